This design comes from an exercise in tuning for small area and a short achievable clock period on the open sky130 flow, not from production work.
Where RTL was checked, it was by simulation tests only, not by an equivalence proof against the original.
Order is by start time. A run may have started before the one above it ended, and the first run may already hold edits.
The series may have gaps, and a smaller design here may also do less where the tests do not look.
The RTL of runs 2 to 10, 14, 15, 17, 20, 22, 23, 27 to 31, 35, 38 to 42 and 47 to 50 was laid out without a check of its function.
No activity file was given, so power comes from the tool's default toggle rates.

File: flow/config.mk
export PLATFORM = sky130hd
export DESIGN_NAME = sigmoid8_pla
export DESIGN_NICKNAME = sigmoid8_pla
export VERILOG_FILES = /design/flow/design.v
export SDC_FILE = /design/flow/constraint.sdc
export NUM_CORES = 4
export LEC_CHECK = 0
export CAP_MARGIN = 20
export CORE_MARGIN = 2
export CORE_UTILIZATION = 40
export SLEW_MARGIN = 20
File: flow/constraint.sdc
create_clock -name core_clock -period 5.5 [get_ports {clk}]
set_input_delay 1.1000 -clock core_clock [delete_from_list [all_inputs] [get_ports {clk}]]
set_output_delay 1.1000 -clock core_clock [all_outputs]
set_load 0.01 [all_outputs]
File: flow/design.v
module sigmoid8_pla #(
    parameter WIDTH = 16,
    parameter SLICES = 8,
    parameter FP = 12
) (
    input wire clk,
    input wire rst,
    input wire signed [WIDTH - 1:0] x,
    output wire [WIDTH - 1:0] y
);
    localparam signed [(WIDTH * (SLICES >> 1) - 1):0] SLOPES = {
        16'sd867,
        16'sd369,
        16'sd99,
        16'sd23
    };
    localparam signed [(WIDTH * SLICES - 1):0] INTERCEPTS = {
        16'sd3946,
        16'sd3603,
        16'sd2796,
        16'sd2048,
        16'sd2048,
        16'sd1300,
        16'sd493,
        16'sd150
    };
    localparam signed [(WIDTH * (SLICES + 1) - 1):0] BREAKPOINTS = {
        16'sd24576,
        16'sd18432,
        16'sd12288,
        16'sd6144,
        16'sd0,
        -16'sd6144,
        -16'sd12288,
        -16'sd18432,
        -16'sd24576
    };
    reg [SLICES:0] sel;  
    reg signed [(2 * WIDTH - 1):0] segmult [(SLICES >> 1) - 1:0];  
    reg [WIDTH - 1:0] segres [SLICES - 1:0];  
    reg [WIDTH - 1:0] mux;  
    integer i;
    always @(*) begin
        for (i = 0; i < SLICES + 1; i = i + 1) begin
            sel[i] = (x_reg > $signed(BREAKPOINTS[WIDTH * i +: WIDTH]));
        end
        for (i = 0; i < (SLICES >> 1); i = i + 1) begin
            segmult[i] = x_reg * $signed(SLOPES[WIDTH * i +: WIDTH]);
        end
        for (i = 0; i < (SLICES >> 1); i = i + 1) begin
            segres[i] = (segmult_reg[i] >> FP) + $signed(INTERCEPTS[WIDTH * i +: WIDTH]);
            segres[(SLICES - 1) - i] = (segmult_reg[i] >> FP) + $signed(INTERCEPTS[(WIDTH * SLICES - 1) - (WIDTH * i) -: WIDTH]);
        end
        mux = {WIDTH{1'b0}};
        if (sel_reg2 == {(SLICES+1){1'b0}}) begin
            mux = {WIDTH{1'b0}};
        end else if (sel_reg2 == {(SLICES+1){1'b1}}) begin
            mux = 16'd4096;
        end else begin
            for (i = 0; i < SLICES; i = i + 1) begin
                if (sel_reg2 == ((1 << (i + 1)) - 1)) begin
                    mux = segres_reg[i];
                end
            end
        end
    end
    reg signed [WIDTH - 1:0] x_reg;
    reg [SLICES:0] sel_reg1;
    reg signed [2 * WIDTH - 1:0] segmult_reg [(SLICES >> 1) - 1:0];
    reg [SLICES:0] sel_reg2;
    reg [WIDTH - 1:0] segres_reg [SLICES - 1:0];
    reg [WIDTH - 1:0] mux_reg;
    always @(posedge clk or posedge rst) begin
        if (rst) begin
            x_reg <= {WIDTH{1'b0}};
            sel_reg1 <= {(SLICES + 1){1'b0}};
            for (i = 0; i < (SLICES >> 1); i = i + 1) begin
                segmult_reg[i] <= {(WIDTH * 2){1'b0}};
            end
            sel_reg2 <= {(SLICES + 1){1'b0}};
            for (i = 0; i < SLICES; i = i + 1) begin
                segres_reg[i] <= {WIDTH{1'b0}};
            end
            mux_reg <= {WIDTH{1'b0}};
        end else begin
            x_reg <= x;
            sel_reg1 <= sel;
            for (i = 0; i < (SLICES >> 1); i = i + 1) begin
                segmult_reg[i] <= segmult[i];
            end
            sel_reg2 <= sel_reg1;
            for (i = 0; i < SLICES; i = i + 1) begin
                segres_reg[i] <= segres[i];
            end
            mux_reg <= mux;
        end
    end
    assign y = mux_reg;
endmodule
File: flow/run.sh
#!/bin/bash
# synth_recipe.tcl (not shown) runs the flow's synth.tcl, then flattens the netlist and writes it again
# the make line also repeats each setting of config.mk as NAME=value (left out here)
make -C /OpenROAD-flow-scripts/flow DESIGN_CONFIG=/design/flow/config.mk WORK_HOME=/design/flow/orfs CLKGATE_MAP_FILE= SYNTH_SCRIPT=/design/flow/synth_recipe.tcl finish
==> impl_metrics.py, run 1 <==
metrics = {
    "sta": {
        "slew_viol_final": 0,
        "fin_crit_ns": 5.20,
        "finalCritPeriodShare_pct": 94.5,
        "fmax_mhz": 192,
        "skew_ns": 0.0164,
        "finalSetupViolCount": 0,
        "relSlewSlack_pct": 44.5,
        "worst_slew_pin_slew_ns": 0.831,
        "hold_viol_final": 0,
        "rsz0062_at_grt": "false",
        "fin_ws_ns": 0.304,
        "tns_ns": 0,
    },
    "placement": {
        "post-place-ws_ns": 0.138,
        "gp_congestion": 0.938,
        "port_buffers": 33,
        "place_hpwl_um": 26800,
    },
    "detailed_routing": {
        "wire_per_inst_um": 17.1,
        "vias": 9385,
        "drt_iter0_drc": 492,
        "routed_via_density": 4.92,
        "wl_um": 32600,
        "drc": 0,
        "ant_nets": 0,
        "drt_first_pass_iters": 5,
    },
    "final_layout": {
        "synthToLayoutAreaGrowth_pct": 12.3,
        "n_fill_cell": 3423,
        "nNetsFinal": 1748,
        "final_layout_size_suffix_gt1_share_pct": 6.47,
        "largest_reg_flops": 101,
        "n_antenna_cell": 0,
    },
    "run": {
        "drv_cap": 0,
    },
    "clocking": {
        "cts_buffer_depth": 3,
        "cts_root_buffer": "clkbuf_16",
        "cts_hold_buf": 0,
        "h-tree-depth": 1,
        "clock_latency_ns": 0.53,
        "numCtsBuffers": 23,
        "numClockSinks": 202,
        "cts_tree": "yes",
        "cts.clk_slew.worst_paths_ns": 0.06,
    },
    "global_route": {
        "first_global_vias": 9884,
        "gr-total-overflow": 0,
        "antenna_found_initial": 0,
        "grt_max_degree": 110,
        "grt_usage_pct": 18.0,
        "grt_pass1_wl_um": 53500,
    },
    "power_and_ir_drop": {
        "vdd_drop_max_mv": 0.286,
        "power_density_mw_per_mm2": 513,
        "leakagePower_nw": 7.98,
    },
    "synthesis": {
        "yosys_most_used_dff": "dfrtp_1",
        "ys_types": 65,
        "synthCells": 1366,
        "ys_warn_count": 5,
        "synth_area_per_cell_sq_um": 10.7,
        "synth_edf_count": 0,
        "syn-cell-area_sq_mm": 0.0146,
        "synthArstFlopShare_pct": 100,
        "seq_area_frac_synth_pct": 34.6,
        "synth_seq_cells": 202,
    },
    "min_path": {
        "timing.hold.worst.class": "flip-flop to flip-flop",
    },
    "critical_path": {
        "reg2reg_slack_ns": 0.30,
        "crit_path_end_kind": "flip-flop",
        "crit_chain": "inv_2 -> ha_1 -> xor2_1 -> ha_1 -> or2_2 -> fa_1 -> inv_1 -> fa_1 -> fa_1 -> inv_1 -> ha_1 -> and3_1 -> nand3_1 -> or2_2 -> o221ai_2 -> o221a_2 -> a41o_1 -> o21ai_1 -> xor2_1",
        "cp_slowest_cell": "fa_1",
        "required_ns": 5.91,
        "cp_num_buf_inv": 3,
        "cp-start-kind": "flip-flop",
        "critPathKind": "flip-flop to flip-flop",
        "arrival_ns": 5.60,
        "cp_slowest_stage_delay_ns": 0.51,
        "cp_top_family": "adder cells",
        "critPathMaxFanout": 6,
    },
    "floorplan": {
        "core_area_sq_mm": 0.0363,
        "die-height_um": 195,
        "fp-row-count": 70,
        "die_area_sq_mm": 0.0381,
        "initial_utilization_pct": 40.3,
        "die_width_um": 195,
        "io_pins": 34,
    },
    "run_status": {
        "status": "complete, no violations",
    },
}
-- routing by layer --
layer	vias up	wire length, um	track usage [%]
li1	4540	-	-
met1	4578	14700	24.4
met2	203	15500	29.9
met3	64	1140	2.07
met4	0	1200	6.39
met5	-	0	0
-- cell usage in the layout (no fill, tap or decap), types with 5 or more instances in the layout --
master           instances
inv_1                  259
dfrtp_1                200
ha_1                   179
fa_1                   129
nor2_1                  73
xnor2_1                 71
nand2_1                 59
o21ai_0                 48
a21oi_1                 42
clkdlybuf4s50_1         33
xor2_1                  30
nand3_1                 23
clkbuf_16               23
buf_4                   23
o21a_1                  19
a31oi_1                 18
nor3_1                  17
and2_1                  12
a221o_1                 12
or2_2                   10
a21o_1                  10
o31ai_1                  9
a21boi_0                 8
nand4_1                  8
a221oi_1                 7
nand2b_1                 6
o21ai_1                  6
nor2b_1                  6
a211oi_1                 5
o211ai_1                 5
a222oi_1                 5
-- synthesized netlist by cell type, drive strengths merged, types with 19 or more instances --
library cell | instances | area, sq um
ha | 180 | 2250
dfrtp | 202 | 5050
o21ai | 54 | 270
nand3 | 23 | 115
nand2 | 59 | 221
xor2 | 30 | 263
o21a | 19 | 143
clkbuf | 19 | 71.3
fa | 129 | 2580
a21oi | 42 | 210
inv | 263 | 987
nor2 | 74 | 285
xnor2 | 71 | 622
-- power by group --
group | leakage [nW] | internal, mW | switching [mW]
Combinational | 5.18 | 1.82 | 2.43
Clock | 0.394 | 0.976 | 0.628
Sequential | 2.41 | 2.12 | 0.453
Total | 7.98 | 4.92 | 3.51
-- stage by stage --
step / utilization (%) / std cells / cell area, sq um / power [mW] / hold WS [ns]
floorplan: - / 1366 / 14600 / 5.66 / 0.331
global placement: 43.0 / 1863 / 15600 / 6.73 / 0.336
detailed placement: 43.0 / 1863 / 15600 / 6.82 / 0.335
CTS: 45.2 / 1905 / 16400 / 8.48 / 0.348
global route: 45.3 / 1906 / 16400 / 9.21 / 0.354
finish: 45.3 / 1906 / 16400 / 8.43 / 0.347
-- area by class of cell --
class                   instances  area [sq um]  share of cell area [%]
inverters                     264           996                    6.07
flip-flops and latches        202          5060                    30.8
repair buffers                 57           523                    3.19
multi-input cells             873          8440                    51.5
clock inverters                11           159                   0.968
clock buffers                  31           646                    3.93
well taps                     468           586                    3.57
-- kinds of logic after synthesis --
| kind of cell | share of synthesized area, % |
|---|---|
| other | 0.0257 |
| muxes | 0.137 |
| buffers and inverters | 7.72 |
| DFF | 34.6 |
| adders and majority gates | 33.1 |
| and+or+nand+nor | 7.66 |
| xor gates and xnor gates | 6.05 |
| AOI/OAI and AO/OA | 10.7 |
-- worst paths after layout --
kind / start / end / cells past startpoint
hold / removal: segmult_reg[3][22]$_DFF_PP0_ / segres_reg[4][10]$_DFF_PP0_ / 0
max in group asynchronous: rst / x_reg[3]$_DFF_PP0_ / 4
min in group asynchronous: rst / mux_reg[13]$_DFF_PP0_ / 3
hold reg to reg: segmult_reg[3][22]$_DFF_PP0_ / segres_reg[4][10]$_DFF_PP0_ / 0
setup / recovery: x_reg[4]$_DFF_PP0_ / segmult_reg[3][26]$_DFF_PP0_ / 19
setup reg to reg: x_reg[4]$_DFF_PP0_ / segmult_reg[3][26]$_DFF_PP0_ / 19
-- timing repair --
| item | in CTS | in global routing |
|---|---|---|
| endpoints found under the setup margin | 0 | 8 |
| gates resized for setup | 0 | 10 |
| buffers inserted | 0 | 1 |
==> inputs of run 2 (changes only) <==
==> flow/design.v (replaced) <==
module sigmoid8_pla #(
    parameter WIDTH = 16,
    parameter SLICES = 8,
    parameter FP = 12
) (
    input wire clk,
    input wire rst,
    input wire signed [WIDTH - 1:0] x,
    output wire [WIDTH - 1:0] y
);
    reg [15:0] x_reg;
    always @(posedge clk) x_reg <= x;
    wire [4:0]  q = x_reg[15:11];
    wire [10:0] r = x_reg[10:0];
    wire        z = ~|r;
    reg s23, s99, s369, s867;
    always @(*) begin
        s23 = 1'b0; s99 = 1'b0; s369 = 1'b0; s867 = 1'b0;
        case (q)
            5'd20, 5'd21, 5'd22, 5'd9, 5'd10, 5'd11: s23 = 1'b1;
            5'd23, 5'd24, 5'd25, 5'd6, 5'd7, 5'd8:   s99 = 1'b1;
            5'd26, 5'd27, 5'd28, 5'd3, 5'd4, 5'd5:   s369 = 1'b1;
            5'd29, 5'd30, 5'd31, 5'd0, 5'd1, 5'd2:   s867 = 1'b1;
            default: ;
        endcase
    end
    wire [20:0] p23  = r * 10'd23;
    wire [20:0] p99  = r * 10'd99;
    wire [20:0] p369 = r * 10'd369;
    wire [20:0] p867 = r * 10'd867;
    wire [20:0] prod = ({21{s23}} & p23) | ({21{s99}} & p99) |
                       ({21{s369}} & p369) | ({21{s867}} & p867);
    wire [20:0] psum = prod + {9'd0, q[0] & (s23 | s99 | s369 | s867), 11'd0};
    reg [8:0] p_reg;
    reg [4:0] q_reg;
    reg       z_reg;
    always @(posedge clk) begin
        p_reg <= psum[20:12];
        q_reg <= q;
        z_reg <= z;
    end
    reg [12:0] t;
    always @(*) begin
        case ({q_reg, z_reg})
            {5'd20,1'b0}: t = 13'd12;   {5'd20,1'b1}: t = 13'd0;
            {5'd21,1'b0}: t = 13'd23;   {5'd21,1'b1}: t = 13'd23;
            {5'd22,1'b0}: t = 13'd35;   {5'd22,1'b1}: t = 13'd35;
            {5'd23,1'b0}: t = 13'd47;   {5'd23,1'b1}: t = 13'd46;
            {5'd24,1'b0}: t = 13'd97;   {5'd24,1'b1}: t = 13'd97;
            {5'd25,1'b0}: t = 13'd146;  {5'd25,1'b1}: t = 13'd146;
            {5'd26,1'b0}: t = 13'd193;  {5'd26,1'b1}: t = 13'd196;
            {5'd27,1'b0}: t = 13'd377;  {5'd27,1'b1}: t = 13'd377;
            {5'd28,1'b0}: t = 13'd562;  {5'd28,1'b1}: t = 13'd562;
            {5'd29,1'b0}: t = 13'd747;  {5'd29,1'b1}: t = 13'd746;
            {5'd30,1'b0}: t = 13'd1181; {5'd30,1'b1}: t = 13'd1181;
            {5'd31,1'b0}: t = 13'd1614; {5'd31,1'b1}: t = 13'd1614;
            {5'd0,1'b0}:  t = 13'd2048; {5'd0,1'b1}:  t = 13'd2048;
            {5'd1,1'b0}:  t = 13'd2481; {5'd1,1'b1}:  t = 13'd2481;
            {5'd2,1'b0}:  t = 13'd2915; {5'd2,1'b1}:  t = 13'd2915;
            {5'd3,1'b0}:  t = 13'd3349; {5'd3,1'b1}:  t = 13'd3348;
            {5'd4,1'b0}:  t = 13'd3534; {5'd4,1'b1}:  t = 13'd3534;
            {5'd5,1'b0}:  t = 13'd3718; {5'd5,1'b1}:  t = 13'd3718;
            {5'd6,1'b0}:  t = 13'd3900; {5'd6,1'b1}:  t = 13'd3903;
            {5'd7,1'b0}:  t = 13'd3949; {5'd7,1'b1}:  t = 13'd3949;
            {5'd8,1'b0}:  t = 13'd3999; {5'd8,1'b1}:  t = 13'd3999;
            {5'd9,1'b0}:  t = 13'd4049; {5'd9,1'b1}:  t = 13'd4048;
            {5'd10,1'b0}: t = 13'd4061; {5'd10,1'b1}: t = 13'd4061;
            {5'd11,1'b0}: t = 13'd4072; {5'd11,1'b1}: t = 13'd4072;
            {5'd12,1'b1}: t = 13'd4084;
            {5'd12,1'b0}, {5'd13,1'b0}, {5'd13,1'b1}, {5'd14,1'b0},
            {5'd14,1'b1}, {5'd15,1'b0}, {5'd15,1'b1}: t = 13'd4096;
            default: t = 13'd0;
        endcase
    end
    reg [12:0] f_reg;
    always @(posedge clk) f_reg <= t + {4'd0, p_reg};
    reg [12:0] y_reg;
    always @(posedge clk or posedge rst) begin
        if (rst) y_reg <= 13'd0;
        else     y_reg <= f_reg;
    end
    assign y = {3'b000, y_reg};
endmodule
==> run 2 against run 1 <==
  * Clock skew is 0.0057 ns higher
  * Utilization is 0.54 points higher
  * Critical endpoint is now p_reg[8]$_DFF_P_
  * Largest cell class unchanged
  * Flip-flop and latch count down 134
  * Largest power group unchanged
  * Sequential power is 74% lower
==> impl_metrics.py, run 2 <==
metrics = {
    "run_status": {
        "status": "complete, no violations",
    },
    "synthesis": {
        "synth_area_per_cell_sq_um": 8.98,
        "syn-cell-area_sq_mm": 0.00816,
        "synthArstFlopShare_pct": 19.1,
        "ys_warn_count": 1,
        "synthCells": 908,
        "synth_edf_count": 0,
        "yosysMostFrequentCell": "inv_1",
        "synth_area_leaders": "ha_1, fa_1, dfxtp_1",
        "ys_types": 71,
        "seq_area_frac_synth_pct": 17.5,
        "yosys_most_used_dff": "dfxtp_1",
        "synth_seq_cells": 68,
        "synth_top_area_cell": "ha_1",
        "synth_common_cells": "inv_1, ha_1, fa_1, dfxtp_1, a21oi_1",
        "yosysTopAreaCellShare_pct": 25.0,
    },
    "detailed_routing": {
        "routed_via_density": 5.10,
        "drt_iter0_drc": 309,
        "wl_um": 18400,
        "drt_first_pass_iters": 4,
        "vias": 6250,
        "ant_nets": 0,
        "wire_per_inst_um": 15.0,
        "drc": 0,
    },
    "final_layout": {
        "multiInputGateArea_sq_mm": 0.00599,
        "nNetsFinal": 1200,
        "layout_common_cells": "inv_1, ha_1, fa_1",
        "largest_reg_flops": 16,
        "final_layout_size_suffix_gt1_share_pct": 6.28,
        "final_common_cell": "inv_1",
        "n_antenna_cell": 0,
        "seqCellArea_sq_mm": 0.00143,
        "synthToLayoutAreaGrowth_pct": 12.9,
        "n_fill_cell": 1950,
    },
    "run": {
        "drv_cap": 0,
    },
    "sta": {
        "finalSetupViolCount": 0,
        "fin_crit_ns": 5.21,
        "rsz0062_at_grt": "false",
        "worst_slew_pin_slew_ns": 0.769,
        "relSlewSlack_pct": 48.7,
        "skew_ns": 0.0221,
        "tns_ns": 0,
        "slew_viol_final": 0,
        "hold_viol_final": 0,
        "fmax_mhz": 192,
        "finalCritPeriodShare_pct": 94.7,
    },
    "critical_path": {
        "cp_slowest_cell": "fa_1",
        "cp-start-kind": "flip-flop",
        "cp_slowest_stage_delay_ns": 0.54,
        "cp_top_family": "adder cells",
        "cp_num_buf_inv": 4,
        "critPathMaxFanout": 5,
        "critPathKind": "flip-flop to flip-flop",
        "arrival_ns": 5.42,
        "crit_chain": "buf_4 -> inv_1 -> ha_2 -> inv_1 -> fa_1 -> fa_1 -> inv_1 -> fa_1 -> ha_1 -> ha_1 -> o21ai_0 -> o21bai_1 -> a21o_1 -> a221oi_2 -> mux2_2 -> and4_4 -> nor3_4 -> nand4_2 -> xor2_1",
        "reg2reg_slack_ns": 0.29,
        "required_ns": 5.72,
        "crit_path_end_kind": "flip-flop",
    },
    "floorplan": {
        "core_area_sq_mm": 0.0201,
        "initial_utilization_pct": 40.6,
        "die_width_um": 147,
        "die-height_um": 147,
        "die_area_sq_mm": 0.0216,
        "fp-row-count": 52,
        "io_pins": 34,
    },
    "power_and_ir_drop": {
        "vdd_drop_max_mv": 0.174,
        "leakagePower_nw": 4.63,
        "power_density_mw_per_mm2": 381,
        "finalPower_mw": 3.51,
    },
    "placement": {
        "gp_congestion": 0.877,
        "place_hpwl_um": 15500,
        "port_buffers": 30,
    },
    "clocking": {
        "cts_root_buffer": "clkbuf_16",
        "cts_buffer_depth": 2,
        "cts.clk_slew.worst_paths_ns": 0.07,
        "clock_latency_ns": 0.35,
        "cts_hold_buf": 0,
        "cts_tree": "yes",
        "h-tree-depth": 3,
        "numClockSinks": 68,
        "numCtsBuffers": 9,
    },
    "global_route": {
        "first_global_vias": 6204,
        "grt_pass1_wl_um": 31000,
        "gr-total-overflow": 0,
        "grt_usage_pct": 18.2,
        "antenna_found_initial": 0,
        "grt_max_degree": 27,
    },
    "min_path": {
        "timing.hold.worst.class": "flip-flop to flip-flop",
    },
}
-- run 2: final timing paths --
path	to	start	cells past startpoint
worst max-delay path	p_reg[8]$_DFF_P_	x_reg[2]$_DFF_P_	19
worst min-delay path	y_reg[8]$_DFF_PP0_	f_reg[8]$_DFF_P_	0
worst max register to register	p_reg[8]$_DFF_P_	x_reg[2]$_DFF_P_	19
worst min register to register	y_reg[8]$_DFF_PP0_	f_reg[8]$_DFF_P_	0
max in group asynchronous	y_reg[6]$_DFF_PP0_	rst	2
min in group asynchronous	y_reg[8]$_DFF_PP0_	rst	2
-- run 2: power by group --
group | leakage (nW) | internal (mW) | switching [mW] | total, mW
clock | 0.145 | 0.360 | 0.258 | 0.617
sequential | 0.618 | 0.614 | 0.0533 | 0.668
combinational | 3.87 | 0.991 | 1.23 | 2.22
total | 4.63 | 1.97 | 1.54 | 3.51
-- run 2: metrics by stage --
stage / setup slack, ns / hold WS (ns) / util, % / instance area [sq um] / cells
2_1_floorplan: 0.378 / 0.316 / - / 8170 / 910
3_3_place_gp: 0.191 / 0.317 / 44.0 / 8850 / 1210
3_5_place_dp: 0.141 / 0.320 / 44.0 / 8850 / 1210
4_1_cts: 0.111 / 0.326 / 45.6 / 9160 / 1226
5_1_grt: 0.0396 / 0.334 / 45.8 / 9210 / 1226
6_report: 0.294 / 0.326 / 45.8 / 9210 / 1226
-- run 2: per-layer routing --
metal,share of wire [%],vias up,wire length (um),global-route usage [%]
li1,-,3167,-,-
met3,3.9,26,716,2.98
met5,0,-,0,0
met2,46,97,8430,29.8
met4,1.9,0,348,4.95
met1,48,2960,8930,24.9
-- run 2: timing repair --
| item | 4_1_cts | 5_1_grt |
|---|---|---|
| hold endpoints to repair | 0 | 0 |
| buffers inserted | 0 | 0 |
| setup endpoints to repair | 0 | 7 |
| resized for setup | 0 | 13 |
-- run 2: cell type report --
type	instances	share of cell area, %
multi-input combinational	635	65.0
sequential	68	15.5
inverter	189	7.70
timing repair buffer	48	4.73
tap	270	3.67
clock buffer	9	2.45
clock inverter	7	0.897
-- run 2: worst register-to-register path, delay by kind of cell, from the launching register on --
kind,cells,cell delay [ns]
AOI/OAI and AO/OA,4,0.76
xor gates and xnor gates,1,0.17
adders and majority gates,6,2.56
buffers and inverters,4,0.33
DFF,1,0.35
muxes,1,0.36
and+or+nand+nor,3,0.56
-- run 2: logic make-up after synthesis --
family                     synth area share (%)
xor gates and xnor gates                   3.54
buffers and inverters                      9.74
and+or+nand+nor                            10.4
AOI/OAI and AO/OA                          15.7
other                                    0.0460
adders and majority gates                  41.7
DFF                                        17.5
muxes                                      1.33
==> inputs of run 3 (changes only) <==
--- a/flow/design.v
+++ b/flow/design.v
@@ -14,3 +14,12 @@
     wire [10:0] r = x_reg[10:0];
-    wire        z = ~|r;
+    reg [10:0] r_reg;
+    reg [12:1] r3_reg;
+    reg [4:0]  q_reg;
+    always @(posedge clk) begin
+        r_reg  <= r;
+        r3_reg <= ({1'b0, r, 1'b0} + {2'b0, r}) >> 1;
+        q_reg  <= q;
+    end
+    wire [12:0] r3 = {r3_reg, r_reg[0]};
+    wire z2 = ~|r_reg;
     reg s23, s99, s369, s867;
@@ -18,3 +27,3 @@
         s23 = 1'b0; s99 = 1'b0; s369 = 1'b0; s867 = 1'b0;
-        case (q)
+        case (q_reg)
             5'd20, 5'd21, 5'd22, 5'd9, 5'd10, 5'd11: s23 = 1'b1;
@@ -26,16 +35,22 @@
     end
-    wire [20:0] p23  = r * 10'd23;
-    wire [20:0] p99  = r * 10'd99;
-    wire [20:0] p369 = r * 10'd369;
-    wire [20:0] p867 = r * 10'd867;
-    wire [20:0] prod = ({21{s23}} & p23) | ({21{s99}} & p99) |
-                       ({21{s369}} & p369) | ({21{s867}} & p867);
-    wire [20:0] psum = prod + {9'd0, q[0] & (s23 | s99 | s369 | s867), 11'd0};
+    wire [20:0] ta = ({21{s23}}  & {5'd0, r3, 3'd0}) |
+                     ({21{s99}}  & {3'd0, r3, 5'd0}) |
+                     ({21{s369}} & {1'd0, r3, 7'd0}) |
+                     ({21{s867}} & {r3, 8'd0});
+    wire [20:0] tb = ({21{s23}}  & ~{10'd0, r_reg}) |
+                     ({21{s99}}  & {8'd0, r3}) |
+                     ({21{s369}} & ~{6'd0, r3, 2'd0}) |
+                     ({21{s867}} & {3'd0, r3, 5'd0});
+    wire [20:0] tc = ({21{s369}} & ~{8'd0, r3}) |
+                     ({21{s867}} & {8'd0, r3});
+    wire [1:0]  ones = {s369, s23};
+    wire [20:0] psum = ta + tb + tc + {19'd0, ones} +
+                       {9'd0, q_reg[0] & (s23 | s99 | s369 | s867), 11'd0};
     reg [8:0] p_reg;
-    reg [4:0] q_reg;
+    reg [4:0] q2_reg;
     reg       z_reg;
     always @(posedge clk) begin
-        p_reg <= psum[20:12];
-        q_reg <= q;
-        z_reg <= z;
+        p_reg  <= psum[20:12];
+        q2_reg <= q_reg;
+        z_reg  <= z2;
     end
@@ -43,3 +58,3 @@
     always @(*) begin
-        case ({q_reg, z_reg})
+        case ({q2_reg, z_reg})
             {5'd20,1'b0}: t = 13'd12;   {5'd20,1'b1}: t = 13'd0;
@@ -74,4 +89,2 @@
     end
-    reg [12:0] f_reg;
-    always @(posedge clk) f_reg <= t + {4'd0, p_reg};
     reg [12:0] y_reg;
@@ -79,3 +92,3 @@
         if (rst) y_reg <= 13'd0;
-        else     y_reg <= f_reg;
+        else     y_reg <= t + {4'd0, p_reg};
     end
--- a/flow/config.mk
+++ b/flow/config.mk
@@ -7,2 +7,3 @@
 export LEC_CHECK = 0
+export ABC_CLOCK_PERIOD_IN_PS = 2500
 export CAP_MARGIN = 20
@@ -10,2 +11,3 @@
 export CORE_UTILIZATION = 40
+export SETUP_SLACK_MARGIN = 3.0
 export SLEW_MARGIN = 20
==> run 3 against run 2 <==
  * Still clean on timing, DRC and antenna
  * Sequential power is 24% higher
  * Setup slack better by 1.9 ns
  * Highest routed layer unchanged
  * Sequential share of layout area is 11 points higher
  * Largest cell class unchanged
  * Global-route usage is 1.5 points lower
==> impl_metrics.py, run 3 <==
metrics = {
    "critical_path": {
        "cp-start-kind": "flip-flop",
        "crit_chain": "nand2_1 -> and3_1 -> fa_1 -> inv_2 -> fa_1 -> ha_4 -> nand4_1 -> o22ai_2 -> nor3_2 -> a21oi_2 -> a221oi_2 -> o21bai_1 -> xor2_1",
        "cp_slowest_stage_delay_ns": 0.58,
        "critPathKind": "flip-flop to flip-flop",
        "cp_top_family": "adder cells",
        "cp-startpoint": "r3_reg[6]$_DFF_P_",
        "crit_path_end_kind": "flip-flop",
        "cp_num_buf_inv": 1,
        "arrival_ns": 3.54,
        "r2r-start": "r3_reg[6]$_DFF_P_",
        "cp_slowest_cell": "fa_1",
        "critPathMaxFanout": 7,
        "required_ns": 5.72,
        "path_common_cell": "fa_1",
    },
    "floorplan": {
        "core_area_sq_mm": 0.0131,
        "initial_utilization_pct": 40.6,
        "die_width_um": 119,
        "io_pins": 34,
        "die-height_um": 119,
        "fp-row-count": 42,
        "die_area_sq_mm": 0.0142,
    },
    "detailed_routing": {
        "routed_via_density": 5.34,
        "wl_um": 11700,
        "vias": 4335,
        "drt_first_pass_iters": 5,
        "drt_iter0_drc": 450,
        "drc": 0,
        "wire_per_inst_um": 14.4,
        "ant_nets": 0,
    },
    "synthesis": {
        "synth_area_leaders": "dfxtp_1, ha_1, fa_1",
        "synth_seq_cells": 83,
        "synthCells": 585,
        "synth_area_per_cell_sq_um": 9.08,
        "yosys_most_used_dff": "dfxtp_1",
        "synth_edf_count": 0,
        "synth_common_cells": "dfxtp_1, ha_1, nand2_1, inv_1, nor2_1",
        "seq_area_frac_synth_pct": 32.5,
        "ys_types": 66,
        "ys_warn_count": 1,
        "synth_top_area_cell": "dfxtp_1",
        "yosysMostFrequentCell": "dfxtp_1",
        "yosysTopAreaCellShare_pct": 26.4,
        "synthArstFlopShare_pct": 15.7,
        "syn-cell-area_sq_mm": 0.00531,
    },
    "placement": {
        "dp_cells": 765,
        "place_hpwl_um": 8030,
        "gp_congestion": 0.849,
        "port_buffers": 30,
    },
    "global_route": {
        "first_global_vias": 4136,
        "grt_max_degree": 27,
        "gr-total-overflow": 0,
        "antenna_found_initial": 0,
        "grt_pass1_wl_um": 19200,
        "grt_usage_pct": 16.7,
    },
    "sta": {
        "tns_ns": 0,
        "fin_crit_ns": 3.31,
        "finalCritPeriodShare_pct": 60.3,
        "slew_viol_final": 0,
        "relSlewSlack_pct": 49.6,
        "hold_viol_final": 0,
        "fmax_mhz": 302,
        "rsz0062_at_grt": "true",
        "worst_slew_pin_slew_ns": 0.756,
        "finalSetupViolCount": 0,
        "skew_ns": 0.0103,
    },
    "power_and_ir_drop": {
        "leakagePower_nw": 2.90,
        "power_switching_uw": 870,
        "vdd_drop_max_mv": 0.158,
        "seqPwrFrac_pct": 33.9,
        "power.clock.fraction_pct": 22.9,
        "combPwrFrac_pct": 43.2,
        "power_density_mw_per_mm2": 371,
        "swShare_pct": 35.7,
        "internal_power_mw": 1.57,
    },
    "final_layout": {
        "largest_reg_flops": 16,
        "final_layout_size_suffix_gt1_share_pct": 17.9,
        "instances_no_fill": 812,
        "n_antenna_cell": 0,
        "layout_common_cells": "dfxtp_1, ha_1, nand2_1",
        "synthToLayoutAreaGrowth_pct": 23.7,
        "final_common_cell": "dfxtp_1",
        "nNetsFinal": 734,
    },
    "clocking": {
        "numCtsBuffers": 9,
        "cts.clk_slew.worst_paths_ns": 0.06,
        "cts_tree": "yes",
        "numClockSinks": 83,
        "clock_latency_ns": 0.34,
        "cts_buffer_depth": 2,
        "cts_root_buffer": "clkbuf_16",
        "h-tree-depth": 3,
    },
    "run": {
        "drv_cap": 0,
    },
    "min_path": {
        "timing.hold.worst.class": "flip-flop to flip-flop",
        "min_from": "x_reg[0]$_DFF_P_",
    },
    "run_status": {
        "status": "complete, no violations",
    },
}
## run 3: path summary, 6_finish.rpt
| path | slack (ns) | to | depth (start not counted) |
|---|---|---|---|
| max | 2.19 | p_reg[6]$_DFF_P_ | 13 |
| min | 0.35 | r_reg[0]$_DFF_P_ | 0 |
| max reg2reg | 2.19 | p_reg[6]$_DFF_P_ | 13 |
| min reg2reg | 0.35 | r_reg[0]$_DFF_P_ | 0 |
| max in group asynchronous | 4.14 | y_reg[12]$_DFF_PP0_ | 2 |
| min in group asynchronous | 1.06 | y_reg[1]$_DFF_PP0_ | 2 |
## run 3: stage by stage
step	worst slack (ns)	cell area, sq um	util (%)	power (mW)	hold WS, ns
after floorplan	2.17	5400	-	1.50	0.329
after global placement	1.64	5760	44.1	1.73	0.340
after detailed placement	1.52	5760	44.1	1.74	0.349
after CTS	2.22	6290	48.0	2.37	0.352
after global routing	2.00	6570	50.2	2.63	0.369
final	2.19	6570	50.2	2.44	0.351
## run 3: repair_timing
item / CTS / global route
buffers inserted: 20 / 11
pin swaps: 15 / 21
setup endpoints to repair: 9 / 10
hold buffers: 0 / 0
resized for setup: 30 / 54
## run 3: routing by layer
metal / track usage [%] / share of wire (%) / vias to the layer above
met4: 7.51 / 3.4 / 0
met3: 2.97 / 5.6 / 36
li1: - / - / 2140
met5: 0 / 0 / -
met1: 21.7 / 45 / 1989
met2: 26.9 / 47 / 170
## run 3: power by group through the flow
stage	Clock (mW)	Combinational [mW]	Sequential, mW
4_1_cts	0.573	0.978	0.820
6_report	0.557	1.05	0.827
5_1_grt	0.605	1.18	0.842
3_3_place_gp	0	0.893	0.837
2_1_floorplan	0	0.688	0.812
3_5_place_dp	0	0.906	0.838
## run 3: logic make-up after synthesis
| kind of cell | after synthesis | share of synthesized area [%] |
|---|---|---|
| xor+xnor | 27 | 4.45 |
| flops | 83 | 32.5 |
| fa+ha+maj | 85 | 23.0 |
| simple gates | 156 | 13.9 |
| compound gates | 150 | 19.1 |
| other cells | 1 | 0.0706 |
| mux | 6 | 1.18 |
| buf+inv | 77 | 5.84 |
## run 3: final cells by class
cell class                 count  area [sq um]
timing repair buffer          61           574
clock buffer                  11           233
fill                        1182          6520
multi-input combinational    427          3540
clock inverter                 5          38.8
inverter                      49           200
sequential                    83          1760
tap                          176           220
==> inputs of run 4 (changes only) <==
--- a/flow/config.mk
+++ b/flow/config.mk
@@ -7,3 +7,3 @@
 export LEC_CHECK = 0
-export ABC_CLOCK_PERIOD_IN_PS = 2500
+export ABC_CLOCK_PERIOD_IN_PS = 2000
 export CAP_MARGIN = 20
@@ -11,3 +11,3 @@
 export CORE_UTILIZATION = 40
-export SETUP_SLACK_MARGIN = 3.0
+export SETUP_SLACK_MARGIN = 3.5
 export SLEW_MARGIN = 20
==> run 4 against run 3 <==
  * Clock-buffer cell count did not move
  * Utilization rose by 0.96 points
  * Critical path depth fell by 1
  * Combinational power rose by 5%
  * Total power rose by 5.0%
  * Synthesized cell count did not move
  * Sequential share of layout area fell by 0.45 points
  * Via count rose by 1.2%
  * Flip-flop and latch count did not move
  * Global-route usage rose by 0.26 points
  * Critical endpoint is now p_reg[8]$_DFF_P_
  * Largest power group unchanged
  * Highest routed layer unchanged
==> impl_metrics.py, run 4 <==
metrics = {
    "sta": {
        "finalCritPeriodShare_pct": 60.3,
        "worst_slew_pin_slew_ns": 0.775,
        "fin_ws_ns": 2.19,
        "slew_viol_final": 0,
        "rsz0062_at_grt": "true",
        "hold_viol_final": 0,
        "fmax_mhz": 302,
        "skew_ns": 0.0114,
        "relSlewSlack_pct": 48.3,
        "tns_ns": 0,
        "worst_hold_slack_ns": 0.376,
        "fin_crit_ns": 3.31,
        "finalSetupViolCount": 0,
    },
    "detailed_routing": {
        "ant_nets": 0,
        "vias": 4389,
        "wire_per_inst_um": 14.6,
        "wl_um": 11900,
        "drc": 0,
        "routed_via_density": 5.38,
        "drt_first_pass_iters": 5,
        "drt_iter0_drc": 410,
    },
    "final_layout": {
        "largest_reg_flops": 16,
        "n_antenna_cell": 0,
        "final_layout_size_suffix_gt1_share_pct": 25.5,
        "final_common_cell": "ha_1",
        "fin_util_pct": 51.2,
        "fin_area_sq_mm": 0.00670,
        "nNetsFinal": 738,
        "synthToLayoutAreaGrowth_pct": 26.1,
        "layout_common_cells": "ha_1, dfxtp_1, nand2_1",
    },
    "synthesis": {
        "synth_area_per_cell_sq_um": 9.08,
        "ys_warn_count": 1,
        "synth_common_cells": "dfxtp_1, ha_1, nand2_1, inv_1, nor2_1",
        "synthCells": 585,
        "ys_types": 66,
        "yosys_most_used_dff": "dfxtp_1",
        "yosysMostFrequentCell": "dfxtp_1",
        "seq_area_frac_synth_pct": 32.5,
        "synthArstFlopShare_pct": 15.7,
        "yosysTopAreaCellShare_pct": 26.4,
        "synth_edf_count": 0,
        "synth_top_area_cell": "dfxtp_1",
        "synth_area_leaders": "dfxtp_1, ha_1, fa_1",
        "syn-cell-area_sq_mm": 0.00531,
        "synth_seq_cells": 83,
    },
    "placement": {
        "gp_congestion": 0.855,
        "placed_cell_area_sq_mm": 0.00577,
        "place_hpwl_um": 8060,
        "port_buffers": 30,
        "post-place-ws_ns": 1.52,
    },
    "clocking": {
        "clock_latency_ns": 0.34,
        "numCtsBuffers": 9,
        "cts_tree": "yes",
        "cts_root_buffer": "clkbuf_16",
        "cts.clk_slew.worst_paths_ns": 0.07,
        "numClockSinks": 83,
        "h-tree-depth": 3,
        "cts_hold_buf": 0,
        "cts_buffer_depth": 2,
    },
    "run": {
        "drv_cap": 0,
    },
    "global_route": {
        "first_global_vias": 4241,
        "gr-total-overflow": 0,
        "grt_max_degree": 27,
        "grt_pass1_wl_um": 19600,
        "grt_usage_pct": 16.9,
        "antenna_found_initial": 0,
    },
    "critical_path": {
        "critPathKind": "flip-flop to flip-flop",
        "crit_path_end_kind": "flip-flop",
        "critPathMaxFanout": 6,
        "cp-start-kind": "flip-flop",
        "reg2reg_slack_ns": 2.19,
        "arrival_ns": 3.53,
        "required_ns": 5.72,
    },
    "floorplan": {
        "die-height_um": 119,
        "die_area_sq_mm": 0.0142,
        "die_width_um": 119,
        "io_pins": 34,
        "core_area_sq_mm": 0.0131,
        "fp-row-count": 42,
        "initial_utilization_pct": 40.6,
    },
    "min_path": {
        "timing.hold.worst.class": "flip-flop to flip-flop",
    },
    "power_and_ir_drop": {
        "power_density_mw_per_mm2": 382,
        "leakagePower_nw": 2.96,
        "vdd_drop_max_mv": 0.148,
    },
    "run_status": {
        "status": "complete, no violations",
    },
}
-- run 4: cell counts after synthesis --
No cell type changed its count.
-- run 4: final cells by class --
cell class / count / area (sq um)
Tap cell: 176 / 220
Clock buffer: 11 / 253
Clock inverter: 5 / 66.3
Timing Repair inverter: 1 / 7.51
Timing Repair Buffer: 64 / 528
Sequential cell: 83 / 1770
Multi-Input combinational cell: 427 / 3660
Inverter: 49 / 193
Fill cell: 1160 / 6390
-- run 4: worst max-delay path, stage by stage, from the launching register on --
cell and delay (ns):
dfxtp_4 0.41, clkinvlp_4 0.21, buf_6 0.18, o211ai_1 0.25, fa_1 0.49, ha_4 0.20
ha_4 0.23, a211o_1 0.30, o221ai_2 0.22, a21oi_2 0.12, a31o_1 0.22, a41o_1 0.24
xnor2_1 0.12
-- run 4: cells by family (layout without fill, tap and decap cells) --
logic type / after synthesis / count (layout) / share of synthesized area (%)
adders and majority gates: 85 / 85 / 23.0
muxes: 6 / 6 / 1.18
DFF: 83 / 83 / 32.5
and+or+nand+nor: 156 / 156 / 13.9
AOI/OAI and AO/OA: 150 / 150 / 19.1
xor gates and xnor gates: 27 / 27 / 4.45
buffers and inverters: 77 / 130 / 5.84
other: 1 / 3 / 0.0706
-- run 4: stage by stage --
step / power, mW / cells
after floorplan: 1.50 / 587
after global placement: 1.73 / 765
after detailed placement: 1.75 / 765
after CTS: 2.47 / 806
after global routing: 2.76 / 816
final: 2.56 / 816
-- run 4: repair_timing --
| action | 4_1_cts | 5_1_grt |
|---|---|---|
| cloned | 1 | 0 |
| pin swaps | 28 | 34 |
| setup buffers | 24 | 10 |
| setup endpoints to repair | 36 | 26 |
| gates resized for setup | 109 | 53 |
-- run 4: power by group --
group | leakage, nW | switching [mW] | internal [mW]
sequential | 0.748 | 0.0961 | 0.731
clock | 0.155 | 0.253 | 0.383
combinational | 2.06 | 0.558 | 0.537
-- run 4: metal layers --
layer	GRT usage (%)	vias up	part of all wire, %
met5	0	-	0
met4	5.43	0	1.4
met3	4.21	20	5.2
met2	27.6	150	48
met1	22.0	2076	45
li1	-	2143	-
-- run 4: path summary, 6_finish.rpt --
kind,from,endpoint,cells after the start
worst max-delay path,ones[0]$_DFF_P_,p_reg[8]$_DFF_P_,12
worst min-delay path,x_reg[0]$_DFF_P_,r_reg[0]$_DFF_P_,0
worst max register to register,ones[0]$_DFF_P_,p_reg[8]$_DFF_P_,12
worst min register to register,x_reg[0]$_DFF_P_,r_reg[0]$_DFF_P_,0
max in group asynchronous,rst,y_reg[12]$_DFF_PP0_,2
min in group asynchronous,rst,y_reg[0]$_DFF_PP0_,2
==> inputs of run 5 (changes only) <==
==> flow/design.v (replaced) <==
module sigmoid8_pla #(
    parameter WIDTH = 16,
    parameter SLICES = 8,
    parameter FP = 12
) (
    input wire clk,
    input wire rst,
    input wire signed [WIDTH - 1:0] x,
    output wire [WIDTH - 1:0] y
);
    reg [15:0] x_reg;
    always @(posedge clk) x_reg <= x;
    reg [10:0] r_reg;
    reg [12:1] r3_reg;
    reg [4:0]  q_reg;
    always @(posedge clk) begin
        r_reg  <= x_reg[10:0];
        r3_reg <= ({1'b0, x_reg[10:0], 1'b0} + {2'b0, x_reg[10:0]}) >> 1;
        q_reg  <= x_reg[15:11];
    end
    wire [12:0] r3 = {r3_reg, r_reg[0]};
    wire z = ~|r_reg;
    reg s23, s99, s369, s867;
    always @(*) begin
        s23 = 1'b0; s99 = 1'b0; s369 = 1'b0; s867 = 1'b0;
        case (q_reg)
            5'd20, 5'd21, 5'd22, 5'd9, 5'd10, 5'd11: s23 = 1'b1;
            5'd23, 5'd24, 5'd25, 5'd6, 5'd7, 5'd8:   s99 = 1'b1;
            5'd26, 5'd27, 5'd28, 5'd3, 5'd4, 5'd5:   s369 = 1'b1;
            5'd29, 5'd30, 5'd31, 5'd0, 5'd1, 5'd2:   s867 = 1'b1;
            default: ;
        endcase
    end
    reg [13:0] tt;
    always @(*) begin
        case ({q_reg, z})
            6'd32: tt = 14'd0;
            6'd33: tt = 14'd0;
            6'd34: tt = 14'd0;
            6'd35: tt = 14'd0;
            6'd36: tt = 14'd0;
            6'd37: tt = 14'd0;
            6'd38: tt = 14'd0;
            6'd39: tt = 14'd0;
            6'd40: tt = 14'd24;
            6'd41: tt = 14'd0;
            6'd42: tt = 14'd47;
            6'd43: tt = 14'd46;
            6'd44: tt = 14'd70;
            6'd45: tt = 14'd70;
            6'd46: tt = 14'd95;
            6'd47: tt = 14'd92;
            6'd48: tt = 14'd194;
            6'd49: tt = 14'd194;
            6'd50: tt = 14'd293;
            6'd51: tt = 14'd292;
            6'd52: tt = 14'd386;
            6'd53: tt = 14'd392;
            6'd54: tt = 14'd755;
            6'd55: tt = 14'd754;
            6'd56: tt = 14'd1124;
            6'd57: tt = 14'd1124;
            6'd58: tt = 14'd1495;
            6'd59: tt = 14'd1492;
            6'd60: tt = 14'd2362;
            6'd61: tt = 14'd2362;
            6'd62: tt = 14'd3229;
            6'd63: tt = 14'd3228;
            6'd0: tt = 14'd4096;
            6'd1: tt = 14'd4096;
            6'd2: tt = 14'd4963;
            6'd3: tt = 14'd4962;
            6'd4: tt = 14'd5830;
            6'd5: tt = 14'd5830;
            6'd6: tt = 14'd6699;
            6'd7: tt = 14'd6696;
            6'd8: tt = 14'd7068;
            6'd9: tt = 14'd7068;
            6'd10: tt = 14'd7437;
            6'd11: tt = 14'd7436;
            6'd12: tt = 14'd7800;
            6'd13: tt = 14'd7806;
            6'd14: tt = 14'd7899;
            6'd15: tt = 14'd7898;
            6'd16: tt = 14'd7998;
            6'd17: tt = 14'd7998;
            6'd18: tt = 14'd8099;
            6'd19: tt = 14'd8096;
            6'd20: tt = 14'd8122;
            6'd21: tt = 14'd8122;
            6'd22: tt = 14'd8145;
            6'd23: tt = 14'd8144;
            6'd24: tt = 14'd8192;
            6'd25: tt = 14'd8168;
            6'd26: tt = 14'd8192;
            6'd27: tt = 14'd8192;
            6'd28: tt = 14'd8192;
            6'd29: tt = 14'd8192;
            6'd30: tt = 14'd8192;
            6'd31: tt = 14'd8192;
            default: tt = 14'd0;
        endcase
    end
    wire [24:0] ta = ({25{s23}}  & {14'd0, r3, 3'd0}) |
                     ({25{s99}}  & {12'd0, r3, 5'd0}) |
                     ({25{s369}} & {10'd0, r3, 7'd0}) |
                     ({25{s867}} & {9'd0, r3, 8'd0}) |
                     {23'd0, s369, s23};
    wire [24:0] tb = ({25{s23}}  & ~{14'd0, r_reg}) |
                     ({25{s99}}  & {12'd0, r3}) |
                     ({25{s369}} & ~{10'd0, r3, 2'd0}) |
                     ({25{s867}} & {7'd0, r3, 5'd0});
    wire [24:0] tc = ({25{s369}} & ~{12'd0, r3}) |
                     ({25{s867}} & {12'd0, r3});
    wire [24:0] td = {tt, 11'd0};
    wire [24:0] s1 = ta ^ tb ^ tc;
    wire [24:0] c1 = {(ta[23:0] & tb[23:0]) | (ta[23:0] & tc[23:0]) | (tb[23:0] & tc[23:0]), 1'b0};
    wire [24:0] s2 = s1 ^ c1 ^ td;
    wire [24:0] c2 = {(s1[23:0] & c1[23:0]) | (s1[23:0] & td[23:0]) | (c1[23:0] & td[23:0]), 1'b0};
    wire [12:0] lo = {1'b0, s2[11:0]} + {1'b0, c2[11:0]};
    reg [12:0] hs_reg, hc_reg;
    reg        lc_reg;
    always @(posedge clk) begin
        hs_reg <= s2[24:12];
        hc_reg <= c2[24:12];
        lc_reg <= lo[12];
    end
    reg [12:0] y_reg;
    always @(posedge clk or posedge rst) begin
        if (rst) y_reg <= 13'd0;
        else     y_reg <= hs_reg + hc_reg + {12'd0, lc_reg};
    end
    assign y = {3'b000, y_reg};
endmodule
--- a/flow/config.mk
+++ b/flow/config.mk
@@ -11,3 +11,3 @@
 export CORE_UTILIZATION = 40
-export SETUP_SLACK_MARGIN = 3.5
+export SETUP_SLACK_MARGIN = 3.0
 export SLEW_MARGIN = 20
==> run 5 against run 4 <==
  * Via count decreased by 8.7%
  * Hold slack got worse by 0.021 ns
  * Critical path depth is 1 lower
  * Synthesized area up 0.42%
  * Synthesized cell count shrank 3.8%
  * Global-route usage decreased by 0.090 points
  * Largest power group unchanged
  * Still clean on timing, DRC and antenna
  * Flip-flop and latch count grew 5
  * Design area fell by 6.5%
  * Die area up 0.41%
==> impl_metrics.py, run 5 <==
metrics = {
    "synthesis": {
        "ys_warn_count": 1,
        "synth_area_leaders": "dfxtp_1, fa_1, ha_1",
        "syn-cell-area_sq_mm": 0.00533,
        "yosys_most_used_dff": "dfxtp_1",
        "synth_seq_cells": 88,
        "synthArstFlopShare_pct": 14.8,
        "yosysMostFrequentCell": "dfxtp_1",
        "synth_edf_count": 0,
        "yosysTopAreaCellShare_pct": 28.1,
        "synthCells": 563,
        "synth_common_cells": "dfxtp_1, ha_1, nand2_1, inv_1, o21ai_0",
        "seq_area_frac_synth_pct": 34.2,
        "ys_types": 54,
        "synth_top_area_cell": "dfxtp_1",
        "synth_area_per_cell_sq_um": 9.47,
    },
    "placement": {
        "placed_cell_area_sq_mm": 0.00576,
        "port_buffers": 30,
        "gp_congestion": 0.908,
        "place_hpwl_um": 8040,
        "post-place-ws_ns": 1.98,
    },
    "run_status": {
        "status": "complete, no violations",
    },
    "global_route": {
        "first_global_vias": 4022,
        "gr-total-overflow": 0,
        "grt_max_degree": 28,
        "grt_pass1_wl_um": 19300,
        "antenna_found_initial": 0,
        "grt_usage_pct": 16.8,
    },
    "sta": {
        "finalSetupViolCount": 0,
        "fin_crit_ns": 2.62,
        "hold_viol_final": 0,
        "worst_hold_slack_ns": 0.355,
        "tns_ns": 0,
        "fin_ws_ns": 2.88,
        "slew_viol_final": 0,
        "rsz0062_at_grt": "true",
        "finalCritPeriodShare_pct": 47.6,
        "fmax_mhz": 382,
        "skew_ns": 0.00755,
    },
    "final_layout": {
        "synthToLayoutAreaGrowth_pct": 17.4,
        "largest_reg_flops": 16,
        "final_layout_size_suffix_gt1_share_pct": 11.2,
        "layout_common_cells": "dfxtp_1, nand2_1, ha_1",
        "final_common_cell": "dfxtp_1",
        "nNetsFinal": 691,
        "fin_area_sq_mm": 0.00626,
        "n_antenna_cell": 0,
    },
    "detailed_routing": {
        "wire_per_inst_um": 14.5,
        "ant_nets": 0,
        "vias": 4008,
        "drt_iter0_drc": 299,
        "wl_um": 11200,
        "drt_first_pass_iters": 7,
        "drc": 0,
        "routed_via_density": 5.19,
    },
    "clocking": {
        "cts_tree": "yes",
        "cts_root_buffer": "clkbuf_16",
        "cts.clk_slew.worst_paths_ns": 0.07,
        "cts_hold_buf": 0,
        "numCtsBuffers": 9,
        "h-tree-depth": 3,
        "numClockSinks": 88,
        "cts_buffer_depth": 2,
        "clock_latency_ns": 0.34,
    },
    "power_and_ir_drop": {
        "power_density_mw_per_mm2": 384,
        "seqPwrFrac_pct": 37.2,
        "power_switching_uw": 800,
        "power.clock.fraction_pct": 25.3,
        "leakagePower_nw": 2.78,
        "vdd_drop_max_mv": 0.166,
        "swShare_pct": 33.3,
        "combPwrFrac_pct": 37.4,
        "internal_power_mw": 1.60,
    },
    "critical_path": {
        "crit_path_end_kind": "flip-flop",
        "arrival_ns": 2.90,
        "critPathMaxFanout": 5,
        "cp_slowest_stage_delay_ns": 0.51,
        "crit_chain": "clkinvlp_2 -> buf_4 -> o21ai_0 -> nor2_1 -> fa_1 -> inv_1 -> ha_1 -> ha_1 -> nand4_1 -> o21a_1 -> o21ai_1",
        "critPathKind": "flip-flop to flip-flop",
        "required_ns": 5.78,
        "cp-start-kind": "flip-flop",
        "cp_slowest_cell": "fa_1",
        "path_common_cell": "ha_1",
    },
    "floorplan": {
        "io_pins": 34,
        "core_area_sq_mm": 0.0131,
        "die_area_sq_mm": 0.0143,
        "die-height_um": 119,
        "initial_utilization_pct": 40.6,
        "fp-row-count": 42,
        "die_width_um": 119,
    },
    "min_path": {
        "timing.hold.worst.class": "flip-flop to flip-flop",
    },
    "run": {
        "drv_cap": 0,
    },
}
run 5: cell count changes after synthesis, moves of 5 or more:
cell	previous run	this run
ha_1	64	50
o21ai_0	30	42
fa_1	21	32
nor2_1	41	31
xnor2_1	23	16
a221oi_1	2	7
dfxtp_1	70	75
nand2_1	55	50
run 5: worst paths after layout:
path	start	end	slack, ns	depth (start not counted)
hold reg to reg	x_reg[0]$_DFF_P_	r_reg[0]$_DFF_P_	0.36	0
min in group asynchronous	rst	y_reg[1]$_DFF_PP0_	1.06	2
hold / removal	x_reg[0]$_DFF_P_	r_reg[0]$_DFF_P_	0.36	0
setup reg to reg	s23$_DFF_P_	lc_reg$_DFF_P_	2.88	11
setup / recovery	s23$_DFF_P_	lc_reg$_DFF_P_	2.88	11
max in group asynchronous	rst	y_reg[7]$_DFF_PP0_	4.13	2
run 5: cell families (layout without fill, tap and decap cells):
group           Yosys count  count (layout)  share of synthesized area [%]
flops                    88              88                           34.2
fa+ha+maj                82              82                           23.7
xor+xnor                 23              23                           3.78
compound gates          148             148                           18.1
mux                       7               7                           1.38
other cells               1               3                         0.0703
simple gates            134             134                           12.5
buf+inv                  80             111                           6.15
run 5: metrics by stage:
stage               std cells  util [%]  total power, mW
global placement          742      43.8             1.75
CTS                       771      47.5             2.42
floorplan                 565         -             1.51
global route              772      47.7             2.60
finish                    772      47.7             2.40
detailed placement        742      43.8             1.77
run 5: repair_timing:
item | CTS | global route
resized for setup | 29 | 6
buffers inserted | 11 | 1
setup endpoints to repair | 22 | 8
gates cloned | 2 | 0
pin swaps | 14 | 1
run 5: power groups by stage:
stage	sequential, mW	clock, mW	combinational, mW
6_report	0.895	0.608	0.900
5_1_grt	0.911	0.655	1.03
4_1_cts	0.894	0.625	0.902
3_5_place_dp	0.913	0	0.858
3_3_place_gp	0.910	0	0.840
2_1_floorplan	0.893	0	0.615
run 5: layer usage:
metal	GRT usage, %	up-vias	part of all wire, %
met3	3.11	20	4.8
met1	21.8	1842	46
li1	-	2016	-
met4	6.62	0	2.3
met2	27.9	130	47
met5	0	-	0
run 5: worst max-delay path, delay by kind of cell (launching register included):
kind,cells,cell delay [ns]
and+or+nand+nor,2,0.16
DFF,1,0.39
buffers and inverters,3,0.44
adders and majority gates,3,1.09
AOI/OAI and AO/OA,3,0.48
run 5: area by class of cell:
class | instances | area (sq um)
inverter | 51 | 205
clock inverter | 5 | 56.3
clock buffer | 11 | 243
timing repair buffer | 42 | 402
fill | 1267 | 6880
sequential | 88 | 1850
timing repair inverter | 2 | 12.5
multi-input combinational | 397 | 3270
tap | 176 | 220
==> inputs of run 6 (changes only) <==
--- a/flow/config.mk
+++ b/flow/config.mk
@@ -7,3 +7,3 @@
 export LEC_CHECK = 0
-export ABC_CLOCK_PERIOD_IN_PS = 2000
+export ABC_CLOCK_PERIOD_IN_PS = 1500
 export CAP_MARGIN = 20
@@ -11,3 +11,3 @@
 export CORE_UTILIZATION = 40
-export SETUP_SLACK_MARGIN = 3.0
+export SETUP_SLACK_MARGIN = 3.3
 export SLEW_MARGIN = 20
==> run 6 against run 5 <==
  * Still clean on timing, DRC and antenna
  * Critical path depth decreased by 2
  * Global-route usage increased by 0.80 points
  * First-iteration DRC count increased by 37%
  * Critical endpoint unchanged
==> impl_metrics.py, run 6 <==
metrics = {
    "detailed_routing": {
        "met2_length_um": 5650,
        "wl_um": 12200,
        "top_layer_used": "met4",
        "routed-wl-met3_um": 791,
        "drt_iter0_drc": 409,
        "drt-met1-wl_um": 5410,
        "routed_via_density": 5.32,
        "drc": 0,
        "drt_first_pass_iters": 6,
        "vias": 4205,
        "wire_per_inst_um": 15.4,
        "ant_nets": 0,
    },
    "sta": {
        "fin_crit_ns": 2.62,
        "finalSetupViolCount": 0,
        "slew_viol_final": 0,
        "finalCritPeriodShare_pct": 47.7,
        "fin_ws_ns": 2.88,
        "hold_viol_final": 0,
        "skew_ns": 0.0119,
        "fmax_mhz": 381,
        "rsz0062_at_grt": "true",
        "relSlewSlack_pct": 65.0,
        "worst_hold_slack_ns": 0.349,
        "worst_slew_pin_slew_ns": 0.525,
        "tns_ns": 0,
    },
    "clocking": {
        "cts_tree": "yes",
        "numClockSinks": 88,
        "cts_hold_buf": 0,
        "cts_root_buffer": "clkbuf_16",
        "cts_buffer_depth": 2,
        "numCtsBuffers": 9,
        "cts.clk_slew.worst_paths_ns": 0.07,
        "clock_latency_ns": 0.36,
        "h-tree-depth": 3,
    },
    "global_route": {
        "antenna_found_initial": 0,
        "use_met3_pct": 3.02,
        "grt_usage_pct": 17.6,
        "first_global_vias": 4131,
        "grt_use_met1_pct": 23.2,
        "grt_max_degree": 28,
        "busiest_layer": "met2",
        "grt_pass1_wl_um": 20100,
        "gr-usage-met2_pct": 28.3,
        "gr-total-overflow": 0,
    },
    "synthesis": {
        "yosysMostFrequentCell": "dfxtp_1",
        "synth_edf_count": 0,
        "yosys_most_used_dff": "dfxtp_1",
        "seq_area_frac_synth_pct": 34.2,
        "yosysTopAreaCellShare_pct": 28.1,
        "synthArstFlopShare_pct": 14.8,
        "ys_warn_count": 1,
        "synth_top_area_cell": "dfxtp_1",
        "synth_area_per_cell_sq_um": 9.47,
        "synthCells": 563,
        "syn-cell-area_sq_mm": 0.00533,
        "synth_common_cells": "dfxtp_1, ha_1, nand2_1, inv_1, o21ai_0",
        "ys_types": 54,
        "synth_area_leaders": "dfxtp_1, fa_1, ha_1",
        "synth_seq_cells": 88,
    },
    "critical_path": {
        "crit_chain": "clkinvlp_4 -> buf_6 -> o211ai_1 -> fa_2 -> ha_1 -> ha_1 -> a21o_1 -> a21oi_1 -> o21ai_1",
        "cp_slowest_cell": "fa_2",
        "cp-start-kind": "flip-flop",
        "cp_slowest_stage_delay_ns": 0.50,
        "crit_path_end_kind": "flip-flop",
        "critPathKind": "flip-flop to flip-flop",
        "path_common_cell": "ha_1",
        "critPathMaxFanout": 7,
        "required_ns": 5.74,
        "arrival_ns": 2.86,
    },
    "final_layout": {
        "n_antenna_cell": 0,
        "layout_common_cells": "dfxtp_1, nand2_1, inv_1",
        "largest_reg_flops": 16,
        "fin_util_pct": 50.4,
        "final_common_cell": "dfxtp_1",
        "synthToLayoutAreaGrowth_pct": 24.2,
        "final_layout_size_suffix_gt1_share_pct": 20.5,
        "nNetsFinal": 709,
        "n_fill_cell": 1216,
    },
    "power_and_ir_drop": {
        "swShare_pct": 35.1,
        "vdd_drop_max_mv": 0.163,
        "combPwrFrac_pct": 38.0,
        "power.clock.fraction_pct": 25.8,
        "power_switching_uw": 868,
        "internal_power_mw": 1.60,
        "seqPwrFrac_pct": 36.2,
        "power_density_mw_per_mm2": 373,
        "leakagePower_nw": 2.90,
    },
    "run": {
        "drv_cap": 0,
    },
    "placement": {
        "post-place-ws_ns": 1.96,
        "place_hpwl_um": 8140,
        "port_buffers": 30,
        "gp_congestion": 0.909,
    },
    "floorplan": {
        "die_area_sq_mm": 0.0143,
        "die-height_um": 119,
        "core_area_sq_mm": 0.0131,
        "initial_utilization_pct": 40.6,
        "io_pins": 34,
        "die_width_um": 119,
        "fp-row-count": 42,
    },
    "run_status": {
        "status": "complete, no violations",
    },
    "min_path": {
        "timing.hold.worst.class": "flip-flop to flip-flop",
    },
}
## run 6: changes by cell type in the layout (fill, tap and decap cells not counted), moves of 8 or more
cell             before  now
buf_4                10   24
ha_1                 48   40
dlygate4sd2_1         0   13
clkdlybuf4s50_1      30   17
o21ai_1               2   11
o21ai_0              39   29
## run 6: final cells by class
type | count | area [sq um] | share of cell area, %
clock buffers | 9 | 225 | 3.40
clock inverters | 7 | 76.3 | 1.15
inverters | 51 | 219 | 3.30
multi-input cells | 397 | 3470 | 52.3
flip-flops and latches | 88 | 1870 | 28.2
well taps | 176 | 220 | 3.32
repair buffers | 61 | 543 | 8.19
repair inverters | 1 | 7.51 | 0.113
## run 6: worst paths after layout
path	from	endpoint	slack, ns	cells after the start
max	s23$_DFF_P_	lc_reg$_DFF_P_	2.88	9
min	x_reg[0]$_DFF_P_	r_reg[0]$_DFF_P_	0.35	0
max reg2reg	s23$_DFF_P_	lc_reg$_DFF_P_	2.88	9
min reg2reg	x_reg[0]$_DFF_P_	r_reg[0]$_DFF_P_	0.35	0
max in group asynchronous	rst	y_reg[9]$_DFF_PP0_	4.14	2
min in group asynchronous	rst	y_reg[7]$_DFF_PP0_	1.05	2
## run 6: timing repair
action                                 in CTS  in global routing
setup endpoints to repair                  39                 18
buffers inserted                           23                  8
endpoints found under the hold margin       0                  0
resized for setup                          70                 40
gates cloned                                1                  0
pin swaps                                  19                 12
## run 6: cell families (layout without fill, tap and decap cells)
group	count (synthesis)	after routing	synth area share [%]
xor+xnor	23	23	3.78
fa+ha+maj	82	82	23.7
other cells	1	3	0.0703
mux	7	7	1.38
compound gates	148	148	18.1
flops	88	88	34.2
simple gates	134	134	12.5
buf+inv	80	129	6.15
## run 6: worst max-delay path, delay by kind of cell, from the launching register on
kind	cells	cell delay, ns
adders and majority gates	3	1.08
DFF	1	0.36
AOI/OAI and AO/OA	4	0.69
buffers and inverters	2	0.38
## run 6: power groups by stage
stage	clock network [mW]	logic [mW]	registers, mW
6_report	0.638	0.938	0.894
5_1_grt	0.678	1.08	0.910
4_1_cts	0.651	0.904	0.891
3_5_place_dp	0	0.857	0.914
3_3_place_gp	0	0.840	0.910
2_1_floorplan	0	0.615	0.893
## run 6: metrics by stage
step / cells / total power, mW / cell area, sq um
2_1_floorplan: 565 / 1.51 / 5420
5_1_grt: 790 / 2.66 / 6630
6_report: 790 / 2.47 / 6630
3_5_place_dp: 742 / 1.77 / 5770
4_1_cts: 782 / 2.45 / 6440
3_3_place_gp: 742 / 1.75 / 5770
==> inputs of run 7 (changes only) <==
==> flow/design.v (replaced) <==
module sigmoid8_pla #(
    parameter WIDTH = 16,
    parameter SLICES = 8,
    parameter FP = 12
) (
    input wire clk,
    input wire rst,
    input wire signed [WIDTH - 1:0] x,
    output wire [WIDTH - 1:0] y
);
    reg [15:0] x_reg;
    always @(posedge clk) x_reg <= x;
    reg [11:0] r_reg;
    reg [13:1] r3_reg;
    reg [4:0]  q_reg;
    always @(posedge clk) begin
        r_reg  <= x_reg[11:0];
        r3_reg <= ({1'b0, x_reg[11:0], 1'b0} + {2'b0, x_reg[11:0]}) >> 1;
        q_reg  <= x_reg[15:11];
    end
    wire [13:0] r3 = {r3_reg, r_reg[0]};
    wire z = ~|r_reg[10:0];
    reg s23, s99, s369, s867;
    always @(*) begin
        s23 = 1'b0; s99 = 1'b0; s369 = 1'b0; s867 = 1'b0;
        case (q_reg)
            5'd20, 5'd21, 5'd22, 5'd9, 5'd10, 5'd11: s23 = 1'b1;
            5'd23, 5'd24, 5'd25, 5'd6, 5'd7, 5'd8: s99 = 1'b1;
            5'd26, 5'd27, 5'd28, 5'd3, 5'd4, 5'd5: s369 = 1'b1;
            5'd29, 5'd30, 5'd31, 5'd0, 5'd1, 5'd2: s867 = 1'b1;
            default: ;
        endcase
    end
    reg [12:0] tt;
    always @(*) begin
        case ({q_reg, z})
            6'd32: tt = 13'd0;
            6'd33: tt = 13'd0;
            6'd34: tt = 13'd0;
            6'd35: tt = 13'd0;
            6'd36: tt = 13'd0;
            6'd37: tt = 13'd0;
            6'd38: tt = 13'd0;
            6'd39: tt = 13'd0;
            6'd40: tt = 13'd11;
            6'd41: tt = 13'd8191;
            6'd42: tt = 13'd11;
            6'd43: tt = 13'd11;
            6'd44: tt = 13'd34;
            6'd45: tt = 13'd34;
            6'd46: tt = 13'd8190;
            6'd47: tt = 13'd8189;
            6'd48: tt = 13'd97;
            6'd49: tt = 13'd97;
            6'd50: tt = 13'd97;
            6'd51: tt = 13'd97;
            6'd52: tt = 13'd173;
            6'd53: tt = 13'd176;
            6'd54: tt = 13'd173;
            6'd55: tt = 13'd173;
            6'd56: tt = 13'd542;
            6'd57: tt = 13'd542;
            6'd58: tt = 13'd314;
            6'd59: tt = 13'd313;
            6'd60: tt = 13'd1181;
            6'd61: tt = 13'd1181;
            6'd62: tt = 13'd1181;
            6'd63: tt = 13'd1181;
            6'd0: tt = 13'd2048;
            6'd1: tt = 13'd2048;
            6'd2: tt = 13'd2048;
            6'd3: tt = 13'd2048;
            6'd4: tt = 13'd2915;
            6'd5: tt = 13'd2915;
            6'd6: tt = 13'd3145;
            6'd7: tt = 13'd3144;
            6'd8: tt = 13'd3514;
            6'd9: tt = 13'd3514;
            6'd10: tt = 13'd3514;
            6'd11: tt = 13'd3514;
            6'd12: tt = 13'd3900;
            6'd13: tt = 13'd3903;
            6'd14: tt = 13'd3900;
            6'd15: tt = 13'd3900;
            6'd16: tt = 13'd3999;
            6'd17: tt = 13'd3999;
            6'd18: tt = 13'd4037;
            6'd19: tt = 13'd4036;
            6'd20: tt = 13'd4060;
            6'd21: tt = 13'd4060;
            6'd22: tt = 13'd4060;
            6'd23: tt = 13'd4060;
            6'd24: tt = 13'd4096;
            6'd25: tt = 13'd4084;
            6'd26: tt = 13'd4096;
            6'd27: tt = 13'd4096;
            6'd28: tt = 13'd4096;
            6'd29: tt = 13'd4096;
            6'd30: tt = 13'd4096;
            6'd31: tt = 13'd4096;
            default: tt = 13'd0;
        endcase
    end
    wire [22:0] ta = ({23{s23}}  & {6'd0, r3, 3'd0}) |
                     ({23{s99}}  & {4'd0, r3, 5'd0}) |
                     ({23{s369}} & {2'd0, r3, 7'd0}) |
                     ({23{s867}} & {1'd0, r3, 8'd0}) |
                     {20'd0, s369, 1'b0, s23 | s369};
    wire [22:0] tb = ({23{s23}}  & {11'd0, ~r_reg}) |
                     ({23{s99}}  & {9'd0, r3}) |
                     ({23{s369}} & {7'd0, ~r3, 2'd0}) |
                     ({23{s867}} & {4'd0, r3, 5'd0});
    wire [22:0] tc = ({23{s369}} & {9'd0, ~r3}) |
                     ({23{s867}} & {9'd0, r3});
    wire [22:0] s1 = ta ^ tb ^ tc;
    wire [23:0] c1 = {(ta & tb) | (ta & tc) | (tb & tc), 1'b0};
    wire [12:0] lo = {1'b0, s1[11:0]} + {1'b0, c1[11:0]};
    wire [12:0] u1 = {2'b0, s1[22:12]};
    wire [12:0] u2 = {1'b0, c1[23:12]};
    wire [12:0] us = u1 ^ u2 ^ tt;
    wire [12:0] uc = {(u1[11:0] & u2[11:0]) | (u1[11:0] & tt[11:0]) | (u2[11:0] & tt[11:0]), 1'b0};
    reg [12:0] hs_reg;
    reg [12:1] hc_reg;
    reg        lc_reg;
    always @(posedge clk) begin
        hs_reg <= us;
        hc_reg <= uc[12:1];
        lc_reg <= lo[12];
    end
    reg [12:0] y_reg;
    always @(posedge clk or posedge rst) begin
        if (rst) y_reg <= 13'd0;
        else     y_reg <= hs_reg + {hc_reg, 1'b0} + {12'd0, lc_reg};
    end
    assign y = {3'b000, y_reg};
endmodule
--- a/flow/config.mk
+++ b/flow/config.mk
@@ -7,3 +7,3 @@
 export LEC_CHECK = 0
-export ABC_CLOCK_PERIOD_IN_PS = 1500
+export ABC_CLOCK_PERIOD_IN_PS = 1200
 export CAP_MARGIN = 20
@@ -11,3 +11,3 @@
 export CORE_UTILIZATION = 40
-export SETUP_SLACK_MARGIN = 3.3
+export SETUP_SLACK_MARGIN = 3.2
 export SLEW_MARGIN = 20
==> run 7 against run 6 <==
  * Still clean on timing, DRC and antenna
  * Clock skew shrank 0.0057 ns
  * Sequential share of layout area grew 1.6 points
  * Via count shrank 0.81%
  * Global-route usage is essentially flat
  * Utilization shrank 0.47 points
  * Critical endpoint is now hs_reg[9]$_DFF_P_
  * Largest cell class unchanged
  * Largest power group is now sequential cells
==> impl_metrics.py, run 7 <==
metrics = {
    "run_status": {
        "status": "complete, no violations",
    },
    "placement": {
        "port_buffers": 30,
        "dp_cells": 726,
        "gp_congestion": 0.853,
        "place_hpwl_um": 8210,
        "post-place-ws_ns": 2.37,
    },
    "sta": {
        "relSlewSlack_pct": 57.8,
        "tns_ns": 0,
        "skew_ns": 0.00622,
        "fmax_mhz": 413,
        "finalSetupViolCount": 0,
        "finalCritPeriodShare_pct": 44.0,
        "hold_viol_final": 0,
        "fin_crit_ns": 2.42,
        "worst_slew_pin_slew_ns": 0.632,
        "slew_viol_final": 0,
        "rsz0062_at_grt": "true",
        "fin_ws_ns": 3.08,
    },
    "clocking": {
        "clock_latency_ns": 0.35,
        "cts.clk_slew.worst_paths_ns": 0.07,
        "numCtsBuffers": 9,
        "cts_hold_buf": 0,
        "numClockSinks": 86,
        "cts_buffer_depth": 2,
        "cts_root_buffer": "clkbuf_16",
        "cts_tree": "yes",
        "h-tree-depth": 3,
    },
    "critical_path": {
        "cp-start-kind": "flip-flop",
        "cp_slowest_stage_delay_ns": 0.57,
        "r2r-start": "r_reg[7]$_DFF_P_",
        "reg2reg_slack_ns": 3.08,
        "cp-startpoint": "r_reg[7]$_DFF_P_",
        "reg2reg_depth": 6,
        "r2r_end": "hs_reg[9]$_DFF_P_",
        "cp_slowest_cell": "or4_4",
        "critPathMaxFanout": 6,
        "crit_path_end_kind": "flip-flop",
        "arrival_ns": 2.65,
        "crit_chain": "or4_4 -> or3_4 -> buf_4 -> maj3_2 -> o31ai_4 -> ha_1",
        "critPathKind": "flip-flop to flip-flop",
        "required_ns": 5.73,
        "cp-endpoint": "hs_reg[9]$_DFF_P_",
    },
    "min_path": {
        "timing.hold.worst.class": "flip-flop to flip-flop",
    },
    "final_layout": {
        "seqCellArea_sq_mm": 0.00181,
        "n_antenna_cell": 0,
        "instances_no_fill": 760,
        "multiInputGateArea_sq_mm": 0.00316,
        "final_common_cell": "dfxtp_1",
        "largest_reg_flops": 16,
        "synthToLayoutAreaGrowth_pct": 20.8,
        "final_layout_size_suffix_gt1_share_pct": 14.2,
        "n_fill_cell": 1116,
        "nNetsFinal": 669,
        "layout_common_cells": "dfxtp_1, nand2_1, ha_1",
    },
    "floorplan": {
        "core_area_sq_mm": 0.0122,
        "initial_utilization_pct": 41.4,
        "io_pins": 34,
        "die_area_sq_mm": 0.0135,
        "die-height_um": 116,
        "die_width_um": 116,
        "fp-row-count": 40,
    },
    "detailed_routing": {
        "vias": 4171,
        "drc": 0,
        "routed_via_density": 5.49,
        "wl_um": 11500,
        "drt_first_pass_iters": 6,
        "wire_per_inst_um": 15.1,
        "ant_nets": 0,
        "drt_iter0_drc": 532,
    },
    "synthesis": {
        "synth-xor-area-share_pct": 3.48,
        "synth_area_leaders": "dfxtp_1, ha_1, fa_1",
        "ys_types": 62,
        "synth_common_cells": "dfxtp_1, nand2_1, a21oi_1, ha_1, inv_1",
        "yosys_most_used_dff": "dfxtp_1",
        "synth_top_family_by_area": "compound AO/OA/AOI/OAI gates",
        "synth_area_per_cell_sq_um": 9.11,
        "yosys.area_share.simple_pct": 14.3,
        "ys_warn_count": 1,
        "syn-cell-area_sq_mm": 0.00503,
        "synthArstFlopShare_pct": 15.1,
        "synth_edf_count": 0,
        "synth-compound-area-share_pct": 20.5,
        "synth_seq_cells": 86,
        "synthCells": 552,
        "synth_top_area_cell": "dfxtp_1",
        "yosys.area_share.adder_pct": 19.4,
        "seq_area_frac_synth_pct": 35.5,
        "yosys-mux-area-fraction_pct": 0.846,
        "yosysTopAreaCellShare_pct": 29.0,
        "yosysMostFrequentCell": "dfxtp_1",
    },
    "run": {
        "drv_cap": 0,
    },
    "global_route": {
        "grt_pass1_wl_um": 18500,
        "gr-total-overflow": 0,
        "first_global_vias": 3836,
        "grt_usage_pct": 17.6,
        "antenna_found_initial": 0,
        "grt_max_degree": 24,
    },
    "power_and_ir_drop": {
        "vdd_drop_max_mv": 0.238,
        "power_density_mw_per_mm2": 357,
        "leakagePower_nw": 2.76,
    },
}
==> run 7: cell types whose count changed after synthesis, sizes merged, moves of 4 or more <==
| cell | change |
|---|---|
| fa | -10 |
| inv | -7 |
| nand2 | +11 |
| a22o | -6 |
| ha | -8 |
| clkbuf | -6 |
| a21oi | +11 |
| a221oi | -4 |
| o21ai | -11 |
| a22oi | +10 |
==> run 7: kinds of logic after synthesis <==
family | Yosys count
XOR/XNOR | 20
flip-flops | 86
buffers and inverters | 67
AND/OR/NAND/NOR | 152
adder cells (fa/ha/maj) | 65
other | 1
AO/OA/AOI/OAI | 157
multiplexers | 4
==> run 7: how the worst min path moves through the flow <==
stage                            from                to  slack [ns]  depth (start not counted)
CTS                  x_reg[0]$_DFF_P_  r_reg[0]$_DFF_P_        0.37                          0
global placement     x_reg[0]$_DFF_P_  r_reg[0]$_DFF_P_        0.35                          0
floorplan           x_reg[13]$_DFF_P_  q_reg[2]$_DFF_P_        0.33                          0
finish               x_reg[0]$_DFF_P_  r_reg[0]$_DFF_P_        0.36                          0
detailed placement   x_reg[3]$_DFF_P_  r_reg[3]$_DFF_P_        0.37                          0
global route         x_reg[0]$_DFF_P_  r_reg[0]$_DFF_P_        0.36                          0
==> run 7: power breakdown <==
part	internal [mW]	switching (mW)
logic	0.329	0.379
registers	0.748	0.0873
clock network	0.367	0.261
==> run 7: metal layers <==
layer  vias up  part of all wire [%]  GRT usage, %
li1       2025                     -             -
met1      1926                    44          23.3
met5         -                     0             0
met2       201                    47          28.6
met4         0                   1.5          5.08
met3        19                   7.4          4.67
==> run 7: worst max-delay path, delay by kind of cell (launching register included) <==
family | cells | cell delay (ns)
buffers and inverters | 1 | 0.16
and+or+nand+nor | 2 | 1.05
DFF | 1 | 0.32
AOI/OAI and AO/OA | 1 | 0.18
adders and majority gates | 2 | 0.60
==> run 7: per-stage QoR <==
stage	total power, mW	cell area, sq um	hold slack [ns]	utilization (%)
finish	2.17	6080	0.356	50.0
global route	2.33	6080	0.364	50.0
CTS	2.15	5880	0.366	48.4
detailed placement	1.53	5410	0.370	44.5
global placement	1.51	5410	0.346	44.5
floorplan	1.31	5070	0.329	-
==> run 7: what timing repair did <==
action,4_1_cts,5_1_grt
gates cloned,1,0
pin swaps,12,27
endpoints found under the setup margin,31,17
buffers inserted,12,5
resized for setup,39,38
==> run 7: final cells by class <==
class                           instances  share of cell area, %
Multi-Input combinational cell        401                   52.0
Sequential cell                        86                   29.8
Timing Repair Buffer                   47                   6.96
Clock buffer                           10                   3.93
Tap cell                              168                   3.46
Inverter                               41                   2.64
Clock inverter                          6                   1.11
Timing Repair inverter                  1                  0.124
==> inputs of run 8 (changes only) <==
--- a/flow/config.mk
+++ b/flow/config.mk
@@ -7,3 +7,3 @@
 export LEC_CHECK = 0
-export ABC_CLOCK_PERIOD_IN_PS = 1200
+export ABC_CLOCK_PERIOD_IN_PS = 2000
 export CAP_MARGIN = 20
==> run 8 against run 7 <==
  * Clock power barely moved
  * Non-clock buffer count did not move
  * Die area did not move
  * Synthesized area did not move
  * Total power did not move
  * Combinational power barely moved
  * Clock-buffer cell count did not move
  * Largest power group unchanged
==> impl_metrics.py, run 8 <==
metrics = {
    "run_status": {
        "status": "complete, no violations",
    },
    "global_route": {
        "grt_usage_pct": 17.6,
        "antenna_found_initial": 0,
        "first_global_vias": 3836,
        "grt_max_degree": 24,
        "gr-total-overflow": 0,
        "grt_pass1_wl_um": 18500,
    },
    "critical_path": {
        "r2r_end": "hs_reg[9]$_DFF_P_",
        "cp_num_buf_inv": 1,
        "r2r-start": "r_reg[7]$_DFF_P_",
        "cp_top_family": "simple AND/OR/NAND/NOR gates",
        "cp-start-kind": "flip-flop",
        "reg2reg_slack_ns": 3.08,
        "cp_slowest_stage_delay_ns": 0.57,
        "crit_path_end_kind": "flip-flop",
        "reg2reg_depth": 6,
        "required_ns": 5.73,
        "arrival_ns": 2.65,
        "critPathMaxFanout": 6,
        "cp_slowest_cell": "or4_4",
        "critPathKind": "flip-flop to flip-flop",
        "crit_chain": "or4_4 -> or3_4 -> buf_4 -> maj3_2 -> o31ai_4 -> ha_1",
    },
    "floorplan": {
        "core_area_sq_mm": 0.0122,
        "io_pins": 34,
        "initial_utilization_pct": 41.4,
        "fp-row-count": 40,
        "die-height_um": 116,
        "die_width_um": 116,
        "die_area_sq_mm": 0.0135,
    },
    "synthesis": {
        "yosys_most_used_dff": "dfxtp_1",
        "synth_top_area_cell": "dfxtp_1",
        "syn-cell-area_sq_mm": 0.00503,
        "ys_types": 62,
        "synthArstFlopShare_pct": 15.1,
        "synthCells": 552,
        "synth_area_per_cell_sq_um": 9.11,
        "synth_edf_count": 0,
        "synth_seq_cells": 86,
        "seq_area_frac_synth_pct": 35.5,
        "synth_common_cells": "dfxtp_1, nand2_1, a21oi_1, ha_1, inv_1",
        "synth_area_leaders": "dfxtp_1, ha_1, fa_1",
        "yosysMostFrequentCell": "dfxtp_1",
        "ys_warn_count": 1,
        "yosysTopAreaCellShare_pct": 29.0,
    },
    "clocking": {
        "numCtsBuffers": 9,
        "clock_latency_ns": 0.35,
        "cts_buffer_depth": 2,
        "numClockSinks": 86,
        "cts.clk_slew.worst_paths_ns": 0.07,
        "cts_hold_buf": 0,
        "cts_tree": "yes",
        "h-tree-depth": 3,
        "cts_root_buffer": "clkbuf_16",
    },
    "detailed_routing": {
        "ant_nets": 0,
        "routed_via_density": 5.49,
        "drt_iter0_drc": 532,
        "drc": 0,
        "wl_um": 11500,
        "wire_per_inst_um": 15.1,
        "vias": 4171,
        "drt_first_pass_iters": 6,
    },
    "sta": {
        "slew_viol_final": 0,
        "hold_viol_final": 0,
        "fin_crit_ns": 2.42,
        "skew_ns": 0.00622,
        "worst_slew_pin_slew_ns": 0.632,
        "tns_ns": 0,
        "finalSetupViolCount": 0,
        "rsz0062_at_grt": "true",
        "relSlewSlack_pct": 57.8,
        "finalCritPeriodShare_pct": 44.0,
        "fmax_mhz": 413,
    },
    "power_and_ir_drop": {
        "clk-power_uw": 627,
        "powerComb_uw": 708,
        "seqPwrFrac_pct": 38.5,
        "power_switching_uw": 727,
        "power_top_consumer": "sequential cells",
        "power_density_mw_per_mm2": 357,
        "power.clock.fraction_pct": 28.9,
        "combPwrFrac_pct": 32.6,
        "internal_power_mw": 1.44,
        "swShare_pct": 33.5,
        "leakagePower_nw": 2.76,
        "pg_seq_uw": 836,
        "vdd_drop_max_mv": 0.238,
    },
    "placement": {
        "dp_cells": 726,
        "gp_congestion": 0.853,
        "place_hpwl_um": 8210,
        "port_buffers": 30,
    },
    "final_layout": {
        "n_antenna_cell": 0,
        "largest_reg_flops": 16,
        "nNetsFinal": 669,
        "final_layout_size_suffix_gt1_share_pct": 14.2,
        "synthToLayoutAreaGrowth_pct": 20.8,
        "final_common_cell": "dfxtp_1",
        "instances_no_fill": 760,
        "layout_common_cells": "dfxtp_1, nand2_1, ha_1",
    },
    "min_path": {
        "min_to": "r_reg[0]$_DFF_P_",
        "hold_depth": 0,
        "min_from": "x_reg[0]$_DFF_P_",
        "timing.hold.worst.class": "flip-flop to flip-flop",
    },
    "run": {
        "drv_cap": 0,
    },
}
==> run 8: cell counts in the layout (fill, tap and decap cells not counted) <==
Identical to the previous run, type by type.
==> run 8: cells by family (layout without fill, tap and decap cells) <==
family | after synthesis | after routing | synth area share (%)
AOI/OAI and AO/OA | 157 | 157 | 20.5
and+or+nand+nor | 152 | 152 | 14.3
DFF | 86 | 86 | 35.5
buffers and inverters | 67 | 105 | 5.87
adders and majority gates | 65 | 65 | 19.4
xor gates and xnor gates | 20 | 20 | 3.48
muxes | 4 | 4 | 0.846
other | 1 | 3 | 0.0745
==> run 8: worst register-to-register path: cells and delay by family (launching register included) <==
family | cells | cell delay, ns
DFF | 1 | 0.32
adders and majority gates | 2 | 0.60
AOI/OAI and AO/OA | 1 | 0.18
and+or+nand+nor | 2 | 1.05
buffers and inverters | 1 | 0.16
==> run 8: how the worst max path moves through the flow <==
stage | start | end | slack (ns) | cells past startpoint
floorplan | s23$_DFF_P_ | lc_reg$_DFF_P_ | 3.20 | 12
detailed placement | s369$_DFF_P_ | lc_reg$_DFF_P_ | 2.37 | 10
finish | r_reg[7]$_DFF_P_ | hs_reg[9]$_DFF_P_ | 3.08 | 6
global placement | s369$_DFF_P_ | lc_reg$_DFF_P_ | 2.46 | 10
CTS | r_reg[5]$_DFF_P_ | hs_reg[1]$_DFF_P_ | 3.08 | 6
global route | r_reg[7]$_DFF_P_ | hs_reg[4]$_DFF_P_ | 3.03 | 6
==> run 8: through the flow <==
stage	utilization [%]	hold slack, ns	area, sq um	setup WS (ns)	power, mW
floorplan	-	0.329	5070	3.20	1.31
global placement	44.5	0.346	5410	2.46	1.51
detailed placement	44.5	0.370	5410	2.37	1.53
CTS	48.4	0.366	5880	3.08	2.15
global route	50.0	0.364	6080	3.03	2.33
finish	50.0	0.356	6080	3.08	2.17
==> run 8: repair_timing <==
item,4_1_cts,5_1_grt
pin swaps,12,27
gates cloned,1,0
setup buffers,12,5
endpoints found under the setup margin,31,17
gates resized for setup,39,38
==> run 8: cell type report <==
cell class              instances  area (sq um)
clock inverters                 6          67.6
repair buffers                 47           423
well taps                     168           210
multi-input cells             401          3160
repair inverters                1          7.51
clock buffers                  10           239
flip-flops and latches         86          1810
inverters                      41           160
fillers                      1116          6080
==> run 8: layer usage <==
layer / wire, um / share of wire [%] / vias up / track usage [%]
li1: - / - / 2025 / -
met1: 5040 / 44 / 1926 / 23.3
met2: 5430 / 47 / 201 / 28.6
met3: 846 / 7.4 / 19 / 4.67
met4: 172 / 1.5 / 0 / 5.08
met5: 0 / 0 / - / 0
==> inputs of run 9 (changes only) <==
--- a/flow/design.v
+++ b/flow/design.v
@@ -15,2 +15,3 @@
     reg [4:0]  q_reg;
+    reg        z_reg;
     always @(posedge clk) begin
@@ -19,5 +20,6 @@
         q_reg  <= x_reg[15:11];
+        z_reg  <= ~|x_reg[10:0];
     end
     wire [13:0] r3 = {r3_reg, r_reg[0]};
-    wire z = ~|r_reg[10:0];
+    wire z = z_reg;
     reg s23, s99, s369, s867;
--- a/flow/config.mk
+++ b/flow/config.mk
@@ -7,3 +7,2 @@
 export LEC_CHECK = 0
-export ABC_CLOCK_PERIOD_IN_PS = 2000
 export CAP_MARGIN = 20
@@ -11,3 +10,3 @@
 export CORE_UTILIZATION = 40
-export SETUP_SLACK_MARGIN = 3.2
+export SETUP_SLACK_MARGIN = 3.3
 export SLEW_MARGIN = 20
==> run 9 against run 8 <==
  * Critical path type unchanged
  * Global-route usage is 1.3 points lower
  * Largest cell class unchanged
  * Total power increased by 6.4%
  * Fmax increased by 5.3%
  * Critical path depth up 2
  * Still clean on timing, DRC and antenna
==> impl_metrics.py, run 9 <==
metrics = {
    "run_status": {
        "status": "complete, no violations",
    },
    "global_route": {
        "grt_pass1_wl_um": 19000,
        "antenna_found_initial": 0,
        "grt_usage_pct": 16.4,
        "gr-total-overflow": 0,
        "first_global_vias": 3935,
        "grt_max_degree": 32,
    },
    "power_and_ir_drop": {
        "vdd_drop_max_mv": 0.159,
        "power_density_mw_per_mm2": 363,
        "leakagePower_nw": 2.90,
    },
    "floorplan": {
        "die-height_um": 120,
        "initial_utilization_pct": 40.8,
        "fp-row-count": 42,
        "die_width_um": 120,
        "io_pins": 34,
        "core_area_sq_mm": 0.0132,
        "die_area_sq_mm": 0.0145,
    },
    "synthesis": {
        "yosysMostFrequentCell": "dfxtp_1",
        "yosys_most_used_dff": "dfxtp_1",
        "synth_common_cells": "dfxtp_1, nand2_1, inv_1, ha_1, a21oi_1",
        "synth_area_leaders": "dfxtp_1, ha_1, fa_1",
        "synthArstFlopShare_pct": 13.7,
        "synth_edf_count": 0,
        "seq_area_frac_synth_pct": 36.4,
        "synth_top_area_cell": "dfxtp_1",
        "ys_warn_count": 1,
        "synth_seq_cells": 95,
        "synth_area_per_cell_sq_um": 8.93,
        "ys_types": 69,
        "yosysTopAreaCellShare_pct": 30.4,
        "synthCells": 605,
        "syn-cell-area_sq_mm": 0.00540,
    },
    "sta": {
        "finalSetupViolCount": 0,
        "hold_viol_final": 0,
        "worst_slew_pin_slew_ns": 0.996,
        "finalCritPeriodShare_pct": 41.8,
        "slew_viol_final": 0,
        "fin_crit_ns": 2.30,
        "tns_ns": 0,
        "skew_ns": 0.00621,
        "relSlewSlack_pct": 33.5,
        "fin_ws_ns": 3.20,
        "rsz0062_at_grt": "true",
        "fmax_mhz": 435,
    },
    "placement": {
        "place_hpwl_um": 8640,
        "port_buffers": 30,
        "gp_congestion": 0.941,
        "post-place-ws_ns": 2.85,
        "placed_cell_area_sq_mm": 0.00582,
        "dp_cells": 785,
    },
    "critical_path": {
        "cp_top_family": "adder cells",
        "cp_num_buf_inv": 1,
        "cp-start-kind": "flip-flop",
        "critPathMaxFanout": 7,
        "arrival_ns": 2.52,
        "cp_slowest_stage_delay_ns": 0.58,
        "critPathKind": "flip-flop to flip-flop",
        "crit_path_end_kind": "flip-flop",
        "cp_slowest_cell": "fa_2",
        "crit_chain": "buf_4 -> a22oi_2 -> nand3_2 -> fa_2 -> ha_1 -> a31o_2 -> o32ai_2 -> a21oi_1",
        "required_ns": 5.72,
    },
    "min_path": {
        "timing.hold.worst.class": "flip-flop to flip-flop",
    },
    "detailed_routing": {
        "routed_via_density": 5.32,
        "drt_first_pass_iters": 7,
        "wl_um": 11800,
        "wire_per_inst_um": 14.5,
        "ant_nets": 0,
        "vias": 4331,
        "drt_iter0_drc": 268,
        "drc": 0,
    },
    "final_layout": {
        "instances_no_fill": 814,
        "fin_area_sq_mm": 0.00637,
        "synthToLayoutAreaGrowth_pct": 17.9,
        "final_layout_size_suffix_gt1_share_pct": 11.6,
        "fin_util_pct": 48.1,
        "n_antenna_cell": 0,
        "largest_reg_flops": 16,
        "layout_common_cells": "nand2_1, dfxtp_1, inv_1",
        "nNetsFinal": 720,
    },
    "clocking": {
        "h-tree-depth": 3,
        "cts_tree": "yes",
        "cts_hold_buf": 0,
        "numCtsBuffers": 9,
        "cts_root_buffer": "clkbuf_16",
        "cts_buffer_depth": 2,
        "numClockSinks": 95,
        "clock_latency_ns": 0.34,
        "cts.clk_slew.worst_paths_ns": 0.07,
    },
    "run": {
        "drv_cap": 0,
    },
}
run 9: power breakdown:
group	total (mW)	switching (mW)	internal, mW
Sequential	0.908	0.0895	0.819
Combinational	0.696	0.364	0.332
Clock	0.706	0.260	0.446
run 9: kinds of logic after synthesis:
group           count (synthesis)  synth area share [%]
other cells                     1                0.0694
simple gates                  172                  15.1
xor+xnor                       16                  2.59
fa+ha+maj                      70                  19.2
flops                          95                  36.4
mux                             2                 0.370
compound gates                152                  19.1
buf+inv                        97                  7.15
run 9: stage by stage:
stage / hold WS [ns] / power, mW
after detailed placement: 0.313 / 1.60
after global routing: 0.335 / 2.47
after floorplan: 0.310 / 1.39
after global placement: 0.313 / 1.59
after CTS: 0.328 / 2.29
final: 0.327 / 2.31
run 9: area by class of cell:
type	count	area, sq um
Clock buffer	11	233
Clock inverter	5	106
Fill cell	1273	6870
Inverter	69	267
Multi-Input combinational cell	415	3160
Sequential cell	95	1990
Tap cell	176	220
Timing Repair Buffer	43	393
run 9: routing by layer:
metal / global-route usage, % / share of wire [%]
met1: 22.7 / 46
met2: 25.7 / 46
met3: 2.78 / 5.7
met4: 6.03 / 2.2
met5: 0 / 0
run 9: path summary, 6_finish.rpt:
path	from	to	slack (ns)	cells after the start
worst min-delay path	tt[11]$_DFF_P_	hs_reg[11]$_DFF_P_	0.33	0
min in group asynchronous	rst	y_reg[0]$_DFF_PP0_	1.07	2
worst max-delay path	s23$_DFF_P_	lc_reg$_DFF_P_	3.20	8
worst max register to register	s23$_DFF_P_	lc_reg$_DFF_P_	3.20	8
max in group asynchronous	rst	y_reg[6]$_DFF_PP0_	4.12	2
worst min register to register	tt[11]$_DFF_P_	hs_reg[11]$_DFF_P_	0.33	0
run 9: timing repair:
action                     CTS  global route
hold endpoints to repair     0             0
setup endpoints to repair   16             6
setup buffers                1            12
pin swaps                    0             9
gates resized for setup     26            36
==> inputs of run 10 (changes only) <==
--- a/flow/config.mk
+++ b/flow/config.mk
@@ -9,3 +9,5 @@
 export CORE_MARGIN = 2
-export CORE_UTILIZATION = 40
+export CORE_UTILIZATION = 65
+export CTS_BUF_LIST = sky130_fd_sc_hd__clkbuf_8
+export CTS_CLUSTER_SIZE = 30
 export SETUP_SLACK_MARGIN = 3.3
==> run 10 against run 9 <==
  * Synthesized cell count stayed put
  * Total power is 13% lower
  * Final cell count is 9.1% lower
  * Critical endpoint unchanged
  * Largest cell class unchanged
  * Highest routed layer unchanged
==> impl_metrics.py, run 10 <==
metrics = {
    "detailed_routing": {
        "wire_per_inst_um": 16.0,
        "wl_um": 11800,
        "ant_nets": 0,
        "vias": 4462,
        "drc": 0,
        "drt_iter0_drc": 556,
        "routed_via_density": 6.03,
        "drt_first_pass_iters": 6,
    },
    "synthesis": {
        "synthCells": 605,
        "synthArstFlopShare_pct": 13.7,
        "ys_types": 69,
        "yosysMostFrequentCell": "dfxtp_1",
        "synth_seq_cells": 95,
        "synth_edf_count": 0,
        "synth_area_per_cell_sq_um": 8.93,
        "yosys_most_used_dff": "dfxtp_1",
        "syn-cell-area_sq_mm": 0.00540,
        "synth_common_cells": "dfxtp_1, nand2_1, inv_1, ha_1, a21oi_1",
        "yosysTopAreaCellShare_pct": 30.4,
        "synth_area_leaders": "dfxtp_1, ha_1, fa_1",
        "ys_warn_count": 1,
        "synth_top_area_cell": "dfxtp_1",
        "seq_area_frac_synth_pct": 36.4,
    },
    "critical_path": {
        "crit_path_end_kind": "flip-flop",
        "required_ns": 5.75,
        "reg2reg_slack_ns": 3.14,
        "critPathKind": "flip-flop to flip-flop",
        "cp-start-kind": "flip-flop",
        "arrival_ns": 2.60,
        "r2r-start": "s369$_DFF_P_",
        "cp-startpoint": "s369$_DFF_P_",
        "critPathMaxFanout": 6,
    },
    "final_layout": {
        "nNetsFinal": 717,
        "n_antenna_cell": 0,
        "synthToLayoutAreaGrowth_pct": 11.8,
        "instances_no_fill": 740,
        "fin_area_sq_mm": 0.00604,
        "final_common_cell": "dfxtp_1",
        "layout_common_cells": "dfxtp_1, nand2_1, inv_1",
        "final_layout_size_suffix_gt1_share_pct": 9.13,
        "largest_reg_flops": 16,
        "n_fill_cell": 596,
    },
    "placement": {
        "gp_congestion": 0.928,
        "dp_cells": 714,
        "place_hpwl_um": 8760,
        "post-place-ws_ns": 2.84,
        "port_buffers": 30,
        "placed_cell_area_sq_mm": 0.00573,
    },
    "floorplan": {
        "die_area_sq_mm": 0.00906,
        "initial_utilization_pct": 66.4,
        "die_width_um": 95.2,
        "fp-row-count": 33,
        "die-height_um": 95.2,
        "core_area_sq_mm": 0.00813,
        "io_pins": 34,
    },
    "global_route": {
        "first_global_vias": 3991,
        "antenna_found_initial": 0,
        "gr-total-overflow": 0,
        "grt_max_degree": 32,
        "grt_pass1_wl_um": 18900,
        "grt_usage_pct": 26.8,
    },
    "sta": {
        "worst_hold_slack_ns": 0.347,
        "slew_viol_final": 0,
        "finalSetupViolCount": 0,
        "fmax_mhz": 424,
        "finalCritPeriodShare_pct": 42.8,
        "fin_ws_ns": 3.14,
        "worst_slew_pin_slew_ns": 1.00,
        "fin_crit_ns": 2.36,
        "tns_ns": 0,
        "skew_ns": 0.0107,
        "relSlewSlack_pct": 33.3,
        "hold_viol_final": 0,
        "rsz0062_at_grt": "true",
    },
    "clocking": {
        "h-tree-depth": 3,
        "cts_root_buffer": "clkbuf_8",
        "numCtsBuffers": 9,
        "cts_tree": "yes",
        "clock_latency_ns": 0.36,
        "cts_buffer_depth": 2,
        "numClockSinks": 95,
        "cts.clk_slew.worst_paths_ns": 0.09,
    },
    "min_path": {
        "min_from": "tt[11]$_DFF_P_",
        "timing.hold.worst.class": "flip-flop to flip-flop",
    },
    "power_and_ir_drop": {
        "power_density_mw_per_mm2": 334,
        "leakagePower_nw": 2.80,
        "vdd_drop_max_mv": 0.225,
    },
    "run": {
        "drv_cap": 0,
    },
    "run_status": {
        "status": "complete, no violations",
    },
}
-- run 10: cell count changes in the layout (fill, tap and decap cells not counted), moves of 3 or more --
| cell | delta |
|---|---|
| dfxtp_1 | +4 |
| clkbuf_16 | -9 |
| clkbuf_8 | +10 |
| bufinv_16 | -3 |
| dfxtp_2 | -4 |
-- run 10: stage by stage --
| stage | utilization (%) | total power, mW |
|---|---|---|
| 5_1_grt | 74.3 | 2.17 |
| 6_report | 74.3 | 2.02 |
| 2_1_floorplan | - | 1.39 |
| 3_3_place_gp | 70.4 | 1.59 |
| 3_5_place_dp | 70.4 | 1.62 |
| 4_1_cts | 72.9 | 2.01 |
-- run 10: final cells by class --
type / instances / area [sq um] / area share (%)
sequential: 95 / 1990 / 32.9
clock buffer: 10 / 138 / 2.28
tap: 105 / 131 / 2.18
multi-input combinational: 415 / 3110 / 51.6
clock inverter: 6 / 45.0 / 0.746
timing repair buffer: 40 / 360 / 5.97
inverter: 69 / 264 / 4.37
-- run 10: logic make-up after synthesis --
logic type | synth area share, %
and+or+nand+nor | 15.1
AOI/OAI and AO/OA | 19.1
buffers and inverters | 7.15
DFF | 36.4
adders and majority gates | 19.2
xor gates and xnor gates | 2.59
muxes | 0.370
other | 0.0694
-- run 10: per-layer routing --
metal	track usage (%)	share of wire, %	vias to the layer above
li1	-	-	2133
met1	37.5	43	2077
met2	43.1	47	224
met3	5.14	8.0	28
met4	6.40	1.6	0
met5	0	0	-
-- run 10: timing repair --
item                       CTS  global route
pin swaps                    0             7
setup endpoints to repair   15             6
hold buffers                 0             0
setup buffers                1             9
gates resized for setup     25            16
cloned                       0             0
-- run 10: path summary, 6_finish.rpt --
kind,end,cells after the start
max,lc_reg$_DFF_P_,9
min,hs_reg[11]$_DFF_P_,0
max reg2reg,lc_reg$_DFF_P_,9
min reg2reg,hs_reg[11]$_DFF_P_,0
max in group asynchronous,y_reg[5]$_DFF_PP0_,2
min in group asynchronous,y_reg[0]$_DFF_PP0_,2
-- run 10: power by group --
| group | internal, mW | leakage (nW) | switching [mW] |
|---|---|---|---|
| combinational | 0.323 | 1.87 | 0.374 |
| clock | 0.178 | 0.0903 | 0.236 |
| sequential | 0.816 | 0.844 | 0.0899 |
-- run 10: critical path, cell delays in order, from the launching register on --
cell	delay [ns]
dfxtp_4	0.37
buf_6	0.13
a222oi_1	0.47
fa_1	0.51
inv_2	0.08
ha_4	0.20
a21oi_2	0.12
o21ai_1	0.08
nor4_1	0.20
a21oi_1	0.10
==> inputs of run 11 (changes only) <==
==> flow/design.v (replaced) <==
module sigmoid8_pla #(
    parameter WIDTH = 16,
    parameter SLICES = 8,
    parameter FP = 12
) (
    input wire clk,
    input wire rst,
    input wire signed [WIDTH - 1:0] x,
    output wire [WIDTH - 1:0] y
);
    localparam [64*13-1:0] TTAB = {13'd1181, 13'd1181, 13'd1181, 13'd1181, 13'd313, 13'd314, 13'd542, 13'd542, 13'd173, 13'd173, 13'd176, 13'd173, 13'd97, 13'd97, 13'd97, 13'd97, 13'd8189, 13'd8190, 13'd34, 13'd34, 13'd11, 13'd11, 13'd8191, 13'd11, 13'd0, 13'd0, 13'd0, 13'd0, 13'd0, 13'd0, 13'd0, 13'd0, 13'd4096, 13'd4096, 13'd4096, 13'd4096, 13'd4096, 13'd4096, 13'd4084, 13'd4096, 13'd4060, 13'd4060, 13'd4060, 13'd4060, 13'd4036, 13'd4037, 13'd3999, 13'd3999, 13'd3900, 13'd3900, 13'd3903, 13'd3900, 13'd3514, 13'd3514, 13'd3514, 13'd3514, 13'd3144, 13'd3145, 13'd2915, 13'd2915, 13'd2048, 13'd2048, 13'd2048, 13'd2048};
    reg [15:0] x_reg;
    always @(posedge clk) x_reg <= x;
    reg [11:0] r_reg;
    reg [13:1] r3_reg;
    reg [4:0]  q_reg;
    reg        z_reg;
    always @(posedge clk) begin
        r_reg  <= x_reg[11:0];
        r3_reg <= ({1'b0, x_reg[11:0], 1'b0} + {2'b0, x_reg[11:0]}) >> 1;
        q_reg  <= x_reg[15:11];
        z_reg  <= ~|x_reg[10:0];
    end
    wire [13:0] r3 = {r3_reg, r_reg[0]};
    reg s23, s99, s369, s867;
    always @(*) begin
        s23 = 1'b0; s99 = 1'b0; s369 = 1'b0; s867 = 1'b0;
        case (q_reg)
            5'd20, 5'd21, 5'd22, 5'd9, 5'd10, 5'd11: s23 = 1'b1;
            5'd23, 5'd24, 5'd25, 5'd6, 5'd7, 5'd8: s99 = 1'b1;
            5'd26, 5'd27, 5'd28, 5'd3, 5'd4, 5'd5: s369 = 1'b1;
            5'd29, 5'd30, 5'd31, 5'd0, 5'd1, 5'd2: s867 = 1'b1;
            default: ;
        endcase
    end
    wire [12:0] tt = TTAB[{q_reg, z_reg}*13 +: 13];
    wire [22:0] ta = ({23{s23}}  & {6'd0, r3, 3'd0}) |
                     ({23{s99}}  & {4'd0, r3, 5'd0}) |
                     ({23{s369}} & {2'd0, r3, 7'd0}) |
                     ({23{s867}} & {1'd0, r3, 8'd0}) |
                     {20'd0, s369, 1'b0, s23 | s369};
    wire [22:0] tb = ({23{s23}}  & {11'd0, ~r_reg}) |
                     ({23{s99}}  & {9'd0, r3}) |
                     ({23{s369}} & {7'd0, ~r3, 2'd0}) |
                     ({23{s867}} & {4'd0, r3, 5'd0});
    wire [22:0] tc = ({23{s369}} & {9'd0, ~r3}) |
                     ({23{s867}} & {9'd0, r3});
    wire [24:0] s1 = {2'b0, ta ^ tb ^ tc};
    wire [24:0] c1 = {1'b0, (ta & tb) | (ta & tc) | (tb & tc), 1'b0};
    wire [8:0] lo = {1'b0, s1[7:0]} + {1'b0, c1[7:0]};
    wire [16:0] u1 = s1[24:8];
    wire [16:0] u2 = c1[24:8];
    wire [16:0] u3 = {tt, {(4){1'b0}}};
    wire [16:0] us = u1 ^ u2 ^ u3;
    wire [16:0] uc = {(u1[15:0] & u2[15:0]) | (u1[15:0] & u3[15:0]) | (u2[15:0] & u3[15:0]), 1'b0};
    reg [16:0] hs_reg;
    reg [16:1] hc_reg;
    reg         lc_reg;
    always @(posedge clk) begin
        hs_reg <= us;
        hc_reg <= uc[16:1];
        lc_reg <= lo[8];
    end
    wire [16:0] ysum = hs_reg + {hc_reg, 1'b0} + {{(16){1'b0}}, lc_reg};
    reg [12:0] y_reg;
    always @(posedge clk or posedge rst) begin
        if (rst) y_reg <= 13'd0;
        else     y_reg <= ysum[16:4];
    end
    assign y = {3'b000, y_reg};
endmodule
--- a/flow/config.mk
+++ b/flow/config.mk
@@ -9,5 +9,3 @@
 export CORE_MARGIN = 2
-export CORE_UTILIZATION = 65
-export CTS_BUF_LIST = sky130_fd_sc_hd__clkbuf_8
-export CTS_CLUSTER_SIZE = 30
+export CORE_UTILIZATION = 40
 export SETUP_SLACK_MARGIN = 3.3
==> run 11 against run 10 <==
  * Sequential share of layout area is 0.27 points lower
  * Global-route usage is 10 points lower
  * Non-clock buffer count is 5 higher
  * Register-to-register slack better by 0.04 ns
  * Clock power is 42% higher
  * Hold slack better by 0.045 ns
  * Die area is 54% higher
  * Sequential power is 2% higher
  * Clock-buffer cell count is 1 lower
  * First-iteration DRC count is 6.7% lower
  * Synthesized area is 3.8% lower
  * Critical endpoint unchanged
  * Highest routed layer unchanged
==> impl_metrics.py, run 11 <==
metrics = {
    "detailed_routing": {
        "drt-met1-wl_um": 5400,
        "vias": 4099,
        "routed_via_density": 5.30,
        "drt_first_pass_iters": 5,
        "drc": 0,
        "ant_nets": 0,
        "top_layer_used": "met4",
        "wire_per_inst_um": 14.5,
        "met2_length_um": 5080,
        "routed-wl-met3_um": 570,
        "wl_um": 11200,
        "drt_iter0_drc": 519,
    },
    "synthesis": {
        "synth_common_cells": "dfxtp_1, ha_1, nand2_1, a21oi_1, inv_1",
        "synth_area_per_cell_sq_um": 9.15,
        "synth_area_leaders": "dfxtp_1, ha_1, fa_1",
        "ys_warn_count": 1,
        "yosysTopAreaCellShare_pct": 31.6,
        "syn-cell-area_sq_mm": 0.00520,
        "synth_top_family_by_area": "compound AO/OA/AOI/OAI gates",
        "synthArstFlopShare_pct": 13.7,
        "yosysMostFrequentCell": "dfxtp_1",
        "synth-xor-area-share_pct": 2.53,
        "ys_types": 59,
        "seq_area_frac_synth_pct": 37.8,
        "yosys.area_share.simple_pct": 12.9,
        "synth_edf_count": 0,
        "synthCells": 568,
        "yosys.area_share.adder_pct": 20.1,
        "synth_seq_cells": 95,
        "synth-compound-area-share_pct": 20.4,
        "yosys_most_used_dff": "dfxtp_1",
        "synth_top_area_cell": "dfxtp_1",
        "yosys-mux-area-fraction_pct": 0.602,
    },
    "clocking": {
        "h-tree-depth": 3,
        "numCtsBuffers": 9,
        "clock_latency_ns": 0.35,
        "cts_root_buffer": "clkbuf_16",
        "cts_tree": "yes",
        "cts.clk_slew.worst_paths_ns": 0.07,
        "numClockSinks": 95,
        "cts_buffer_depth": 2,
    },
    "critical_path": {
        "cp-start-kind": "flip-flop",
        "reg2reg_depth": 10,
        "required_ns": 5.73,
        "critPathMaxFanout": 4,
        "arrival_ns": 2.55,
        "critPathKind": "flip-flop to flip-flop",
        "crit_path_end_kind": "flip-flop",
    },
    "final_layout": {
        "final_layout_size_suffix_gt1_share_pct": 12.3,
        "n_fill_cell": 1238,
        "n_antenna_cell": 0,
        "layout_common_cells": "dfxtp_1, ha_1, nand2_1",
        "seqCellArea_sq_mm": 0.00200,
        "fin_util_pct": 48.4,
        "multiInputGateArea_sq_mm": 0.00306,
        "largest_reg_flops": 17,
        "synthToLayoutAreaGrowth_pct": 18.0,
        "nNetsFinal": 685,
        "final_common_cell": "dfxtp_1",
        "fin_area_sq_mm": 0.00613,
        "instances_no_fill": 773,
    },
    "sta": {
        "finalCritPeriodShare_pct": 42.1,
        "worst_hold_slack_ns": 0.392,
        "fin_crit_ns": 2.31,
        "rsz0062_at_grt": "true",
        "finalSetupViolCount": 0,
        "tns_ns": 0,
        "slew_viol_final": 0,
        "worst_slew_pin_slew_ns": 0.549,
        "fmax_mhz": 432,
        "fin_ws_ns": 3.19,
        "skew_ns": 0.00805,
        "hold_viol_final": 0,
        "relSlewSlack_pct": 63.0,
    },
    "floorplan": {
        "initial_utilization_pct": 41.0,
        "fp-row-count": 41,
        "die_width_um": 118,
        "core_area_sq_mm": 0.0127,
        "io_pins": 34,
        "die_area_sq_mm": 0.0139,
        "die-height_um": 118,
    },
    "placement": {
        "placed_cell_area_sq_mm": 0.00560,
        "post-place-ws_ns": 2.40,
        "place_hpwl_um": 8090,
        "dp_cells": 742,
        "gp_congestion": 0.862,
        "port_buffers": 30,
    },
    "min_path": {
        "hold_depth": 0,
        "timing.hold.worst.class": "flip-flop to flip-flop",
    },
    "power_and_ir_drop": {
        "vdd_drop_max_mv": 0.155,
        "finalPower_mw": 2.19,
        "power_density_mw_per_mm2": 357,
        "leakagePower_nw": 2.72,
    },
    "global_route": {
        "antenna_found_initial": 0,
        "grt_usage_pct": 16.7,
        "first_global_vias": 3834,
        "grt_max_degree": 30,
        "grt_pass1_wl_um": 18800,
        "gr-total-overflow": 0,
    },
    "run_status": {
        "status": "complete, no violations",
    },
    "run": {
        "drv_cap": 0,
    },
}
==> run 11: cells by family (layout without fill, tap and decap cells) <==
kind of cell / after synthesis / count (layout)
AOI/OAI and AO/OA: 165 / 165
xor gates and xnor gates: 15 / 15
adders and majority gates: 71 / 71
buffers and inverters: 74 / 105
DFF: 95 / 95
muxes: 3 / 3
other: 1 / 3
and+or+nand+nor: 144 / 144
==> run 11: critical path, stage by stage (launching register included) <==
cell	delay, ns
dfxtp_4	0.37
clkinvlp_4	0.15
buf_6	0.16
o221a_2	0.26
fa_1	0.47
inv_1	0.04
ha_1	0.28
nor2_1	0.13
a211oi_2	0.05
a211oi_2	0.20
o21ai_1	0.08
==> run 11: what timing repair did <==
item                                    CTS  global route
pin swaps                                 7            12
hold buffers                              0             0
endpoints found under the setup margin   39            13
buffers inserted                          9             6
resized for setup                        34            30
==> run 11: final timing paths <==
| path | from | endpoint | slack [ns] |
|---|---|---|---|
| max | s369$_DFF_P_ | lc_reg$_DFF_P_ | 3.19 |
| min | x_reg[3]$_DFF_P_ | r_reg[3]$_DFF_P_ | 0.39 |
| max reg2reg | s369$_DFF_P_ | lc_reg$_DFF_P_ | 3.19 |
| min reg2reg | x_reg[3]$_DFF_P_ | r_reg[3]$_DFF_P_ | 0.39 |
| max in group asynchronous | rst | y_reg[0]$_DFF_PP0_ | 4.13 |
| min in group asynchronous | rst | y_reg[2]$_DFF_PP0_ | 1.05 |
==> run 11: final cells by class <==
type | instances | share of cell area (%)
multi-input cells | 401 | 49.9
well taps | 172 | 3.51
clock buffers | 9 | 3.67
flip-flops and latches | 95 | 32.6
repair buffers | 45 | 6.55
inverters | 44 | 2.81
clock inverters | 7 | 0.918
==> run 11: where the power goes <==
group,switching [mW],leakage (nW),total [mW],internal (mW)
Clock,0.277,0.136,0.589,0.312
Sequential,0.0910,0.845,0.924,0.833
Combinational,0.363,1.74,0.680,0.318
==> run 11: routing by layer <==
layer	vias to the layer above	track usage [%]
met5	-	0
met3	13	4.02
met1	1917	22.7
li1	2053	-
met2	116	25.9
met4	0	5.95
==> inputs of run 12 (changes only) <==
--- a/flow/config.mk
+++ b/flow/config.mk
@@ -9,3 +9,5 @@
 export CORE_MARGIN = 2
-export CORE_UTILIZATION = 40
+export CORE_UTILIZATION = 65
+export CTS_BUF_LIST = sky130_fd_sc_hd__clkbuf_8
+export CTS_CLUSTER_SIZE = 30
 export SETUP_SLACK_MARGIN = 3.3
==> run 12 against run 11 <==
  * First-iteration DRC count up 43%
  * Final cell count shrank 8.9%
  * Die area shrank 37%
  * Critical path depth is 2 lower
  * Combinational power about the same
  * Register-to-register slack about the same
  * Design area decreased by 2.2%
  * Via count increased by 3.5%
  * Synthesized area is the same
  * Largest power group unchanged
==> impl_metrics.py, run 12 <==
metrics = {
    "run_status": {
        "status": "complete, no violations",
    },
    "sta": {
        "rsz0062_at_grt": "true",
        "skew_ns": 0.00887,
        "finalCritPeriodShare_pct": 41.8,
        "worst_hold_slack_ns": 0.404,
        "fmax_mhz": 435,
        "slew_viol_final": 0,
        "finalSetupViolCount": 0,
        "relSlewSlack_pct": 66.0,
        "fin_crit_ns": 2.30,
        "tns_ns": 0,
        "worst_slew_pin_slew_ns": 0.510,
        "hold_viol_final": 0,
    },
    "synthesis": {
        "yosysMostFrequentCell": "dfxtp_1",
        "synth_common_cells": "dfxtp_1, ha_1, nand2_1, a21oi_1, inv_1",
        "synth_edf_count": 0,
        "synthCells": 568,
        "seq_area_frac_synth_pct": 37.8,
        "yosysTopAreaCellShare_pct": 31.6,
        "ys_types": 59,
        "synth_top_area_cell": "dfxtp_1",
        "synthArstFlopShare_pct": 13.7,
        "syn-cell-area_sq_mm": 0.00520,
        "synth_area_per_cell_sq_um": 9.15,
        "synth_seq_cells": 95,
        "ys_warn_count": 1,
        "yosys_most_used_dff": "dfxtp_1",
        "synth_area_leaders": "dfxtp_1, ha_1, fa_1",
    },
    "final_layout": {
        "n_antenna_cell": 0,
        "synthToLayoutAreaGrowth_pct": 15.4,
        "final_layout_size_suffix_gt1_share_pct": 12.3,
        "final_common_cell": "dfxtp_1",
        "nNetsFinal": 686,
        "largest_reg_flops": 17,
        "layout_common_cells": "dfxtp_1, nand2_1, ha_1",
        "n_fill_cell": 543,
        "fin_util_pct": 77.6,
    },
    "global_route": {
        "first_global_vias": 3887,
        "grt_pass1_wl_um": 17900,
        "antenna_found_initial": 0,
        "grt_usage_pct": 25.6,
        "gr-total-overflow": 0,
        "grt_max_degree": 30,
    },
    "clocking": {
        "clock_latency_ns": 0.36,
        "numCtsBuffers": 9,
        "cts_hold_buf": 0,
        "cts_tree": "yes",
        "cts.clk_slew.worst_paths_ns": 0.10,
        "cts_buffer_depth": 2,
        "h-tree-depth": 3,
        "cts_root_buffer": "clkbuf_8",
        "numClockSinks": 95,
    },
    "critical_path": {
        "arrival_ns": 2.56,
        "crit_path_end_kind": "flip-flop",
        "r2r-start": "s23$_DFF_P_",
        "cp-startpoint": "s23$_DFF_P_",
        "critPathMaxFanout": 9,
        "cp_num_buf_inv": 3,
        "required_ns": 5.76,
        "cp-start-kind": "flip-flop",
        "crit_chain": "buf_4 -> buf_4 -> a222oi_1 -> fa_1 -> inv_1 -> ha_1 -> a21oi_1 -> o21ai_1",
        "path_common_cell": "buf_4",
        "cp_slowest_cell": "fa_1",
        "cp_top_family": "adder cells",
        "critPathKind": "flip-flop to flip-flop",
        "cp_slowest_stage_delay_ns": 0.50,
    },
    "power_and_ir_drop": {
        "swShare_pct": 34.4,
        "combPwrFrac_pct": 32.5,
        "power_switching_uw": 721,
        "internal_power_mw": 1.38,
        "power.clock.fraction_pct": 23.5,
        "power_density_mw_per_mm2": 350,
        "seqPwrFrac_pct": 44.0,
        "leakagePower_nw": 2.70,
        "vdd_drop_max_mv": 0.162,
    },
    "detailed_routing": {
        "drc": 0,
        "vias": 4241,
        "routed_via_density": 6.02,
        "wl_um": 11100,
        "ant_nets": 0,
        "drt_first_pass_iters": 6,
        "drt_iter0_drc": 742,
        "wire_per_inst_um": 15.7,
    },
    "min_path": {
        "timing.hold.worst.class": "flip-flop to flip-flop",
        "min_from": "x_reg[3]$_DFF_P_",
    },
    "run": {
        "drv_cap": 0,
    },
    "floorplan": {
        "core_area_sq_mm": 0.00773,
        "die_area_sq_mm": 0.00873,
        "die_width_um": 93.4,
        "initial_utilization_pct": 67.3,
        "die-height_um": 93.4,
        "io_pins": 34,
        "fp-row-count": 32,
    },
    "placement": {
        "port_buffers": 30,
        "place_hpwl_um": 7720,
        "gp_congestion": 0.947,
    },
}
## run 12: cell counts after synthesis
Identical to the previous run, type by type.
## run 12: power by group through the flow
stage	clock network [mW]	logic [mW]	registers, mW
after floorplan	0	0.453	0.924
after detailed placement	0	0.651	0.942
after global routing	0.526	0.778	0.937
final	0.493	0.682	0.923
after CTS	0.496	0.640	0.922
after global placement	0	0.632	0.939
## run 12: final timing paths
kind                                           end  slack [ns]  cells past startpoint
worst max-delay path                lc_reg$_DFF_P_        3.20                      8
worst min-delay path              r_reg[3]$_DFF_P_        0.40                      0
worst max register to register      lc_reg$_DFF_P_        3.20                      8
worst min register to register    r_reg[3]$_DFF_P_        0.40                      0
max in group asynchronous       y_reg[3]$_DFF_PP0_        4.13                      2
min in group asynchronous       y_reg[0]$_DFF_PP0_        1.05                      2
## run 12: what timing repair did
item / CTS / global route
gates resized for setup: 31 / 28
endpoints found under the setup margin: 36 / 18
buffers inserted: 8 / 8
pin swaps: 7 / 15
## run 12: final cells by class
| class | count | area [sq um] | share of cell area (%) |
|---|---|---|---|
| multi-input cells | 401 | 3070 | 51.3 |
| well taps | 102 | 128 | 2.13 |
| repair buffers | 46 | 412 | 6.86 |
| clock buffers | 10 | 138 | 2.30 |
| flip-flops and latches | 95 | 2000 | 33.3 |
| inverters | 44 | 173 | 2.88 |
| clock inverters | 6 | 75.1 | 1.25 |
## run 12: metrics by stage
step | area [sq um] | total power [mW] | setup WS [ns] | instances
detailed placement | 5510 | 1.59 | 2.51 | 672
global placement | 5510 | 1.57 | 2.69 | 672
finish | 6000 | 2.10 | 3.20 | 704
global route | 6000 | 2.24 | 3.09 | 704
floorplan | 5210 | 1.38 | 3.26 | 570
CTS | 5810 | 2.06 | 3.20 | 696
## run 12: logic make-up (layout without fill, tap and decap cells)
group,Yosys count,in the layout,share of synthesized area [%]
AND/OR/NAND/NOR,144,144,12.9
AO/OA/AOI/OAI,165,165,20.4
buffers and inverters,74,106,5.56
other,1,3,0.0721
flip-flops,95,95,37.8
XOR/XNOR,15,15,2.53
multiplexers,3,3,0.602
adder cells (fa/ha/maj),71,71,20.1
## run 12: metal layers
| layer | track usage (%) | vias up | routed length [um] |
|---|---|---|---|
| li1 | - | 2050 | - |
| met1 | 36.1 | 1963 | 5010 |
| met2 | 41.0 | 207 | 5100 |
| met3 | 3.46 | 21 | 766 |
| met4 | 7.97 | 0 | 191 |
| met5 | 0 | - | 0 |
==> inputs of run 13 (changes only) <==
==> flow/flow/run.sh (new file) <==
#!/bin/bash
# Own layout flow: the standard ORFS flow (standard.sh, unchanged synthesis),
# with a plain buffer on every port instead of the delay cells buffer_ports
# picks by default, and a clock tree with fewer, smaller buffers.
set -euo pipefail
export BUFFER_PORTS_ARGS="-buffer_cell ${OWN_PORT_BUF:-sky130_fd_sc_hd__buf_2}"
export CTS_ARGS="-sink_clustering_enable -repair_clock_nets -sink_clustering_size ${OWN_CTS_SIZE:-30} -sink_clustering_max_diameter ${OWN_CTS_DIAM:-80} -buf_list ${OWN_CTS_BUF:-sky130_fd_sc_hd__clkbuf_8} -dont_use_dummy_load"
bash standard.sh > standard_flow.log 2>&1
==> flow/standard.sh (new file) <==
#!/bin/bash
# synth_recipe.tcl (not shown) runs the flow's synth.tcl, then flattens the netlist and writes it again
# the make line also repeats each setting of config.mk as NAME=value (left out here)
make -C /OpenROAD-flow-scripts/flow DESIGN_CONFIG=/design/flow/config.mk WORK_HOME=/design/flow/orfs CLKGATE_MAP_FILE= SYNTH_SCRIPT=/design/flow/synth_recipe.tcl "${@:-finish}"
--- a/flow/config.mk
+++ b/flow/config.mk
@@ -10,4 +10,2 @@
 export CORE_UTILIZATION = 65
-export CTS_BUF_LIST = sky130_fd_sc_hd__clkbuf_8
-export CTS_CLUSTER_SIZE = 30
 export SETUP_SLACK_MARGIN = 3.3
removed: flow/run.sh
==> run 13 against run 12 <==
  * Still clean
  * Sequential power barely moved
  * Non-clock buffer count did not move
  * First-iteration DRC count fell by 28%
  * Setup slack improved by 0.068 ns
  * Register-to-register slack improved by 0.07 ns
  * Routed wire length fell by 2.2%
  * Clock power fell by 28%
  * Design area fell by 4.6%
  * Die area did not move
  * Critical path depth did not move
  * Via count fell by 0.47%
  * Flip-flop and latch count did not move
  * Critical path type unchanged
  * Largest cell class unchanged
==> impl_metrics.py, run 13 <==
metrics = {
    "clocking": {
        "cts_tree": "yes",
        "cts_buffer_depth": 2,
        "numClockSinks": 95,
        "cts.clk_slew.worst_paths_ns": 0.10,
        "clock_latency_ns": 0.36,
        "cts_root_buffer": "clkbuf_8",
        "h-tree-depth": 3,
        "numCtsBuffers": 9,
    },
    "power_and_ir_drop": {
        "power_switching_uw": 658,
        "power_density_mw_per_mm2": 338,
        "vdd_drop_max_mv": 0.194,
        "power.clock.fraction_pct": 18.3,
        "swShare_pct": 34.1,
        "leakagePower_nw": 2.63,
        "combPwrFrac_pct": 33.9,
        "internal_power_mw": 1.27,
        "seqPwrFrac_pct": 47.8,
    },
    "placement": {
        "gp_congestion": 0.946,
        "port_buffers": 30,
        "post-place-ws_ns": 2.54,
        "place_hpwl_um": 7750,
    },
    "synthesis": {
        "yosys_most_used_dff": "dfxtp_1",
        "synth_area_per_cell_sq_um": 9.15,
        "synthCells": 568,
        "ys_types": 59,
        "yosysMostFrequentCell": "dfxtp_1",
        "synth_seq_cells": 95,
        "synth_common_cells": "dfxtp_1, ha_1, nand2_1, a21oi_1, inv_1",
        "synthArstFlopShare_pct": 13.7,
        "syn-cell-area_sq_mm": 0.00520,
        "synth_area_leaders": "dfxtp_1, ha_1, fa_1",
        "ys_warn_count": 1,
        "synth_top_area_cell": "dfxtp_1",
        "seq_area_frac_synth_pct": 37.8,
        "yosysTopAreaCellShare_pct": 31.6,
        "synth_edf_count": 0,
    },
    "sta": {
        "slew_viol_final": 0,
        "hold_viol_final": 0,
        "worst_slew_pin_slew_ns": 0.575,
        "skew_ns": 0.0362,
        "relSlewSlack_pct": 60.7,
        "tns_ns": 0,
        "fin_crit_ns": 2.23,
        "fin_ws_ns": 3.27,
        "finalCritPeriodShare_pct": 40.6,
        "fmax_mhz": 448,
        "rsz0062_at_grt": "true",
        "finalSetupViolCount": 0,
    },
    "critical_path": {
        "crit_chain": "ha_4 -> fa_2 -> a211oi_2 -> o21bai_2 -> a2111oi_4 -> o41ai_2 -> a21oi_2 -> xor2_1",
        "cp_num_buf_inv": 0,
        "critPathKind": "flip-flop to flip-flop",
        "cp_top_family": "compound AO/OA/AOI/OAI gates",
        "critPathMaxFanout": 3,
        "cp-start-kind": "flip-flop",
        "cp_slowest_cell": "fa_2",
        "arrival_ns": 2.48,
        "crit_path_end_kind": "flip-flop",
        "cp_slowest_stage_delay_ns": 0.39,
        "required_ns": 5.75,
    },
    "floorplan": {
        "initial_utilization_pct": 67.3,
        "die-height_um": 93.4,
        "io_pins": 34,
        "core_area_sq_mm": 0.00773,
        "die_area_sq_mm": 0.00873,
        "fp-row-count": 32,
        "die_width_um": 93.4,
    },
    "final_layout": {
        "final_layout_size_suffix_gt1_share_pct": 15.3,
        "synthToLayoutAreaGrowth_pct": 10.0,
        "largest_reg_flops": 17,
        "nNetsFinal": 686,
        "n_fill_cell": 592,
        "layout_common_cells": "dfxtp_1, ha_1, nand2_1",
        "n_antenna_cell": 0,
        "final_common_cell": "dfxtp_1",
    },
    "global_route": {
        "grt_use_met1_pct": 35.4,
        "antenna_found_initial": 0,
        "grt_max_degree": 30,
        "gr-usage-met2_pct": 42.1,
        "grt_pass1_wl_um": 17800,
        "use_met3_pct": 3.30,
        "first_global_vias": 3809,
        "gr-total-overflow": 0,
        "grt_usage_pct": 25.5,
        "busiest_layer": "met2",
    },
    "detailed_routing": {
        "wire_per_inst_um": 15.5,
        "drt_first_pass_iters": 6,
        "top_layer_used": "met4",
        "met2_length_um": 4970,
        "routed-wl-met3_um": 751,
        "drc": 0,
        "routed_via_density": 6.06,
        "vias": 4221,
        "ant_nets": 0,
        "drt_iter0_drc": 532,
        "drt-met1-wl_um": 4920,
        "wl_um": 10800,
    },
    "min_path": {
        "timing.hold.worst.class": "flip-flop to flip-flop",
    },
    "run": {
        "drv_cap": 0,
    },
    "run_status": {
        "status": "complete, no violations",
    },
}
==> run 13: cell count changes in the layout (fill, tap and decap cells not counted), sizes merged, moves of 3 or more <==
cell           delta
dlygate4sd2      -13
clkdlybuf4s50    -17
buf              +30
inv               -3
==> run 13: logic make-up (layout without fill, tap and decap cells) <==
kind of cell | count (synthesis) | after routing | synth area share (%)
adder cells (fa/ha/maj) | 71 | 71 | 20.1
AND/OR/NAND/NOR | 144 | 144 | 12.9
other | 1 | 3 | 0.0721
flip-flops | 95 | 95 | 37.8
AO/OA/AOI/OAI | 165 | 165 | 20.4
multiplexers | 3 | 3 | 0.602
XOR/XNOR | 15 | 15 | 2.53
buffers and inverters | 74 | 99 | 5.56
==> run 13: cell type report <==
class | count | area [sq um] | area share (%)
Clock buffer | 9 | 124 | 2.17
Inverter | 44 | 173 | 3.02
Multi-Input combinational cell | 401 | 3030 | 52.9
Sequential cell | 95 | 2000 | 35.0
Tap cell | 102 | 128 | 2.23
Timing Repair Buffer | 46 | 270 | 4.73
==> run 13: through the flow <==
stage / hold WS, ns / util [%] / std cells / power (mW) / cell area (sq um)
after detailed placement: 0.377 / 69.4 / 672 / 1.55 / 5360
after global placement: 0.377 / 69.4 / 672 / 1.53 / 5360
after global routing: 0.404 / 74.0 / 697 / 2.07 / 5720
final: 0.402 / 74.0 / 697 / 1.93 / 5720
after CTS: 0.401 / 72.4 / 687 / 1.91 / 5590
after floorplan: 0.329 / - / 570 / 1.38 / 5210
==> run 13: path summary, 6_finish.rpt <==
kind	start	to	slack (ns)	depth (start not counted)
min in group asynchronous	rst	y_reg[10]$_DFF_PP0_	0.74	2
max in group asynchronous	rst	y_reg[1]$_DFF_PP0_	4.43	2
setup / recovery	x_reg[1]$_DFF_P_	r3_reg[11]$_DFF_P_	3.27	8
hold reg to reg	x_reg[7]$_DFF_P_	r_reg[7]$_DFF_P_	0.40	0
hold / removal	x_reg[7]$_DFF_P_	r_reg[7]$_DFF_P_	0.40	0
setup reg to reg	x_reg[1]$_DFF_P_	r3_reg[11]$_DFF_P_	3.27	8
==> run 13: power groups by stage <==
stage	registers [mW]	clock network (mW)	logic (mW)
2_1_floorplan	0.924	0	0.453
6_report	0.924	0.354	0.655
4_1_cts	0.921	0.359	0.632
3_5_place_dp	0.938	0	0.611
5_1_grt	0.938	0.385	0.750
3_3_place_gp	0.938	0	0.588
==> run 13: timing repair <==
item / in CTS / in global routing
gates resized for setup: 21 / 17
pin swaps: 7 / 0
buffers inserted: 6 / 10
hold buffers: 0 / 0
setup endpoints to repair: 20 / 15
cloned: 0 / 0
==> inputs of run 14 (changes only) <==
==> flow/design.v (replaced) <==
module sigmoid8_pla #(
    parameter WIDTH = 16,
    parameter SLICES = 8,
    parameter FP = 12
) (
    input wire clk,
    input wire rst,
    input wire signed [WIDTH - 1:0] x,
    output wire [WIDTH - 1:0] y
);
    localparam [64*13-1:0] TTAB = {13'd1181, 13'd1181, 13'd1181, 13'd1181, 13'd313, 13'd314, 13'd546, 13'd546, 13'd177, 13'd177, 13'd180, 13'd177, 13'd97, 13'd97, 13'd97, 13'd97, 13'd8189, 13'd8190, 13'd34, 13'd34, 13'd11, 13'd11, 13'd8191, 13'd11, 13'd0, 13'd0, 13'd0, 13'd0, 13'd0, 13'd0, 13'd0, 13'd0, 13'd4096, 13'd4096, 13'd4096, 13'd4096, 13'd4096, 13'd4096, 13'd4084, 13'd4096, 13'd4060, 13'd4060, 13'd4060, 13'd4060, 13'd4036, 13'd4037, 13'd3999, 13'd3999, 13'd3900, 13'd3900, 13'd3903, 13'd3900, 13'd3518, 13'd3518, 13'd3518, 13'd3518, 13'd3148, 13'd3149, 13'd2915, 13'd2915, 13'd2048, 13'd2048, 13'd2048, 13'd2048};
    reg [15:0] x_reg;
    always @(posedge clk) x_reg <= x;
    wire [9:0] r3lo = {1'b0, x_reg[8:0]} + {1'b0, x_reg[7:0], 1'b0};
    wire [4:0] r3hi = {2'b0, x_reg[11:9]} + {1'b0, x_reg[11:8]};
    reg [11:0] r_reg;
    reg [8:1] r3l_reg;
    reg [13:9] r3h_reg, r3h1_reg;
    reg        r3c_reg;
    reg [4:0]  q_reg;
    reg        z_reg;
    always @(posedge clk) begin
        r_reg   <= x_reg[11:0];
        r3l_reg <= r3lo[8:1];
        r3h_reg <= r3hi;
        r3h1_reg <= r3hi + 1'b1;
        r3c_reg <= r3lo[9];
        q_reg   <= x_reg[15:11];
        z_reg   <= ~|x_reg[10:0];
    end
    wire [13:0] r3 = {r3c_reg ? r3h1_reg : r3h_reg, r3l_reg, r_reg[0]};
    reg s23, s99, s369, s867, sc;
    always @(*) begin
        s23 = 1'b0; s99 = 1'b0; s369 = 1'b0; s867 = 1'b0; sc = 1'b0;
        case (q_reg)
            5'd20, 5'd21, 5'd22, 5'd9, 5'd10, 5'd11: s23 = 1'b1;
            5'd23, 5'd24, 5'd25, 5'd6, 5'd7, 5'd8: begin s99 = 1'b1; sc = 1'b1; end
            5'd26, 5'd27, 5'd28, 5'd3, 5'd4, 5'd5: s369 = 1'b1;
            5'd29, 5'd30, 5'd31, 5'd0, 5'd1, 5'd2: begin s867 = 1'b1; sc = 1'b1; end
            default: ;
        endcase
    end
    wire [12:0] tt = TTAB[{q_reg, z_reg}*13 +: 13];
    wire [11:0] nr = ~r_reg;
    wire [22:0] ta = ({23{s23}}  & {6'd0, r3, 3'd0}) |
                     ({23{s99}}  & {4'd0, r3, 5'd0}) |
                     ({23{s369}} & {2'd0, r3, 7'd0}) |
                     ({23{s867}} & {1'd0, r3, 8'd0}) |
                     {18'd0, s369, 3'b0, s23};
    wire [22:0] tb = ({23{s23}}  & {11'd0, nr}) |
                     ({23{s369}} & {7'd0, nr, 4'd0}) |
                     ({23{s867}} & {4'd0, r3, 5'd0});
    wire [22:0] tc = ({23{sc}} & {9'd0, r3}) |
                     ({23{s369}} & {11'd0, r_reg});
    wire [24:0] s1 = {2'b0, ta ^ tb ^ tc};
    wire [24:0] c1 = {1'b0, (ta & tb) | (ta & tc) | (tb & tc), 1'b0};
    wire [8:0] lo = {1'b0, s1[7:0]} + {1'b0, c1[7:0]};
    wire [16:0] u1 = s1[24:8];
    wire [16:0] u2 = c1[24:8];
    wire [16:0] u3 = {tt, {(4){1'b0}}};
    wire [16:0] us = u1 ^ u2 ^ u3;
    wire [16:0] uc = {(u1[15:0] & u2[15:0]) | (u1[15:0] & u3[15:0]) | (u2[15:0] & u3[15:0]), 1'b0};
    reg [16:0] hs_reg;
    reg [16:1] hc_reg;
    reg         lc_reg;
    always @(posedge clk) begin
        hs_reg <= us;
        hc_reg <= uc[16:1];
        lc_reg <= lo[8];
    end
    wire [16:0] ysum = hs_reg + {hc_reg, 1'b0} + {{(16){1'b0}}, lc_reg};
    reg [12:0] y_reg;
    always @(posedge clk or posedge rst) begin
        if (rst) y_reg <= 13'd0;
        else     y_reg <= ysum[16:4];
    end
    assign y = {3'b000, y_reg};
endmodule
==> run 14 against run 13 <==
  * Largest power group unchanged
  * Clock-buffer cell count stayed put
  * Sequential share of layout area is 1.3 points higher
  * Critical path depth is 2 lower
  * Clock skew is 0.0062 ns lower
  * Still clean
  * Total power is 7.7% higher
  * Largest cell class unchanged
  * Fmax is 3.5% higher
  * Synthesized cell count is 2.1% higher
  * First-iteration DRC count is 2.1% lower
  * Sequential power is 7.4% higher
==> impl_metrics.py, run 14 <==
metrics = {
    "global_route": {
        "first_global_vias": 3873,
        "grt_pass1_wl_um": 17900,
        "grt_max_degree": 32,
        "gr-total-overflow": 0,
        "antenna_found_initial": 0,
        "grt_usage_pct": 25.4,
    },
    "critical_path": {
        "required_ns": 5.72,
        "cp_top_family": "adder cells",
        "r2r_end": "hs_reg[4]$_DFF_P_",
        "cp-start-kind": "flip-flop",
        "crit_path_end_kind": "flip-flop",
        "cp_slowest_cell": "fa_1",
        "crit_chain": "buf_4 -> a222oi_1 -> a21boi_0 -> fa_1 -> inv_1 -> fa_1",
        "critPathMaxFanout": 10,
        "r2r-start": "s369$_DFF_P_",
        "cp_slowest_stage_delay_ns": 0.44,
        "arrival_ns": 2.38,
        "cp_num_buf_inv": 2,
        "reg2reg_depth": 6,
        "critPathKind": "flip-flop to flip-flop",
        "reg2reg_slack_ns": 3.34,
        "path_common_cell": "fa_1",
    },
    "sta": {
        "fmax_mhz": 463,
        "fin_ws_ns": 3.34,
        "tns_ns": 0,
        "slew_viol_final": 0,
        "fin_crit_ns": 2.16,
        "rsz0062_at_grt": "true",
        "finalCritPeriodShare_pct": 39.2,
        "finalSetupViolCount": 0,
        "hold_viol_final": 0,
        "skew_ns": 0.0300,
    },
    "synthesis": {
        "ys_types": 68,
        "synth_area_leaders": "dfxtp_1, ha_1, fa_1",
        "synthArstFlopShare_pct": 12.7,
        "yosysMostFrequentCell": "dfxtp_1",
        "synth_top_area_cell": "dfxtp_1",
        "synth_seq_cells": 102,
        "yosysTopAreaCellShare_pct": 32.2,
        "synth_edf_count": 0,
        "syn-cell-area_sq_mm": 0.00554,
        "yosys_most_used_dff": "dfxtp_1",
        "synthCells": 580,
        "synth_common_cells": "dfxtp_1, inv_1, ha_1, a21oi_1, nand2_1",
        "seq_area_frac_synth_pct": 38.1,
        "synth_area_per_cell_sq_um": 9.54,
        "ys_warn_count": 1,
    },
    "placement": {
        "gp_congestion": 0.910,
        "port_buffers": 30,
        "dp_cells": 684,
        "post-place-ws_ns": 2.57,
        "place_hpwl_um": 8390,
    },
    "final_layout": {
        "final_layout_size_suffix_gt1_share_pct": 11.8,
        "nNetsFinal": 686,
        "synthToLayoutAreaGrowth_pct": 6.53,
        "layout_common_cells": "dfxtp_1, inv_1, ha_1",
        "final_common_cell": "dfxtp_1",
        "largest_reg_flops": 17,
        "instances_no_fill": 698,
        "n_antenna_cell": 0,
    },
    "run": {
        "drv_cap": 0,
    },
    "min_path": {
        "timing.hold.worst.class": "flip-flop to flip-flop",
        "hold_depth": 0,
        "min_from": "x_reg[0]$_DFF_P_",
        "min_to": "r_reg[0]$_DFF_P_",
    },
    "detailed_routing": {
        "drt_iter0_drc": 521,
        "ant_nets": 0,
        "vias": 4314,
        "drt_first_pass_iters": 8,
        "drc": 0,
        "wire_per_inst_um": 16.3,
        "routed_via_density": 6.18,
        "wl_um": 11400,
    },
    "power_and_ir_drop": {
        "vdd_drop_max_mv": 0.206,
        "power_density_mw_per_mm2": 353,
        "leakagePower_nw": 2.76,
    },
    "clocking": {
        "cts_hold_buf": 0,
        "clock_latency_ns": 0.36,
        "cts_buffer_depth": 2,
        "h-tree-depth": 3,
        "cts_tree": "yes",
        "cts.clk_slew.worst_paths_ns": 0.10,
        "cts_root_buffer": "clkbuf_8",
        "numClockSinks": 102,
        "numCtsBuffers": 9,
    },
    "floorplan": {
        "die_area_sq_mm": 0.00927,
        "die-height_um": 96.3,
        "die_width_um": 96.3,
        "fp-row-count": 33,
        "initial_utilization_pct": 67.4,
        "core_area_sq_mm": 0.00822,
        "io_pins": 34,
    },
    "run_status": {
        "status": "complete, no violations",
    },
}
[run 14: stage by stage]
stage	utilization, %	area (sq um)	power (mW)	hold slack [ns]
2_1_floorplan	-	5550	1.53	0.329
3_3_place_gp	69.1	5680	1.69	0.390
3_5_place_dp	69.1	5680	1.72	0.389
4_1_cts	70.9	5830	2.08	0.369
5_1_grt	71.8	5900	2.23	0.381
6_report	71.8	5900	2.08	0.375
[run 14: final cells by class]
cell class / count / area (sq um)
multi-input cells: 393 / 3110
inverters: 54 / 203
clock buffers: 9 / 124
well taps: 105 / 131
flip-flops and latches: 102 / 2140
fillers: 655 / 2320
repair buffers: 35 / 188
[run 14: power breakdown]
| group | leakage, nW | internal (mW) | switching, mW | total, mW |
|---|---|---|---|---|
| Combinational | 1.79 | 0.323 | 0.412 | 0.734 |
| Clock | 0.0647 | 0.147 | 0.208 | 0.355 |
| Sequential | 0.904 | 0.894 | 0.0986 | 0.992 |
| Total | 2.76 | 1.36 | 0.718 | 2.08 |
[run 14: worst max-delay path by stage]
stage,cells past startpoint,end,slack (ns),startpoint
floorplan,9,lc_reg$_DFF_P_,3.34,s369$_DFF_P_
detailed placement,7,lc_reg$_DFF_P_,2.57,s369$_DFF_P_
finish,6,hs_reg[4]$_DFF_P_,3.34,s369$_DFF_P_
CTS,7,lc_reg$_DFF_P_,3.27,s23$_DFF_P_
global route,7,lc_reg$_DFF_P_,3.26,s23$_DFF_P_
global placement,8,lc_reg$_DFF_P_,2.67,s369$_DFF_P_
[run 14: worst reg2reg max path, cell delays in order, from the launching register on]
cell and delay (ns):
dfxtp_4 0.38, buf_4 0.16, a222oi_1 0.28, a21boi_0 0.32
fa_1 0.44, inv_1 0.09, fa_1 0.39
[run 14: timing repair]
item                       4_1_cts  5_1_grt
buffers inserted                 1        4
resized for setup               13       12
pin swaps                        1        2
setup endpoints to repair       22       12
[run 14: logic make-up after synthesis]
logic type | share of synthesized area (%)
and+or+nand+nor | 9.36
adders and majority gates | 19.3
other | 0.0677
buffers and inverters | 6.33
AOI/OAI and AO/OA | 22.1
xor gates and xnor gates | 3.16
DFF | 38.1
muxes | 1.60
[run 14: routing by layer]
layer	GRT usage, %	part of all wire, %	vias to the layer above
met4	10.2	1.6	0
met2	42.8	48	212
met1	31.9	43	2008
met5	0	0	-
met3	5.09	7.5	18
li1	-	-	2076
==> inputs of run 15 (changes only) <==
--- a/flow/design.v
+++ b/flow/design.v
@@ -56,10 +56,10 @@
     wire [24:0] c1 = {1'b0, (ta & tb) | (ta & tc) | (tb & tc), 1'b0};
-    wire [8:0] lo = {1'b0, s1[7:0]} + {1'b0, c1[7:0]};
-    wire [16:0] u1 = s1[24:8];
-    wire [16:0] u2 = c1[24:8];
-    wire [16:0] u3 = {tt, {(4){1'b0}}};
-    wire [16:0] us = u1 ^ u2 ^ u3;
-    wire [16:0] uc = {(u1[15:0] & u2[15:0]) | (u1[15:0] & u3[15:0]) | (u2[15:0] & u3[15:0]), 1'b0};
-    reg [16:0] hs_reg;
-    reg [16:1] hc_reg;
+    wire [6:0] lo = {1'b0, s1[5:0]} + {1'b0, c1[5:0]};
+    wire [18:0] u1 = s1[24:6];
+    wire [18:0] u2 = c1[24:6];
+    wire [18:0] u3 = {tt, {(6){1'b0}}};
+    wire [18:0] us = u1 ^ u2 ^ u3;
+    wire [18:0] uc = {(u1[17:0] & u2[17:0]) | (u1[17:0] & u3[17:0]) | (u2[17:0] & u3[17:0]), 1'b0};
+    reg [18:0] hs_reg;
+    reg [18:1] hc_reg;
     reg         lc_reg;
@@ -67,6 +67,6 @@
         hs_reg <= us;
-        hc_reg <= uc[16:1];
-        lc_reg <= lo[8];
+        hc_reg <= uc[18:1];
+        lc_reg <= lo[6];
     end
-    wire [16:0] ysum = hs_reg + {hc_reg, 1'b0} + {{(16){1'b0}}, lc_reg};
+    wire [18:0] ysum = hs_reg + {hc_reg, 1'b0} + {{(18){1'b0}}, lc_reg};
     reg [12:0] y_reg;
@@ -74,3 +74,3 @@
         if (rst) y_reg <= 13'd0;
-        else     y_reg <= ysum[16:4];
+        else     y_reg <= ysum[18:6];
     end
==> run 15 against run 14 <==
  * Sequential power rose by 4%
  * Fmax grew 1.8%
  * Register-to-register slack gained 0.04 ns
==> impl_metrics.py, run 15 <==
metrics = {
    "global_route": {
        "gr-total-overflow": 0,
        "grt_usage_pct": 23.8,
        "grt_pass1_wl_um": 18400,
        "first_global_vias": 4045,
        "antenna_found_initial": 0,
        "grt_use_met1_pct": 31.1,
        "busiest_layer": "met2",
        "use_met3_pct": 3.45,
        "grt_max_degree": 33,
        "gr-usage-met2_pct": 41.2,
    },
    "detailed_routing": {
        "routed_via_density": 6.00,
        "wire_per_inst_um": 15.6,
        "wl_um": 11200,
        "drt_iter0_drc": 601,
        "drc": 0,
        "vias": 4304,
        "drt_first_pass_iters": 6,
        "ant_nets": 0,
    },
    "critical_path": {
        "required_ns": 5.74,
        "crit_chain": "inv_1 -> nor2_1 -> fa_1 -> ha_1 -> a21o_1 -> a21o_1 -> a21o_1",
        "critPathKind": "flip-flop to flip-flop",
        "critPathMaxFanout": 21,
        "crit_path_end_kind": "flip-flop",
        "arrival_ns": 2.36,
        "cp-start-kind": "flip-flop",
        "path_common_cell": "a21o_1",
        "cp_slowest_cell": "dfxtp_4",
        "cp_slowest_stage_delay_ns": 0.49,
    },
    "sta": {
        "finalSetupViolCount": 0,
        "finalCritPeriodShare_pct": 38.5,
        "slew_viol_final": 0,
        "worst_slew_pin_slew_ns": 0.518,
        "fin_crit_ns": 2.12,
        "fmax_mhz": 472,
        "rsz0062_at_grt": "false",
        "skew_ns": 0.0247,
        "tns_ns": 0,
        "relSlewSlack_pct": 65.2,
        "worst_hold_slack_ns": 0.386,
        "hold_viol_final": 0,
    },
    "power_and_ir_drop": {
        "vdd_drop_max_mv": 0.165,
        "finalPower_mw": 2.14,
        "power.clock.fraction_pct": 17.0,
        "power_switching_uw": 740,
        "combPwrFrac_pct": 34.9,
        "power_density_mw_per_mm2": 355,
        "swShare_pct": 34.6,
        "internal_power_mw": 1.40,
        "leakagePower_nw": 2.91,
        "seqPwrFrac_pct": 48.1,
    },
    "synthesis": {
        "syn-cell-area_sq_mm": 0.00566,
        "yosys-mux-area-fraction_pct": 1.37,
        "synth_edf_count": 0,
        "synth_area_per_cell_sq_um": 9.56,
        "synthArstFlopShare_pct": 12.3,
        "synth_top_area_cell": "dfxtp_1",
        "seq_area_frac_synth_pct": 38.7,
        "synth-compound-area-share_pct": 20.8,
        "yosys.area_share.simple_pct": 10.6,
        "synthCells": 592,
        "ys_types": 64,
        "yosys.area_share.adder_pct": 19.4,
        "synth-xor-area-share_pct": 3.41,
        "synth_top_family_by_area": "compound AO/OA/AOI/OAI gates",
        "yosys_most_used_dff": "dfxtp_1",
        "synth_seq_cells": 106,
        "ys_warn_count": 1,
        "synth_area_leaders": "dfxtp_1, ha_1, fa_1",
        "synth_common_cells": "dfxtp_1, ha_1, inv_1, nand2_1, a21oi_1",
        "yosysTopAreaCellShare_pct": 32.9,
        "yosysMostFrequentCell": "dfxtp_1",
    },
    "floorplan": {
        "core_area_sq_mm": 0.00859,
        "die_area_sq_mm": 0.00946,
        "initial_utilization_pct": 65.8,
        "io_pins": 34,
        "fp-row-count": 34,
        "die_width_um": 97.3,
        "die-height_um": 97.3,
    },
    "clocking": {
        "cts_root_buffer": "clkbuf_8",
        "cts.clk_slew.worst_paths_ns": 0.10,
        "h-tree-depth": 3,
        "numClockSinks": 106,
        "clock_latency_ns": 0.35,
        "numCtsBuffers": 9,
        "cts_tree": "yes",
        "cts_buffer_depth": 2,
    },
    "placement": {
        "gp_congestion": 0.883,
        "placed_cell_area_sq_mm": 0.00582,
        "place_hpwl_um": 8320,
        "port_buffers": 30,
    },
    "run_status": {
        "status": "complete, no violations",
    },
    "final_layout": {
        "nNetsFinal": 704,
        "n_antenna_cell": 0,
        "final_layout_size_suffix_gt1_share_pct": 13.0,
        "fin_area_sq_mm": 0.00603,
        "final_common_cell": "dfxtp_1",
        "layout_common_cells": "dfxtp_1, ha_1, nand2_1",
        "synthToLayoutAreaGrowth_pct": 6.59,
        "largest_reg_flops": 19,
        "fin_util_pct": 70.2,
    },
    "min_path": {
        "timing.hold.worst.class": "flip-flop to flip-flop",
    },
    "run": {
        "drv_cap": 0,
    },
}
==> run 15: final cells by class <==
cell class | instances | area [sq um]
tap | 108 | 135
fill | 682 | 2560
timing repair buffer | 37 | 203
sequential | 106 | 2210
multi-input combinational | 407 | 3160
inverter | 50 | 193
clock buffer | 9 | 124
==> run 15: per-layer routing <==
| layer | vias to the layer above | routed length, um |
|---|---|---|
| met1 | 1997 | 5100 |
| met3 | 18 | 553 |
| met4 | 0 | 176 |
| li1 | 2126 | - |
| met5 | - | 0 |
| met2 | 163 | 5360 |
==> run 15: worst max-delay path: cells and delay by family (launching register included) <==
| family | cells | cell delay [ns] |
|---|---|---|
| AOI/OAI and AO/OA | 3 | 0.47 |
| buffers and inverters | 1 | 0.16 |
| and+or+nand+nor | 1 | 0.17 |
| adders and majority gates | 2 | 0.73 |
| DFF | 1 | 0.49 |
==> run 15: stage by stage <==
step | std cells | worst slack, ns
detailed placement | 701 | 2.60
finish | 717 | 3.38
CTS | 711 | 3.27
floorplan | 594 | 3.34
global placement | 701 | 2.66
global route | 717 | 3.29
==> run 15: kinds of logic (layout without fill, tap and decap cells) <==
family	Yosys count	count (layout)
AO/OA/AOI/OAI	172	172
AND/OR/NAND/NOR	128	128
flip-flops	106	106
buffers and inverters	81	96
adder cells (fa/ha/maj)	75	75
XOR/XNOR	22	22
multiplexers	7	7
other	1	3
==> run 15: worst paths after layout <==
kind                                   from                  to  slack (ns)  cells past startpoint
hold reg to reg            x_reg[0]$_DFF_P_    r_reg[0]$_DFF_P_        0.39                      0
setup reg to reg                s23$_DFF_P_      lc_reg$_DFF_P_        3.38                      7
hold / removal             x_reg[0]$_DFF_P_    r_reg[0]$_DFF_P_        0.39                      0
min in group asynchronous               rst  y_reg[7]$_DFF_PP0_        0.75                      2
max in group asynchronous               rst  y_reg[6]$_DFF_PP0_        4.42                      2
setup / recovery                s23$_DFF_P_      lc_reg$_DFF_P_        3.38                      7
==> run 15: repair_timing <==
| item | in CTS | in global routing |
|---|---|---|
| gates resized for setup | 11 | 9 |
| endpoints found under the setup margin | 20 | 13 |
| buffers inserted | 1 | 6 |
| gates cloned | 0 | 0 |
| pin swaps | 0 | 1 |
| hold buffers | 0 | 0 |
==> run 15: power by group through the flow <==
stage | Sequential, mW | Combinational, mW | Clock [mW]
final | 1.03 | 0.748 | 0.363
after CTS | 1.03 | 0.732 | 0.371
after detailed placement | 1.05 | 0.725 | 0
after global placement | 1.05 | 0.701 | 0
after global routing | 1.05 | 0.831 | 0.398
after floorplan | 1.02 | 0.555 | 0
==> inputs of run 16 (changes only) <==
--- a/flow/design.v
+++ b/flow/design.v
@@ -17,3 +17,3 @@
     reg [8:1] r3l_reg;
-    reg [13:9] r3h_reg, r3h1_reg;
+    reg [13:9] r3h_reg;
     reg        r3c_reg;
@@ -25,3 +25,2 @@
         r3h_reg <= r3hi;
-        r3h1_reg <= r3hi + 1'b1;
         r3c_reg <= r3lo[9];
@@ -30,11 +29,11 @@
     end
-    wire [13:0] r3 = {r3c_reg ? r3h1_reg : r3h_reg, r3l_reg, r_reg[0]};
-    reg s23, s99, s369, s867, sc;
+    wire [13:0] r3 = {r3h_reg + {{(4){1'b0}}, r3c_reg}, r3l_reg, r_reg[0]};
+    reg s23, s99, s369, s867;
     always @(*) begin
-        s23 = 1'b0; s99 = 1'b0; s369 = 1'b0; s867 = 1'b0; sc = 1'b0;
+        s23 = 1'b0; s99 = 1'b0; s369 = 1'b0; s867 = 1'b0;
         case (q_reg)
             5'd20, 5'd21, 5'd22, 5'd9, 5'd10, 5'd11: s23 = 1'b1;
-            5'd23, 5'd24, 5'd25, 5'd6, 5'd7, 5'd8: begin s99 = 1'b1; sc = 1'b1; end
+            5'd23, 5'd24, 5'd25, 5'd6, 5'd7, 5'd8: s99 = 1'b1;
             5'd26, 5'd27, 5'd28, 5'd3, 5'd4, 5'd5: s369 = 1'b1;
-            5'd29, 5'd30, 5'd31, 5'd0, 5'd1, 5'd2: begin s867 = 1'b1; sc = 1'b1; end
+            5'd29, 5'd30, 5'd31, 5'd0, 5'd1, 5'd2: s867 = 1'b1;
             default: ;
@@ -52,3 +51,3 @@
                      ({23{s867}} & {4'd0, r3, 5'd0});
-    wire [22:0] tc = ({23{sc}} & {9'd0, r3}) |
+    wire [22:0] tc = ({23{s99 | s867}} & {9'd0, r3}) |
                      ({23{s369}} & {11'd0, r_reg});
@@ -56,10 +55,10 @@
     wire [24:0] c1 = {1'b0, (ta & tb) | (ta & tc) | (tb & tc), 1'b0};
-    wire [6:0] lo = {1'b0, s1[5:0]} + {1'b0, c1[5:0]};
-    wire [18:0] u1 = s1[24:6];
-    wire [18:0] u2 = c1[24:6];
-    wire [18:0] u3 = {tt, {(6){1'b0}}};
-    wire [18:0] us = u1 ^ u2 ^ u3;
-    wire [18:0] uc = {(u1[17:0] & u2[17:0]) | (u1[17:0] & u3[17:0]) | (u2[17:0] & u3[17:0]), 1'b0};
-    reg [18:0] hs_reg;
-    reg [18:1] hc_reg;
+    wire [8:0] lo = {1'b0, s1[7:0]} + {1'b0, c1[7:0]};
+    wire [16:0] u1 = s1[24:8];
+    wire [16:0] u2 = c1[24:8];
+    wire [16:0] u3 = {tt, {(4){1'b0}}};
+    wire [16:0] us = u1 ^ u2 ^ u3;
+    wire [16:0] uc = {(u1[15:0] & u2[15:0]) | (u1[15:0] & u3[15:0]) | (u2[15:0] & u3[15:0]), 1'b0};
+    reg [16:0] hs_reg;
+    reg [16:1] hc_reg;
     reg         lc_reg;
@@ -67,6 +66,6 @@
         hs_reg <= us;
-        hc_reg <= uc[18:1];
-        lc_reg <= lo[6];
+        hc_reg <= uc[16:1];
+        lc_reg <= lo[8];
     end
-    wire [18:0] ysum = hs_reg + {hc_reg, 1'b0} + {{(18){1'b0}}, lc_reg};
+    wire [16:0] ysum = hs_reg + {hc_reg, 1'b0} + {{(16){1'b0}}, lc_reg};
     reg [12:0] y_reg;
@@ -74,3 +73,3 @@
         if (rst) y_reg <= 13'd0;
-        else     y_reg <= ysum[18:6];
+        else     y_reg <= ysum[16:4];
     end
--- a/flow/config.mk
+++ b/flow/config.mk
@@ -10,3 +10,3 @@
 export CORE_UTILIZATION = 65
-export SETUP_SLACK_MARGIN = 3.3
+export SETUP_SLACK_MARGIN = 3.5
 export SLEW_MARGIN = 20
==> run 16 against run 15 <==
  * Hold slack got worse by 0.0080 ns
  * Highest routed layer unchanged
  * Still clean
  * Clock power decreased by 5%
  * Setup slack got worse by 0.10 ns
  * Combinational power decreased by 4.8%
  * Largest power group unchanged
==> impl_metrics.py, run 16 <==
metrics = {
    "final_layout": {
        "final_layout_size_suffix_gt1_share_pct": 20.9,
        "nNetsFinal": 664,
        "final_common_cell": "dfxtp_1",
        "seqCellArea_sq_mm": 0.00202,
        "largest_reg_flops": 17,
        "fin_area_sq_mm": 0.00586,
        "n_fill_cell": 584,
        "layout_common_cells": "dfxtp_1, nand2_1, ha_1",
        "n_antenna_cell": 0,
        "synthToLayoutAreaGrowth_pct": 13.9,
        "multiInputGateArea_sq_mm": 0.00312,
    },
    "critical_path": {
        "cp_slowest_stage_delay_ns": 0.55,
        "reg2reg_depth": 8,
        "reg2reg_slack_ns": 3.28,
        "cp_slowest_cell": "fa_2",
        "arrival_ns": 2.52,
        "cp-start-kind": "flip-flop",
        "required_ns": 5.81,
        "critPathKind": "flip-flop to flip-flop",
        "path_common_cell": "ha_4",
        "critPathMaxFanout": 3,
        "r2r_end": "hs_reg[9]$_DFF_P_",
        "cp_top_family": "adder cells",
        "r2r-start": "r3c_reg$_DFF_P_",
        "crit_path_end_kind": "flip-flop",
        "cp_num_buf_inv": 3,
        "crit_chain": "ha_4 -> ha_4 -> buf_4 -> buf_6 -> a222oi_1 -> inv_1 -> ha_4 -> fa_2",
    },
    "synthesis": {
        "yosysTopAreaCellShare_pct": 32.3,
        "synth-xor-area-share_pct": 3.92,
        "synth_area_per_cell_sq_um": 9.65,
        "synth_top_family_by_area": "adder cells",
        "yosys-mux-area-fraction_pct": 0.219,
        "synthArstFlopShare_pct": 13.5,
        "synth_edf_count": 0,
        "yosysMostFrequentCell": "dfxtp_1",
        "synth-compound-area-share_pct": 18.6,
        "yosys_most_used_dff": "dfxtp_1",
        "ys_types": 56,
        "ys_warn_count": 1,
        "synth_top_area_cell": "dfxtp_1",
        "synth_area_leaders": "dfxtp_1, ha_1, fa_1",
        "yosys.area_share.adder_pct": 21.1,
        "yosys.area_share.simple_pct": 12.7,
        "synth_seq_cells": 96,
        "syn-cell-area_sq_mm": 0.00514,
        "synthCells": 533,
        "seq_area_frac_synth_pct": 38.6,
        "synth_common_cells": "dfxtp_1, ha_1, nand2_1, a21oi_1, inv_1",
    },
    "clocking": {
        "h-tree-depth": 3,
        "cts_buffer_depth": 2,
        "numClockSinks": 96,
        "cts_tree": "yes",
        "cts_root_buffer": "clkbuf_8",
        "cts.clk_slew.worst_paths_ns": 0.09,
        "numCtsBuffers": 9,
        "clock_latency_ns": 0.36,
    },
    "sta": {
        "slew_viol_final": 0,
        "worst_hold_slack_ns": 0.378,
        "skew_ns": 0.0229,
        "relSlewSlack_pct": 64.1,
        "finalSetupViolCount": 0,
        "fmax_mhz": 451,
        "fin_crit_ns": 2.22,
        "hold_viol_final": 0,
        "tns_ns": 0,
        "rsz0062_at_grt": "true",
        "fin_ws_ns": 3.28,
        "worst_slew_pin_slew_ns": 0.538,
        "finalCritPeriodShare_pct": 40.4,
    },
    "detailed_routing": {
        "wire_per_inst_um": 15.1,
        "routed_via_density": 5.79,
        "met2_length_um": 4780,
        "vias": 3889,
        "drt_iter0_drc": 478,
        "top_layer_used": "met4",
        "drc": 0,
        "drt-met1-wl_um": 4560,
        "routed-wl-met3_um": 609,
        "wl_um": 10100,
        "drt_first_pass_iters": 5,
        "ant_nets": 0,
    },
    "placement": {
        "placed_cell_area_sq_mm": 0.00537,
        "port_buffers": 30,
        "gp_congestion": 0.899,
        "place_hpwl_um": 7400,
        "post-place-ws_ns": 2.76,
    },
    "run": {
        "drv_cap": 0,
    },
    "power_and_ir_drop": {
        "seqPwrFrac_pct": 46.7,
        "power_switching_uw": 661,
        "power_density_mw_per_mm2": 339,
        "vdd_drop_max_mv": 0.172,
        "power.clock.fraction_pct": 17.4,
        "leakagePower_nw": 2.74,
        "finalPower_mw": 1.98,
        "internal_power_mw": 1.32,
        "combPwrFrac_pct": 35.9,
        "swShare_pct": 33.3,
    },
    "min_path": {
        "min_from": "x_reg[0]$_DFF_P_",
        "hold_depth": 0,
        "timing.hold.worst.class": "flip-flop to flip-flop",
        "min_to": "r_reg[0]$_DFF_P_",
    },
    "global_route": {
        "grt_usage_pct": 24.4,
        "antenna_found_initial": 0,
        "first_global_vias": 3644,
        "grt_max_degree": 37,
        "gr-total-overflow": 0,
        "grt_pass1_wl_um": 16700,
    },
    "floorplan": {
        "die_area_sq_mm": 0.00864,
        "fp-row-count": 32,
        "initial_utilization_pct": 66.9,
        "die-height_um": 93.0,
        "core_area_sq_mm": 0.00769,
        "io_pins": 34,
        "die_width_um": 93.0,
    },
    "run_status": {
        "status": "complete, no violations",
    },
}
[run 16: changes by cell type after synthesis, moves of 4 or more]
| cell | change |
|---|---|
| a22oi_1 | -5 |
| dfxtp_1 | -10 |
| o221ai_1 | +5 |
| xnor2_1 | +8 |
| inv_1 | -15 |
| mux2_2 | -5 |
| a222oi_1 | -4 |
| a21o_1 | -4 |
| xor2_1 | -7 |
| nor2b_1 | +4 |
| o21ai_0 | -11 |
| o22ai_1 | -6 |
[run 16: worst max-delay path by stage]
stage,slack (ns),endpoint,depth (start not counted),start
final,3.28,hs_reg[9]$_DFF_P_,8,r3c_reg$_DFF_P_
after global routing,3.25,hs_reg[5]$_DFF_P_,7,r3c_reg$_DFF_P_
after CTS,3.30,lc_reg$_DFF_P_,9,s99$_DFF_P_
after detailed placement,2.76,lc_reg$_DFF_P_,8,s369$_DFF_P_
after global placement,2.77,lc_reg$_DFF_P_,8,s369$_DFF_P_
after floorplan,3.39,hs_reg[5]$_DFF_P_,7,r3h_reg[9]$_DFF_P_
[run 16: power groups by stage]
stage / Sequential (mW) / Clock [mW] / Combinational, mW
4_1_cts: 0.928 / 0.355 / 0.654
5_1_grt: 0.943 / 0.378 / 0.806
6_report: 0.926 / 0.346 / 0.712
2_1_floorplan: 0.929 / 0 / 0.473
3_3_place_gp: 0.944 / 0 / 0.604
3_5_place_dp: 0.943 / 0 / 0.626
[run 16: through the flow]
step	cells	utilization, %
finish	672	76.2
global route	672	76.2
CTS	656	73.4
detailed placement	640	69.9
global placement	640	69.9
floorplan	535	-
[run 16: timing repair]
action                                  4_1_cts  5_1_grt
endpoints found under the setup margin       27       27
pin swaps                                    13        6
gates resized for setup                      26       29
buffers inserted                              7       16
hold buffers                                  0        0
[run 16: cell type report]
cell class              instances  area share [%]
clock buffers                   9            2.11
inverters                      34            2.31
multi-input cells             378            53.2
flip-flops and latches         96            34.5
well taps                     102            2.18
repair buffers                 53            5.70
[run 16: cells by family after synthesis]
family,after synthesis
compound gates,139
xor+xnor,23
fa+ha+maj,74
buf+inv,61
flops,96
mux,1
other cells,1
simple gates,138
[run 16: per-layer routing]
layer / global-route usage (%) / vias up
li1: - / 1941
met1: 33.4 / 1783
met2: 39.6 / 149
met3: 3.50 / 16
met4: 9.07 / 0
met5: 0 / -
--- run 17: outline of the changes from run 16 ---
flow/design.v: 77 -> 104 lines; modules unchanged: 0
  sigmoid8_pla: edited, 77 -> 104 lines, shown in part
==> module sigmoid8_pla, changes in run 17, first 17 of 138 lines <==
@@ -10,30 +10,64 @@
 );
-    localparam [64*13-1:0] TTAB = {13'd1181, 13'd1181, 13'd1181, 13'd1181, 13'd313, 13'd314, 13'd546, 13'd546, 13'd177, 13'd177, 13'd180, 13'd177, 13'd97, 13'd97, 13'd97, 13'd97, 13'd8189, 13'd8190, 13'd34, 13'd34, 13'd11, 13'd11, 13'd8191, 13'd11, 13'd0, 13'd0, 13'd0, 13'd0, 13'd0, 13'd0, 13'd0, 13'd0, 13'd4096, 13'd4096, 13'd4096, 13'd4096, 13'd4096, 13'd4096, 13'd4084, 13'd4096, 13'd4060, 13'd4060, 13'd4060, 13'd4060, 13'd4036, 13'd4037, 13'd3999, 13'd3999, 13'd3900, 13'd3900, 13'd3903, 13'd3900, 13'd3518, 13'd3518, 13'd3518, 13'd3518, 13'd3148, 13'd3149, 13'd2915, 13'd2915, 13'd2048, 13'd2048, 13'd2048, 13'd2048};
+    localparam [256*13-1:0] TTAB = {13'd1183, 13'd1183, 13'd1182, 13'd1181, 13'd1183, 13'd1183, 13'd1182, 13'd1181,
+        13'd1183, 13'd1183, 13'd1182, 13'd1181, 13'd1183, 13'd1183, 13'd1182, 13'd1181,
+        13'd315, 13'd315, 13'd314, 13'd313, 13'd316, 13'd316, 13'd315, 13'd314,
+        13'd546, 13'd546, 13'd546, 13'd546, 13'd546, 13'd546, 13'd546, 13'd546,
+        13'd177, 13'd177, 13'd177, 13'd177, 13'd177, 13'd177, 13'd177, 13'd177,
+        13'd180, 13'd180, 13'd180, 13'd180, 13'd177, 13'd177, 13'd177, 13'd177,
+        13'd99, 13'd99, 13'd98, 13'd97, 13'd99, 13'd99, 13'd98, 13'd97,
+        13'd99, 13'd99, 13'd98, 13'd97, 13'd99, 13'd99, 13'd98, 13'd97,
+        13'd8191, 13'd8191, 13'd8190, 13'd8189, 13'd0, 13'd0, 13'd8191, 13'd8190,
+        13'd34, 13'd34, 13'd34, 13'd34, 13'd34, 13'd34, 13'd34, 13'd34,
+        13'd11, 13'd11, 13'd11, 13'd11, 13'd11, 13'd11, 13'd11, 13'd11,
+        13'd8191, 13'd8191, 13'd8191, 13'd8191, 13'd11, 13'd11, 13'd11, 13'd11,
+        13'd0, 13'd0, 13'd0, 13'd0, 13'd0, 13'd0, 13'd0, 13'd0,
+        13'd0, 13'd0, 13'd0, 13'd0, 13'd0, 13'd0, 13'd0, 13'd0,
--- a/flow/config.mk
+++ b/flow/config.mk
@@ -10,3 +10,3 @@
 export CORE_UTILIZATION = 65
-export SETUP_SLACK_MARGIN = 3.5
+export SETUP_SLACK_MARGIN = 3.3
 export SLEW_MARGIN = 20
==> run 17 against run 16 <==
  * Still clean
  * Clock-buffer cell count is the same
  * Design area grew 12%
  * Die area grew 9.7%
  * Combinational power shrank 14%
  * Critical endpoint is now t_reg[0]$_DFF_P_
  * Largest cell class unchanged
==> impl_metrics.py, run 17 <==
metrics = {
    "critical_path": {
        "cp-start-kind": "flip-flop",
        "crit_path_end_kind": "flip-flop",
        "required_ns": 5.71,
        "r2r-start": "x_reg[1]$_DFF_P_",
        "reg2reg_slack_ns": 3.17,
        "cp_num_buf_inv": 1,
        "cp_slowest_cell": "or4_1",
        "reg2reg_depth": 9,
        "r2r_end": "t_reg[0]$_DFF_P_",
        "cp_top_family": "simple AND/OR/NAND/NOR gates",
        "critPathMaxFanout": 8,
        "arrival_ns": 2.54,
        "crit_chain": "inv_1 -> ha_1 -> and4b_2 -> nand3_4 -> a211oi_2 -> o41ai_1 -> o2111ai_1 -> nor2_1 -> or4_1",
        "cp_slowest_stage_delay_ns": 0.48,
        "critPathKind": "flip-flop to flip-flop",
    },
    "placement": {
        "dp_cells": 693,
        "place_hpwl_um": 8490,
        "gp_congestion": 0.919,
        "port_buffers": 30,
        "placed_cell_area_sq_mm": 0.00581,
    },
    "final_layout": {
        "largest_reg_flops": 17,
        "seqCellArea_sq_mm": 0.00234,
        "n_antenna_cell": 0,
        "fin_util_pct": 76.1,
        "final_common_cell": "dfxtp_1",
        "fin_area_sq_mm": 0.00654,
        "instances_no_fill": 743,
        "final_layout_size_suffix_gt1_share_pct": 24.9,
        "n_fill_cell": 576,
        "nNetsFinal": 728,
        "multiInputGateArea_sq_mm": 0.00332,
        "synthToLayoutAreaGrowth_pct": 15.4,
        "layout_common_cells": "dfxtp_1, nand2_1, ha_1",
    },
    "global_route": {
        "grt_pass1_wl_um": 20500,
        "first_global_vias": 4137,
        "use_met3_pct": 3.81,
        "gr-usage-met2_pct": 42.1,
        "grt_use_met1_pct": 36.9,
        "busiest_layer": "met2",
        "grt_usage_pct": 26.5,
        "gr-total-overflow": 0,
        "antenna_found_initial": 0,
        "grt_max_degree": 30,
    },
    "sta": {
        "tns_ns": 0,
        "relSlewSlack_pct": 53.5,
        "finalCritPeriodShare_pct": 42.4,
        "rsz0062_at_grt": "true",
        "slew_viol_final": 0,
        "finalSetupViolCount": 0,
        "fin_crit_ns": 2.33,
        "worst_slew_pin_slew_ns": 0.695,
        "hold_viol_final": 0,
        "skew_ns": 0.0453,
        "fmax_mhz": 429,
    },
    "min_path": {
        "min_from": "t_reg[10]$_DFF_P_",
        "hold_depth": 0,
        "timing.hold.worst.class": "flip-flop to flip-flop",
        "min_to": "hs_reg[22]$_DFF_P_",
    },
    "detailed_routing": {
        "drt_iter0_drc": 375,
        "routed-wl-met3_um": 1110,
        "wire_per_inst_um": 18.2,
        "drt_first_pass_iters": 7,
        "drc": 0,
        "vias": 4622,
        "met2_length_um": 6210,
        "drt-met1-wl_um": 5800,
        "top_layer_used": "met4",
        "ant_nets": 0,
        "routed_via_density": 6.22,
        "wl_um": 13500,
    },
    "floorplan": {
        "core_area_sq_mm": 0.00859,
        "die-height_um": 97.4,
        "initial_utilization_pct": 65.9,
        "fp-row-count": 34,
        "die_area_sq_mm": 0.00948,
        "die_width_um": 97.4,
        "io_pins": 34,
    },
    "clocking": {
        "cts_hold_buf": 0,
        "cts_root_buffer": "clkbuf_8",
        "cts_tree": "yes",
        "cts.clk_slew.worst_paths_ns": 0.12,
        "numClockSinks": 111,
        "h-tree-depth": 3,
        "numCtsBuffers": 9,
        "clock_latency_ns": 0.38,
        "cts_buffer_depth": 2,
    },
    "synthesis": {
        "synth_seq_cells": 111,
        "synth_area_leaders": "dfxtp_1, ha_1, fa_1",
        "synthArstFlopShare_pct": 11.7,
        "synth_common_cells": "dfxtp_1, nand2_1, ha_1, inv_1, a21oi_1",
        "synth_edf_count": 0,
        "seq_area_frac_synth_pct": 40.4,
        "synth_top_area_cell": "dfxtp_1",
        "yosys_most_used_dff": "dfxtp_1",
        "synthCells": 581,
        "synth_area_per_cell_sq_um": 9.75,
        "ys_types": 69,
        "yosysMostFrequentCell": "dfxtp_1",
        "yosysTopAreaCellShare_pct": 34.6,
        "syn-cell-area_sq_mm": 0.00567,
        "ys_warn_count": 1,
    },
    "run_status": {
        "status": "complete, no violations",
    },
    "power_and_ir_drop": {
        "leakagePower_nw": 2.95,
        "power.clock.fraction_pct": 18.7,
        "combPwrFrac_pct": 30.0,
        "seqPwrFrac_pct": 51.3,
        "power_density_mw_per_mm2": 312,
        "internal_power_mw": 1.38,
        "power_switching_uw": 663,
        "vdd_drop_max_mv": 0.165,
        "swShare_pct": 32.5,
        "finalPower_mw": 2.04,
    },
    "run": {
        "drv_cap": 0,
    },
}
-- run 17: changes by cell type after synthesis, moves of 4 or more --
cell / change
nand2_1: +9
and2_1: -5
dfxtp_1: +15
mux2_2: +5
o211ai_1: +10
nand2b_1: -6
inv_1: +5
o21ai_0: +4
a21o_1: -5
nor2b_1: -6
-- run 17: cells by family (layout without fill, tap and decap cells) --
| logic type | Yosys count | count (layout) | share of synthesized area, % |
|---|---|---|---|
| muxes | 8 | 8 | 1.55 |
| buffers and inverters | 69 | 120 | 5.32 |
| AOI/OAI and AO/OA | 162 | 163 | 20.0 |
| and+or+nand+nor | 133 | 133 | 10.5 |
| DFF | 111 | 111 | 40.4 |
| other | 1 | 3 | 0.0662 |
| xor gates and xnor gates | 23 | 23 | 3.56 |
| adders and majority gates | 74 | 74 | 18.7 |
-- run 17: worst reg2reg max path: stages, from the launching register on --
cell and delay (ns):
dfxtp_4 0.39, inv_1 0.06, ha_1 0.17, and4b_2 0.31, nand3_4 0.17, a211oi_2 0.27, o41ai_1 0.12, o2111ai_1 0.12
nor2_1 0.06, or4_1 0.48
-- run 17: timing repair --
item	in CTS	in global routing
setup buffers	15	24
gates cloned	1	1
resized for setup	54	39
pin swaps	14	19
setup endpoints to repair	14	12
-- run 17: area by class of cell --
cell class,instances,area share [%]
Clock buffer,9,1.89
Inverter,40,2.51
Multi-Input combinational cell,404,50.8
Sequential cell,111,35.8
Tap cell,108,2.07
Timing Repair Buffer,70,6.91
Timing Repair inverter,1,0.0765
-- run 17: per-stage QoR --
stage / worst slack (ns) / hold slack (ns)
floorplan: 3.32 / 0.310
global placement: 2.80 / 0.315
detailed placement: 2.72 / 0.313
CTS: 3.26 / 0.323
global route: 3.09 / 0.323
finish: 3.17 / 0.322
-- run 17: worst max-delay path by stage --
stage	slack, ns	start	depth (start not counted)	to
2_1_floorplan	3.32	s369$_DFF_P_	10	lc_reg$_DFF_P_
3_3_place_gp	2.80	x_reg[11]$_DFF_P_	7	t_reg[0]$_DFF_P_
3_5_place_dp	2.72	x_reg[11]$_DFF_P_	7	t_reg[0]$_DFF_P_
4_1_cts	3.26	x_reg[2]$_DFF_P_	8	t_reg[0]$_DFF_P_
5_1_grt	3.09	x_reg[1]$_DFF_P_	9	t_reg[0]$_DFF_P_
6_report	3.17	x_reg[1]$_DFF_P_	9	t_reg[0]$_DFF_P_
-- run 17: power groups by stage --
stage,Clock [mW],Combinational [mW],Sequential [mW]
2_1_floorplan,0,0.398,1.05
3_3_place_gp,0,0.509,1.06
3_5_place_dp,0,0.532,1.06
4_1_cts,0.388,0.553,1.04
5_1_grt,0.418,0.681,1.06
6_report,0.381,0.612,1.05
==> inputs of run 18 (changes only) <==
==> flow/design.v: back to that of run 16 <==
==> run 18 against run 17 <==
  * Still clean on timing, DRC and antenna
  * Sequential share of layout area shrank 0.22 points
  * Utilization shrank 2.5 points
  * Synthesized area shrank 9.2%
  * Hold slack gained 0.059 ns
  * Critical path type unchanged
  * Critical endpoint is now hs_reg[5]$_DFF_P_
  * Highest routed layer unchanged
==> impl_metrics.py, run 18 <==
metrics = {
    "global_route": {
        "grt_max_degree": 37,
        "grt_usage_pct": 24.0,
        "first_global_vias": 3525,
        "antenna_found_initial": 0,
        "gr-total-overflow": 0,
        "grt_pass1_wl_um": 16400,
    },
    "critical_path": {
        "cp-start-kind": "flip-flop",
        "cp_slowest_stage_delay_ns": 0.55,
        "cp_slowest_cell": "fa_1",
        "required_ns": 5.78,
        "arrival_ns": 2.49,
        "critPathKind": "flip-flop to flip-flop",
        "cp_num_buf_inv": 1,
        "crit_chain": "ha_4 -> ha_4 -> a22oi_1 -> and3_1 -> fa_1 -> inv_2 -> fa_2",
        "cp_top_family": "adder cells",
        "critPathMaxFanout": 3,
        "path_common_cell": "ha_4",
        "crit_path_end_kind": "flip-flop",
    },
    "detailed_routing": {
        "drt-met1-wl_um": 4550,
        "wl_um": 10000,
        "drc": 0,
        "top_layer_used": "met4",
        "routed-wl-met3_um": 560,
        "vias": 3877,
        "wire_per_inst_um": 15.2,
        "ant_nets": 0,
        "met2_length_um": 4730,
        "drt_first_pass_iters": 5,
        "drt_iter0_drc": 489,
        "routed_via_density": 5.87,
    },
    "floorplan": {
        "core_area_sq_mm": 0.00769,
        "die_area_sq_mm": 0.00864,
        "io_pins": 34,
        "die-height_um": 93.0,
        "fp-row-count": 32,
        "initial_utilization_pct": 66.9,
        "die_width_um": 93.0,
    },
    "synthesis": {
        "synth_edf_count": 0,
        "syn-cell-area_sq_mm": 0.00514,
        "synth_common_cells": "dfxtp_1, ha_1, nand2_1, a21oi_1, inv_1",
        "yosysTopAreaCellShare_pct": 32.3,
        "ys_types": 56,
        "synthArstFlopShare_pct": 13.5,
        "synth_area_per_cell_sq_um": 9.65,
        "synthCells": 533,
        "synth_area_leaders": "dfxtp_1, ha_1, fa_1",
        "synth_seq_cells": 96,
        "ys_warn_count": 1,
        "yosysMostFrequentCell": "dfxtp_1",
        "seq_area_frac_synth_pct": 38.6,
        "synth_top_area_cell": "dfxtp_1",
        "yosys_most_used_dff": "dfxtp_1",
    },
    "sta": {
        "finalSetupViolCount": 0,
        "slew_viol_final": 0,
        "tns_ns": 0,
        "fmax_mhz": 452,
        "worst_slew_pin_slew_ns": 0.604,
        "relSlewSlack_pct": 59.3,
        "fin_crit_ns": 2.21,
        "skew_ns": 0.0259,
        "fin_ws_ns": 3.29,
        "rsz0062_at_grt": "true",
        "hold_viol_final": 0,
        "finalCritPeriodShare_pct": 40.2,
    },
    "power_and_ir_drop": {
        "vdd_drop_max_mv": 0.183,
        "leakagePower_nw": 2.68,
        "power_density_mw_per_mm2": 343,
        "finalPower_mw": 1.94,
    },
    "placement": {
        "port_buffers": 30,
        "post-place-ws_ns": 2.70,
        "gp_congestion": 0.930,
        "place_hpwl_um": 7380,
    },
    "final_layout": {
        "fin_util_pct": 73.6,
        "final_common_cell": "dfxtp_1",
        "n_antenna_cell": 0,
        "synthToLayoutAreaGrowth_pct": 10.0,
        "layout_common_cells": "dfxtp_1, nand2_1, ha_1",
        "nNetsFinal": 652,
        "largest_reg_flops": 17,
        "final_layout_size_suffix_gt1_share_pct": 15.2,
    },
    "clocking": {
        "cts_tree": "yes",
        "cts_buffer_depth": 2,
        "cts.clk_slew.worst_paths_ns": 0.08,
        "cts_hold_buf": 0,
        "numClockSinks": 96,
        "h-tree-depth": 3,
        "cts_root_buffer": "clkbuf_8",
        "numCtsBuffers": 9,
        "clock_latency_ns": 0.35,
    },
    "run_status": {
        "status": "complete, no violations",
    },
    "run": {
        "drv_cap": 0,
    },
    "min_path": {
        "timing.hold.worst.class": "flip-flop to flip-flop",
    },
}
-- run 18: repair_timing --
item | in CTS | in global routing
buffers inserted | 3 | 8
pin swaps | 7 | 10
endpoints found under the hold margin | 0 | 0
setup endpoints to repair | 21 | 13
gates resized for setup | 20 | 12
-- run 18: final cells by class --
type	count	area, sq um
timing repair buffer	41	239
tap	102	128
clock buffer	9	124
sequential	96	2010
multi-input combinational	378	3030
inverter	34	131
fill	588	2030
-- run 18: per-stage QoR --
stage | area [sq um] | hold WS, ns | instances
after floorplan | 5160 | 0.329 | 535
after global placement | 5320 | 0.366 | 640
after detailed placement | 5320 | 0.370 | 640
after CTS | 5550 | 0.381 | 652
after global routing | 5660 | 0.398 | 660
final | 5660 | 0.381 | 660
-- run 18: layer usage --
metal  up-vias  global-route usage [%]
met4         0                    8.46
met5         -                       0
met3        21                    4.07
met1      1801                    32.4
met2       139                    38.9
li1       1916                       -
-- run 18: where the power goes --
part	switching (mW)	total, mW	internal (mW)
Combinational	0.358	0.665	0.308
Clock	0.198	0.345	0.147
Sequential	0.0920	0.931	0.839
Total	0.648	1.94	1.29
-- run 18: cells by family (layout without fill, tap and decap cells) --
kind of cell,count (synthesis),count (layout),synth area share [%]
flip-flops,96,96,38.6
buffers and inverters,61,84,4.84
AND/OR/NAND/NOR,138,138,12.7
XOR/XNOR,23,23,3.92
multiplexers,1,1,0.219
AO/OA/AOI/OAI,139,139,18.6
other,1,3,0.0729
adder cells (fa/ha/maj),74,74,21.1
-- run 18: worst paths after layout --
path | slack (ns) | from | endpoint | depth (start not counted)
hold / removal | 0.38 | x_reg[0]$_DFF_P_ | r_reg[0]$_DFF_P_ | 0
min in group asynchronous | 0.74 | rst | y_reg[10]$_DFF_PP0_ | 2
hold reg to reg | 0.38 | x_reg[0]$_DFF_P_ | r_reg[0]$_DFF_P_ | 0
setup reg to reg | 3.29 | r3c_reg$_DFF_P_ | hs_reg[5]$_DFF_P_ | 7
max in group asynchronous | 4.41 | rst | y_reg[2]$_DFF_PP0_ | 2
setup / recovery | 3.29 | r3c_reg$_DFF_P_ | hs_reg[5]$_DFF_P_ | 7
==> inputs of run 19 (changes only) <==
--- a/flow/config.mk
+++ b/flow/config.mk
@@ -7,2 +7,3 @@
 export LEC_CHECK = 0
+export ABC_AREA = 1
 export CAP_MARGIN = 20
==> run 19 against run 18 <==
  * Still clean
  * Clock-buffer cell count did not move
  * Clock power about the same
  * Final cell count rose by 18%
  * Setup slack better by 0.083 ns
  * Critical endpoint unchanged
  * Largest power group unchanged
==> impl_metrics.py, run 19 <==
metrics = {
    "run_status": {
        "status": "complete, no violations",
    },
    "final_layout": {
        "nNetsFinal": 768,
        "instances_no_fill": 779,
        "synthToLayoutAreaGrowth_pct": 8.83,
        "fin_area_sq_mm": 0.00587,
        "final_layout_size_suffix_gt1_share_pct": 14.5,
        "n_antenna_cell": 0,
        "fin_util_pct": 72.2,
        "largest_reg_flops": 17,
        "final_common_cell": "nand2_1",
        "layout_common_cells": "nand2_1, inv_1, dfxtp_1",
    },
    "critical_path": {
        "critPathMaxFanout": 11,
        "r2r-start": "s99$_DFF_P_",
        "cp-start-kind": "flip-flop",
        "arrival_ns": 2.34,
        "critPathKind": "flip-flop to flip-flop",
        "reg2reg_slack_ns": 3.37,
        "r2r_end": "hs_reg[5]$_DFF_P_",
        "crit_path_end_kind": "flip-flop",
        "required_ns": 5.71,
        "reg2reg_depth": 6,
    },
    "synthesis": {
        "synthCells": 640,
        "ys_warn_count": 1,
        "ys_types": 48,
        "yosysTopAreaCellShare_pct": 30.8,
        "synth-compound-area-share_pct": 13.9,
        "synth_area_leaders": "dfxtp_1, ha_1, nand2_1",
        "yosys-mux-area-fraction_pct": 0,
        "synth_common_cells": "nand2_1, dfxtp_1, inv_1, ha_1, nor2_1",
        "synth_area_per_cell_sq_um": 8.43,
        "yosys.area_share.simple_pct": 18.7,
        "synth_edf_count": 0,
        "syn-cell-area_sq_mm": 0.00540,
        "synth_top_family_by_area": "adder cells",
        "seq_area_frac_synth_pct": 36.8,
        "yosysMostFrequentCell": "nand2_1",
        "synth_seq_cells": 96,
        "synth_top_area_cell": "dfxtp_1",
        "synthArstFlopShare_pct": 13.5,
        "yosys_most_used_dff": "dfxtp_1",
        "yosys.area_share.adder_pct": 20.1,
        "synth-xor-area-share_pct": 2.27,
    },
    "global_route": {
        "use_met3_pct": 4.19,
        "grt_use_met1_pct": 31.4,
        "gr-total-overflow": 0,
        "grt_max_degree": 20,
        "grt_pass1_wl_um": 18800,
        "first_global_vias": 4275,
        "busiest_layer": "met2",
        "gr-usage-met2_pct": 48.1,
        "grt_usage_pct": 26.5,
        "antenna_found_initial": 0,
    },
    "placement": {
        "post-place-ws_ns": 2.75,
        "gp_congestion": 0.910,
        "dp_cells": 760,
        "port_buffers": 30,
        "place_hpwl_um": 9100,
        "placed_cell_area_sq_mm": 0.00558,
    },
    "run": {
        "drv_cap": 0,
    },
    "sta": {
        "relSlewSlack_pct": 61.5,
        "finalCritPeriodShare_pct": 38.7,
        "tns_ns": 0,
        "hold_viol_final": 0,
        "skew_ns": 0.0262,
        "worst_slew_pin_slew_ns": 0.572,
        "worst_hold_slack_ns": 0.381,
        "rsz0062_at_grt": "true",
        "fin_crit_ns": 2.13,
        "slew_viol_final": 0,
        "fmax_mhz": 470,
        "fin_ws_ns": 3.37,
        "finalSetupViolCount": 0,
    },
    "min_path": {
        "timing.hold.worst.class": "flip-flop to flip-flop",
        "min_from": "x_reg[0]$_DFF_P_",
        "min_to": "r_reg[0]$_DFF_P_",
        "hold_depth": 0,
    },
    "detailed_routing": {
        "wire_per_inst_um": 14.7,
        "drt_iter0_drc": 305,
        "ant_nets": 0,
        "drc": 0,
        "vias": 4420,
        "drt_first_pass_iters": 5,
        "routed_via_density": 5.67,
        "wl_um": 11500,
    },
    "power_and_ir_drop": {
        "finalPower_mw": 2.06,
        "power_density_mw_per_mm2": 351,
        "leakagePower_nw": 2.96,
        "vdd_drop_max_mv": 0.157,
    },
    "floorplan": {
        "core_area_sq_mm": 0.00813,
        "die_width_um": 95.1,
        "fp-row-count": 33,
        "die-height_um": 95.1,
        "die_area_sq_mm": 0.00905,
        "io_pins": 34,
        "initial_utilization_pct": 66.3,
    },
    "clocking": {
        "cts_hold_buf": 0,
        "numCtsBuffers": 9,
        "clock_latency_ns": 0.35,
        "h-tree-depth": 3,
        "cts_root_buffer": "clkbuf_8",
        "cts_buffer_depth": 2,
        "numClockSinks": 96,
        "cts_tree": "yes",
        "cts.clk_slew.worst_paths_ns": 0.09,
    },
}
==> run 19: cell types whose count changed in the layout (fill, tap and decap cells not counted), sizes merged, moves of 7 or more <==
| cell | change |
|---|---|
| a21o | -10 |
| a22o | -8 |
| a22oi | -8 |
| inv | +54 |
| nand2 | +102 |
| nand2b | -9 |
| nand3 | +16 |
| nand4 | +10 |
| nor2b | -7 |
| xnor2 | -13 |
==> run 19: area by class of cell <==
cell class	instances	area (sq um)
Clock buffer	9	124
Multi-Input combinational cell	441	3050
Sequential cell	96	2000
Timing Repair inverter	1	5.00
Inverter	88	339
Tap cell	105	131
Timing Repair Buffer	39	218
Fill cell	636	2260
==> run 19: worst max path at each step <==
stage	slack, ns	endpoint	start	depth (start not counted)
floorplan	3.37	hs_reg[5]$_DFF_P_	r3h_reg[9]$_DFF_P_	6
finish	3.37	hs_reg[5]$_DFF_P_	s99$_DFF_P_	6
CTS	3.30	hs_reg[5]$_DFF_P_	s99$_DFF_P_	6
detailed placement	2.75	lc_reg$_DFF_P_	s369$_DFF_P_	9
global route	3.28	lc_reg$_DFF_P_	s369$_DFF_P_	10
global placement	2.83	lc_reg$_DFF_P_	s369$_DFF_P_	9
==> run 19: cells by family after synthesis <==
family	after synthesis
AOI/OAI and AO/OA	113
buffers and inverters	105
and+or+nand+nor	237
xor gates and xnor gates	14
adders and majority gates	74
DFF	96
other	1
==> run 19: power breakdown <==
part / switching, mW / leakage [nW] / internal [mW] / total, mW
clock: 0.198 / 0.0647 / 0.147 / 0.345
sequential: 0.0818 / 0.855 / 0.841 / 0.922
combinational: 0.495 / 2.04 / 0.302 / 0.796
==> run 19: metal layers <==
| metal | wire length, um | vias to the layer above |
|---|---|---|
| met5 | 0 | - |
| met3 | 558 | 35 |
| met1 | 4860 | 2029 |
| li1 | - | 2188 |
| met4 | 310 | 0 |
| met2 | 5720 | 168 |
==> run 19: repair_timing <==
action	in CTS	in global routing
setup buffers	3	6
gates resized for setup	14	17
pin swaps	3	5
setup endpoints to repair	23	13
cloned	1	0
==> run 19: critical path, stage by stage (launching register included) <==
cell and delay, ns:
dfxtp_4 0.46, inv_1 0.15, o21ai_1 0.26, a221oi_4 0.06
fa_1 0.56, inv_2 0.04, fa_1 0.46
==> inputs of run 20 (changes only) <==
--- a/flow/design.v
+++ b/flow/design.v
@@ -17,3 +17,3 @@
     reg [8:1] r3l_reg;
-    reg [13:9] r3h_reg;
+    reg [13:9] r3h_reg, r3h1_reg;
     reg        r3c_reg;
@@ -25,2 +25,3 @@
         r3h_reg <= r3hi;
+        r3h1_reg <= r3hi + 1'b1;
         r3c_reg <= r3lo[9];
@@ -29,11 +30,11 @@
     end
-    wire [13:0] r3 = {r3h_reg + {{(4){1'b0}}, r3c_reg}, r3l_reg, r_reg[0]};
-    reg s23, s99, s369, s867;
+    wire [13:0] r3 = {r3c_reg ? r3h1_reg : r3h_reg, r3l_reg, r_reg[0]};
+    reg s23, s99, s369, s867, sc;
     always @(*) begin
-        s23 = 1'b0; s99 = 1'b0; s369 = 1'b0; s867 = 1'b0;
+        s23 = 1'b0; s99 = 1'b0; s369 = 1'b0; s867 = 1'b0; sc = 1'b0;
         case (q_reg)
             5'd20, 5'd21, 5'd22, 5'd9, 5'd10, 5'd11: s23 = 1'b1;
-            5'd23, 5'd24, 5'd25, 5'd6, 5'd7, 5'd8: s99 = 1'b1;
+            5'd23, 5'd24, 5'd25, 5'd6, 5'd7, 5'd8: begin s99 = 1'b1; sc = 1'b1; end
             5'd26, 5'd27, 5'd28, 5'd3, 5'd4, 5'd5: s369 = 1'b1;
-            5'd29, 5'd30, 5'd31, 5'd0, 5'd1, 5'd2: s867 = 1'b1;
+            5'd29, 5'd30, 5'd31, 5'd0, 5'd1, 5'd2: begin s867 = 1'b1; sc = 1'b1; end
             default: ;
@@ -51,3 +52,3 @@
                      ({23{s867}} & {4'd0, r3, 5'd0});
-    wire [22:0] tc = ({23{s99 | s867}} & {9'd0, r3}) |
+    wire [22:0] tc = ({23{sc}} & {9'd0, r3}) |
                      ({23{s369}} & {11'd0, r_reg});
==> run 20 against run 19 <==
  * First-iteration DRC count up 30%
  * Via count increased by 7.0%
  * Clock power up 1%
  * Synthesized area is 6.3% higher
  * Clock skew rose by 0.018 ns
  * Die area is 6.0% higher
  * Synthesized cell count grew 10%
  * Final cell count is 8.3% higher
  * Critical path depth did not move
  * Setup slack got worse by 0.082 ns
  * Hold slack better by 0.016 ns
  * Sequential power rose by 6.3%
  * Critical path type unchanged
  * Highest routed layer unchanged
==> impl_metrics.py, run 20 <==
metrics = {
    "synthesis": {
        "yosysMostFrequentCell": "nand2_1",
        "synth_common_cells": "nand2_1, inv_1, dfxtp_1, ha_1, a21oi_1",
        "synth_area_per_cell_sq_um": 8.14,
        "synth_edf_count": 0,
        "yosysTopAreaCellShare_pct": 31.1,
        "synth_top_area_cell": "dfxtp_1",
        "synthArstFlopShare_pct": 12.7,
        "seq_area_frac_synth_pct": 36.7,
        "synthCells": 705,
        "synth_area_leaders": "dfxtp_1, ha_1, nand2_1",
        "synth_seq_cells": 102,
        "yosys_most_used_dff": "dfxtp_1",
        "ys_warn_count": 1,
        "ys_types": 50,
        "syn-cell-area_sq_mm": 0.00574,
    },
    "final_layout": {
        "layout_common_cells": "nand2_1, inv_1, dfxtp_1",
        "largest_reg_flops": 17,
        "instances_no_fill": 844,
        "n_fill_cell": 696,
        "final_common_cell": "nand2_1",
        "fin_area_sq_mm": 0.00612,
        "synthToLayoutAreaGrowth_pct": 6.78,
        "nNetsFinal": 829,
        "final_layout_size_suffix_gt1_share_pct": 13.3,
        "n_antenna_cell": 0,
    },
    "sta": {
        "finalCritPeriodShare_pct": 40.2,
        "rsz0062_at_grt": "true",
        "skew_ns": 0.0439,
        "fmax_mhz": 452,
        "worst_hold_slack_ns": 0.396,
        "worst_slew_pin_slew_ns": 0.527,
        "slew_viol_final": 0,
        "relSlewSlack_pct": 64.6,
        "hold_viol_final": 0,
        "finalSetupViolCount": 0,
        "fin_crit_ns": 2.21,
        "tns_ns": 0,
    },
    "detailed_routing": {
        "drt_iter0_drc": 395,
        "vias": 4730,
        "wl_um": 12100,
        "drt_first_pass_iters": 7,
        "drc": 0,
        "wire_per_inst_um": 14.3,
        "ant_nets": 0,
        "routed_via_density": 5.60,
    },
    "critical_path": {
        "crit_path_end_kind": "flip-flop",
        "r2r_end": "hs_reg[0]$_DFF_P_",
        "critPathKind": "flip-flop to flip-flop",
        "reg2reg_slack_ns": 3.29,
        "r2r-start": "s369$_DFF_P_",
        "critPathMaxFanout": 11,
        "arrival_ns": 2.44,
        "cp-start-kind": "flip-flop",
        "required_ns": 5.73,
        "reg2reg_depth": 6,
    },
    "placement": {
        "place_hpwl_um": 9540,
        "gp_congestion": 0.921,
        "port_buffers": 30,
        "placed_cell_area_sq_mm": 0.00591,
        "dp_cells": 827,
    },
    "clocking": {
        "cts.clk_slew.worst_paths_ns": 0.09,
        "cts_buffer_depth": 2,
        "cts_root_buffer": "clkbuf_8",
        "h-tree-depth": 3,
        "cts_tree": "yes",
        "numClockSinks": 102,
        "clock_latency_ns": 0.36,
        "numCtsBuffers": 9,
    },
    "min_path": {
        "timing.hold.worst.class": "flip-flop to flip-flop",
        "min_to": "r_reg[0]$_DFF_P_",
        "min_from": "x_reg[0]$_DFF_P_",
        "hold_depth": 0,
    },
    "floorplan": {
        "io_pins": 34,
        "die_area_sq_mm": 0.00959,
        "fp-row-count": 34,
        "die-height_um": 97.9,
        "core_area_sq_mm": 0.00864,
        "initial_utilization_pct": 66.4,
        "die_width_um": 97.9,
    },
    "run": {
        "drv_cap": 0,
    },
    "global_route": {
        "grt_max_degree": 22,
        "grt_pass1_wl_um": 20000,
        "first_global_vias": 4511,
        "antenna_found_initial": 0,
        "grt_usage_pct": 25.5,
        "gr-total-overflow": 0,
    },
    "run_status": {
        "status": "complete, no violations",
    },
    "power_and_ir_drop": {
        "finalPower_mw": 2.23,
        "vdd_drop_max_mv": 0.188,
        "power_density_mw_per_mm2": 365,
        "leakagePower_nw": 3.20,
    },
}
==> run 20: cell types whose count changed after synthesis, moves of 7 or more <==
cell     change
inv_1       +31
nand2_1     +11
o21ai_0      +8
nor2_1       -7
==> run 20: worst max-delay path by stage <==
| stage | startpoint | to | slack [ns] |
|---|---|---|---|
| after floorplan | s369$_DFF_P_ | lc_reg$_DFF_P_ | 3.42 |
| after global placement | s369$_DFF_P_ | lc_reg$_DFF_P_ | 2.80 |
| after detailed placement | s369$_DFF_P_ | lc_reg$_DFF_P_ | 2.79 |
| after CTS | s369$_DFF_P_ | lc_reg$_DFF_P_ | 3.25 |
| after global routing | s23$_DFF_P_ | lc_reg$_DFF_P_ | 3.16 |
| final | s369$_DFF_P_ | hs_reg[0]$_DFF_P_ | 3.29 |
==> run 20: where the power goes <==
part	switching (mW)	internal, mW	total (mW)
combinational	0.570	0.333	0.903
sequential	0.0808	0.899	0.980
clock	0.203	0.147	0.350
total	0.853	1.38	2.23
==> run 20: per-layer routing <==
metal  up-vias  wire length (um)  track usage (%)
met5         -                 0                0
met4         0               317             10.4
met3        32               652             3.58
met2       185              6030             45.5
met1      2175              5080             31.0
li1       2338                 -                -
==> run 20: logic make-up after synthesis <==
family	count (synthesis)	synth area share, %
adders and majority gates	73	18.7
and+or+nand+nor	249	18.7
other	1	0.0654
xor gates and xnor gates	12	1.83
DFF	102	36.7
muxes	1	0.175
AOI/OAI and AO/OA	125	13.6
buffers and inverters	142	10.3
==> run 20: stage by stage <==
step | setup slack (ns) | utilization, %
final | 3.29 | 70.9
after floorplan | 3.42 | -
after CTS | 3.25 | 70.5
after global routing | 3.16 | 70.9
after detailed placement | 2.79 | 68.4
after global placement | 2.80 | 68.4
==> run 20: worst max-delay path: stages, from the launching register on <==
cell and delay, ns:
dfxtp_4 0.46, clkinvlp_2 0.40, o22ai_1 0.24, a221oi_1 0.11, fa_1 0.56, inv_1 0.04
ha_1 0.27
==> run 20: layout make-up <==
type / count / area, sq um / share of cell area [%]
timing repair inverter: 2 / 12.5 / 0.204
multi-input combinational: 463 / 3060 / 50.0
sequential: 102 / 2120 / 34.6
inverter: 124 / 478 / 7.80
clock buffer: 9 / 124 / 2.02
tap: 108 / 135 / 2.21
timing repair buffer: 36 / 195 / 3.19
==> run 20: what timing repair did <==
action / 4_1_cts / 5_1_grt
setup buffers: 3 / 3
gates cloned: 1 / 1
resized for setup: 11 / 4
endpoints found under the setup margin: 21 / 9
hold buffers: 0 / 0
==> inputs of run 21 (changes only) <==
--- a/flow/design.v
+++ b/flow/design.v
@@ -17,3 +17,3 @@
     reg [8:1] r3l_reg;
-    reg [13:9] r3h_reg, r3h1_reg;
+    reg [13:9] r3h_reg;
     reg        r3c_reg;
@@ -25,3 +25,2 @@
         r3h_reg <= r3hi;
-        r3h1_reg <= r3hi + 1'b1;
         r3c_reg <= r3lo[9];
@@ -30,11 +29,11 @@
     end
-    wire [13:0] r3 = {r3c_reg ? r3h1_reg : r3h_reg, r3l_reg, r_reg[0]};
-    reg s23, s99, s369, s867, sc;
+    wire [13:0] r3 = {r3h_reg + {{(4){1'b0}}, r3c_reg}, r3l_reg, r_reg[0]};
+    reg s23, s99, s369, s867;
     always @(*) begin
-        s23 = 1'b0; s99 = 1'b0; s369 = 1'b0; s867 = 1'b0; sc = 1'b0;
+        s23 = 1'b0; s99 = 1'b0; s369 = 1'b0; s867 = 1'b0;
         case (q_reg)
             5'd20, 5'd21, 5'd22, 5'd9, 5'd10, 5'd11: s23 = 1'b1;
-            5'd23, 5'd24, 5'd25, 5'd6, 5'd7, 5'd8: begin s99 = 1'b1; sc = 1'b1; end
+            5'd23, 5'd24, 5'd25, 5'd6, 5'd7, 5'd8: s99 = 1'b1;
             5'd26, 5'd27, 5'd28, 5'd3, 5'd4, 5'd5: s369 = 1'b1;
-            5'd29, 5'd30, 5'd31, 5'd0, 5'd1, 5'd2: begin s867 = 1'b1; sc = 1'b1; end
+            5'd29, 5'd30, 5'd31, 5'd0, 5'd1, 5'd2: s867 = 1'b1;
             default: ;
@@ -52,3 +51,3 @@
                      ({23{s867}} & {4'd0, r3, 5'd0});
-    wire [22:0] tc = ({23{sc}} & {9'd0, r3}) |
+    wire [22:0] tc = ({23{s99 | s867}} & {9'd0, r3}) |
                      ({23{s369}} & {11'd0, r_reg});
--- a/flow/config.mk
+++ b/flow/config.mk
@@ -7,3 +7,2 @@
 export LEC_CHECK = 0
-export ABC_AREA = 1
 export CAP_MARGIN = 20
@@ -11,2 +10,3 @@
 export CORE_UTILIZATION = 65
+export PLACE_DENSITY = 0.8
 export SETUP_SLACK_MARGIN = 3.3
==> run 21 against run 20 <==
  * Still clean
  * First-iteration DRC count is 61% higher
  * Synthesized cell count is 24% lower
  * Clock skew is 0.019 ns lower
  * Synthesized area is 10% lower
  * Hold slack worse by 0.018 ns
  * Die area is 9.9% lower
  * Sequential share of layout area is 0.085 points higher
  * Combinational power is 23% lower
  * Critical path type unchanged
  * Critical endpoint is now hs_reg[5]$_DFF_P_
  * Largest cell class unchanged
==> impl_metrics.py, run 21 <==
metrics = {
    "synthesis": {
        "ys_types": 56,
        "synth-compound-area-share_pct": 18.6,
        "synth_area_leaders": "dfxtp_1, ha_1, fa_1",
        "synth_top_area_cell": "dfxtp_1",
        "synth_area_per_cell_sq_um": 9.65,
        "seq_area_frac_synth_pct": 38.6,
        "synthCells": 533,
        "synth-xor-area-share_pct": 3.92,
        "syn-cell-area_sq_mm": 0.00514,
        "synth_top_family_by_area": "adder cells",
        "yosys-mux-area-fraction_pct": 0.219,
        "ys_warn_count": 1,
        "synth_common_cells": "dfxtp_1, ha_1, nand2_1, a21oi_1, inv_1",
        "yosys.area_share.simple_pct": 12.7,
        "synth_seq_cells": 96,
        "yosysTopAreaCellShare_pct": 32.3,
        "yosysMostFrequentCell": "dfxtp_1",
        "synth_edf_count": 0,
        "yosys_most_used_dff": "dfxtp_1",
        "synthArstFlopShare_pct": 13.5,
        "yosys.area_share.adder_pct": 21.1,
    },
    "detailed_routing": {
        "wl_um": 11000,
        "drt_first_pass_iters": 8,
        "drc": 0,
        "routed_via_density": 6.09,
        "drt_iter0_drc": 637,
        "ant_nets": 0,
        "wire_per_inst_um": 16.3,
        "vias": 4116,
    },
    "clocking": {
        "cts_hold_buf": 0,
        "cts_buffer_depth": 2,
        "numClockSinks": 96,
        "numCtsBuffers": 9,
        "h-tree-depth": 3,
        "cts_root_buffer": "clkbuf_8",
        "cts_tree": "yes",
        "cts.clk_slew.worst_paths_ns": 0.08,
        "clock_latency_ns": 0.35,
    },
    "final_layout": {
        "final_layout_size_suffix_gt1_share_pct": 18.6,
        "final_common_cell": "dfxtp_1",
        "synthToLayoutAreaGrowth_pct": 12.8,
        "n_fill_cell": 546,
        "n_antenna_cell": 0,
        "fin_util_pct": 75.5,
        "nNetsFinal": 668,
        "instances_no_fill": 676,
        "layout_common_cells": "dfxtp_1, nand2_1, ha_1",
        "largest_reg_flops": 17,
    },
    "sta": {
        "worst_hold_slack_ns": 0.378,
        "finalCritPeriodShare_pct": 40.7,
        "slew_viol_final": 0,
        "fmax_mhz": 447,
        "hold_viol_final": 0,
        "tns_ns": 0,
        "rsz0062_at_grt": "true",
        "finalSetupViolCount": 0,
        "skew_ns": 0.0246,
        "worst_slew_pin_slew_ns": 0.564,
        "fin_crit_ns": 2.24,
        "relSlewSlack_pct": 62.4,
    },
    "placement": {
        "gp_congestion": 0.971,
        "dp_cells": 640,
        "port_buffers": 30,
        "place_hpwl_um": 7530,
    },
    "global_route": {
        "grt_usage_pct": 25.2,
        "grt_pass1_wl_um": 17300,
        "gr-total-overflow": 0,
        "antenna_found_initial": 0,
        "first_global_vias": 3712,
        "grt_max_degree": 37,
    },
    "floorplan": {
        "fp-row-count": 32,
        "io_pins": 34,
        "die_area_sq_mm": 0.00864,
        "initial_utilization_pct": 66.9,
        "die_width_um": 93.0,
        "die-height_um": 93.0,
        "core_area_sq_mm": 0.00769,
    },
    "critical_path": {
        "critPathMaxFanout": 15,
        "critPathKind": "flip-flop to flip-flop",
        "cp-start-kind": "flip-flop",
        "crit_path_end_kind": "flip-flop",
        "arrival_ns": 2.44,
        "required_ns": 5.71,
    },
    "run": {
        "drv_cap": 0,
    },
    "power_and_ir_drop": {
        "finalPower_mw": 1.96,
        "power_density_mw_per_mm2": 338,
        "leakagePower_nw": 2.76,
        "vdd_drop_max_mv": 0.172,
    },
    "run_status": {
        "status": "complete, no violations",
    },
    "min_path": {
        "timing.hold.worst.class": "flip-flop to flip-flop",
    },
}
run 21: cell types whose count changed after synthesis, sizes merged, moves of 9 or more:
| cell | previous run | this run |
|---|---|---|
| nand2 | 165 | 52 |
| inv | 123 | 34 |
| nand3 | 36 | 15 |
| clkbuf | 2 | 20 |
| xnor2 | 3 | 17 |
| o22ai | 14 | 3 |
| a21o | 1 | 11 |
| o21ai | 36 | 26 |
| a21oi | 45 | 36 |
| buf | 16 | 7 |
| nand2b | 0 | 9 |
run 21: worst paths after layout:
check,from,slack [ns],to,cells after the start
setup reg to reg,s369$_DFF_P_,3.26,hs_reg[5]$_DFF_P_,6
max in group asynchronous,rst,4.41,y_reg[9]$_DFF_PP0_,2
setup / recovery,s369$_DFF_P_,3.26,hs_reg[5]$_DFF_P_,6
hold / removal,x_reg[0]$_DFF_P_,0.38,r_reg[0]$_DFF_P_,0
min in group asynchronous,rst,0.76,y_reg[2]$_DFF_PP0_,2
hold reg to reg,x_reg[0]$_DFF_P_,0.38,r_reg[0]$_DFF_P_,0
run 21: per-stage QoR:
step | instance area, sq um | setup WS (ns)
detailed placement | 5320 | 2.71
global route | 5800 | 3.18
global placement | 5320 | 2.82
finish | 5800 | 3.26
floorplan | 5160 | 3.31
CTS | 5610 | 3.28
run 21: timing repair:
item,in CTS,in global routing
gates resized for setup,25,13
pin swaps,8,14
endpoints found under the setup margin,20,17
buffers inserted,11,16
run 21: area by class of cell:
cell class | instances | area (sq um) | area share [%]
Multi-Input combinational cell | 378 | 3050 | 52.6
Clock buffer | 9 | 124 | 2.13
Inverter | 34 | 135 | 2.33
Timing Repair Buffer | 57 | 350 | 6.04
Tap cell | 102 | 128 | 2.20
Sequential cell | 96 | 2010 | 34.7
run 21: cells by family after synthesis:
| group | Yosys count |
|---|---|
| AO/OA/AOI/OAI | 139 |
| AND/OR/NAND/NOR | 138 |
| flip-flops | 96 |
| adder cells (fa/ha/maj) | 74 |
| buffers and inverters | 61 |
| XOR/XNOR | 23 |
| other | 1 |
| multiplexers | 1 |
run 21: where the power goes:
part,switching [mW],internal (mW),total (mW)
logic,0.370,0.322,0.691
clock network,0.194,0.147,0.341
registers,0.0931,0.839,0.932
run 21: worst max-delay path, stage by stage, from the launching register on:
cell	delay [ns]
dfxtp_4	0.48
clkinvlp_4	0.23
buf_4	0.20
a2bb2oi_1	0.15
fa_1	0.53
inv_2	0.04
fa_1	0.47
run 21: routing by layer:
metal,track usage (%),vias to the layer above,wire length [um]
li1,-,1946,-
met1,32.7,1921,4620
met2,41.4,214,5380
met3,4.64,35,766
met4,10.4,0,275
met5,0,-,0
==> inputs of run 22 (changes only) <==
--- a/flow/design.v
+++ b/flow/design.v
@@ -17,3 +17,3 @@
     reg [8:1] r3l_reg;
-    reg [13:9] r3h_reg;
+    reg [13:9] r3h_reg, r3h1_reg;
     reg        r3c_reg;
@@ -25,2 +25,3 @@
         r3h_reg <= r3hi;
+        r3h1_reg <= r3hi + 1'b1;
         r3c_reg <= r3lo[9];
@@ -29,11 +30,11 @@
     end
-    wire [13:0] r3 = {r3h_reg + {{(4){1'b0}}, r3c_reg}, r3l_reg, r_reg[0]};
-    reg s23, s99, s369, s867;
+    wire [13:0] r3 = {r3c_reg ? r3h1_reg : r3h_reg, r3l_reg, r_reg[0]};
+    reg s23, s99, s369, s867, sc;
     always @(*) begin
-        s23 = 1'b0; s99 = 1'b0; s369 = 1'b0; s867 = 1'b0;
+        s23 = 1'b0; s99 = 1'b0; s369 = 1'b0; s867 = 1'b0; sc = 1'b0;
         case (q_reg)
             5'd20, 5'd21, 5'd22, 5'd9, 5'd10, 5'd11: s23 = 1'b1;
-            5'd23, 5'd24, 5'd25, 5'd6, 5'd7, 5'd8: s99 = 1'b1;
+            5'd23, 5'd24, 5'd25, 5'd6, 5'd7, 5'd8: begin s99 = 1'b1; sc = 1'b1; end
             5'd26, 5'd27, 5'd28, 5'd3, 5'd4, 5'd5: s369 = 1'b1;
-            5'd29, 5'd30, 5'd31, 5'd0, 5'd1, 5'd2: s867 = 1'b1;
+            5'd29, 5'd30, 5'd31, 5'd0, 5'd1, 5'd2: begin s867 = 1'b1; sc = 1'b1; end
             default: ;
@@ -51,3 +52,3 @@
                      ({23{s867}} & {4'd0, r3, 5'd0});
-    wire [22:0] tc = ({23{s99 | s867}} & {9'd0, r3}) |
+    wire [22:0] tc = ({23{sc}} & {9'd0, r3}) |
                      ({23{s369}} & {11'd0, r_reg});
@@ -55,17 +56,22 @@
     wire [24:0] c1 = {1'b0, (ta & tb) | (ta & tc) | (tb & tc), 1'b0};
-    wire [8:0] lo = {1'b0, s1[7:0]} + {1'b0, c1[7:0]};
-    wire [16:0] u1 = s1[24:8];
-    wire [16:0] u2 = c1[24:8];
-    wire [16:0] u3 = {tt, {(4){1'b0}}};
-    wire [16:0] us = u1 ^ u2 ^ u3;
-    wire [16:0] uc = {(u1[15:0] & u2[15:0]) | (u1[15:0] & u3[15:0]) | (u2[15:0] & u3[15:0]), 1'b0};
-    reg [16:0] hs_reg;
-    reg [16:1] hc_reg;
-    reg         lc_reg;
+    wire [6:0] gl = {1'b0, s1[5:0]} + {1'b0, c1[5:0]};
+    wire [6:0] gh = {1'b0, s1[11:6]} + {1'b0, c1[11:6]};
+    wire ph = &(s1[11:6] ^ c1[11:6]);
+    wire [12:0] u1 = s1[24:12];
+    wire [12:0] u2 = c1[24:12];
+    wire [12:0] u3 = {tt, {(0){1'b0}}};
+    wire [12:0] us = u1 ^ u2 ^ u3;
+    wire [12:0] uc = {(u1[11:0] & u2[11:0]) | (u1[11:0] & u3[11:0]) | (u2[11:0] & u3[11:0]), 1'b0};
+    reg [12:0] hs_reg;
+    reg [12:1] hc_reg;
+    reg         gl_reg, gh_reg, ph_reg;
     always @(posedge clk) begin
         hs_reg <= us;
-        hc_reg <= uc[16:1];
-        lc_reg <= lo[8];
+        hc_reg <= uc[12:1];
+        gl_reg <= gl[6];
+        gh_reg <= gh[6];
+        ph_reg <= ph;
     end
-    wire [16:0] ysum = hs_reg + {hc_reg, 1'b0} + {{(16){1'b0}}, lc_reg};
+    wire lc = gh_reg | (ph_reg & gl_reg);
+    wire [12:0] ysum = hs_reg + {hc_reg, 1'b0} + {{(12){1'b0}}, lc};
     reg [12:0] y_reg;
@@ -73,3 +79,3 @@
         if (rst) y_reg <= 13'd0;
-        else     y_reg <= ysum[16:4];
+        else     y_reg <= ysum[12:0];
     end
--- a/flow/config.mk
+++ b/flow/config.mk
@@ -10,3 +10,2 @@
 export CORE_UTILIZATION = 65
-export PLACE_DENSITY = 0.8
 export SETUP_SLACK_MARGIN = 3.3
==> run 22 against run 21 <==
  * Still clean
  * Flip-flop and latch count did not move
  * Design area fell by 2.0%
  * First-iteration DRC count shrank 32%
  * Via count fell by 4.2%
  * Sequential power down 2%
  * Hold slack better by 0.0019 ns
  * Die area grew 0.70%
  * Routed wire length shrank 8.3%
  * Final cell count fell by 1.3%
  * Critical path type unchanged
  * Largest power group unchanged
==> impl_metrics.py, run 22 <==
metrics = {
    "final_layout": {
        "final_common_cell": "dfxtp_1",
        "instances_no_fill": 667,
        "largest_reg_flops": 16,
        "layout_common_cells": "dfxtp_1, nand2_1, ha_1",
        "n_fill_cell": 588,
        "multiInputGateArea_sq_mm": 0.00299,
        "n_antenna_cell": 0,
        "nNetsFinal": 656,
        "final_layout_size_suffix_gt1_share_pct": 15.6,
        "synthToLayoutAreaGrowth_pct": 9.71,
        "fin_util_pct": 73.6,
        "seqCellArea_sq_mm": 0.00202,
    },
    "synthesis": {
        "synth_seq_cells": 96,
        "synthCells": 542,
        "yosys_most_used_dff": "dfxtp_1",
        "synth_edf_count": 0,
        "synth_top_area_cell": "dfxtp_1",
        "syn-cell-area_sq_mm": 0.00518,
        "yosysMostFrequentCell": "dfxtp_1",
        "synth_area_per_cell_sq_um": 9.56,
        "ys_types": 57,
        "seq_area_frac_synth_pct": 38.3,
        "ys_warn_count": 1,
        "synthArstFlopShare_pct": 13.5,
        "yosysTopAreaCellShare_pct": 32.1,
        "synth_common_cells": "dfxtp_1, nand2_1, ha_1, inv_1, nor2_1",
        "synth_area_leaders": "dfxtp_1, ha_1, fa_1",
    },
    "clocking": {
        "cts.clk_slew.worst_paths_ns": 0.10,
        "numClockSinks": 96,
        "cts_root_buffer": "clkbuf_8",
        "clock_latency_ns": 0.36,
        "cts_hold_buf": 0,
        "h-tree-depth": 3,
        "cts_tree": "yes",
        "cts_buffer_depth": 2,
        "numCtsBuffers": 9,
    },
    "floorplan": {
        "die_area_sq_mm": 0.00870,
        "core_area_sq_mm": 0.00773,
        "fp-row-count": 32,
        "initial_utilization_pct": 67.1,
        "io_pins": 34,
        "die-height_um": 93.3,
        "die_width_um": 93.3,
    },
    "run_status": {
        "status": "complete, no violations",
    },
    "sta": {
        "hold_viol_final": 0,
        "rsz0062_at_grt": "true",
        "fin_crit_ns": 2.32,
        "fmax_mhz": 431,
        "finalSetupViolCount": 0,
        "slew_viol_final": 0,
        "skew_ns": 0.0303,
        "finalCritPeriodShare_pct": 42.2,
        "tns_ns": 0,
    },
    "critical_path": {
        "critPathKind": "flip-flop to flip-flop",
        "required_ns": 5.72,
        "cp_slowest_stage_delay_ns": 0.48,
        "crit_path_end_kind": "flip-flop",
        "cp_slowest_cell": "fa_1",
        "critPathMaxFanout": 15,
        "crit_chain": "buf_12 -> a222oi_1 -> fa_1 -> inv_1 -> ha_1 -> a21oi_2 -> nor2b_1 -> o21ai_0 -> nand2_1",
        "cp-start-kind": "flip-flop",
        "arrival_ns": 2.54,
    },
    "detailed_routing": {
        "drt_first_pass_iters": 6,
        "vias": 3944,
        "ant_nets": 0,
        "wire_per_inst_um": 15.2,
        "wl_um": 10100,
        "drt_iter0_drc": 432,
        "drc": 0,
        "routed_via_density": 5.91,
    },
    "global_route": {
        "grt_pass1_wl_um": 16700,
        "grt_usage_pct": 23.9,
        "first_global_vias": 3627,
        "grt_max_degree": 31,
        "gr-total-overflow": 0,
        "antenna_found_initial": 0,
    },
    "power_and_ir_drop": {
        "vdd_drop_max_mv": 0.189,
        "seqPwrFrac_pct": 46.8,
        "internal_power_mw": 1.29,
        "power.clock.fraction_pct": 17.7,
        "power_density_mw_per_mm2": 344,
        "power_switching_uw": 664,
        "swShare_pct": 33.9,
        "leakagePower_nw": 2.65,
        "finalPower_mw": 1.96,
        "combPwrFrac_pct": 35.6,
    },
    "placement": {
        "gp_congestion": 0.872,
        "dp_cells": 650,
        "port_buffers": 30,
        "place_hpwl_um": 7430,
    },
    "run": {
        "drv_cap": 0,
    },
    "min_path": {
        "timing.hold.worst.class": "flip-flop to flip-flop",
    },
}
[run 22: worst max-delay path, delay by kind of cell, from the launching register on]
kind / cells / cell delay (ns)
buf+inv: 2 / 0.22
fa+ha+maj: 2 / 0.74
flops: 1 / 0.37
compound gates: 3 / 0.73
simple gates: 2 / 0.12
[run 22: cell families after synthesis]
logic type               count (synthesis)  share of synthesized area (%)
AO/OA/AOI/OAI                          154                           20.5
XOR/XNOR                                19                           3.21
adder cells (fa/ha/maj)                 71                           20.3
buffers and inverters                   71                           5.55
flip-flops                              96                           38.3
multiplexers                             6                           1.30
other                                    1                         0.0724
AND/OR/NAND/NOR                        124                           10.7
[run 22: final timing paths]
check                                      start                  end  slack [ns]  cells past startpoint
worst max-delay path                s369$_DFF_P_       gh_reg$_DFF_P_        3.18                      9
worst min-delay path            x_reg[0]$_DFF_P_     r_reg[0]$_DFF_P_        0.38                      0
worst max register to register      s369$_DFF_P_       gh_reg$_DFF_P_        3.18                      9
worst min register to register  x_reg[0]$_DFF_P_     r_reg[0]$_DFF_P_        0.38                      0
max in group asynchronous                    rst   y_reg[3]$_DFF_PP0_        4.39                      2
min in group asynchronous                    rst  y_reg[12]$_DFF_PP0_        0.76                      2
[run 22: layer usage]
layer	wire, um	up-vias	part of all wire (%)	GRT usage (%)
met5	0	-	0	0
met4	119	0	1.2	7.23
met3	549	13	5.4	3.46
met2	5010	155	49	39.9
met1	4450	1835	44	32.5
li1	-	1941	-	-
[run 22: area by class of cell]
class | count | area share [%]
clock buffers | 9 | 2.18
well taps | 102 | 2.24
multi-input cells | 377 | 52.5
flip-flops and latches | 96 | 35.5
repair buffers | 39 | 4.60
inverters | 44 | 3.01
[run 22: timing repair]
| item | in CTS | in global routing |
|---|---|---|
| buffers inserted | 0 | 7 |
| resized for setup | 20 | 22 |
| endpoints found under the setup margin | 11 | 11 |
| pin swaps | 3 | 9 |
| cloned | 0 | 1 |
[run 22: stage by stage]
| stage | setup slack, ns | hold WS [ns] | instance area [sq um] |
|---|---|---|---|
| 2_1_floorplan | 3.27 | 0.329 | 5190 |
| 5_1_grt | 3.07 | 0.395 | 5690 |
| 3_5_place_dp | 2.97 | 0.372 | 5350 |
| 3_3_place_gp | 3.04 | 0.365 | 5350 |
| 4_1_cts | 3.24 | 0.382 | 5520 |
| 6_report | 3.18 | 0.380 | 5690 |
[run 22: power by group through the flow]
stage	clock, mW	sequential, mW	combinational, mW
finish	0.346	0.916	0.697
global route	0.381	0.935	0.784
CTS	0.358	0.916	0.664
detailed placement	0	0.930	0.655
global placement	0	0.926	0.634
floorplan	0	0.915	0.487
==> inputs of run 23 (changes only) <==
==> flow/design.v (replaced) <==
module sigmoid8_pla #(
    parameter WIDTH = 16,
    parameter SLICES = 8,
    parameter FP = 12
) (
    input wire clk,
    input wire rst,
    input wire signed [WIDTH - 1:0] x,
    output wire [WIDTH - 1:0] y
);
    localparam [64*13-1:0] TTAB = {13'd1181, 13'd1181, 13'd1181, 13'd1181, 13'd313, 13'd314, 13'd546, 13'd546, 13'd177, 13'd177, 13'd180, 13'd177, 13'd97, 13'd97, 13'd97, 13'd97, 13'd8189, 13'd8190, 13'd34, 13'd34, 13'd11, 13'd11, 13'd8191, 13'd11, 13'd0, 13'd0, 13'd0, 13'd0, 13'd0, 13'd0, 13'd0, 13'd0, 13'd4096, 13'd4096, 13'd4096, 13'd4096, 13'd4096, 13'd4096, 13'd4084, 13'd4096, 13'd4060, 13'd4060, 13'd4060, 13'd4060, 13'd4036, 13'd4037, 13'd3999, 13'd3999, 13'd3900, 13'd3900, 13'd3903, 13'd3900, 13'd3518, 13'd3518, 13'd3518, 13'd3518, 13'd3148, 13'd3149, 13'd2915, 13'd2915, 13'd2048, 13'd2048, 13'd2048, 13'd2048};
    reg [15:0] x_reg;
    always @(posedge clk) x_reg <= x;
    wire [9:0] r3lo = {1'b0, x_reg[8:0]} + {1'b0, x_reg[7:0], 1'b0};
    wire [4:0] r3hi = {2'b0, x_reg[11:9]} + {1'b0, x_reg[11:8]};
    reg [11:0] r_reg;
    reg [8:1] r3l_reg;
    reg [13:9] r3h_reg, r3h1_reg;
    reg        r3c_reg;
    reg [4:0]  q_reg;
    reg        z_reg;
    always @(posedge clk) begin
        r_reg   <= x_reg[11:0];
        r3l_reg <= r3lo[8:1];
        r3h_reg <= r3hi;
        r3h1_reg <= r3hi + 1'b1;
        r3c_reg <= r3lo[9];
        q_reg   <= x_reg[15:11];
        z_reg   <= ~|x_reg[10:0];
    end
    wire [13:0] r3 = {r3c_reg ? r3h1_reg : r3h_reg, r3l_reg, r_reg[0]};
    reg s23, s99, s369, s867;
    always @(*) begin
        s23 = 1'b0; s99 = 1'b0; s369 = 1'b0; s867 = 1'b0;
        case (q_reg)
            5'd20, 5'd21, 5'd22, 5'd9, 5'd10, 5'd11: s23 = 1'b1;
            5'd23, 5'd24, 5'd25, 5'd6, 5'd7, 5'd8: s99 = 1'b1;
            5'd26, 5'd27, 5'd28, 5'd3, 5'd4, 5'd5: s369 = 1'b1;
            5'd29, 5'd30, 5'd31, 5'd0, 5'd1, 5'd2: s867 = 1'b1;
            default: ;
        endcase
    end
    wire [12:0] tt = TTAB[{q_reg, z_reg}*13 +: 13];
    wire [11:0] nr = ~r_reg;
    wire [22:0] a23  = {6'd0, r3, 3'd1};
    wire [22:0] b23  = {11'd0, nr};
    wire [22:0] a99  = {4'd0, r3, 5'd0};
    wire [22:0] b99  = {9'd0, r3};
    wire [22:0] x369 = {2'd0, r3, 7'd16};
    wire [22:0] y369 = {7'd0, nr, 4'd0};
    wire [22:0] z369 = {11'd0, r_reg};
    wire [22:0] a369 = x369 ^ y369 ^ z369;
    wire [22:0] b369 = {(x369[21:0] & y369[21:0]) | (x369[21:0] & z369[21:0]) | (y369[21:0] & z369[21:0]), 1'b0};
    wire [22:0] x867 = {1'd0, r3, 8'd0};
    wire [22:0] y867 = {4'd0, r3, 5'd0};
    wire [22:0] z867 = {9'd0, r3};
    wire [22:0] a867 = x867 ^ y867 ^ z867;
    wire [22:0] b867 = {(x867[21:0] & y867[21:0]) | (x867[21:0] & z867[21:0]) | (y867[21:0] & z867[21:0]), 1'b0};
    wire [22:0] pa = ({23{s23}} & a23) | ({23{s99}} & a99) | ({23{s369}} & a369) | ({23{s867}} & a867);
    wire [22:0] pb = ({23{s23}} & b23) | ({23{s99}} & b99) | ({23{s369}} & b369) | ({23{s867}} & b867);
    wire [24:0] s1 = {2'b0, pa};
    wire [24:0] c1 = {2'b0, pb};
    wire [8:0] lo = {1'b0, s1[7:0]} + {1'b0, c1[7:0]};
    wire [16:0] u1 = s1[24:8];
    wire [16:0] u2 = c1[24:8];
    wire [16:0] u3 = {tt, {(4){1'b0}}};
    wire [16:0] us = u1 ^ u2 ^ u3;
    wire [16:0] uc = {(u1[15:0] & u2[15:0]) | (u1[15:0] & u3[15:0]) | (u2[15:0] & u3[15:0]), 1'b0};
    reg [16:0] hs_reg;
    reg [16:1] hc_reg;
    reg         lc_reg;
    always @(posedge clk) begin
        hs_reg <= us;
        hc_reg <= uc[16:1];
        lc_reg <= lo[8];
    end
    wire [16:0] ysum = hs_reg + {hc_reg, 1'b0} + {{(16){1'b0}}, lc_reg};
    reg [12:0] y_reg;
    always @(posedge clk or posedge rst) begin
        if (rst) y_reg <= 13'd0;
        else     y_reg <= ysum[16:4];
    end
    assign y = {3'b000, y_reg};
endmodule
==> run 23 against run 22 <==
  * First-iteration DRC count grew 24%
  * Die area rose by 5.3%
  * Still clean on timing, DRC and antenna
  * Utilization down 0.57 points
  * Synthesized cell count up 5.7%
  * Total power is 5.3% higher
  * Final cell count rose by 5.1%
  * Combinational power grew 3.7%
  * Largest cell class unchanged
  * Clock skew rose by 0.0029 ns
  * Via count is 8.1% higher
  * Fmax up 7.6%
  * Hold slack worse by 0.013 ns
  * Highest routed layer unchanged
==> impl_metrics.py, run 23 <==
metrics = {
    "critical_path": {
        "r2r-start": "r3c_reg$_DFF_P_",
        "crit_chain": "mux2_4 -> fa_1 -> a222oi_1 -> nand2_1 -> fa_1",
        "cp_top_family": "adder cells",
        "crit_path_end_kind": "flip-flop",
        "arrival_ns": 2.38,
        "critPathKind": "flip-flop to flip-flop",
        "cp-startpoint": "r3c_reg$_DFF_P_",
        "critPathMaxFanout": 5,
        "path_common_cell": "fa_1",
        "r2r_end": "hs_reg[4]$_DFF_P_",
        "cp_slowest_cell": "fa_1",
        "cp-start-kind": "flip-flop",
        "cp-endpoint": "hs_reg[4]$_DFF_P_",
        "reg2reg_slack_ns": 3.34,
        "cp_slowest_stage_delay_ns": 0.44,
        "cp_num_buf_inv": 0,
        "required_ns": 5.72,
        "cp_num_cells": 5,
        "reg2reg_depth": 5,
    },
    "placement": {
        "port_buffers": 30,
        "gp_congestion": 0.934,
        "placed_cell_area_sq_mm": 0.00565,
        "dp_cells": 684,
        "place_hpwl_um": 8360,
        "post-place-ws_ns": 3.18,
    },
    "clocking": {
        "clock_latency_ns": 0.36,
        "numCtsBuffers": 9,
        "cts.clk_slew.worst_paths_ns": 0.08,
        "cts_tree": "yes",
        "cts_root_buffer": "clkbuf_8",
        "h-tree-depth": 3,
        "numClockSinks": 101,
        "cts_buffer_depth": 2,
    },
    "final_layout": {
        "fin_util_pct": 73.0,
        "nNetsFinal": 698,
        "final_common_cell": "dfxtp_1",
        "final_layout_size_suffix_gt1_share_pct": 14.8,
        "largest_reg_flops": 17,
        "n_antenna_cell": 0,
        "fin_area_sq_mm": 0.00597,
        "synthToLayoutAreaGrowth_pct": 9.13,
        "n_fill_cell": 623,
        "layout_common_cells": "dfxtp_1, nand2_1, ha_1",
        "instances_no_fill": 701,
    },
    "detailed_routing": {
        "met2_length_um": 5660,
        "drt_iter0_drc": 534,
        "drc": 0,
        "drt_first_pass_iters": 6,
        "routed-wl-met3_um": 671,
        "ant_nets": 0,
        "top_layer_used": "met4",
        "wire_per_inst_um": 16.2,
        "vias": 4263,
        "drt-met1-wl_um": 4860,
        "routed_via_density": 6.08,
        "wl_um": 11400,
    },
    "global_route": {
        "antenna_found_initial": 0,
        "grt_usage_pct": 26.3,
        "grt_pass1_wl_um": 18700,
        "grt_max_degree": 37,
        "first_global_vias": 4048,
        "gr-total-overflow": 0,
    },
    "min_path": {
        "timing.hold.worst.class": "flip-flop to flip-flop",
    },
    "synthesis": {
        "seq_area_frac_synth_pct": 38.2,
        "synth_edf_count": 0,
        "syn-cell-area_sq_mm": 0.00547,
        "ys_types": 61,
        "synthCells": 573,
        "synth_top_area_cell": "dfxtp_1",
        "yosysMostFrequentCell": "dfxtp_1",
        "synthArstFlopShare_pct": 12.9,
        "yosysTopAreaCellShare_pct": 32.2,
        "synth_area_per_cell_sq_um": 9.54,
        "ys_warn_count": 1,
        "synth_area_leaders": "dfxtp_1, ha_1, fa_1",
        "synth_common_cells": "dfxtp_1, nand2_1, ha_1, inv_1, o21ai_0",
        "yosys_most_used_dff": "dfxtp_1",
        "synth_seq_cells": 101,
    },
    "power_and_ir_drop": {
        "vdd_drop_max_mv": 0.189,
        "seqPwrFrac_pct": 47.7,
        "power.clock.fraction_pct": 17.2,
        "swShare_pct": 34.6,
        "combPwrFrac_pct": 35.1,
        "power_switching_uw": 713,
        "internal_power_mw": 1.35,
        "leakagePower_nw": 2.72,
        "power_density_mw_per_mm2": 345,
    },
    "floorplan": {
        "io_pins": 34,
        "core_area_sq_mm": 0.00818,
        "die-height_um": 95.7,
        "die_width_um": 95.7,
        "die_area_sq_mm": 0.00916,
        "fp-row-count": 33,
        "initial_utilization_pct": 66.9,
    },
    "sta": {
        "fin_ws_ns": 3.34,
        "fin_crit_ns": 2.16,
        "tns_ns": 0,
        "rsz0062_at_grt": "true",
        "finalCritPeriodShare_pct": 39.2,
        "skew_ns": 0.0332,
        "slew_viol_final": 0,
        "finalSetupViolCount": 0,
        "fmax_mhz": 463,
        "hold_viol_final": 0,
    },
    "run": {
        "drv_cap": 0,
    },
    "run_status": {
        "status": "complete, no violations",
    },
}
run 23: cell types whose count changed in the layout (fill, tap and decap cells not counted), moves of 5 or more:
cell and delta:
nand2_1 +18, nor3_1 +6, nor2_1 -8, o211ai_1 +7
o21ai_1 -5, a221o_1 +5, ha_1 +10, dfxtp_1 +6
run 23: area by class of cell:
cell class / instances / area (sq um) / share of cell area (%)
clock buffers: 9 / 124 / 2.08
inverters: 46 / 176 / 2.96
multi-input cells: 400 / 3190 / 53.5
flip-flops and latches: 101 / 2100 / 35.3
well taps: 105 / 131 / 2.20
repair buffers: 40 / 241 / 4.05
run 23: power by group through the flow:
stage	Sequential, mW	Combinational, mW	Clock, mW
floorplan	0.975	0.486	0
finish	0.984	0.723	0.355
CTS	0.982	0.671	0.363
global route	1.00	0.817	0.390
detailed placement	0.997	0.662	0
global placement	0.992	0.633	0
run 23: kinds of logic (layout without fill, tap and decap cells):
kind of cell	Yosys count	in the layout	synth area share (%)
other	1	3	0.0686
muxes	6	6	1.24
buffers and inverters	74	95	5.33
adders and majority gates	84	84	22.0
AOI/OAI and AO/OA	151	151	19.2
DFF	101	101	38.2
xor gates and xnor gates	18	18	2.88
and+or+nand+nor	138	138	11.1
run 23: how the worst min path moves through the flow:
| stage | startpoint | to | slack [ns] | cells past startpoint |
|---|---|---|---|---|
| 2_1_floorplan | x_reg[13]$_DFF_P_ | q_reg[2]$_DFF_P_ | 0.33 | 0 |
| 3_3_place_gp | x_reg[0]$_DFF_P_ | r_reg[0]$_DFF_P_ | 0.37 | 0 |
| 3_5_place_dp | x_reg[0]$_DFF_P_ | r_reg[0]$_DFF_P_ | 0.37 | 0 |
| 4_1_cts | x_reg[0]$_DFF_P_ | r_reg[0]$_DFF_P_ | 0.37 | 0 |
| 5_1_grt | x_reg[0]$_DFF_P_ | r_reg[0]$_DFF_P_ | 0.38 | 0 |
| 6_report | x_reg[0]$_DFF_P_ | r_reg[0]$_DFF_P_ | 0.37 | 0 |
run 23: layer usage:
layer	vias to the layer above	GRT usage [%]
li1	2061	-
met1	2006	34.1
met2	180	44.6
met3	16	4.31
met4	0	9.05
met5	-	0
run 23: timing repair:
| action | CTS | global route |
|---|---|---|
| setup endpoints to repair | 13 | 17 |
| hold buffers | 0 | 0 |
| gates resized for setup | 12 | 22 |
| buffers inserted | 0 | 8 |
| pin swaps | 1 | 12 |
run 23: per-stage QoR:
step / power (mW) / hold slack [ns]
after floorplan: 1.46 / 0.329
after global placement: 1.63 / 0.367
after detailed placement: 1.66 / 0.368
after CTS: 2.02 / 0.373
after global routing: 2.21 / 0.383
final: 2.06 / 0.367
==> inputs of run 24 (changes only) <==
--- a/flow/design.v
+++ b/flow/design.v
@@ -17,3 +17,3 @@
     reg [8:1] r3l_reg;
-    reg [13:9] r3h_reg, r3h1_reg;
+    reg [13:9] r3h_reg;
     reg        r3c_reg;
@@ -25,3 +25,2 @@
         r3h_reg <= r3hi;
-        r3h1_reg <= r3hi + 1'b1;
         r3c_reg <= r3lo[9];
@@ -30,3 +29,3 @@
     end
-    wire [13:0] r3 = {r3c_reg ? r3h1_reg : r3h_reg, r3l_reg, r_reg[0]};
+    wire [13:0] r3 = {r3h_reg + {{(4){1'b0}}, r3c_reg}, r3l_reg, r_reg[0]};
     reg s23, s99, s369, s867;
@@ -44,20 +43,14 @@
     wire [11:0] nr = ~r_reg;
-    wire [22:0] a23  = {6'd0, r3, 3'd1};
-    wire [22:0] b23  = {11'd0, nr};
-    wire [22:0] a99  = {4'd0, r3, 5'd0};
-    wire [22:0] b99  = {9'd0, r3};
-    wire [22:0] x369 = {2'd0, r3, 7'd16};
-    wire [22:0] y369 = {7'd0, nr, 4'd0};
-    wire [22:0] z369 = {11'd0, r_reg};
-    wire [22:0] a369 = x369 ^ y369 ^ z369;
-    wire [22:0] b369 = {(x369[21:0] & y369[21:0]) | (x369[21:0] & z369[21:0]) | (y369[21:0] & z369[21:0]), 1'b0};
-    wire [22:0] x867 = {1'd0, r3, 8'd0};
-    wire [22:0] y867 = {4'd0, r3, 5'd0};
-    wire [22:0] z867 = {9'd0, r3};
-    wire [22:0] a867 = x867 ^ y867 ^ z867;
-    wire [22:0] b867 = {(x867[21:0] & y867[21:0]) | (x867[21:0] & z867[21:0]) | (y867[21:0] & z867[21:0]), 1'b0};
-    wire [22:0] pa = ({23{s23}} & a23) | ({23{s99}} & a99) | ({23{s369}} & a369) | ({23{s867}} & a867);
-    wire [22:0] pb = ({23{s23}} & b23) | ({23{s99}} & b99) | ({23{s369}} & b369) | ({23{s867}} & b867);
-    wire [24:0] s1 = {2'b0, pa};
-    wire [24:0] c1 = {2'b0, pb};
+    wire [22:0] ta = ({23{s23}}  & {6'd0, r3, 3'd0}) |
+                     ({23{s99}}  & {4'd0, r3, 5'd0}) |
+                     ({23{s369}} & {2'd0, r3, 7'd0}) |
+                     ({23{s867}} & {1'd0, r3, 8'd0}) |
+                     {18'd0, s369, 3'b0, s23};
+    wire [22:0] tb = ({23{s23}}  & {11'd0, nr}) |
+                     ({23{s369}} & {7'd0, nr, 4'd0}) |
+                     ({23{s867}} & {4'd0, r3, 5'd0});
+    wire [22:0] tc = ({23{s99 | s867}} & {9'd0, r3}) |
+                     ({23{s369}} & {11'd0, r_reg});
+    wire [24:0] s1 = {2'b0, ta ^ tb ^ tc};
+    wire [24:0] c1 = {1'b0, (ta & tb) | (ta & tc) | (tb & tc), 1'b0};
     wire [8:0] lo = {1'b0, s1[7:0]} + {1'b0, c1[7:0]};
--- a/flow/config.mk
+++ b/flow/config.mk
@@ -10,3 +10,3 @@
 export CORE_UTILIZATION = 65
-export SETUP_SLACK_MARGIN = 3.3
+export SETUP_SLACK_MARGIN = 3.0
 export SLEW_MARGIN = 20
==> run 24 against run 23 <==
  * Highest routed layer unchanged
  * Clock power shrank 4%
  * Global-route usage shrank 2.3 points
  * Clock-buffer cell count is the same
==> impl_metrics.py, run 24 <==
metrics = {
    "run_status": {
        "status": "complete, no violations",
    },
    "critical_path": {
        "cp-startpoint": "s99$_DFF_P_",
        "cp-start-kind": "flip-flop",
        "cp_num_buf_inv": 0,
        "cp_slowest_cell": "or2_2",
        "path_common_cell": "ha_1",
        "critPathKind": "flip-flop to flip-flop",
        "required_ns": 5.74,
        "cp_top_family": "compound AO/OA/AOI/OAI gates",
        "r2r-start": "s99$_DFF_P_",
        "crit_path_end_kind": "flip-flop",
        "cp_slowest_stage_delay_ns": 0.49,
        "critPathMaxFanout": 16,
        "crit_chain": "or2_2 -> a22o_1 -> ha_1 -> ha_1 -> a41o_1 -> a21oi_1 -> o21ai_1 -> nand3_1 -> nand2_1",
        "arrival_ns": 2.72,
    },
    "sta": {
        "tns_ns": 0,
        "skew_ns": 0.0239,
        "finalSetupViolCount": 0,
        "slew_viol_final": 0,
        "fin_crit_ns": 2.48,
        "worst_hold_slack_ns": 0.386,
        "relSlewSlack_pct": 49.2,
        "worst_slew_pin_slew_ns": 0.761,
        "finalCritPeriodShare_pct": 45.1,
        "hold_viol_final": 0,
        "rsz0062_at_grt": "true",
        "fin_ws_ns": 3.02,
        "fmax_mhz": 403,
    },
    "global_route": {
        "grt_max_degree": 37,
        "first_global_vias": 3545,
        "grt_usage_pct": 24.0,
        "antenna_found_initial": 0,
        "gr-total-overflow": 0,
        "grt_pass1_wl_um": 16500,
    },
    "min_path": {
        "timing.hold.worst.class": "flip-flop to flip-flop",
        "min_from": "x_reg[0]$_DFF_P_",
    },
    "synthesis": {
        "synth_area_per_cell_sq_um": 9.65,
        "ys_warn_count": 1,
        "synth_edf_count": 0,
        "synthCells": 533,
        "synth_common_cells": "dfxtp_1, ha_1, nand2_1, a21oi_1, inv_1",
        "synth_seq_cells": 96,
        "seq_area_frac_synth_pct": 38.6,
        "synthArstFlopShare_pct": 13.5,
        "synth_area_leaders": "dfxtp_1, ha_1, fa_1",
        "yosysTopAreaCellShare_pct": 32.3,
        "yosysMostFrequentCell": "dfxtp_1",
        "syn-cell-area_sq_mm": 0.00514,
        "ys_types": 56,
        "yosys_most_used_dff": "dfxtp_1",
        "synth_top_area_cell": "dfxtp_1",
    },
    "power_and_ir_drop": {
        "vdd_drop_max_mv": 0.175,
        "finalPower_mw": 1.90,
        "seqPwrFrac_pct": 48.9,
        "combPwrFrac_pct": 33.1,
        "internal_power_mw": 1.27,
        "power.clock.fraction_pct": 18.0,
        "power_switching_uw": 626,
        "power_density_mw_per_mm2": 348,
        "leakagePower_nw": 2.63,
        "swShare_pct": 33.0,
    },
    "placement": {
        "dp_cells": 640,
        "gp_congestion": 0.911,
        "post-place-ws_ns": 2.68,
        "port_buffers": 30,
        "place_hpwl_um": 7550,
        "placed_cell_area_sq_mm": 0.00531,
    },
    "clocking": {
        "clock_latency_ns": 0.35,
        "cts_tree": "yes",
        "numClockSinks": 96,
        "cts_buffer_depth": 2,
        "h-tree-depth": 3,
        "cts.clk_slew.worst_paths_ns": 0.09,
        "cts_hold_buf": 0,
        "numCtsBuffers": 9,
        "cts_root_buffer": "clkbuf_8",
    },
    "detailed_routing": {
        "drt_iter0_drc": 432,
        "wire_per_inst_um": 15.0,
        "ant_nets": 0,
        "drc": 0,
        "wl_um": 9710,
        "vias": 3806,
        "drt_first_pass_iters": 7,
        "routed_via_density": 5.86,
    },
    "floorplan": {
        "die_area_sq_mm": 0.00864,
        "io_pins": 34,
        "fp-row-count": 32,
        "die_width_um": 93.0,
        "core_area_sq_mm": 0.00769,
        "die-height_um": 93.0,
        "initial_utilization_pct": 66.9,
    },
    "run": {
        "drv_cap": 0,
    },
    "final_layout": {
        "layout_common_cells": "dfxtp_1, ha_1, nand2_1",
        "fin_util_pct": 70.9,
        "fin_area_sq_mm": 0.00545,
        "final_common_cell": "dfxtp_1",
        "n_antenna_cell": 0,
        "n_fill_cell": 634,
        "final_layout_size_suffix_gt1_share_pct": 10.2,
        "instances_no_fill": 649,
        "nNetsFinal": 641,
        "multiInputGateArea_sq_mm": 0.00292,
        "largest_reg_flops": 17,
        "seqCellArea_sq_mm": 0.00199,
        "synthToLayoutAreaGrowth_pct": 5.89,
    },
}
==> run 24: changes by cell type in the layout (fill, tap and decap cells not counted), moves of 6 or more <==
cell	change
a21o_1	+6
a21oi_1	+10
buf_4	-8
inv_1	-10
nand2_1	-16
o211ai_1	-8
o21ai_0	-6
==> run 24: path summary, 6_finish.rpt <==
kind                                             to  slack (ns)  depth (start not counted)
worst max register to register       lc_reg$_DFF_P_        3.02                          9
worst max-delay path                 lc_reg$_DFF_P_        3.02                          9
max in group asynchronous        y_reg[2]$_DFF_PP0_        4.41                          2
min in group asynchronous       y_reg[12]$_DFF_PP0_        0.75                          2
worst min register to register     r_reg[0]$_DFF_P_        0.39                          0
worst min-delay path               r_reg[0]$_DFF_P_        0.39                          0
==> run 24: cell type report <==
type	instances	area share, %
Multi-Input combinational cell	378	53.7
Sequential cell	96	36.6
Timing Repair Buffer	30	2.76
Inverter	34	2.34
Tap cell	102	2.34
Clock buffer	9	2.27
==> run 24: cells by family (layout without fill, tap and decap cells) <==
| logic type | Yosys count | in the layout | synth area share (%) |
|---|---|---|---|
| other cells | 1 | 3 | 0.0729 |
| simple gates | 138 | 138 | 12.7 |
| flops | 96 | 96 | 38.6 |
| compound gates | 139 | 139 | 18.6 |
| mux | 1 | 1 | 0.219 |
| xor+xnor | 23 | 23 | 3.92 |
| fa+ha+maj | 74 | 74 | 21.1 |
| buf+inv | 61 | 73 | 4.84 |
==> run 24: metal layers <==
layer / wire length, um / up-vias / GRT usage (%)
li1: - / 1890 / -
met1: 4390 / 1741 / 32.3
met2: 4650 / 163 / 39.4
met3: 579 / 12 / 3.91
met4: 91 / 0 / 8.09
met5: 0 / - / 0
==> run 24: power by group through the flow <==
stage	clock network (mW)	registers (mW)	logic (mW)
after global placement	0	0.942	0.597
after global routing	0.378	0.945	0.720
after CTS	0.351	0.927	0.631
after detailed placement	0	0.942	0.627
final	0.341	0.928	0.628
after floorplan	0	0.926	0.463
==> run 24: worst register-to-register path, delay by kind of cell (launching register included) <==
family / cells / cell delay (ns)
flip-flops: 1 / 0.48
AND/OR/NAND/NOR: 3 / 0.62
adder cells (fa/ha/maj): 2 / 0.55
AO/OA/AOI/OAI: 4 / 0.74
==> run 24: timing repair <==
| action | CTS | global route |
|---|---|---|
| buffers inserted | 0 | 0 |
| endpoints found under the setup margin | 10 | 6 |
| resized for setup | 3 | 3 |
==> inputs of run 25 (changes only) <==
--- a/flow/config.mk
+++ b/flow/config.mk
@@ -10,3 +10,3 @@
 export CORE_UTILIZATION = 65
-export SETUP_SLACK_MARGIN = 3.0
+export SETUP_SLACK_MARGIN = 3.15
 export SLEW_MARGIN = 20
==> run 25 against run 24 <==
  * Critical path depth is the same
  * Flip-flop and latch count did not move
  * Clock skew about the same
  * Utilization up 1.5 points
  * Die area unchanged
  * Hold slack about the same
  * Critical path type unchanged
  * Highest routed layer unchanged
==> impl_metrics.py, run 25 <==
metrics = {
    "run_status": {
        "status": "complete, no violations",
    },
    "final_layout": {
        "n_antenna_cell": 0,
        "final_layout_size_suffix_gt1_share_pct": 13.4,
        "final_common_cell": "dfxtp_1",
        "largest_reg_flops": 17,
        "layout_common_cells": "dfxtp_1, nand2_1, ha_1",
        "multiInputGateArea_sq_mm": 0.00297,
        "nNetsFinal": 648,
        "seqCellArea_sq_mm": 0.00200,
        "synthToLayoutAreaGrowth_pct": 8.17,
        "n_fill_cell": 618,
    },
    "detailed_routing": {
        "drc": 0,
        "routed_via_density": 5.92,
        "vias": 3883,
        "ant_nets": 0,
        "wl_um": 9970,
        "drt_iter0_drc": 442,
        "wire_per_inst_um": 15.2,
        "drt_first_pass_iters": 6,
    },
    "critical_path": {
        "critPathMaxFanout": 21,
        "required_ns": 5.74,
        "arrival_ns": 2.52,
        "crit_path_end_kind": "flip-flop",
        "reg2reg_slack_ns": 3.22,
        "critPathKind": "flip-flop to flip-flop",
        "cp-start-kind": "flip-flop",
    },
    "power_and_ir_drop": {
        "power_switching_uw": 632,
        "power.clock.fraction_pct": 17.7,
        "power_density_mw_per_mm2": 344,
        "seqPwrFrac_pct": 48.6,
        "swShare_pct": 33.0,
        "combPwrFrac_pct": 33.7,
        "leakagePower_nw": 2.66,
        "internal_power_mw": 1.28,
        "vdd_drop_max_mv": 0.180,
    },
    "floorplan": {
        "die-height_um": 93.0,
        "io_pins": 34,
        "die_area_sq_mm": 0.00864,
        "core_area_sq_mm": 0.00769,
        "die_width_um": 93.0,
        "initial_utilization_pct": 66.9,
        "fp-row-count": 32,
    },
    "synthesis": {
        "synth_area_per_cell_sq_um": 9.65,
        "synthArstFlopShare_pct": 13.5,
        "synth_area_leaders": "dfxtp_1, ha_1, fa_1",
        "yosys_most_used_dff": "dfxtp_1",
        "synth_top_area_cell": "dfxtp_1",
        "synth_edf_count": 0,
        "synth_common_cells": "dfxtp_1, ha_1, nand2_1, a21oi_1, inv_1",
        "ys_warn_count": 1,
        "syn-cell-area_sq_mm": 0.00514,
        "seq_area_frac_synth_pct": 38.6,
        "yosysTopAreaCellShare_pct": 32.3,
        "ys_types": 56,
        "yosysMostFrequentCell": "dfxtp_1",
        "synth_seq_cells": 96,
        "synthCells": 533,
    },
    "min_path": {
        "timing.hold.worst.class": "flip-flop to flip-flop",
    },
    "clocking": {
        "cts.clk_slew.worst_paths_ns": 0.09,
        "clock_latency_ns": 0.35,
        "cts_root_buffer": "clkbuf_8",
        "numClockSinks": 96,
        "numCtsBuffers": 9,
        "cts_hold_buf": 0,
        "h-tree-depth": 3,
        "cts_tree": "yes",
        "cts_buffer_depth": 2,
    },
    "global_route": {
        "antenna_found_initial": 0,
        "grt_pass1_wl_um": 16500,
        "gr-total-overflow": 0,
        "grt_max_degree": 37,
        "grt_usage_pct": 24.0,
        "first_global_vias": 3541,
    },
    "placement": {
        "place_hpwl_um": 7550,
        "gp_congestion": 0.911,
        "port_buffers": 30,
    },
    "sta": {
        "rsz0062_at_grt": "true",
        "skew_ns": 0.0240,
        "fmax_mhz": 439,
        "worst_hold_slack_ns": 0.386,
        "fin_crit_ns": 2.28,
        "worst_slew_pin_slew_ns": 0.639,
        "tns_ns": 0,
        "hold_viol_final": 0,
        "finalSetupViolCount": 0,
        "relSlewSlack_pct": 57.3,
        "finalCritPeriodShare_pct": 41.5,
        "slew_viol_final": 0,
    },
    "run": {
        "drv_cap": 0,
    },
}
## run 25: power by group through the flow
stage          logic, mW  registers [mW]  clock network, mW
2_1_floorplan      0.463           0.926                  0
3_3_place_gp       0.597           0.942                  0
3_5_place_dp       0.627           0.942                  0
4_1_cts            0.634           0.928              0.351
5_1_grt            0.737           0.948              0.378
6_report           0.646           0.930              0.339
## run 25: final cells by class
class                           count  share of cell area [%]
Sequential cell                    96                    36.0
Tap cell                          102                    2.29
Multi-Input combinational cell    378                    53.3
Clock buffer                        9                    2.23
Inverter                           34                    2.43
Timing Repair Buffer               37                    3.75
## run 25: what timing repair did
action                                  in CTS  in global routing
cloned                                       0                  0
pin swaps                                    0                  3
endpoints found under the setup margin      17                 12
endpoints found under the hold margin        0                  0
gates resized for setup                      6                 15
setup buffers                                0                  7
## run 25: logic make-up after synthesis
kind of cell,Yosys count,share of synthesized area (%)
buffers and inverters,61,4.84
and+or+nand+nor,138,12.7
muxes,1,0.219
adders and majority gates,74,21.1
xor gates and xnor gates,23,3.92
other,1,0.0729
DFF,96,38.6
AOI/OAI and AO/OA,139,18.6
## run 25: critical path, cell delays in order, from the launching register on
cell	delay, ns
dfxtp_2	0.44
or2_4	0.34
a22o_1	0.23
ha_1	0.28
ha_1	0.27
a41o_1	0.25
a21oi_1	0.16
o21ai_1	0.08
nand3_1	0.08
nand2_1	0.04
## run 25: routing by layer
layer / global-route usage, % / wire (um) / share of wire, %
met5: 0 / 0 / 0
met4: 8.09 / 127 / 1.3
met3: 3.91 / 503 / 5.0
met2: 39.4 / 4800 / 48
met1: 32.3 / 4530 / 45
## run 25: path summary, 6_finish.rpt
path,startpoint,end,cells after the start
hold reg to reg,x_reg[0]$_DFF_P_,r_reg[0]$_DFF_P_,0
min in group asynchronous,rst,y_reg[12]$_DFF_PP0_,2
hold / removal,x_reg[0]$_DFF_P_,r_reg[0]$_DFF_P_,0
max in group asynchronous,rst,y_reg[2]$_DFF_PP0_,2
setup / recovery,s867$_DFF_P_,lc_reg$_DFF_P_,9
setup reg to reg,s867$_DFF_P_,lc_reg$_DFF_P_,9
## run 25: through the flow
stage	worst slack, ns	std cells	total power [mW]	area, sq um	util, %
2_1_floorplan	3.30	535	1.39	5150	-
3_3_place_gp	2.78	640	1.54	5310	69.1
3_5_place_dp	2.68	640	1.57	5310	69.1
4_1_cts	3.02	649	1.91	5460	71.0
5_1_grt	3.08	656	2.06	5570	72.4
6_report	3.22	656	1.91	5570	72.4
==> inputs of run 26 (changes only) <==
--- a/flow/config.mk
+++ b/flow/config.mk
@@ -10,3 +10,3 @@
 export CORE_UTILIZATION = 65
-export SETUP_SLACK_MARGIN = 3.15
+export SETUP_SLACK_MARGIN = 3.4
 export SLEW_MARGIN = 20
==> run 26 against run 25 <==
  * Still clean on timing, DRC and antenna
  * Sequential share of layout area decreased by 1.5 points
  * Clock power about the same
  * Synthesized cell count unchanged
  * Critical path depth decreased by 2
  * Flip-flop and latch count unchanged
  * Utilization increased by 3.6 points
  * Clock skew increased by 0.0042 ns
  * Hold slack got worse by 0.0087 ns
  * Die area unchanged
  * Design area increased by 4.9%
  * Combinational power increased by 7.9%
  * Synthesized area unchanged
  * Highest routed layer unchanged
==> impl_metrics.py, run 26 <==
metrics = {
    "run_status": {
        "status": "complete, no violations",
    },
    "sta": {
        "relSlewSlack_pct": 64.7,
        "rsz0062_at_grt": "true",
        "hold_viol_final": 0,
        "slew_viol_final": 0,
        "tns_ns": 0,
        "finalCritPeriodShare_pct": 40.3,
        "fmax_mhz": 451,
        "fin_crit_ns": 2.22,
        "skew_ns": 0.0281,
        "worst_slew_pin_slew_ns": 0.530,
        "finalSetupViolCount": 0,
    },
    "critical_path": {
        "cp_num_buf_inv": 2,
        "crit_path_end_kind": "flip-flop",
        "arrival_ns": 2.44,
        "critPathKind": "flip-flop to flip-flop",
        "critPathMaxFanout": 5,
        "path_common_cell": "ha_4",
        "crit_chain": "ha_4 -> ha_4 -> buf_4 -> a222oi_1 -> inv_1 -> ha_1 -> fa_1",
        "cp-start-kind": "flip-flop",
        "cp_slowest_cell": "fa_1",
        "cp_slowest_stage_delay_ns": 0.45,
        "required_ns": 5.72,
        "cp_top_family": "adder cells",
    },
    "synthesis": {
        "yosysTopAreaCellShare_pct": 32.3,
        "ys_warn_count": 1,
        "synthCells": 533,
        "synth_area_leaders": "dfxtp_1, ha_1, fa_1",
        "syn-cell-area_sq_mm": 0.00514,
        "synthArstFlopShare_pct": 13.5,
        "yosys_most_used_dff": "dfxtp_1",
        "seq_area_frac_synth_pct": 38.6,
        "synth_common_cells": "dfxtp_1, ha_1, nand2_1, a21oi_1, inv_1",
        "ys_types": 56,
        "yosysMostFrequentCell": "dfxtp_1",
        "synth_edf_count": 0,
        "synth_top_area_cell": "dfxtp_1",
        "synth_seq_cells": 96,
        "synth_area_per_cell_sq_um": 9.65,
    },
    "detailed_routing": {
        "drt_first_pass_iters": 6,
        "ant_nets": 0,
        "routed-wl-met3_um": 743,
        "vias": 4046,
        "met2_length_um": 5130,
        "drt-met1-wl_um": 4560,
        "drt_iter0_drc": 560,
        "top_layer_used": "met4",
        "wire_per_inst_um": 15.7,
        "drc": 0,
        "wl_um": 10600,
        "routed_via_density": 6.00,
    },
    "floorplan": {
        "initial_utilization_pct": 66.9,
        "die_width_um": 93.0,
        "io_pins": 34,
        "core_area_sq_mm": 0.00769,
        "fp-row-count": 32,
        "die-height_um": 93.0,
        "die_area_sq_mm": 0.00864,
    },
    "clocking": {
        "cts.clk_slew.worst_paths_ns": 0.08,
        "cts_tree": "yes",
        "cts_root_buffer": "clkbuf_8",
        "h-tree-depth": 3,
        "numClockSinks": 96,
        "numCtsBuffers": 9,
        "cts_hold_buf": 0,
        "clock_latency_ns": 0.35,
        "cts_buffer_depth": 2,
    },
    "global_route": {
        "grt_max_degree": 37,
        "grt_pass1_wl_um": 17000,
        "grt_usage_pct": 24.7,
        "first_global_vias": 3707,
        "gr-total-overflow": 0,
        "antenna_found_initial": 0,
    },
    "run": {
        "drv_cap": 0,
    },
    "placement": {
        "port_buffers": 30,
        "gp_congestion": 0.913,
        "dp_cells": 640,
        "place_hpwl_um": 7420,
    },
    "final_layout": {
        "largest_reg_flops": 17,
        "instances_no_fill": 674,
        "final_common_cell": "dfxtp_1",
        "n_antenna_cell": 0,
        "final_layout_size_suffix_gt1_share_pct": 19.4,
        "n_fill_cell": 548,
        "nNetsFinal": 666,
        "layout_common_cells": "dfxtp_1, nand2_1, ha_1",
        "synthToLayoutAreaGrowth_pct": 13.5,
    },
    "power_and_ir_drop": {
        "power_density_mw_per_mm2": 337,
        "finalPower_mw": 1.97,
        "leakagePower_nw": 2.76,
        "vdd_drop_max_mv": 0.228,
    },
    "min_path": {
        "timing.hold.worst.class": "flip-flop to flip-flop",
    },
}
## run 26: cell counts after synthesis
Identical to the previous run, type by type.
## run 26: where the power goes
part           total, mW  internal, mW  leakage [nW]  switching, mW
Sequential         0.930         0.839         0.855         0.0914
Combinational      0.697         0.326          1.84          0.371
Clock              0.342         0.147        0.0647          0.195
Total               1.97          1.31          2.76          0.658
## run 26: final timing paths
kind                                    start                   to  slack, ns  depth (start not counted)
max                        r3h_reg[9]$_DFF_P_    hs_reg[9]$_DFF_P_       3.28                          7
min                          x_reg[0]$_DFF_P_     r_reg[0]$_DFF_P_       0.38                          0
max reg2reg                r3h_reg[9]$_DFF_P_    hs_reg[9]$_DFF_P_       3.28                          7
min reg2reg                  x_reg[0]$_DFF_P_     r_reg[0]$_DFF_P_       0.38                          0
max in group asynchronous                 rst   y_reg[2]$_DFF_PP0_       4.41                          2
min in group asynchronous                 rst  y_reg[10]$_DFF_PP0_       0.74                          2
## run 26: cell type report
type | instances | area [sq um] | area share [%]
Sequential cell | 96 | 2020 | 34.5
Timing Repair inverter | 1 | 5.00 | 0.0857
Tap cell | 102 | 128 | 2.19
Clock buffer | 9 | 124 | 2.12
Inverter | 34 | 135 | 2.31
Multi-Input combinational cell | 379 | 3100 | 53.0
Timing Repair Buffer | 53 | 335 | 5.74
## run 26: cell families (layout without fill, tap and decap cells)
| kind of cell | after synthesis | after routing | share of synthesized area, % |
|---|---|---|---|
| AOI/OAI and AO/OA | 139 | 139 | 18.6 |
| and+or+nand+nor | 138 | 139 | 12.7 |
| DFF | 96 | 96 | 38.6 |
| adders and majority gates | 74 | 74 | 21.1 |
| buffers and inverters | 61 | 97 | 4.84 |
| xor gates and xnor gates | 23 | 23 | 3.92 |
| other | 1 | 3 | 0.0729 |
| muxes | 1 | 1 | 0.219 |
## run 26: layer usage
| layer | track usage, % | vias up |
|---|---|---|
| li1 | - | 1942 |
| met1 | 34.4 | 1906 |
| met2 | 39.7 | 182 |
| met3 | 3.66 | 16 |
| met4 | 8.09 | 0 |
| met5 | 0 | - |
## run 26: per-stage QoR
stage	hold WS (ns)	util [%]	instance area, sq um	setup slack, ns
CTS	0.380	72.0	5540	3.27
global route	0.392	76.0	5840	3.24
floorplan	0.329	-	5190	3.38
global placement	0.365	69.4	5330	2.75
finish	0.377	76.0	5840	3.28
detailed placement	0.368	69.4	5330	2.72
## run 26: what timing repair did
item | 4_1_cts | 5_1_grt
cloned | 0 | 2
pin swaps | 13 | 22
hold endpoints to repair | 0 | 0
setup buffers | 3 | 20
gates resized for setup | 19 | 27
endpoints found under the setup margin | 25 | 20
==> inputs of run 27 (changes only) <==
--- a/flow/design.v
+++ b/flow/design.v
@@ -30,11 +30,12 @@
     wire [13:0] r3 = {r3h_reg + {{(4){1'b0}}, r3c_reg}, r3l_reg, r_reg[0]};
-    reg s23, s99, s369, s867;
+    reg sa23, sa369, sa867, sb23, sb369, sbc, sc369;
     always @(*) begin
-        s23 = 1'b0; s99 = 1'b0; s369 = 1'b0; s867 = 1'b0;
+        sa23 = 1'b0; sa369 = 1'b0; sa867 = 1'b0;
+        sb23 = 1'b0; sb369 = 1'b0; sbc = 1'b0; sc369 = 1'b0;
         case (q_reg)
-            5'd20, 5'd21, 5'd22, 5'd9, 5'd10, 5'd11: s23 = 1'b1;
-            5'd23, 5'd24, 5'd25, 5'd6, 5'd7, 5'd8: s99 = 1'b1;
-            5'd26, 5'd27, 5'd28, 5'd3, 5'd4, 5'd5: s369 = 1'b1;
-            5'd29, 5'd30, 5'd31, 5'd0, 5'd1, 5'd2: s867 = 1'b1;
-            default: ;
+            5'd20, 5'd21, 5'd22, 5'd9, 5'd10, 5'd11: begin sa23 = 1'b1; sb23 = 1'b1; end
+            5'd23, 5'd24, 5'd25, 5'd6, 5'd7, 5'd8: sbc = 1'b1;
+            5'd26, 5'd27, 5'd28, 5'd3, 5'd4, 5'd5: begin sa369 = 1'b1; sb369 = 1'b1; sc369 = 1'b1; end
+            5'd29, 5'd30, 5'd31, 5'd0, 5'd1, 5'd2: begin sa867 = 1'b1; sbc = 1'b1; end
+            default: begin sb23 = 1'b1; sc369 = 1'b1; end
         endcase
@@ -43,12 +44,11 @@
     wire [11:0] nr = ~r_reg;
-    wire [22:0] ta = ({23{s23}}  & {6'd0, r3, 3'd0}) |
-                     ({23{s99}}  & {4'd0, r3, 5'd0}) |
-                     ({23{s369}} & {2'd0, r3, 7'd0}) |
-                     ({23{s867}} & {1'd0, r3, 8'd0}) |
-                     {18'd0, s369, 3'b0, s23};
-    wire [22:0] tb = ({23{s23}}  & {11'd0, nr}) |
-                     ({23{s369}} & {7'd0, nr, 4'd0}) |
-                     ({23{s867}} & {4'd0, r3, 5'd0});
-    wire [22:0] tc = ({23{s99 | s867}} & {9'd0, r3}) |
-                     ({23{s369}} & {11'd0, r_reg});
+    wire [22:0] ta = ({23{sa23}}  & {6'd0, r3, 3'd0}) |
+                     ({23{sa369}} & {2'd0, r3, 7'd0}) |
+                     ({23{sa867}} & {1'd0, r3, 8'd0}) |
+                     {18'd0, sa369, 3'b0, sa23};
+    wire [22:0] tb = ({23{sb23}}  & {11'd0, nr}) |
+                     ({23{sb369}} & {7'd0, nr, 4'd0}) |
+                     ({23{sbc}}   & {4'd0, r3, 5'd0});
+    wire [22:0] tc = ({23{sbc}}   & {9'd0, r3}) |
+                     ({23{sc369}} & {11'd0, r_reg});
     wire [24:0] s1 = {2'b0, ta ^ tb ^ tc};
--- a/flow/config.mk
+++ b/flow/config.mk
@@ -10,3 +10,3 @@
 export CORE_UTILIZATION = 65
-export SETUP_SLACK_MARGIN = 3.4
+export SETUP_SLACK_MARGIN = 3.3
 export SLEW_MARGIN = 20
==> run 27 against run 26 <==
  * Clock skew hardly changed
  * Via count is 1.9% higher
  * Combinational power is 15% higher
  * Synthesized area is 4.2% higher
  * Sequential share of layout area is 0.83 points higher
  * Largest cell class unchanged
  * Highest routed layer unchanged
  * Total power is 7.1% higher
  * Clock-buffer cell count stayed put
  * Hold slack better by 0.0037 ns
  * Flip-flop and latch count is 2 higher
  * Register-to-register slack worse by 0.05 ns
==> impl_metrics.py, run 27 <==
metrics = {
    "floorplan": {
        "core_area_sq_mm": 0.00809,
        "die_width_um": 94.8,
        "fp-row-count": 33,
        "io_pins": 34,
        "die-height_um": 94.8,
        "die_area_sq_mm": 0.00899,
        "initial_utilization_pct": 66.2,
    },
    "final_layout": {
        "multiInputGateArea_sq_mm": 0.00310,
        "n_antenna_cell": 0,
        "seqCellArea_sq_mm": 0.00205,
        "fin_area_sq_mm": 0.00579,
        "layout_common_cells": "dfxtp_1, inv_1, ha_1",
        "n_fill_cell": 636,
        "largest_reg_flops": 17,
        "final_layout_size_suffix_gt1_share_pct": 13.8,
        "nNetsFinal": 674,
        "synthToLayoutAreaGrowth_pct": 7.96,
        "final_common_cell": "dfxtp_1",
    },
    "sta": {
        "finalSetupViolCount": 0,
        "skew_ns": 0.0283,
        "finalCritPeriodShare_pct": 41.3,
        "rsz0062_at_grt": "true",
        "hold_viol_final": 0,
        "fmax_mhz": 441,
        "fin_crit_ns": 2.27,
        "worst_hold_slack_ns": 0.381,
        "slew_viol_final": 0,
        "tns_ns": 0,
    },
    "critical_path": {
        "cp_slowest_stage_delay_ns": 0.48,
        "crit_path_end_kind": "flip-flop",
        "cp-start-kind": "flip-flop",
        "critPathKind": "flip-flop to flip-flop",
        "required_ns": 5.71,
        "cp_num_buf_inv": 2,
        "crit_chain": "ha_4 -> nand3_1 -> xnor2_2 -> buf_4 -> a222oi_1 -> inv_1 -> ha_1 -> fa_1",
        "reg2reg_depth": 8,
        "arrival_ns": 2.48,
        "cp_num_cells": 8,
        "r2r_end": "hs_reg[7]$_DFF_P_",
        "cp_slowest_cell": "fa_1",
        "critPathMaxFanout": 4,
        "cp_top_family": "adder cells",
        "cp-endpoint": "hs_reg[7]$_DFF_P_",
        "cp-startpoint": "r3c_reg$_DFF_P_",
        "r2r-start": "r3c_reg$_DFF_P_",
        "reg2reg_slack_ns": 3.23,
    },
    "clocking": {
        "numCtsBuffers": 9,
        "numClockSinks": 98,
        "cts_root_buffer": "clkbuf_8",
        "clock_latency_ns": 0.36,
        "cts_buffer_depth": 2,
        "cts_tree": "yes",
        "h-tree-depth": 3,
        "cts.clk_slew.worst_paths_ns": 0.09,
    },
    "synthesis": {
        "synth_area_leaders": "dfxtp_1, ha_1, fa_1",
        "synthCells": 564,
        "synth_edf_count": 0,
        "yosysMostFrequentCell": "dfxtp_1",
        "synth_top_area_cell": "dfxtp_1",
        "synthArstFlopShare_pct": 13.3,
        "yosys_most_used_dff": "dfxtp_1",
        "yosysTopAreaCellShare_pct": 31.7,
        "synth_area_per_cell_sq_um": 9.50,
        "ys_warn_count": 1,
        "seq_area_frac_synth_pct": 37.8,
        "synth_common_cells": "dfxtp_1, ha_1, inv_1, nand2_1, nor2_1",
        "syn-cell-area_sq_mm": 0.00536,
        "ys_types": 65,
        "synth_seq_cells": 98,
    },
    "detailed_routing": {
        "wl_um": 10500,
        "routed_via_density": 6.02,
        "drt_first_pass_iters": 8,
        "drc": 0,
        "wire_per_inst_um": 15.4,
        "drt_iter0_drc": 543,
        "ant_nets": 0,
        "vias": 4124,
    },
    "power_and_ir_drop": {
        "leakagePower_nw": 2.69,
        "vdd_drop_max_mv": 0.177,
        "power_density_mw_per_mm2": 364,
    },
    "min_path": {
        "timing.hold.worst.class": "flip-flop to flip-flop",
        "min_from": "x_reg[0]$_DFF_P_",
    },
    "global_route": {
        "grt_pass1_wl_um": 17100,
        "grt_usage_pct": 24.3,
        "first_global_vias": 3830,
        "grt_max_degree": 32,
        "gr-total-overflow": 0,
        "antenna_found_initial": 0,
    },
    "placement": {
        "port_buffers": 30,
        "gp_congestion": 0.944,
        "placed_cell_area_sq_mm": 0.00552,
        "place_hpwl_um": 8100,
    },
    "run": {
        "drv_cap": 0,
    },
    "run_status": {
        "status": "complete, no violations",
    },
}
[run 27: cell types whose count changed after synthesis, moves of 6 or more]
| cell | previous run | this run |
|---|---|---|
| xnor2_1 | 17 | 9 |
| nand3_1 | 14 | 7 |
| nor2_1 | 29 | 42 |
| o21ai_0 | 25 | 31 |
| inv_1 | 34 | 51 |
| nand2_1 | 52 | 44 |
[run 27: logic make-up (layout without fill, tap and decap cells)]
logic type	Yosys count	in the layout	share of synthesized area, %
flip-flops	98	98	37.8
AO/OA/AOI/OAI	166	166	22.1
AND/OR/NAND/NOR	124	124	10.5
buffers and inverters	82	96	6.23
multiplexers	1	1	0.187
XOR/XNOR	18	18	2.94
other	1	3	0.0700
adder cells (fa/ha/maj)	74	74	20.2
[run 27: repair_timing]
action,4_1_cts,5_1_grt
endpoints found under the setup margin,15,15
hold buffers,0,0
gates resized for setup,8,21
endpoints found under the hold margin,0,0
buffers inserted,1,4
pin swaps,2,3
[run 27: how the worst min path moves through the flow]
stage / endpoint / slack (ns) / depth (start not counted)
2_1_floorplan: q_reg[1]$_DFF_P_ / 0.35 / 0
3_3_place_gp: r_reg[0]$_DFF_P_ / 0.37 / 0
3_5_place_dp: r_reg[0]$_DFF_P_ / 0.37 / 0
4_1_cts: r_reg[0]$_DFF_P_ / 0.38 / 0
5_1_grt: r_reg[0]$_DFF_P_ / 0.39 / 0
6_report: r_reg[0]$_DFF_P_ / 0.38 / 0
[run 27: layer usage]
| layer | part of all wire [%] | track usage [%] | vias up |
|---|---|---|---|
| met5 | 0 | 0 | - |
| met4 | 2.2 | 11.6 | 0 |
| met3 | 5.4 | 3.11 | 20 |
| met2 | 50 | 42.3 | 164 |
| met1 | 42 | 29.7 | 1930 |
| li1 | - | - | 2010 |
[run 27: final cells by class]
type                       count  area share [%]
multi-input combinational    386            53.6
tap                          105            2.27
timing repair buffer          35            3.24
sequential                    98            35.4
inverter                      52            3.42
clock buffer                   9            2.14
[run 27: per-stage QoR]
stage	util (%)	power (mW)	setup WS [ns]	cells
3_3_place_gp	68.3	1.71	2.98	671
6_report	71.5	2.11	3.23	685
5_1_grt	71.5	2.27	3.22	685
2_1_floorplan	-	1.55	3.32	566
3_5_place_dp	68.3	1.74	2.87	671
4_1_cts	70.2	2.10	3.10	681
[run 27: power by group]
part           switching [mW]  internal [mW]  total [mW]
sequential             0.0974          0.863       0.960
combinational           0.449          0.350       0.800
clock                   0.201          0.147       0.348
total                   0.747           1.36        2.11
==> inputs of run 28 (changes only) <==
--- a/flow/design.v
+++ b/flow/design.v
@@ -30,12 +30,11 @@
     wire [13:0] r3 = {r3h_reg + {{(4){1'b0}}, r3c_reg}, r3l_reg, r_reg[0]};
-    reg sa23, sa369, sa867, sb23, sb369, sbc, sc369;
+    reg s23, s99, s369, s867, sc;
     always @(*) begin
-        sa23 = 1'b0; sa369 = 1'b0; sa867 = 1'b0;
-        sb23 = 1'b0; sb369 = 1'b0; sbc = 1'b0; sc369 = 1'b0;
+        s23 = 1'b0; s99 = 1'b0; s369 = 1'b0; s867 = 1'b0; sc = 1'b0;
         case (q_reg)
-            5'd20, 5'd21, 5'd22, 5'd9, 5'd10, 5'd11: begin sa23 = 1'b1; sb23 = 1'b1; end
-            5'd23, 5'd24, 5'd25, 5'd6, 5'd7, 5'd8: sbc = 1'b1;
-            5'd26, 5'd27, 5'd28, 5'd3, 5'd4, 5'd5: begin sa369 = 1'b1; sb369 = 1'b1; sc369 = 1'b1; end
-            5'd29, 5'd30, 5'd31, 5'd0, 5'd1, 5'd2: begin sa867 = 1'b1; sbc = 1'b1; end
-            default: begin sb23 = 1'b1; sc369 = 1'b1; end
+            5'd20, 5'd21, 5'd22, 5'd9, 5'd10, 5'd11: s23 = 1'b1;
+            5'd23, 5'd24, 5'd25, 5'd6, 5'd7, 5'd8: begin s99 = 1'b1; sc = 1'b1; end
+            5'd26, 5'd27, 5'd28, 5'd3, 5'd4, 5'd5: s369 = 1'b1;
+            5'd29, 5'd30, 5'd31, 5'd0, 5'd1, 5'd2: begin s867 = 1'b1; sc = 1'b1; end
+            default: ;
         endcase
@@ -44,11 +43,12 @@
     wire [11:0] nr = ~r_reg;
-    wire [22:0] ta = ({23{sa23}}  & {6'd0, r3, 3'd0}) |
-                     ({23{sa369}} & {2'd0, r3, 7'd0}) |
-                     ({23{sa867}} & {1'd0, r3, 8'd0}) |
-                     {18'd0, sa369, 3'b0, sa23};
-    wire [22:0] tb = ({23{sb23}}  & {11'd0, nr}) |
-                     ({23{sb369}} & {7'd0, nr, 4'd0}) |
-                     ({23{sbc}}   & {4'd0, r3, 5'd0});
-    wire [22:0] tc = ({23{sbc}}   & {9'd0, r3}) |
-                     ({23{sc369}} & {11'd0, r_reg});
+    wire [22:0] ta = ({23{s23}}  & {6'd0, r3, 3'd0}) |
+                     ({23{s99}}  & {4'd0, r3, 5'd0}) |
+                     ({23{s369}} & {2'd0, r3, 7'd0}) |
+                     ({23{s867}} & {1'd0, r3, 8'd0}) |
+                     {18'd0, s369, 3'b0, s23};
+    wire [22:0] tb = ({23{s23}}  & {11'd0, nr}) |
+                     ({23{s369}} & {7'd0, nr, 4'd0}) |
+                     ({23{s867}} & {4'd0, r3, 5'd0});
+    wire [22:0] tc = ({23{sc}} & {9'd0, r3}) |
+                     ({23{s369}} & {11'd0, r_reg});
     wire [24:0] s1 = {2'b0, ta ^ tb ^ tc};
==> run 28 against run 27 <==
  * Synthesized area fell by 1.5%
  * Combinational power fell by 12%
  * First-iteration DRC count fell by 19%
  * Clock skew fell by 0.011 ns
  * Utilization rose by 3.1 points
  * Setup slack improved by 0.062 ns
  * Total power fell by 5.4%
==> impl_metrics.py, run 28 <==
metrics = {
    "synthesis": {
        "synth_common_cells": "dfxtp_1, nand2_1, ha_1, a21oi_1, inv_1",
        "synth_seq_cells": 97,
        "synthArstFlopShare_pct": 13.4,
        "synth_area_per_cell_sq_um": 9.36,
        "ys_types": 59,
        "synth_top_area_cell": "dfxtp_1",
        "synth_area_leaders": "dfxtp_1, ha_1, fa_1",
        "synthCells": 564,
        "syn-cell-area_sq_mm": 0.00528,
        "synth_edf_count": 0,
        "yosysMostFrequentCell": "dfxtp_1",
        "yosysTopAreaCellShare_pct": 31.9,
        "yosys_most_used_dff": "dfxtp_1",
        "seq_area_frac_synth_pct": 38.0,
        "ys_warn_count": 1,
    },
    "final_layout": {
        "nNetsFinal": 685,
        "largest_reg_flops": 17,
        "final_layout_size_suffix_gt1_share_pct": 15.2,
        "synthToLayoutAreaGrowth_pct": 10.3,
        "layout_common_cells": "dfxtp_1, nand2_1, ha_1",
        "final_common_cell": "dfxtp_1",
        "n_antenna_cell": 0,
    },
    "floorplan": {
        "fp-row-count": 32,
        "die-height_um": 94.1,
        "die_width_um": 94.1,
        "core_area_sq_mm": 0.00781,
        "initial_utilization_pct": 67.6,
        "io_pins": 34,
        "die_area_sq_mm": 0.00886,
    },
    "global_route": {
        "gr-total-overflow": 0,
        "antenna_found_initial": 0,
        "grt_pass1_wl_um": 17200,
        "first_global_vias": 3802,
        "grt_max_degree": 37,
        "grt_usage_pct": 24.4,
    },
    "power_and_ir_drop": {
        "leakagePower_nw": 2.69,
        "power_density_mw_per_mm2": 342,
        "vdd_drop_max_mv": 0.189,
        "finalPower_mw": 1.99,
    },
    "clocking": {
        "h-tree-depth": 3,
        "numCtsBuffers": 9,
        "numClockSinks": 97,
        "cts_buffer_depth": 2,
        "cts.clk_slew.worst_paths_ns": 0.08,
        "cts_hold_buf": 0,
        "cts_tree": "yes",
        "cts_root_buffer": "clkbuf_8",
        "clock_latency_ns": 0.34,
    },
    "placement": {
        "place_hpwl_um": 7470,
        "port_buffers": 30,
        "gp_congestion": 0.892,
    },
    "sta": {
        "finalCritPeriodShare_pct": 40.1,
        "tns_ns": 0,
        "slew_viol_final": 0,
        "skew_ns": 0.0177,
        "hold_viol_final": 0,
        "relSlewSlack_pct": 67.3,
        "fin_crit_ns": 2.21,
        "rsz0062_at_grt": "true",
        "finalSetupViolCount": 0,
        "fmax_mhz": 453,
        "worst_slew_pin_slew_ns": 0.486,
    },
    "critical_path": {
        "reg2reg_depth": 7,
        "cp_top_family": "adder cells",
        "required_ns": 5.71,
        "cp_num_buf_inv": 1,
        "cp-start-kind": "flip-flop",
        "critPathMaxFanout": 6,
        "cp_num_cells": 7,
        "crit_chain": "ha_4 -> ha_4 -> nand2_1 -> and3_4 -> fa_1 -> inv_1 -> fa_1",
        "cp_slowest_cell": "fa_1",
        "critPathKind": "flip-flop to flip-flop",
        "crit_path_end_kind": "flip-flop",
        "arrival_ns": 2.41,
        "cp_slowest_stage_delay_ns": 0.53,
    },
    "detailed_routing": {
        "routed_via_density": 5.90,
        "vias": 4087,
        "drt_iter0_drc": 440,
        "drt_first_pass_iters": 8,
        "wl_um": 10400,
        "drc": 0,
        "wire_per_inst_um": 15.1,
        "ant_nets": 0,
    },
    "min_path": {
        "hold_depth": 0,
        "timing.hold.worst.class": "flip-flop to flip-flop",
    },
    "run_status": {
        "status": "complete, no violations",
    },
    "run": {
        "drv_cap": 0,
    },
}
[run 28: repair_timing]
action / CTS / global route
setup buffers: 2 / 15
gates cloned: 0 / 1
pin swaps: 3 / 9
resized for setup: 16 / 14
setup endpoints to repair: 21 / 11
[run 28: final timing paths]
path	start	end	slack, ns
max	r3c_reg$_DFF_P_	hs_reg[5]$_DFF_P_	3.29
min reg2reg	x_reg[0]$_DFF_P_	r_reg[0]$_DFF_P_	0.38
max in group asynchronous	rst	y_reg[4]$_DFF_PP0_	4.41
min in group asynchronous	rst	y_reg[10]$_DFF_PP0_	0.76
max reg2reg	r3c_reg$_DFF_P_	hs_reg[5]$_DFF_P_	3.29
min	x_reg[0]$_DFF_P_	r_reg[0]$_DFF_P_	0.38
[run 28: cell families after synthesis]
| family | after synthesis | share of synthesized area (%) |
|---|---|---|
| buf+inv | 67 | 5.00 |
| simple gates | 150 | 13.2 |
| fa+ha+maj | 74 | 20.5 |
| compound gates | 152 | 19.3 |
| mux | 1 | 0.213 |
| flops | 97 | 38.0 |
| xor+xnor | 22 | 3.65 |
| other cells | 1 | 0.0711 |
[run 28: metal layers]
layer	GRT usage [%]	vias to the layer above	share of wire [%]
met1	30.5	1888	43
met4	8.33	0	1.3
li1	-	2022	-
met3	4.41	15	6.0
met5	0	-	0
met2	42.3	162	50
[run 28: worst register-to-register path: stages (launching register included)]
cell	delay [ns]
dfxtp_2	0.34
ha_4	0.16
ha_4	0.29
nand2_1	0.06
and3_4	0.18
fa_1	0.53
inv_1	0.05
fa_1	0.46
[run 28: final cells by class]
class	count	area, sq um
well taps	102	128
inverters	35	139
multi-input cells	402	3120
clock buffers	9	124
repair buffers	47	278
fillers	557	1980
flip-flops and latches	97	2030
repair inverters	1	5.00
[run 28: power by group]
| part | internal, mW | switching, mW | total, mW |
|---|---|---|---|
| clock network | 0.147 | 0.195 | 0.342 |
| logic | 0.321 | 0.384 | 0.705 |
| registers | 0.849 | 0.0971 | 0.946 |
| total | 1.32 | 0.676 | 1.99 |
[run 28: through the flow]
step	instance area, sq um	instances	hold slack, ns	setup slack [ns]	utilization (%)
5_1_grt	5820	693	0.385	3.21	74.6
2_1_floorplan	5300	566	0.329	3.31	-
6_report	5820	693	0.382	3.29	74.6
3_5_place_dp	5440	666	0.368	2.72	69.7
3_3_place_gp	5440	666	0.364	2.76	69.7
4_1_cts	5630	677	0.382	3.24	72.2
==> inputs of run 29 (changes only) <==
--- a/flow/design.v
+++ b/flow/design.v
@@ -55,10 +55,10 @@
     wire [24:0] c1 = {1'b0, (ta & tb) | (ta & tc) | (tb & tc), 1'b0};
-    wire [8:0] lo = {1'b0, s1[7:0]} + {1'b0, c1[7:0]};
-    wire [16:0] u1 = s1[24:8];
-    wire [16:0] u2 = c1[24:8];
-    wire [16:0] u3 = {tt, {(4){1'b0}}};
-    wire [16:0] us = u1 ^ u2 ^ u3;
-    wire [16:0] uc = {(u1[15:0] & u2[15:0]) | (u1[15:0] & u3[15:0]) | (u2[15:0] & u3[15:0]), 1'b0};
-    reg [16:0] hs_reg;
-    reg [16:1] hc_reg;
+    wire [10:0] lo = {1'b0, s1[9:0]} + {1'b0, c1[9:0]};
+    wire [14:0] u1 = s1[24:10];
+    wire [14:0] u2 = c1[24:10];
+    wire [14:0] u3 = {tt, {(2){1'b0}}};
+    wire [14:0] us = u1 ^ u2 ^ u3;
+    wire [14:0] uc = {(u1[13:0] & u2[13:0]) | (u1[13:0] & u3[13:0]) | (u2[13:0] & u3[13:0]), 1'b0};
+    reg [14:0] hs_reg;
+    reg [14:1] hc_reg;
     reg         lc_reg;
@@ -66,6 +66,6 @@
         hs_reg <= us;
-        hc_reg <= uc[16:1];
-        lc_reg <= lo[8];
+        hc_reg <= uc[14:1];
+        lc_reg <= lo[10];
     end
-    wire [16:0] ysum = hs_reg + {hc_reg, 1'b0} + {{(16){1'b0}}, lc_reg};
+    wire [14:0] ysum = hs_reg + {hc_reg, 1'b0} + {{(14){1'b0}}, lc_reg};
     reg [12:0] y_reg;
@@ -73,3 +73,3 @@
         if (rst) y_reg <= 13'd0;
-        else     y_reg <= ysum[16:4];
+        else     y_reg <= ysum[14:2];
     end
==> run 29 against run 28 <==
  * Still clean on timing, DRC and antenna
  * Register-to-register slack got worse by 0.06 ns
  * Design area decreased by 1.2%
  * Fmax decreased by 2.5%
  * Setup slack got worse by 0.056 ns
  * First-iteration DRC count increased by 18%
  * Clock power decreased by 2%
  * Final cell count decreased by 0.43%
  * Utilization decreased by 0.52 points
  * Non-clock buffer count decreased by 4
  * Global-route usage increased by 0.77 points
  * Via count increased by 1.4%
  * Largest cell class unchanged
  * Largest power group unchanged
  * Highest routed layer unchanged
==> impl_metrics.py, run 29 <==
metrics = {
    "critical_path": {
        "cp_top_family": "adder cells",
        "cp_slowest_stage_delay_ns": 0.56,
        "required_ns": 5.72,
        "cp_num_buf_inv": 1,
        "arrival_ns": 2.48,
        "critPathKind": "flip-flop to flip-flop",
        "cp_slowest_cell": "fa_1",
        "critPathMaxFanout": 20,
        "crit_path_end_kind": "flip-flop",
        "crit_chain": "nand2_1 -> and3_1 -> fa_1 -> inv_1 -> ha_1 -> or3_1 -> o21ai_0 -> a21oi_1",
        "cp-start-kind": "flip-flop",
    },
    "placement": {
        "place_hpwl_um": 7800,
        "port_buffers": 30,
        "gp_congestion": 0.893,
        "placed_cell_area_sq_mm": 0.00538,
    },
    "sta": {
        "slew_viol_final": 0,
        "rsz0062_at_grt": "true",
        "relSlewSlack_pct": 63.2,
        "finalSetupViolCount": 0,
        "skew_ns": 0.0262,
        "fmax_mhz": 442,
        "fin_crit_ns": 2.26,
        "worst_hold_slack_ns": 0.382,
        "worst_slew_pin_slew_ns": 0.547,
        "finalCritPeriodShare_pct": 41.2,
        "hold_viol_final": 0,
        "tns_ns": 0,
    },
    "run": {
        "drv_cap": 0,
    },
    "clocking": {
        "h-tree-depth": 3,
        "cts_tree": "yes",
        "clock_latency_ns": 0.35,
        "cts.clk_slew.worst_paths_ns": 0.09,
        "cts_buffer_depth": 2,
        "numClockSinks": 93,
        "numCtsBuffers": 9,
        "cts_root_buffer": "clkbuf_8",
        "cts_hold_buf": 0,
    },
    "floorplan": {
        "core_area_sq_mm": 0.00777,
        "fp-row-count": 32,
        "initial_utilization_pct": 67.3,
        "die-height_um": 93.7,
        "io_pins": 34,
        "die_width_um": 93.7,
        "die_area_sq_mm": 0.00877,
    },
    "synthesis": {
        "synthCells": 566,
        "synth_area_per_cell_sq_um": 9.23,
        "seq_area_frac_synth_pct": 36.9,
        "syn-cell-area_sq_mm": 0.00523,
        "synthArstFlopShare_pct": 14.0,
        "yosys_most_used_dff": "dfxtp_1",
        "synth_edf_count": 0,
        "synth_common_cells": "dfxtp_1, nand2_1, ha_1, inv_1, nor2_1",
        "ys_warn_count": 1,
        "synth_area_leaders": "dfxtp_1, ha_1, fa_1",
        "yosysTopAreaCellShare_pct": 30.7,
        "yosysMostFrequentCell": "dfxtp_1",
        "synth_top_area_cell": "dfxtp_1",
        "synth_seq_cells": 93,
        "ys_types": 61,
    },
    "detailed_routing": {
        "drc": 0,
        "drt_first_pass_iters": 6,
        "routed-wl-met3_um": 565,
        "top_layer_used": "met4",
        "routed_via_density": 6.01,
        "wl_um": 10800,
        "met2_length_um": 5340,
        "ant_nets": 0,
        "vias": 4145,
        "drt_iter0_drc": 517,
        "wire_per_inst_um": 15.6,
        "drt-met1-wl_um": 4680,
    },
    "global_route": {
        "grt_usage_pct": 25.2,
        "grt_max_degree": 37,
        "first_global_vias": 3861,
        "grt_pass1_wl_um": 17600,
        "antenna_found_initial": 0,
        "gr-total-overflow": 0,
    },
    "final_layout": {
        "synthToLayoutAreaGrowth_pct": 10.1,
        "final_common_cell": "dfxtp_1",
        "layout_common_cells": "dfxtp_1, nand2_1, ha_1",
        "n_antenna_cell": 0,
        "largest_reg_flops": 16,
        "fin_area_sq_mm": 0.00575,
        "final_layout_size_suffix_gt1_share_pct": 15.5,
        "nNetsFinal": 680,
        "fin_util_pct": 74.1,
    },
    "power_and_ir_drop": {
        "finalPower_mw": 1.94,
        "power_density_mw_per_mm2": 338,
        "leakagePower_nw": 2.67,
        "vdd_drop_max_mv": 0.164,
    },
    "min_path": {
        "timing.hold.worst.class": "flip-flop to flip-flop",
    },
    "run_status": {
        "status": "complete, no violations",
    },
}
==> run 29: cell types whose count changed after synthesis, sizes merged, moves of 3 or more <==
cell	delta
inv	+6
a21boi	+4
nor2	+4
xnor2	-4
buf	+5
or3	+3
dfxtp	-4
nand2b	-4
and3	+3
a21oi	-11
clkbuf	-5
==> run 29: repair_timing <==
action                     in CTS  in global routing
pin swaps                       4                 12
gates resized for setup        19                 19
buffers inserted                9                  4
setup endpoints to repair      16                 11
==> run 29: cells by family after synthesis <==
kind of cell             share of synthesized area [%]
AND/OR/NAND/NOR                                   13.1
adder cells (fa/ha/maj)                           20.5
other                                           0.0718
multiplexers                                     0.599
flip-flops                                        36.9
buffers and inverters                             5.70
XOR/XNOR                                          2.85
AO/OA/AOI/OAI                                     20.4
==> run 29: final cells by class <==
class / count / area, sq um
multi-input combinational: 401 / 3120
fill: 570 / 2010
sequential: 93 / 1960
timing repair buffer: 43 / 260
inverter: 42 / 159
tap: 102 / 128
clock buffer: 9 / 124
==> run 29: stage by stage <==
step	instances	worst slack (ns)
floorplan	568	3.28
global placement	668	2.67
detailed placement	668	2.62
CTS	686	3.26
global route	690	3.14
finish	690	3.24
==> run 29: metal layers <==
layer  global-route usage (%)  vias up
li1                         -     2024
met1                     32.9     1924
met2                     42.6      180
met3                     3.61       17
met4                     9.06        0
met5                        0        -
==> run 29: power by group <==
| group | total [mW] | switching, mW | internal, mW |
|---|---|---|---|
| logic | 0.704 | 0.382 | 0.322 |
| clock network | 0.336 | 0.190 | 0.147 |
| registers | 0.905 | 0.0953 | 0.809 |
==> run 29: path summary, 6_finish.rpt <==
kind / cells past startpoint / end / slack [ns] / from
worst max register to register: 8 / lc_reg$_DFF_P_ / 3.24 / s867$_DFF_P_
min in group asynchronous: 2 / y_reg[9]$_DFF_PP0_ / 0.76 / rst
worst min register to register: 0 / r_reg[0]$_DFF_P_ / 0.38 / x_reg[0]$_DFF_P_
max in group asynchronous: 2 / y_reg[5]$_DFF_PP0_ / 4.39 / rst
worst max-delay path: 8 / lc_reg$_DFF_P_ / 3.24 / s867$_DFF_P_
worst min-delay path: 0 / r_reg[0]$_DFF_P_ / 0.38 / x_reg[0]$_DFF_P_
==> inputs of run 30 (changes only) <==
--- a/flow/design.v
+++ b/flow/design.v
@@ -11,9 +11,7 @@
     localparam [64*13-1:0] TTAB = {13'd1181, 13'd1181, 13'd1181, 13'd1181, 13'd313, 13'd314, 13'd546, 13'd546, 13'd177, 13'd177, 13'd180, 13'd177, 13'd97, 13'd97, 13'd97, 13'd97, 13'd8189, 13'd8190, 13'd34, 13'd34, 13'd11, 13'd11, 13'd8191, 13'd11, 13'd0, 13'd0, 13'd0, 13'd0, 13'd0, 13'd0, 13'd0, 13'd0, 13'd4096, 13'd4096, 13'd4096, 13'd4096, 13'd4096, 13'd4096, 13'd4084, 13'd4096, 13'd4060, 13'd4060, 13'd4060, 13'd4060, 13'd4036, 13'd4037, 13'd3999, 13'd3999, 13'd3900, 13'd3900, 13'd3903, 13'd3900, 13'd3518, 13'd3518, 13'd3518, 13'd3518, 13'd3148, 13'd3149, 13'd2915, 13'd2915, 13'd2048, 13'd2048, 13'd2048, 13'd2048};
-    reg [15:0] x_reg;
-    always @(posedge clk) x_reg <= x;
-    wire [9:0] r3lo = {1'b0, x_reg[8:0]} + {1'b0, x_reg[7:0], 1'b0};
-    wire [4:0] r3hi = {2'b0, x_reg[11:9]} + {1'b0, x_reg[11:8]};
+    wire [7:0] r3lo = {1'b0, x[6:0]} + {1'b0, x[5:0], 1'b0};
+    wire [6:0] r3hi = {2'b0, x[11:7]} + {1'b0, x[11:6]};
     reg [11:0] r_reg;
-    reg [8:1] r3l_reg;
-    reg [13:9] r3h_reg;
+    reg [6:1] r3l_reg;
+    reg [13:7] r3h_reg;
     reg        r3c_reg;
@@ -22,10 +20,10 @@
     always @(posedge clk) begin
-        r_reg   <= x_reg[11:0];
-        r3l_reg <= r3lo[8:1];
+        r_reg   <= x[11:0];
+        r3l_reg <= r3lo[6:1];
         r3h_reg <= r3hi;
-        r3c_reg <= r3lo[9];
-        q_reg   <= x_reg[15:11];
-        z_reg   <= ~|x_reg[10:0];
+        r3c_reg <= r3lo[7];
+        q_reg   <= x[15:11];
+        z_reg   <= ~|x[10:0];
     end
-    wire [13:0] r3 = {r3h_reg + {{(4){1'b0}}, r3c_reg}, r3l_reg, r_reg[0]};
+    wire [13:0] r3 = {r3h_reg + {{(6){1'b0}}, r3c_reg}, r3l_reg, r_reg[0]};
     reg s23, s99, s369, s867, sc;
@@ -55,17 +53,24 @@
     wire [24:0] c1 = {1'b0, (ta & tb) | (ta & tc) | (tb & tc), 1'b0};
-    wire [10:0] lo = {1'b0, s1[9:0]} + {1'b0, c1[9:0]};
-    wire [14:0] u1 = s1[24:10];
-    wire [14:0] u2 = c1[24:10];
-    wire [14:0] u3 = {tt, {(2){1'b0}}};
-    wire [14:0] us = u1 ^ u2 ^ u3;
-    wire [14:0] uc = {(u1[13:0] & u2[13:0]) | (u1[13:0] & u3[13:0]) | (u2[13:0] & u3[13:0]), 1'b0};
-    reg [14:0] hs_reg;
-    reg [14:1] hc_reg;
-    reg         lc_reg;
+    wire [6:0] gl = {1'b0, s1[5:0]} + {1'b0, c1[5:0]};
+    wire [6:0] gh = {1'b0, s1[11:6]} + {1'b0, c1[11:6]};
+    wire ph = &(s1[11:6] ^ c1[11:6]);
+    wire [12:0] u1 = s1[24:12];
+    wire [12:0] u2 = c1[24:12];
+    wire [12:0] u3 = {tt, {(0){1'b0}}};
+    wire [12:0] us = u1 ^ u2 ^ u3;
+    wire [12:0] uc = {(u1[11:0] & u2[11:0]) | (u1[11:0] & u3[11:0]) | (u2[11:0] & u3[11:0]), 1'b0};
+    reg [12:0] hs_reg;
+    reg [12:1] hc_reg;
+    reg         gl_reg, gh_reg, ph_reg;
     always @(posedge clk) begin
         hs_reg <= us;
-        hc_reg <= uc[14:1];
-        lc_reg <= lo[10];
+        hc_reg <= uc[12:1];
+        gl_reg <= gl[6];
+        gh_reg <= gh[6];
+        ph_reg <= ph;
     end
-    wire [14:0] ysum = hs_reg + {hc_reg, 1'b0} + {{(14){1'b0}}, lc_reg};
+    wire lc = gh_reg | (ph_reg & gl_reg);
+    wire [12:0] ysum = hs_reg + {hc_reg, 1'b0} + {{(12){1'b0}}, lc};
+    reg [12:0] f_reg;
+    always @(posedge clk) f_reg <= ysum[12:0];
     reg [12:0] y_reg;
@@ -73,3 +78,3 @@
         if (rst) y_reg <= 13'd0;
-        else     y_reg <= ysum[14:2];
+        else     y_reg <= f_reg;
     end
==> run 30 against run 29 <==
  * Still clean on timing, DRC and antenna
  * Sequential power decreased by 1%
  * Setup slack got worse by 0.099 ns
  * Global-route usage increased by 0.074 points
  * Routed wire length decreased by 1.6%
  * Register-to-register slack got worse by 0.099 ns
  * Clock skew decreased by 0.0031 ns
  * Final cell count decreased by 2.2%
  * Clock power decreased by 2%
  * Hold slack got worse by 0.060 ns
  * Total power increased by 1.5%
==> impl_metrics.py, run 30 <==
metrics = {
    "run_status": {
        "status": "complete, no violations",
    },
    "sta": {
        "tns_ns": 0,
        "fin_crit_ns": 2.36,
        "hold_viol_final": 0,
        "finalSetupViolCount": 0,
        "fmax_mhz": 423,
        "slew_viol_final": 0,
        "skew_ns": 0.0231,
        "finalCritPeriodShare_pct": 42.9,
        "rsz0062_at_grt": "true",
    },
    "final_layout": {
        "layout_common_cells": "dfxtp_1, nand2_1, inv_1, ha_1, o21ai_0",
        "final_common_cell": "dfxtp_1",
        "n_all_inverters": 45,
        "multiInputGateArea_sq_mm": 0.00316,
        "instances_no_fill": 675,
        "n_fill_cell": 537,
        "seq_cells": 88,
        "buffer_area_share_pct": 5.37,
        "seq_share_pct": 32.3,
        "seqCellArea_sq_mm": 0.00186,
        "final_layout_size_suffix_gt1_share_pct": 19.7,
        "multi_input_cells": 380,
        "n_clock_buffer": 9,
        "largest_class": "multi-input combinational cells",
        "clock_area_share_pct": 2.15,
        "synthToLayoutAreaGrowth_pct": 14.2,
        "multi_input_area_share_pct": 54.9,
        "n_antenna_cell": 0,
        "nNetsFinal": 665,
        "buffers": 51,
    },
    "detailed_routing": {
        "wire_per_inst_um": 15.7,
        "wl_um": 10600,
        "routed_via_density": 6.05,
        "drt_iter0_drc": 352,
        "drc": 0,
        "drt_first_pass_iters": 6,
        "vias": 4083,
        "ant_nets": 0,
    },
    "synthesis": {
        "yosysMostFrequentCell": "dfxtp_1",
        "synth_area_per_cell_sq_um": 9.29,
        "yosysTopAreaCellShare_pct": 29.8,
        "seq_area_frac_synth_pct": 36.2,
        "ys_types": 52,
        "syn-cell-area_sq_mm": 0.00504,
        "synth_common_cells": "dfxtp_1, ha_1, inv_1, nand2_1, o21ai_0",
        "ys_warn_count": 1,
        "yosys_most_used_dff": "dfxtp_1",
        "synth_seq_cells": 88,
        "synth_edf_count": 0,
        "synthCells": 543,
        "synth_top_area_cell": "dfxtp_1",
        "synthArstFlopShare_pct": 14.8,
        "synth_area_leaders": "dfxtp_1, ha_1, fa_1",
    },
    "critical_path": {
        "cp_slowest_cell": "a222oi_1",
        "required_ns": 5.71,
        "critPathMaxFanout": 4,
        "reg2reg_slack_ns": 3.14,
        "critPathKind": "flip-flop to flip-flop",
        "cp_top_family": "adder cells",
        "crit_path_end_kind": "flip-flop",
        "cp-start-kind": "flip-flop",
        "cp_slowest_stage_delay_ns": 0.41,
        "crit_chain": "ha_4 -> ha_4 -> nand3_2 -> xnor2_4 -> a222oi_1 -> inv_1 -> ha_4 -> fa_1",
        "r2r-start": "r3h_reg[7]$_DFF_P_",
        "path_common_cell": "ha_4",
        "cp_num_buf_inv": 1,
        "cp_num_cells": 8,
        "reg2reg_depth": 8,
        "arrival_ns": 2.57,
        "r2r_end": "hs_reg[6]$_DFF_P_",
    },
    "power_and_ir_drop": {
        "vdd_drop_max_mv": 0.148,
        "power.clock.fraction_pct": 16.7,
        "seqPwrFrac_pct": 45.4,
        "internal_power_mw": 1.30,
        "power_switching_uw": 678,
        "leakagePower_nw": 2.65,
        "power_density_mw_per_mm2": 343,
        "swShare_pct": 34.3,
        "combPwrFrac_pct": 37.9,
    },
    "clocking": {
        "numClockSinks": 88,
        "clock_latency_ns": 0.35,
        "cts_root_buffer": "clkbuf_8",
        "cts_hold_buf": 0,
        "cts_tree": "yes",
        "cts_buffer_depth": 2,
        "cts.clk_slew.worst_paths_ns": 0.08,
        "numCtsBuffers": 9,
        "h-tree-depth": 3,
    },
    "floorplan": {
        "die_width_um": 92.1,
        "core_area_sq_mm": 0.00761,
        "die_area_sq_mm": 0.00848,
        "fp-row-count": 32,
        "nWellTaps": 102,
        "initial_utilization_pct": 66.3,
        "die-height_um": 92.1,
        "io_pins": 34,
    },
    "global_route": {
        "grt_pass1_wl_um": 17200,
        "gr-total-overflow": 0,
        "antenna_found_initial": 0,
        "grt_usage_pct": 25.2,
        "grt_max_degree": 30,
        "first_global_vias": 3806,
    },
    "run": {
        "drv_cap": 0,
    },
    "placement": {
        "place_hpwl_um": 7330,
        "gp_congestion": 0.890,
        "dp_cells": 645,
        "port_buffers": 30,
    },
    "min_path": {
        "min_to": "y_reg[5]$_DFF_PP0_",
        "timing.hold.worst.class": "flip-flop to flip-flop",
        "hold_depth": 0,
        "min_from": "f_reg[5]$_DFF_P_",
    },
}
-- run 30: changes by cell type in the layout (fill, tap and decap cells not counted), sizes merged, moves of 3 or more --
cell	previous run	this run
and3	5	1
o21ai	36	42
nand2	60	44
a211oi	1	4
a311oi	3	0
a222oi	7	11
dfxtp	80	75
a21o	7	12
a21boi	5	2
xnor2	12	15
a2111oi	1	4
buf	43	50
-- run 30: timing repair --
item / CTS / global route
pin swaps: 14 / 18
buffers inserted: 7 / 14
gates resized for setup: 27 / 20
setup endpoints to repair: 20 / 21
-- run 30: worst max-delay path by stage --
stage	start	endpoint	slack, ns
global placement	s369$_DFF_P_	gh_reg$_DFF_P_	2.80
global route	r3h_reg[7]$_DFF_P_	hs_reg[6]$_DFF_P_	3.06
CTS	r3c_reg$_DFF_P_	gh_reg$_DFF_P_	3.16
detailed placement	s369$_DFF_P_	gh_reg$_DFF_P_	2.67
floorplan	r3c_reg$_DFF_P_	gh_reg$_DFF_P_	3.24
finish	r3h_reg[7]$_DFF_P_	hs_reg[6]$_DFF_P_	3.14
-- run 30: kinds of logic (layout without fill, tap and decap cells) --
group                    Yosys count  in the layout  synth area share [%]
XOR/XNOR                          20             20                  3.47
buffers and inverters             77            105                  6.08
adder cells (fa/ha/maj)           72             72                  21.1
multiplexers                       1              1                 0.223
AND/OR/NAND/NOR                  128            128                  11.7
flip-flops                        88             88                  36.2
other                              1              3                0.0743
AO/OA/AOI/OAI                    156            156                  21.1
-- run 30: per-stage QoR --
stage / util (%) / hold WS (ns) / cell area [sq um] / setup slack (ns) / power [mW]
finish: 75.7 / 0.323 / 5760 / 3.14 / 1.97
global route: 75.7 / 0.336 / 5760 / 3.06 / 2.11
global placement: 69.4 / 0.317 / 5280 / 2.80 / 1.54
detailed placement: 69.4 / 0.321 / 5280 / 2.67 / 1.56
CTS: 73.2 / 0.321 / 5570 / 3.16 / 1.93
floorplan: - / 0.316 / 5140 / 3.24 / 1.37
-- run 30: power by group through the flow --
stage	Clock (mW)	Sequential [mW]	Combinational [mW]
floorplan	0	0.886	0.489
global placement	0	0.899	0.636
detailed placement	0	0.906	0.654
CTS	0.338	0.897	0.696
global route	0.363	0.917	0.835
finish	0.330	0.896	0.749
-- run 30: layer usage --
metal,vias to the layer above,share of wire [%],GRT usage [%]
met1,1895,40,31.9
met2,195,51,43.4
li1,1964,-,-
met4,0,2.0,9.70
met3,29,6.5,4.03
met5,-,0,0
==> inputs of run 31 (changes only) <==
--- a/flow/design.v
+++ b/flow/design.v
@@ -11,7 +11,7 @@
     localparam [64*13-1:0] TTAB = {13'd1181, 13'd1181, 13'd1181, 13'd1181, 13'd313, 13'd314, 13'd546, 13'd546, 13'd177, 13'd177, 13'd180, 13'd177, 13'd97, 13'd97, 13'd97, 13'd97, 13'd8189, 13'd8190, 13'd34, 13'd34, 13'd11, 13'd11, 13'd8191, 13'd11, 13'd0, 13'd0, 13'd0, 13'd0, 13'd0, 13'd0, 13'd0, 13'd0, 13'd4096, 13'd4096, 13'd4096, 13'd4096, 13'd4096, 13'd4096, 13'd4084, 13'd4096, 13'd4060, 13'd4060, 13'd4060, 13'd4060, 13'd4036, 13'd4037, 13'd3999, 13'd3999, 13'd3900, 13'd3900, 13'd3903, 13'd3900, 13'd3518, 13'd3518, 13'd3518, 13'd3518, 13'd3148, 13'd3149, 13'd2915, 13'd2915, 13'd2048, 13'd2048, 13'd2048, 13'd2048};
-    wire [7:0] r3lo = {1'b0, x[6:0]} + {1'b0, x[5:0], 1'b0};
-    wire [6:0] r3hi = {2'b0, x[11:7]} + {1'b0, x[11:6]};
+    wire [9:0] r3lo = {1'b0, x[8:0]} + {1'b0, x[7:0], 1'b0};
+    wire [4:0] r3hi = {2'b0, x[11:9]} + {1'b0, x[11:8]};
     reg [11:0] r_reg;
-    reg [6:1] r3l_reg;
-    reg [13:7] r3h_reg;
+    reg [8:1] r3l_reg;
+    reg [13:9] r3h_reg;
     reg        r3c_reg;
@@ -21,5 +21,5 @@
         r_reg   <= x[11:0];
-        r3l_reg <= r3lo[6:1];
+        r3l_reg <= r3lo[8:1];
         r3h_reg <= r3hi;
-        r3c_reg <= r3lo[7];
+        r3c_reg <= r3lo[9];
         q_reg   <= x[15:11];
@@ -27,3 +27,3 @@
     end
-    wire [13:0] r3 = {r3h_reg + {{(6){1'b0}}, r3c_reg}, r3l_reg, r_reg[0]};
+    wire [13:0] r3 = {r3h_reg + {{(4){1'b0}}, r3c_reg}, r3l_reg, r_reg[0]};
     reg s23, s99, s369, s867, sc;
==> run 31 against run 30 <==
  * Routed wire length fell by 1.2%
  * Hold slack improved by 0.0075 ns
  * Final cell count fell by 2.1%
  * Utilization rose by 1.1 points
  * Critical endpoint unchanged
  * Largest cell class unchanged
  * Largest power group unchanged
==> impl_metrics.py, run 31 <==
metrics = {
    "synthesis": {
        "synth_seq_cells": 88,
        "yosys_most_used_dff": "dfxtp_1",
        "syn-cell-area_sq_mm": 0.00497,
        "synth_edf_count": 0,
        "yosysTopAreaCellShare_pct": 30.2,
        "synthCells": 532,
        "seq_area_frac_synth_pct": 36.8,
        "synth_area_leaders": "dfxtp_1, ha_1, fa_1",
        "synthArstFlopShare_pct": 14.8,
        "synth_common_cells": "dfxtp_1, ha_1, nand2_1, inv_1, o21ai_0",
        "ys_warn_count": 1,
        "yosysMostFrequentCell": "dfxtp_1",
        "ys_types": 54,
        "synth_top_area_cell": "dfxtp_1",
        "synth_area_per_cell_sq_um": 9.34,
    },
    "clocking": {
        "cts_root_buffer": "clkbuf_8",
        "cts_hold_buf": 0,
        "numCtsBuffers": 9,
        "h-tree-depth": 3,
        "cts.clk_slew.worst_paths_ns": 0.08,
        "numClockSinks": 88,
        "clock_latency_ns": 0.34,
        "cts_tree": "yes",
        "cts_buffer_depth": 2,
    },
    "sta": {
        "skew_ns": 0.0243,
        "worst_hold_slack_ns": 0.330,
        "hold_viol_final": 0,
        "rsz0062_at_grt": "true",
        "fin_crit_ns": 2.26,
        "tns_ns": 0,
        "fmax_mhz": 443,
        "finalCritPeriodShare_pct": 41.1,
        "finalSetupViolCount": 0,
        "slew_viol_final": 0,
    },
    "floorplan": {
        "io_pins": 34,
        "die_area_sq_mm": 0.00836,
        "initial_utilization_pct": 67.8,
        "die-height_um": 91.4,
        "core_area_sq_mm": 0.00733,
        "fp-row-count": 31,
        "die_width_um": 91.4,
    },
    "run": {
        "drv_cap": 0,
    },
    "detailed_routing": {
        "drc": 0,
        "vias": 3973,
        "drt_first_pass_iters": 10,
        "wl_um": 10500,
        "ant_nets": 0,
        "wire_per_inst_um": 15.8,
        "drt_iter0_drc": 373,
        "routed_via_density": 6.01,
    },
    "critical_path": {
        "critPathKind": "flip-flop to flip-flop",
        "arrival_ns": 2.47,
        "cp_slowest_cell": "fa_1",
        "r2r-start": "r3h_reg[9]$_DFF_P_",
        "required_ns": 5.71,
        "crit_chain": "ha_4 -> ha_4 -> nand3_4 -> xnor2_4 -> a222oi_1 -> inv_1 -> ha_1 -> fa_1",
        "path_common_cell": "ha_4",
        "crit_path_end_kind": "flip-flop",
        "cp-start-kind": "flip-flop",
        "critPathMaxFanout": 4,
        "cp_slowest_stage_delay_ns": 0.47,
        "cp-startpoint": "r3h_reg[9]$_DFF_P_",
    },
    "global_route": {
        "antenna_found_initial": 0,
        "first_global_vias": 3653,
        "grt_pass1_wl_um": 17100,
        "grt_max_degree": 31,
        "grt_usage_pct": 24.9,
        "gr-total-overflow": 0,
    },
    "placement": {
        "gp_congestion": 0.877,
        "port_buffers": 30,
        "place_hpwl_um": 7400,
    },
    "final_layout": {
        "final_common_cell": "dfxtp_1",
        "nNetsFinal": 654,
        "fin_util_pct": 76.8,
        "multiInputGateArea_sq_mm": 0.00304,
        "n_fill_cell": 506,
        "seqCellArea_sq_mm": 0.00185,
        "layout_common_cells": "dfxtp_1, nand2_1, ha_1",
        "synthToLayoutAreaGrowth_pct": 13.3,
        "final_layout_size_suffix_gt1_share_pct": 18.7,
        "n_antenna_cell": 0,
    },
    "run_status": {
        "status": "complete, no violations",
    },
    "power_and_ir_drop": {
        "vdd_drop_max_mv": 0.171,
        "leakagePower_nw": 2.63,
        "power_density_mw_per_mm2": 343,
    },
    "min_path": {
        "timing.hold.worst.class": "flip-flop to flip-flop",
        "min_from": "f_reg[5]$_DFF_P_",
    },
}
run 31: path summary, 6_finish.rpt:
path | cells after the start | slack (ns) | endpoint
max | 8 | 3.24 | hs_reg[6]$_DFF_P_
min | 0 | 0.33 | y_reg[5]$_DFF_PP0_
max reg2reg | 8 | 3.24 | hs_reg[6]$_DFF_P_
min reg2reg | 0 | 0.33 | y_reg[5]$_DFF_PP0_
max in group asynchronous | 2 | 4.41 | y_reg[8]$_DFF_PP0_
min in group asynchronous | 2 | 0.75 | y_reg[1]$_DFF_PP0_
run 31: worst max-delay path, delay by kind of cell, from the launching register on:
kind	cells	cell delay [ns]
XOR/XNOR	1	0.16
buffers and inverters	1	0.09
AO/OA/AOI/OAI	1	0.29
adder cells (fa/ha/maj)	4	1.13
flip-flops	1	0.37
AND/OR/NAND/NOR	1	0.10
run 31: layout make-up:
type	instances	share of cell area, %
multi-input combinational	374	54.0
clock buffer	9	2.20
timing repair buffer	46	5.62
inverter	45	3.11
sequential	88	32.9
tap	99	2.20
run 31: repair_timing:
action                                  CTS  global route
cloned                                    0             1
pin swaps                                12            18
gates resized for setup                  22            32
endpoints found under the setup margin   16            21
setup buffers                             6             8
run 31: cell families (layout without fill, tap and decap cells):
family | Yosys count | after routing | synth area share (%)
buffers and inverters | 72 | 100 | 5.82
flip-flops | 88 | 88 | 36.8
multiplexers | 1 | 1 | 0.227
adder cells (fa/ha/maj) | 72 | 72 | 21.5
AND/OR/NAND/NOR | 124 | 124 | 11.0
AO/OA/AOI/OAI | 155 | 155 | 21.3
other | 1 | 3 | 0.0755
XOR/XNOR | 19 | 19 | 3.35
run 31: stage by stage:
step / power [mW] / cells / setup slack [ns] / instance area [sq um]
floorplan: 1.36 / 534 / 3.15 / 5010
global placement: 1.51 / 637 / 2.92 / 5170
detailed placement: 1.54 / 637 / 2.79 / 5170
CTS: 1.88 / 652 / 3.24 / 5400
global route: 2.07 / 661 / 3.16 / 5630
finish: 1.93 / 661 / 3.24 / 5630
run 31: where the power goes:
| group | internal (mW) | switching (mW) |
|---|---|---|
| sequential | 0.796 | 0.0900 |
| clock | 0.146 | 0.182 |
| combinational | 0.334 | 0.383 |
| total | 1.28 | 0.655 |
run 31: layer usage:
metal,wire [um],track usage [%],up-vias,share of wire [%]
li1,-,-,1917,-
met2,5180,41.1,175,50
met1,4380,33.4,1850,42
met4,225,8.59,0,2.2
met5,0,0,-,0
met3,669,3.73,31,6.4
==> inputs of run 32 (changes only) <==
==> flow/design.v: back to that of run 16 <==
--- a/flow/config.mk
+++ b/flow/config.mk
@@ -9,3 +9,3 @@
 export CORE_MARGIN = 2
-export CORE_UTILIZATION = 65
+export CORE_UTILIZATION = 70
 export SETUP_SLACK_MARGIN = 3.3
==> run 32 against run 31 <==
  * Register-to-register slack improved by 0.03 ns
  * Still clean
  * Final cell count increased by 2.0%
  * Combinational power decreased by 2.9%
  * Global-route usage increased by 0.64 points
  * Clock skew increased by 0.00082 ns
  * Hold slack improved by 0.052 ns
  * Synthesized cell count increased by 0.19%
  * Fmax increased by 1.2%
==> impl_metrics.py, run 32 <==
metrics = {
    "run_status": {
        "status": "complete, no violations",
    },
    "global_route": {
        "grt_use_met1_pct": 34.2,
        "grt_max_degree": 37,
        "grt_usage_pct": 25.5,
        "grt_pass1_wl_um": 16800,
        "first_global_vias": 3758,
        "gr-total-overflow": 0,
        "antenna_found_initial": 0,
        "busiest_layer": "met2",
        "gr-usage-met2_pct": 42.5,
        "use_met3_pct": 4.53,
    },
    "power_and_ir_drop": {
        "leakagePower_nw": 2.77,
        "power_density_mw_per_mm2": 338,
        "vdd_drop_max_mv": 0.194,
    },
    "sta": {
        "finalCritPeriodShare_pct": 40.6,
        "relSlewSlack_pct": 63.2,
        "rsz0062_at_grt": "true",
        "finalSetupViolCount": 0,
        "fin_crit_ns": 2.23,
        "fmax_mhz": 448,
        "hold_viol_final": 0,
        "slew_viol_final": 0,
        "tns_ns": 0,
        "worst_slew_pin_slew_ns": 0.546,
        "skew_ns": 0.0251,
    },
    "floorplan": {
        "io_pins": 34,
        "die_area_sq_mm": 0.00805,
        "initial_utilization_pct": 71.7,
        "core_area_sq_mm": 0.00718,
        "die_width_um": 89.7,
        "fp-row-count": 31,
        "die-height_um": 89.7,
    },
    "clocking": {
        "cts_tree": "yes",
        "numClockSinks": 96,
        "cts_root_buffer": "clkbuf_8",
        "cts_buffer_depth": 2,
        "h-tree-depth": 3,
        "numCtsBuffers": 9,
        "cts.clk_slew.worst_paths_ns": 0.08,
        "clock_latency_ns": 0.35,
    },
    "min_path": {
        "timing.hold.worst.class": "flip-flop to flip-flop",
    },
    "synthesis": {
        "synth_seq_cells": 96,
        "synth_area_leaders": "dfxtp_1, ha_1, fa_1",
        "seq_area_frac_synth_pct": 38.6,
        "yosysMostFrequentCell": "dfxtp_1",
        "synth_edf_count": 0,
        "ys_types": 56,
        "synth_top_area_cell": "dfxtp_1",
        "yosys_most_used_dff": "dfxtp_1",
        "synth_common_cells": "dfxtp_1, ha_1, nand2_1, a21oi_1, inv_1",
        "synth_area_per_cell_sq_um": 9.65,
        "ys_warn_count": 1,
        "synthArstFlopShare_pct": 13.5,
        "syn-cell-area_sq_mm": 0.00514,
        "synthCells": 533,
        "yosysTopAreaCellShare_pct": 32.3,
    },
    "final_layout": {
        "multiInputGateArea_sq_mm": 0.00306,
        "final_layout_size_suffix_gt1_share_pct": 19.0,
        "instances_no_fill": 674,
        "nNetsFinal": 669,
        "n_antenna_cell": 0,
        "n_fill_cell": 452,
        "fin_area_sq_mm": 0.00582,
        "final_common_cell": "dfxtp_1",
        "synthToLayoutAreaGrowth_pct": 13.2,
        "largest_reg_flops": 17,
        "seqCellArea_sq_mm": 0.00201,
        "layout_common_cells": "dfxtp_1, nand2_1, ha_1",
    },
    "critical_path": {
        "crit_path_end_kind": "flip-flop",
        "arrival_ns": 2.44,
        "cp_slowest_cell": "fa_1",
        "critPathMaxFanout": 3,
        "cp-start-kind": "flip-flop",
        "critPathKind": "flip-flop to flip-flop",
        "required_ns": 5.71,
        "crit_chain": "ha_4 -> ha_4 -> nand3_4 -> xnor2_4 -> nand2_2 -> fa_1 -> inv_2 -> fa_1",
        "cp_slowest_stage_delay_ns": 0.55,
    },
    "detailed_routing": {
        "drc": 0,
        "wire_per_inst_um": 16.1,
        "wl_um": 10800,
        "vias": 4060,
        "drt_iter0_drc": 494,
        "ant_nets": 0,
        "drt_first_pass_iters": 6,
        "routed_via_density": 6.02,
    },
    "placement": {
        "gp_congestion": 0.920,
        "port_buffers": 30,
        "placed_cell_area_sq_mm": 0.00532,
        "dp_cells": 637,
        "place_hpwl_um": 7370,
    },
    "run": {
        "drv_cap": 0,
    },
}
run 32: worst paths after layout:
check / start / to / slack, ns / depth (start not counted)
min in group asynchronous: rst / y_reg[12]$_DFF_PP0_ / 0.74 / 2
max reg2reg: r3c_reg$_DFF_P_ / hs_reg[5]$_DFF_P_ / 3.27 / 8
max: r3c_reg$_DFF_P_ / hs_reg[5]$_DFF_P_ / 3.27 / 8
min reg2reg: x_reg[0]$_DFF_P_ / r_reg[0]$_DFF_P_ / 0.38 / 0
max in group asynchronous: rst / y_reg[1]$_DFF_PP0_ / 4.42 / 2
min: x_reg[0]$_DFF_P_ / r_reg[0]$_DFF_P_ / 0.38 / 0
run 32: through the flow:
stage / utilization [%] / setup slack, ns / power, mW / hold WS (ns)
floorplan: - / 3.31 / 1.39 / 0.329
global placement: 74.1 / 2.76 / 1.54 / 0.368
detailed placement: 74.1 / 2.73 / 1.57 / 0.372
CTS: 77.5 / 3.26 / 1.93 / 0.385
global route: 81.1 / 3.22 / 2.10 / 0.395
finish: 81.1 / 3.27 / 1.97 / 0.382
run 32: final cells by class:
| type | instances | share of cell area (%) |
|---|---|---|
| flip-flops and latches | 96 | 34.6 |
| repair buffers | 57 | 6.36 |
| well taps | 99 | 2.13 |
| inverters | 34 | 2.32 |
| multi-input cells | 379 | 52.5 |
| clock buffers | 9 | 2.13 |
run 32: timing repair:
action | in CTS | in global routing
buffers inserted | 7 | 20
cloned | 0 | 1
setup endpoints to repair | 20 | 15
hold buffers | 0 | 0
pin swaps | 8 | 15
gates resized for setup | 18 | 22
run 32: worst max-delay path: cells and delay by family, from the launching register on:
kind,cells,cell delay (ns)
xor+xnor,1,0.21
fa+ha+maj,4,1.31
buf+inv,1,0.04
flops,1,0.35
simple gates,2,0.19
run 32: report_power, final:
group	total (mW)	switching, mW	internal [mW]
clock	0.345	0.198	0.147
combinational	0.696	0.372	0.324
sequential	0.930	0.0909	0.839
total	1.97	0.661	1.31
run 32: cell families after synthesis:
group / share of synthesized area (%)
and+or+nand+nor: 12.7
buffers and inverters: 4.84
xor gates and xnor gates: 3.92
AOI/OAI and AO/OA: 18.6
muxes: 0.219
DFF: 38.6
adders and majority gates: 21.1
other: 0.0729
run 32: per-layer routing:
| metal | wire length [um] | up-vias |
|---|---|---|
| met4 | 331 | 0 |
| met5 | 0 | - |
| met3 | 782 | 38 |
| li1 | - | 1957 |
| met2 | 5110 | 199 |
| met1 | 4610 | 1866 |
==> inputs of run 33 (changes only) <==
--- a/flow/config.mk
+++ b/flow/config.mk
@@ -9,3 +9,3 @@
 export CORE_MARGIN = 2
-export CORE_UTILIZATION = 70
+export CORE_UTILIZATION = 45
 export SETUP_SLACK_MARGIN = 3.3
==> run 33 against run 32 <==
  * Total power down 1.1%
  * Synthesized area unchanged
  * Flip-flop and latch count stayed put
  * Clock-buffer cell count did not move
  * Clock skew is 0.0050 ns lower
  * Critical path type unchanged
  * Routed wire length is 3.7% lower
  * Setup slack better by 0.018 ns
  * Via count down 3.9%
  * Utilization is 29 points lower
  * Sequential share of layout area barely moved
  * Clock power barely moved
==> impl_metrics.py, run 33 <==
metrics = {
    "clocking": {
        "cts_root_buffer": "clkbuf_8",
        "cts_tree": "yes",
        "cts_buffer_depth": 2,
        "cts_hold_buf": 0,
        "numCtsBuffers": 9,
        "h-tree-depth": 3,
        "numClockSinks": 96,
        "clock_latency_ns": 0.35,
        "cts.clk_slew.worst_paths_ns": 0.09,
    },
    "power_and_ir_drop": {
        "vdd_drop_max_mv": 0.223,
        "power_density_mw_per_mm2": 334,
        "leakagePower_nw": 2.74,
    },
    "floorplan": {
        "die-height_um": 111,
        "initial_utilization_pct": 45.6,
        "die_area_sq_mm": 0.0123,
        "die_width_um": 111,
        "fp-row-count": 39,
        "core_area_sq_mm": 0.0113,
        "io_pins": 34,
    },
    "detailed_routing": {
        "wl_um": 10400,
        "ant_nets": 0,
        "routed_via_density": 5.48,
        "wire_per_inst_um": 14.6,
        "drt_iter0_drc": 438,
        "drt_first_pass_iters": 7,
        "vias": 3900,
        "drc": 0,
    },
    "global_route": {
        "gr-total-overflow": 0,
        "grt_usage_pct": 16.5,
        "antenna_found_initial": 0,
        "first_global_vias": 3488,
        "grt_pass1_wl_um": 16700,
        "grt_max_degree": 37,
    },
    "synthesis": {
        "ys_types": 56,
        "synth_area_leaders": "dfxtp_1, ha_1, fa_1",
        "synthArstFlopShare_pct": 13.5,
        "yosysMostFrequentCell": "dfxtp_1",
        "synth_edf_count": 0,
        "synth_area_per_cell_sq_um": 9.65,
        "synthCells": 533,
        "seq_area_frac_synth_pct": 38.6,
        "ys_warn_count": 1,
        "syn-cell-area_sq_mm": 0.00514,
        "synth_top_area_cell": "dfxtp_1",
        "yosys_most_used_dff": "dfxtp_1",
        "synth_common_cells": "dfxtp_1, ha_1, nand2_1, a21oi_1, inv_1",
        "synth_seq_cells": 96,
        "yosysTopAreaCellShare_pct": 32.3,
    },
    "critical_path": {
        "critPathKind": "flip-flop to flip-flop",
        "required_ns": 5.74,
        "cp_slowest_stage_delay_ns": 0.44,
        "crit_path_end_kind": "flip-flop",
        "crit_chain": "ha_4 -> ha_4 -> xor2_4 -> a222oi_1 -> inv_1 -> ha_4 -> fa_1",
        "arrival_ns": 2.45,
        "cp-start-kind": "flip-flop",
        "cp_slowest_cell": "fa_1",
        "path_common_cell": "ha_4",
        "critPathMaxFanout": 5,
    },
    "sta": {
        "worst_hold_slack_ns": 0.377,
        "fin_crit_ns": 2.21,
        "hold_viol_final": 0,
        "skew_ns": 0.0201,
        "slew_viol_final": 0,
        "finalCritPeriodShare_pct": 40.3,
        "relSlewSlack_pct": 64.3,
        "finalSetupViolCount": 0,
        "fmax_mhz": 452,
        "rsz0062_at_grt": "true",
        "worst_slew_pin_slew_ns": 0.535,
        "tns_ns": 0,
    },
    "run": {
        "drv_cap": 0,
    },
    "run_status": {
        "status": "complete, no violations",
    },
    "final_layout": {
        "seqCellArea_sq_mm": 0.00201,
        "nNetsFinal": 663,
        "final_layout_size_suffix_gt1_share_pct": 18.1,
        "multiInputGateArea_sq_mm": 0.00306,
        "layout_common_cells": "dfxtp_1, nand2_1, ha_1",
        "n_antenna_cell": 0,
        "largest_reg_flops": 17,
        "n_fill_cell": 1011,
        "final_common_cell": "dfxtp_1",
        "synthToLayoutAreaGrowth_pct": 13.3,
    },
    "min_path": {
        "timing.hold.worst.class": "flip-flop to flip-flop",
    },
    "placement": {
        "port_buffers": 30,
        "gp_congestion": 0.930,
        "place_hpwl_um": 7380,
    },
}
run 33: power breakdown:
part	internal, mW	total, mW	switching, mW
clock	0.147	0.344	0.198
sequential	0.839	0.930	0.0911
combinational	0.316	0.675	0.359
total	1.30	1.95	0.647
run 33: kinds of logic after synthesis:
family,synth area share [%]
other,0.0729
muxes,0.219
adders and majority gates,21.1
and+or+nand+nor,12.7
xor gates and xnor gates,3.92
AOI/OAI and AO/OA,18.6
DFF,38.6
buffers and inverters,4.84
run 33: through the flow:
step | utilization [%] | area [sq um] | instances | power, mW | setup slack (ns)
after global placement | 47.7 | 5370 | 681 | 1.55 | 2.78
after floorplan | - | 5160 | 535 | 1.39 | 3.31
after global routing | 51.7 | 5830 | 712 | 2.10 | 3.24
after CTS | 49.4 | 5560 | 692 | 1.92 | 3.24
after detailed placement | 47.7 | 5370 | 681 | 1.56 | 2.71
final | 51.7 | 5830 | 712 | 1.95 | 3.29
run 33: final timing paths:
path	startpoint	end	slack (ns)	cells after the start
max	r3h_reg[9]$_DFF_P_	hs_reg[10]$_DFF_P_	3.29	7
min	x_reg[0]$_DFF_P_	r_reg[0]$_DFF_P_	0.38	0
max reg2reg	r3h_reg[9]$_DFF_P_	hs_reg[10]$_DFF_P_	3.29	7
min reg2reg	x_reg[0]$_DFF_P_	r_reg[0]$_DFF_P_	0.38	0
max in group asynchronous	rst	y_reg[1]$_DFF_PP0_	4.42	2
min in group asynchronous	rst	y_reg[8]$_DFF_PP0_	0.74	2
run 33: area by class of cell:
| class | instances | area share [%] |
|---|---|---|
| Multi-Input combinational cell | 378 | 52.6 |
| Tap cell | 143 | 3.07 |
| Clock buffer | 9 | 2.12 |
| Timing Repair Buffer | 51 | 5.24 |
| Sequential cell | 96 | 34.6 |
| Timing Repair inverter | 1 | 0.129 |
| Inverter | 34 | 2.32 |
run 33: worst max-delay path, delay by kind of cell, from the launching register on:
family / cells / cell delay [ns]
xor gates and xnor gates: 1 / 0.17
buffers and inverters: 1 / 0.14
DFF: 1 / 0.34
adders and majority gates: 4 / 1.04
AOI/OAI and AO/OA: 1 / 0.41
run 33: metal layers:
| metal | wire (um) | track usage [%] | vias up |
|---|---|---|---|
| li1 | - | - | 1933 |
| met1 | 4690 | 22.9 | 1797 |
| met2 | 4930 | 26.2 | 157 |
| met3 | 644 | 2.79 | 13 |
| met4 | 155 | 6.08 | 0 |
| met5 | 0 | 0 | - |
run 33: timing repair:
action                                  in CTS  in global routing
endpoints found under the setup margin      21                 17
pin swaps                                    9                 14
cloned                                       0                  1
hold endpoints to repair                     0                  0
resized for setup                           16                 25
buffers inserted                             2                 19
==> inputs of run 34 (changes only) <==
--- a/flow/config.mk
+++ b/flow/config.mk
@@ -9,3 +9,3 @@
 export CORE_MARGIN = 2
-export CORE_UTILIZATION = 45
+export CORE_UTILIZATION = 50
 export SETUP_SLACK_MARGIN = 3.3
==> run 34 against run 33 <==
  * Largest cell class unchanged
  * Still clean
  * First-iteration DRC count up 5.5%
  * Critical path type unchanged
  * Via count down 2.4%
  * Flip-flop and latch count unchanged
  * Non-clock buffer count down 5
==> impl_metrics.py, run 34 <==
metrics = {
    "clocking": {
        "numCtsBuffers": 9,
        "cts_tree": "yes",
        "cts_root_buffer": "clkbuf_8",
        "numClockSinks": 96,
        "h-tree-depth": 3,
        "cts.clk_slew.worst_paths_ns": 0.08,
        "cts_hold_buf": 0,
        "clock_latency_ns": 0.36,
        "cts_buffer_depth": 2,
    },
    "critical_path": {
        "arrival_ns": 2.39,
        "critPathMaxFanout": 5,
        "cp_slowest_cell": "fa_1",
        "critPathKind": "flip-flop to flip-flop",
        "cp_slowest_stage_delay_ns": 0.53,
        "crit_chain": "ha_4 -> ha_4 -> nand3_4 -> xnor2_4 -> nand2_2 -> fa_1 -> inv_1 -> fa_1",
        "required_ns": 5.71,
        "cp-start-kind": "flip-flop",
        "crit_path_end_kind": "flip-flop",
    },
    "run_status": {
        "status": "complete, no violations",
    },
    "power_and_ir_drop": {
        "internal_power_mw": 1.29,
        "leakagePower_nw": 2.71,
        "power_switching_uw": 635,
        "swShare_pct": 33.0,
        "combPwrFrac_pct": 34.1,
        "vdd_drop_max_mv": 0.152,
        "power.clock.fraction_pct": 17.8,
        "seqPwrFrac_pct": 48.1,
        "power_density_mw_per_mm2": 336,
    },
    "sta": {
        "fmax_mhz": 458,
        "skew_ns": 0.0338,
        "finalSetupViolCount": 0,
        "finalCritPeriodShare_pct": 39.7,
        "slew_viol_final": 0,
        "worst_slew_pin_slew_ns": 0.501,
        "fin_crit_ns": 2.18,
        "fin_ws_ns": 3.32,
        "rsz0062_at_grt": "true",
        "relSlewSlack_pct": 66.2,
        "hold_viol_final": 0,
        "tns_ns": 0,
    },
    "synthesis": {
        "synth_edf_count": 0,
        "synth_common_cells": "dfxtp_1, ha_1, nand2_1, a21oi_1, inv_1",
        "ys_warn_count": 1,
        "synth_top_area_cell": "dfxtp_1",
        "yosys_most_used_dff": "dfxtp_1",
        "yosysMostFrequentCell": "dfxtp_1",
        "syn-cell-area_sq_mm": 0.00514,
        "ys_types": 56,
        "yosysTopAreaCellShare_pct": 32.3,
        "synthArstFlopShare_pct": 13.5,
        "synth_seq_cells": 96,
        "synthCells": 533,
        "seq_area_frac_synth_pct": 38.6,
        "synth_area_leaders": "dfxtp_1, ha_1, fa_1",
        "synth_area_per_cell_sq_um": 9.65,
    },
    "detailed_routing": {
        "drc": 0,
        "drt_iter0_drc": 462,
        "ant_nets": 0,
        "met2_length_um": 4720,
        "routed_via_density": 5.44,
        "drt_first_pass_iters": 5,
        "wire_per_inst_um": 14.3,
        "wl_um": 10000,
        "drt-met1-wl_um": 4710,
        "vias": 3806,
        "top_layer_used": "met4",
        "routed-wl-met3_um": 438,
    },
    "floorplan": {
        "die_width_um": 105,
        "fp-row-count": 37,
        "io_pins": 34,
        "die_area_sq_mm": 0.0111,
        "initial_utilization_pct": 50.7,
        "core_area_sq_mm": 0.0101,
        "die-height_um": 105,
    },
    "placement": {
        "port_buffers": 30,
        "place_hpwl_um": 7360,
        "placed_cell_area_sq_mm": 0.00536,
        "post-place-ws_ns": 2.74,
        "gp_congestion": 0.899,
    },
    "final_layout": {
        "seqCellArea_sq_mm": 0.00201,
        "n_antenna_cell": 0,
        "synthToLayoutAreaGrowth_pct": 11.4,
        "final_common_cell": "dfxtp_1",
        "multiInputGateArea_sq_mm": 0.00302,
        "fin_area_sq_mm": 0.00573,
        "nNetsFinal": 658,
        "layout_common_cells": "dfxtp_1, nand2_1, ha_1",
        "n_fill_cell": 943,
        "final_layout_size_suffix_gt1_share_pct": 16.3,
        "largest_reg_flops": 17,
    },
    "global_route": {
        "grt_pass1_wl_um": 16700,
        "gr-total-overflow": 0,
        "grt_max_degree": 37,
        "grt_usage_pct": 18.5,
        "antenna_found_initial": 0,
        "first_global_vias": 3495,
    },
    "min_path": {
        "timing.hold.worst.class": "flip-flop to flip-flop",
    },
    "run": {
        "drv_cap": 0,
    },
}
## run 34: cell families after synthesis
group / after synthesis / synth area share, %
xor+xnor: 23 / 3.92
mux: 1 / 0.219
compound gates: 139 / 18.6
buf+inv: 61 / 4.84
fa+ha+maj: 74 / 21.1
simple gates: 138 / 12.7
other cells: 1 / 0.0729
flops: 96 / 38.6
## run 34: through the flow
step / utilization (%) / hold slack, ns / power [mW] / instances
3_3_place_gp: 52.9 / 0.369 / 1.56 / 674
4_1_cts: 55.3 / 0.385 / 1.93 / 688
2_1_floorplan: - / 0.329 / 1.39 / 535
3_5_place_dp: 52.9 / 0.373 / 1.56 / 674
6_report: 56.5 / 0.380 / 1.93 / 700
5_1_grt: 56.5 / 0.389 / 2.08 / 700
## run 34: final timing paths
kind | from | end | slack (ns) | cells after the start
max | r3h_reg[9]$_DFF_P_ | hs_reg[5]$_DFF_P_ | 3.32 | 8
min | x_reg[0]$_DFF_P_ | r_reg[0]$_DFF_P_ | 0.38 | 0
max reg2reg | r3h_reg[9]$_DFF_P_ | hs_reg[5]$_DFF_P_ | 3.32 | 8
min reg2reg | x_reg[0]$_DFF_P_ | r_reg[0]$_DFF_P_ | 0.38 | 0
max in group asynchronous | rst | y_reg[3]$_DFF_PP0_ | 4.41 | 2
min in group asynchronous | rst | y_reg[10]$_DFF_PP0_ | 0.76 | 2
## run 34: metal layers
layer  vias to the layer above  GRT usage, %
met5                         -             0
met4                         0          7.14
met3                        13          2.16
met2                       108          30.1
met1                      1750          25.3
li1                       1935             -
## run 34: layout make-up
class	count	area share (%)
flip-flops and latches	96	35.1
inverters	34	2.36
repair inverters	1	0.0873
well taps	136	2.97
repair buffers	46	4.67
clock buffers	9	2.16
multi-input cells	378	52.6
## run 34: power groups by stage
stage	combinational (mW)	sequential (mW)	clock (mW)
after floorplan	0.465	0.927	0
after global placement	0.612	0.943	0
after detailed placement	0.620	0.943	0
after CTS	0.641	0.928	0.360
after global routing	0.755	0.942	0.381
final	0.656	0.927	0.344
## run 34: worst max-delay path: cells and delay by family (launching register included)
family / cells / cell delay [ns]
adders and majority gates: 4 / 1.25
xor gates and xnor gates: 1 / 0.21
buffers and inverters: 1 / 0.05
DFF: 1 / 0.35
and+or+nand+nor: 2 / 0.19
## run 34: repair_timing
| item | in CTS | in global routing |
|---|---|---|
| setup endpoints to repair | 20 | 12 |
| gates cloned | 0 | 1 |
| setup buffers | 5 | 11 |
| hold endpoints to repair | 0 | 0 |
| pin swaps | 5 | 11 |
| resized for setup | 23 | 10 |
==> inputs of run 35 (changes only) <==
==> flow/design.v: back to that of run 31 <==
--- a/flow/config.mk
+++ b/flow/config.mk
@@ -9,3 +9,3 @@
 export CORE_MARGIN = 2
-export CORE_UTILIZATION = 50
+export CORE_UTILIZATION = 58
 export SETUP_SLACK_MARGIN = 3.3
==> run 35 against run 34 <==
  * Still clean
  * Die area fell by 16%
  * First-iteration DRC count fell by 10%
  * Critical path depth rose by 1
  * Flip-flop and latch count fell by 8
  * Synthesized area fell by 3.4%
  * Largest cell class unchanged
==> impl_metrics.py, run 35 <==
metrics = {
    "run_status": {
        "status": "complete, no violations",
    },
    "synthesis": {
        "yosys_most_used_dff": "dfxtp_1",
        "synth_top_family_by_area": "adder cells",
        "synth_edf_count": 0,
        "synth_seq_cells": 88,
        "yosysMostFrequentCell": "dfxtp_1",
        "synth_top_area_cell": "dfxtp_1",
        "yosys.area_share.simple_pct": 11.0,
        "syn-cell-area_sq_mm": 0.00497,
        "ys_types": 54,
        "yosysTopAreaCellShare_pct": 30.2,
        "synthCells": 532,
        "seq_area_frac_synth_pct": 36.8,
        "synth_area_per_cell_sq_um": 9.34,
        "synth-xor-area-share_pct": 3.35,
        "yosys.area_share.adder_pct": 21.5,
        "synth-compound-area-share_pct": 21.3,
        "synthArstFlopShare_pct": 14.8,
        "ys_warn_count": 1,
        "yosys-mux-area-fraction_pct": 0.227,
        "synth_area_leaders": "dfxtp_1, ha_1, fa_1",
        "synth_common_cells": "dfxtp_1, ha_1, nand2_1, inv_1, o21ai_0",
    },
    "global_route": {
        "busiest_layer": "met2",
        "grt_usage_pct": 22.9,
        "gr-total-overflow": 0,
        "grt_max_degree": 31,
        "grt_use_met1_pct": 30.8,
        "grt_pass1_wl_um": 16400,
        "first_global_vias": 3437,
        "use_met3_pct": 3.26,
        "antenna_found_initial": 0,
        "gr-usage-met2_pct": 37.6,
    },
    "final_layout": {
        "final_common_cell": "dfxtp_1",
        "layout_common_cells": "dfxtp_1, nand2_1, ha_1",
        "n_all_inverters": 45,
        "multi_input_cells": 374,
        "multiInputGateArea_sq_mm": 0.00310,
        "clock_area_share_pct": 2.17,
        "nNetsFinal": 656,
        "largest_class": "multi-input combinational cells",
        "n_antenna_cell": 0,
        "seq_share_pct": 32.5,
        "synthToLayoutAreaGrowth_pct": 14.8,
        "multi_input_area_share_pct": 54.3,
        "seq_cells": 88,
        "n_fill_cell": 685,
        "buffers": 48,
        "seqCellArea_sq_mm": 0.00185,
        "final_layout_size_suffix_gt1_share_pct": 20.7,
        "buffer_area_share_pct": 5.64,
        "n_clock_buffer": 9,
    },
    "floorplan": {
        "fp-row-count": 33,
        "die-height_um": 96.6,
        "die_width_um": 96.6,
        "die_area_sq_mm": 0.00932,
        "initial_utilization_pct": 60.2,
        "nWellTaps": 105,
        "core_area_sq_mm": 0.00826,
        "io_pins": 34,
    },
    "critical_path": {
        "cp-start-kind": "flip-flop",
        "crit_path_end_kind": "flip-flop",
        "reg2reg_slack_ns": 3.28,
        "critPathMaxFanout": 8,
        "critPathKind": "flip-flop to flip-flop",
        "required_ns": 5.75,
        "arrival_ns": 2.47,
        "r2r_end": "gh_reg$_DFF_P_",
        "r2r-start": "s23$_DFF_P_",
        "reg2reg_depth": 9,
        "cp-startpoint": "s23$_DFF_P_",
        "cp-endpoint": "gh_reg$_DFF_P_",
    },
    "sta": {
        "hold_viol_final": 0,
        "fin_crit_ns": 2.22,
        "tns_ns": 0,
        "finalSetupViolCount": 0,
        "finalCritPeriodShare_pct": 40.4,
        "slew_viol_final": 0,
        "fin_ws_ns": 3.28,
        "skew_ns": 0.0217,
        "rsz0062_at_grt": "true",
        "fmax_mhz": 451,
    },
    "clocking": {
        "numClockSinks": 88,
        "h-tree-depth": 3,
        "cts_tree": "yes",
        "numCtsBuffers": 9,
        "cts_buffer_depth": 2,
        "clock_latency_ns": 0.35,
        "cts.clk_slew.worst_paths_ns": 0.08,
        "cts_root_buffer": "clkbuf_8",
    },
    "power_and_ir_drop": {
        "internal_power_mw": 1.29,
        "power.clock.fraction_pct": 16.9,
        "seqPwrFrac_pct": 45.3,
        "vdd_drop_max_mv": 0.140,
        "power_switching_uw": 673,
        "leakagePower_nw": 2.63,
        "power_density_mw_per_mm2": 344,
        "swShare_pct": 34.3,
        "combPwrFrac_pct": 37.8,
    },
    "detailed_routing": {
        "ant_nets": 0,
        "drc": 0,
        "wire_per_inst_um": 15.9,
        "drt-met1-wl_um": 4740,
        "routed_via_density": 5.88,
        "top_layer_used": "met4",
        "drt_first_pass_iters": 6,
        "vias": 3934,
        "routed-wl-met3_um": 612,
        "drt_iter0_drc": 415,
        "wl_um": 10600,
        "met2_length_um": 5100,
    },
    "min_path": {
        "timing.hold.worst.class": "flip-flop to flip-flop",
    },
    "run": {
        "drv_cap": 0,
    },
    "placement": {
        "place_hpwl_um": 7670,
        "port_buffers": 30,
        "gp_congestion": 0.883,
        "post-place-ws_ns": 2.86,
    },
}
[run 35: cell types whose count changed in the layout (fill, tap and decap cells not counted), moves of 5 or more]
cell | previous run | this run
nand2_1 | 51 | 46
nor2_1 | 29 | 36
a21oi_2 | 1 | 6
ha_1 | 49 | 42
o21ai_0 | 24 | 32
o221ai_1 | 6 | 1
a22oi_1 | 11 | 16
inv_1 | 32 | 41
a211oi_2 | 0 | 5
a21oi_1 | 35 | 29
dfxtp_1 | 71 | 63
[run 35: kinds of logic (layout without fill, tap and decap cells)]
family,count (synthesis),count (layout)
compound gates,155,155
xor+xnor,19,19
fa+ha+maj,72,72
buf+inv,72,102
flops,88,88
mux,1,1
other cells,1,3
simple gates,124,124
[run 35: power by group through the flow]
stage	Combinational [mW]	Sequential (mW)	Clock, mW
4_1_cts	0.684	0.889	0.337
3_5_place_dp	0.658	0.897	0
2_1_floorplan	0.476	0.880	0
3_3_place_gp	0.635	0.891	0
6_report	0.743	0.889	0.332
5_1_grt	0.829	0.906	0.362
[run 35: worst max-delay path, cell delays in order, from the launching register on]
cell      delay, ns
dfxtp_4        0.37
buf_4          0.17
a222oi_1       0.37
inv_1          0.11
fa_1           0.49
ha_1           0.32
a21oi_2        0.12
nor2_1         0.06
nor2_1         0.08
nand2_1        0.05
[run 35: repair_timing]
item                                    CTS  global route
setup buffers                             4            13
hold buffers                              0             0
pin swaps                                11            31
endpoints found under the setup margin   15            17
cloned                                    0             0
gates resized for setup                  25            47
[run 35: worst min path at each step]
stage | from | end | slack (ns) | cells after the start
5_1_grt | f_reg[0]$_DFF_P_ | y_reg[0]$_DFF_PP0_ | 0.34 | 0
2_1_floorplan | f_reg[0]$_DFF_P_ | y_reg[0]$_DFF_PP0_ | 0.32 | 0
3_3_place_gp | f_reg[1]$_DFF_P_ | y_reg[1]$_DFF_PP0_ | 0.32 | 0
3_5_place_dp | f_reg[7]$_DFF_P_ | y_reg[7]$_DFF_PP0_ | 0.32 | 0
4_1_cts | f_reg[4]$_DFF_P_ | y_reg[4]$_DFF_PP0_ | 0.33 | 0
6_report | f_reg[4]$_DFF_P_ | y_reg[4]$_DFF_PP0_ | 0.33 | 0
[run 35: per-stage QoR]
stage | hold WS [ns] | total power, mW | cells | util, % | cell area, sq um
2_1_floorplan | 0.316 | 1.36 | 534 | - | 5010
3_5_place_dp | 0.320 | 1.55 | 643 | 62.7 | 5170
5_1_grt | 0.339 | 2.10 | 669 | 69.1 | 5700
3_3_place_gp | 0.317 | 1.53 | 643 | 62.7 | 5170
4_1_cts | 0.334 | 1.91 | 656 | 65.5 | 5410
6_report | 0.332 | 1.96 | 669 | 69.1 | 5700
==> inputs of run 36 (changes only) <==
==> flow/design.v: back to that of run 16 <==
--- a/flow/flow/run.sh
+++ b/flow/flow/run.sh
@@ -5,3 +5,3 @@
 set -euo pipefail
-export BUFFER_PORTS_ARGS="-buffer_cell ${OWN_PORT_BUF:-sky130_fd_sc_hd__buf_2}"
+export BUFFER_PORTS_ARGS="-buffer_cell ${OWN_PORT_BUF:-sky130_fd_sc_hd__buf_1}"
 export CTS_ARGS="-sink_clustering_enable -repair_clock_nets -sink_clustering_size ${OWN_CTS_SIZE:-30} -sink_clustering_max_diameter ${OWN_CTS_DIAM:-80} -buf_list ${OWN_CTS_BUF:-sky130_fd_sc_hd__clkbuf_8} -dont_use_dummy_load"
==> run 36 against run 35 <==
  * Non-clock buffer count is 6 lower
  * Still clean on timing, DRC and antenna
  * Combinational power fell by 15%
  * Total power is 2.2% lower
  * Clock power rose by 7.5%
  * Utilization shrank 4.3 points
  * First-iteration DRC count decreased by 32%
  * Via count is 1.1% lower
  * Global-route usage is 1.8 points lower
  * Largest power group unchanged
  * Highest routed layer unchanged
  * Critical path depth down 1
  * Largest cell class unchanged
==> impl_metrics.py, run 36 <==
metrics = {
    "sta": {
        "rsz0062_at_grt": "true",
        "fmax_mhz": 452,
        "worst_slew_pin_slew_ns": 0.706,
        "relSlewSlack_pct": 52.5,
        "finalSetupViolCount": 0,
        "fin_crit_ns": 2.21,
        "skew_ns": 0.0290,
        "slew_viol_final": 0,
        "tns_ns": 0,
        "hold_viol_final": 0,
        "finalCritPeriodShare_pct": 40.2,
    },
    "critical_path": {
        "required_ns": 5.81,
        "cp_top_family": "adder cells",
        "cp_slowest_stage_delay_ns": 0.55,
        "cp_slowest_cell": "fa_2",
        "critPathMaxFanout": 3,
        "crit_chain": "ha_4 -> ha_4 -> nand3_4 -> xnor2_4 -> a222oi_1 -> inv_1 -> ha_4 -> fa_2",
        "arrival_ns": 2.52,
        "cp-start-kind": "flip-flop",
        "path_common_cell": "ha_4",
        "crit_path_end_kind": "flip-flop",
        "critPathKind": "flip-flop to flip-flop",
        "cp_num_buf_inv": 1,
    },
    "final_layout": {
        "synthToLayoutAreaGrowth_pct": 9.29,
        "n_fill_cell": 734,
        "largest_reg_flops": 17,
        "fin_util_pct": 64.8,
        "n_antenna_cell": 0,
        "final_common_cell": "dfxtp_1",
        "layout_common_cells": "dfxtp_1, nand2_1, ha_1",
        "fin_area_sq_mm": 0.00562,
        "nNetsFinal": 653,
        "final_layout_size_suffix_gt1_share_pct": 10.0,
    },
    "clocking": {
        "cts.clk_slew.worst_paths_ns": 0.10,
        "cts_tree": "yes",
        "cts_hold_buf": 0,
        "cts_root_buffer": "clkbuf_8",
        "cts_buffer_depth": 2,
        "clock_latency_ns": 0.36,
        "numClockSinks": 96,
        "h-tree-depth": 3,
        "numCtsBuffers": 9,
    },
    "synthesis": {
        "seq_area_frac_synth_pct": 38.6,
        "synth_seq_cells": 96,
        "synth_top_area_cell": "dfxtp_1",
        "synthArstFlopShare_pct": 13.5,
        "synth_edf_count": 0,
        "yosysMostFrequentCell": "dfxtp_1",
        "yosysTopAreaCellShare_pct": 32.3,
        "ys_types": 56,
        "ys_warn_count": 1,
        "synth_area_leaders": "dfxtp_1, ha_1, fa_1",
        "synth_common_cells": "dfxtp_1, ha_1, nand2_1, a21oi_1, inv_1",
        "syn-cell-area_sq_mm": 0.00514,
        "synthCells": 533,
        "synth_area_per_cell_sq_um": 9.65,
        "yosys_most_used_dff": "dfxtp_1",
    },
    "min_path": {
        "timing.hold.worst.class": "flip-flop to flip-flop",
    },
    "floorplan": {
        "die_width_um": 98.2,
        "die_area_sq_mm": 0.00964,
        "initial_utilization_pct": 59.3,
        "io_pins": 34,
        "die-height_um": 98.2,
        "fp-row-count": 34,
        "core_area_sq_mm": 0.00868,
    },
    "power_and_ir_drop": {
        "power_density_mw_per_mm2": 342,
        "vdd_drop_max_mv": 0.159,
        "leakagePower_nw": 2.60,
    },
    "placement": {
        "port_buffers": 30,
        "placed_cell_area_sq_mm": 0.00529,
        "place_hpwl_um": 7410,
        "gp_congestion": 0.865,
    },
    "detailed_routing": {
        "wire_per_inst_um": 15.3,
        "drt_first_pass_iters": 8,
        "drt_iter0_drc": 282,
        "ant_nets": 0,
        "routed_via_density": 5.83,
        "vias": 3889,
        "wl_um": 10200,
        "drc": 0,
    },
    "global_route": {
        "grt_usage_pct": 21.1,
        "grt_pass1_wl_um": 16500,
        "first_global_vias": 3485,
        "grt_max_degree": 37,
        "antenna_found_initial": 0,
        "gr-total-overflow": 0,
    },
    "run": {
        "drv_cap": 0,
    },
    "run_status": {
        "status": "complete, no violations",
    },
}
-- run 36: cell type report --
| type | count | area, sq um | area share, % |
|---|---|---|---|
| clock buffer | 9 | 124 | 2.20 |
| inverter | 34 | 135 | 2.40 |
| multi-input combinational | 378 | 3010 | 53.5 |
| sequential | 96 | 2020 | 35.8 |
| tap | 108 | 135 | 2.40 |
| timing repair buffer | 42 | 203 | 3.60 |
-- run 36: repair_timing --
| action | in CTS | in global routing |
|---|---|---|
| setup endpoints to repair | 21 | 12 |
| pin swaps | 9 | 8 |
| buffers inserted | 2 | 10 |
| cloned | 0 | 0 |
| gates resized for setup | 18 | 15 |
-- run 36: worst paths after layout --
kind / from / to / slack, ns / cells past startpoint
setup / recovery: r3h_reg[9]$_DFF_P_ / hs_reg[10]$_DFF_P_ / 3.29 / 8
hold / removal: x_reg[0]$_DFF_P_ / r_reg[0]$_DFF_P_ / 0.40 / 0
setup reg to reg: r3h_reg[9]$_DFF_P_ / hs_reg[10]$_DFF_P_ / 3.29 / 8
hold reg to reg: x_reg[0]$_DFF_P_ / r_reg[0]$_DFF_P_ / 0.40 / 0
max in group asynchronous: rst / y_reg[1]$_DFF_PP0_ / 4.46 / 2
min in group asynchronous: rst / y_reg[11]$_DFF_PP0_ / 0.71 / 2
-- run 36: per-layer routing --
layer | vias up | part of all wire, % | track usage [%]
li1 | 1910 | - | -
met1 | 1810 | 50 | 31.9
met2 | 150 | 43 | 31.3
met3 | 19 | 5.2 | 3.44
met4 | 0 | 1.7 | 6.32
met5 | - | 0 | 0
-- run 36: report_power, final --
group / leakage, nW / total, mW / internal, mW / switching (mW)
Sequential: 0.855 / 0.935 / 0.839 / 0.0967
Combinational: 1.68 / 0.629 / 0.288 / 0.341
Clock: 0.0647 / 0.357 / 0.147 / 0.209
-- run 36: logic make-up after synthesis --
kind of cell             Yosys count  share of synthesized area, %
AO/OA/AOI/OAI                    139                          18.6
XOR/XNOR                          23                          3.92
adder cells (fa/ha/maj)           74                          21.1
buffers and inverters             61                          4.84
flip-flops                        96                          38.6
multiplexers                       1                         0.219
other                              1                        0.0729
AND/OR/NAND/NOR                  138                          12.7
-- run 36: stage by stage --
stage / total power [mW] / hold WS, ns / instances / setup WS [ns]
CTS: 1.91 / 0.399 / 657 / 3.27
floorplan: 1.39 / 0.329 / 535 / 3.31
global placement: 1.53 / 0.383 / 646 / 2.79
global route: 2.06 / 0.415 / 667 / 3.20
finish: 1.92 / 0.400 / 667 / 3.29
detailed placement: 1.54 / 0.388 / 646 / 2.70
==> inputs of run 37 (changes only) <==
--- a/flow/flow/run.sh
+++ b/flow/flow/run.sh
@@ -5,3 +5,3 @@
 set -euo pipefail
-export BUFFER_PORTS_ARGS="-buffer_cell ${OWN_PORT_BUF:-sky130_fd_sc_hd__buf_1}"
+export BUFFER_PORTS_ARGS="-buffer_cell ${OWN_PORT_BUF:-sky130_fd_sc_hd__buf_2}"
 export CTS_ARGS="-sink_clustering_enable -repair_clock_nets -sink_clustering_size ${OWN_CTS_SIZE:-30} -sink_clustering_max_diameter ${OWN_CTS_DIAM:-80} -buf_list ${OWN_CTS_BUF:-sky130_fd_sc_hd__clkbuf_8} -dont_use_dummy_load"
==> run 37 against run 36 <==
  * Hold slack got worse by 0.022 ns
  * Design area rose by 1.4%
  * Global-route usage rose by 0.10 points
  * Flip-flop and latch count did not move
  * Synthesized area did not move
  * Sequential share of layout area fell by 0.50 points
  * Register-to-register slack improved by 0.07 ns
  * Clock skew fell by 0.0013 ns
  * Critical path depth fell by 2
  * Via count fell by 0.72%
  * Combinational power rose by 4.1%
  * Largest cell class unchanged
  * Highest routed layer unchanged
==> impl_metrics.py, run 37 <==
metrics = {
    "run_status": {
        "status": "complete, no violations",
    },
    "synthesis": {
        "yosysMostFrequentCell": "dfxtp_1",
        "synth_seq_cells": 96,
        "synth_common_cells": "dfxtp_1, ha_1, nand2_1, a21oi_1, inv_1",
        "synth_top_area_cell": "dfxtp_1",
        "synthArstFlopShare_pct": 13.5,
        "synthCells": 533,
        "yosys_most_used_dff": "dfxtp_1",
        "seq_area_frac_synth_pct": 38.6,
        "ys_warn_count": 1,
        "ys_types": 56,
        "synth_area_per_cell_sq_um": 9.65,
        "yosysTopAreaCellShare_pct": 32.3,
        "syn-cell-area_sq_mm": 0.00514,
        "synth_area_leaders": "dfxtp_1, ha_1, fa_1",
        "synth_edf_count": 0,
    },
    "final_layout": {
        "fin_util_pct": 65.7,
        "fin_area_sq_mm": 0.00570,
        "largest_reg_flops": 17,
        "n_antenna_cell": 0,
        "final_layout_size_suffix_gt1_share_pct": 16.4,
        "layout_common_cells": "dfxtp_1, nand2_1, ha_1",
        "instances_no_fill": 670,
        "synthToLayoutAreaGrowth_pct": 10.8,
        "nNetsFinal": 656,
        "final_common_cell": "dfxtp_1",
    },
    "run": {
        "drv_cap": 0,
    },
    "power_and_ir_drop": {
        "vdd_drop_max_mv": 0.136,
        "finalPower_mw": 1.94,
        "power_density_mw_per_mm2": 340,
        "leakagePower_nw": 2.70,
    },
    "floorplan": {
        "die_width_um": 98.2,
        "core_area_sq_mm": 0.00868,
        "fp-row-count": 34,
        "io_pins": 34,
        "die-height_um": 98.2,
        "die_area_sq_mm": 0.00964,
        "initial_utilization_pct": 59.3,
    },
    "clocking": {
        "cts_root_buffer": "clkbuf_8",
        "clock_latency_ns": 0.36,
        "cts.clk_slew.worst_paths_ns": 0.10,
        "h-tree-depth": 3,
        "cts_hold_buf": 0,
        "numClockSinks": 96,
        "numCtsBuffers": 9,
        "cts_buffer_depth": 2,
        "cts_tree": "yes",
    },
    "critical_path": {
        "crit_path_end_kind": "flip-flop",
        "cp-start-kind": "flip-flop",
        "r2r-start": "s369$_DFF_P_",
        "reg2reg_depth": 6,
        "reg2reg_slack_ns": 3.35,
        "cp-startpoint": "s369$_DFF_P_",
        "r2r_end": "hs_reg[7]$_DFF_P_",
        "arrival_ns": 2.36,
        "critPathMaxFanout": 15,
        "critPathKind": "flip-flop to flip-flop",
        "required_ns": 5.72,
    },
    "placement": {
        "dp_cells": 646,
        "post-place-ws_ns": 2.75,
        "gp_congestion": 0.878,
        "placed_cell_area_sq_mm": 0.00533,
        "place_hpwl_um": 7430,
        "port_buffers": 30,
    },
    "global_route": {
        "gr-total-overflow": 0,
        "grt_max_degree": 37,
        "grt_usage_pct": 21.2,
        "first_global_vias": 3461,
        "grt_pass1_wl_um": 16500,
        "antenna_found_initial": 0,
    },
    "detailed_routing": {
        "wire_per_inst_um": 15.3,
        "wl_um": 10200,
        "drc": 0,
        "ant_nets": 0,
        "drt_first_pass_iters": 7,
        "vias": 3861,
        "drt_iter0_drc": 328,
        "routed_via_density": 5.76,
    },
    "sta": {
        "hold_viol_final": 0,
        "worst_hold_slack_ns": 0.378,
        "fmax_mhz": 466,
        "finalSetupViolCount": 0,
        "slew_viol_final": 0,
        "skew_ns": 0.0276,
        "tns_ns": 0,
        "fin_crit_ns": 2.15,
        "rsz0062_at_grt": "true",
        "fin_ws_ns": 3.35,
        "finalCritPeriodShare_pct": 39.0,
    },
    "min_path": {
        "min_from": "x_reg[8]$_DFF_P_",
        "hold_depth": 0,
        "min_to": "r_reg[8]$_DFF_P_",
        "timing.hold.worst.class": "flip-flop to flip-flop",
    },
}
-- run 37: worst max-delay path by stage --
stage | depth (start not counted) | endpoint | slack, ns
after floorplan | 10 | lc_reg$_DFF_P_ | 3.31
after global placement | 8 | lc_reg$_DFF_P_ | 2.80
after detailed placement | 8 | lc_reg$_DFF_P_ | 2.75
after CTS | 8 | lc_reg$_DFF_P_ | 3.28
after global routing | 8 | hs_reg[5]$_DFF_P_ | 3.22
final | 6 | hs_reg[7]$_DFF_P_ | 3.35
-- run 37: cell type report --
cell class	instances	area (sq um)
clock buffer	9	124
fill	715	2980
inverter	34	135
multi-input combinational	379	3040
sequential	96	2020
tap	108	135
timing repair buffer	44	255
-- run 37: report_power, final --
group | total [mW] | switching, mW | internal, mW
clock network | 0.353 | 0.206 | 0.147
registers | 0.932 | 0.0934 | 0.838
logic | 0.655 | 0.347 | 0.308
-- run 37: worst max-delay path, cell delays in order, from the launching register on --
cell	delay, ns
dfxtp_4	0.46
clkinvlp_4	0.19
buf_4	0.17
buf_4	0.13
o21ai_0	0.33
ha_4	0.27
fa_1	0.46
-- run 37: per-layer routing --
metal | wire length (um) | GRT usage [%]
met3 | 712 | 3.72
met5 | 0 | 0
met1 | 4900 | 32.2
met4 | 151 | 5.48
met2 | 4480 | 31.5
-- run 37: what timing repair did --
| item | in CTS | in global routing |
|---|---|---|
| pin swaps | 6 | 8 |
| gates cloned | 0 | 1 |
| setup endpoints to repair | 20 | 11 |
| endpoints found under the hold margin | 0 | 0 |
| setup buffers | 3 | 11 |
| resized for setup | 17 | 20 |
-- run 37: kinds of logic after synthesis --
| kind of cell | Yosys count | share of synthesized area, % |
|---|---|---|
| AOI/OAI and AO/OA | 139 | 18.6 |
| and+or+nand+nor | 138 | 12.7 |
| DFF | 96 | 38.6 |
| adders and majority gates | 74 | 21.1 |
| buffers and inverters | 61 | 4.84 |
| xor gates and xnor gates | 23 | 3.92 |
| other | 1 | 0.0729 |
| muxes | 1 | 0.219 |
==> inputs of run 38 (changes only) <==
--- a/flow/design.v
+++ b/flow/design.v
@@ -30,10 +30,10 @@
     wire [13:0] r3 = {r3h_reg + {{(4){1'b0}}, r3c_reg}, r3l_reg, r_reg[0]};
-    reg s23, s99, s369, s867;
+    reg s23, s99, s369, s867, sc;
     always @(*) begin
-        s23 = 1'b0; s99 = 1'b0; s369 = 1'b0; s867 = 1'b0;
+        s23 = 1'b0; s99 = 1'b0; s369 = 1'b0; s867 = 1'b0; sc = 1'b0;
         case (q_reg)
             5'd20, 5'd21, 5'd22, 5'd9, 5'd10, 5'd11: s23 = 1'b1;
-            5'd23, 5'd24, 5'd25, 5'd6, 5'd7, 5'd8: s99 = 1'b1;
+            5'd23, 5'd24, 5'd25, 5'd6, 5'd7, 5'd8: begin s99 = 1'b1; sc = 1'b1; end
             5'd26, 5'd27, 5'd28, 5'd3, 5'd4, 5'd5: s369 = 1'b1;
-            5'd29, 5'd30, 5'd31, 5'd0, 5'd1, 5'd2: s867 = 1'b1;
+            5'd29, 5'd30, 5'd31, 5'd0, 5'd1, 5'd2: begin s867 = 1'b1; sc = 1'b1; end
             default: ;
@@ -51,3 +51,3 @@
                      ({23{s867}} & {4'd0, r3, 5'd0});
-    wire [22:0] tc = ({23{s99 | s867}} & {9'd0, r3}) |
+    wire [22:0] tc = ({23{sc}} & {9'd0, r3}) |
                      ({23{s369}} & {11'd0, r_reg});
==> run 38 against run 37 <==
  * Still clean
  * Global-route usage increased by 0.96 points
  * Combinational power increased by 8.9%
  * Total power is 3.6% higher
  * Non-clock buffer count up 1
  * Setup slack worse by 0.044 ns
  * Utilization is 0.78 points higher
  * Critical path depth is 1 higher
  * Routed wire length increased by 3.7%
  * Synthesized area up 2.6%
  * Critical path type unchanged
  * Critical endpoint is now hs_reg[5]$_DFF_P_
  * Largest cell class unchanged
==> impl_metrics.py, run 38 <==
metrics = {
    "sta": {
        "relSlewSlack_pct": 67.2,
        "fin_crit_ns": 2.19,
        "rsz0062_at_grt": "true",
        "fmax_mhz": 457,
        "worst_slew_pin_slew_ns": 0.487,
        "finalCritPeriodShare_pct": 39.8,
        "finalSetupViolCount": 0,
        "tns_ns": 0,
        "skew_ns": 0.0202,
        "worst_hold_slack_ns": 0.375,
        "hold_viol_final": 0,
        "slew_viol_final": 0,
    },
    "detailed_routing": {
        "wire_per_inst_um": 15.2,
        "routed_via_density": 5.85,
        "drt_iter0_drc": 368,
        "ant_nets": 0,
        "drt_first_pass_iters": 5,
        "wl_um": 10600,
        "vias": 4074,
        "drc": 0,
    },
    "floorplan": {
        "core_area_sq_mm": 0.00876,
        "initial_utilization_pct": 60.2,
        "fp-row-count": 34,
        "die_width_um": 99.4,
        "io_pins": 34,
        "die-height_um": 99.4,
        "die_area_sq_mm": 0.00988,
    },
    "critical_path": {
        "crit_path_end_kind": "flip-flop",
        "r2r_end": "hs_reg[5]$_DFF_P_",
        "reg2reg_depth": 7,
        "critPathKind": "flip-flop to flip-flop",
        "cp-start-kind": "flip-flop",
        "critPathMaxFanout": 3,
        "r2r-start": "r3c_reg$_DFF_P_",
        "arrival_ns": 2.41,
        "required_ns": 5.72,
        "reg2reg_slack_ns": 3.31,
    },
    "clocking": {
        "cts.clk_slew.worst_paths_ns": 0.09,
        "numCtsBuffers": 9,
        "cts_buffer_depth": 2,
        "cts_root_buffer": "clkbuf_8",
        "cts_tree": "yes",
        "cts_hold_buf": 0,
        "clock_latency_ns": 0.36,
        "numClockSinks": 97,
        "h-tree-depth": 3,
    },
    "final_layout": {
        "instances_no_fill": 697,
        "seqCellArea_sq_mm": 0.00203,
        "final_common_cell": "dfxtp_1",
        "nNetsFinal": 683,
        "synthToLayoutAreaGrowth_pct": 10.4,
        "largest_reg_flops": 17,
        "n_fill_cell": 738,
        "n_antenna_cell": 0,
        "fin_area_sq_mm": 0.00583,
        "layout_common_cells": "dfxtp_1, nand2_1, ha_1",
        "final_layout_size_suffix_gt1_share_pct": 15.3,
        "multiInputGateArea_sq_mm": 0.00313,
    },
    "power_and_ir_drop": {
        "combPwrFrac_pct": 35.5,
        "power.clock.fraction_pct": 17.5,
        "finalPower_mw": 2.01,
        "leakagePower_nw": 2.68,
        "power_switching_uw": 690,
        "seqPwrFrac_pct": 47.1,
        "internal_power_mw": 1.32,
        "vdd_drop_max_mv": 0.175,
        "power_density_mw_per_mm2": 345,
        "swShare_pct": 34.3,
    },
    "global_route": {
        "gr-total-overflow": 0,
        "antenna_found_initial": 0,
        "grt_pass1_wl_um": 17700,
        "grt_usage_pct": 22.2,
        "first_global_vias": 3833,
        "grt_max_degree": 37,
    },
    "placement": {
        "placed_cell_area_sq_mm": 0.00545,
        "port_buffers": 30,
        "place_hpwl_um": 7730,
        "dp_cells": 672,
        "gp_congestion": 0.873,
    },
    "synthesis": {
        "synth_top_area_cell": "dfxtp_1",
        "syn-cell-area_sq_mm": 0.00528,
        "yosysMostFrequentCell": "dfxtp_1",
        "synth_edf_count": 0,
        "synthCells": 564,
        "synth_common_cells": "dfxtp_1, nand2_1, ha_1, a21oi_1, inv_1",
        "synth_area_per_cell_sq_um": 9.36,
        "seq_area_frac_synth_pct": 38.0,
        "yosys_most_used_dff": "dfxtp_1",
        "ys_types": 59,
        "synth_area_leaders": "dfxtp_1, ha_1, fa_1",
        "ys_warn_count": 1,
        "synthArstFlopShare_pct": 13.4,
        "yosysTopAreaCellShare_pct": 31.9,
        "synth_seq_cells": 97,
    },
    "run_status": {
        "status": "complete, no violations",
    },
    "min_path": {
        "timing.hold.worst.class": "flip-flop to flip-flop",
        "min_from": "x_reg[0]$_DFF_P_",
        "hold_depth": 0,
        "min_to": "r_reg[0]$_DFF_P_",
    },
    "run": {
        "drv_cap": 0,
    },
}
-- run 38: cell types whose count changed after synthesis, sizes merged, moves of 3 or more --
cell / delta
o21ai: +8
clkbuf: +6
o31ai: +3
nand2: +8
a21oi: +6
-- run 38: metrics by stage --
| step | setup WS [ns] | utilization, % |
|---|---|---|
| global placement | 2.67 | 62.2 |
| detailed placement | 2.65 | 62.2 |
| global route | 3.23 | 66.5 |
| finish | 3.31 | 66.5 |
| floorplan | 3.31 | - |
| CTS | 3.23 | 65.1 |
-- run 38: kinds of logic after synthesis --
kind of cell	after synthesis	share of synthesized area, %
compound gates	152	19.3
mux	1	0.213
xor+xnor	22	3.65
other cells	1	0.0711
simple gates	150	13.2
fa+ha+maj	74	20.5
flops	97	38.0
buf+inv	67	5.00
-- run 38: worst max path at each step --
stage | end | start | cells past startpoint
final | hs_reg[5]$_DFF_P_ | r3c_reg$_DFF_P_ | 7
after global placement | lc_reg$_DFF_P_ | s369$_DFF_P_ | 8
after floorplan | hs_reg[5]$_DFF_P_ | r3h_reg[9]$_DFF_P_ | 7
after global routing | hs_reg[10]$_DFF_P_ | r3c_reg$_DFF_P_ | 8
after CTS | hs_reg[5]$_DFF_P_ | r3c_reg$_DFF_P_ | 8
after detailed placement | lc_reg$_DFF_P_ | s369$_DFF_P_ | 8
-- run 38: final cells by class --
class	count	share of cell area (%)
multi-input cells	402	53.7
flip-flops and latches	97	34.8
repair buffers	45	4.51
inverters	35	2.38
well taps	108	2.32
clock buffers	9	2.13
repair inverters	1	0.0859
-- run 38: critical path, cell delays in order, from the launching register on --
cell and delay [ns]:
dfxtp_2 0.34, ha_4 0.17, ha_4 0.27, nand2_1 0.04, and3_1 0.21, fa_1 0.53, inv_1 0.05, fa_1 0.44
-- run 38: power groups by stage --
| stage | Clock, mW | Combinational [mW] | Sequential (mW) |
|---|---|---|---|
| after CTS | 0.357 | 0.692 | 0.948 |
| after global placement | 0 | 0.656 | 0.960 |
| final | 0.351 | 0.713 | 0.946 |
| after detailed placement | 0 | 0.672 | 0.959 |
| after floorplan | 0 | 0.503 | 0.936 |
| after global routing | 0.381 | 0.817 | 0.965 |
-- run 38: layer usage --
layer	share of wire [%]	global-route usage, %
met4	2.0	6.95
met1	46	29.1
met2	48	36.5
met5	0	0
met3	4.5	5.20
-- run 38: what timing repair did --
| action | in CTS | in global routing |
|---|---|---|
| gates resized for setup | 21 | 12 |
| setup endpoints to repair | 20 | 19 |
| pin swaps | 6 | 8 |
| buffers inserted | 7 | 8 |
| gates cloned | 1 | 0 |
==> inputs of run 39 (changes only) <==
--- a/flow/design.v
+++ b/flow/design.v
@@ -13,7 +13,7 @@
     always @(posedge clk) x_reg <= x;
-    wire [9:0] r3lo = {1'b0, x_reg[8:0]} + {1'b0, x_reg[7:0], 1'b0};
-    wire [4:0] r3hi = {2'b0, x_reg[11:9]} + {1'b0, x_reg[11:8]};
+    wire [11:0] r3lo = {1'b0, x_reg[10:0]} + {1'b0, x_reg[9:0], 1'b0};
+    wire [2:0] r3hi = {2'b0, x_reg[11:11]} + {1'b0, x_reg[11:10]};
     reg [11:0] r_reg;
-    reg [8:1] r3l_reg;
-    reg [13:9] r3h_reg;
+    reg [10:1] r3l_reg;
+    reg [13:11] r3h_reg;
     reg        r3c_reg;
@@ -23,5 +23,5 @@
         r_reg   <= x_reg[11:0];
-        r3l_reg <= r3lo[8:1];
+        r3l_reg <= r3lo[10:1];
         r3h_reg <= r3hi;
-        r3c_reg <= r3lo[9];
+        r3c_reg <= r3lo[11];
         q_reg   <= x_reg[15:11];
@@ -29,11 +29,11 @@
     end
-    wire [13:0] r3 = {r3h_reg + {{(4){1'b0}}, r3c_reg}, r3l_reg, r_reg[0]};
-    reg s23, s99, s369, s867, sc;
+    wire [13:0] r3 = {r3h_reg + {{(2){1'b0}}, r3c_reg}, r3l_reg, r_reg[0]};
+    reg s23, s99, s369, s867;
     always @(*) begin
-        s23 = 1'b0; s99 = 1'b0; s369 = 1'b0; s867 = 1'b0; sc = 1'b0;
+        s23 = 1'b0; s99 = 1'b0; s369 = 1'b0; s867 = 1'b0;
         case (q_reg)
             5'd20, 5'd21, 5'd22, 5'd9, 5'd10, 5'd11: s23 = 1'b1;
-            5'd23, 5'd24, 5'd25, 5'd6, 5'd7, 5'd8: begin s99 = 1'b1; sc = 1'b1; end
+            5'd23, 5'd24, 5'd25, 5'd6, 5'd7, 5'd8: s99 = 1'b1;
             5'd26, 5'd27, 5'd28, 5'd3, 5'd4, 5'd5: s369 = 1'b1;
-            5'd29, 5'd30, 5'd31, 5'd0, 5'd1, 5'd2: begin s867 = 1'b1; sc = 1'b1; end
+            5'd29, 5'd30, 5'd31, 5'd0, 5'd1, 5'd2: s867 = 1'b1;
             default: ;
@@ -51,3 +51,3 @@
                      ({23{s867}} & {4'd0, r3, 5'd0});
-    wire [22:0] tc = ({23{sc}} & {9'd0, r3}) |
+    wire [22:0] tc = ({23{s99 | s867}} & {9'd0, r3}) |
                      ({23{s369}} & {11'd0, r_reg});
==> run 39 against run 38 <==
  * Highest routed layer unchanged
  * Setup slack improved by 0.035 ns
  * Non-clock buffer count grew 7
  * Final cell count rose by 0.29%
  * Routed wire length rose by 0.19%
  * Clock skew is 0.013 ns higher
  * Die area decreased by 1.1%
  * Sequential share of layout area fell by 0.18 points
  * Largest cell class unchanged
  * Total power down 4.2%
  * Still clean on timing, DRC and antenna
  * Combinational power is 7.0% lower
==> impl_metrics.py, run 39 <==
metrics = {
    "critical_path": {
        "critPathMaxFanout": 8,
        "reg2reg_slack_ns": 3.34,
        "critPathKind": "flip-flop to flip-flop",
        "cp_num_buf_inv": 3,
        "cp-start-kind": "flip-flop",
        "required_ns": 5.70,
        "crit_chain": "buf_4 -> buf_4 -> nand2_1 -> and3_1 -> fa_1 -> inv_1 -> fa_1",
        "cp_slowest_stage_delay_ns": 0.54,
        "crit_path_end_kind": "flip-flop",
        "r2r-start": "s867$_DFF_P_",
        "arrival_ns": 2.36,
        "cp_slowest_cell": "fa_1",
        "cp_top_family": "adder cells",
        "reg2reg_depth": 7,
        "r2r_end": "hs_reg[5]$_DFF_P_",
    },
    "sta": {
        "fin_crit_ns": 2.16,
        "slew_viol_final": 0,
        "tns_ns": 0,
        "hold_viol_final": 0,
        "finalSetupViolCount": 0,
        "worst_hold_slack_ns": 0.384,
        "finalCritPeriodShare_pct": 39.2,
        "fin_ws_ns": 3.34,
        "relSlewSlack_pct": 61.5,
        "skew_ns": 0.0331,
        "worst_slew_pin_slew_ns": 0.570,
        "fmax_mhz": 464,
        "rsz0062_at_grt": "true",
    },
    "final_layout": {
        "n_fill_cell": 696,
        "fin_util_pct": 66.8,
        "final_layout_size_suffix_gt1_share_pct": 16.2,
        "n_antenna_cell": 0,
        "layout_common_cells": "dfxtp_1, nand2_1, ha_1",
        "synthToLayoutAreaGrowth_pct": 11.6,
        "final_common_cell": "dfxtp_1",
        "nNetsFinal": 683,
        "largest_reg_flops": 17,
    },
    "floorplan": {
        "initial_utilization_pct": 59.8,
        "die_width_um": 98.9,
        "fp-row-count": 34,
        "io_pins": 34,
        "die-height_um": 98.9,
        "core_area_sq_mm": 0.00872,
        "die_area_sq_mm": 0.00977,
    },
    "placement": {
        "post-place-ws_ns": 2.75,
        "place_hpwl_um": 7610,
        "port_buffers": 30,
        "gp_congestion": 0.914,
    },
    "global_route": {
        "grt_max_degree": 37,
        "first_global_vias": 3620,
        "grt_pass1_wl_um": 17000,
        "grt_usage_pct": 21.4,
        "antenna_found_initial": 0,
        "gr-total-overflow": 0,
    },
    "detailed_routing": {
        "vias": 4097,
        "routed-wl-met3_um": 649,
        "met2_length_um": 4880,
        "wl_um": 10600,
        "ant_nets": 0,
        "drt-met1-wl_um": 4910,
        "top_layer_used": "met4",
        "drt_iter0_drc": 555,
        "routed_via_density": 5.86,
        "drc": 0,
        "wire_per_inst_um": 15.2,
        "drt_first_pass_iters": 6,
    },
    "clocking": {
        "clock_latency_ns": 0.35,
        "cts_buffer_depth": 2,
        "cts.clk_slew.worst_paths_ns": 0.09,
        "numClockSinks": 96,
        "cts_tree": "yes",
        "numCtsBuffers": 9,
        "cts_root_buffer": "clkbuf_8",
        "h-tree-depth": 3,
    },
    "synthesis": {
        "synth_area_leaders": "dfxtp_1, ha_1, fa_1",
        "yosysMostFrequentCell": "dfxtp_1",
        "ys_types": 63,
        "synthArstFlopShare_pct": 13.5,
        "syn-cell-area_sq_mm": 0.00522,
        "seq_area_frac_synth_pct": 38.1,
        "ys_warn_count": 1,
        "synth_edf_count": 0,
        "synthCells": 554,
        "synth_area_per_cell_sq_um": 9.42,
        "yosysTopAreaCellShare_pct": 31.8,
        "synth_seq_cells": 96,
        "synth_top_area_cell": "dfxtp_1",
        "yosys_most_used_dff": "dfxtp_1",
        "synth_common_cells": "dfxtp_1, nand2_1, ha_1, inv_1, nor2_1",
    },
    "power_and_ir_drop": {
        "vdd_drop_max_mv": 0.166,
        "combPwrFrac_pct": 34.5,
        "swShare_pct": 33.5,
        "internal_power_mw": 1.28,
        "power.clock.fraction_pct": 17.6,
        "finalPower_mw": 1.93,
        "power_density_mw_per_mm2": 331,
        "seqPwrFrac_pct": 47.9,
        "power_switching_uw": 644,
        "leakagePower_nw": 2.66,
    },
    "run_status": {
        "status": "complete, no violations",
    },
    "min_path": {
        "hold_depth": 0,
        "min_to": "r_reg[0]$_DFF_P_",
        "timing.hold.worst.class": "flip-flop to flip-flop",
        "min_from": "x_reg[0]$_DFF_P_",
    },
    "run": {
        "drv_cap": 0,
    },
}
run 39: area by class of cell:
| class | count | area, sq um | area share [%] |
|---|---|---|---|
| Clock buffer | 9 | 124 | 2.13 |
| Inverter | 37 | 143 | 2.45 |
| Multi-Input combinational cell | 397 | 3080 | 52.9 |
| Sequential cell | 96 | 2020 | 34.7 |
| Tap cell | 108 | 135 | 2.32 |
| Timing Repair Buffer | 52 | 325 | 5.59 |
run 39: stage by stage:
step	cells	instance area [sq um]
after floorplan	556	5240
after global placement	667	5400
final	699	5820
after global routing	699	5820
after CTS	678	5560
after detailed placement	667	5400
run 39: what timing repair did:
item,4_1_cts,5_1_grt
pin swaps,1,17
hold buffers,0,0
buffers inserted,2,20
gates resized for setup,11,24
gates cloned,0,1
setup endpoints to repair,19,10
run 39: cell families (layout without fill, tap and decap cells):
family | Yosys count | after routing | share of synthesized area, %
and+or+nand+nor | 153 | 154 | 13.7
buffers and inverters | 64 | 98 | 5.01
adders and majority gates | 73 | 73 | 20.3
other | 1 | 3 | 0.0719
AOI/OAI and AO/OA | 144 | 144 | 18.9
DFF | 96 | 96 | 38.1
xor gates and xnor gates | 20 | 20 | 3.36
muxes | 3 | 3 | 0.623
run 39: worst max-delay path by stage:
stage,end,slack (ns),startpoint,cells after the start
after floorplan,lc_reg$_DFF_P_,3.35,s867$_DFF_P_,10
after global placement,lc_reg$_DFF_P_,2.80,s369$_DFF_P_,7
after detailed placement,lc_reg$_DFF_P_,2.75,s369$_DFF_P_,7
after CTS,lc_reg$_DFF_P_,3.20,s867$_DFF_P_,9
after global routing,lc_reg$_DFF_P_,3.27,s23$_DFF_P_,7
final,hs_reg[5]$_DFF_P_,3.34,s867$_DFF_P_,7
run 39: power groups by stage:
stage | Clock (mW) | Combinational [mW] | Sequential (mW)
CTS | 0.356 | 0.621 | 0.925
finish | 0.339 | 0.663 | 0.923
global route | 0.377 | 0.749 | 0.938
floorplan | 0 | 0.466 | 0.924
detailed placement | 0 | 0.613 | 0.940
global placement | 0 | 0.600 | 0.939
run 39: routing by layer:
| metal | GRT usage (%) | vias to the layer above |
|---|---|---|
| met2 | 32.8 | 159 |
| met1 | 30.9 | 1895 |
| met3 | 3.12 | 17 |
| li1 | - | 2026 |
| met4 | 7.38 | 0 |
| met5 | 0 | - |
==> inputs of run 40 (changes only) <==
--- a/flow/design.v
+++ b/flow/design.v
@@ -13,7 +13,7 @@
     always @(posedge clk) x_reg <= x;
-    wire [11:0] r3lo = {1'b0, x_reg[10:0]} + {1'b0, x_reg[9:0], 1'b0};
-    wire [2:0] r3hi = {2'b0, x_reg[11:11]} + {1'b0, x_reg[11:10]};
+    wire [10:0] r3lo = {1'b0, x_reg[9:0]} + {1'b0, x_reg[8:0], 1'b0};
+    wire [3:0] r3hi = {2'b0, x_reg[11:10]} + {1'b0, x_reg[11:9]};
     reg [11:0] r_reg;
-    reg [10:1] r3l_reg;
-    reg [13:11] r3h_reg;
+    reg [9:1] r3l_reg;
+    reg [13:10] r3h_reg;
     reg        r3c_reg;
@@ -23,5 +23,5 @@
         r_reg   <= x_reg[11:0];
-        r3l_reg <= r3lo[10:1];
+        r3l_reg <= r3lo[9:1];
         r3h_reg <= r3hi;
-        r3c_reg <= r3lo[11];
+        r3c_reg <= r3lo[10];
         q_reg   <= x_reg[15:11];
@@ -29,3 +29,3 @@
     end
-    wire [13:0] r3 = {r3h_reg + {{(2){1'b0}}, r3c_reg}, r3l_reg, r_reg[0]};
+    wire [13:0] r3 = {r3h_reg + {{(3){1'b0}}, r3c_reg}, r3l_reg, r_reg[0]};
     reg s23, s99, s369, s867;
==> run 40 against run 39 <==
  * Routed wire length down 3.5%
  * Combinational power hardly changed
  * Critical path depth grew 1
==> impl_metrics.py, run 40 <==
metrics = {
    "power_and_ir_drop": {
        "internal_power_mw": 1.28,
        "combPwrFrac_pct": 34.3,
        "power_switching_uw": 650,
        "seqPwrFrac_pct": 48.0,
        "leakagePower_nw": 2.64,
        "power.clock.fraction_pct": 17.7,
        "power_density_mw_per_mm2": 340,
        "swShare_pct": 33.6,
        "vdd_drop_max_mv": 0.189,
    },
    "final_layout": {
        "largest_reg_flops": 17,
        "instances_no_fill": 672,
        "fin_util_pct": 65.2,
        "synthToLayoutAreaGrowth_pct": 8.66,
        "nNetsFinal": 657,
        "final_common_cell": "dfxtp_1",
        "n_fill_cell": 706,
        "layout_common_cells": "dfxtp_1, nand2_1, ha_1",
        "final_layout_size_suffix_gt1_share_pct": 14.2,
        "n_antenna_cell": 0,
    },
    "placement": {
        "port_buffers": 30,
        "dp_cells": 655,
        "place_hpwl_um": 7650,
        "gp_congestion": 0.890,
        "post-place-ws_ns": 2.59,
    },
    "clocking": {
        "cts.clk_slew.worst_paths_ns": 0.08,
        "cts_tree": "yes",
        "h-tree-depth": 3,
        "clock_latency_ns": 0.34,
        "numCtsBuffers": 9,
        "cts_buffer_depth": 2,
        "numClockSinks": 96,
        "cts_root_buffer": "clkbuf_8",
    },
    "floorplan": {
        "die_area_sq_mm": 0.00980,
        "initial_utilization_pct": 60.0,
        "fp-row-count": 34,
        "io_pins": 34,
        "die_width_um": 99.0,
        "core_area_sq_mm": 0.00872,
        "die-height_um": 99.0,
    },
    "synthesis": {
        "synthArstFlopShare_pct": 13.5,
        "synth_seq_cells": 96,
        "synth_area_per_cell_sq_um": 9.58,
        "yosysMostFrequentCell": "dfxtp_1",
        "synth_area_leaders": "dfxtp_1, ha_1, fa_1",
        "synthCells": 546,
        "synth_edf_count": 0,
        "yosysTopAreaCellShare_pct": 31.8,
        "ys_warn_count": 1,
        "yosys_most_used_dff": "dfxtp_1",
        "synth_common_cells": "dfxtp_1, ha_1, nand2_1, a21oi_1, inv_1",
        "seq_area_frac_synth_pct": 38.0,
        "ys_types": 65,
        "synth_top_area_cell": "dfxtp_1",
        "syn-cell-area_sq_mm": 0.00523,
    },
    "critical_path": {
        "cp_num_buf_inv": 0,
        "cp_slowest_cell": "fa_1",
        "required_ns": 5.73,
        "arrival_ns": 2.49,
        "cp-start-kind": "flip-flop",
        "cp_slowest_stage_delay_ns": 0.46,
        "crit_chain": "or2_4 -> a22o_1 -> fa_1 -> ha_1 -> o211ai_1 -> a21oi_1 -> a211oi_1 -> o21ai_1",
        "critPathKind": "flip-flop to flip-flop",
        "reg2reg_slack_ns": 3.24,
        "cp_top_family": "compound AO/OA/AOI/OAI gates",
        "crit_path_end_kind": "flip-flop",
        "critPathMaxFanout": 7,
    },
    "min_path": {
        "timing.hold.worst.class": "flip-flop to flip-flop",
    },
    "global_route": {
        "use_met3_pct": 3.26,
        "first_global_vias": 3687,
        "grt_use_met1_pct": 29.8,
        "gr-usage-met2_pct": 35.2,
        "antenna_found_initial": 0,
        "gr-total-overflow": 0,
        "busiest_layer": "met2",
        "grt_max_degree": 37,
        "grt_usage_pct": 21.8,
        "grt_pass1_wl_um": 17400,
    },
    "detailed_routing": {
        "ant_nets": 0,
        "vias": 3968,
        "drt_first_pass_iters": 6,
        "routed_via_density": 5.90,
        "wl_um": 10300,
        "drc": 0,
        "wire_per_inst_um": 15.3,
        "drt_iter0_drc": 337,
    },
    "sta": {
        "slew_viol_final": 0,
        "rsz0062_at_grt": "true",
        "tns_ns": 0,
        "fin_ws_ns": 3.24,
        "relSlewSlack_pct": 61.6,
        "finalSetupViolCount": 0,
        "fmax_mhz": 442,
        "worst_slew_pin_slew_ns": 0.576,
        "finalCritPeriodShare_pct": 41.2,
        "hold_viol_final": 0,
        "fin_crit_ns": 2.26,
        "skew_ns": 0.0182,
    },
    "run_status": {
        "status": "complete, no violations",
    },
    "run": {
        "drv_cap": 0,
    },
}
==> run 40: timing repair <==
item	CTS	global route
resized for setup	20	8
setup endpoints to repair	21	11
pin swaps	2	3
hold buffers	0	0
setup buffers	8	0
==> run 40: power by group through the flow <==
stage / sequential [mW] / combinational [mW] / clock [mW]
floorplan: 0.928 / 0.477 / 0
global placement: 0.945 / 0.618 / 0
detailed placement: 0.943 / 0.634 / 0
CTS: 0.924 / 0.660 / 0.357
global route: 0.943 / 0.753 / 0.380
finish: 0.928 / 0.664 / 0.343
==> run 40: cell type report <==
type | instances | area [sq um] | area share [%]
sequential | 96 | 2010 | 35.4
multi-input combinational | 385 | 3060 | 53.9
inverter | 36 | 139 | 2.44
timing repair buffer | 38 | 210 | 3.70
tap | 108 | 135 | 2.38
clock buffer | 9 | 124 | 2.18
==> run 40: through the flow <==
stage	hold slack, ns	total power, mW	instance area, sq um
2_1_floorplan	0.329	1.40	5250
3_3_place_gp	0.369	1.56	5390
3_5_place_dp	0.369	1.58	5390
4_1_cts	0.381	1.94	5650
5_1_grt	0.387	2.07	5680
6_report	0.376	1.93	5680
==> run 40: path summary, 6_finish.rpt <==
path,from,to,cells past startpoint
setup / recovery,s867$_DFF_P_,lc_reg$_DFF_P_,8
hold / removal,x_reg[0]$_DFF_P_,r_reg[0]$_DFF_P_,0
setup reg to reg,s867$_DFF_P_,lc_reg$_DFF_P_,8
hold reg to reg,x_reg[0]$_DFF_P_,r_reg[0]$_DFF_P_,0
max in group asynchronous,rst,y_reg[3]$_DFF_PP0_,2
min in group asynchronous,rst,y_reg[9]$_DFF_PP0_,2
==> run 40: routing by layer <==
layer	routed length, um	vias to the layer above
met3	530	21
met5	0	-
met1	4710	1846
li1	-	1955
met2	4820	146
met4	212	0
==> run 40: cell families (layout without fill, tap and decap cells) <==
family                   Yosys count  in the layout  synth area share [%]
other                              1              3                0.0717
multiplexers                       1              1                 0.215
adder cells (fa/ha/maj)           73             73                  20.5
AND/OR/NAND/NOR                  131            131                  12.1
XOR/XNOR                          22             22                  3.68
AO/OA/AOI/OAI                    155            155                  20.4
flip-flops                        96             96                  38.0
buffers and inverters             67             83                  5.09
==> inputs of run 41 (changes only) <==
--- a/flow/design.v
+++ b/flow/design.v
@@ -30,10 +30,10 @@
     wire [13:0] r3 = {r3h_reg + {{(3){1'b0}}, r3c_reg}, r3l_reg, r_reg[0]};
-    reg s23, s99, s369, s867;
+    reg s23, s99, s369, s867, sc;
     always @(*) begin
-        s23 = 1'b0; s99 = 1'b0; s369 = 1'b0; s867 = 1'b0;
+        s23 = 1'b0; s99 = 1'b0; s369 = 1'b0; s867 = 1'b0; sc = 1'b0;
         case (q_reg)
             5'd20, 5'd21, 5'd22, 5'd9, 5'd10, 5'd11: s23 = 1'b1;
-            5'd23, 5'd24, 5'd25, 5'd6, 5'd7, 5'd8: s99 = 1'b1;
+            5'd23, 5'd24, 5'd25, 5'd6, 5'd7, 5'd8: begin s99 = 1'b1; sc = 1'b1; end
             5'd26, 5'd27, 5'd28, 5'd3, 5'd4, 5'd5: s369 = 1'b1;
-            5'd29, 5'd30, 5'd31, 5'd0, 5'd1, 5'd2: s867 = 1'b1;
+            5'd29, 5'd30, 5'd31, 5'd0, 5'd1, 5'd2: begin s867 = 1'b1; sc = 1'b1; end
             default: ;
@@ -51,3 +51,3 @@
                      ({23{s867}} & {4'd0, r3, 5'd0});
-    wire [22:0] tc = ({23{s99 | s867}} & {9'd0, r3}) |
+    wire [22:0] tc = ({23{sc}} & {9'd0, r3}) |
                      ({23{s369}} & {11'd0, r_reg});
@@ -55,3 +55,5 @@
     wire [24:0] c1 = {1'b0, (ta & tb) | (ta & tc) | (tb & tc), 1'b0};
-    wire [8:0] lo = {1'b0, s1[7:0]} + {1'b0, c1[7:0]};
+    wire [4:0] gl = {1'b0, s1[3:0]} + {1'b0, c1[3:0]};
+    wire [4:0] gh = {1'b0, s1[7:4]} + {1'b0, c1[7:4]};
+    wire ph = &(s1[7:4] ^ c1[7:4]);
     wire [16:0] u1 = s1[24:8];
@@ -63,3 +65,3 @@
     reg [16:1] hc_reg;
-    reg         lc_reg;
+    reg         gl_reg, gh_reg, ph_reg;
     always @(posedge clk) begin
@@ -67,5 +69,8 @@
         hc_reg <= uc[16:1];
-        lc_reg <= lo[8];
+        gl_reg <= gl[4];
+        gh_reg <= gh[4];
+        ph_reg <= ph;
     end
-    wire [16:0] ysum = hs_reg + {hc_reg, 1'b0} + {{(16){1'b0}}, lc_reg};
+    wire lc = gh_reg | (ph_reg & gl_reg);
+    wire [16:0] ysum = hs_reg + {hc_reg, 1'b0} + {{(16){1'b0}}, lc};
     reg [12:0] y_reg;
==> run 41 against run 40 <==
  * First-iteration DRC count increased by 93%
  * Setup slack better by 0.088 ns
  * Synthesized cell count increased by 3.7%
  * Via count increased by 2.3%
  * Fmax increased by 4.1%
  * Global-route usage fell by 0.83 points
  * Sequential share of layout area rose by 0.082 points
  * Final cell count is 3.6% higher
  * Critical path depth unchanged
  * Critical path type unchanged
  * Largest power group unchanged
==> impl_metrics.py, run 41 <==
metrics = {
    "run_status": {
        "status": "complete, no violations",
    },
    "critical_path": {
        "reg2reg_depth": 8,
        "critPathKind": "flip-flop to flip-flop",
        "cp-endpoint": "gh_reg$_DFF_P_",
        "arrival_ns": 2.42,
        "crit_chain": "a22oi_1 -> fa_1 -> inv_1 -> ha_1 -> a21oi_1 -> nor2b_1 -> o21ai_0 -> nand2b_1",
        "cp-start-kind": "flip-flop",
        "cp-startpoint": "sc$_DFF_P_",
        "r2r-start": "sc$_DFF_P_",
        "critPathMaxFanout": 14,
        "cp_slowest_stage_delay_ns": 0.65,
        "reg2reg_slack_ns": 3.32,
        "cp_slowest_cell": "dfxtp_1",
        "required_ns": 5.75,
        "r2r_end": "gh_reg$_DFF_P_",
        "crit_path_end_kind": "flip-flop",
    },
    "global_route": {
        "grt_usage_pct": 20.9,
        "grt_max_degree": 30,
        "first_global_vias": 3663,
        "grt_pass1_wl_um": 17000,
        "gr-total-overflow": 0,
        "antenna_found_initial": 0,
    },
    "final_layout": {
        "synthToLayoutAreaGrowth_pct": 8.74,
        "n_fill_cell": 769,
        "layout_common_cells": "dfxtp_1, ha_1, nand2_1",
        "n_antenna_cell": 0,
        "largest_reg_flops": 17,
        "final_layout_size_suffix_gt1_share_pct": 13.7,
        "final_common_cell": "dfxtp_1",
        "nNetsFinal": 678,
    },
    "sta": {
        "fin_crit_ns": 2.18,
        "worst_hold_slack_ns": 0.385,
        "skew_ns": 0.0325,
        "worst_slew_pin_slew_ns": 0.520,
        "slew_viol_final": 0,
        "hold_viol_final": 0,
        "fmax_mhz": 460,
        "finalCritPeriodShare_pct": 39.6,
        "relSlewSlack_pct": 65.3,
        "finalSetupViolCount": 0,
        "rsz0062_at_grt": "true",
        "tns_ns": 0,
    },
    "power_and_ir_drop": {
        "leakagePower_nw": 2.69,
        "power_density_mw_per_mm2": 346,
        "vdd_drop_max_mv": 0.156,
    },
    "detailed_routing": {
        "drt_iter0_drc": 650,
        "vias": 4058,
        "drt_first_pass_iters": 6,
        "drc": 0,
        "routed_via_density": 5.83,
        "wl_um": 10300,
        "ant_nets": 0,
        "wire_per_inst_um": 14.7,
    },
    "synthesis": {
        "synth_area_leaders": "dfxtp_1, ha_1, fa_1",
        "yosysTopAreaCellShare_pct": 32.1,
        "synth_top_area_cell": "dfxtp_1",
        "synth_common_cells": "dfxtp_1, ha_1, nand2_1, inv_1, o21ai_0",
        "synthArstFlopShare_pct": 13.1,
        "synth_area_per_cell_sq_um": 9.48,
        "synth_edf_count": 0,
        "synthCells": 566,
        "synth_seq_cells": 99,
        "seq_area_frac_synth_pct": 38.1,
        "ys_warn_count": 1,
        "ys_types": 64,
        "yosys_most_used_dff": "dfxtp_1",
        "syn-cell-area_sq_mm": 0.00537,
        "yosysMostFrequentCell": "dfxtp_1",
    },
    "clocking": {
        "numClockSinks": 99,
        "h-tree-depth": 3,
        "cts.clk_slew.worst_paths_ns": 0.09,
        "cts_root_buffer": "clkbuf_8",
        "clock_latency_ns": 0.35,
        "cts_hold_buf": 0,
        "cts_tree": "yes",
        "numCtsBuffers": 9,
        "cts_buffer_depth": 2,
    },
    "floorplan": {
        "die_width_um": 100,
        "die_area_sq_mm": 0.0100,
        "io_pins": 34,
        "initial_utilization_pct": 58.9,
        "core_area_sq_mm": 0.00911,
        "fp-row-count": 35,
        "die-height_um": 100,
    },
    "placement": {
        "place_hpwl_um": 7540,
        "port_buffers": 30,
        "gp_congestion": 0.879,
    },
    "min_path": {
        "timing.hold.worst.class": "flip-flop to flip-flop",
    },
    "run": {
        "drv_cap": 0,
    },
}
[run 41: power by group]
part	total (mW)	internal [mW]	switching, mW
Combinational	0.712	0.316	0.396
Clock	0.350	0.147	0.203
Sequential	0.958	0.866	0.0921
[run 41: how the worst min path moves through the flow]
stage                      startpoint               end  slack [ns]  cells after the start
floorplan           x_reg[12]$_DFF_P_  q_reg[1]$_DFF_P_        0.33                      0
global placement     x_reg[0]$_DFF_P_  r_reg[0]$_DFF_P_        0.37                      0
detailed placement   x_reg[0]$_DFF_P_  r_reg[0]$_DFF_P_        0.38                      0
CTS                  x_reg[0]$_DFF_P_  r_reg[0]$_DFF_P_        0.39                      0
global route         x_reg[7]$_DFF_P_  r_reg[7]$_DFF_P_        0.40                      0
finish               x_reg[0]$_DFF_P_  r_reg[0]$_DFF_P_        0.38                      0
[run 41: cell families after synthesis]
family          share of synthesized area (%)
compound gates                           20.3
xor+xnor                                 3.43
fa+ha+maj                                20.0
buf+inv                                  5.62
flops                                    38.1
mux                                     0.583
other cells                            0.0699
simple gates                             12.0
[run 41: cell type report]
class / count / area [sq um] / area share (%)
Clock buffer: 9 / 124 / 2.12
Inverter: 40 / 161 / 2.77
Multi-Input combinational cell: 395 / 3100 / 53.1
Sequential cell: 99 / 2070 / 35.5
Tap cell: 111 / 139 / 2.38
Timing Repair Buffer: 42 / 240 / 4.12
[run 41: what timing repair did]
action,in CTS,in global routing
pin swaps,3,5
endpoints found under the setup margin,24,14
resized for setup,20,11
buffers inserted,3,9
gates cloned,0,0
[run 41: critical path, delay by kind of cell, from the launching register on]
| family | cells | cell delay (ns) |
|---|---|---|
| compound gates | 3 | 0.47 |
| fa+ha+maj | 2 | 0.80 |
| buf+inv | 1 | 0.04 |
| flops | 1 | 0.65 |
| simple gates | 2 | 0.12 |
[run 41: metal layers]
metal	up-vias	global-route usage, %	routed length [um]
met4	0	7.27	163
li1	2048	-	-
met2	160	32.2	4630
met3	22	3.76	627
met5	-	0	0
met1	1828	29.8	4830
[run 41: per-stage QoR]
step                total power, mW  setup WS (ns)  utilization, %  instances  cell area (sq um)
detailed placement             1.65           2.71            60.5        675               5510
global placement               1.64           2.78            60.5        675               5510
CTS                            2.02           3.26            62.8        687               5720
global route                   2.18           3.19            64.1        696               5840
finish                         2.02           3.32            64.1        696               5840
floorplan                      1.48           3.32               -        568               5380
==> inputs of run 42 (changes only) <==
--- a/flow/design.v
+++ b/flow/design.v
@@ -13,7 +13,7 @@
     always @(posedge clk) x_reg <= x;
-    wire [10:0] r3lo = {1'b0, x_reg[9:0]} + {1'b0, x_reg[8:0], 1'b0};
-    wire [3:0] r3hi = {2'b0, x_reg[11:10]} + {1'b0, x_reg[11:9]};
+    wire [9:0] r3lo = {1'b0, x_reg[8:0]} + {1'b0, x_reg[7:0], 1'b0};
+    wire [4:0] r3hi = {2'b0, x_reg[11:9]} + {1'b0, x_reg[11:8]};
     reg [11:0] r_reg;
-    reg [9:1] r3l_reg;
-    reg [13:10] r3h_reg;
+    reg [8:1] r3l_reg;
+    reg [13:9] r3h_reg;
     reg        r3c_reg;
@@ -23,5 +23,5 @@
         r_reg   <= x_reg[11:0];
-        r3l_reg <= r3lo[9:1];
+        r3l_reg <= r3lo[8:1];
         r3h_reg <= r3hi;
-        r3c_reg <= r3lo[10];
+        r3c_reg <= r3lo[9];
         q_reg   <= x_reg[15:11];
@@ -29,3 +29,3 @@
     end
-    wire [13:0] r3 = {r3h_reg + {{(3){1'b0}}, r3c_reg}, r3l_reg, r_reg[0]};
+    wire [13:0] r3 = {r3h_reg + {{(4){1'b0}}, r3c_reg}, r3l_reg, r_reg[0]};
     reg s23, s99, s369, s867, sc;
==> run 42 against run 41 <==
  * Synthesized cell count up 1.8%
  * Global-route usage increased by 0.81 points
  * Fmax fell by 1.3%
  * Routed wire length increased by 4.9%
  * Synthesized area grew 0.96%
  * First-iteration DRC count is 24% lower
  * Sequential power about the same
  * Critical path depth shrank 1
==> impl_metrics.py, run 42 <==
metrics = {
    "final_layout": {
        "n_antenna_cell": 0,
        "final_common_cell": "dfxtp_1",
        "final_layout_size_suffix_gt1_share_pct": 14.5,
        "layout_common_cells": "dfxtp_1, nand2_1, ha_1",
        "fin_util_pct": 65.2,
        "largest_reg_flops": 17,
        "instances_no_fill": 710,
        "synthToLayoutAreaGrowth_pct": 10.1,
        "nNetsFinal": 693,
    },
    "critical_path": {
        "cp-start-kind": "flip-flop",
        "critPathMaxFanout": 6,
        "cp-endpoint": "hs_reg[5]$_DFF_P_",
        "r2r-start": "r3h_reg[9]$_DFF_P_",
        "cp_top_family": "adder cells",
        "reg2reg_slack_ns": 3.29,
        "reg2reg_depth": 7,
        "cp_num_cells": 7,
        "r2r_end": "hs_reg[5]$_DFF_P_",
        "cp_num_buf_inv": 1,
        "cp_slowest_cell": "fa_1",
        "crit_path_end_kind": "flip-flop",
        "cp-startpoint": "r3h_reg[9]$_DFF_P_",
        "crit_chain": "ha_4 -> ha_4 -> nand2_1 -> and3_4 -> fa_1 -> inv_2 -> fa_1",
        "arrival_ns": 2.42,
        "cp_slowest_stage_delay_ns": 0.54,
        "required_ns": 5.72,
        "critPathKind": "flip-flop to flip-flop",
    },
    "placement": {
        "dp_cells": 688,
        "gp_congestion": 0.907,
        "port_buffers": 30,
        "place_hpwl_um": 7910,
    },
    "synthesis": {
        "yosysTopAreaCellShare_pct": 31.8,
        "synthArstFlopShare_pct": 13.1,
        "yosysMostFrequentCell": "dfxtp_1",
        "seq_area_frac_synth_pct": 37.8,
        "yosys_most_used_dff": "dfxtp_1",
        "synth_common_cells": "dfxtp_1, ha_1, nand2_1, inv_1, a21oi_1",
        "synth_seq_cells": 99,
        "syn-cell-area_sq_mm": 0.00542,
        "synth_top_area_cell": "dfxtp_1",
        "ys_warn_count": 1,
        "synthCells": 576,
        "synth_area_leaders": "dfxtp_1, ha_1, fa_1",
        "synth_edf_count": 0,
        "synth_area_per_cell_sq_um": 9.41,
        "ys_types": 61,
    },
    "power_and_ir_drop": {
        "leakagePower_nw": 2.78,
        "vdd_drop_max_mv": 0.176,
        "combPwrFrac_pct": 35.7,
        "power_switching_uw": 701,
        "seqPwrFrac_pct": 47.1,
        "power_density_mw_per_mm2": 342,
        "swShare_pct": 34.4,
        "internal_power_mw": 1.34,
        "power.clock.fraction_pct": 17.2,
    },
    "global_route": {
        "grt_usage_pct": 21.8,
        "grt_pass1_wl_um": 17400,
        "antenna_found_initial": 0,
        "gr-total-overflow": 0,
        "first_global_vias": 3749,
        "grt_max_degree": 33,
    },
    "min_path": {
        "timing.hold.worst.class": "flip-flop to flip-flop",
    },
    "detailed_routing": {
        "wire_per_inst_um": 15.2,
        "ant_nets": 0,
        "wl_um": 10800,
        "vias": 4174,
        "drc": 0,
        "routed_via_density": 5.88,
        "drt_first_pass_iters": 6,
        "drt_iter0_drc": 491,
    },
    "sta": {
        "fin_crit_ns": 2.21,
        "worst_slew_pin_slew_ns": 0.505,
        "finalCritPeriodShare_pct": 40.1,
        "relSlewSlack_pct": 66.3,
        "finalSetupViolCount": 0,
        "skew_ns": 0.0282,
        "fmax_mhz": 453,
        "slew_viol_final": 0,
        "rsz0062_at_grt": "true",
        "tns_ns": 0,
        "hold_viol_final": 0,
    },
    "floorplan": {
        "core_area_sq_mm": 0.00915,
        "fp-row-count": 35,
        "die-height_um": 101,
        "io_pins": 34,
        "initial_utilization_pct": 59.2,
        "die_area_sq_mm": 0.0101,
        "die_width_um": 101,
    },
    "clocking": {
        "cts_tree": "yes",
        "h-tree-depth": 3,
        "cts.clk_slew.worst_paths_ns": 0.10,
        "numClockSinks": 99,
        "cts_root_buffer": "clkbuf_8",
        "cts_buffer_depth": 2,
        "clock_latency_ns": 0.36,
        "numCtsBuffers": 9,
        "cts_hold_buf": 0,
    },
    "run": {
        "drv_cap": 0,
    },
    "run_status": {
        "status": "complete, no violations",
    },
}
## run 42: power groups by stage
| stage | Combinational, mW | Clock [mW] | Sequential, mW |
|---|---|---|---|
| floorplan | 0.523 | 0 | 0.953 |
| global placement | 0.676 | 0 | 0.971 |
| detailed placement | 0.689 | 0 | 0.971 |
| CTS | 0.706 | 0.366 | 0.957 |
| global route | 0.839 | 0.392 | 0.980 |
| finish | 0.728 | 0.351 | 0.960 |
## run 42: kinds of logic after synthesis
group	Yosys count	synth area share (%)
DFF	99	37.8
adders and majority gates	74	20.0
muxes	2	0.393
xor gates and xnor gates	20	3.23
and+or+nand+nor	140	12.1
other	1	0.0692
buffers and inverters	77	5.54
AOI/OAI and AO/OA	163	20.9
## run 42: worst min-delay path by stage
stage	startpoint	endpoint	slack [ns]	cells past startpoint
after global placement	x_reg[0]$_DFF_P_	r_reg[0]$_DFF_P_	0.37	0
final	x_reg[5]$_DFF_P_	r_reg[5]$_DFF_P_	0.38	0
after CTS	x_reg[5]$_DFF_P_	r_reg[5]$_DFF_P_	0.38	0
after detailed placement	x_reg[0]$_DFF_P_	r_reg[0]$_DFF_P_	0.38	0
after global routing	x_reg[5]$_DFF_P_	r_reg[5]$_DFF_P_	0.40	0
after floorplan	x_reg[12]$_DFF_P_	q_reg[1]$_DFF_P_	0.33	0
## run 42: cell type report
cell class | instances | area, sq um
tap | 111 | 139
clock buffer | 9 | 124
sequential | 99 | 2070
inverter | 46 | 180
timing repair buffer | 43 | 260
multi-input combinational | 402 | 3200
fill | 751 | 3180
## run 42: what timing repair did
| item | in CTS | in global routing |
|---|---|---|
| pin swaps | 3 | 11 |
| resized for setup | 16 | 16 |
| endpoints found under the setup margin | 23 | 17 |
| buffers inserted | 8 | 5 |
## run 42: metrics by stage
stage | instance area, sq um | hold slack, ns | power (mW) | worst slack (ns)
final | 5970 | 0.379 | 2.04 | 3.29
after floorplan | 5440 | 0.329 | 1.48 | 3.32
after CTS | 5840 | 0.380 | 2.03 | 3.25
after global placement | 5600 | 0.375 | 1.65 | 2.77
after global routing | 5970 | 0.400 | 2.21 | 3.22
after detailed placement | 5600 | 0.383 | 1.66 | 2.67
## run 42: per-layer routing
layer  global-route usage (%)  up-vias  wire (um)
met4                     9.17        0        197
met2                     33.1      168       4880
li1                         -     2068          -
met5                        0        -          0
met3                     2.98       18        603
met1                     31.1     1920       5080
==> inputs of run 43 (changes only) <==
--- a/flow/design.v
+++ b/flow/design.v
@@ -30,10 +30,10 @@
     wire [13:0] r3 = {r3h_reg + {{(4){1'b0}}, r3c_reg}, r3l_reg, r_reg[0]};
-    reg s23, s99, s369, s867, sc;
+    reg s23, s99, s369, s867;
     always @(*) begin
-        s23 = 1'b0; s99 = 1'b0; s369 = 1'b0; s867 = 1'b0; sc = 1'b0;
+        s23 = 1'b0; s99 = 1'b0; s369 = 1'b0; s867 = 1'b0;
         case (q_reg)
             5'd20, 5'd21, 5'd22, 5'd9, 5'd10, 5'd11: s23 = 1'b1;
-            5'd23, 5'd24, 5'd25, 5'd6, 5'd7, 5'd8: begin s99 = 1'b1; sc = 1'b1; end
+            5'd23, 5'd24, 5'd25, 5'd6, 5'd7, 5'd8: s99 = 1'b1;
             5'd26, 5'd27, 5'd28, 5'd3, 5'd4, 5'd5: s369 = 1'b1;
-            5'd29, 5'd30, 5'd31, 5'd0, 5'd1, 5'd2: begin s867 = 1'b1; sc = 1'b1; end
+            5'd29, 5'd30, 5'd31, 5'd0, 5'd1, 5'd2: s867 = 1'b1;
             default: ;
@@ -51,3 +51,3 @@
                      ({23{s867}} & {4'd0, r3, 5'd0});
-    wire [22:0] tc = ({23{sc}} & {9'd0, r3}) |
+    wire [22:0] tc = ({23{s99 | s867}} & {9'd0, r3}) |
                      ({23{s369}} & {11'd0, r_reg});
@@ -55,5 +55,3 @@
     wire [24:0] c1 = {1'b0, (ta & tb) | (ta & tc) | (tb & tc), 1'b0};
-    wire [4:0] gl = {1'b0, s1[3:0]} + {1'b0, c1[3:0]};
-    wire [4:0] gh = {1'b0, s1[7:4]} + {1'b0, c1[7:4]};
-    wire ph = &(s1[7:4] ^ c1[7:4]);
+    wire [8:0] lo = {1'b0, s1[7:0]} + {1'b0, c1[7:0]};
     wire [16:0] u1 = s1[24:8];
@@ -65,3 +63,3 @@
     reg [16:1] hc_reg;
-    reg         gl_reg, gh_reg, ph_reg;
+    reg         lc_reg;
     always @(posedge clk) begin
@@ -69,8 +67,5 @@
         hc_reg <= uc[16:1];
-        gl_reg <= gl[4];
-        gh_reg <= gh[4];
-        ph_reg <= ph;
+        lc_reg <= lo[8];
     end
-    wire lc = gh_reg | (ph_reg & gl_reg);
-    wire [16:0] ysum = hs_reg + {hc_reg, 1'b0} + {{(16){1'b0}}, lc};
+    wire [16:0] ysum = hs_reg + {hc_reg, 1'b0} + {{(16){1'b0}}, lc_reg};
     reg [12:0] y_reg;
--- a/flow/config.mk
+++ b/flow/config.mk
@@ -9,3 +9,3 @@
 export CORE_MARGIN = 2
-export CORE_UTILIZATION = 58
+export CORE_UTILIZATION = 61
 export SETUP_SLACK_MARGIN = 3.3
==> run 43 against run 42 <==
  * Still clean on timing, DRC and antenna
  * Critical path depth unchanged
  * Clock skew decreased by 0.0034 ns
  * Fmax down 1.3%
  * Total power decreased by 5.6%
  * Synthesized area decreased by 5.1%
  * Setup slack worse by 0.030 ns
  * Clock power about the same
  * Synthesized cell count down 7.5%
  * First-iteration DRC count shrank 5.9%
  * Hold slack better by 0.0091 ns
==> impl_metrics.py, run 43 <==
metrics = {
    "sta": {
        "finalSetupViolCount": 0,
        "rsz0062_at_grt": "true",
        "fin_crit_ns": 2.24,
        "tns_ns": 0,
        "worst_slew_pin_slew_ns": 0.494,
        "fmax_mhz": 447,
        "skew_ns": 0.0248,
        "slew_viol_final": 0,
        "finalCritPeriodShare_pct": 40.6,
        "relSlewSlack_pct": 66.7,
        "hold_viol_final": 0,
    },
    "synthesis": {
        "ys_warn_count": 1,
        "synth_top_family_by_area": "adder cells",
        "synth_seq_cells": 96,
        "synth_common_cells": "dfxtp_1, ha_1, nand2_1, a21oi_1, inv_1",
        "yosysMostFrequentCell": "dfxtp_1",
        "synthArstFlopShare_pct": 13.5,
        "synth-xor-area-share_pct": 3.92,
        "synth_area_per_cell_sq_um": 9.65,
        "ys_types": 56,
        "synth-compound-area-share_pct": 18.6,
        "seq_area_frac_synth_pct": 38.6,
        "yosys.area_share.adder_pct": 21.1,
        "yosys-mux-area-fraction_pct": 0.219,
        "syn-cell-area_sq_mm": 0.00514,
        "synthCells": 533,
        "synth_top_area_cell": "dfxtp_1",
        "yosys.area_share.simple_pct": 12.7,
        "synth_edf_count": 0,
        "yosys_most_used_dff": "dfxtp_1",
        "yosysTopAreaCellShare_pct": 32.3,
        "synth_area_leaders": "dfxtp_1, ha_1, fa_1",
    },
    "floorplan": {
        "core_area_sq_mm": 0.00822,
        "die_area_sq_mm": 0.00919,
        "fp-row-count": 33,
        "initial_utilization_pct": 62.6,
        "die-height_um": 95.8,
        "die_width_um": 95.8,
        "io_pins": 34,
    },
    "final_layout": {
        "layout_common_cells": "dfxtp_1, nand2_1, ha_1",
        "final_layout_size_suffix_gt1_share_pct": 13.8,
        "n_antenna_cell": 0,
        "nNetsFinal": 645,
        "synthToLayoutAreaGrowth_pct": 8.68,
        "fin_area_sq_mm": 0.00559,
        "fin_util_pct": 68.1,
        "final_common_cell": "dfxtp_1",
        "largest_reg_flops": 17,
        "n_fill_cell": 695,
    },
    "clocking": {
        "cts_tree": "yes",
        "cts_root_buffer": "clkbuf_8",
        "clock_latency_ns": 0.35,
        "cts_buffer_depth": 2,
        "cts.clk_slew.worst_paths_ns": 0.09,
        "h-tree-depth": 3,
        "numCtsBuffers": 9,
        "numClockSinks": 96,
    },
    "placement": {
        "place_hpwl_um": 7360,
        "gp_congestion": 0.937,
        "port_buffers": 30,
        "placed_cell_area_sq_mm": 0.00533,
    },
    "detailed_routing": {
        "drc": 0,
        "vias": 3836,
        "drt_first_pass_iters": 7,
        "wire_per_inst_um": 14.9,
        "ant_nets": 0,
        "drt_iter0_drc": 462,
        "wl_um": 9810,
        "routed_via_density": 5.85,
    },
    "global_route": {
        "grt_pass1_wl_um": 15800,
        "grt_usage_pct": 22.4,
        "antenna_found_initial": 0,
        "grt_max_degree": 37,
        "gr-total-overflow": 0,
        "first_global_vias": 3346,
    },
    "power_and_ir_drop": {
        "vdd_drop_max_mv": 0.154,
        "power_density_mw_per_mm2": 344,
        "leakagePower_nw": 2.65,
        "finalPower_mw": 1.92,
    },
    "run_status": {
        "status": "complete, no violations",
    },
    "critical_path": {
        "critPathMaxFanout": 5,
        "reg2reg_depth": 7,
        "critPathKind": "flip-flop to flip-flop",
        "cp-start-kind": "flip-flop",
        "crit_path_end_kind": "flip-flop",
        "arrival_ns": 2.47,
        "cp-endpoint": "hs_reg[10]$_DFF_P_",
        "required_ns": 5.74,
        "cp-startpoint": "r3c_reg$_DFF_P_",
        "r2r_end": "hs_reg[10]$_DFF_P_",
        "r2r-start": "r3c_reg$_DFF_P_",
        "reg2reg_slack_ns": 3.26,
    },
    "run": {
        "drv_cap": 0,
    },
    "min_path": {
        "timing.hold.worst.class": "flip-flop to flip-flop",
    },
}
run 43: metrics by stage:
stage | std cells | worst slack [ns] | hold WS (ns)
floorplan | 535 | 3.31 | 0.329
global placement | 643 | 2.79 | 0.370
detailed placement | 643 | 2.74 | 0.380
CTS | 652 | 3.26 | 0.392
global route | 656 | 3.19 | 0.407
finish | 656 | 3.26 | 0.389
run 43: critical path, stage by stage, from the launching register on:
cell	delay (ns)
dfxtp_2	0.34
ha_4	0.16
ha_4	0.17
xor2_1	0.19
a222oi_1	0.39
inv_1	0.15
ha_4	0.27
fa_1	0.46
run 43: cell families after synthesis:
kind of cell / count (synthesis)
AO/OA/AOI/OAI: 139
AND/OR/NAND/NOR: 138
flip-flops: 96
adder cells (fa/ha/maj): 74
buffers and inverters: 61
XOR/XNOR: 23
other: 1
multiplexers: 1
run 43: worst min path at each step:
stage	startpoint	endpoint	cells past startpoint
2_1_floorplan	x_reg[13]$_DFF_P_	q_reg[2]$_DFF_P_	0
3_3_place_gp	x_reg[0]$_DFF_P_	r_reg[0]$_DFF_P_	0
3_5_place_dp	x_reg[0]$_DFF_P_	r_reg[0]$_DFF_P_	0
4_1_cts	x_reg[9]$_DFF_P_	r_reg[9]$_DFF_P_	0
5_1_grt	x_reg[5]$_DFF_P_	r_reg[5]$_DFF_P_	0
6_report	x_reg[9]$_DFF_P_	r_reg[9]$_DFF_P_	0
run 43: where the power goes:
part           internal [mW]  switching, mW  leakage (nW)
Clock                  0.147          0.204        0.0647
Sequential             0.839         0.0930         0.854
Combinational          0.295          0.346          1.73
Total                   1.28          0.643          2.65
run 43: final cells by class:
class | instances | area [sq um] | area share, %
clock buffer | 9 | 124 | 2.22
inverter | 34 | 135 | 2.42
tap | 105 | 131 | 2.35
multi-input combinational | 378 | 3010 | 53.8
timing repair buffer | 34 | 180 | 3.22
sequential | 96 | 2010 | 36.0
run 43: what timing repair did:
item | CTS | global route
resized for setup | 19 | 10
hold buffers | 0 | 0
pin swaps | 5 | 9
setup endpoints to repair | 20 | 13
setup buffers | 0 | 4
run 43: per-layer routing:
layer  vias up  global-route usage [%]  routed length [um]  share of wire [%]
met5         -                       0                   0                  0
met4         0                    9.40                 189                1.9
met3        21                    3.21                 562                5.7
met2       133                    34.9                4390                 45
met1      1786                    31.4                4660                 48
li1       1896                       -                   -                  -
==> inputs of run 44 (changes only) <==
--- a/flow/config.mk
+++ b/flow/config.mk
@@ -9,3 +9,3 @@
 export CORE_MARGIN = 2
-export CORE_UTILIZATION = 61
+export CORE_UTILIZATION = 55
 export SETUP_SLACK_MARGIN = 3.3
==> run 44 against run 43 <==
  * Synthesized area did not move
  * Clock skew is 0.0039 ns lower
  * Fmax grew 2.1%
  * Largest cell class unchanged
==> impl_metrics.py, run 44 <==
metrics = {
    "sta": {
        "relSlewSlack_pct": 63.7,
        "skew_ns": 0.0210,
        "finalCritPeriodShare_pct": 39.8,
        "fmax_mhz": 457,
        "finalSetupViolCount": 0,
        "hold_viol_final": 0,
        "slew_viol_final": 0,
        "rsz0062_at_grt": "true",
        "fin_crit_ns": 2.19,
        "worst_slew_pin_slew_ns": 0.539,
        "tns_ns": 0,
    },
    "placement": {
        "place_hpwl_um": 7450,
        "gp_congestion": 0.935,
        "port_buffers": 30,
    },
    "final_layout": {
        "nNetsFinal": 661,
        "largest_reg_flops": 17,
        "fin_util_pct": 62.6,
        "layout_common_cells": "dfxtp_1, nand2_1, ha_1",
        "n_antenna_cell": 0,
        "n_fill_cell": 760,
        "synthToLayoutAreaGrowth_pct": 11.4,
        "final_layout_size_suffix_gt1_share_pct": 16.4,
        "final_common_cell": "dfxtp_1",
    },
    "critical_path": {
        "reg2reg_depth": 7,
        "cp_top_family": "adder cells",
        "critPathKind": "flip-flop to flip-flop",
        "cp_slowest_stage_delay_ns": 0.53,
        "cp-startpoint": "r3h_reg[9]$_DFF_P_",
        "critPathMaxFanout": 6,
        "cp-start-kind": "flip-flop",
        "arrival_ns": 2.39,
        "required_ns": 5.70,
        "cp_slowest_cell": "fa_1",
        "cp_num_buf_inv": 1,
        "crit_path_end_kind": "flip-flop",
        "r2r_end": "hs_reg[5]$_DFF_P_",
        "reg2reg_slack_ns": 3.31,
        "r2r-start": "r3h_reg[9]$_DFF_P_",
        "crit_chain": "ha_4 -> ha_4 -> a22oi_1 -> and3_1 -> fa_1 -> inv_1 -> fa_1",
    },
    "synthesis": {
        "ys_types": 56,
        "synth_area_per_cell_sq_um": 9.65,
        "synth_edf_count": 0,
        "syn-cell-area_sq_mm": 0.00514,
        "synth_common_cells": "dfxtp_1, ha_1, nand2_1, a21oi_1, inv_1",
        "yosysTopAreaCellShare_pct": 32.3,
        "synthArstFlopShare_pct": 13.5,
        "synthCells": 533,
        "seq_area_frac_synth_pct": 38.6,
        "synth_area_leaders": "dfxtp_1, ha_1, fa_1",
        "yosysMostFrequentCell": "dfxtp_1",
        "yosys_most_used_dff": "dfxtp_1",
        "synth_seq_cells": 96,
        "ys_warn_count": 1,
        "synth_top_area_cell": "dfxtp_1",
    },
    "min_path": {
        "hold_depth": 0,
        "min_from": "x_reg[0]$_DFF_P_",
        "min_to": "r_reg[0]$_DFF_P_",
        "timing.hold.worst.class": "flip-flop to flip-flop",
    },
    "detailed_routing": {
        "drt_iter0_drc": 501,
        "wire_per_inst_um": 15.3,
        "drt_first_pass_iters": 6,
        "ant_nets": 0,
        "routed_via_density": 5.74,
        "vias": 3893,
        "drc": 0,
        "wl_um": 10400,
    },
    "clocking": {
        "numClockSinks": 96,
        "cts_tree": "yes",
        "cts_root_buffer": "clkbuf_8",
        "cts_hold_buf": 0,
        "h-tree-depth": 3,
        "cts.clk_slew.worst_paths_ns": 0.09,
        "clock_latency_ns": 0.34,
        "numCtsBuffers": 9,
        "cts_buffer_depth": 2,
    },
    "power_and_ir_drop": {
        "power_density_mw_per_mm2": 338,
        "finalPower_mw": 1.94,
        "vdd_drop_max_mv": 0.158,
        "leakagePower_nw": 2.74,
    },
    "run_status": {
        "status": "complete, no violations",
    },
    "floorplan": {
        "die_area_sq_mm": 0.0101,
        "io_pins": 34,
        "core_area_sq_mm": 0.00915,
        "die_width_um": 101,
        "initial_utilization_pct": 56.2,
        "die-height_um": 101,
        "fp-row-count": 35,
    },
    "run": {
        "drv_cap": 0,
    },
    "global_route": {
        "grt_usage_pct": 20.3,
        "grt_pass1_wl_um": 16400,
        "antenna_found_initial": 0,
        "first_global_vias": 3458,
        "gr-total-overflow": 0,
        "grt_max_degree": 37,
    },
}
## run 44: cell counts after synthesis
No cell type changed its count.
## run 44: repair_timing
item | 4_1_cts | 5_1_grt
gates cloned | 0 | 1
resized for setup | 17 | 15
pin swaps | 5 | 9
endpoints found under the setup margin | 20 | 13
setup buffers | 5 | 14
## run 44: area by class of cell
cell class	instances	area (sq um)	area share [%]
Clock buffer	9	124	2.16
Inverter	34	135	2.36
Multi-Input combinational cell	379	3020	52.6
Sequential cell	96	2010	35.1
Tap cell	111	139	2.42
Timing Repair Buffer	49	304	5.30
## run 44: how the worst max path moves through the flow
stage,to,depth (start not counted)
2_1_floorplan,lc_reg$_DFF_P_,10
3_3_place_gp,lc_reg$_DFF_P_,8
3_5_place_dp,lc_reg$_DFF_P_,8
4_1_cts,hs_reg[5]$_DFF_P_,8
5_1_grt,hs_reg[8]$_DFF_P_,7
6_report,hs_reg[5]$_DFF_P_,7
## run 44: cell families (layout without fill, tap and decap cells)
kind of cell    count (synthesis)  after routing  synth area share [%]
simple gates                  138            139                  12.7
buf+inv                        61             92                  4.84
fa+ha+maj                      74             74                  21.1
other cells                     1              3                0.0729
compound gates                139            139                  18.6
flops                          96             96                  38.6
xor+xnor                       23             23                  3.92
mux                             1              1                 0.219
## run 44: metal layers
metal / track usage (%) / vias to the layer above / part of all wire (%)
li1: - / 1935 / -
met1: 28.2 / 1822 / 47
met2: 31.9 / 127 / 47
met3: 4.30 / 9 / 4.8
met4: 6.43 / 0 / 0.73
met5: 0 / - / 0
## run 44: through the flow
step / instances / worst slack, ns / hold slack (ns) / area, sq um
after global routing: 678 / 3.22 / 0.397 / 5730
after global placement: 649 / 2.77 / 0.367 / 5330
after CTS: 663 / 3.26 / 0.382 / 5540
after detailed placement: 649 / 2.70 / 0.369 / 5330
after floorplan: 535 / 3.31 / 0.329 / 5160
final: 678 / 3.31 / 0.378 / 5730
## run 44: report_power, final
part | internal, mW | leakage [nW] | switching [mW]
sequential | 0.838 | 0.855 | 0.0888
combinational | 0.305 | 1.82 | 0.353
clock | 0.147 | 0.0647 | 0.204
==> inputs of run 45 (changes only) <==
--- a/flow/config.mk
+++ b/flow/config.mk
@@ -9,4 +9,4 @@
 export CORE_MARGIN = 2
-export CORE_UTILIZATION = 55
-export SETUP_SLACK_MARGIN = 3.3
+export CORE_UTILIZATION = 58
+export SETUP_SLACK_MARGIN = 3.25
 export SLEW_MARGIN = 20
==> run 45 against run 44 <==
  * Still clean on timing, DRC and antenna
  * Clock-buffer cell count unchanged
  * Total power down 1.2%
  * Via count is 1.3% lower
  * Hold slack better by 0.010 ns
  * Global-route usage up 0.68 points
  * Register-to-register slack got worse by 0.05 ns
  * Synthesized area did not move
  * Routed wire length down 4.2%
==> impl_metrics.py, run 45 <==
metrics = {
    "global_route": {
        "grt_pass1_wl_um": 16500,
        "first_global_vias": 3564,
        "grt_usage_pct": 21.0,
        "grt_max_degree": 37,
        "gr-total-overflow": 0,
        "antenna_found_initial": 0,
    },
    "detailed_routing": {
        "routed_via_density": 5.82,
        "drt_iter0_drc": 441,
        "drc": 0,
        "wl_um": 9920,
        "drt_first_pass_iters": 6,
        "wire_per_inst_um": 15.0,
        "vias": 3842,
        "ant_nets": 0,
    },
    "placement": {
        "gp_congestion": 0.919,
        "post-place-ws_ns": 2.72,
        "port_buffers": 30,
        "dp_cells": 646,
        "place_hpwl_um": 7410,
    },
    "clocking": {
        "clock_latency_ns": 0.35,
        "cts.clk_slew.worst_paths_ns": 0.09,
        "numClockSinks": 96,
        "cts_root_buffer": "clkbuf_8",
        "cts_tree": "yes",
        "numCtsBuffers": 9,
        "cts_buffer_depth": 2,
        "h-tree-depth": 3,
    },
    "final_layout": {
        "instances_no_fill": 660,
        "n_antenna_cell": 0,
        "nNetsFinal": 646,
        "final_common_cell": "dfxtp_1",
        "largest_reg_flops": 17,
        "final_layout_size_suffix_gt1_share_pct": 13.8,
        "synthToLayoutAreaGrowth_pct": 8.90,
        "n_fill_cell": 730,
        "layout_common_cells": "dfxtp_1, nand2_1, ha_1",
    },
    "synthesis": {
        "yosysMostFrequentCell": "dfxtp_1",
        "ys_types": 56,
        "synth_seq_cells": 96,
        "seq_area_frac_synth_pct": 38.6,
        "synthCells": 533,
        "synth_top_area_cell": "dfxtp_1",
        "ys_warn_count": 1,
        "yosysTopAreaCellShare_pct": 32.3,
        "syn-cell-area_sq_mm": 0.00514,
        "synth_area_leaders": "dfxtp_1, ha_1, fa_1",
        "synthArstFlopShare_pct": 13.5,
        "synth_area_per_cell_sq_um": 9.65,
        "yosys_most_used_dff": "dfxtp_1",
        "synth_common_cells": "dfxtp_1, ha_1, nand2_1, a21oi_1, inv_1",
        "synth_edf_count": 0,
    },
    "critical_path": {
        "required_ns": 5.70,
        "crit_path_end_kind": "flip-flop",
        "crit_chain": "ha_4 -> ha_4 -> a22oi_1 -> and3_1 -> fa_1 -> inv_1 -> fa_1",
        "cp-start-kind": "flip-flop",
        "arrival_ns": 2.44,
        "reg2reg_slack_ns": 3.26,
        "cp_top_family": "adder cells",
        "critPathMaxFanout": 6,
        "cp_num_buf_inv": 1,
        "critPathKind": "flip-flop to flip-flop",
        "cp_slowest_stage_delay_ns": 0.53,
        "cp_slowest_cell": "fa_1",
    },
    "sta": {
        "relSlewSlack_pct": 62.1,
        "fmax_mhz": 446,
        "rsz0062_at_grt": "true",
        "finalSetupViolCount": 0,
        "fin_crit_ns": 2.24,
        "hold_viol_final": 0,
        "fin_ws_ns": 3.26,
        "finalCritPeriodShare_pct": 40.8,
        "skew_ns": 0.0241,
        "slew_viol_final": 0,
        "worst_slew_pin_slew_ns": 0.562,
        "tns_ns": 0,
    },
    "power_and_ir_drop": {
        "swShare_pct": 33.1,
        "power_switching_uw": 633,
        "vdd_drop_max_mv": 0.183,
        "power_density_mw_per_mm2": 341,
        "leakagePower_nw": 2.65,
        "power.clock.fraction_pct": 17.9,
        "seqPwrFrac_pct": 48.6,
        "combPwrFrac_pct": 33.5,
        "internal_power_mw": 1.28,
    },
    "floorplan": {
        "core_area_sq_mm": 0.00868,
        "die_area_sq_mm": 0.00964,
        "io_pins": 34,
        "fp-row-count": 34,
        "initial_utilization_pct": 59.3,
        "die_width_um": 98.2,
        "die-height_um": 98.2,
    },
    "min_path": {
        "timing.hold.worst.class": "flip-flop to flip-flop",
    },
    "run_status": {
        "status": "complete, no violations",
    },
    "run": {
        "drv_cap": 0,
    },
}
==> run 45: final cells by class <==
type	instances	area [sq um]	area share [%]
Tap cell	108	135	2.41
Sequential cell	96	2010	35.9
Timing Repair Buffer	35	188	3.35
Multi-Input combinational cell	378	3010	53.7
Clock buffer	9	124	2.21
Inverter	34	135	2.41
==> run 45: path summary, 6_finish.rpt <==
check / cells after the start / from / end
max in group asynchronous: 2 / rst / y_reg[0]$_DFF_PP0_
max reg2reg: 7 / r3c_reg$_DFF_P_ / hs_reg[5]$_DFF_P_
min in group asynchronous: 2 / rst / y_reg[12]$_DFF_PP0_
min reg2reg: 0 / x_reg[0]$_DFF_P_ / r_reg[0]$_DFF_P_
max: 7 / r3c_reg$_DFF_P_ / hs_reg[5]$_DFF_P_
min: 0 / x_reg[0]$_DFF_P_ / r_reg[0]$_DFF_P_
==> run 45: per-layer routing <==
layer | GRT usage [%] | share of wire, %
met5 | 0 | 0
met4 | 6.32 | 1.5
met2 | 34.1 | 46
met1 | 29.1 | 47
met3 | 3.36 | 5.1
==> run 45: power by group through the flow <==
stage / logic, mW / clock network [mW] / registers [mW]
after floorplan: 0.463 / 0 / 0.926
after global placement: 0.602 / 0 / 0.942
after detailed placement: 0.620 / 0 / 0.941
after CTS: 0.634 / 0.354 / 0.931
after global routing: 0.730 / 0.377 / 0.947
final: 0.641 / 0.343 / 0.929
==> run 45: stage by stage <==
stage	instance area, sq um	total power [mW]	hold WS, ns	utilization (%)
3_3_place_gp	5320	1.54	0.367	61.3
3_5_place_dp	5320	1.56	0.381	61.3
2_1_floorplan	5150	1.39	0.329	-
5_1_grt	5600	2.05	0.403	64.6
4_1_cts	5520	1.92	0.393	63.6
6_report	5600	1.91	0.388	64.6
==> run 45: cells by family (layout without fill, tap and decap cells) <==
family                   after synthesis  in the layout  share of synthesized area (%)
AO/OA/AOI/OAI                        139            139                           18.6
XOR/XNOR                              23             23                           3.92
adder cells (fa/ha/maj)               74             74                           21.1
buffers and inverters                 61             78                           4.84
flip-flops                            96             96                           38.6
multiplexers                           1              1                          0.219
other                                  1              3                         0.0729
AND/OR/NAND/NOR                      138            138                           12.7
==> run 45: what timing repair did <==
item | 4_1_cts | 5_1_grt
pin swaps | 4 | 5
setup buffers | 0 | 5
gates resized for setup | 21 | 10
setup endpoints to repair | 22 | 11
hold buffers | 0 | 0
==> run 45: worst reg2reg max path, stage by stage, from the launching register on <==
cell and delay, ns:
dfxtp_2 0.33, ha_4 0.17, ha_4 0.30, a22oi_1 0.07, and3_1 0.18, fa_1 0.54
inv_1 0.06, fa_1 0.47
==> inputs of run 46 (changes only) <==
--- a/flow/config.mk
+++ b/flow/config.mk
@@ -10,3 +10,3 @@
 export CORE_UTILIZATION = 58
-export SETUP_SLACK_MARGIN = 3.25
+export SETUP_SLACK_MARGIN = 3.4
 export SLEW_MARGIN = 20
==> run 46 against run 45 <==
  * Synthesized area unchanged
  * Total power up 2.9%
  * Non-clock buffer count up 20
  * Critical endpoint is now hs_reg[9]$_DFF_P_
  * Sequential share of layout area down 1.7 points
  * Critical path type unchanged
  * Clock-buffer cell count unchanged
  * Clock skew up 0.0031 ns
  * Sequential power about the same
  * Largest cell class unchanged
  * Highest routed layer unchanged
==> impl_metrics.py, run 46 <==
metrics = {
    "floorplan": {
        "io_pins": 34,
        "die-height_um": 98.2,
        "core_area_sq_mm": 0.00868,
        "fp-row-count": 34,
        "die_area_sq_mm": 0.00964,
        "initial_utilization_pct": 59.3,
        "die_width_um": 98.2,
    },
    "global_route": {
        "grt_max_degree": 37,
        "grt_pass1_wl_um": 17100,
        "antenna_found_initial": 0,
        "first_global_vias": 3613,
        "grt_usage_pct": 21.7,
        "gr-total-overflow": 0,
    },
    "clocking": {
        "cts_root_buffer": "clkbuf_8",
        "cts_buffer_depth": 2,
        "numClockSinks": 96,
        "cts_tree": "yes",
        "numCtsBuffers": 9,
        "clock_latency_ns": 0.35,
        "h-tree-depth": 3,
        "cts_hold_buf": 0,
        "cts.clk_slew.worst_paths_ns": 0.09,
    },
    "final_layout": {
        "n_fill_cell": 687,
        "largest_reg_flops": 17,
        "n_antenna_cell": 0,
        "layout_common_cells": "dfxtp_1, nand2_1, ha_1",
        "nNetsFinal": 666,
        "final_layout_size_suffix_gt1_share_pct": 20.8,
        "multiInputGateArea_sq_mm": 0.00313,
        "synthToLayoutAreaGrowth_pct": 14.6,
        "seqCellArea_sq_mm": 0.00202,
        "final_common_cell": "dfxtp_1",
    },
    "detailed_routing": {
        "routed_via_density": 5.73,
        "drt_first_pass_iters": 8,
        "drc": 0,
        "ant_nets": 0,
        "wire_per_inst_um": 14.8,
        "vias": 3898,
        "wl_um": 10100,
        "drt_iter0_drc": 449,
    },
    "synthesis": {
        "synth_edf_count": 0,
        "yosys-mux-area-fraction_pct": 0.219,
        "synth_common_cells": "dfxtp_1, ha_1, nand2_1, a21oi_1, inv_1",
        "ys_types": 56,
        "yosys.area_share.simple_pct": 12.7,
        "synth_top_family_by_area": "adder cells",
        "synth_area_per_cell_sq_um": 9.65,
        "yosysMostFrequentCell": "dfxtp_1",
        "syn-cell-area_sq_mm": 0.00514,
        "synthCells": 533,
        "synthArstFlopShare_pct": 13.5,
        "yosysTopAreaCellShare_pct": 32.3,
        "ys_warn_count": 1,
        "synth-compound-area-share_pct": 18.6,
        "synth_top_area_cell": "dfxtp_1",
        "synth_area_leaders": "dfxtp_1, ha_1, fa_1",
        "seq_area_frac_synth_pct": 38.6,
        "synth-xor-area-share_pct": 3.92,
        "yosys_most_used_dff": "dfxtp_1",
        "synth_seq_cells": 96,
        "yosys.area_share.adder_pct": 21.1,
    },
    "critical_path": {
        "cp_slowest_cell": "fa_2",
        "r2r-start": "r3h_reg[9]$_DFF_P_",
        "crit_path_end_kind": "flip-flop",
        "arrival_ns": 2.47,
        "crit_chain": "ha_4 -> ha_4 -> buf_6 -> a222oi_1 -> inv_1 -> ha_4 -> fa_2",
        "reg2reg_depth": 7,
        "path_common_cell": "ha_4",
        "cp_slowest_stage_delay_ns": 0.52,
        "cp-start-kind": "flip-flop",
        "cp-startpoint": "r3h_reg[9]$_DFF_P_",
        "critPathKind": "flip-flop to flip-flop",
        "reg2reg_slack_ns": 3.31,
        "critPathMaxFanout": 4,
        "required_ns": 5.78,
        "cp-endpoint": "hs_reg[9]$_DFF_P_",
        "r2r_end": "hs_reg[9]$_DFF_P_",
    },
    "sta": {
        "skew_ns": 0.0273,
        "fin_ws_ns": 3.31,
        "tns_ns": 0,
        "finalSetupViolCount": 0,
        "rsz0062_at_grt": "true",
        "slew_viol_final": 0,
        "fmax_mhz": 457,
        "hold_viol_final": 0,
        "fin_crit_ns": 2.19,
        "finalCritPeriodShare_pct": 39.8,
    },
    "power_and_ir_drop": {
        "leakagePower_nw": 2.76,
        "power_density_mw_per_mm2": 334,
        "vdd_drop_max_mv": 0.146,
    },
    "run": {
        "drv_cap": 0,
    },
    "min_path": {
        "hold_depth": 0,
        "min_from": "x_reg[0]$_DFF_P_",
        "timing.hold.worst.class": "flip-flop to flip-flop",
    },
    "placement": {
        "post-place-ws_ns": 2.67,
        "place_hpwl_um": 7180,
        "gp_congestion": 0.916,
        "port_buffers": 30,
    },
    "run_status": {
        "status": "complete, no violations",
    },
}
run 46: cell counts after synthesis:
No cell type changed its count.
run 46: layout make-up:
type,instances,area share [%]
tap,108,2.29
timing repair buffer,55,5.96
sequential,96,34.2
inverter,34,2.29
multi-input combinational,378,53.1
clock buffer,9,2.10
run 46: report_power, final:
group / total, mW / leakage (nW) / internal (mW) / switching (mW)
registers: 0.928 / 0.855 / 0.838 / 0.0895
clock network: 0.343 / 0.0647 / 0.147 / 0.197
logic: 0.697 / 1.84 / 0.331 / 0.366
run 46: timing repair:
action / in CTS / in global routing
setup buffers: 10 / 15
gates cloned: 0 / 0
pin swaps: 17 / 19
endpoints found under the setup margin: 23 / 19
gates resized for setup: 28 / 29
run 46: critical path: cells and delay by family, from the launching register on:
kind / cells / cell delay (ns)
adders and majority gates: 4 / 1.19
buffers and inverters: 2 / 0.26
AOI/OAI and AO/OA: 1 / 0.34
DFF: 1 / 0.34
run 46: logic make-up after synthesis:
group           after synthesis
fa+ha+maj                    74
simple gates                138
xor+xnor                     23
other cells                   1
flops                        96
mux                           1
buf+inv                      61
compound gates              139
run 46: layer usage:
metal	track usage (%)	share of wire (%)	vias up	routed length (um)
li1	-	-	1940	-
met1	31.4	46	1782	4670
met2	33.9	47	162	4690
met3	3.36	5.9	14	599
met4	6.74	1.3	0	129
met5	0	0	-	0
run 46: how the worst min path moves through the flow:
stage                                   to  slack [ns]
after detailed placement  r_reg[0]$_DFF_P_        0.38
after global placement    r_reg[0]$_DFF_P_        0.37
after floorplan           q_reg[2]$_DFF_P_        0.33
final                     r_reg[0]$_DFF_P_        0.38
after global routing      r_reg[0]$_DFF_P_        0.40
after CTS                 r_reg[0]$_DFF_P_        0.39
run 46: through the flow:
stage | hold WS [ns] | utilization, % | total power, mW | cell area [sq um] | cells
finish | 0.384 | 67.9 | 1.97 | 5890 | 680
global route | 0.395 | 67.9 | 2.12 | 5890 | 680
CTS | 0.389 | 65.3 | 1.94 | 5670 | 665
detailed placement | 0.375 | 61.5 | 1.56 | 5340 | 646
global placement | 0.370 | 61.5 | 1.55 | 5340 | 646
floorplan | 0.329 | - | 1.40 | 5190 | 535
==> inputs of run 47 (changes only) <==
--- a/flow/design.v
+++ b/flow/design.v
@@ -55,10 +55,10 @@
     wire [24:0] c1 = {1'b0, (ta & tb) | (ta & tc) | (tb & tc), 1'b0};
-    wire [8:0] lo = {1'b0, s1[7:0]} + {1'b0, c1[7:0]};
-    wire [16:0] u1 = s1[24:8];
-    wire [16:0] u2 = c1[24:8];
-    wire [16:0] u3 = {tt, {(4){1'b0}}};
-    wire [16:0] us = u1 ^ u2 ^ u3;
-    wire [16:0] uc = {(u1[15:0] & u2[15:0]) | (u1[15:0] & u3[15:0]) | (u2[15:0] & u3[15:0]), 1'b0};
-    reg [16:0] hs_reg;
-    reg [16:1] hc_reg;
+    wire [9:0] lo = {1'b0, s1[8:0]} + {1'b0, c1[8:0]};
+    wire [15:0] u1 = s1[24:9];
+    wire [15:0] u2 = c1[24:9];
+    wire [15:0] u3 = {tt, {(3){1'b0}}};
+    wire [15:0] us = u1 ^ u2 ^ u3;
+    wire [15:0] uc = {(u1[14:0] & u2[14:0]) | (u1[14:0] & u3[14:0]) | (u2[14:0] & u3[14:0]), 1'b0};
+    reg [15:0] hs_reg;
+    reg [15:1] hc_reg;
     reg         lc_reg;
@@ -66,6 +66,6 @@
         hs_reg <= us;
-        hc_reg <= uc[16:1];
-        lc_reg <= lo[8];
+        hc_reg <= uc[15:1];
+        lc_reg <= lo[9];
     end
-    wire [16:0] ysum = hs_reg + {hc_reg, 1'b0} + {{(16){1'b0}}, lc_reg};
+    wire [15:0] ysum = hs_reg + {hc_reg, 1'b0} + {{(15){1'b0}}, lc_reg};
     reg [12:0] y_reg;
@@ -73,3 +73,3 @@
         if (rst) y_reg <= 13'd0;
-        else     y_reg <= ysum[16:4];
+        else     y_reg <= ysum[15:3];
     end
--- a/flow/config.mk
+++ b/flow/config.mk
@@ -10,3 +10,3 @@
 export CORE_UTILIZATION = 58
-export SETUP_SLACK_MARGIN = 3.4
+export SETUP_SLACK_MARGIN = 3.3
 export SLEW_MARGIN = 20
==> run 47 against run 46 <==
  * Setup slack worse by 0.083 ns
  * First-iteration DRC count down 17%
  * Flip-flop and latch count down 2
  * Routed wire length down 2.4%
  * Register-to-register slack worse by 0.08 ns
  * Critical path type unchanged
  * Largest cell class unchanged
  * Highest routed layer unchanged
==> impl_metrics.py, run 47 <==
metrics = {
    "floorplan": {
        "die_area_sq_mm": 0.00940,
        "core_area_sq_mm": 0.00830,
        "die_width_um": 97.0,
        "initial_utilization_pct": 60.4,
        "fp-row-count": 33,
        "die-height_um": 97.0,
        "io_pins": 34,
    },
    "critical_path": {
        "cp_slowest_stage_delay_ns": 0.37,
        "critPathKind": "flip-flop to flip-flop",
        "cp_top_family": "compound AO/OA/AOI/OAI gates",
        "cp_slowest_cell": "dfxtp_4",
        "cp-start-kind": "flip-flop",
        "cp_num_buf_inv": 0,
        "arrival_ns": 2.52,
        "required_ns": 5.75,
        "critPathMaxFanout": 8,
        "crit_path_end_kind": "flip-flop",
        "cp-startpoint": "s867$_DFF_P_",
        "crit_chain": "or2_4 -> a22o_1 -> ha_1 -> ha_1 -> a41o_1 -> a21o_1 -> a21oi_2 -> o21ai_1 -> a21o_1",
        "r2r-start": "s867$_DFF_P_",
    },
    "synthesis": {
        "ys_warn_count": 1,
        "synthArstFlopShare_pct": 13.8,
        "synthCells": 528,
        "syn-cell-area_sq_mm": 0.00501,
        "yosysMostFrequentCell": "dfxtp_1",
        "synth_common_cells": "dfxtp_1, ha_1, nand2_1, inv_1, a21oi_1",
        "synth_seq_cells": 94,
        "seq_area_frac_synth_pct": 38.8,
        "ys_types": 51,
        "synth_area_leaders": "dfxtp_1, ha_1, fa_1",
        "synth_area_per_cell_sq_um": 9.50,
        "yosys_most_used_dff": "dfxtp_1",
        "synth_edf_count": 0,
        "synth_top_area_cell": "dfxtp_1",
        "yosysTopAreaCellShare_pct": 32.3,
    },
    "min_path": {
        "timing.hold.worst.class": "flip-flop to flip-flop",
        "min_from": "x_reg[4]$_DFF_P_",
    },
    "sta": {
        "fin_ws_ns": 3.23,
        "fin_crit_ns": 2.27,
        "tns_ns": 0,
        "fmax_mhz": 440,
        "worst_slew_pin_slew_ns": 0.506,
        "rsz0062_at_grt": "true",
        "skew_ns": 0.0322,
        "hold_viol_final": 0,
        "finalCritPeriodShare_pct": 41.3,
        "relSlewSlack_pct": 65.9,
        "finalSetupViolCount": 0,
        "slew_viol_final": 0,
    },
    "power_and_ir_drop": {
        "finalPower_mw": 1.87,
        "power_density_mw_per_mm2": 336,
        "leakagePower_nw": 2.65,
        "vdd_drop_max_mv": 0.186,
    },
    "run_status": {
        "status": "complete, no violations",
    },
    "placement": {
        "dp_cells": 639,
        "gp_congestion": 0.872,
        "post-place-ws_ns": 2.48,
        "place_hpwl_um": 7030,
        "port_buffers": 30,
    },
    "global_route": {
        "grt_pass1_wl_um": 16300,
        "grt_usage_pct": 21.1,
        "gr-total-overflow": 0,
        "first_global_vias": 3571,
        "antenna_found_initial": 0,
        "grt_max_degree": 37,
    },
    "detailed_routing": {
        "drt_iter0_drc": 374,
        "drc": 0,
        "routed_via_density": 5.80,
        "wl_um": 9850,
        "drt_first_pass_iters": 8,
        "wire_per_inst_um": 14.9,
        "ant_nets": 0,
        "vias": 3825,
    },
    "run": {
        "drv_cap": 0,
    },
    "final_layout": {
        "fin_util_pct": 67.1,
        "layout_common_cells": "dfxtp_1, nand2_1, ha_1",
        "nNetsFinal": 648,
        "multiInputGateArea_sq_mm": 0.00292,
        "final_common_cell": "dfxtp_1",
        "final_layout_size_suffix_gt1_share_pct": 16.9,
        "seqCellArea_sq_mm": 0.00197,
        "n_fill_cell": 648,
        "synthToLayoutAreaGrowth_pct": 11.1,
        "instances_no_fill": 660,
        "n_antenna_cell": 0,
    },
    "clocking": {
        "numClockSinks": 94,
        "cts_buffer_depth": 2,
        "numCtsBuffers": 9,
        "cts.clk_slew.worst_paths_ns": 0.09,
        "clock_latency_ns": 0.36,
        "cts_root_buffer": "clkbuf_8",
        "h-tree-depth": 3,
        "cts_tree": "yes",
    },
}
-- run 47: cell count changes in the layout (fill, tap and decap cells not counted), moves of 3 or more --
cell	previous run	this run
dfxtp_2	4	7
a22oi_1	9	15
ha_4	7	4
buf_4	22	10
and3_1	2	5
dfxtp_1	72	69
inv_1	29	43
nor2b_1	6	2
a2bb2oi_1	3	0
-- run 47: cell type report --
class	count	share of cell area, %
Sequential cell	94	35.5
Timing Repair Buffer	42	4.45
Multi-Input combinational cell	364	52.4
Inverter	46	3.12
Tap cell	105	2.36
Clock buffer	9	2.22
-- run 47: final timing paths --
| check | depth (start not counted) | slack, ns | end |
|---|---|---|---|
| setup reg to reg | 9 | 3.23 | lc_reg$_DFF_P_ |
| setup / recovery | 9 | 3.23 | lc_reg$_DFF_P_ |
| max in group asynchronous | 2 | 4.42 | y_reg[5]$_DFF_PP0_ |
| hold reg to reg | 0 | 0.38 | r_reg[4]$_DFF_P_ |
| hold / removal | 0 | 0.38 | r_reg[4]$_DFF_P_ |
| min in group asynchronous | 2 | 0.75 | y_reg[0]$_DFF_PP0_ |
-- run 47: per-stage QoR --
stage	cell area, sq um	hold WS [ns]
floorplan	5050	0.329
global placement	5210	0.370
detailed placement	5210	0.373
CTS	5480	0.383
global route	5570	0.390
finish	5570	0.378
-- run 47: power by group --
part           internal, mW  leakage, nW  switching [mW]  total (mW)
Clock                 0.147       0.0647           0.198       0.344
Combinational         0.290         1.75           0.337       0.627
Sequential            0.819        0.837          0.0821       0.901
-- run 47: routing by layer --
metal,part of all wire [%],vias up,track usage [%]
met5,0,-,0
met4,1.8,0,8.02
met3,4.9,14,3.61
met2,47,133,34.5
met1,46,1791,27.9
li1,-,1887,-
-- run 47: cells by family after synthesis --
logic type	synth area share, %
compound gates	18.5
flops	38.8
fa+ha+maj	21.4
buf+inv	5.61
simple gates	11.9
mux	0.225
other cells	0.0748
xor+xnor	3.49
-- run 47: repair_timing --
| action | CTS | global route |
|---|---|---|
| resized for setup | 17 | 22 |
| endpoints found under the setup margin | 18 | 14 |
| pin swaps | 11 | 12 |
| hold buffers | 0 | 0 |
| buffers inserted | 12 | 0 |
| cloned | 0 | 0 |
==> inputs of run 48 (changes only) <==
--- a/flow/design.v
+++ b/flow/design.v
@@ -13,7 +13,7 @@
     always @(posedge clk) x_reg <= x;
-    wire [9:0] r3lo = {1'b0, x_reg[8:0]} + {1'b0, x_reg[7:0], 1'b0};
-    wire [4:0] r3hi = {2'b0, x_reg[11:9]} + {1'b0, x_reg[11:8]};
+    wire [8:0] r3lo = {1'b0, x_reg[7:0]} + {1'b0, x_reg[6:0], 1'b0};
+    wire [5:0] r3hi = {2'b0, x_reg[11:8]} + {1'b0, x_reg[11:7]};
     reg [11:0] r_reg;
-    reg [8:1] r3l_reg;
-    reg [13:9] r3h_reg;
+    reg [7:1] r3l_reg;
+    reg [13:8] r3h_reg;
     reg        r3c_reg;
@@ -23,5 +23,5 @@
         r_reg   <= x_reg[11:0];
-        r3l_reg <= r3lo[8:1];
+        r3l_reg <= r3lo[7:1];
         r3h_reg <= r3hi;
-        r3c_reg <= r3lo[9];
+        r3c_reg <= r3lo[8];
         q_reg   <= x_reg[15:11];
@@ -29,3 +29,3 @@
     end
-    wire [13:0] r3 = {r3h_reg + {{(4){1'b0}}, r3c_reg}, r3l_reg, r_reg[0]};
+    wire [13:0] r3 = {r3h_reg + {{(5){1'b0}}, r3c_reg}, r3l_reg, r_reg[0]};
     reg s23, s99, s369, s867;
@@ -55,10 +55,10 @@
     wire [24:0] c1 = {1'b0, (ta & tb) | (ta & tc) | (tb & tc), 1'b0};
-    wire [9:0] lo = {1'b0, s1[8:0]} + {1'b0, c1[8:0]};
-    wire [15:0] u1 = s1[24:9];
-    wire [15:0] u2 = c1[24:9];
-    wire [15:0] u3 = {tt, {(3){1'b0}}};
-    wire [15:0] us = u1 ^ u2 ^ u3;
-    wire [15:0] uc = {(u1[14:0] & u2[14:0]) | (u1[14:0] & u3[14:0]) | (u2[14:0] & u3[14:0]), 1'b0};
-    reg [15:0] hs_reg;
-    reg [15:1] hc_reg;
+    wire [8:0] lo = {1'b0, s1[7:0]} + {1'b0, c1[7:0]};
+    wire [16:0] u1 = s1[24:8];
+    wire [16:0] u2 = c1[24:8];
+    wire [16:0] u3 = {tt, {(4){1'b0}}};
+    wire [16:0] us = u1 ^ u2 ^ u3;
+    wire [16:0] uc = {(u1[15:0] & u2[15:0]) | (u1[15:0] & u3[15:0]) | (u2[15:0] & u3[15:0]), 1'b0};
+    reg [16:0] hs_reg;
+    reg [16:1] hc_reg;
     reg         lc_reg;
@@ -66,6 +66,6 @@
         hs_reg <= us;
-        hc_reg <= uc[15:1];
-        lc_reg <= lo[9];
+        hc_reg <= uc[16:1];
+        lc_reg <= lo[8];
     end
-    wire [15:0] ysum = hs_reg + {hc_reg, 1'b0} + {{(15){1'b0}}, lc_reg};
+    wire [16:0] ysum = hs_reg + {hc_reg, 1'b0} + {{(16){1'b0}}, lc_reg};
     reg [12:0] y_reg;
@@ -73,3 +73,3 @@
         if (rst) y_reg <= 13'd0;
-        else     y_reg <= ysum[15:3];
+        else     y_reg <= ysum[16:4];
     end
==> run 48 against run 47 <==
  * Still clean
  * Total power increased by 3.7%
  * Sequential share of layout area decreased by 0.17 points
  * Die area increased by 2.6%
  * Utilization decreased by 1.2 points
  * Clock-buffer cell count unchanged
  * Critical path type unchanged
  * Critical endpoint is now hs_reg[5]$_DFF_P_
  * Largest cell class unchanged
  * Largest power group unchanged
==> impl_metrics.py, run 48 <==
metrics = {
    "run_status": {
        "status": "complete, no violations",
    },
    "run": {
        "drv_cap": 0,
    },
    "final_layout": {
        "instances_no_fill": 668,
        "layout_common_cells": "dfxtp_1, ha_1, inv_1",
        "final_layout_size_suffix_gt1_share_pct": 16.4,
        "seqCellArea_sq_mm": 0.00202,
        "fin_area_sq_mm": 0.00572,
        "synthToLayoutAreaGrowth_pct": 11.2,
        "nNetsFinal": 654,
        "n_antenna_cell": 0,
        "multiInputGateArea_sq_mm": 0.00305,
        "final_common_cell": "dfxtp_1",
        "n_fill_cell": 735,
        "largest_reg_flops": 17,
    },
    "min_path": {
        "timing.hold.worst.class": "flip-flop to flip-flop",
    },
    "critical_path": {
        "arrival_ns": 2.42,
        "crit_chain": "ha_4 -> and3_4 -> nand3_4 -> xnor2_4 -> nand2_2 -> fa_1 -> inv_2 -> fa_1",
        "crit_path_end_kind": "flip-flop",
        "cp-start-kind": "flip-flop",
        "cp-startpoint": "r3h_reg[8]$_DFF_P_",
        "path_common_cell": "fa_1",
        "r2r_end": "hs_reg[5]$_DFF_P_",
        "critPathMaxFanout": 4,
        "cp_slowest_cell": "fa_1",
        "reg2reg_slack_ns": 3.30,
        "cp-endpoint": "hs_reg[5]$_DFF_P_",
        "required_ns": 5.72,
        "reg2reg_depth": 8,
        "critPathKind": "flip-flop to flip-flop",
        "r2r-start": "r3h_reg[8]$_DFF_P_",
        "cp_slowest_stage_delay_ns": 0.49,
    },
    "sta": {
        "skew_ns": 0.0230,
        "finalCritPeriodShare_pct": 39.9,
        "tns_ns": 0,
        "worst_hold_slack_ns": 0.387,
        "rsz0062_at_grt": "true",
        "hold_viol_final": 0,
        "fmax_mhz": 455,
        "fin_crit_ns": 2.20,
        "finalSetupViolCount": 0,
        "slew_viol_final": 0,
    },
    "synthesis": {
        "syn-cell-area_sq_mm": 0.00515,
        "seq_area_frac_synth_pct": 38.6,
        "yosys_most_used_dff": "dfxtp_1",
        "yosysTopAreaCellShare_pct": 32.3,
        "synth_edf_count": 0,
        "synth_common_cells": "dfxtp_1, ha_1, inv_1, nand2_1, a21oi_1",
        "yosysMostFrequentCell": "dfxtp_1",
        "synthArstFlopShare_pct": 13.5,
        "synth_area_per_cell_sq_um": 9.61,
        "synth_seq_cells": 96,
        "synthCells": 536,
        "synth_top_area_cell": "dfxtp_1",
        "ys_types": 54,
        "ys_warn_count": 1,
        "synth_area_leaders": "dfxtp_1, ha_1, fa_1",
    },
    "placement": {
        "gp_congestion": 0.850,
        "placed_cell_area_sq_mm": 0.00534,
        "port_buffers": 30,
        "dp_cells": 650,
        "place_hpwl_um": 7370,
    },
    "floorplan": {
        "die_area_sq_mm": 0.00965,
        "io_pins": 34,
        "die-height_um": 98.2,
        "die_width_um": 98.2,
        "fp-row-count": 34,
        "core_area_sq_mm": 0.00868,
        "initial_utilization_pct": 59.3,
    },
    "global_route": {
        "antenna_found_initial": 0,
        "grt_pass1_wl_um": 16600,
        "grt_usage_pct": 21.2,
        "grt_max_degree": 31,
        "gr-total-overflow": 0,
        "first_global_vias": 3546,
    },
    "power_and_ir_drop": {
        "vdd_drop_max_mv": 0.160,
        "leakagePower_nw": 2.64,
        "finalPower_mw": 1.94,
        "power_density_mw_per_mm2": 339,
    },
    "clocking": {
        "h-tree-depth": 3,
        "numClockSinks": 96,
        "cts_root_buffer": "clkbuf_8",
        "numCtsBuffers": 9,
        "cts_buffer_depth": 2,
        "cts.clk_slew.worst_paths_ns": 0.08,
        "clock_latency_ns": 0.35,
        "cts_tree": "yes",
    },
    "detailed_routing": {
        "vias": 3870,
        "wl_um": 10100,
        "routed_via_density": 5.79,
        "drt_iter0_drc": 455,
        "drt_first_pass_iters": 6,
        "drc": 0,
        "wire_per_inst_um": 15.1,
        "ant_nets": 0,
    },
}
==> run 48: cell count changes after synthesis, sizes merged, moves of 3 or more <==
| cell | delta |
|---|---|
| clkbuf | -3 |
| a22oi | -6 |
| nor3 | -3 |
| xnor2 | +4 |
| o22ai | +4 |
| o21bai | -3 |
| buf | +3 |
| a22o | +5 |
| o21ai | +7 |
| a21oi | +3 |
| a211oi | +4 |
| nand2 | -10 |
==> run 48: how the worst min path moves through the flow <==
stage	start	to	cells past startpoint
after global placement	x_reg[0]$_DFF_P_	r_reg[0]$_DFF_P_	0
final	x_reg[9]$_DFF_P_	r_reg[9]$_DFF_P_	0
after detailed placement	x_reg[0]$_DFF_P_	r_reg[0]$_DFF_P_	0
after global routing	x_reg[8]$_DFF_P_	r_reg[8]$_DFF_P_	0
after floorplan	x_reg[13]$_DFF_P_	q_reg[2]$_DFF_P_	0
after CTS	x_reg[9]$_DFF_P_	r_reg[9]$_DFF_P_	0
==> run 48: report_power, final <==
part | internal [mW] | switching, mW
combinational | 0.309 | 0.348
sequential | 0.836 | 0.0936
clock | 0.147 | 0.208
==> run 48: through the flow <==
stage	util [%]	worst slack, ns
after floorplan	-	3.29
after global placement	61.5	2.78
after detailed placement	61.5	2.71
after CTS	64.6	3.26
after global routing	65.9	3.23
final	65.9	3.30
==> run 48: cells by family after synthesis <==
group	after synthesis	share of synthesized area [%]
xor gates and xnor gates	23	3.91
buffers and inverters	72	5.64
adders and majority gates	74	21.0
AOI/OAI and AO/OA	152	20.0
and+or+nand+nor	117	10.5
other	1	0.0728
DFF	96	38.6
muxes	1	0.219
==> run 48: area by class of cell <==
| class | instances | area share, % |
|---|---|---|
| multi-input combinational | 370 | 53.2 |
| tap | 108 | 2.36 |
| clock buffer | 9 | 2.16 |
| timing repair buffer | 39 | 3.80 |
| sequential | 96 | 35.3 |
| inverter | 46 | 3.17 |
==> run 48: critical path: cells and delay by family (launching register included) <==
kind	cells	cell delay (ns)
XOR/XNOR	1	0.23
adder cells (fa/ha/maj)	3	1.07
buffers and inverters	1	0.04
flip-flops	1	0.35
AND/OR/NAND/NOR	3	0.36
==> run 48: layer usage <==
layer | share of wire, % | vias up | track usage (%) | wire (um)
li1 | - | 1930 | - | -
met1 | 47 | 1794 | 29.8 | 4770
met2 | 46 | 136 | 33.6 | 4670
met3 | 5.4 | 10 | 3.79 | 542
met4 | 0.85 | 0 | 6.53 | 86
met5 | 0 | - | 0 | 0
==> run 48: timing repair <==
item / CTS / global route
pin swaps: 9 / 9
gates resized for setup: 30 / 16
buffers inserted: 3 / 6
hold buffers: 0 / 0
endpoints found under the setup margin: 24 / 13
==> inputs of run 49 (changes only) <==
--- a/flow/design.v
+++ b/flow/design.v
@@ -13,7 +13,7 @@
     always @(posedge clk) x_reg <= x;
-    wire [8:0] r3lo = {1'b0, x_reg[7:0]} + {1'b0, x_reg[6:0], 1'b0};
-    wire [5:0] r3hi = {2'b0, x_reg[11:8]} + {1'b0, x_reg[11:7]};
+    wire [9:0] r3lo = {1'b0, x_reg[8:0]} + {1'b0, x_reg[7:0], 1'b0};
+    wire [4:0] r3hi = {2'b0, x_reg[11:9]} + {1'b0, x_reg[11:8]};
     reg [11:0] r_reg;
-    reg [7:1] r3l_reg;
-    reg [13:8] r3h_reg;
+    reg [8:1] r3l_reg;
+    reg [13:9] r3h_reg;
     reg        r3c_reg;
@@ -23,5 +23,5 @@
         r_reg   <= x_reg[11:0];
-        r3l_reg <= r3lo[7:1];
+        r3l_reg <= r3lo[8:1];
         r3h_reg <= r3hi;
-        r3c_reg <= r3lo[8];
+        r3c_reg <= r3lo[9];
         q_reg   <= x_reg[15:11];
@@ -29,3 +29,3 @@
     end
-    wire [13:0] r3 = {r3h_reg + {{(5){1'b0}}, r3c_reg}, r3l_reg, r_reg[0]};
+    wire [13:0] r3 = {r3h_reg + {{(4){1'b0}}, r3c_reg}, r3l_reg, r_reg[0]};
     reg s23, s99, s369, s867;
@@ -56,16 +56,15 @@
     wire [8:0] lo = {1'b0, s1[7:0]} + {1'b0, c1[7:0]};
-    wire [16:0] u1 = s1[24:8];
-    wire [16:0] u2 = c1[24:8];
-    wire [16:0] u3 = {tt, {(4){1'b0}}};
-    wire [16:0] us = u1 ^ u2 ^ u3;
-    wire [16:0] uc = {(u1[15:0] & u2[15:0]) | (u1[15:0] & u3[15:0]) | (u2[15:0] & u3[15:0]), 1'b0};
+    wire [12:0] u1 = s1[24:12];
+    wire [12:0] u2 = c1[24:12];
+    wire [12:0] us = u1 ^ u2 ^ tt;
+    wire [12:0] uc = {(u1[11:0] & u2[11:0]) | (u1[11:0] & tt[11:0]) | (u2[11:0] & tt[11:0]), 1'b0};
     reg [16:0] hs_reg;
-    reg [16:1] hc_reg;
+    reg [16:0] hc_reg;
     reg         lc_reg;
     always @(posedge clk) begin
-        hs_reg <= us;
-        hc_reg <= uc[16:1];
+        hs_reg <= {us, s1[11:8]};
+        hc_reg <= {uc, c1[11:8]};
         lc_reg <= lo[8];
     end
-    wire [16:0] ysum = hs_reg + {hc_reg, 1'b0} + {{(16){1'b0}}, lc_reg};
+    wire [16:0] ysum = hs_reg + hc_reg + {{(16){1'b0}}, lc_reg};
     reg [12:0] y_reg;
--- a/flow/config.mk
+++ b/flow/config.mk
@@ -9,3 +9,3 @@
 export CORE_MARGIN = 2
-export CORE_UTILIZATION = 58
+export CORE_UTILIZATION = 65
 export SETUP_SLACK_MARGIN = 3.3
==> run 49 against run 48 <==
  * Still clean
  * Sequential power about the same
  * Register-to-register slack hardly changed
  * Via count rose by 5.8%
  * Sequential share of layout area decreased by 0.29 points
  * Flip-flop and latch count did not move
  * Clock power about the same
  * Die area shrank 11%
  * Routed wire length grew 8.4%
  * Critical endpoint unchanged
  * Largest cell class unchanged
  * Highest routed layer unchanged
==> impl_metrics.py, run 49 <==
metrics = {
    "run_status": {
        "status": "complete, no violations",
    },
    "global_route": {
        "gr-total-overflow": 0,
        "grt_usage_pct": 24.5,
        "first_global_vias": 3568,
        "grt_pass1_wl_um": 16500,
        "grt_max_degree": 32,
        "antenna_found_initial": 0,
    },
    "final_layout": {
        "layout_common_cells": "dfxtp_1, ha_1, nand2_1",
        "final_common_cell": "dfxtp_1",
        "largest_reg_flops": 17,
        "n_fill_cell": 563,
        "nNetsFinal": 661,
        "n_antenna_cell": 0,
        "fin_util_pct": 75.4,
        "fin_area_sq_mm": 0.00576,
        "synthToLayoutAreaGrowth_pct": 13.1,
        "final_layout_size_suffix_gt1_share_pct": 18.0,
    },
    "clocking": {
        "h-tree-depth": 3,
        "numClockSinks": 96,
        "cts_root_buffer": "clkbuf_8",
        "cts_hold_buf": 0,
        "clock_latency_ns": 0.35,
        "cts_tree": "yes",
        "cts_buffer_depth": 2,
        "cts.clk_slew.worst_paths_ns": 0.09,
        "numCtsBuffers": 9,
    },
    "synthesis": {
        "synth_top_area_cell": "dfxtp_1",
        "yosysTopAreaCellShare_pct": 32.6,
        "synth_seq_cells": 96,
        "synth-compound-area-share_pct": 20.9,
        "seq_area_frac_synth_pct": 39.0,
        "synth_top_family_by_area": "compound AO/OA/AOI/OAI gates",
        "yosys.area_share.adder_pct": 20.3,
        "synth_area_per_cell_sq_um": 9.62,
        "synthCells": 530,
        "ys_warn_count": 1,
        "yosys_most_used_dff": "dfxtp_1",
        "syn-cell-area_sq_mm": 0.00510,
        "synth-xor-area-share_pct": 3.61,
        "synth_area_leaders": "dfxtp_1, ha_1, fa_1",
        "yosys.area_share.simple_pct": 10.5,
        "synthArstFlopShare_pct": 13.5,
        "yosysMostFrequentCell": "dfxtp_1",
        "ys_types": 60,
        "yosys-mux-area-fraction_pct": 0.221,
        "synth_common_cells": "dfxtp_1, ha_1, inv_1, nand2_1, a21oi_1",
        "synth_edf_count": 0,
    },
    "placement": {
        "place_hpwl_um": 7610,
        "gp_congestion": 0.952,
        "placed_cell_area_sq_mm": 0.00527,
        "post-place-ws_ns": 2.55,
        "port_buffers": 30,
    },
    "detailed_routing": {
        "drt_first_pass_iters": 8,
        "drt_iter0_drc": 469,
        "drt-met1-wl_um": 4680,
        "wl_um": 10900,
        "vias": 4094,
        "ant_nets": 0,
        "drc": 0,
        "routed-wl-met3_um": 808,
        "met2_length_um": 5220,
        "wire_per_inst_um": 16.2,
        "top_layer_used": "met4",
        "routed_via_density": 6.08,
    },
    "floorplan": {
        "die_area_sq_mm": 0.00857,
        "die-height_um": 92.6,
        "io_pins": 34,
        "core_area_sq_mm": 0.00765,
        "fp-row-count": 32,
        "initial_utilization_pct": 66.7,
        "die_width_um": 92.6,
    },
    "critical_path": {
        "crit_chain": "ha_4 -> ha_4 -> a22oi_1 -> and3_1 -> fa_1 -> inv_1 -> fa_1",
        "cp_num_buf_inv": 1,
        "cp_top_family": "adder cells",
        "crit_path_end_kind": "flip-flop",
        "critPathMaxFanout": 5,
        "cp_num_cells": 7,
        "cp_slowest_stage_delay_ns": 0.53,
        "cp-start-kind": "flip-flop",
        "reg2reg_depth": 7,
        "required_ns": 5.71,
        "cp_slowest_cell": "fa_1",
        "critPathKind": "flip-flop to flip-flop",
        "arrival_ns": 2.42,
    },
    "power_and_ir_drop": {
        "finalPower_mw": 1.93,
        "leakagePower_nw": 2.68,
        "vdd_drop_max_mv": 0.194,
        "power_density_mw_per_mm2": 335,
    },
    "min_path": {
        "timing.hold.worst.class": "flip-flop to flip-flop",
        "hold_depth": 0,
    },
    "sta": {
        "rsz0062_at_grt": "true",
        "tns_ns": 0,
        "finalSetupViolCount": 0,
        "hold_viol_final": 0,
        "finalCritPeriodShare_pct": 40.1,
        "fin_crit_ns": 2.20,
        "skew_ns": 0.0233,
        "fmax_mhz": 454,
        "slew_viol_final": 0,
        "fin_ws_ns": 3.30,
    },
    "run": {
        "drv_cap": 0,
    },
}
-- run 49: cell types whose count changed after synthesis, moves of 4 or more --
cell	before	now
ha_1	53	49
or3_1	0	4
xnor2_1	19	14
a21o_1	10	6
a21oi_1	38	34
-- run 49: what timing repair did --
action,in CTS,in global routing
setup endpoints to repair,18,14
cloned,0,2
gates resized for setup,15,21
endpoints found under the hold margin,0,0
buffers inserted,2,25
pin swaps,5,11
-- run 49: final timing paths --
check | from | slack, ns | endpoint
worst max register to register | r3h_reg[9]$_DFF_P_ | 3.30 | hs_reg[5]$_DFF_P_
worst min register to register | x_reg[0]$_DFF_P_ | 0.39 | r_reg[0]$_DFF_P_
worst max-delay path | r3h_reg[9]$_DFF_P_ | 3.30 | hs_reg[5]$_DFF_P_
max in group asynchronous | rst | 4.43 | y_reg[2]$_DFF_PP0_
worst min-delay path | x_reg[0]$_DFF_P_ | 0.39 | r_reg[0]$_DFF_P_
min in group asynchronous | rst | 0.73 | y_reg[12]$_DFF_PP0_
-- run 49: routing by layer --
metal	up-vias	global-route usage (%)
met3	22	3.91
met5	-	0
met2	198	40.9
met1	1909	32.6
li1	1965	-
met4	0	7.96
-- run 49: cell type report --
cell class / count / area, sq um / area share (%)
flip-flops and latches: 96 / 2020 / 35.0
multi-input cells: 368 / 2980 / 51.7
repair inverters: 1 / 5.00 / 0.0868
clock buffers: 9 / 124 / 2.15
inverters: 40 / 158 / 2.74
repair buffers: 57 / 353 / 6.12
well taps: 102 / 128 / 2.21
-- run 49: cell families (layout without fill, tap and decap cells) --
| family | after synthesis | in the layout |
|---|---|---|
| AO/OA/AOI/OAI | 155 | 155 |
| AND/OR/NAND/NOR | 117 | 118 |
| flip-flops | 96 | 96 |
| adder cells (fa/ha/maj) | 70 | 70 |
| buffers and inverters | 69 | 107 |
| XOR/XNOR | 21 | 21 |
| other | 1 | 3 |
| multiplexers | 1 | 1 |
-- run 49: power by group --
group | switching [mW] | internal, mW | total (mW) | leakage, nW
sequential | 0.0929 | 0.835 | 0.928 | 0.857
clock | 0.207 | 0.147 | 0.354 | 0.0647
combinational | 0.352 | 0.300 | 0.651 | 1.76
total | 0.651 | 1.28 | 1.93 | 2.68
-- run 49: through the flow --
step	hold WS, ns	instances
after floorplan	0.329	532
after global placement	0.374	635
after detailed placement	0.385	635
after CTS	0.396	646
after global routing	0.410	673
final	0.394	673
==> inputs of run 50 (changes only) <==
--- a/flow/config.mk
+++ b/flow/config.mk
@@ -9,3 +9,3 @@
 export CORE_MARGIN = 2
-export CORE_UTILIZATION = 65
+export CORE_UTILIZATION = 58
 export SETUP_SLACK_MARGIN = 3.3
==> run 50 against run 49 <==
  * Total power decreased by 1.3%
  * Still clean
  * Critical endpoint is now lc_reg$_DFF_P_
  * Critical path depth did not move
  * Largest power group unchanged
  * First-iteration DRC count shrank 18%
  * Clock power down 4%
  * Via count is 4.0% lower
==> impl_metrics.py, run 50 <==
metrics = {
    "run_status": {
        "status": "complete, no violations",
    },
    "sta": {
        "finalCritPeriodShare_pct": 40.2,
        "worst_slew_pin_slew_ns": 0.485,
        "finalSetupViolCount": 0,
        "skew_ns": 0.0307,
        "fin_crit_ns": 2.21,
        "fin_ws_ns": 3.29,
        "fmax_mhz": 452,
        "hold_viol_final": 0,
        "tns_ns": 0,
        "slew_viol_final": 0,
        "relSlewSlack_pct": 66.9,
        "worst_hold_slack_ns": 0.387,
        "rsz0062_at_grt": "true",
    },
    "critical_path": {
        "reg2reg_depth": 7,
        "r2r-start": "s867$_DFF_P_",
        "cp_slowest_stage_delay_ns": 0.43,
        "cp_slowest_cell": "fa_1",
        "critPathMaxFanout": 8,
        "cp-start-kind": "flip-flop",
        "crit_path_end_kind": "flip-flop",
        "arrival_ns": 2.44,
        "critPathKind": "flip-flop to flip-flop",
        "cp-endpoint": "lc_reg$_DFF_P_",
        "required_ns": 5.73,
        "cp-startpoint": "s867$_DFF_P_",
        "r2r_end": "lc_reg$_DFF_P_",
        "crit_chain": "or2_4 -> a22o_1 -> fa_1 -> ha_1 -> o211a_1 -> a221oi_2 -> o21ai_1",
        "reg2reg_slack_ns": 3.29,
    },
    "final_layout": {
        "n_antenna_cell": 0,
        "fin_area_sq_mm": 0.00576,
        "final_common_cell": "dfxtp_1",
        "largest_reg_flops": 17,
        "nNetsFinal": 658,
        "layout_common_cells": "dfxtp_1, ha_1, nand2_1",
        "fin_util_pct": 66.7,
        "instances_no_fill": 676,
        "synthToLayoutAreaGrowth_pct": 13.0,
        "final_layout_size_suffix_gt1_share_pct": 18.1,
    },
    "placement": {
        "port_buffers": 30,
        "placed_cell_area_sq_mm": 0.00528,
        "dp_cells": 641,
        "post-place-ws_ns": 2.59,
        "gp_congestion": 0.884,
        "place_hpwl_um": 7450,
    },
    "clocking": {
        "cts_tree": "yes",
        "numClockSinks": 96,
        "cts_root_buffer": "clkbuf_8",
        "cts.clk_slew.worst_paths_ns": 0.09,
        "cts_hold_buf": 0,
        "numCtsBuffers": 9,
        "clock_latency_ns": 0.35,
        "cts_buffer_depth": 2,
        "h-tree-depth": 3,
    },
    "min_path": {
        "timing.hold.worst.class": "flip-flop to flip-flop",
        "min_from": "x_reg[6]$_DFF_P_",
    },
    "power_and_ir_drop": {
        "finalPower_mw": 1.91,
        "vdd_drop_max_mv": 0.168,
        "power_density_mw_per_mm2": 331,
        "leakagePower_nw": 2.67,
    },
    "synthesis": {
        "yosysTopAreaCellShare_pct": 32.6,
        "ys_types": 60,
        "synth_top_area_cell": "dfxtp_1",
        "yosys_most_used_dff": "dfxtp_1",
        "synth_seq_cells": 96,
        "synth_edf_count": 0,
        "yosysMostFrequentCell": "dfxtp_1",
        "synth_area_per_cell_sq_um": 9.62,
        "seq_area_frac_synth_pct": 39.0,
        "synth_area_leaders": "dfxtp_1, ha_1, fa_1",
        "synthCells": 530,
        "synth_common_cells": "dfxtp_1, ha_1, inv_1, nand2_1, a21oi_1",
        "syn-cell-area_sq_mm": 0.00510,
        "ys_warn_count": 1,
        "synthArstFlopShare_pct": 13.5,
    },
    "floorplan": {
        "die_area_sq_mm": 0.00955,
        "core_area_sq_mm": 0.00864,
        "die-height_um": 97.7,
        "io_pins": 34,
        "die_width_um": 97.7,
        "initial_utilization_pct": 59.0,
        "fp-row-count": 34,
    },
    "detailed_routing": {
        "drt_iter0_drc": 383,
        "wl_um": 10200,
        "drt_first_pass_iters": 6,
        "vias": 3929,
        "ant_nets": 0,
        "wire_per_inst_um": 15.2,
        "routed_via_density": 5.81,
        "drc": 0,
    },
    "global_route": {
        "first_global_vias": 3544,
        "grt_usage_pct": 20.8,
        "grt_max_degree": 32,
        "grt_pass1_wl_um": 16400,
        "gr-total-overflow": 0,
        "antenna_found_initial": 0,
    },
    "run": {
        "drv_cap": 0,
    },
}
-- run 50: worst min-delay path by stage --
stage	to	slack, ns	cells past startpoint
CTS	r_reg[6]$_DFF_P_	0.38	0
finish	r_reg[6]$_DFF_P_	0.39	0
global route	r_reg[9]$_DFF_P_	0.41	0
detailed placement	r_reg[9]$_DFF_P_	0.39	0
global placement	r_reg[0]$_DFF_P_	0.38	0
floorplan	q_reg[2]$_DFF_P_	0.33	0
-- run 50: cells by family after synthesis --
family / count (synthesis) / synth area share, %
buffers and inverters: 69 / 5.50
XOR/XNOR: 21 / 3.61
multiplexers: 1 / 0.221
adder cells (fa/ha/maj): 70 / 20.3
other: 1 / 0.0736
flip-flops: 96 / 39.0
AND/OR/NAND/NOR: 117 / 10.5
AO/OA/AOI/OAI: 155 / 20.9
-- run 50: cell type report --
class / instances / area, sq um
clock buffer: 9 / 124
sequential: 96 / 2020
tap: 108 / 135
timing repair buffer: 56 / 352
fill: 712 / 2880
inverter: 40 / 158
multi-input combinational: 367 / 2980
-- run 50: per-layer routing --
layer	up-vias	wire length, um	global-route usage, %
met5	-	0	0
met2	128	4710	33.3
met3	20	527	3.44
met4	0	127	5.45
met1	1834	4880	29.6
li1	1947	-	-
-- run 50: where the power goes --
group | internal [mW] | switching [mW] | total [mW]
logic | 0.299 | 0.347 | 0.646
clock network | 0.147 | 0.192 | 0.339
registers | 0.835 | 0.0875 | 0.922
-- run 50: timing repair --
action,in CTS,in global routing
setup buffers,1,25
setup endpoints to repair,17,13
gates cloned,0,0
resized for setup,15,20
pin swaps,4,12
-- run 50: critical path: cells and delay by family (launching register included) --
| kind | cells | cell delay (ns) |
|---|---|---|
| compound gates | 4 | 0.77 |
| simple gates | 1 | 0.29 |
| flops | 1 | 0.36 |
| fa+ha+maj | 2 | 0.72 |

==> port drivers added, routing unchanged <==
How much do the figures lean on ideal ports? The routed layouts below were timed once more, with nothing changed but the port constraints.
Step 1 (the two cells are an assumption about what drives the block):
set clk [get_ports {clk}]
set_driving_cell -lib_cell sky130_fd_sc_hd__clkbuf_16 $clk
set_driving_cell -lib_cell sky130_fd_sc_hd__buf_2 [delete_from_list [all_inputs] $clk]
Step 2 adds t to the input delays and takes it off the output delays; t is the mean of the earliest and latest rising clock arrival at the registers after step 1. Input paths then give back, and output paths get back, about the clock's delay inside the block.
Slacks: ideal ports / drivers / drivers and shift; pairs: ideal ports / drivers.
| run | shift t [ns] | setup WS [ns] | worst hold slack (ns) |
|---|---|---|---|
| run 1 | 0.571 | 0.304 / 0.304 / 0.304 | 0.347 / 0.347 / 0.347 |
| run 2 | 0.384 | 0.294 / 0.294 / 0.294 | 0.326 / 0.326 / 0.326 |
| run 3 | 0.378 | 2.185 / 2.185 / 2.185 | 0.351 / 0.351 / 0.351 |
| run 4 | 0.372 | 2.185 / 2.185 / 2.185 | 0.376 / 0.376 / 0.376 |
| run 5 | 0.376 | 2.883 / 2.883 / 2.883 | 0.355 / 0.355 / 0.355 |
| run 6 | 0.390 | 2.878 / 2.878 / 2.878 | 0.349 / 0.349 / 0.349 |
| run 7 | 0.385 | 3.081 / 3.081 / 3.081 | 0.356 / 0.356 / 0.356 |
| run 8 | 0.385 | 3.081 / 3.081 / 3.081 | 0.356 / 0.356 / 0.356 |
| run 9 | 0.370 | 3.203 / 3.203 / 3.203 | 0.327 / 0.327 / 0.327 |
| run 10 | 0.380 | 3.144 / 3.144 / 3.144 | 0.347 / 0.347 / 0.347 |
| run 11 | 0.387 | 3.185 / 3.185 / 3.185 | 0.392 / 0.392 / 0.392 |
| run 12 | 0.390 | 3.199 / 3.199 / 3.199 | 0.404 / 0.404 / 0.404 |
| run 13 | 0.368 | 3.267 / 3.267 / 3.267 | 0.402 / 0.402 / 0.402 |
| run 14 | 0.383 | 3.342 / 3.342 / 3.342 | 0.375 / 0.375 / 0.375 |
| run 15 | 0.380 | 3.381 / 3.381 / 3.381 | 0.386 / 0.386 / 0.386 |
| run 16 | 0.378 | 3.280 / 3.280 / 3.280 | 0.378 / 0.378 / 0.378 |
| run 17 | 0.392 | 3.171 / 3.171 / 3.171 | 0.322 / 0.322 / 0.322 |
| run 18 | 0.368 | 3.288 / 3.288 / 3.288 | 0.381 / 0.381 / 0.381 |
| run 19 | 0.365 | 3.371 / 3.371 / 3.371 | 0.381 / 0.381 / 0.381 |
| run 20 | 0.376 | 3.289 / 3.289 / 3.289 | 0.396 / 0.396 / 0.396 |
| run 21 | 0.366 | 3.264 / 3.264 / 3.264 | 0.378 / 0.378 / 0.378 |
| run 22 | 0.369 | 3.178 / 3.178 / 3.178 | 0.380 / 0.380 / 0.380 |
| run 23 | 0.366 | 3.342 / 3.342 / 3.342 | 0.367 / 0.367 / 0.367 |
| run 24 | 0.366 | 3.018 / 3.018 / 3.018 | 0.386 / 0.386 / 0.386 |
| run 25 | 0.362 | 3.220 / 3.220 / 3.220 | 0.386 / 0.386 / 0.386 |
| run 26 | 0.368 | 3.283 / 3.283 / 3.283 | 0.377 / 0.377 / 0.377 |
| run 27 | 0.376 | 3.230 / 3.230 / 3.230 | 0.381 / 0.381 / 0.381 |
| run 28 | 0.365 | 3.293 / 3.293 / 3.293 | 0.382 / 0.382 / 0.382 |
| run 29 | 0.366 | 3.236 / 3.236 / 3.236 | 0.382 / 0.382 / 0.382 |
| run 30 | 0.368 | 3.138 / 3.138 / 3.074 | 0.323 / 0.323 / 0.323 |
| run 31 | 0.362 | 3.241 / 3.241 / 2.898 | 0.330 / 0.330 / 0.330 |
| run 32 | 0.370 | 3.267 / 3.267 / 3.267 | 0.382 / 0.382 / 0.382 |
| run 33 | 0.379 | 3.286 / 3.286 / 3.286 | 0.377 / 0.377 / 0.377 |
| run 34 | 0.378 | 3.315 / 3.315 / 3.315 | 0.380 / 0.380 / 0.380 |
| run 35 | 0.372 | 3.280 / 3.277 / 2.905 | 0.332 / 0.332 / 0.332 |
| run 36 | 0.379 | 3.288 / 3.288 / 3.288 | 0.400 / 0.400 / 0.400 |
| run 37 | 0.380 | 3.354 / 3.354 / 3.354 | 0.378 / 0.378 / 0.378 |
| run 38 | 0.379 | 3.310 / 3.310 / 3.310 | 0.375 / 0.375 / 0.375 |
| run 39 | 0.374 | 3.345 / 3.345 / 3.345 | 0.384 / 0.384 / 0.384 |
| run 40 | 0.364 | 3.236 / 3.236 / 3.236 | 0.376 / 0.376 / 0.376 |
| run 41 | 0.363 | 3.324 / 3.324 / 3.324 | 0.385 / 0.385 / 0.385 |
| run 42 | 0.378 | 3.294 / 3.294 / 3.294 | 0.379 / 0.379 / 0.379 |
| run 43 | 0.373 | 3.265 / 3.265 / 3.265 | 0.389 / 0.389 / 0.389 |
| run 44 | 0.360 | 3.311 / 3.311 / 3.311 | 0.378 / 0.378 / 0.378 |
| run 45 | 0.369 | 3.258 / 3.258 / 3.258 | 0.388 / 0.388 / 0.388 |
| run 46 | 0.370 | 3.310 / 3.310 / 3.310 | 0.384 / 0.384 / 0.384 |
| run 47 | 0.381 | 3.228 / 3.228 / 3.228 | 0.378 / 0.378 / 0.378 |
| run 48 | 0.377 | 3.305 / 3.305 / 3.305 | 0.387 / 0.387 / 0.387 |
| run 49 | 0.381 | 3.297 / 3.297 / 3.297 | 0.394 / 0.394 / 0.394 |
| run 50 | 0.362 | 3.288 / 3.288 / 3.288 | 0.387 / 0.387 / 0.387 |
After both steps setup and hold are still met in every run listed. For run 35, which loses most, drivers alone change the setup slack by -0.003 ns; drivers and shift together by -0.375 ns.
